Context: an optimization exercise on an open-source flow, tuned for small area and a short achievable clock period. The choices shown serve that exercise and are no tape-out recipe.
RTL that was checked went through simulation tests only; none was proved equivalent to the original.
Order is by start time. A run may have started before the one above it ended, and the first run may already hold edits.
The series may have gaps, and a smaller design here may also do less where the tests do not look.
Only the layout flow was run in runs 22, 25 and 26; the RTL was not checked for function there.

<file path="run.sh">
#!/bin/bash
# synth_recipe.tcl (not shown) runs the flow's synth.tcl, then flattens the netlist and writes it again
# the make line also repeats each setting of config.mk as NAME=value (left out here)
make -C /OpenROAD-flow-scripts/flow DESIGN_CONFIG=/design/flow/config.mk WORK_HOME=/design/flow/orfs CLKGATE_MAP_FILE= SYNTH_SCRIPT=/design/flow/synth_recipe.tcl finish
</file>
<file path="config.mk">
export PLATFORM = sky130hd
export DESIGN_NAME = fir_pipe_1
export DESIGN_NICKNAME = fir_pipe_1
export VERILOG_FILES = /design/flow/design.v
export SDC_FILE = /design/flow/constraint.sdc
export NUM_CORES = 4
export LEC_CHECK = 0
export CAP_MARGIN = 20
export CORE_MARGIN = 2
export CORE_UTILIZATION = 40
export SLEW_MARGIN = 20
</file>
<file path="constraint.sdc">
create_clock -name core_clock -period 10.0 [get_ports {clk}]
set_input_delay 2.0000 -clock core_clock [delete_from_list [all_inputs] [get_ports {clk}]]
set_output_delay 2.0000 -clock core_clock [all_outputs]
set_load 0.01 [all_outputs]
</file>
<file path="design.v">
`timescale 1ns / 1ps
module fir_pipe_1(
    input clk,
    input reset_p,
    input [15:0]x,
    output [15:0]y
    );
    wire [15:0]w_x[0:9];
    wire [31:0]w_acc[0:9];
    wire [31:0]tmp_y;
    FIR_stage state_0_inst( .clk( clk), .reset_p( reset_p), .x_in( x), .acc_in( 32'b0), 
        .coef( 16'b1111111101111000), .x_out( w_x[0]), .acc_out( w_acc[0]));
    FIR_stage state_1_inst( .clk( clk), .reset_p( reset_p), .x_in( w_x[0]), .acc_in( w_acc[0]), 
        .coef( 16'b1111111001110011), .x_out( w_x[1]), .acc_out( w_acc[1]));
    FIR_stage state_2_inst( .clk( clk), .reset_p( reset_p), .x_in( w_x[1]), .acc_in( w_acc[1]), 
        .coef( 16'b1111111110101001), .x_out( w_x[2]), .acc_out( w_acc[2]));
    FIR_stage state_3_inst( .clk( clk), .reset_p( reset_p), .x_in( w_x[2]), .acc_in( w_acc[2]), 
        .coef( 16'b0000101110111100), .x_out( w_x[3]), .acc_out( w_acc[3]));
    FIR_stage state_4_inst( .clk( clk), .reset_p( reset_p), .x_in( w_x[3]), .acc_in( w_acc[3]), 
        .coef( 16'b0010000010010010), .x_out( w_x[4]), .acc_out( w_acc[4]));
    FIR_stage state_5_inst( .clk( clk), .reset_p( reset_p), .x_in( w_x[4]), .acc_in( w_acc[4]), 
        .coef( 16'b0010101110000110), .x_out( w_x[5]), .acc_out( w_acc[5]));
    FIR_stage state_6_inst( .clk( clk), .reset_p( reset_p), .x_in( w_x[5]), .acc_in( w_acc[5]), 
        .coef( 16'b0010000010010010), .x_out( w_x[6]), .acc_out( w_acc[6]));
    FIR_stage state_7_inst( .clk( clk), .reset_p( reset_p), .x_in( w_x[6]), .acc_in( w_acc[6]), 
        .coef( 16'b0000101110111100), .x_out( w_x[7]), .acc_out( w_acc[7]));
    FIR_stage state_8_inst( .clk( clk), .reset_p( reset_p), .x_in( w_x[7]), .acc_in( w_acc[7]), 
        .coef( 16'b1111111110101001), .x_out( w_x[8]), .acc_out( w_acc[8]));
    FIR_stage state_9_inst( .clk( clk), .reset_p( reset_p), .x_in( w_x[8]), .acc_in( w_acc[8]), 
        .coef( 16'b1111111001110011), .x_out( w_x[9]), .acc_out( w_acc[9]));
    FIR_stage state_10_inst( .clk( clk), .reset_p( reset_p), .x_in( w_x[9]), .acc_in( w_acc[9]), 
        .coef( 16'b1111111101111000), .x_out( ), .acc_out( tmp_y));
    assign y = tmp_y[31:16];
endmodule
module FIR_stage(
    input clk,
    input reset_p,
    input [15:0]x_in,
    input [31:0]acc_in,
    input [15:0]coef,
    output [15:0]x_out,
    output [31:0]acc_out
);
    reg [15:0]shift_reg;
    reg [15:0]pipe_reg_in;
    reg [31:0]pipe_reg_acc;
    always@( posedge clk or posedge reset_p)begin
        if( reset_p == 1'b1)begin
            shift_reg <= 16'b0;
            pipe_reg_in <= 16'b0;
            pipe_reg_acc <= 16'b0;
        end else begin
            pipe_reg_in <= x_in;
            shift_reg <= pipe_reg_in;
            pipe_reg_acc <= acc_in;
        end
    end
    assign x_out = shift_reg;
    assign acc_out = $signed(pipe_reg_acc) + ($signed(coef) * $signed(shift_reg));
endmodule
</file>
==> impl_metrics.json, run 1 <==
{
  "vias_per_cell": 4.92,
  "slew_headroom_pct": 35.9,
  "syn_area_mm2": 0.0647,
  "holdPathStages": 0,
  "tritoncts": "yes",
  "r2r_cells": 27,
  "finalNonFillerCells": 8673,
  "numCtsBuffers": 74,
  "vias": 42700,
  "end_kind": "output port",
  "syn_avg_cell_area_um2": 10.2,
  "synth_edf_count": 0,
  "setup_viol": 0,
  "layout_commonest_cell": "inv_1",
  "drt_iter0_drc": 1964,
  "synth-main-ff-cell": "dfrtp_1",
  "rsz0062_at_grt": "no",
  "n_fill_cell": 15300,
  "pre_cts_ws_ps": 393,
  "max_cap_viol_count": 0,
  "hold_slack_ps": 333,
  "drc": 0,
  "finalMaxSlewViolations": 0,
  "grt_pass1_wl_um": 226000,
  "area_growth_pct": 9.00,
  "syn_nets": 8091,
  "gp_congestion": 0.860,
  "root_buffer": "clkbuf_16",
  "outcome": "no timing/DRC/antenna violations",
  "grt_pass1_vias": 43800,
  "die_width_um": 406,
  "fmax_ghz": 0.105,
  "h-tree-depth": 3,
  "start_kind": "flip-flop",
  "start_util_pct": 40.3,
  "worstSkewPairLatency_ps": 670,
  "crit_fanout": 4,
  "path_buf_inv": 5,
  "crit_family": "adder cells",
  "ys_ff_latch": 657,
  "die_area_mm2": 0.165,
  "layout_setup_ws_ps": 447,
  "drive_above_1_share_pct": 3.58,
  "antenna_found_initial": 1,
  "grt_usage_pct": 17.0,
  "cpMostUsedCell": "inv_1",
  "clk_pin_slew_ps": 70,
  "cp.required_ps": 8000,
  "synthArstFlopShare_pct": 100,
  "core_region_area_mm2": 0.161,
  "grt_max_degree": 148,
  "synthCells": 6355,
  "dp.cells": 8540,
  "tns_ps": 0,
  "worst_slew_pin_slew_ps": 962,
  "period_share_pct": 95.5,
  "min_period_ps": 9550,
  "clk_path_buf_depth": 3,
  "wl_um": 134000,
  "die_h_um": 406,
  "grt_overflow": 0,
  "std_cell_rows": 147,
  "finClkSkew_ps": 33.1,
  "synth_cell_types": 98,
  "dp_hpwl_um": 110000,
  "boundaryPins": 34,
  "ys_seq_area_share_pct": 25.4,
  "drtAntennaViolNets": 0,
  "final_cell_mix": "inv_1 (1251), ha_1 (1126), dfrtp_1 (657), fa_1 (592), xnor2_1 (382)",
  "cp_slowest_cell": "fa_1",
  "critPathKind": "flip-flop to output port",
  "multi_input_area_mm2": 0.0435,
  "synth_warnings": 2,
  "cts_sinks": 657,
  "diodes": 0,
  "nets": 8196,
  "port_buffers": 33,
  "cp_num_cells": 30,
  "hp-class": "flip-flop to flip-flop",
  "ff_latch_area_mm2": 0.0164,
  "finalHoldViolations": 0,
  "critPathMaxStageDelay_ps": 550,
  "wl_per_cell_um": 15.4,
  "drtPass1Iterations": 5,
  "worstPathArrival_ps": 7550
}
final cells by class:
class,instances,share of cell area (%)
Multi-Input combinational cell,4426,61.7
Sequential cell,657,23.3
Tap cell,2160,3.83
Clock buffer,89,2.84
Inverter,1252,6.67
Timing Repair Buffer,49,0.703
Clock inverter,40,0.877
cells by family (layout without fill, tap and decap cells):
group	Yosys count	after routing	share of synthesized area, %
multiplexers	15	15	0.244
AND/OR/NAND/NOR	994	994	7.53
buffers and inverters	1272	1430	7.39
XOR/XNOR	523	523	7.15
flip-flops	657	657	25.4
adder cells (fa/ha/maj)	1718	1718	40.1
AO/OA/AOI/OAI	1176	1176	12.1
stage by stage:
stage	instance area, um2	util [%]
global route	70500	43.9
detailed placement	67700	42.2
finish	70500	43.9
floorplan	64700	-
CTS	70400	43.9
global placement	67700	42.2
worst paths after layout:
| path | start | end | slack, ps |
|---|---|---|---|
| setup reg to reg | state_9_inst.shift_reg[5] | state_10_inst.pipe_reg_acc[31] | 2290 |
| max in group asynchronous | reset_p | state_4_inst.shift_reg[14] | 6090 |
| setup / recovery | state_10_inst.shift_reg[4] | y[12] | 450 |
| hold / removal | state_7_inst.pipe_reg_in[10] | state_7_inst.shift_reg[10] | 330 |
| min in group asynchronous | reset_p | state_8_inst.pipe_reg_in[9] | 1830 |
| hold reg to reg | state_7_inst.pipe_reg_in[10] | state_7_inst.shift_reg[10] | 330 |
Yosys cell counts (8+ instances only):
cell / count / area (um2)
mux2i_1: 9 / 90.1
a21oi_1: 347 / 1740
and3_1: 39 / 244
a211o_1: 19 / 166
ha_1: 1126 / 14100
o211ai_1: 26 / 195
or3_1: 37 / 231
nand3b_1: 11 / 82.6
o21bai_1: 64 / 480
nand2_1: 179 / 672
nor4_1: 8 / 50.1
nor2_1: 302 / 1130
o31a_1: 12 / 105
dfrtp_1: 657 / 16400
o21a_1: 81 / 608
fa_1: 592 / 11900
nand2b_1: 66 / 413
or2_2: 24 / 150
nand4_1: 27 / 169
nor3_1: 89 / 445
a31oi_1: 38 / 238
a41oi_1: 8 / 70.1
and2_1: 25 / 156
o2111ai_1: 12 / 105
a31o_2: 11 / 96.3
xnor2_1: 383 / 3350
o31ai_1: 15 / 113
o21ai_0: 191 / 956
nand3_1: 94 / 470
xor2_1: 137 / 1200
clkbuf_1: 17 / 63.8
a2111oi_0: 9 / 78.8
a211oi_1: 45 / 338
a21boi_0: 16 / 120
inv_1: 1252 / 4700
a21o_1: 178 / 1340
and4_1: 11 / 96.3
nor2b_1: 62 / 388
metal layers:
metal	up-vias	global-route usage, %	part of all wire [%]
li1	21300	-	-
met1	20800	23.6	48
met2	492	28.1	47
met3	155	2.10	3.1
met4	0	4.08	2.3
met5	-	0	0
worst register-to-register path: stages (launching register included):
cell and delay (ps):
dfrtp_1 480, inv_1 210, fa_1 550, inv_1 60
fa_1 470, inv_1 50, fa_1 470, inv_1 50
fa_1 470, inv_1 50, fa_1 480, inv_1 40
ha_1 190, nor3_1 350, nand3_1 190, a31oi_1 450
o31a_1 290, a211oi_1 140, a211o_1 300, a21oi_1 180
xor2_1 530, ha_1 410, a21oi_1 170, o21ai_0 160
a21oi_4 180, o21ai_0 110, a21oi_1 200, xnor3_1 340
timing repair:
item	4_1_cts	5_1_grt
endpoints found under the setup margin	5	5
gates resized for setup	8	14
gates cloned	0	0
pin swaps	3	1
hold buffers	0	0
setup buffers	3	1
Power of run 1 is not shown: default switching activity piles up to over one toggle a cycle in this logic, so the estimate is an artifact.
==> run 2, diff against run 1 <==
==> design.v (replaced) <==
`timescale 1ns / 1ps
module fir_pipe_1(
    input clk,
    input reset_p,
    input [15:0]x,
    output [15:0]y
    );
    reg [15:0] d [1:19];
    integer i;
    always @(posedge clk or posedge reset_p) begin
        if (reset_p) begin
            for (i = 1; i <= 19; i = i + 1) d[i] <= 16'd0;
        end else begin
            d[1] <= x;
            for (i = 2; i <= 19; i = i + 1) d[i] <= d[i-1];
        end
    end
    reg [16:0] p0;
    reg [16:0] p1;
    reg [16:0] p2;
    reg [16:0] p3;
    reg [16:0] p4;
    always @(posedge clk or posedge reset_p) begin
        if (reset_p) begin
            p0 <= 17'd0;
            p1 <= 17'd0;
            p2 <= 17'd0;
            p3 <= 17'd0;
            p4 <= 17'd0;
        end else begin
            p0 <= {d[9][15], d[9]} + {d[19][15], d[19]};
            p1 <= {d[10][15], d[10]} + {d[18][15], d[18]};
            p2 <= {d[11][15], d[11]} + {d[17][15], d[17]};
            p3 <= {d[12][15], d[12]} + {d[16][15], d[16]};
            p4 <= {d[13][15], d[13]} + {d[15][15], d[15]};
        end
    end
    wire fs1, fc2;
    assign {fc2, fs1} = {1'b0, ~p0[7]} + {1'b0, ~p0[3]} + {1'b0, ~p1[10]};
    wire fs3, fc4;
    assign {fc4, fs3} = {1'b0, ~p0[8]} + {1'b0, ~p0[4]} + {1'b0, ~p1[11]};
    wire fs5, fc6;
    assign {fc6, fs5} = {1'b0, p1[9]} + {1'b0, ~p1[7]};
    wire fs7, fc8;
    assign {fc8, fs7} = {1'b0, ~p0[9]} + {1'b0, ~p0[5]} + {1'b0, ~p1[12]};
    wire fs9, fc10;
    assign {fc10, fs9} = {1'b0, p1[10]} + {1'b0, ~p1[8]} + {1'b0, p1[5]};
    wire fs11, fc12;
    assign {fc12, fs11} = {1'b0, ~p1[3]} + {1'b0, p2[12]} + {1'b0, p2[9]};
    wire fs13, fc14;
    assign {fc14, fs13} = {1'b0, ~p0[10]} + {1'b0, ~p0[6]} + {1'b0, ~p1[13]};
    wire fs15, fc16;
    assign {fc16, fs15} = {1'b0, p1[11]} + {1'b0, ~p1[9]} + {1'b0, p1[6]};
    wire fs17, fc18;
    assign {fc18, fs17} = {1'b0, ~p1[4]} + {1'b0, p2[13]} + {1'b0, p2[10]};
    wire fs19, fc20;
    assign {fc20, fs19} = {1'b0, p2[8]} + {1'b0, ~p2[6]} + {1'b0, ~p3[11]};
    wire fs21, fc22;
    assign {fc22, fs21} = {1'b0, ~p0[11]} + {1'b0, ~p0[7]} + {1'b0, ~p1[14]};
    wire fs23, fc24;
    assign {fc24, fs23} = {1'b0, p1[12]} + {1'b0, ~p1[10]} + {1'b0, p1[7]};
    wire fs25, fc26;
    assign {fc26, fs25} = {1'b0, ~p1[5]} + {1'b0, p2[14]} + {1'b0, p2[11]};
    wire fs27, fc28;
    assign {fc28, fs27} = {1'b0, p2[9]} + {1'b0, ~p2[7]} + {1'b0, ~p3[12]};
    wire fs29, fc30;
    assign {fc30, fs29} = {1'b0, ~p3[8]} + {1'b0, ~p3[4]} + {1'b0, p3[2]};
    wire fs31, fc32;
    assign {fc32, fs31} = {1'b0, ~p0[12]} + {1'b0, ~p0[8]} + {1'b0, ~p1[15]};
    wire fs33, fc34;
    assign {fc34, fs33} = {1'b0, p1[13]} + {1'b0, ~p1[11]} + {1'b0, p1[8]};
    wire fs35, fc36;
    assign {fc36, fs35} = {1'b0, ~p1[6]} + {1'b0, p2[15]} + {1'b0, p2[12]};
    wire fs37, fc38;
    assign {fc38, fs37} = {1'b0, p2[10]} + {1'b0, ~p2[8]} + {1'b0, ~p3[13]};
    wire fs39, fc40;
    assign {fc40, fs39} = {1'b0, ~p3[9]} + {1'b0, ~p3[5]} + {1'b0, p3[3]};
    wire fs41, fc42;
    assign {fc42, fs41} = {1'b0, p4[14]} + {1'b0, p4[11]};
    wire fs43, fc44;
    assign {fc44, fs43} = {1'b0, ~p0[13]} + {1'b0, ~p0[9]} + {1'b0, p1[16]};
    wire fs45, fc46;
    assign {fc46, fs45} = {1'b0, p1[14]} + {1'b0, ~p1[12]} + {1'b0, p1[9]};
    wire fs47, fc48;
    assign {fc48, fs47} = {1'b0, ~p1[7]} + {1'b0, ~p2[16]} + {1'b0, p2[13]};
    wire fs49, fc50;
    assign {fc50, fs49} = {1'b0, p2[11]} + {1'b0, ~p2[9]} + {1'b0, ~p3[14]};
    wire fs51, fc52;
    assign {fc52, fs51} = {1'b0, ~p3[10]} + {1'b0, ~p3[6]} + {1'b0, p3[4]};
    wire fs53, fc54;
    assign {fc54, fs53} = {1'b0, p4[15]} + {1'b0, p4[12]} + {1'b0, p4[9]};
    wire fs55, fc56;
    assign {fc56, fs55} = {1'b0, ~p0[14]} + {1'b0, ~p0[10]} + {1'b0, p1[15]};
    wire fs57, fc58;
    assign {fc58, fs57} = {1'b0, ~p1[13]} + {1'b0, p1[10]} + {1'b0, ~p1[8]};
    wire fs59, fc60;
    assign {fc60, fs59} = {1'b0, p2[14]} + {1'b0, p2[12]} + {1'b0, ~p2[10]};
    wire fs61, fc62;
    assign {fc62, fs61} = {1'b0, ~p3[15]} + {1'b0, ~p3[11]} + {1'b0, ~p3[7]};
    wire fs63, fc64;
    assign {fc64, fs63} = {1'b0, p3[5]} + {1'b0, ~p4[16]};
    wire fs65, fc66;
    assign {fc66, fs65} = {1'b0, ~p0[15]} + {1'b0, ~p0[11]} + {1'b0, ~p1[16]};
    wire fs67, fc68;
    assign {fc68, fs67} = {1'b0, ~p1[14]} + {1'b0, p1[11]} + {1'b0, ~p1[9]};
    wire fs69, fc70;
    assign {fc70, fs69} = {1'b0, p2[15]} + {1'b0, p2[13]} + {1'b0, ~p2[11]};
    wire fs71, fc72;
    assign {fc72, fs71} = {1'b0, p3[16]} + {1'b0, ~p3[12]};
    wire fs73, fc74;
    assign {fc74, fs73} = {1'b0, p0[16]} + {1'b0, ~p0[12]} + {1'b0, ~p1[15]};
    wire fs75, fc76;
    assign {fc76, fs75} = {1'b0, p1[12]} + {1'b0, ~p1[10]};
    wire fs77, fc78;
    assign {fc78, fs77} = {1'b0, ~p0[4]} + {1'b0, ~p0[0]} + {1'b0, ~p1[7]};
    wire fs79, fc80;
    assign {fc80, fs79} = {1'b0, p1[5]} + {1'b0, ~p1[3]} + {1'b0, p1[0]};
    wire fs81, fc82;
    assign {fc82, fs81} = {1'b0, p2[7]} + {1'b0, p2[4]};
    wire fs83, fc84;
    assign {fc84, fs83} = {1'b0, ~p0[5]} + {1'b0, ~p0[1]} + {1'b0, ~p1[8]};
    wire fs85, fc86;
    assign {fc86, fs85} = {1'b0, p1[6]} + {1'b0, ~p1[4]} + {1'b0, p1[1]};
    wire fs87, fc88;
    assign {fc88, fs87} = {1'b0, p2[8]} + {1'b0, p2[5]} + {1'b0, p2[3]};
    wire fs89, fc90;
    assign {fc90, fs89} = {1'b0, ~p2[1]} + {1'b0, ~p3[6]} + {1'b0, ~p3[2]};
    wire fs91, fc92;
    assign {fc92, fs91} = {1'b0, ~p0[6]} + {1'b0, ~p0[2]} + {1'b0, ~p1[9]};
    wire fs93, fc94;
    assign {fc94, fs93} = {1'b0, p1[7]} + {1'b0, ~p1[5]} + {1'b0, p1[2]};
    wire fs95, fc96;
    assign {fc96, fs95} = {1'b0, ~p1[0]} + {1'b0, p2[9]} + {1'b0, p2[6]};
    wire fs97, fc98;
    assign {fc98, fs97} = {1'b0, p2[4]} + {1'b0, ~p2[2]} + {1'b0, ~p3[7]};
    wire fs99, fc100;
    assign {fc100, fs99} = {1'b0, ~p3[3]} + {1'b0, p4[8]} + {1'b0, p4[5]};
    wire fs101, fc102;
    assign {fc102, fs101} = {1'b0, p1[8]} + {1'b0, ~p1[6]} + {1'b0, p1[3]};
    wire fs103, fc104;
    assign {fc104, fs103} = {1'b0, ~p1[1]} + {1'b0, p2[10]} + {1'b0, p2[7]};
    wire fs105, fc106;
    assign {fc106, fs105} = {1'b0, p2[5]} + {1'b0, ~p2[3]} + {1'b0, ~p3[8]};
    wire fs107, fc108;
    assign {fc108, fs107} = {1'b0, ~p3[4]} + {1'b0, ~p3[0]} + {1'b0, p4[9]};
    wire fs109, fc110;
    assign {fc110, fs109} = {1'b0, p4[6]} + {1'b0, p4[3]} + {1'b0, ~d[15][9]};
    wire fs111, fc112;
    assign {fc112, fs111} = {1'b0, d[15][7]} + {1'b0, ~d[15][3]};
    wire fs113, fc114;
    assign {fc114, fs113} = {1'b0, p1[4]} + {1'b0, ~p1[2]} + {1'b0, p2[11]};
    wire fs115, fc116;
    assign {fc116, fs115} = {1'b0, p2[8]} + {1'b0, p2[6]} + {1'b0, ~p2[4]};
    wire fs117, fc118;
    assign {fc118, fs117} = {1'b0, ~p3[9]} + {1'b0, ~p3[5]} + {1'b0, ~p3[1]};
    wire fs119, fc120;
    assign {fc120, fs119} = {1'b0, p4[10]} + {1'b0, p4[7]} + {1'b0, p4[4]};
    wire fs121, fc122;
    assign {fc122, fs121} = {1'b0, ~d[15][10]} + {1'b0, d[15][8]} + {1'b0, ~d[15][4]};
    wire fs123, fc124;
    assign {fc124, fs123} = {1'b0, ~d[15][1]} + {1'b0, fs5} + {1'b0, fc2};
    wire fs125, fc126;
    assign {fc126, fs125} = {1'b0, p2[7]} + {1'b0, ~p2[5]} + {1'b0, ~p3[10]};
    wire fs127, fc128;
    assign {fc128, fs127} = {1'b0, ~p3[6]} + {1'b0, ~p3[2]} + {1'b0, p3[0]};
    wire fs129, fc130;
    assign {fc130, fs129} = {1'b0, p4[11]} + {1'b0, p4[8]} + {1'b0, p4[5]};
    wire fs131, fc132;
    assign {fc132, fs131} = {1'b0, ~d[15][11]} + {1'b0, d[15][9]} + {1'b0, ~d[15][5]};
    wire fs133, fc134;
    assign {fc134, fs133} = {1'b0, ~d[15][2]} + {1'b0, ~d[15][0]} + {1'b0, fc6};
    wire fs135, fc136;
    assign {fc136, fs135} = {1'b0, fc4} + {1'b0, fs7} + {1'b0, fs9};
    wire fs137, fc138;
    assign {fc138, fs137} = {1'b0, ~p3[7]} + {1'b0, ~p3[3]} + {1'b0, p3[1]};
    wire fs139, fc140;
    assign {fc140, fs139} = {1'b0, p4[12]} + {1'b0, p4[9]} + {1'b0, p4[6]};
    wire fs141, fc142;
    assign {fc142, fs141} = {1'b0, p4[0]} + {1'b0, ~d[15][12]} + {1'b0, d[15][10]};
    wire fs143, fc144;
    assign {fc144, fs143} = {1'b0, ~d[15][6]} + {1'b0, ~d[15][3]} + {1'b0, ~d[15][1]};
    wire fs145, fc146;
    assign {fc146, fs145} = {1'b0, fc8} + {1'b0, fc10} + {1'b0, fc12};
    wire fs147, fc148;
    assign {fc148, fs147} = {1'b0, fs13} + {1'b0, fs15} + {1'b0, fs17};
    wire fs149, fc150;
    assign {fc150, fs149} = {1'b0, p4[13]} + {1'b0, p4[10]} + {1'b0, p4[7]};
    wire fs151, fc152;
    assign {fc152, fs151} = {1'b0, p4[1]} + {1'b0, ~d[15][13]} + {1'b0, d[15][11]};
    wire fs153, fc154;
    assign {fc154, fs153} = {1'b0, ~d[15][7]} + {1'b0, ~d[15][4]} + {1'b0, ~d[15][2]};
    wire fs155, fc156;
    assign {fc156, fs155} = {1'b0, d[15][0]} + {1'b0, fc14} + {1'b0, fc16};
    wire fs157, fc158;
    assign {fc158, fs157} = {1'b0, fc18} + {1'b0, fc20} + {1'b0, fs21};
    wire fs159, fc160;
    assign {fc160, fs159} = {1'b0, fs23} + {1'b0, fs25} + {1'b0, fs27};
    wire fs161, fc162;
    assign {fc162, fs161} = {1'b0, p4[8]} + {1'b0, p4[2]} + {1'b0, ~d[15][14]};
    wire fs163, fc164;
    assign {fc164, fs163} = {1'b0, d[15][12]} + {1'b0, ~d[15][8]} + {1'b0, ~d[15][5]};
    wire fs165, fc166;
    assign {fc166, fs165} = {1'b0, ~d[15][3]} + {1'b0, d[15][1]} + {1'b0, fs41};
    wire fs167, fc168;
    assign {fc168, fs167} = {1'b0, fc22} + {1'b0, fc24} + {1'b0, fc26};
    wire fs169, fc170;
    assign {fc170, fs169} = {1'b0, fc28} + {1'b0, fc30} + {1'b0, fs31};
    wire fs171, fc172;
    assign {fc172, fs171} = {1'b0, fs33} + {1'b0, fs35} + {1'b0, fs37};
    wire fs173, fc174;
    assign {fc174, fs173} = {1'b0, p4[3]} + {1'b0, d[15][15]} + {1'b0, d[15][13]};
    wire fs175, fc176;
    assign {fc176, fs175} = {1'b0, ~d[15][9]} + {1'b0, ~d[15][6]} + {1'b0, ~d[15][4]};
    wire fs177, fc178;
    assign {fc178, fs177} = {1'b0, d[15][2]} + {1'b0, fc42} + {1'b0, fc32};
    wire fs179, fc180;
    assign {fc180, fs179} = {1'b0, fc34} + {1'b0, fc36} + {1'b0, fc38};
    wire fs181, fc182;
    assign {fc182, fs181} = {1'b0, fc40} + {1'b0, fs43} + {1'b0, fs45};
    wire fs183, fc184;
    assign {fc184, fs183} = {1'b0, fs47} + {1'b0, fs49} + {1'b0, fs51};
    wire fs185, fc186;
    assign {fc186, fs185} = {1'b0, p4[13]} + {1'b0, p4[10]} + {1'b0, p4[4]};
    wire fs187, fc188;
    assign {fc188, fs187} = {1'b0, d[15][14]} + {1'b0, ~d[15][10]} + {1'b0, ~d[15][7]};
    wire fs189, fc190;
    assign {fc190, fs189} = {1'b0, ~d[15][5]} + {1'b0, d[15][3]} + {1'b0, fs63};
    wire fs191, fc192;
    assign {fc192, fs191} = {1'b0, fc44} + {1'b0, fc46} + {1'b0, fc48};
    wire fs193, fc194;
    assign {fc194, fs193} = {1'b0, fc50} + {1'b0, fc52} + {1'b0, fc54};
    wire fs195, fc196;
    assign {fc196, fs195} = {1'b0, fs55} + {1'b0, fs57} + {1'b0, fs59};
    wire fs197, fc198;
    assign {fc198, fs197} = {1'b0, ~p3[8]} + {1'b0, p3[6]} + {1'b0, p4[14]};
    wire fs199, fc200;
    assign {fc200, fs199} = {1'b0, p4[11]} + {1'b0, p4[5]} + {1'b0, ~d[15][15]};
    wire fs201, fc202;
    assign {fc202, fs201} = {1'b0, ~d[15][11]} + {1'b0, ~d[15][8]} + {1'b0, ~d[15][6]};
    wire fs203, fc204;
    assign {fc204, fs203} = {1'b0, d[15][4]} + {1'b0, fc64} + {1'b0, fs71};
    wire fs205, fc206;
    assign {fc206, fs205} = {1'b0, fc56} + {1'b0, fc58} + {1'b0, fc60};
    wire fs207, fc208;
    assign {fc208, fs207} = {1'b0, fc62} + {1'b0, fs65} + {1'b0, fs67};
    wire fs209, fc210;
    assign {fc210, fs209} = {1'b0, ~p2[16]} + {1'b0, p2[14]} + {1'b0, ~p2[12]};
    wire fs211, fc212;
    assign {fc212, fs211} = {1'b0, ~p3[13]} + {1'b0, ~p3[9]} + {1'b0, p3[7]};
    wire fs213, fc214;
    assign {fc214, fs213} = {1'b0, p4[15]} + {1'b0, p4[12]} + {1'b0, p4[6]};
    wire fs215, fc216;
    assign {fc216, fs215} = {1'b0, ~d[15][12]} + {1'b0, ~d[15][9]} + {1'b0, ~d[15][7]};
    wire fs217, fc218;
    assign {fc218, fs217} = {1'b0, d[15][5]} + {1'b0, fc72} + {1'b0, fs75};
    wire fs219, fc220;
    assign {fc220, fs219} = {1'b0, fc66} + {1'b0, fc68} + {1'b0, fc70};
    wire fs221, fc222;
    assign {fc222, fs221} = {1'b0, ~p0[13]} + {1'b0, p1[16]} + {1'b0, p1[13]};
    wire fs223, fc224;
    assign {fc224, fs223} = {1'b0, ~p1[11]} + {1'b0, p2[15]} + {1'b0, ~p2[13]};
    wire fs225, fc226;
    assign {fc226, fs225} = {1'b0, ~p3[14]} + {1'b0, ~p3[10]} + {1'b0, p3[8]};
    wire fs227, fc228;
    assign {fc228, fs227} = {1'b0, ~p4[16]} + {1'b0, p4[13]} + {1'b0, p4[7]};
    wire fs229, fc230;
    assign {fc230, fs229} = {1'b0, ~d[15][13]} + {1'b0, ~d[15][10]} + {1'b0, ~d[15][8]};
    wire fs231, fc232;
    assign {fc232, fs231} = {1'b0, d[15][6]} + {1'b0, fc76};
    wire fs233, fc234;
    assign {fc234, fs233} = {1'b0, ~p0[14]} + {1'b0, p1[14]} + {1'b0, ~p1[12]};
    wire fs235, fc236;
    assign {fc236, fs235} = {1'b0, ~p2[16]} + {1'b0, ~p2[14]} + {1'b0, ~p3[15]};
    wire fs237, fc238;
    assign {fc238, fs237} = {1'b0, ~p3[11]} + {1'b0, p3[9]} + {1'b0, p4[14]};
    wire fs239, fc240;
    assign {fc240, fs239} = {1'b0, p4[8]} + {1'b0, ~d[15][14]};
    wire fs241, fc242;
    assign {fc242, fs241} = {1'b0, ~p0[15]} + {1'b0, p1[15]} + {1'b0, ~p1[13]};
    wire fs243, fc244;
    assign {fc244, fs243} = {1'b0, ~p2[15]} + {1'b0, p3[16]} + {1'b0, ~p3[12]};
    wire fs245, fc246;
    assign {fc246, fs245} = {1'b0, ~p0[1]} + {1'b0, ~p1[4]} + {1'b0, p1[2]};
    wire fs247, fc248;
    assign {fc248, fs247} = {1'b0, ~p0[2]} + {1'b0, ~p1[5]} + {1'b0, p1[3]};
    wire fs249, fc250;
    assign {fc250, fs249} = {1'b0, ~p1[1]} + {1'b0, p2[5]} + {1'b0, p2[2]};
    wire fs251, fc252;
    assign {fc252, fs251} = {1'b0, ~p0[3]} + {1'b0, ~p1[6]} + {1'b0, p1[4]};
    wire fs253, fc254;
    assign {fc254, fs253} = {1'b0, ~p1[2]} + {1'b0, p2[6]} + {1'b0, p2[3]};
    wire fs255, fc256;
    assign {fc256, fs255} = {1'b0, p2[1]} + {1'b0, ~p3[4]} + {1'b0, ~p3[0]};
    wire fs257, fc258;
    assign {fc258, fs257} = {1'b0, p2[2]} + {1'b0, ~p2[0]} + {1'b0, ~p3[5]};
    wire fs259, fc260;
    assign {fc260, fs259} = {1'b0, ~p3[1]} + {1'b0, p4[6]} + {1'b0, p4[3]};
    wire fs261, fc262;
    assign {fc262, fs261} = {1'b0, p4[0]} + {1'b0, ~d[15][6]} + {1'b0, d[15][4]};
    wire fs263, fc264;
    assign {fc264, fs263} = {1'b0, ~d[15][0]} + {1'b0, fs81};
    wire fs265, fc266;
    assign {fc266, fs265} = {1'b0, p4[7]} + {1'b0, p4[4]} + {1'b0, p4[1]};
    wire fs267, fc268;
    assign {fc268, fs267} = {1'b0, ~d[15][7]} + {1'b0, d[15][5]} + {1'b0, ~d[15][1]};
    wire fs269, fc270;
    assign {fc270, fs269} = {1'b0, fc82} + {1'b0, fc78} + {1'b0, fc80};
    wire fs271, fc272;
    assign {fc272, fs271} = {1'b0, fs83} + {1'b0, fs85} + {1'b0, fs87};
    wire fs273, fc274;
    assign {fc274, fs273} = {1'b0, p4[2]} + {1'b0, ~d[15][8]} + {1'b0, d[15][6]};
    wire fs275, fc276;
    assign {fc276, fs275} = {1'b0, ~d[15][2]} + {1'b0, fc84} + {1'b0, fc86};
    wire fs277, fc278;
    assign {fc278, fs277} = {1'b0, fc88} + {1'b0, fc90} + {1'b0, fs91};
    wire fs279, fc280;
    assign {fc280, fs279} = {1'b0, fs93} + {1'b0, fs95} + {1'b0, fs97};
    wire fs281, fc282;
    assign {fc282, fs281} = {1'b0, ~d[15][0]} + {1'b0, fs111} + {1'b0, fc92};
    wire fs283, fc284;
    assign {fc284, fs283} = {1'b0, fc94} + {1'b0, fc96} + {1'b0, fc98};
    wire fs285, fc286;
    assign {fc286, fs285} = {1'b0, fc100} + {1'b0, fs101} + {1'b0, fs103};
    wire fs287, fc288;
    assign {fc288, fs287} = {1'b0, fs105} + {1'b0, fs107} + {1'b0, fs109};
    wire fs289, fc290;
    assign {fc290, fs289} = {1'b0, fc112} + {1'b0, fc102} + {1'b0, fc104};
    wire fs291, fc292;
    assign {fc292, fs291} = {1'b0, fc106} + {1'b0, fc108} + {1'b0, fc110};
    wire fs293, fc294;
    assign {fc294, fs293} = {1'b0, fs113} + {1'b0, fs115} + {1'b0, fs117};
    wire fs295, fc296;
    assign {fc296, fs295} = {1'b0, fs119} + {1'b0, fs121} + {1'b0, fs3};
    wire fs297, fc298;
    assign {fc298, fs297} = {1'b0, fc114} + {1'b0, fc116} + {1'b0, fc118};
    wire fs299, fc300;
    assign {fc300, fs299} = {1'b0, fc120} + {1'b0, fc122} + {1'b0, fs125};
    wire fs301, fc302;
    assign {fc302, fs301} = {1'b0, fs127} + {1'b0, fs129} + {1'b0, fs131};
    wire fs303, fc304;
    assign {fc304, fs303} = {1'b0, fs11} + {1'b0, fs133} + {1'b0, fc124};
    wire fs305, fc306;
    assign {fc306, fs305} = {1'b0, fc126} + {1'b0, fc128} + {1'b0, fc130};
    wire fs307, fc308;
    assign {fc308, fs307} = {1'b0, fc132} + {1'b0, fs137} + {1'b0, fs139};
    wire fs309, fc310;
    assign {fc310, fs309} = {1'b0, fs141} + {1'b0, fs143} + {1'b0, fs19};
    wire fs311, fc312;
    assign {fc312, fs311} = {1'b0, fc134} + {1'b0, fc136} + {1'b0, fs145};
    wire fs313, fc314;
    assign {fc314, fs313} = {1'b0, fc138} + {1'b0, fc140} + {1'b0, fc142};
    wire fs315, fc316;
    assign {fc316, fs315} = {1'b0, fc144} + {1'b0, fs149} + {1'b0, fs151};
    wire fs317, fc318;
    assign {fc318, fs317} = {1'b0, fs153} + {1'b0, fs29} + {1'b0, fc146};
    wire fs319, fc320;
    assign {fc320, fs319} = {1'b0, fc148} + {1'b0, fs155} + {1'b0, fs157};
    wire fs321, fc322;
    assign {fc322, fs321} = {1'b0, fc150} + {1'b0, fc152} + {1'b0, fc154};
    wire fs323, fc324;
    assign {fc324, fs323} = {1'b0, fs161} + {1'b0, fs163} + {1'b0, fs39};
    wire fs325, fc326;
    assign {fc326, fs325} = {1'b0, fs165} + {1'b0, fc156} + {1'b0, fc158};
    wire fs327, fc328;
    assign {fc328, fs327} = {1'b0, fc160} + {1'b0, fs167} + {1'b0, fs169};
    wire fs329, fc330;
    assign {fc330, fs329} = {1'b0, fc162} + {1'b0, fc164} + {1'b0, fs173};
    wire fs331, fc332;
    assign {fc332, fs331} = {1'b0, fs175} + {1'b0, fs53} + {1'b0, fc166};
    wire fs333, fc334;
    assign {fc334, fs333} = {1'b0, fc168} + {1'b0, fc170} + {1'b0, fc172};
    wire fs335, fc336;
    assign {fc336, fs335} = {1'b0, fs177} + {1'b0, fs179} + {1'b0, fs181};
    wire fs337, fc338;
    assign {fc338, fs337} = {1'b0, fc174} + {1'b0, fc176} + {1'b0, fs185};
    wire fs339, fc340;
    assign {fc340, fs339} = {1'b0, fs187} + {1'b0, fs61} + {1'b0, fs189};
    wire fs341, fc342;
    assign {fc342, fs341} = {1'b0, fc178} + {1'b0, fc180} + {1'b0, fc182};
    wire fs343, fc344;
    assign {fc344, fs343} = {1'b0, fc184} + {1'b0, fs191} + {1'b0, fs193};
    wire fs345, fc346;
    assign {fc346, fs345} = {1'b0, fc186} + {1'b0, fc188} + {1'b0, fs197};
    wire fs347, fc348;
    assign {fc348, fs347} = {1'b0, fs199} + {1'b0, fs201} + {1'b0, fs69};
    wire fs349, fc350;
    assign {fc350, fs349} = {1'b0, fc190} + {1'b0, fs203} + {1'b0, fc192};
    wire fs351, fc352;
    assign {fc352, fs351} = {1'b0, fc194} + {1'b0, fc196} + {1'b0, fs205};
    wire fs353, fc354;
    assign {fc354, fs353} = {1'b0, fc198} + {1'b0, fc200} + {1'b0, fc202};
    wire fs355, fc356;
    assign {fc356, fs355} = {1'b0, fs209} + {1'b0, fs211} + {1'b0, fs213};
    wire fs357, fc358;
    assign {fc358, fs357} = {1'b0, fs215} + {1'b0, fs73} + {1'b0, fc204};
    wire fs359, fc360;
    assign {fc360, fs359} = {1'b0, fs217} + {1'b0, fc206} + {1'b0, fc208};
    wire fs361, fc362;
    assign {fc362, fs361} = {1'b0, fc210} + {1'b0, fc212} + {1'b0, fc214};
    wire fs363, fc364;
    assign {fc364, fs363} = {1'b0, fc216} + {1'b0, fc74} + {1'b0, fs221};
    wire fs365, fc366;
    assign {fc366, fs365} = {1'b0, fs223} + {1'b0, fs225} + {1'b0, fs227};
    wire fs367, fc368;
    assign {fc368, fs367} = {1'b0, fs229} + {1'b0, fs231} + {1'b0, fc218};
    wire fs369, fc370;
    assign {fc370, fs369} = {1'b0, ~d[15][11]} + {1'b0, ~d[15][9]} + {1'b0, d[15][7]};
    wire fs371, fc372;
    assign {fc372, fs371} = {1'b0, fs239} + {1'b0, fc222} + {1'b0, fc224};
    wire fs373, fc374;
    assign {fc374, fs373} = {1'b0, fc226} + {1'b0, fc228} + {1'b0, fc230};
    wire fs375, fc376;
    assign {fc376, fs375} = {1'b0, fs233} + {1'b0, fs235} + {1'b0, fs237};
    wire fs377, fc378;
    assign {fc378, fs377} = {1'b0, p3[10]} + {1'b0, p4[15]} + {1'b0, p4[9]};
    wire fs379, fc380;
    assign {fc380, fs379} = {1'b0, d[15][15]} + {1'b0, ~d[15][12]} + {1'b0, ~d[15][10]};
    wire fs381, fc382;
    assign {fc382, fs381} = {1'b0, d[15][8]} + {1'b0, fc240} + {1'b0, fc234};
    wire fs383, fc384;
    assign {fc384, fs383} = {1'b0, fc236} + {1'b0, fc238} + {1'b0, fs241};
    wire fs385, fc386;
    assign {fc386, fs385} = {1'b0, p0[16]} + {1'b0, ~p1[16]} + {1'b0, ~p1[14]};
    wire fs387, fc388;
    assign {fc388, fs387} = {1'b0, p2[16]} + {1'b0, ~p3[13]} + {1'b0, p3[11]};
    wire fs389, fc390;
    assign {fc390, fs389} = {1'b0, ~p4[16]} + {1'b0, p4[10]} + {1'b0, ~d[15][13]};
    wire fs391, fc392;
    assign {fc392, fs391} = {1'b0, ~d[15][11]} + {1'b0, d[15][9]} + {1'b0, fc242};
    wire fs393, fc394;
    assign {fc394, fs393} = {1'b0, ~p1[15]} + {1'b0, ~p3[14]} + {1'b0, p3[12]};
    wire fs395, fc396;
    assign {fc396, fs395} = {1'b0, ~p0[0]} + {1'b0, ~p1[3]} + {1'b0, p1[1]};
    wire fs397, fc398;
    assign {fc398, fs397} = {1'b0, p2[3]} + {1'b0, p2[0]};
    wire fs399, fc400;
    assign {fc400, fs399} = {1'b0, ~p1[0]} + {1'b0, p2[4]} + {1'b0, p2[1]};
    wire fs401, fc402;
    assign {fc402, fs401} = {1'b0, ~p3[2]} + {1'b0, p4[3]} + {1'b0, p4[0]};
    wire fs403, fc404;
    assign {fc404, fs403} = {1'b0, ~d[15][3]} + {1'b0, d[15][1]};
    wire fs405, fc406;
    assign {fc406, fs405} = {1'b0, p2[0]} + {1'b0, ~p3[3]} + {1'b0, p4[4]};
    wire fs407, fc408;
    assign {fc408, fs407} = {1'b0, p4[1]} + {1'b0, ~d[15][4]} + {1'b0, d[15][2]};
    wire fs409, fc410;
    assign {fc410, fs409} = {1'b0, fc246} + {1'b0, fs247} + {1'b0, fs249};
    wire fs411, fc412;
    assign {fc412, fs411} = {1'b0, p4[5]} + {1'b0, p4[2]} + {1'b0, ~d[15][5]};
    wire fs413, fc414;
    assign {fc414, fs413} = {1'b0, d[15][3]} + {1'b0, fc248} + {1'b0, fc250};
    wire fs415, fc416;
    assign {fc416, fs415} = {1'b0, fs251} + {1'b0, fs253} + {1'b0, fs255};
    wire fs417, fc418;
    assign {fc418, fs417} = {1'b0, fc252} + {1'b0, fc254} + {1'b0, fc256};
    wire fs419, fc420;
    assign {fc420, fs419} = {1'b0, fs257} + {1'b0, fs259} + {1'b0, fs261};
    wire fs421, fc422;
    assign {fc422, fs421} = {1'b0, fs77} + {1'b0, fs79} + {1'b0, fs263};
    wire fs423, fc424;
    assign {fc424, fs423} = {1'b0, fc258} + {1'b0, fc260} + {1'b0, fc262};
    wire fs425, fc426;
    assign {fc426, fs425} = {1'b0, fs265} + {1'b0, fs267} + {1'b0, fs89};
    wire fs427, fc428;
    assign {fc428, fs427} = {1'b0, fc264} + {1'b0, fs269} + {1'b0, fs271};
    wire fs429, fc430;
    assign {fc430, fs429} = {1'b0, fc266} + {1'b0, fc268} + {1'b0, fs273};
    wire fs431, fc432;
    assign {fc432, fs431} = {1'b0, fs99} + {1'b0, fc270} + {1'b0, fc272};
    wire fs433, fc434;
    assign {fc434, fs433} = {1'b0, fs275} + {1'b0, fs277} + {1'b0, fs279};
    wire fs435, fc436;
    assign {fc436, fs435} = {1'b0, fc274} + {1'b0, fs1} + {1'b0, fc276};
    wire fs437, fc438;
    assign {fc438, fs437} = {1'b0, fc278} + {1'b0, fc280} + {1'b0, fs281};
    wire fs439, fc440;
    assign {fc440, fs439} = {1'b0, fs283} + {1'b0, fs285} + {1'b0, fs287};
    wire fs441, fc442;
    assign {fc442, fs441} = {1'b0, fc282} + {1'b0, fc284} + {1'b0, fc286};
    wire fs443, fc444;
    assign {fc444, fs443} = {1'b0, fc288} + {1'b0, fs289} + {1'b0, fs291};
    wire fs445, fc446;
    assign {fc446, fs445} = {1'b0, fs123} + {1'b0, fs293} + {1'b0, fs295};
    wire fs447, fc448;
    assign {fc448, fs447} = {1'b0, fc290} + {1'b0, fc292} + {1'b0, fc294};
    wire fs449, fc450;
    assign {fc450, fs449} = {1'b0, fc296} + {1'b0, fs297} + {1'b0, fs299};
    wire fs451, fc452;
    assign {fc452, fs451} = {1'b0, fs301} + {1'b0, fs135} + {1'b0, fs303};
    wire fs453, fc454;
    assign {fc454, fs453} = {1'b0, fc298} + {1'b0, fc300} + {1'b0, fc302};
    wire fs455, fc456;
    assign {fc456, fs455} = {1'b0, fs305} + {1'b0, fs307} + {1'b0, fs309};
    wire fs457, fc458;
    assign {fc458, fs457} = {1'b0, fs147} + {1'b0, fc304} + {1'b0, fs311};
    wire fs459, fc460;
    assign {fc460, fs459} = {1'b0, fc306} + {1'b0, fc308} + {1'b0, fc310};
    wire fs461, fc462;
    assign {fc462, fs461} = {1'b0, fs313} + {1'b0, fs315} + {1'b0, fs159};
    wire fs463, fc464;
    assign {fc464, fs463} = {1'b0, fc312} + {1'b0, fs317} + {1'b0, fs319};
    wire fs465, fc466;
    assign {fc466, fs465} = {1'b0, fc314} + {1'b0, fc316} + {1'b0, fs321};
    wire fs467, fc468;
    assign {fc468, fs467} = {1'b0, fs323} + {1'b0, fs171} + {1'b0, fc318};
    wire fs469, fc470;
    assign {fc470, fs469} = {1'b0, fc320} + {1'b0, fs325} + {1'b0, fs327};
    wire fs471, fc472;
    assign {fc472, fs471} = {1'b0, fc322} + {1'b0, fc324} + {1'b0, fs329};
    wire fs473, fc474;
    assign {fc474, fs473} = {1'b0, fs183} + {1'b0, fs331} + {1'b0, fc326};
    wire fs475, fc476;
    assign {fc476, fs475} = {1'b0, fc328} + {1'b0, fs333} + {1'b0, fs335};
    wire fs477, fc478;
    assign {fc478, fs477} = {1'b0, fc330} + {1'b0, fs337} + {1'b0, fs195};
    wire fs479, fc480;
    assign {fc480, fs479} = {1'b0, fc332} + {1'b0, fs339} + {1'b0, fc334};
    wire fs481, fc482;
    assign {fc482, fs481} = {1'b0, fc336} + {1'b0, fs341} + {1'b0, fs343};
    wire fs483, fc484;
    assign {fc484, fs483} = {1'b0, fc338} + {1'b0, fs345} + {1'b0, fs347};
    wire fs485, fc486;
    assign {fc486, fs485} = {1'b0, fs207} + {1'b0, fc340} + {1'b0, fc342};
    wire fs487, fc488;
    assign {fc488, fs487} = {1'b0, fc344} + {1'b0, fs349} + {1'b0, fs351};
    wire fs489, fc490;
    assign {fc490, fs489} = {1'b0, fc346} + {1'b0, fc348} + {1'b0, fs353};
    wire fs491, fc492;
    assign {fc492, fs491} = {1'b0, fs219} + {1'b0, fs355} + {1'b0, fs357};
    wire fs493, fc494;
    assign {fc494, fs493} = {1'b0, fc350} + {1'b0, fc352} + {1'b0, fs359};
    wire fs495, fc496;
    assign {fc496, fs495} = {1'b0, fc354} + {1'b0, fc220} + {1'b0, fc356};
    wire fs497, fc498;
    assign {fc498, fs497} = {1'b0, fs361} + {1'b0, fs363} + {1'b0, fs365};
    wire fs499, fc500;
    assign {fc500, fs499} = {1'b0, fc358} + {1'b0, fs367} + {1'b0, fc360};
    wire fs501, fc502;
    assign {fc502, fs501} = {1'b0, fs369} + {1'b0, fc232} + {1'b0, fc362};
    wire fs503, fc504;
    assign {fc504, fs503} = {1'b0, fc364} + {1'b0, fc366} + {1'b0, fs371};
    wire fs505, fc506;
    assign {fc506, fs505} = {1'b0, fs373} + {1'b0, fs375} + {1'b0, fc368};
    wire fs507, fc508;
    assign {fc508, fs507} = {1'b0, fc370} + {1'b0, fs377} + {1'b0, fs379};
    wire fs509, fc510;
    assign {fc510, fs509} = {1'b0, fs243} + {1'b0, fc372} + {1'b0, fc374};
    wire fs511, fc512;
    assign {fc512, fs511} = {1'b0, fc376} + {1'b0, fs381} + {1'b0, fs383};
    wire fs513, fc514;
    assign {fc514, fs513} = {1'b0, fc378} + {1'b0, fc380} + {1'b0, fc244};
    wire fs515, fc516;
    assign {fc516, fs515} = {1'b0, fs385} + {1'b0, fs387} + {1'b0, fs389};
    wire fs517, fc518;
    assign {fc518, fs517} = {1'b0, fc382} + {1'b0, fc384} + {1'b0, fs391};
    wire fs519, fc520;
    assign {fc520, fs519} = {1'b0, p4[11]} + {1'b0, ~d[15][14]} + {1'b0, ~d[15][12]};
    wire fs521, fc522;
    assign {fc522, fs521} = {1'b0, d[15][10]} + {1'b0, fc386} + {1'b0, fc388};
    wire fs523, fc524;
    assign {fc524, fs523} = {1'b0, fc390} + {1'b0, fs393} + {1'b0, fc392};
    wire fs525, fc526;
    assign {fc526, fs525} = {1'b0, p1[16]} + {1'b0, ~p3[15]} + {1'b0, p3[13]};
    wire fs527, fc528;
    assign {fc528, fs527} = {1'b0, p4[12]} + {1'b0, d[15][15]} + {1'b0, ~d[15][13]};
    wire fs529, fc530;
    assign {fc530, fs529} = {1'b0, d[15][11]} + {1'b0, fc394};
    wire fs531, fc532;
    assign {fc532, fs531} = {1'b0, p3[16]} + {1'b0, p3[14]} + {1'b0, p4[13]};
    wire fs533, fc534;
    assign {fc534, fs533} = {1'b0, ~p1[2]} + {1'b0, p1[0]} + {1'b0, p2[2]};
    wire fs535, fc536;
    assign {fc536, fs535} = {1'b0, ~p3[1]} + {1'b0, p4[2]} + {1'b0, ~d[15][2]};
    wire fs537, fc538;
    assign {fc538, fs537} = {1'b0, d[15][0]} + {1'b0, fs397};
    wire fs539, fc540;
    assign {fc540, fs539} = {1'b0, fc398} + {1'b0, fs403} + {1'b0, fc396};
    wire fs541, fc542;
    assign {fc542, fs541} = {1'b0, fs399} + {1'b0, fs401} + {1'b0, fs245};
    wire fs543, fc544;
    assign {fc544, fs543} = {1'b0, fc404} + {1'b0, fc400} + {1'b0, fc402};
    wire fs545, fc546;
    assign {fc546, fs545} = {1'b0, fs405} + {1'b0, fs407} + {1'b0, fs409};
    wire fs547, fc548;
    assign {fc548, fs547} = {1'b0, fc406} + {1'b0, fc408} + {1'b0, fs411};
    wire fs549, fc550;
    assign {fc550, fs549} = {1'b0, fc410} + {1'b0, fs413} + {1'b0, fs415};
    wire fs551, fc552;
    assign {fc552, fs551} = {1'b0, fc412} + {1'b0, fc414} + {1'b0, fc416};
    wire fs553, fc554;
    assign {fc554, fs553} = {1'b0, fs417} + {1'b0, fs419} + {1'b0, fs421};
    wire fs555, fc556;
    assign {fc556, fs555} = {1'b0, fc418} + {1'b0, fc420} + {1'b0, fs423};
    wire fs557, fc558;
    assign {fc558, fs557} = {1'b0, fs425} + {1'b0, fc422} + {1'b0, fs427};
    wire fs559, fc560;
    assign {fc560, fs559} = {1'b0, fc424} + {1'b0, fc426} + {1'b0, fs429};
    wire fs561, fc562;
    assign {fc562, fs561} = {1'b0, fc428} + {1'b0, fs431} + {1'b0, fs433};
    wire fs563, fc564;
    assign {fc564, fs563} = {1'b0, fc430} + {1'b0, fc432} + {1'b0, fs435};
    wire fs565, fc566;
    assign {fc566, fs565} = {1'b0, fc434} + {1'b0, fs437} + {1'b0, fs439};
    wire fs567, fc568;
    assign {fc568, fs567} = {1'b0, fc436} + {1'b0, fc438} + {1'b0, fc440};
    wire fs569, fc570;
    assign {fc570, fs569} = {1'b0, fs441} + {1'b0, fs443} + {1'b0, fs445};
    wire fs571, fc572;
    assign {fc572, fs571} = {1'b0, fc442} + {1'b0, fc444} + {1'b0, fc446};
    wire fs573, fc574;
    assign {fc574, fs573} = {1'b0, fs447} + {1'b0, fs449} + {1'b0, fs451};
    wire fs575, fc576;
    assign {fc576, fs575} = {1'b0, fc448} + {1'b0, fc450} + {1'b0, fs453};
    wire fs577, fc578;
    assign {fc578, fs577} = {1'b0, fs455} + {1'b0, fc452} + {1'b0, fs457};
    wire fs579, fc580;
    assign {fc580, fs579} = {1'b0, fc454} + {1'b0, fc456} + {1'b0, fs459};
    wire fs581, fc582;
    assign {fc582, fs581} = {1'b0, fs461} + {1'b0, fc458} + {1'b0, fs463};
    wire fs583, fc584;
    assign {fc584, fs583} = {1'b0, fc460} + {1'b0, fc462} + {1'b0, fs465};
    wire fs585, fc586;
    assign {fc586, fs585} = {1'b0, fs467} + {1'b0, fc464} + {1'b0, fs469};
    wire fs587, fc588;
    assign {fc588, fs587} = {1'b0, fc466} + {1'b0, fs471} + {1'b0, fc468};
    wire fs589, fc590;
    assign {fc590, fs589} = {1'b0, fs473} + {1'b0, fc470} + {1'b0, fs475};
    wire fs591, fc592;
    assign {fc592, fs591} = {1'b0, fc472} + {1'b0, fs477} + {1'b0, fc474};
    wire fs593, fc594;
    assign {fc594, fs593} = {1'b0, fs479} + {1'b0, fc476} + {1'b0, fs481};
    wire fs595, fc596;
    assign {fc596, fs595} = {1'b0, fc478} + {1'b0, fs483} + {1'b0, fc480};
    wire fs597, fc598;
    assign {fc598, fs597} = {1'b0, fc482} + {1'b0, fs485} + {1'b0, fs487};
    wire fs599, fc600;
    assign {fc600, fs599} = {1'b0, fc484} + {1'b0, fs489} + {1'b0, fs491};
    wire fs601, fc602;
    assign {fc602, fs601} = {1'b0, fc486} + {1'b0, fc488} + {1'b0, fs493};
    wire fs603, fc604;
    assign {fc604, fs603} = {1'b0, fc490} + {1'b0, fs495} + {1'b0, fs497};
    wire fs605, fc606;
    assign {fc606, fs605} = {1'b0, fc492} + {1'b0, fc494} + {1'b0, fs499};
    wire fs607, fc608;
    assign {fc608, fs607} = {1'b0, fc496} + {1'b0, fs501} + {1'b0, fc498};
    wire fs609, fc610;
    assign {fc610, fs609} = {1'b0, fs503} + {1'b0, fs505} + {1'b0, fc500};
    wire fs611, fc612;
    assign {fc612, fs611} = {1'b0, fs507} + {1'b0, fc502} + {1'b0, fc504};
    wire fs613, fc614;
    assign {fc614, fs613} = {1'b0, fs509} + {1'b0, fs511} + {1'b0, fc506};
    wire fs615, fc616;
    assign {fc616, fs615} = {1'b0, fc508} + {1'b0, fs513} + {1'b0, fs515};
    wire fs617, fc618;
    assign {fc618, fs617} = {1'b0, fc510} + {1'b0, fc512} + {1'b0, fs517};
    wire fs619, fc620;
    assign {fc620, fs619} = {1'b0, fs519} + {1'b0, fc514} + {1'b0, fc516};
    wire fs621, fc622;
    assign {fc622, fs621} = {1'b0, fs521} + {1'b0, fc518} + {1'b0, fs523};
    wire fs623, fc624;
    assign {fc624, fs623} = {1'b0, fc520} + {1'b0, fs525} + {1'b0, fs527};
    wire fs625, fc626;
    assign {fc626, fs625} = {1'b0, fs529} + {1'b0, fc522} + {1'b0, fc524};
    wire fs627, fc628;
    assign {fc628, fs627} = {1'b0, ~d[15][14]} + {1'b0, d[15][12]} + {1'b0, fc526};
    wire fs629, fc630;
    assign {fc630, fs629} = {1'b0, fc528} + {1'b0, fs531} + {1'b0, fc530};
    wire fs631, fc632;
    assign {fc632, fs631} = {1'b0, p3[15]} + {1'b0, p4[14]} + {1'b0, d[15][15]};
    wire fs633, fc634;
    assign {fc634, fs633} = {1'b0, d[15][13]} + {1'b0, fc532};
    wire fs635, fc636;
    assign {fc636, fs635} = {1'b0, ~p3[16]} + {1'b0, p4[15]};
    wire fs637, fc638;
    assign {fc638, fs637} = {1'b0, ~p1[1]} + {1'b0, p2[1]};
    wire fs639, fc640;
    assign {fc640, fs639} = {1'b0, ~p3[0]} + {1'b0, p4[1]} + {1'b0, ~d[15][1]};
    wire fs641, fc642;
    assign {fc642, fs641} = {1'b0, fc534} + {1'b0, fs535} + {1'b0, fs395};
    wire fs643, fc644;
    assign {fc644, fs643} = {1'b0, fc536} + {1'b0, fc538} + {1'b0, fs539};
    wire fs645, fc646;
    assign {fc646, fs645} = {1'b0, fc540} + {1'b0, fc542} + {1'b0, fs543};
    wire fs647, fc648;
    assign {fc648, fs647} = {1'b0, fc544} + {1'b0, fs547} + {1'b0, fc546};
    wire fs649, fc650;
    assign {fc650, fs649} = {1'b0, fc548} + {1'b0, fc550} + {1'b0, fs551};
    wire fs651, fc652;
    assign {fc652, fs651} = {1'b0, fc552} + {1'b0, fs555} + {1'b0, fc554};
    wire fs653, fc654;
    assign {fc654, fs653} = {1'b0, fc556} + {1'b0, fs559} + {1'b0, fc558};
    wire fs655, fc656;
    assign {fc656, fs655} = {1'b0, fc560} + {1'b0, fs563} + {1'b0, fc562};
    wire fs657, fc658;
    assign {fc658, fs657} = {1'b0, fc564} + {1'b0, fc566} + {1'b0, fs567};
    wire fs659, fc660;
    assign {fc660, fs659} = {1'b0, fc568} + {1'b0, fc570} + {1'b0, fs571};
    wire fs661, fc662;
    assign {fc662, fs661} = {1'b0, fc572} + {1'b0, fs575} + {1'b0, fc574};
    wire fs663, fc664;
    assign {fc664, fs663} = {1'b0, fc576} + {1'b0, fs579} + {1'b0, fc578};
    wire fs665, fc666;
    assign {fc666, fs665} = {1'b0, fc580} + {1'b0, fs583} + {1'b0, fc582};
    wire fs667, fc668;
    assign {fc668, fs667} = {1'b0, fc584} + {1'b0, fs587} + {1'b0, fc586};
    wire fs669, fc670;
    assign {fc670, fs669} = {1'b0, fc588} + {1'b0, fs591} + {1'b0, fs593};
    wire fs671, fc672;
    assign {fc672, fs671} = {1'b0, fc592} + {1'b0, fs595} + {1'b0, fc594};
    wire fs673, fc674;
    assign {fc674, fs673} = {1'b0, fs599} + {1'b0, fc596} + {1'b0, fc598};
    wire fs675, fc676;
    assign {fc676, fs675} = {1'b0, fs603} + {1'b0, fc600} + {1'b0, fc602};
    wire fs677, fc678;
    assign {fc678, fs677} = {1'b0, fc604} + {1'b0, fs607} + {1'b0, fc606};
    wire fs679, fc680;
    assign {fc680, fs679} = {1'b0, fc608} + {1'b0, fs611} + {1'b0, fs613};
    wire fs681, fc682;
    assign {fc682, fs681} = {1'b0, fs615} + {1'b0, fc612} + {1'b0, fs617};
    wire fs683, fc684;
    assign {fc684, fs683} = {1'b0, fc616} + {1'b0, fs619} + {1'b0, fc618};
    wire fs685, fc686;
    assign {fc686, fs685} = {1'b0, fs623} + {1'b0, fc620} + {1'b0, fc622};
    wire fs687, fc688;
    assign {fc688, fs687} = {1'b0, fc624} + {1'b0, fs627} + {1'b0, fs629};
    wire fs689, fc690;
    assign {fc690, fs689} = {1'b0, fs631} + {1'b0, fs633} + {1'b0, fc628};
    wire fs691, fc692;
    assign {fc692, fs691} = {1'b0, d[15][14]} + {1'b0, fs635} + {1'b0, fc632};
    wire fs693, fc694;
    assign {fc694, fs693} = {1'b0, ~p4[16]} + {1'b0, ~d[15][15]};
    reg [89:0] rr;
    wire [89:0] rr_d = {fc694, fc636, fs693, fc692, fc634, fs691, fc690, fc630, fs689, fc688, fc626, fs687, fc686, fs625, fs685, fc684, fs621, fs683, fc682, fc614, fs681, fc680, fc610, fs679, fc678, fs609, fs677, fc676, fs605, fs675, fc674, fs601, fs673, fc672, fs597, fs671, fc670, fc590, fs669, fc668, fs589, fs667, fc666, fs585, fs665, fc664, fs581, fs663, fc662, fs577, fs661, fc660, fs573, fs659, fc658, fs569, fs657, fc656, fs565, fs655, fc654, fs561, fs653, fc652, fs557, fs651, fc650, fs553, fs649, fc648, fs549, fs647, fc646, fs545, fs645, fc644, fs541, fs643, fc642, fs537, fs641, fc640, fs533, fs639, fc638, ~d[15][0], p4[0], fs637, p2[0], ~p1[0]};
    always @(posedge clk or posedge reset_p)
        if (reset_p) rr <= 90'h2118e3cb6f190bca37a1195;
        else rr <= rr_d;
    wire fs695, fc696;
    assign {fc696, fs695} = {1'b0, 1'b1} + {1'b0, rr[2]};
    wire fs697, fc698;
    assign {fc698, fs697} = {1'b0, 1'b1} + {1'b0, rr[5]} + {1'b0, rr[6]};
    wire fs699, fc700;
    assign {fc700, fs699} = {1'b0, 1'b1} + {1'b0, rr[8]} + {1'b0, rr[9]};
    wire fs701, fc702;
    assign {fc702, fs701} = {1'b0, 1'b1} + {1'b0, rr[11]} + {1'b0, rr[12]};
    wire fs703, fc704;
    assign {fc704, fs703} = {1'b0, rr[14]} + {1'b0, rr[15]};
    wire fs705, fc706;
    assign {fc706, fs705} = {1'b0, 1'b1} + {1'b0, rr[17]} + {1'b0, rr[18]};
    wire fs707, fc708;
    assign {fc708, fs707} = {1'b0, 1'b1} + {1'b0, rr[20]} + {1'b0, rr[21]};
    wire fs709, fc710;
    assign {fc710, fs709} = {1'b0, 1'b1} + {1'b0, rr[23]} + {1'b0, rr[24]};
    wire fs711, fc712;
    assign {fc712, fs711} = {1'b0, 1'b1} + {1'b0, rr[26]} + {1'b0, rr[27]};
    wire fs713, fc714;
    assign {fc714, fs713} = {1'b0, rr[29]} + {1'b0, rr[30]};
    wire fs715, fc716;
    assign {fc716, fs715} = {1'b0, 1'b1} + {1'b0, rr[32]} + {1'b0, rr[33]};
    wire fs717, fc718;
    assign {fc718, fs717} = {1'b0, 1'b1} + {1'b0, rr[35]} + {1'b0, rr[36]};
    wire fs719, fc720;
    assign {fc720, fs719} = {1'b0, rr[38]} + {1'b0, rr[39]};
    wire fs721, fc722;
    assign {fc722, fs721} = {1'b0, rr[41]} + {1'b0, rr[42]};
    wire fs723, fc724;
    assign {fc724, fs723} = {1'b0, rr[44]} + {1'b0, rr[45]};
    wire fs725, fc726;
    assign {fc726, fs725} = {1'b0, 1'b1} + {1'b0, rr[47]} + {1'b0, rr[48]};
    wire fs727, fc728;
    assign {fc728, fs727} = {1'b0, 1'b1} + {1'b0, rr[50]} + {1'b0, rr[51]};
    wire fs729, fc730;
    assign {fc730, fs729} = {1'b0, 1'b1} + {1'b0, rr[53]} + {1'b0, rr[54]};
    wire fs731, fc732;
    assign {fc732, fs731} = {1'b0, 1'b1} + {1'b0, rr[56]} + {1'b0, rr[57]};
    wire fs733, fc734;
    assign {fc734, fs733} = {1'b0, 1'b1} + {1'b0, rr[59]} + {1'b0, rr[60]};
    wire fs735, fc736;
    assign {fc736, fs735} = {1'b0, rr[62]} + {1'b0, rr[63]};
    wire fs737, fc738;
    assign {fc738, fs737} = {1'b0, rr[65]} + {1'b0, rr[66]};
    wire fs739, fc740;
    assign {fc740, fs739} = {1'b0, rr[68]} + {1'b0, rr[69]};
    wire fs741, fc742;
    assign {fc742, fs741} = {1'b0, 1'b1} + {1'b0, rr[71]} + {1'b0, rr[72]};
    wire fs743, fc744;
    assign {fc744, fs743} = {1'b0, rr[74]} + {1'b0, rr[75]};
    wire fs745, fc746;
    assign {fc746, fs745} = {1'b0, 1'b1} + {1'b0, rr[77]} + {1'b0, rr[78]};
    wire fs747, fc748;
    assign {fc748, fs747} = {1'b0, 1'b1} + {1'b0, rr[80]} + {1'b0, rr[81]};
    wire fs749, fc750;
    assign {fc750, fs749} = {1'b0, 1'b1} + {1'b0, rr[83]} + {1'b0, rr[84]};
    wire fs751, fc752;
    assign {fc752, fs751} = {1'b0, rr[86]} + {1'b0, rr[87]};
    wire fs753, fc754;
    assign {fc754, fs753} = {1'b0, 1'b1} + {1'b0, rr[0]};
    wire fs755, fc756;
    assign {fc756, fs755} = {1'b0, rr[3]} + {1'b0, rr[4]} + {1'b0, fs695};
    wire fs757, fc758;
    assign {fc758, fs757} = {1'b0, rr[7]} + {1'b0, fc696} + {1'b0, fs697};
    wire fs759, fc760;
    assign {fc760, fs759} = {1'b0, rr[10]} + {1'b0, fc698} + {1'b0, fs699};
    wire fs761, fc762;
    assign {fc762, fs761} = {1'b0, rr[13]} + {1'b0, fc700} + {1'b0, fs701};
    wire fs763, fc764;
    assign {fc764, fs763} = {1'b0, rr[16]} + {1'b0, fs703} + {1'b0, fc702};
    wire fs765, fc766;
    assign {fc766, fs765} = {1'b0, rr[19]} + {1'b0, fc704} + {1'b0, fs705};
    wire fs767, fc768;
    assign {fc768, fs767} = {1'b0, rr[22]} + {1'b0, fc706} + {1'b0, fs707};
    wire fs769, fc770;
    assign {fc770, fs769} = {1'b0, rr[25]} + {1'b0, fc708} + {1'b0, fs709};
    wire fs771, fc772;
    assign {fc772, fs771} = {1'b0, rr[28]} + {1'b0, fc710} + {1'b0, fs711};
    wire fs773, fc774;
    assign {fc774, fs773} = {1'b0, rr[31]} + {1'b0, fs713} + {1'b0, fc712};
    wire fs775, fc776;
    assign {fc776, fs775} = {1'b0, rr[34]} + {1'b0, fc714} + {1'b0, fs715};
    wire fs777, fc778;
    assign {fc778, fs777} = {1'b0, rr[37]} + {1'b0, fc716} + {1'b0, fs717};
    wire fs779, fc780;
    assign {fc780, fs779} = {1'b0, rr[40]} + {1'b0, fs719} + {1'b0, fc718};
    wire fs781, fc782;
    assign {fc782, fs781} = {1'b0, rr[43]} + {1'b0, fc720} + {1'b0, fs721};
    wire fs783, fc784;
    assign {fc784, fs783} = {1'b0, rr[46]} + {1'b0, fc722} + {1'b0, fs723};
    wire fs785, fc786;
    assign {fc786, fs785} = {1'b0, rr[49]} + {1'b0, fc724} + {1'b0, fs725};
    wire fs787, fc788;
    assign {fc788, fs787} = {1'b0, rr[52]} + {1'b0, fc726} + {1'b0, fs727};
    wire fs789, fc790;
    assign {fc790, fs789} = {1'b0, rr[55]} + {1'b0, fc728} + {1'b0, fs729};
    wire fs791, fc792;
    assign {fc792, fs791} = {1'b0, rr[58]} + {1'b0, fc730} + {1'b0, fs731};
    wire fs793, fc794;
    assign {fc794, fs793} = {1'b0, rr[61]} + {1'b0, fc732} + {1'b0, fs733};
    wire fs795, fc796;
    assign {fc796, fs795} = {1'b0, rr[64]} + {1'b0, fs735} + {1'b0, fc734};
    wire fs797, fc798;
    assign {fc798, fs797} = {1'b0, rr[67]} + {1'b0, fc736} + {1'b0, fs737};
    wire fs799, fc800;
    assign {fc800, fs799} = {1'b0, rr[70]} + {1'b0, fc738} + {1'b0, fs739};
    wire fs801, fc802;
    assign {fc802, fs801} = {1'b0, rr[73]} + {1'b0, fc740} + {1'b0, fs741};
    wire fs803, fc804;
    assign {fc804, fs803} = {1'b0, rr[76]} + {1'b0, fs743} + {1'b0, fc742};
    wire fs805, fc806;
    assign {fc806, fs805} = {1'b0, rr[79]} + {1'b0, fc744} + {1'b0, fs745};
    wire fs807, fc808;
    assign {fc808, fs807} = {1'b0, rr[82]} + {1'b0, fc746} + {1'b0, fs747};
    wire fs809, fc810;
    assign {fc810, fs809} = {1'b0, rr[85]} + {1'b0, fc748} + {1'b0, fs749};
    wire fs811, fc812;
    assign {fc812, fs811} = {1'b0, rr[88]} + {1'b0, fs751} + {1'b0, fc750};
    wire fs813, fc814;
    assign {fc814, fs813} = {1'b0, rr[89]} + {1'b0, fc752};
    wire [31:0] fa_ = {fc814, fc812, fc810, fc808, fc806, fc804, fc802, fc800, fc798, fc796, fc794, fc792, fc790, fc788, fc786, fc784, fc782, fc780, fc778, fc776, fc774, fc772, fc770, fc768, fc766, fc764, fc762, fc760, fc758, fc756, fc754, fs753};
    wire [31:0] fb_ = {1'b1, fs813, fs811, fs809, fs807, fs805, fs803, fs801, fs799, fs797, fs795, fs793, fs791, fs789, fs787, fs785, fs783, fs781, fs779, fs777, fs775, fs773, fs771, fs769, fs767, fs765, fs763, fs761, fs759, fs757, fs755, rr[1]};
    wire [31:0] acc = fa_ + fb_;
    reg [15:0] y_r;
    always @(posedge clk) y_r <= acc[31:16];
    assign y = y_r;
endmodule
==> run 2 against run 1 <==
Against the previous run:
- die area down 58%
- global-route usage up 1.1 points
- first-iteration DRC count shrank 49%
- clock skew is 2.2 ps higher
- critical path type is now flip-flop to flip-flop
==> impl_metrics.json, run 2 <==
{
  "outcome": "no timing/DRC/antenna violations",
  "drc": 0,
  "antenna_found_initial": 0,
  "synth_warnings": 2,
  "worst_slew_pin_slew_ps": 892,
  "grt_usage_pct": 18.1,
  "final_cell_mix": "inv_1 (518), dfrtp_1 (436), fa_1 (363), ha_1 (157), a21oi_1 (70)",
  "min_from": "d[14][9]",
  "synth_top_family_by_area": "adder cells",
  "slew_headroom_pct": 40.5,
  "ctsResizeCount": 0,
  "diodes": 0,
  "vias": 14700,
  "cts_sinks": 495,
  "die_area_mm2": 0.0695,
  "tns_ps": 0,
  "grt_overflow": 0,
  "hp-class": "flip-flop to flip-flop",
  "die_width_um": 264,
  "crit_family": "adder cells",
  "core_region_area_mm2": 0.0669,
  "n_fill_cell": 6016,
  "wl_um": 60200,
  "synth_cell_types": 73,
  "grt_pass1_wl_um": 94900,
  "cpMostUsedCell": "fa_1",
  "gp_congestion": 0.921,
  "setup_viol": 0,
  "reg_top3": "d (304), rr (90)",
  "cp.required_ps": 10470,
  "synth.most_common_cell": "inv_1",
  "synthSimpleGateAreaFrac_pct": 3.96,
  "max_cap_viol_count": 0,
  "grt_max_degree": 171,
  "synth_xor_area_share_pct": 2.18,
  "layout_commonest_cell": "inv_1",
  "synth.area.top_cells": "dfrtp_1 (40%), fa_1 (27%), ha_1 (7.3%), inv_1 (7.2%), dfstp_2 (4.2%)",
  "cp_slowest_cell": "fa_1",
  "h-tree-depth": 2,
  "end_kind": "flip-flop",
  "synthMuxAreaShare_pct": 0.186,
  "finClkSkew_ps": 35.3,
  "clk_pin_slew_ps": 60,
  "syn_area_mm2": 0.0269,
  "synth-compound-area-share_pct": 6.20,
  "drtPass1Iterations": 5,
  "worstSkewPairLatency_ps": 630,
  "nets": 2698,
  "cp-startpoint": "p3[4]",
  "root_buffer": "clkbuf_16",
  "drtAntennaViolNets": 0,
  "port_buffers": 33,
  "syn_avg_cell_area_um2": 13.0,
  "r2r-start": "p3[4]",
  "synthArstFlopShare_pct": 96.8,
  "ys_seq_area_share_pct": 45.9,
  "netlist.area_leader.share_pct": 40.5,
  "clk_path_buf_depth": 3,
  "synth_edf_count": 0,
  "period_share_pct": 40.1,
  "crit_chain": "inv_1 > fa_1 > fa_1 > fa_1 > inv_1 > fa_1 > inv_1 > fa_1 > inv_1 > fa_1",
  "finalMaxSlewViolations": 0,
  "cp_num_cells": 10,
  "vias_per_cell": 4.78,
  "fmax_ghz": 0.250,
  "drt_iter0_drc": 992,
  "min_period_ps": 4010,
  "ys_ff_latch": 495,
  "start_util_pct": 40.3,
  "die_h_um": 264,
  "path_buf_inv": 4,
  "dp_hpwl_um": 48500,
  "start_kind": "flip-flop",
  "hold_buffers": 0,
  "top_register": "d",
  "area_growth_pct": 12.5,
  "synth_common_cells": "inv_1 (519), dfrtp_1 (436), fa_1 (363)",
  "worstPathArrival_ps": 4480,
  "rsz0062_at_grt": "no",
  "tritoncts": "yes",
  "critPathKind": "flip-flop to flip-flop",
  "crit_fanout": 4,
  "boundaryPins": 34,
  "multi_input_area_mm2": 0.0126,
  "synthCells": 2074,
  "synth-main-ff-cell": "dfrtp_1",
  "synth_top_area_cell": "dfrtp_1",
  "drive_above_1_share_pct": 7.08,
  "r2r_cells": 10,
  "largest_reg_flops": 304,
  "grt_pass1_vias": 16300,
  "syn_nets": 2612,
  "numCtsBuffers": 52,
  "wl_per_cell_um": 19.6,
  "ff_latch_area_mm2": 0.0124,
  "finalHoldViolations": 0,
  "critPathMaxStageDelay_ps": 570,
  "holdPathStages": 0,
  "std_cell_rows": 95,
  "synthAdderAreaFrac_pct": 34.3,
  "cts_setup_buffers": 0
}
## run 2: cell types whose count changed in the layout (fill, tap and decap cells not counted), sizes merged, moves of 155 or more
cell	delta
a21oi	-281
dfrtp	-221
fa	-229
ha	-969
inv	-741
nor2	-246
o21ai	-155
xnor2	-337
## run 2: layer usage
layer / share of wire, % / GRT usage (%) / vias to the layer above / wire, um
met3: 3.7 / 2.39 / 86 / 2250
met1: 46 / 25.5 / 7711 / 28000
met2: 47 / 29.6 / 308 / 28500
li1: - / - / 6586 / -
met5: 0 / 0 / - / 0
met4: 2.4 / 4.90 / 0 / 1420
## run 2: worst reg2reg max path: stages, from the launching register on
cell	delay, ps
dfrtp_1	560
inv_1	120
fa_1	510
fa_1	440
fa_1	570
inv_1	70
fa_1	500
inv_1	50
fa_1	540
inv_1	70
fa_1	440
## run 2: path summary, 6_finish.rpt
path | endpoint | slack, ps
worst min-delay path | d[15][9] | 330
worst max register to register | rr[51] | 5990
max in group asynchronous | rr[59] | 6540
min in group asynchronous | d[1][6] | 1620
worst min register to register | d[15][9] | 330
worst max-delay path | rr[51] | 5990
## run 2: kinds of logic (layout without fill, tap and decap cells)
| kind of cell | Yosys count | count (layout) |
|---|---|---|
| AOI/OAI and AO/OA | 245 | 245 |
| xor gates and xnor gates | 67 | 67 |
| and+or+nand+nor | 215 | 215 |
| DFF | 495 | 495 |
| adders and majority gates | 520 | 520 |
| muxes | 5 | 5 |
| buffers and inverters | 527 | 656 |
## run 2: per-stage QoR
stage,util (%),hold slack (ps),cell area (um2),setup slack (ps),std cells
after CTS,45.3,334,30300,6000,3076
after global placement,42.4,331,28400,5680,2979
after detailed placement,42.4,335,28400,5600,2979
after global routing,45.3,331,30300,5830,3076
after floorplan,-,331,26900,1540,2074
final,45.3,329,30300,5990,3076
## run 2: final cells by class
class,count,area share [%]
clock buffers,66,4.66
clock inverters,31,1.67
inverters,520,6.45
multi-input cells,1052,41.6
flip-flops and latches,495,40.8
well taps,873,3.60
repair buffers,39,1.29
Power of run 2 is left out for the same reason.
==> run 3, diff against run 2 <==
--- a/design.v
+++ b/design.v
@@ -729,131 +729,131 @@
     assign {fc692, fs691} = {1'b0, d[15][14]} + {1'b0, fs635} + {1'b0, fc632};
     wire fs693, fc694;
     assign {fc694, fs693} = {1'b0, ~p4[16]} + {1'b0, ~d[15][15]};
-    reg [89:0] rr;
-    wire [89:0] rr_d = {fc694, fc636, fs693, fc692, fc634, fs691, fc690, fc630, fs689, fc688, fc626, fs687, fc686, fs625, fs685, fc684, fs621, fs683, fc682, fc614, fs681, fc680, fc610, fs679, fc678, fs609, fs677, fc676, fs605, fs675, fc674, fs601, fs673, fc672, fs597, fs671, fc670, fc590, fs669, fc668, fs589, fs667, fc666, fs585, fs665, fc664, fs581, fs663, fc662, fs577, fs661, fc660, fs573, fs659, fc658, fs569, fs657, fc656, fs565, fs655, fc654, fs561, fs653, fc652, fs557, fs651, fc650, fs553, fs649, fc648, fs549, fs647, fc646, fs545, fs645, fc644, fs541, fs643, fc642, fs537, fs641, fc640, fs533, fs639, fc638, ~d[15][0], p4[0], fs637, p2[0], ~p1[0]};
-    always @(posedge clk or posedge reset_p)
-        if (reset_p) rr <= 90'h2118e3cb6f190bca37a1195;
-        else rr <= rr_d;
     wire fs695, fc696;
-    assign {fc696, fs695} = {1'b0, 1'b1} + {1'b0, rr[2]};
+    assign {fc696, fs695} = {1'b0, p4[0]} + {1'b0, ~d[15][0]};
     wire fs697, fc698;
-    assign {fc698, fs697} = {1'b0, 1'b1} + {1'b0, rr[5]} + {1'b0, rr[6]};
+    assign {fc698, fs697} = {1'b0, fc638} + {1'b0, fs639} + {1'b0, fs533};
     wire fs699, fc700;
-    assign {fc700, fs699} = {1'b0, 1'b1} + {1'b0, rr[8]} + {1'b0, rr[9]};
+    assign {fc700, fs699} = {1'b0, fc640} + {1'b0, fs537} + {1'b0, fs641};
     wire fs701, fc702;
-    assign {fc702, fs701} = {1'b0, 1'b1} + {1'b0, rr[11]} + {1'b0, rr[12]};
+    assign {fc702, fs701} = {1'b0, fc642} + {1'b0, fs541} + {1'b0, fs643};
     wire fs703, fc704;
-    assign {fc704, fs703} = {1'b0, rr[14]} + {1'b0, rr[15]};
+    assign {fc704, fs703} = {1'b0, fc644} + {1'b0, fs645} + {1'b0, fs545};
     wire fs705, fc706;
-    assign {fc706, fs705} = {1'b0, 1'b1} + {1'b0, rr[17]} + {1'b0, rr[18]};
+    assign {fc706, fs705} = {1'b0, fc646} + {1'b0, fs549} + {1'b0, fs647};
     wire fs707, fc708;
-    assign {fc708, fs707} = {1'b0, 1'b1} + {1'b0, rr[20]} + {1'b0, rr[21]};
+    assign {fc708, fs707} = {1'b0, fs553} + {1'b0, fc648} + {1'b0, fs649};
     wire fs709, fc710;
-    assign {fc710, fs709} = {1'b0, 1'b1} + {1'b0, rr[23]} + {1'b0, rr[24]};
+    assign {fc710, fs709} = {1'b0, fc650} + {1'b0, fs557} + {1'b0, fs651};
     wire fs711, fc712;
-    assign {fc712, fs711} = {1'b0, 1'b1} + {1'b0, rr[26]} + {1'b0, rr[27]};
+    assign {fc712, fs711} = {1'b0, fs561} + {1'b0, fc652} + {1'b0, fs653};
     wire fs713, fc714;
-    assign {fc714, fs713} = {1'b0, rr[29]} + {1'b0, rr[30]};
+    assign {fc714, fs713} = {1'b0, fs565} + {1'b0, fc654} + {1'b0, fs655};
     wire fs715, fc716;
-    assign {fc716, fs715} = {1'b0, 1'b1} + {1'b0, rr[32]} + {1'b0, rr[33]};
+    assign {fc716, fs715} = {1'b0, fs569} + {1'b0, fc656} + {1'b0, fs657};
     wire fs717, fc718;
-    assign {fc718, fs717} = {1'b0, 1'b1} + {1'b0, rr[35]} + {1'b0, rr[36]};
+    assign {fc718, fs717} = {1'b0, fc658} + {1'b0, fs573} + {1'b0, fs659};
     wire fs719, fc720;
-    assign {fc720, fs719} = {1'b0, rr[38]} + {1'b0, rr[39]};
+    assign {fc720, fs719} = {1'b0, fc660} + {1'b0, fs577} + {1'b0, fs661};
     wire fs721, fc722;
-    assign {fc722, fs721} = {1'b0, rr[41]} + {1'b0, rr[42]};
+    assign {fc722, fs721} = {1'b0, fs581} + {1'b0, fc662} + {1'b0, fs663};
     wire fs723, fc724;
-    assign {fc724, fs723} = {1'b0, rr[44]} + {1'b0, rr[45]};
+    assign {fc724, fs723} = {1'b0, fs585} + {1'b0, fc664} + {1'b0, fs665};
     wire fs725, fc726;
-    assign {fc726, fs725} = {1'b0, 1'b1} + {1'b0, rr[47]} + {1'b0, rr[48]};
+    assign {fc726, fs725} = {1'b0, fs589} + {1'b0, fc666} + {1'b0, fs667};
     wire fs727, fc728;
-    assign {fc728, fs727} = {1'b0, 1'b1} + {1'b0, rr[50]} + {1'b0, rr[51]};
+    assign {fc728, fs727} = {1'b0, fc590} + {1'b0, fc668} + {1'b0, fs669};
     wire fs729, fc730;
-    assign {fc730, fs729} = {1'b0, 1'b1} + {1'b0, rr[53]} + {1'b0, rr[54]};
+    assign {fc730, fs729} = {1'b0, fs597} + {1'b0, fc670} + {1'b0, fs671};
     wire fs731, fc732;
-    assign {fc732, fs731} = {1'b0, 1'b1} + {1'b0, rr[56]} + {1'b0, rr[57]};
+    assign {fc732, fs731} = {1'b0, fs601} + {1'b0, fc672} + {1'b0, fs673};
     wire fs733, fc734;
-    assign {fc734, fs733} = {1'b0, 1'b1} + {1'b0, rr[59]} + {1'b0, rr[60]};
+    assign {fc734, fs733} = {1'b0, fs605} + {1'b0, fc674} + {1'b0, fs675};
     wire fs735, fc736;
-    assign {fc736, fs735} = {1'b0, rr[62]} + {1'b0, rr[63]};
+    assign {fc736, fs735} = {1'b0, fs609} + {1'b0, fc676} + {1'b0, fs677};
     wire fs737, fc738;
-    assign {fc738, fs737} = {1'b0, rr[65]} + {1'b0, rr[66]};
+    assign {fc738, fs737} = {1'b0, fc610} + {1'b0, fs679} + {1'b0, fc678};
     wire fs739, fc740;
-    assign {fc740, fs739} = {1'b0, rr[68]} + {1'b0, rr[69]};
+    assign {fc740, fs739} = {1'b0, fc614} + {1'b0, fs681} + {1'b0, fc680};
     wire fs741, fc742;
-    assign {fc742, fs741} = {1'b0, 1'b1} + {1'b0, rr[71]} + {1'b0, rr[72]};
+    assign {fc742, fs741} = {1'b0, fs621} + {1'b0, fc682} + {1'b0, fs683};
     wire fs743, fc744;
-    assign {fc744, fs743} = {1'b0, rr[74]} + {1'b0, rr[75]};
+    assign {fc744, fs743} = {1'b0, fs625} + {1'b0, fc684} + {1'b0, fs685};
     wire fs745, fc746;
-    assign {fc746, fs745} = {1'b0, 1'b1} + {1'b0, rr[77]} + {1'b0, rr[78]};
+    assign {fc746, fs745} = {1'b0, fs687} + {1'b0, fc626} + {1'b0, fc686};
     wire fs747, fc748;
-    assign {fc748, fs747} = {1'b0, 1'b1} + {1'b0, rr[80]} + {1'b0, rr[81]};
+    assign {fc748, fs747} = {1'b0, fc630} + {1'b0, fs689} + {1'b0, fc688};
     wire fs749, fc750;
-    assign {fc750, fs749} = {1'b0, 1'b1} + {1'b0, rr[83]} + {1'b0, rr[84]};
+    assign {fc750, fs749} = {1'b0, fc634} + {1'b0, fs691} + {1'b0, fc690};
     wire fs751, fc752;
-    assign {fc752, fs751} = {1'b0, rr[86]} + {1'b0, rr[87]};
+    assign {fc752, fs751} = {1'b0, fs693} + {1'b0, fc636} + {1'b0, fc692};
+    reg [61:0] rr;
+    wire [61:0] rr_d = {fc694, fc752, fs751, fc750, fs749, fc748, fs747, fc746, fs745, fc744, fs743, fc742, fs741, fc740, fs739, fc738, fs737, fc736, fs735, fc734, fs733, fc732, fs731, fc730, fs729, fc728, fs727, fc726, fs725, fc724, fs723, fc722, fs721, fc720, fs719, fc718, fs717, fc716, fs715, fc714, fs713, fc712, fs711, fc710, fs709, fc708, fs707, fc706, fs705, fc704, fs703, fc702, fs701, fc700, fs699, fc698, fs697, fc696, fs637, fs695, p2[0], ~p1[0]};
+    always @(posedge clk or posedge reset_p)
+        if (reset_p) rr <= 62'h22b34d6c8ec5c2ad;
+        else rr <= rr_d;
     wire fs753, fc754;
     assign {fc754, fs753} = {1'b0, 1'b1} + {1'b0, rr[0]};
     wire fs755, fc756;
-    assign {fc756, fs755} = {1'b0, rr[3]} + {1'b0, rr[4]} + {1'b0, fs695};
+    assign {fc756, fs755} = {1'b0, 1'b1} + {1'b0, rr[2]} + {1'b0, rr[3]};
     wire fs757, fc758;
-    assign {fc758, fs757} = {1'b0, rr[7]} + {1'b0, fc696} + {1'b0, fs697};
+    assign {fc758, fs757} = {1'b0, 1'b1} + {1'b0, rr[4]} + {1'b0, rr[5]};
     wire fs759, fc760;
-    assign {fc760, fs759} = {1'b0, rr[10]} + {1'b0, fc698} + {1'b0, fs699};
+    assign {fc760, fs759} = {1'b0, 1'b1} + {1'b0, rr[6]} + {1'b0, rr[7]};
     wire fs761, fc762;
-    assign {fc762, fs761} = {1'b0, rr[13]} + {1'b0, fc700} + {1'b0, fs701};
+    assign {fc762, fs761} = {1'b0, 1'b1} + {1'b0, rr[8]} + {1'b0, rr[9]};
     wire fs763, fc764;
-    assign {fc764, fs763} = {1'b0, rr[16]} + {1'b0, fs703} + {1'b0, fc702};
+    assign {fc764, fs763} = {1'b0, rr[10]} + {1'b0, rr[11]};
     wire fs765, fc766;
-    assign {fc766, fs765} = {1'b0, rr[19]} + {1'b0, fc704} + {1'b0, fs705};
+    assign {fc766, fs765} = {1'b0, 1'b1} + {1'b0, rr[12]} + {1'b0, rr[13]};
     wire fs767, fc768;
-    assign {fc768, fs767} = {1'b0, rr[22]} + {1'b0, fc706} + {1'b0, fs707};
+    assign {fc768, fs767} = {1'b0, 1'b1} + {1'b0, rr[14]} + {1'b0, rr[15]};
     wire fs769, fc770;
-    assign {fc770, fs769} = {1'b0, rr[25]} + {1'b0, fc708} + {1'b0, fs709};
+    assign {fc770, fs769} = {1'b0, 1'b1} + {1'b0, rr[16]} + {1'b0, rr[17]};
     wire fs771, fc772;
-    assign {fc772, fs771} = {1'b0, rr[28]} + {1'b0, fc710} + {1'b0, fs711};
+    assign {fc772, fs771} = {1'b0, 1'b1} + {1'b0, rr[18]} + {1'b0, rr[19]};
     wire fs773, fc774;
-    assign {fc774, fs773} = {1'b0, rr[31]} + {1'b0, fs713} + {1'b0, fc712};
+    assign {fc774, fs773} = {1'b0, rr[20]} + {1'b0, rr[21]};
     wire fs775, fc776;
-    assign {fc776, fs775} = {1'b0, rr[34]} + {1'b0, fc714} + {1'b0, fs715};
+    assign {fc776, fs775} = {1'b0, 1'b1} + {1'b0, rr[22]} + {1'b0, rr[23]};
     wire fs777, fc778;
-    assign {fc778, fs777} = {1'b0, rr[37]} + {1'b0, fc716} + {1'b0, fs717};
+    assign {fc778, fs777} = {1'b0, 1'b1} + {1'b0, rr[24]} + {1'b0, rr[25]};
     wire fs779, fc780;
-    assign {fc780, fs779} = {1'b0, rr[40]} + {1'b0, fs719} + {1'b0, fc718};
+    assign {fc780, fs779} = {1'b0, rr[26]} + {1'b0, rr[27]};
     wire fs781, fc782;
-    assign {fc782, fs781} = {1'b0, rr[43]} + {1'b0, fc720} + {1'b0, fs721};
+    assign {fc782, fs781} = {1'b0, rr[28]} + {1'b0, rr[29]};
     wire fs783, fc784;
-    assign {fc784, fs783} = {1'b0, rr[46]} + {1'b0, fc722} + {1'b0, fs723};
+    assign {fc784, fs783} = {1'b0, rr[30]} + {1'b0, rr[31]};
     wire fs785, fc786;
-    assign {fc786, fs785} = {1'b0, rr[49]} + {1'b0, fc724} + {1'b0, fs725};
+    assign {fc786, fs785} = {1'b0, 1'b1} + {1'b0, rr[32]} + {1'b0, rr[33]};
     wire fs787, fc788;
-    assign {fc788, fs787} = {1'b0, rr[52]} + {1'b0, fc726} + {1'b0, fs727};
+    assign {fc788, fs787} = {1'b0, 1'b1} + {1'b0, rr[34]} + {1'b0, rr[35]};
     wire fs789, fc790;
-    assign {fc790, fs789} = {1'b0, rr[55]} + {1'b0, fc728} + {1'b0, fs729};
+    assign {fc790, fs789} = {1'b0, 1'b1} + {1'b0, rr[36]} + {1'b0, rr[37]};
     wire fs791, fc792;
-    assign {fc792, fs791} = {1'b0, rr[58]} + {1'b0, fc730} + {1'b0, fs731};
+    assign {fc792, fs791} = {1'b0, 1'b1} + {1'b0, rr[38]} + {1'b0, rr[39]};
     wire fs793, fc794;
-    assign {fc794, fs793} = {1'b0, rr[61]} + {1'b0, fc732} + {1'b0, fs733};
+    assign {fc794, fs793} = {1'b0, 1'b1} + {1'b0, rr[40]} + {1'b0, rr[41]};
     wire fs795, fc796;
-    assign {fc796, fs795} = {1'b0, rr[64]} + {1'b0, fs735} + {1'b0, fc734};
+    assign {fc796, fs795} = {1'b0, rr[42]} + {1'b0, rr[43]};
     wire fs797, fc798;
-    assign {fc798, fs797} = {1'b0, rr[67]} + {1'b0, fc736} + {1'b0, fs737};
+    assign {fc798, fs797} = {1'b0, rr[44]} + {1'b0, rr[45]};
     wire fs799, fc800;
-    assign {fc800, fs799} = {1'b0, rr[70]} + {1'b0, fc738} + {1'b0, fs739};
+    assign {fc800, fs799} = {1'b0, rr[46]} + {1'b0, rr[47]};
     wire fs801, fc802;
-    assign {fc802, fs801} = {1'b0, rr[73]} + {1'b0, fc740} + {1'b0, fs741};
+    assign {fc802, fs801} = {1'b0, 1'b1} + {1'b0, rr[48]} + {1'b0, rr[49]};
     wire fs803, fc804;
-    assign {fc804, fs803} = {1'b0, rr[76]} + {1'b0, fs743} + {1'b0, fc742};
+    assign {fc804, fs803} = {1'b0, rr[50]} + {1'b0, rr[51]};
     wire fs805, fc806;
-    assign {fc806, fs805} = {1'b0, rr[79]} + {1'b0, fc744} + {1'b0, fs745};
+    assign {fc806, fs805} = {1'b0, 1'b1} + {1'b0, rr[52]} + {1'b0, rr[53]};
     wire fs807, fc808;
-    assign {fc808, fs807} = {1'b0, rr[82]} + {1'b0, fc746} + {1'b0, fs747};
+    assign {fc808, fs807} = {1'b0, 1'b1} + {1'b0, rr[54]} + {1'b0, rr[55]};
     wire fs809, fc810;
-    assign {fc810, fs809} = {1'b0, rr[85]} + {1'b0, fc748} + {1'b0, fs749};
+    assign {fc810, fs809} = {1'b0, 1'b1} + {1'b0, rr[56]} + {1'b0, rr[57]};
     wire fs811, fc812;
-    assign {fc812, fs811} = {1'b0, rr[88]} + {1'b0, fs751} + {1'b0, fc750};
+    assign {fc812, fs811} = {1'b0, rr[58]} + {1'b0, rr[59]};
     wire fs813, fc814;
-    assign {fc814, fs813} = {1'b0, rr[89]} + {1'b0, fc752};
+    assign {fc814, fs813} = {1'b0, rr[60]} + {1'b0, rr[61]};
     wire [31:0] fa_ = {fc814, fc812, fc810, fc808, fc806, fc804, fc802, fc800, fc798, fc796, fc794, fc792, fc790, fc788, fc786, fc784, fc782, fc780, fc778, fc776, fc774, fc772, fc770, fc768, fc766, fc764, fc762, fc760, fc758, fc756, fc754, fs753};
     wire [31:0] fb_ = {1'b1, fs813, fs811, fs809, fs807, fs805, fs803, fs801, fs799, fs797, fs795, fs793, fs791, fs789, fs787, fs785, fs783, fs781, fs779, fs777, fs775, fs773, fs771, fs769, fs767, fs765, fs763, fs761, fs759, fs757, fs755, rr[1]};
     wire [31:0] acc = fa_ + fb_;
==> run 3 against run 2 <==
Against the previous run:
- hold slack improved by 11 ps
- design area decreased by 4.7%
- critical endpoint is now rr[33]
- non-clock buffer count unchanged
- utilization increased by 0.41 points
- register-to-register slack got worse by 330 ps
- global-route usage about the same
- critical path depth decreased by 1
- sequential share of layout area decreased by 0.46 points
- critical path type unchanged
- maximum frequency decreased by 7.5%
- clock-buffer cell count increased by 1
- worst setup slack got worse by 330 ps
==> impl_metrics.json, run 3 <==
{
  "outcome": "no timing/DRC/antenna violations",
  "synthArstFlopShare_pct": 96.6,
  "synthCells": 1931,
  "synth.most_common_cell": "inv_1",
  "syn_area_mm2": 0.0257,
  "synth.area.top_cells": "dfrtp_1 (41%), fa_1 (28%), ha_1 (7.8%), inv_1 (6.7%), dfstp_2 (3.2%)",
  "fin_area_mm2": 0.0289,
  "drtPass1Iterations": 5,
  "tns_ps": 0,
  "cp_slowest_cell": "fa_1",
  "top_register": "d",
  "clk_path_buf_depth": 3,
  "h-tree-depth": 2,
  "drt_iter0_drc": 742,
  "drtAntennaViolNets": 0,
  "std_cell_rows": 92,
  "worst_slew_pin_slew_ps": 835,
  "hold_buffers": 0,
  "finalNonFillerCells": 2902,
  "synth_warnings": 2,
  "path_buf_inv": 2,
  "numCtsBuffers": 49,
  "finalMaxSlewViolations": 0,
  "die_h_um": 257,
  "wl_per_cell_um": 19.6,
  "max_cap_viol_count": 0,
  "setup_viol": 0,
  "synth_edf_count": 0,
  "start_kind": "flip-flop",
  "vias": 13600,
  "grt_pass1_vias": 15200,
  "nets": 2557,
  "critPathMaxStageDelay_ps": 580,
  "cpMostUsedCell": "fa_1",
  "critPathKind": "flip-flop to flip-flop",
  "end_kind": "flip-flop",
  "synth-main-ff-cell": "dfrtp_1",
  "netlist.area_leader.share_pct": 41.0,
  "dp.cells": 2812,
  "crit_family": "adder cells",
  "synth_cell_types": 56,
  "tritoncts": "yes",
  "wl_um": 56800,
  "boundaryPins": 34,
  "cts_setup_buffers": 0,
  "rsz0062_at_grt": "no",
  "dpl_cell_area_mm2": 0.0271,
  "synth_top_area_cell": "dfrtp_1",
  "drc": 0,
  "worstPathArrival_ps": 4820,
  "reg_top3": "d (304), rr (62)",
  "largest_reg_flops": 304,
  "start_util_pct": 40.6,
  "root_buffer": "clkbuf_16",
  "syn_nets": 2470,
  "crit_fanout": 3,
  "n_fill_cell": 5627,
  "min_period_ps": 4330,
  "gp_congestion": 0.909,
  "grt_pass1_wl_um": 89500,
  "syn_avg_cell_area_um2": 13.3,
  "finalHoldViolations": 0,
  "cts_sinks": 467,
  "ctsResizeCount": 0,
  "ys_seq_area_share_pct": 45.4,
  "period_share_pct": 43.3,
  "ys_ff_latch": 467,
  "antenna_found_initial": 0,
  "grt_overflow": 0,
  "crit_chain": "inv_1 > fa_1 > fa_1 > fa_1 > fa_1 > fa_1 > fa_1 > fa_1 > inv_1",
  "hp-class": "flip-flop to flip-flop",
  "synth_common_cells": "inv_1 (458), dfrtp_1 (420), fa_1 (362)",
  "grt_max_degree": 195,
  "die_area_mm2": 0.0662,
  "port_buffers": 33,
  "slew_headroom_pct": 42.9,
  "clk_pin_slew_ps": 60,
  "layout_commonest_cell": "inv_1",
  "dp_hpwl_um": 46500,
  "diodes": 0,
  "fmax_ghz": 0.231,
  "final_cell_mix": "inv_1 (457), dfrtp_1 (420), fa_1 (362), ha_1 (159), a21oi_1 (72)",
  "worstSkewPairLatency_ps": 610,
  "grt_usage_pct": 18.1,
  "cp.required_ps": 10480,
  "area_growth_pct": 12.6,
  "core_region_area_mm2": 0.0632,
  "drive_above_1_share_pct": 6.37,
  "finClkSkew_ps": 30.5,
  "die_width_um": 257,
  "vias_per_cell": 4.69
}
==> run 3: changes by cell type after synthesis, sizes merged, moves of 4 or more <==
cell	change
inv	-61
a21o	+18
xnor2	+7
nand4	-9
dfrtp	-16
nand2	-12
o21bai	-6
nand3b	-4
nor3	-15
nor4	-4
nor2b	+7
dfstp	-12
nor2	-7
==> run 3: path summary, 6_finish.rpt <==
check / startpoint / slack [ps] / to / depth (start not counted)
worst max-delay path: p1[7] / 5670 / rr[33] / 9
worst min-delay path: d[4][9] / 340 / d[5][9] / 0
worst max register to register: p1[7] / 5670 / rr[33] / 9
worst min register to register: d[4][9] / 340 / d[5][9] / 0
max in group asynchronous: reset_p / 6100 / d[2][11] / 5
min in group asynchronous: reset_p / 1820 / d[18][2] / 2
==> run 3: final cells by class <==
cell class | instances | area (um2) | area share (%)
Multi-Input combinational cell | 1003 | 12300 | 42.5
Sequential cell | 467 | 11600 | 40.3
Inverter | 458 | 1720 | 5.96
Clock buffer | 67 | 1370 | 4.75
Tap cell | 846 | 1060 | 3.66
Timing Repair Buffer | 39 | 408 | 1.41
Clock inverter | 22 | 405 | 1.40
==> run 3: per-layer routing <==
layer  vias up  part of all wire [%]  global-route usage, %
met5         -                     0                      0
met1      7128                    47                   25.9
met2       284                    47                   29.1
met3        83                   4.0                   2.64
li1       6118                     -                      -
met4         0                   2.2                   4.38
==> run 3: worst register-to-register path: cells and delay by family, from the launching register on <==
family / cells / cell delay [ps]
buffers and inverters: 2 / 230
flip-flops: 1 / 490
adder cells (fa/ha/maj): 7 / 3500
==> run 3: per-stage QoR <==
stage	hold slack, ps	util, %	setup WS [ps]
after detailed placement	335	42.9	5350
after global placement	332	42.9	5450
after global routing	350	45.7	5520
final	340	45.7	5670
after CTS	345	45.7	5640
after floorplan	331	-	1930
==> run 3: logic make-up (layout without fill, tap and decap cells) <==
| group | count (synthesis) | count (layout) | share of synthesized area [%] |
|---|---|---|---|
| multiplexers | 3 | 3 | 0.122 |
| AND/OR/NAND/NOR | 173 | 173 | 3.38 |
| adder cells (fa/ha/maj) | 521 | 521 | 36.0 |
| XOR/XNOR | 74 | 74 | 2.53 |
| flip-flops | 467 | 467 | 45.4 |
| AO/OA/AOI/OAI | 232 | 232 | 5.85 |
| buffers and inverters | 461 | 586 | 6.74 |
Power of run 3 is left out for the same reason.
==> run 4, diff against run 3 <==
==> design.v (replaced) <==
`timescale 1ns / 1ps
module fir_pipe_1(
    input clk,
    input reset_p,
    input [15:0]x,
    output [15:0]y
    );
    reg [15:0] d [1:19];
    integer i;
    always @(posedge clk or posedge reset_p) begin
        if (reset_p) begin
            for (i = 1; i <= 19; i = i + 1) d[i] <= 16'd0;
        end else begin
            d[1] <= x;
            for (i = 2; i <= 19; i = i + 1) d[i] <= d[i-1];
        end
    end
    reg [16:0] p0;
    reg [16:0] p1;
    reg [16:0] p2;
    reg [16:0] p3;
    reg [16:0] p4;
    always @(posedge clk or posedge reset_p) begin
        if (reset_p) begin
            p0 <= 17'd0;
            p1 <= 17'd0;
            p2 <= 17'd0;
            p3 <= 17'd0;
            p4 <= 17'd0;
        end else begin
            p0 <= {d[9][15], d[9]} + {d[19][15], d[19]};
            p1 <= {d[10][15], d[10]} + {d[18][15], d[18]};
            p2 <= {d[11][15], d[11]} + {d[17][15], d[17]};
            p3 <= {d[12][15], d[12]} + {d[16][15], d[16]};
            p4 <= {d[13][15], d[13]} + {d[15][15], d[15]};
        end
    end
    wire fs1, fc2;
    assign fs1 = p0[6] ^ p1[7];
    assign fc2 = p0[6] & p1[7];
    wire fs3, fc4;
    fa3 ufs3 (.a(p1[8]), .b(p1[3]), .c(p2[10]), .s(fs3), .co(fc4));
    wire fs5, fc6;
    fa3 ufs5 (.a(p2[7]), .b(p2[5]), .c(p4[9]), .s(fs5), .co(fc6));
    wire fs7, fc8;
    fa3 ufs7 (.a(p0[8]), .b(p1[9]), .c(p1[4]), .s(fs7), .co(fc8));
    wire fs9, fc10;
    fa3 ufs9 (.a(p2[11]), .b(p2[8]), .c(p2[6]), .s(fs9), .co(fc10));
    wire fs11, fc12;
    fa3 ufs11 (.a(p0[9]), .b(p1[10]), .c(p1[5]), .s(fs11), .co(fc12));
    wire fs13, fc14;
    fa3 ufs13 (.a(p2[12]), .b(p2[9]), .c(p2[7]), .s(fs13), .co(fc14));
    wire fs15, fc16;
    fa3 ufs15 (.a(p3[0]), .b(p4[11]), .c(p4[8]), .s(fs15), .co(fc16));
    wire fs17, fc18;
    assign fs17 = p4[5] ^ d[15][9];
    assign fc18 = p4[5] & d[15][9];
    wire fs19, fc20;
    fa3 ufs19 (.a(p1[11]), .b(p1[6]), .c(p2[13]), .s(fs19), .co(fc20));
    wire fs21, fc22;
    fa3 ufs21 (.a(p2[10]), .b(p2[8]), .c(p3[1]), .s(fs21), .co(fc22));
    wire fs23, fc24;
    fa3 ufs23 (.a(p4[12]), .b(p4[9]), .c(p4[6]), .s(fs23), .co(fc24));
    wire fs25, fc26;
    fa3 ufs25 (.a(p0[10]), .b(p0[6]), .c(p1[13]), .s(fs25), .co(fc26));
    wire fs27, fc28;
    fa3 ufs27 (.a(p1[9]), .b(p1[4]), .c(p2[6]), .s(fs27), .co(fc28));
    wire fs29, fc30;
    fa3 ufs29 (.a(p1[12]), .b(p1[7]), .c(p2[14]), .s(fs29), .co(fc30));
    wire fs31, fc32;
    fa3 ufs31 (.a(p2[11]), .b(p2[9]), .c(p3[2]), .s(fs31), .co(fc32));
    wire fs33, fc34;
    fa3 ufs33 (.a(p4[13]), .b(p4[10]), .c(p4[7]), .s(fs33), .co(fc34));
    wire fs35, fc36;
    fa3 ufs35 (.a(p4[1]), .b(d[15][11]), .c(d[15][0]), .s(fs35), .co(fc36));
    wire fs37, fc38;
    fa3 ufs37 (.a(p0[11]), .b(p0[7]), .c(p1[14]), .s(fs37), .co(fc38));
    wire fs39, fc40;
    assign fs39 = p1[10] ^ p1[5];
    assign fc40 = ~p1[10] & ~p1[5];
    wire fs41, fc42;
    fa3 ufs41 (.a(p1[13]), .b(p1[8]), .c(p2[15]), .s(fs41), .co(fc42));
    wire fs43, fc44;
    fa3 ufs43 (.a(p2[12]), .b(p2[10]), .c(p3[3]), .s(fs43), .co(fc44));
    wire fs45, fc46;
    fa3 ufs45 (.a(p4[14]), .b(p4[11]), .c(p4[8]), .s(fs45), .co(fc46));
    wire fs47, fc48;
    fa3 ufs47 (.a(p4[2]), .b(d[15][12]), .c(d[15][1]), .s(fs47), .co(fc48));
    wire fs49, fc50;
    fa3 ufs49 (.a(p0[12]), .b(p0[8]), .c(p1[15]), .s(fs49), .co(fc50));
    wire fs51, fc52;
    fa3 ufs51 (.a(p1[11]), .b(p1[6]), .c(p2[8]), .s(fs51), .co(fc52));
    wire fs53, fc54;
    fa3 ufs53 (.a(p0[13]), .b(p1[16]), .c(p1[14]), .s(fs53), .co(fc54));
    wire fs55, fc56;
    fa3 ufs55 (.a(p1[9]), .b(p2[13]), .c(p2[11]), .s(fs55), .co(fc56));
    wire fs57, fc58;
    fa3 ufs57 (.a(p3[4]), .b(p4[15]), .c(p4[12]), .s(fs57), .co(fc58));
    wire fs59, fc60;
    fa3 ufs59 (.a(p4[9]), .b(p4[3]), .c(d[15][15]), .s(fs59), .co(fc60));
    wire fs61, fc62;
    fa3 ufs61 (.a(p0[9]), .b(p1[12]), .c(p1[7]), .s(fs61), .co(fc62));
    wire fs63, fc64;
    fa3 ufs63 (.a(p2[16]), .b(p2[9]), .c(p3[14]), .s(fs63), .co(fc64));
    wire fs65, fc66;
    fa3 ufs65 (.a(p0[14]), .b(p1[15]), .c(p1[10]), .s(fs65), .co(fc66));
    wire fs67, fc68;
    fa3 ufs67 (.a(p2[14]), .b(p2[12]), .c(p3[5]), .s(fs67), .co(fc68));
    wire fs69, fc70;
    fa3 ufs69 (.a(p4[13]), .b(p4[10]), .c(p4[4]), .s(fs69), .co(fc70));
    wire fs71, fc72;
    fa3 ufs71 (.a(p0[10]), .b(p1[13]), .c(p1[8]), .s(fs71), .co(fc72));
    wire fs73, fc74;
    fa3 ufs73 (.a(p2[10]), .b(p3[15]), .c(p3[11]), .s(fs73), .co(fc74));
    wire fs75, fc76;
    fa3 ufs75 (.a(p0[15]), .b(p1[11]), .c(p2[15]), .s(fs75), .co(fc76));
    wire fs77, fc78;
    fa3 ufs77 (.a(p2[13]), .b(p3[16]), .c(p3[6]), .s(fs77), .co(fc78));
    wire fs79, fc80;
    fa3 ufs79 (.a(p4[14]), .b(p4[11]), .c(p4[5]), .s(fs79), .co(fc80));
    wire fs81, fc82;
    fa3 ufs81 (.a(p0[11]), .b(p1[16]), .c(p1[14]), .s(fs81), .co(fc82));
    wire fs83, fc84;
    fa3 ufs83 (.a(p1[12]), .b(p2[14]), .c(p3[7]), .s(fs83), .co(fc84));
    wire fs85, fc86;
    fa3 ufs85 (.a(p4[15]), .b(p4[12]), .c(p4[6]), .s(fs85), .co(fc86));
    wire fs87, fc88;
    fa3 ufs87 (.a(p0[4]), .b(p1[5]), .c(p1[0]), .s(fs87), .co(fc88));
    wire fs89, fc90;
    fa3 ufs89 (.a(p2[7]), .b(p2[4]), .c(p2[2]), .s(fs89), .co(fc90));
    wire fs91, fc92;
    fa3 ufs91 (.a(p4[6]), .b(p4[3]), .c(p4[0]), .s(fs91), .co(fc92));
    wire fs93, fc94;
    fa3 ufs93 (.a(p0[5]), .b(p1[6]), .c(p1[1]), .s(fs93), .co(fc94));
    wire fs95, fc96;
    fa3 ufs95 (.a(p2[8]), .b(p2[5]), .c(p2[3]), .s(fs95), .co(fc96));
    wire fs97, fc98;
    fa3 ufs97 (.a(p4[7]), .b(p4[4]), .c(p4[1]), .s(fs97), .co(fc98));
    wire fs99, fc100;
    fa3 ufs99 (.a(p0[1]), .b(p1[8]), .c(p1[4]), .s(fs99), .co(fc100));
    wire fs101, fc102;
    assign fs101 = d[15][5] ^ p2[1];
    assign fc102 = d[15][5] & ~p2[1];
    wire fs103, fc104;
    fa3 ufs103 (.a(p1[2]), .b(p2[9]), .c(p2[6]), .s(fs103), .co(fc104));
    wire fs105, fc106;
    fa3 ufs105 (.a(p2[4]), .b(p4[8]), .c(p4[5]), .s(fs105), .co(fc106));
    wire fs107, fc108;
    fa3 ufs107 (.a(p4[2]), .b(d[15][6]), .c(fs1), .s(fs107), .co(fc108));
    wire fs109, fc110;
    fa3 ufs109 (.a(p0[2]), .b(p1[9]), .c(p1[5]), .s(fs109), .co(fc110));
    wire fs111, fc112;
    fa3 ufs111 (.a(p1[0]), .b(p2[2]), .c(p3[7]), .s(fs111), .co(fc112));
    wire fs113, fc114;
    assign fs113 = p3[3] ^ d[15][8];
    assign fc114 = ~p3[3] & ~d[15][8];
    wire fs115, fc116;
    fa3 ufs115 (.a(p4[6]), .b(p4[3]), .c(d[15][7]), .s(fs115), .co(fc116));
    wire fs117, fc118;
    fa3 ufs117 (.a(p0[7]), .b(p0[3]), .c(p1[10]), .s(fs117), .co(fc118));
    wire fs119, fc120;
    fa3 ufs119 (.a(p1[6]), .b(p1[1]), .c(p2[3]), .s(fs119), .co(fc120));
    wire fs121, fc122;
    fa3 ufs121 (.a(p3[8]), .b(p3[4]), .c(p3[0]), .s(fs121), .co(fc122));
    wire fs123, fc124;
    fa3 ufs123 (.a(d[15][9]), .b(d[15][3]), .c(d[15][0]), .s(fs123), .co(fc124));
    wire fs125, fc126;
    fa3 ufs125 (.a(fc2), .b(fs3), .c(fs5), .s(fs125), .co(fc126));
    wire fs127, fc128;
    fa3 ufs127 (.a(p4[10]), .b(p4[7]), .c(p4[4]), .s(fs127), .co(fc128));
    wire fs129, fc130;
    fa3 ufs129 (.a(d[15][8]), .b(fc4), .c(fc6), .s(fs129), .co(fc130));
    wire fs131, fc132;
    fa3 ufs131 (.a(p0[4]), .b(p1[11]), .c(p1[7]), .s(fs131), .co(fc132));
    wire fs133, fc134;
    fa3 ufs133 (.a(p1[2]), .b(p2[4]), .c(p3[9]), .s(fs133), .co(fc134));
    wire fs135, fc136;
    fa3 ufs135 (.a(p3[5]), .b(p3[1]), .c(d[15][10]), .s(fs135), .co(fc136));
    wire fs137, fc138;
    fa3 ufs137 (.a(d[15][4]), .b(d[15][1]), .c(~fs7), .s(fs137), .co(fc138));
    wire fs139, fc140;
    fa3 ufs139 (.a(p0[5]), .b(p1[12]), .c(p1[8]), .s(fs139), .co(fc140));
    wire fs141, fc142;
    fa3 ufs141 (.a(p1[3]), .b(p2[5]), .c(p3[10]), .s(fs141), .co(fc142));
    wire fs143, fc144;
    fa3 ufs143 (.a(p3[6]), .b(p3[2]), .c(d[15][11]), .s(fs143), .co(fc144));
    wire fs145, fc146;
    fa3 ufs145 (.a(d[15][5]), .b(d[15][2]), .c(d[15][0]), .s(fs145), .co(fc146));
    wire fs147, fc148;
    fa3 ufs147 (.a(fs17), .b(fc8), .c(fc10), .s(fs147), .co(fc148));
    wire fs149, fc150;
    fa3 ufs149 (.a(fs11), .b(fs13), .c(fs15), .s(fs149), .co(fc150));
    wire fs151, fc152;
    fa3 ufs151 (.a(p4[0]), .b(d[15][10]), .c(fc18), .s(fs151), .co(fc152));
    wire fs153, fc154;
    fa3 ufs153 (.a(p3[11]), .b(p3[7]), .c(p3[3]), .s(fs153), .co(fc154));
    wire fs155, fc156;
    fa3 ufs155 (.a(d[15][12]), .b(d[15][6]), .c(d[15][3]), .s(fs155), .co(fc156));
    wire fs157, fc158;
    fa3 ufs157 (.a(d[15][1]), .b(p0[9]), .c(fs25), .s(fs157), .co(fc158));
    wire fs159, fc160;
    fa3 ufs159 (.a(fc12), .b(fc14), .c(fc16), .s(fs159), .co(fc160));
    wire fs161, fc162;
    fa3 ufs161 (.a(fs19), .b(fs21), .c(fs23), .s(fs161), .co(fc162));
    wire fs163, fc164;
    fa3 ufs163 (.a(p2[7]), .b(p3[12]), .c(p3[8]), .s(fs163), .co(fc164));
    wire fs165, fc166;
    fa3 ufs165 (.a(p3[4]), .b(d[15][13]), .c(d[15][7]), .s(fs165), .co(fc166));
    wire fs167, fc168;
    fa3 ufs167 (.a(d[15][4]), .b(d[15][2]), .c(fc26), .s(fs167), .co(fc168));
    wire fs169, fc170;
    fa3 ufs169 (.a(fs39), .b(fc20), .c(fc22), .s(fs169), .co(fc170));
    wire fs171, fc172;
    fa3 ufs171 (.a(fc24), .b(fs29), .c(fs31), .s(fs171), .co(fc172));
    wire fs173, fc174;
    fa3 ufs173 (.a(~fc28), .b(fs33), .c(fs35), .s(fs173), .co(fc174));
    wire fs175, fc176;
    fa3 ufs175 (.a(p3[13]), .b(p3[9]), .c(p3[5]), .s(fs175), .co(fc176));
    wire fs177, fc178;
    fa3 ufs177 (.a(d[15][14]), .b(d[15][8]), .c(d[15][5]), .s(fs177), .co(fc178));
    wire fs179, fc180;
    fa3 ufs179 (.a(d[15][3]), .b(fc38), .c(fs49), .s(fs179), .co(fc180));
    wire fs181, fc182;
    fa3 ufs181 (.a(fc40), .b(fc30), .c(fc32), .s(fs181), .co(fc182));
    wire fs183, fc184;
    fa3 ufs183 (.a(fc34), .b(fc36), .c(fs41), .s(fs183), .co(fc184));
    wire fs185, fc186;
    fa3 ufs185 (.a(fs43), .b(fs45), .c(fs47), .s(fs185), .co(fc186));
    wire fs187, fc188;
    fa3 ufs187 (.a(d[15][13]), .b(d[15][2]), .c(fc42), .s(fs187), .co(fc188));
    wire fs189, fc190;
    fa3 ufs189 (.a(p3[10]), .b(p3[6]), .c(d[15][9]), .s(fs189), .co(fc190));
    wire fs191, fc192;
    fa3 ufs191 (.a(d[15][6]), .b(d[15][4]), .c(fc50), .s(fs191), .co(fc192));
    wire fs193, fc194;
    fa3 ufs193 (.a(fc44), .b(fc46), .c(fc48), .s(fs193), .co(fc194));
    wire fs195, fc196;
    fa3 ufs195 (.a(fc52), .b(fs61), .c(fs63), .s(fs195), .co(fc196));
    wire fs197, fc198;
    fa3 ufs197 (.a(fs53), .b(fs55), .c(fs57), .s(fs197), .co(fc198));
    wire fs199, fc200;
    fa3 ufs199 (.a(d[15][14]), .b(d[15][3]), .c(fc54), .s(fs199), .co(fc200));
    wire fs201, fc202;
    fa3 ufs201 (.a(p3[7]), .b(p4[16]), .c(d[15][10]), .s(fs201), .co(fc202));
    wire fs203, fc204;
    fa3 ufs203 (.a(d[15][7]), .b(d[15][5]), .c(p0[13]), .s(fs203), .co(fc204));
    wire fs205, fc206;
    fa3 ufs205 (.a(fc56), .b(fc58), .c(fc60), .s(fs205), .co(fc206));
    wire fs207, fc208;
    fa3 ufs207 (.a(fc62), .b(fc64), .c(fs71), .s(fs207), .co(fc208));
    wire fs209, fc210;
    fa3 ufs209 (.a(fs65), .b(fs67), .c(fs69), .s(fs209), .co(fc210));
    wire fs211, fc212;
    fa3 ufs211 (.a(d[15][4]), .b(fc66), .c(fc68), .s(fs211), .co(fc212));
    wire fs213, fc214;
    fa3 ufs213 (.a(p1[9]), .b(p2[11]), .c(p3[12]), .s(fs213), .co(fc214));
    wire fs215, fc216;
    fa3 ufs215 (.a(p3[8]), .b(d[15][15]), .c(d[15][11]), .s(fs215), .co(fc216));
    wire fs217, fc218;
    fa3 ufs217 (.a(d[15][8]), .b(d[15][6]), .c(p0[14]), .s(fs217), .co(fc218));
    wire fs219, fc220;
    fa3 ufs219 (.a(fc70), .b(fs75), .c(fs77), .s(fs219), .co(fc220));
    wire fs221, fc222;
    fa3 ufs221 (.a(fc72), .b(fc74), .c(fs81), .s(fs221), .co(fc222));
    wire fs223, fc224;
    fa3 ufs223 (.a(d[15][5]), .b(fc76), .c(fc78), .s(fs223), .co(fc224));
    wire fs225, fc226;
    fa3 ufs225 (.a(p0[16]), .b(p0[12]), .c(p1[15]), .s(fs225), .co(fc226));
    wire fs227, fc228;
    fa3 ufs227 (.a(p1[10]), .b(p2[16]), .c(p2[12]), .s(fs227), .co(fc228));
    wire fs229, fc230;
    fa3 ufs229 (.a(p3[13]), .b(p3[9]), .c(d[15][12]), .s(fs229), .co(fc230));
    wire fs231, fc232;
    fa3 ufs231 (.a(d[15][9]), .b(d[15][7]), .c(p0[15]), .s(fs231), .co(fc232));
    wire fs233, fc234;
    fa3 ufs233 (.a(fc80), .b(fs83), .c(fs85), .s(fs233), .co(fc234));
    wire fs235, fc236;
    fa3 ufs235 (.a(p0[13]), .b(p1[16]), .c(p1[13]), .s(fs235), .co(fc236));
    wire fs237, fc238;
    fa3 ufs237 (.a(p2[15]), .b(p3[8]), .c(p4[13]), .s(fs237), .co(fc238));
    wire fs239, fc240;
    fa3 ufs239 (.a(p4[7]), .b(d[15][6]), .c(p0[16]), .s(fs239), .co(fc240));
    wire fs241, fc242;
    fa3 ufs241 (.a(p1[11]), .b(p2[13]), .c(p3[14]), .s(fs241), .co(fc242));
    wire fs243, fc244;
    fa3 ufs243 (.a(p3[10]), .b(p4[16]), .c(d[15][13]), .s(fs243), .co(fc244));
    wire fs245, fc246;
    fa3 ufs245 (.a(d[15][10]), .b(d[15][8]), .c(~fc84), .s(fs245), .co(fc246));
    wire fs247, fc248;
    fa3 ufs247 (.a(p1[14]), .b(p3[9]), .c(p4[14]), .s(fs247), .co(fc248));
    wire fs249, fc250;
    fa3 ufs249 (.a(p0[14]), .b(p1[12]), .c(p2[16]), .s(fs249), .co(fc250));
    wire fs251, fc252;
    fa3 ufs251 (.a(p2[14]), .b(p3[15]), .c(p3[11]), .s(fs251), .co(fc252));
    wire fs253, fc254;
    fa3 ufs253 (.a(d[15][14]), .b(d[15][11]), .c(d[15][9]), .s(fs253), .co(fc254));
    wire fs255, fc256;
    fa3 ufs255 (.a(p1[15]), .b(p3[16]), .c(p3[10]), .s(fs255), .co(fc256));
    wire fs257, fc258;
    fa3 ufs257 (.a(p4[15]), .b(p4[9]), .c(d[15][15]), .s(fs257), .co(fc258));
    wire fs259, fc260;
    assign fs259 = p0[0] ^ p1[1];
    assign fc260 = p0[0] & p1[1];
    wire fs261, fc262;
    fa3 ufs261 (.a(p0[1]), .b(p1[2]), .c(p2[4]), .s(fs261), .co(fc262));
    wire fs263, fc264;
    fa3 ufs263 (.a(p2[1]), .b(p4[3]), .c(p4[0]), .s(fs263), .co(fc264));
    wire fs265, fc266;
    fa3 ufs265 (.a(p1[3]), .b(p2[5]), .c(p2[2]), .s(fs265), .co(fc266));
    wire fs267, fc268;
    fa3 ufs267 (.a(p2[0]), .b(p4[4]), .c(p4[1]), .s(fs267), .co(fc268));
    wire fs269, fc270;
    fa3 ufs269 (.a(p0[2]), .b(p1[5]), .c(p1[1]), .s(fs269), .co(fc270));
    wire fs271, fc272;
    fa3 ufs271 (.a(p0[3]), .b(p1[4]), .c(p2[6]), .s(fs271), .co(fc272));
    wire fs273, fc274;
    fa3 ufs273 (.a(p2[3]), .b(p2[1]), .c(p4[5]), .s(fs273), .co(fc274));
    wire fs275, fc276;
    fa3 ufs275 (.a(p1[6]), .b(p1[2]), .c(p3[4]), .s(fs275), .co(fc276));
    wire fs277, fc278;
    assign fs277 = p4[2] ^ d[15][3];
    assign fc278 = p4[2] & d[15][3];
    wire fs279, fc280;
    fa3 ufs279 (.a(d[15][4]), .b(fs87), .c(fs89), .s(fs279), .co(fc280));
    wire fs281, fc282;
    fa3 ufs281 (.a(p0[0]), .b(p1[7]), .c(p1[3]), .s(fs281), .co(fc282));
    wire fs283, fc284;
    fa3 ufs283 (.a(p2[0]), .b(p3[5]), .c(p3[1]), .s(fs283), .co(fc284));
    wire fs285, fc286;
    fa3 ufs285 (.a(d[15][6]), .b(d[15][0]), .c(p0[3]), .s(fs285), .co(fc286));
    wire fs287, fc288;
    fa3 ufs287 (.a(p3[6]), .b(p3[2]), .c(d[15][7]), .s(fs287), .co(fc288));
    wire fs289, fc290;
    fa3 ufs289 (.a(d[15][1]), .b(p0[4]), .c(fs101), .s(fs289), .co(fc290));
    wire fs291, fc292;
    fa3 ufs291 (.a(fc88), .b(fc90), .c(fc92), .s(fs291), .co(fc292));
    wire fs293, fc294;
    fa3 ufs293 (.a(fs93), .b(fs95), .c(fs97), .s(fs293), .co(fc294));
    wire fs295, fc296;
    fa3 ufs295 (.a(d[15][2]), .b(p0[5]), .c(fc100), .s(fs295), .co(fc296));
    wire fs297, fc298;
    fa3 ufs297 (.a(fc102), .b(fs113), .c(fc94), .s(fs297), .co(fc298));
    wire fs299, fc300;
    fa3 ufs299 (.a(fc96), .b(fc98), .c(fs103), .s(fs299), .co(fc300));
    wire fs301, fc302;
    fa3 ufs301 (.a(~fs105), .b(fs109), .c(fs111), .s(fs301), .co(fc302));
    wire fs303, fc304;
    fa3 ufs303 (.a(p0[6]), .b(fc110), .c(fc112), .s(fs303), .co(fc304));
    wire fs305, fc306;
    fa3 ufs305 (.a(fc114), .b(fc104), .c(fc106), .s(fs305), .co(fc306));
    wire fs307, fc308;
    fa3 ufs307 (.a(fs115), .b(fc108), .c(fs125), .s(fs307), .co(fc308));
    wire fs309, fc310;
    fa3 ufs309 (.a(fs117), .b(fs119), .c(fs121), .s(fs309), .co(fc310));
    wire fs311, fc312;
    fa3 ufs311 (.a(fc116), .b(fs127), .c(fs9), .s(fs311), .co(fc312));
    wire fs313, fc314;
    fa3 ufs313 (.a(fc118), .b(fc120), .c(fc122), .s(fs313), .co(fc314));
    wire fs315, fc316;
    fa3 ufs315 (.a(fc124), .b(fs131), .c(fs133), .s(fs315), .co(fc316));
    wire fs317, fc318;
    fa3 ufs317 (.a(~fs135), .b(fc126), .c(fs129), .s(fs317), .co(fc318));
    wire fs319, fc320;
    fa3 ufs319 (.a(p0[8]), .b(fc132), .c(fc134), .s(fs319), .co(fc320));
    wire fs321, fc322;
    fa3 ufs321 (.a(fc128), .b(fc130), .c(fs147), .s(fs321), .co(fc322));
    wire fs323, fc324;
    fa3 ufs323 (.a(fc136), .b(fs139), .c(fs141), .s(fs323), .co(fc324));
    wire fs325, fc326;
    fa3 ufs325 (.a(fs143), .b(fs145), .c(fc138), .s(fs325), .co(fc326));
    wire fs327, fc328;
    fa3 ufs327 (.a(fc140), .b(fc142), .c(fc144), .s(fs327), .co(fc328));
    wire fs329, fc330;
    fa3 ufs329 (.a(fc146), .b(fs153), .c(fs155), .s(fs329), .co(fc330));
    wire fs331, fc332;
    fa3 ufs331 (.a(fs151), .b(fc148), .c(fc150), .s(fs331), .co(fc332));
    wire fs333, fc334;
    fa3 ufs333 (.a(~fs27), .b(fs159), .c(fs161), .s(fs333), .co(fc334));
    wire fs335, fc336;
    fa3 ufs335 (.a(fc154), .b(fc156), .c(fs163), .s(fs335), .co(fc336));
    wire fs337, fc338;
    fa3 ufs337 (.a(fs165), .b(fs37), .c(fc158), .s(fs337), .co(fc338));
    wire fs339, fc340;
    fa3 ufs339 (.a(fc152), .b(fc160), .c(fc162), .s(fs339), .co(fc340));
    wire fs341, fc342;
    fa3 ufs341 (.a(fs169), .b(fs171), .c(fs173), .s(fs341), .co(fc342));
    wire fs343, fc344;
    fa3 ufs343 (.a(fc164), .b(fc166), .c(fs175), .s(fs343), .co(fc344));
    wire fs345, fc346;
    fa3 ufs345 (.a(fs177), .b(fs51), .c(fc168), .s(fs345), .co(fc346));
    wire fs347, fc348;
    fa3 ufs347 (.a(fc170), .b(fc172), .c(fs181), .s(fs347), .co(fc348));
    wire fs349, fc350;
    fa3 ufs349 (.a(fs183), .b(fs185), .c(fc174), .s(fs349), .co(fc350));
    wire fs351, fc352;
    fa3 ufs351 (.a(fc176), .b(fc178), .c(fs189), .s(fs351), .co(fc352));
    wire fs353, fc354;
    fa3 ufs353 (.a(fs59), .b(fc182), .c(fc184), .s(fs353), .co(fc354));
    wire fs355, fc356;
    fa3 ufs355 (.a(fc186), .b(fs187), .c(fs193), .s(fs355), .co(fc356));
    wire fs357, fc358;
    fa3 ufs357 (.a(fc180), .b(fs191), .c(fs195), .s(fs357), .co(fc358));
    wire fs359, fc360;
    fa3 ufs359 (.a(fc190), .b(fs201), .c(fs203), .s(fs359), .co(fc360));
    wire fs361, fc362;
    fa3 ufs361 (.a(fs73), .b(fc192), .c(fc196), .s(fs361), .co(fc362));
    wire fs363, fc364;
    fa3 ufs363 (.a(fc188), .b(fc194), .c(fc198), .s(fs363), .co(fc364));
    wire fs365, fc366;
    fa3 ufs365 (.a(fs199), .b(fs205), .c(fs209), .s(fs365), .co(fc366));
    wire fs367, fc368;
    fa3 ufs367 (.a(fc202), .b(fc204), .c(fs213), .s(fs367), .co(fc368));
    wire fs369, fc370;
    fa3 ufs369 (.a(fs79), .b(fc200), .c(fc206), .s(fs369), .co(fc370));
    wire fs371, fc372;
    fa3 ufs371 (.a(fs215), .b(fs217), .c(fc208), .s(fs371), .co(fc372));
    wire fs373, fc374;
    fa3 ufs373 (.a(fc210), .b(fs211), .c(fs219), .s(fs373), .co(fc374));
    wire fs375, fc376;
    fa3 ufs375 (.a(fc214), .b(fc216), .c(fc218), .s(fs375), .co(fc376));
    wire fs377, fc378;
    fa3 ufs377 (.a(fc82), .b(fs225), .c(fs227), .s(fs377), .co(fc378));
    wire fs379, fc380;
    fa3 ufs379 (.a(fs229), .b(fs231), .c(fc222), .s(fs379), .co(fc380));
    wire fs381, fc382;
    fa3 ufs381 (.a(fc212), .b(fc220), .c(fs223), .s(fs381), .co(fc382));
    wire fs383, fc384;
    fa3 ufs383 (.a(fc86), .b(fs235), .c(fs237), .s(fs383), .co(fc384));
    wire fs385, fc386;
    fa3 ufs385 (.a(fc226), .b(fc228), .c(fc230), .s(fs385), .co(fc386));
    wire fs387, fc388;
    fa3 ufs387 (.a(fc232), .b(fs241), .c(fs243), .s(fs387), .co(fc388));
    wire fs389, fc390;
    fa3 ufs389 (.a(fs239), .b(fc224), .c(fc234), .s(fs389), .co(fc390));
    wire fs391, fc392;
    fa3 ufs391 (.a(p4[8]), .b(d[15][7]), .c(fc236), .s(fs391), .co(fc392));
    wire fs393, fc394;
    fa3 ufs393 (.a(p0[13]), .b(fc242), .c(fc244), .s(fs393), .co(fc394));
    wire fs395, fc396;
    fa3 ufs395 (.a(fc238), .b(fc240), .c(fs247), .s(fs395), .co(fc396));
    wire fs397, fc398;
    fa3 ufs397 (.a(fs249), .b(fs251), .c(fs253), .s(fs397), .co(fc398));
    wire fs399, fc400;
    fa3 ufs399 (.a(d[15][8]), .b(fc248), .c(fs255), .s(fs399), .co(fc400));
    wire fs401, fc402;
    fa3 ufs401 (.a(p0[15]), .b(p1[13]), .c(p2[15]), .s(fs401), .co(fc402));
    wire fs403, fc404;
    fa3 ufs403 (.a(p3[12]), .b(d[15][12]), .c(d[15][10]), .s(fs403), .co(fc404));
    wire fs405, fc406;
    fa3 ufs405 (.a(fc250), .b(fc252), .c(fc254), .s(fs405), .co(fc406));
    wire fs407, fc408;
    fa3 ufs407 (.a(p0[16]), .b(p2[16]), .c(p3[11]), .s(fs407), .co(fc408));
    wire fs409, fc410;
    fa3 ufs409 (.a(p4[10]), .b(d[15][9]), .c(fc256), .s(fs409), .co(fc410));
    wire fs411, fc412;
    fa3 ufs411 (.a(p1[16]), .b(p1[14]), .c(p3[13]), .s(fs411), .co(fc412));
    wire fs413, fc414;
    fa3 ufs413 (.a(p4[16]), .b(d[15][13]), .c(d[15][11]), .s(fs413), .co(fc414));
    wire fs415, fc416;
    fa3 ufs415 (.a(p1[15]), .b(p3[12]), .c(p4[11]), .s(fs415), .co(fc416));
    wire fs417, fc418;
    assign fs417 = p1[2] ^ p1[0];
    assign fc418 = p1[2] & p1[0];
    wire fs419, fc420;
    fa3 ufs419 (.a(p2[3]), .b(p2[0]), .c(p4[2]), .s(fs419), .co(fc420));
    wire fs421, fc422;
    fa3 ufs421 (.a(p1[3]), .b(p3[1]), .c(d[15][2]), .s(fs421), .co(fc422));
    wire fs423, fc424;
    fa3 ufs423 (.a(d[15][1]), .b(fc260), .c(fs261), .s(fs423), .co(fc424));
    wire fs425, fc426;
    fa3 ufs425 (.a(p1[4]), .b(p1[0]), .c(p3[2]), .s(fs425), .co(fc426));
    wire fs427, fc428;
    assign fs427 = d[15][3] ^ p0[0];
    assign fc428 = ~d[15][3] & ~p0[0];
    wire fs429, fc430;
    fa3 ufs429 (.a(d[15][2]), .b(fc262), .c(fc264), .s(fs429), .co(fc430));
    wire fs431, fc432;
    fa3 ufs431 (.a(p3[3]), .b(d[15][4]), .c(p0[1]), .s(fs431), .co(fc432));
    wire fs433, fc434;
    fa3 ufs433 (.a(fs265), .b(fs267), .c(~fs269), .s(fs433), .co(fc434));
    wire fs435, fc436;
    fa3 ufs435 (.a(p3[0]), .b(d[15][5]), .c(fc270), .s(fs435), .co(fc436));
    wire fs437, fc438;
    fa3 ufs437 (.a(fs277), .b(fc266), .c(fc268), .s(fs437), .co(fc438));
    wire fs439, fc440;
    fa3 ufs439 (.a(fs271), .b(fs273), .c(~fs275), .s(fs439), .co(fc440));
    wire fs441, fc442;
    fa3 ufs441 (.a(fc278), .b(fc272), .c(fc274), .s(fs441), .co(fc442));
    wire fs443, fc444;
    fa3 ufs443 (.a(fc276), .b(fs281), .c(fs283), .s(fs443), .co(fc444));
    wire fs445, fc446;
    fa3 ufs445 (.a(fs91), .b(~fs285), .c(fs279), .s(fs445), .co(fc446));
    wire fs447, fc448;
    fa3 ufs447 (.a(fc282), .b(fc284), .c(fc286), .s(fs447), .co(fc448));
    wire fs449, fc450;
    fa3 ufs449 (.a(fs287), .b(fs99), .c(fs289), .s(fs449), .co(fc450));
    wire fs451, fc452;
    fa3 ufs451 (.a(fc280), .b(fs291), .c(fs293), .s(fs451), .co(fc452));
    wire fs453, fc454;
    fa3 ufs453 (.a(fc288), .b(fc290), .c(fs295), .s(fs453), .co(fc454));
    wire fs455, fc456;
    fa3 ufs455 (.a(fs107), .b(fc292), .c(fc294), .s(fs455), .co(fc456));
    wire fs457, fc458;
    fa3 ufs457 (.a(fs297), .b(fs299), .c(~fs301), .s(fs457), .co(fc458));
    wire fs459, fc460;
    fa3 ufs459 (.a(fs123), .b(fc296), .c(fs303), .s(fs459), .co(fc460));
    wire fs461, fc462;
    fa3 ufs461 (.a(fc298), .b(fc300), .c(fs305), .s(fs461), .co(fc462));
    wire fs463, fc464;
    fa3 ufs463 (.a(fs309), .b(fc302), .c(~fs307), .s(fs463), .co(fc464));
    wire fs465, fc466;
    fa3 ufs465 (.a(fc306), .b(fs311), .c(fc308), .s(fs465), .co(fc466));
    wire fs467, fc468;
    fa3 ufs467 (.a(fc304), .b(fc310), .c(fs313), .s(fs467), .co(fc468));
    wire fs469, fc470;
    fa3 ufs469 (.a(fs315), .b(fs137), .c(~fs317), .s(fs469), .co(fc470));
    wire fs471, fc472;
    fa3 ufs471 (.a(fc312), .b(fs149), .c(fc318), .s(fs471), .co(fc472));
    wire fs473, fc474;
    fa3 ufs473 (.a(fc314), .b(fc316), .c(fs319), .s(fs473), .co(fc474));
    wire fs475, fc476;
    fa3 ufs475 (.a(fs323), .b(~fs321), .c(fs325), .s(fs475), .co(fc476));
    wire fs477, fc478;
    fa3 ufs477 (.a(fc320), .b(fc324), .c(fs327), .s(fs477), .co(fc478));
    wire fs479, fc480;
    fa3 ufs479 (.a(fs329), .b(fs157), .c(fc326), .s(fs479), .co(fc480));
    wire fs481, fc482;
    fa3 ufs481 (.a(fc322), .b(fs331), .c(fs333), .s(fs481), .co(fc482));
    wire fs483, fc484;
    fa3 ufs483 (.a(fc328), .b(fc330), .c(fs335), .s(fs483), .co(fc484));
    wire fs485, fc486;
    fa3 ufs485 (.a(fc332), .b(fc334), .c(fs339), .s(fs485), .co(fc486));
    wire fs487, fc488;
    fa3 ufs487 (.a(fs167), .b(fs337), .c(~fs341), .s(fs487), .co(fc488));
    wire fs489, fc490;
    fa3 ufs489 (.a(fc336), .b(fs343), .c(fs179), .s(fs489), .co(fc490));
    wire fs491, fc492;
    fa3 ufs491 (.a(fc340), .b(fc342), .c(fs347), .s(fs491), .co(fc492));
    wire fs493, fc494;
    fa3 ufs493 (.a(fc338), .b(fs345), .c(~fs349), .s(fs493), .co(fc494));
    wire fs495, fc496;
    fa3 ufs495 (.a(fs197), .b(fc348), .c(fc350), .s(fs495), .co(fc496));
    wire fs497, fc498;
    fa3 ufs497 (.a(fc344), .b(fs351), .c(fc346), .s(fs497), .co(fc498));
    wire fs499, fc500;
    fa3 ufs499 (.a(fs353), .b(fs355), .c(~fs357), .s(fs499), .co(fc500));
    wire fs501, fc502;
    fa3 ufs501 (.a(fc352), .b(fs359), .c(fs207), .s(fs501), .co(fc502));
    wire fs503, fc504;
    fa3 ufs503 (.a(fc354), .b(fc356), .c(fs363), .s(fs503), .co(fc504));
    wire fs505, fc506;
    fa3 ufs505 (.a(~fs365), .b(fc358), .c(fs361), .s(fs505), .co(fc506));
    wire fs507, fc508;
    fa3 ufs507 (.a(fc360), .b(fs367), .c(fs221), .s(fs507), .co(fc508));
    wire fs509, fc510;
    fa3 ufs509 (.a(fc364), .b(fs369), .c(fc366), .s(fs509), .co(fc510));
    wire fs511, fc512;
    fa3 ufs511 (.a(fc362), .b(~fs373), .c(fs371), .s(fs511), .co(fc512));
    wire fs513, fc514;
    fa3 ufs513 (.a(fs233), .b(fc370), .c(fc374), .s(fs513), .co(fc514));
    wire fs515, fc516;
    fa3 ufs515 (.a(fc368), .b(fs375), .c(fs377), .s(fs515), .co(fc516));
    wire fs517, fc518;
    fa3 ufs517 (.a(fc372), .b(~fs381), .c(fs379), .s(fs517), .co(fc518));
    wire fs519, fc520;
    fa3 ufs519 (.a(fs383), .b(fc382), .c(fs389), .s(fs519), .co(fc520));
    wire fs521, fc522;
    fa3 ufs521 (.a(fc376), .b(fc378), .c(fs385), .s(fs521), .co(fc522));
    wire fs523, fc524;
    fa3 ufs523 (.a(fs387), .b(fs245), .c(fc380), .s(fs523), .co(fc524));
    wire fs525, fc526;
    fa3 ufs525 (.a(fc384), .b(fs391), .c(fs395), .s(fs525), .co(fc526));
    wire fs527, fc528;
    fa3 ufs527 (.a(fc386), .b(fc388), .c(fs393), .s(fs527), .co(fc528));
    wire fs529, fc530;
    fa3 ufs529 (.a(fs397), .b(fc246), .c(~fc390), .s(fs529), .co(fc530));
    wire fs531, fc532;
    fa3 ufs531 (.a(fs257), .b(fc392), .c(fc396), .s(fs531), .co(fc532));
    wire fs533, fc534;
    fa3 ufs533 (.a(fs401), .b(fs403), .c(fc394), .s(fs533), .co(fc534));
    wire fs535, fc536;
    fa3 ufs535 (.a(~fs399), .b(fc398), .c(fs405), .s(fs535), .co(fc536));
    wire fs537, fc538;
    fa3 ufs537 (.a(fc258), .b(fs407), .c(fc400), .s(fs537), .co(fc538));
    wire fs539, fc540;
    fa3 ufs539 (.a(fc402), .b(fc404), .c(fs411), .s(fs539), .co(fc540));
    wire fs541, fc542;
    fa3 ufs541 (.a(fs413), .b(~fs409), .c(fc406), .s(fs541), .co(fc542));
    wire fs543, fc544;
    fa3 ufs543 (.a(d[15][10]), .b(fc408), .c(fs415), .s(fs543), .co(fc544));
    wire fs545, fc546;
    fa3 ufs545 (.a(p3[14]), .b(d[15][14]), .c(d[15][12]), .s(fs545), .co(fc546));
    wire fs547, fc548;
    fa3 ufs547 (.a(fc412), .b(fc414), .c(~fc410), .s(fs547), .co(fc548));
    wire fs549, fc550;
    fa3 ufs549 (.a(p1[16]), .b(p3[13]), .c(p4[12]), .s(fs549), .co(fc550));
    wire fs551, fc552;
    fa3 ufs551 (.a(d[15][15]), .b(d[15][11]), .c(fc416), .s(fs551), .co(fc552));
    wire fs553, fc554;
    fa3 ufs553 (.a(p3[15]), .b(d[15][13]), .c(p1[15]), .s(fs553), .co(fc554));
    wire fs555, fc556;
    fa3 ufs555 (.a(p3[14]), .b(p4[13]), .c(d[15][12]), .s(fs555), .co(fc556));
    wire fs557, fc558;
    assign fs557 = p1[1] ^ p2[1];
    assign fc558 = p1[1] & p2[1];
    wire fs559, fc560;
    fa3 ufs559 (.a(p2[2]), .b(p4[1]), .c(fs417), .s(fs559), .co(fc560));
    wire fs561, fc562;
    assign fs561 = p3[0] ^ d[15][1];
    assign fc562 = ~p3[0] & ~d[15][1];
    wire fs563, fc564;
    fa3 ufs563 (.a(d[15][0]), .b(fc418), .c(fs259), .s(fs563), .co(fc564));
    wire fs565, fc566;
    fa3 ufs565 (.a(p1[2]), .b(~fs419), .c(fs421), .s(fs565), .co(fc566));
    wire fs567, fc568;
    fa3 ufs567 (.a(fs427), .b(fc420), .c(fs263), .s(fs567), .co(fc568));
    wire fs569, fc570;
    fa3 ufs569 (.a(fc422), .b(fs425), .c(~fs423), .s(fs569), .co(fc570));
    wire fs571, fc572;
    fa3 ufs571 (.a(~fc428), .b(fc426), .c(fs431), .s(fs571), .co(fc572));
    wire fs573, fc574;
    fa3 ufs573 (.a(fc424), .b(fs429), .c(fs433), .s(fs573), .co(fc574));
    wire fs575, fc576;
    fa3 ufs575 (.a(fc430), .b(fs437), .c(fc434), .s(fs575), .co(fc576));
    wire fs577, fc578;
    fa3 ufs577 (.a(fc432), .b(fs435), .c(~fs439), .s(fs577), .co(fc578));
    wire fs579, fc580;
    fa3 ufs579 (.a(fc438), .b(fs441), .c(fc440), .s(fs579), .co(fc580));
    wire fs581, fc582;
    fa3 ufs581 (.a(fc436), .b(fs443), .c(~fs445), .s(fs581), .co(fc582));
    wire fs583, fc584;
    fa3 ufs583 (.a(fc442), .b(fc446), .c(fs451), .s(fs583), .co(fc584));
    wire fs585, fc586;
    fa3 ufs585 (.a(fc444), .b(fs447), .c(fs449), .s(fs585), .co(fc586));
    wire fs587, fc588;
    fa3 ufs587 (.a(fc448), .b(fc450), .c(fs453), .s(fs587), .co(fc588));
    wire fs589, fc590;
    fa3 ufs589 (.a(fc452), .b(fs455), .c(fs457), .s(fs589), .co(fc590));
    wire fs591, fc592;
    fa3 ufs591 (.a(fc456), .b(fs461), .c(fc458), .s(fs591), .co(fc592));
    wire fs593, fc594;
    fa3 ufs593 (.a(fc454), .b(fs459), .c(fs463), .s(fs593), .co(fc594));
    wire fs595, fc596;
    fa3 ufs595 (.a(fc460), .b(fs467), .c(fc464), .s(fs595), .co(fc596));
    wire fs597, fc598;
    fa3 ufs597 (.a(fc462), .b(fs465), .c(~fs469), .s(fs597), .co(fc598));
    wire fs599, fc600;
    fa3 ufs599 (.a(fc468), .b(fs473), .c(fc470), .s(fs599), .co(fc600));
    wire fs601, fc602;
    fa3 ufs601 (.a(fc466), .b(fs471), .c(~fs475), .s(fs601), .co(fc602));
    wire fs603, fc604;
    fa3 ufs603 (.a(fc474), .b(fs477), .c(fc476), .s(fs603), .co(fc604));
    wire fs605, fc606;
    fa3 ufs605 (.a(fc472), .b(fs481), .c(~fs479), .s(fs605), .co(fc606));
    wire fs607, fc608;
    fa3 ufs607 (.a(fc478), .b(fs483), .c(fc480), .s(fs607), .co(fc608));
    wire fs609, fc610;
    fa3 ufs609 (.a(fc482), .b(fs485), .c(~fs487), .s(fs609), .co(fc610));
    wire fs611, fc612;
    fa3 ufs611 (.a(fc484), .b(fs489), .c(fc488), .s(fs611), .co(fc612));
    wire fs613, fc614;
    fa3 ufs613 (.a(fc486), .b(fs491), .c(~fs493), .s(fs613), .co(fc614));
    wire fs615, fc616;
    fa3 ufs615 (.a(fc490), .b(fs497), .c(fc494), .s(fs615), .co(fc616));
    wire fs617, fc618;
    fa3 ufs617 (.a(fc492), .b(fs495), .c(fs499), .s(fs617), .co(fc618));
    wire fs619, fc620;
    fa3 ufs619 (.a(fs501), .b(fc498), .c(fs505), .s(fs619), .co(fc620));
    wire fs621, fc622;
    fa3 ufs621 (.a(fc496), .b(fs503), .c(fc500), .s(fs621), .co(fc622));
    wire fs623, fc624;
    fa3 ufs623 (.a(fc502), .b(fs507), .c(fc506), .s(fs623), .co(fc624));
    wire fs625, fc626;
    fa3 ufs625 (.a(fc504), .b(fs509), .c(~fs511), .s(fs625), .co(fc626));
    wire fs627, fc628;
    fa3 ufs627 (.a(fc508), .b(fs515), .c(fc512), .s(fs627), .co(fc628));
    wire fs629, fc630;
    fa3 ufs629 (.a(fc510), .b(fs513), .c(~fs517), .s(fs629), .co(fc630));
    wire fs631, fc632;
    fa3 ufs631 (.a(fc516), .b(fs521), .c(fs523), .s(fs631), .co(fc632));
    wire fs633, fc634;
    fa3 ufs633 (.a(fc514), .b(fs519), .c(~fc518), .s(fs633), .co(fc634));
    wire fs635, fc636;
    fa3 ufs635 (.a(fc522), .b(fs527), .c(fc524), .s(fs635), .co(fc636));
    wire fs637, fc638;
    fa3 ufs637 (.a(fs525), .b(fc520), .c(~fs529), .s(fs637), .co(fc638));
    wire fs639, fc640;
    fa3 ufs639 (.a(fc528), .b(fs533), .c(fs535), .s(fs639), .co(fc640));
    wire fs641, fc642;
    fa3 ufs641 (.a(fc526), .b(fs531), .c(~fc530), .s(fs641), .co(fc642));
    wire fs643, fc644;
    fa3 ufs643 (.a(fs539), .b(fc534), .c(fc536), .s(fs643), .co(fc644));
    wire fs645, fc646;
    fa3 ufs645 (.a(fc532), .b(fs537), .c(~fs541), .s(fs645), .co(fc646));
    wire fs647, fc648;
    fa3 ufs647 (.a(fs545), .b(~fs543), .c(fc540), .s(fs647), .co(fc648));
    wire fs649, fc650;
    fa3 ufs649 (.a(~fc538), .b(fc542), .c(fs547), .s(fs649), .co(fc650));
    wire fs651, fc652;
    fa3 ufs651 (.a(fs549), .b(fc544), .c(fs551), .s(fs651), .co(fc652));
    wire fs653, fc654;
    fa3 ufs653 (.a(fc546), .b(fs553), .c(fc548), .s(fs653), .co(fc654));
    wire fs655, fc656;
    fa3 ufs655 (.a(p3[16]), .b(d[15][14]), .c(fc554), .s(fs655), .co(fc656));
    wire fs657, fc658;
    fa3 ufs657 (.a(fc550), .b(fs555), .c(fc552), .s(fs657), .co(fc658));
    wire fs659, fc660;
    fa3 ufs659 (.a(p4[14]), .b(d[15][15]), .c(d[15][13]), .s(fs659), .co(fc660));
    wire fs661, fc662;
    fa3 ufs661 (.a(p3[16]), .b(~p3[15]), .c(fc556), .s(fs661), .co(fc662));
    wire fs663, fc664;
    fa3 ufs663 (.a(p3[16]), .b(p4[15]), .c(d[15][14]), .s(fs663), .co(fc664));
    reg [117:0] rr;
    wire [117:0] rr_d = {p3[16], d[15][15], p4[16], fc664, p3[15], fs663, fc662, fc660, fs661, fs659, fc658, fc656, fs657, fs655, fc654, fc652, fs653, fs651, fc650, fc648, fs649, fs647, fc646, fc644, fs645, fs643, fc642, fc640, fs641, fs639, fc638, fc636, fs637, fs635, fc634, fc632, fs633, fs631, fc630, fc628, fs629, fs627, fc626, fc624, fs625, fs623, fc622, fc620, fs621, fs619, fc618, fc616, fs617, fs615, fc614, fc612, fs613, fs611, fc610, fc608, fs609, fs607, fc606, fc604, fs605, fs603, fc602, fc600, fs601, fs599, fc598, fc596, fs597, fs595, fc594, fc592, fs593, fs591, fc590, fc588, fs589, fs587, fc586, fc584, fs585, fs583, fc582, fc580, fs581, fs579, fc578, fc576, fs577, fs575, fc574, fc572, fs573, fs571, fc570, fc568, fs569, fs567, fc566, fc564, fs565, fs563, fc562, fc560, p1[1], fs561, fs559, fc558, p1[0], d[15][0], p4[0], fs557, p2[0], p1[0]};
    always @(posedge clk or posedge reset_p)
        if (reset_p) rr <= 118'h2009030300122280030000222800;
        else rr <= rr_d;
    wire fs665, fc666;
    assign fs665 = rr[2] ^ rr[3];
    assign fc666 = rr[2] & rr[3];
    wire fs667, fc668;
    fa3 ufs667 (.a(rr[6]), .b(rr[7]), .c(rr[8]), .s(fs667), .co(fc668));
    wire fs669, fc670;
    fa3 ufs669 (.a(rr[10]), .b(rr[11]), .c(rr[12]), .s(fs669), .co(fc670));
    wire fs671, fc672;
    fa3 ufs671 (.a(rr[14]), .b(rr[16]), .c(~rr[15]), .s(fs671), .co(fc672));
    wire fs673, fc674;
    fa3 ufs673 (.a(rr[18]), .b(rr[21]), .c(~rr[19]), .s(fs673), .co(fc674));
    wire fs675, fc676;
    fa3 ufs675 (.a(rr[23]), .b(rr[24]), .c(~rr[22]), .s(fs675), .co(fc676));
    wire fs677, fc678;
    fa3 ufs677 (.a(rr[26]), .b(rr[28]), .c(~rr[27]), .s(fs677), .co(fc678));
    wire fs679, fc680;
    fa3 ufs679 (.a(rr[30]), .b(rr[32]), .c(~rr[31]), .s(fs679), .co(fc680));
    wire fs681, fc682;
    fa3 ufs681 (.a(rr[34]), .b(rr[37]), .c(~rr[35]), .s(fs681), .co(fc682));
    wire fs683, fc684;
    fa3 ufs683 (.a(rr[39]), .b(rr[40]), .c(~rr[38]), .s(fs683), .co(fc684));
    wire fs685, fc686;
    fa3 ufs685 (.a(rr[42]), .b(rr[45]), .c(~rr[43]), .s(fs685), .co(fc686));
    wire fs687, fc688;
    fa3 ufs687 (.a(rr[47]), .b(rr[49]), .c(~rr[46]), .s(fs687), .co(fc688));
    wire fs689, fc690;
    fa3 ufs689 (.a(rr[51]), .b(rr[53]), .c(~rr[50]), .s(fs689), .co(fc690));
    wire fs691, fc692;
    fa3 ufs691 (.a(rr[55]), .b(rr[57]), .c(~rr[54]), .s(fs691), .co(fc692));
    wire fs693, fc694;
    fa3 ufs693 (.a(rr[59]), .b(rr[61]), .c(~rr[58]), .s(fs693), .co(fc694));
    wire fs695, fc696;
    fa3 ufs695 (.a(rr[63]), .b(rr[65]), .c(~rr[62]), .s(fs695), .co(fc696));
    wire fs697, fc698;
    fa3 ufs697 (.a(rr[67]), .b(rr[69]), .c(~rr[66]), .s(fs697), .co(fc698));
    wire fs699, fc700;
    fa3 ufs699 (.a(rr[71]), .b(rr[73]), .c(~rr[70]), .s(fs699), .co(fc700));
    wire fs701, fc702;
    fa3 ufs701 (.a(rr[75]), .b(rr[77]), .c(~rr[74]), .s(fs701), .co(fc702));
    wire fs703, fc704;
    fa3 ufs703 (.a(rr[79]), .b(rr[81]), .c(~rr[78]), .s(fs703), .co(fc704));
    wire fs705, fc706;
    fa3 ufs705 (.a(rr[83]), .b(rr[85]), .c(~rr[82]), .s(fs705), .co(fc706));
    wire fs707, fc708;
    fa3 ufs707 (.a(rr[87]), .b(rr[89]), .c(~rr[86]), .s(fs707), .co(fc708));
    wire fs709, fc710;
    fa3 ufs709 (.a(rr[91]), .b(rr[93]), .c(~rr[90]), .s(fs709), .co(fc710));
    wire fs711, fc712;
    fa3 ufs711 (.a(rr[94]), .b(rr[96]), .c(rr[97]), .s(fs711), .co(fc712));
    wire fs713, fc714;
    fa3 ufs713 (.a(rr[98]), .b(rr[99]), .c(rr[101]), .s(fs713), .co(fc714));
    wire fs715, fc716;
    fa3 ufs715 (.a(rr[102]), .b(rr[105]), .c(~rr[103]), .s(fs715), .co(fc716));
    wire fs717, fc718;
    fa3 ufs717 (.a(rr[107]), .b(rr[108]), .c(rr[109]), .s(fs717), .co(fc718));
    wire fs719, fc720;
    fa3 ufs719 (.a(rr[110]), .b(rr[111]), .c(rr[112]), .s(fs719), .co(fc720));
    wire fs721, fc722;
    fa3 ufs721 (.a(rr[115]), .b(rr[116]), .c(rr[117]), .s(fs721), .co(fc722));
    wire fs723, fc724;
    assign fs723 = rr[4] ^ rr[5];
    assign fc724 = ~rr[4] & ~rr[5];
    wire fs725, fc726;
    fa3 ufs725 (.a(~rr[9]), .b(fc666), .c(fs667), .s(fs725), .co(fc726));
    wire fs727, fc728;
    fa3 ufs727 (.a(~rr[13]), .b(fc668), .c(fs669), .s(fs727), .co(fc728));
    wire fs729, fc730;
    fa3 ufs729 (.a(~rr[17]), .b(fc670), .c(fs671), .s(fs729), .co(fc730));
    wire fs731, fc732;
    fa3 ufs731 (.a(~rr[20]), .b(fc672), .c(fs673), .s(fs731), .co(fc732));
    wire fs733, fc734;
    fa3 ufs733 (.a(~rr[25]), .b(fc674), .c(fs675), .s(fs733), .co(fc734));
    wire fs735, fc736;
    fa3 ufs735 (.a(~rr[29]), .b(fc676), .c(fs677), .s(fs735), .co(fc736));
    wire fs737, fc738;
    fa3 ufs737 (.a(~rr[33]), .b(fc678), .c(fs679), .s(fs737), .co(fc738));
    wire fs739, fc740;
    fa3 ufs739 (.a(~rr[36]), .b(fc680), .c(fs681), .s(fs739), .co(fc740));
    wire fs741, fc742;
    fa3 ufs741 (.a(~rr[41]), .b(fc682), .c(fs683), .s(fs741), .co(fc742));
    wire fs743, fc744;
    fa3 ufs743 (.a(~rr[44]), .b(fc684), .c(fs685), .s(fs743), .co(fc744));
    wire fs745, fc746;
    fa3 ufs745 (.a(~rr[48]), .b(fc686), .c(fs687), .s(fs745), .co(fc746));
    wire fs747, fc748;
    fa3 ufs747 (.a(~rr[52]), .b(fc688), .c(fs689), .s(fs747), .co(fc748));
    wire fs749, fc750;
    fa3 ufs749 (.a(~rr[56]), .b(fc690), .c(fs691), .s(fs749), .co(fc750));
    wire fs751, fc752;
    fa3 ufs751 (.a(~rr[60]), .b(fc692), .c(fs693), .s(fs751), .co(fc752));
    wire fs753, fc754;
    fa3 ufs753 (.a(~rr[64]), .b(fc694), .c(fs695), .s(fs753), .co(fc754));
    wire fs755, fc756;
    fa3 ufs755 (.a(~rr[68]), .b(fc696), .c(fs697), .s(fs755), .co(fc756));
    wire fs757, fc758;
    fa3 ufs757 (.a(~rr[72]), .b(fc698), .c(fs699), .s(fs757), .co(fc758));
    wire fs759, fc760;
    fa3 ufs759 (.a(~rr[76]), .b(fc700), .c(fs701), .s(fs759), .co(fc760));
    wire fs761, fc762;
    fa3 ufs761 (.a(~rr[80]), .b(fc702), .c(fs703), .s(fs761), .co(fc762));
    wire fs763, fc764;
    fa3 ufs763 (.a(~rr[84]), .b(fc704), .c(fs705), .s(fs763), .co(fc764));
    wire fs765, fc766;
    fa3 ufs765 (.a(~rr[88]), .b(fc706), .c(fs707), .s(fs765), .co(fc766));
    wire fs767, fc768;
    fa3 ufs767 (.a(~rr[92]), .b(fc708), .c(fs709), .s(fs767), .co(fc768));
    wire fs769, fc770;
    fa3 ufs769 (.a(rr[95]), .b(fc710), .c(~fs711), .s(fs769), .co(fc770));
    wire fs771, fc772;
    fa3 ufs771 (.a(~rr[100]), .b(fc712), .c(fs713), .s(fs771), .co(fc772));
    wire fs773, fc774;
    fa3 ufs773 (.a(rr[104]), .b(fc714), .c(~fs715), .s(fs773), .co(fc774));
    wire fs775, fc776;
    fa3 ufs775 (.a(~rr[106]), .b(fc716), .c(fs717), .s(fs775), .co(fc776));
    wire fs777, fc778;
    fa3 ufs777 (.a(rr[113]), .b(fc718), .c(fs719), .s(fs777), .co(fc778));
    wire fs779, fc780;
    fa3 ufs779 (.a(rr[114]), .b(fc720), .c(~fs721), .s(fs779), .co(fc780));
    wire [31:0] fa_ = {1'b0, fc780, fc778, fc776, ~fc774, ~fc772, fc770, fc768, fc766, fc764, fc762, fc760, fc758, fc756, fc754, fc752, fc750, fc748, fc746, fc744, fc742, fc740, fc738, fc736, fc734, fc732, fc730, fc728, fc726, fc724, fs723, rr[0]};
    wire [31:0] fb_ = {1'b0, ~fc722, fs779, fs777, fs775, ~fs773, ~fs771, fs769, fs767, fs765, fs763, fs761, fs759, fs757, fs755, fs753, fs751, fs749, fs747, fs745, fs743, fs741, fs739, fs737, fs735, fs733, fs731, fs729, fs727, fs725, fs665, rr[1]};
    wire [31:0] acc = fa_ + fb_ + 32'd2147483648;
    reg [15:0] y_r;
    always @(posedge clk) y_r <= acc[31:16];
    assign y = y_r;
endmodule
module fa3(input a, input b, input c, output s, output co);
    assign s = a ^ b ^ c;
    assign co = (a & b) | (a & c) | (b & c);
endmodule
--- a/config.mk
+++ b/config.mk
@@ -9,3 +9,4 @@
 export CORE_MARGIN = 2
 export CORE_UTILIZATION = 40
 export SLEW_MARGIN = 20
+export SYNTH_HIERARCHICAL = 1
==> run 4 against run 3 <==
Against the previous run:
- still clean
- design area grew 0.39%
- first-iteration DRC count grew 16%
- register-to-register slack gained 420 ps
- area after synthesis grew 0.68%
- via count shrank 4.5%
- sequential share of layout area grew 4.4 points
- final cell count shrank 9.6%
- clock skew grew 3.3 ps
- die area grew 0.67%
- maximum frequency grew 11%
- synthesized cell count shrank 15%
- largest cell class is now flip-flops and latches
==> impl_metrics.json, run 4 <==
{
  "finalHoldViolations": 0,
  "tritoncts": "yes",
  "finClkSkew_ps": 33.8,
  "syn_area_mm2": 0.0258,
  "syn_avg_cell_area_um2": 15.8,
  "cp.required_ps": 10510,
  "ys_ff_latch": 520,
  "slew_headroom_pct": 25.2,
  "synth_warnings": 9,
  "nets": 2252,
  "clk_path_buf_depth": 3,
  "crit_family": "compound AO/OA/AOI/OAI gates",
  "synth_top_area_cell": "dfrtp_1",
  "drt_iter0_drc": 858,
  "cp_slowest_cell": "a311oi_1",
  "wl_um": 56800,
  "hp-class": "flip-flop to flip-flop",
  "hold_buffers": 0,
  "synthCells": 1637,
  "area_growth_pct": 12.3,
  "cts_setup_buffers": 0,
  "end_kind": "flip-flop",
  "netlist.area_leader.share_pct": 47.1,
  "synth-main-ff-cell": "dfrtp_1",
  "die_h_um": 258,
  "finalMaxSlewViolations": 0,
  "grt_overflow": 0,
  "multi_input_area_mm2": 0.0124,
  "period_share_pct": 39.1,
  "grt_max_degree": 171,
  "port_buffers": 33,
  "drive_above_1_share_pct": 7.24,
  "synth.most_common_cell": "dfrtp_1",
  "pre_cts_ws_ps": 5830,
  "antenna_found_initial": 0,
  "top_register": "d",
  "holdPathStages": 0,
  "max_cap_viol_count": 0,
  "critPathMaxStageDelay_ps": 930,
  "wl_per_cell_um": 21.7,
  "die_width_um": 258,
  "largest_reg_flops": 303,
  "grt_usage_pct": 18.1,
  "grt_pass1_vias": 14700,
  "ff_latch_area_mm2": 0.0130,
  "drtAntennaViolNets": 0,
  "tns_ps": 0,
  "worstSkewPairLatency_ps": 620,
  "crit_fanout": 4,
  "start_util_pct": 40.3,
  "boundaryPins": 34,
  "gp_congestion": 0.916,
  "crit_chain": "fa_1 > fa_1 > ha_1 > nand4_1 > a21oi_1 > nor2_1 > a311oi_1 > a21oi_1 > o211a_1 > a221oi_1",
  "synth_cell_types": 69,
  "numCtsBuffers": 54,
  "cts_sinks": 520,
  "syn_nets": 2160,
  "synth.area.top_cells": "dfrtp_1 (47%), fa_1 (30%), ha_1 (6.0%), dfstp_2 (1.8%), inv_1 (1.8%)",
  "rsz0062_at_grt": "no",
  "ys_seq_area_share_pct": 50.1,
  "root_buffer": "clkbuf_16",
  "cp_num_cells": 10,
  "worst_slew_pin_slew_ps": 1120,
  "dp_hpwl_um": 43600,
  "outcome": "no timing/DRC/antenna violations",
  "path_buf_inv": 0,
  "synth_common_cells": "dfrtp_1 (486), fa_1 (382), inv_1 (125)",
  "drtPass1Iterations": 6,
  "h-tree-depth": 2,
  "fin_util_pct": 45.2,
  "drc": 0,
  "vias": 13000,
  "core_region_area_mm2": 0.0641,
  "layout_setup_ws_ps": 6090,
  "n_fill_cell": 5537,
  "grt_pass1_wl_um": 89100,
  "worstPathArrival_ps": 4420,
  "synthArstFlopShare_pct": 96.9,
  "diodes": 0,
  "synth_edf_count": 0,
  "ctsResizeCount": 0,
  "r2r_cells": 10,
  "die_area_mm2": 0.0666,
  "clk_pin_slew_ps": 60,
  "critPathKind": "flip-flop to flip-flop",
  "final_cell_mix": "dfrtp_1 (486), fa_1 (382), inv_1 (124), ha_1 (123), a21oi_1 (68)",
  "fmax_ghz": 0.256,
  "std_cell_rows": 93,
  "reg_top3": "d (303), rr (116)",
  "start_kind": "flip-flop",
  "min_period_ps": 3910,
  "vias_per_cell": 4.95,
  "setup_viol": 0,
  "layout_commonest_cell": "dfrtp_1"
}
==> run 4: changes by cell type after synthesis, sizes merged, moves of 8 or more <==
cell	delta
inv	-333
dfrtp	+66
ha	-36
fa	+20
dfstp	-13
o21ai	-13
a21o	-11
o21bai	+11
nor2	-10
nor3b	+10
xnor2	-10
o21a	-8
==> run 4: cell families after synthesis <==
kind of cell / count (synthesis) / share of synthesized area, %
adder cells (fa/ha/maj): 505 / 35.6
AND/OR/NAND/NOR: 171 / 3.47
buffers and inverters: 127 / 1.87
XOR/XNOR: 71 / 2.41
flip-flops: 520 / 50.1
AO/OA/AOI/OAI: 239 / 6.39
multiplexers: 4 / 0.155
==> run 4: per-layer routing <==
layer	GRT usage [%]	vias to the layer above	wire, um
li1	-	5624	-
met1	25.1	6962	25700
met2	29.0	304	26500
met3	3.52	105	2830
met4	5.44	0	1750
met5	0	-	0
==> run 4: per-stage QoR <==
| step | hold WS, ps | instances | area (um2) |
|---|---|---|---|
| after floorplan | 331 | 1637 | 25800 |
| after global placement | 331 | 2528 | 27300 |
| after detailed placement | 335 | 2528 | 27300 |
| after CTS | 346 | 2623 | 29000 |
| after global routing | 348 | 2623 | 29000 |
| final | 345 | 2623 | 29000 |
==> run 4: layout make-up <==
type	count	area share, %
clock buffers	78	5.24
clock inverters	17	0.699
inverters	125	1.63
multi-input cells	990	42.7
flip-flops and latches	520	44.7
well taps	855	3.69
repair buffers	38	1.35
==> run 4: per-module statistics from Yosys (local to each module, per instance) <==
module,cells inside,times used
fa3,1,377
fir_pipe_1,1260,1
==> run 4: worst register-to-register path, cell delays in order, from the launching register on <==
cell      delay [ps]
dfstp_2          540
fa_1             430
fa_1             450
ha_1             300
nand4_1           90
a21oi_1          260
nor2_1           130
a311oi_1         930
a21oi_1          190
o211a_1          270
a221oi_1         220
==> run 4: worst paths after layout <==
kind | start | end | slack, ps
max | rr[21] | y_r[12] | 6090
min | d[8][14] | d[9][14] | 340
min reg2reg | d[8][14] | d[9][14] | 340
max in group asynchronous | reset_p | rr[106] | 6520
min in group asynchronous | reset_p | d[5][6] | 1730
max reg2reg | rr[21] | y_r[12] | 6090
Power of run 4 is left out for the same reason.
==> run 5, diff against run 4 <==
--- a/design.v
+++ b/design.v
@@ -710,131 +710,131 @@
     fa3 ufs661 (.a(p3[16]), .b(~p3[15]), .c(fc556), .s(fs661), .co(fc662));
     wire fs663, fc664;
     fa3 ufs663 (.a(p3[16]), .b(p4[15]), .c(d[15][14]), .s(fs663), .co(fc664));
-    reg [117:0] rr;
-    wire [117:0] rr_d = {p3[16], d[15][15], p4[16], fc664, p3[15], fs663, fc662, fc660, fs661, fs659, fc658, fc656, fs657, fs655, fc654, fc652, fs653, fs651, fc650, fc648, fs649, fs647, fc646, fc644, fs645, fs643, fc642, fc640, fs641, fs639, fc638, fc636, fs637, fs635, fc634, fc632, fs633, fs631, fc630, fc628, fs629, fs627, fc626, fc624, fs625, fs623, fc622, fc620, fs621, fs619, fc618, fc616, fs617, fs615, fc614, fc612, fs613, fs611, fc610, fc608, fs609, fs607, fc606, fc604, fs605, fs603, fc602, fc600, fs601, fs599, fc598, fc596, fs597, fs595, fc594, fc592, fs593, fs591, fc590, fc588, fs589, fs587, fc586, fc584, fs585, fs583, fc582, fc580, fs581, fs579, fc578, fc576, fs577, fs575, fc574, fc572, fs573, fs571, fc570, fc568, fs569, fs567, fc566, fc564, fs565, fs563, fc562, fc560, p1[1], fs561, fs559, fc558, p1[0], d[15][0], p4[0], fs557, p2[0], p1[0]};
-    always @(posedge clk or posedge reset_p)
-        if (reset_p) rr <= 118'h2009030300122280030000222800;
-        else rr <= rr_d;
     wire fs665, fc666;
-    assign fs665 = rr[2] ^ rr[3];
-    assign fc666 = rr[2] & rr[3];
+    assign fs665 = p4[0] ^ d[15][0];
+    assign fc666 = p4[0] & ~d[15][0];
     wire fs667, fc668;
-    fa3 ufs667 (.a(rr[6]), .b(rr[7]), .c(rr[8]), .s(fs667), .co(fc668));
+    fa3 ufs667 (.a(~p1[1]), .b(fc558), .c(fs561), .s(fs667), .co(fc668));
     wire fs669, fc670;
-    fa3 ufs669 (.a(rr[10]), .b(rr[11]), .c(rr[12]), .s(fs669), .co(fc670));
+    fa3 ufs669 (.a(fc562), .b(fc560), .c(fs563), .s(fs669), .co(fc670));
     wire fs671, fc672;
-    fa3 ufs671 (.a(rr[14]), .b(rr[16]), .c(~rr[15]), .s(fs671), .co(fc672));
+    fa3 ufs671 (.a(fc564), .b(fs567), .c(~fc566), .s(fs671), .co(fc672));
     wire fs673, fc674;
-    fa3 ufs673 (.a(rr[18]), .b(rr[21]), .c(~rr[19]), .s(fs673), .co(fc674));
+    fa3 ufs673 (.a(~fc568), .b(fs571), .c(fc570), .s(fs673), .co(fc674));
     wire fs675, fc676;
-    fa3 ufs675 (.a(rr[23]), .b(rr[24]), .c(~rr[22]), .s(fs675), .co(fc676));
+    fa3 ufs675 (.a(~fc572), .b(fc574), .c(fs575), .s(fs675), .co(fc676));
     wire fs677, fc678;
-    fa3 ufs677 (.a(rr[26]), .b(rr[28]), .c(~rr[27]), .s(fs677), .co(fc678));
+    fa3 ufs677 (.a(fc576), .b(fs579), .c(~fc578), .s(fs677), .co(fc678));
     wire fs679, fc680;
-    fa3 ufs679 (.a(rr[30]), .b(rr[32]), .c(~rr[31]), .s(fs679), .co(fc680));
+    fa3 ufs679 (.a(fc580), .b(~fs585), .c(fs583), .s(fs679), .co(fc680));
     wire fs681, fc682;
-    fa3 ufs681 (.a(rr[34]), .b(rr[37]), .c(~rr[35]), .s(fs681), .co(fc682));
+    fa3 ufs681 (.a(fc586), .b(fs587), .c(~fc584), .s(fs681), .co(fc682));
     wire fs683, fc684;
-    fa3 ufs683 (.a(rr[39]), .b(rr[40]), .c(~rr[38]), .s(fs683), .co(fc684));
+    fa3 ufs683 (.a(~fc588), .b(fc590), .c(fs591), .s(fs683), .co(fc684));
     wire fs685, fc686;
-    fa3 ufs685 (.a(rr[42]), .b(rr[45]), .c(~rr[43]), .s(fs685), .co(fc686));
+    fa3 ufs685 (.a(~fc592), .b(fc594), .c(fs595), .s(fs685), .co(fc686));
     wire fs687, fc688;
-    fa3 ufs687 (.a(rr[47]), .b(rr[49]), .c(~rr[46]), .s(fs687), .co(fc688));
+    fa3 ufs687 (.a(fc596), .b(~fc598), .c(fs599), .s(fs687), .co(fc688));
     wire fs689, fc690;
-    fa3 ufs689 (.a(rr[51]), .b(rr[53]), .c(~rr[50]), .s(fs689), .co(fc690));
+    fa3 ufs689 (.a(fc602), .b(fs605), .c(~fc600), .s(fs689), .co(fc690));
     wire fs691, fc692;
-    fa3 ufs691 (.a(rr[55]), .b(rr[57]), .c(~rr[54]), .s(fs691), .co(fc692));
+    fa3 ufs691 (.a(fs607), .b(~fc606), .c(fc604), .s(fs691), .co(fc692));
     wire fs693, fc694;
-    fa3 ufs693 (.a(rr[59]), .b(rr[61]), .c(~rr[58]), .s(fs693), .co(fc694));
+    fa3 ufs693 (.a(fc608), .b(fs611), .c(~fc610), .s(fs693), .co(fc694));
     wire fs695, fc696;
-    fa3 ufs695 (.a(rr[63]), .b(rr[65]), .c(~rr[62]), .s(fs695), .co(fc696));
+    fa3 ufs695 (.a(fc614), .b(fs617), .c(~fc612), .s(fs695), .co(fc696));
     wire fs697, fc698;
-    fa3 ufs697 (.a(rr[67]), .b(rr[69]), .c(~rr[66]), .s(fs697), .co(fc698));
+    fa3 ufs697 (.a(fc618), .b(fs621), .c(~fc616), .s(fs697), .co(fc698));
     wire fs699, fc700;
-    fa3 ufs699 (.a(rr[71]), .b(rr[73]), .c(~rr[70]), .s(fs699), .co(fc700));
+    fa3 ufs699 (.a(fc622), .b(fs625), .c(~fc620), .s(fs699), .co(fc700));
     wire fs701, fc702;
-    fa3 ufs701 (.a(rr[75]), .b(rr[77]), .c(~rr[74]), .s(fs701), .co(fc702));
+    fa3 ufs701 (.a(~fc624), .b(fc626), .c(fs629), .s(fs701), .co(fc702));
     wire fs703, fc704;
-    fa3 ufs703 (.a(rr[79]), .b(rr[81]), .c(~rr[78]), .s(fs703), .co(fc704));
+    fa3 ufs703 (.a(fc628), .b(fs631), .c(~fc630), .s(fs703), .co(fc704));
     wire fs705, fc706;
-    fa3 ufs705 (.a(rr[83]), .b(rr[85]), .c(~rr[82]), .s(fs705), .co(fc706));
+    fa3 ufs705 (.a(fc632), .b(fs635), .c(~fc634), .s(fs705), .co(fc706));
     wire fs707, fc708;
-    fa3 ufs707 (.a(rr[87]), .b(rr[89]), .c(~rr[86]), .s(fs707), .co(fc708));
+    fa3 ufs707 (.a(fs639), .b(fc636), .c(~fc638), .s(fs707), .co(fc708));
     wire fs709, fc710;
-    fa3 ufs709 (.a(rr[91]), .b(rr[93]), .c(~rr[90]), .s(fs709), .co(fc710));
+    fa3 ufs709 (.a(~fs645), .b(fc640), .c(fs643), .s(fs709), .co(fc710));
     wire fs711, fc712;
-    fa3 ufs711 (.a(rr[94]), .b(rr[96]), .c(rr[97]), .s(fs711), .co(fc712));
+    fa3 ufs711 (.a(fs647), .b(fc644), .c(fs649), .s(fs711), .co(fc712));
     wire fs713, fc714;
-    fa3 ufs713 (.a(rr[98]), .b(rr[99]), .c(rr[101]), .s(fs713), .co(fc714));
+    fa3 ufs713 (.a(fc648), .b(fs653), .c(fc650), .s(fs713), .co(fc714));
     wire fs715, fc716;
-    fa3 ufs715 (.a(rr[102]), .b(rr[105]), .c(~rr[103]), .s(fs715), .co(fc716));
+    fa3 ufs715 (.a(~fs655), .b(fc652), .c(fs657), .s(fs715), .co(fc716));
     wire fs717, fc718;
-    fa3 ufs717 (.a(rr[107]), .b(rr[108]), .c(rr[109]), .s(fs717), .co(fc718));
+    fa3 ufs717 (.a(fs659), .b(~fc656), .c(fs661), .s(fs717), .co(fc718));
     wire fs719, fc720;
-    fa3 ufs719 (.a(rr[110]), .b(rr[111]), .c(rr[112]), .s(fs719), .co(fc720));
+    fa3 ufs719 (.a(p3[15]), .b(fc660), .c(fs663), .s(fs719), .co(fc720));
     wire fs721, fc722;
-    fa3 ufs721 (.a(rr[115]), .b(rr[116]), .c(rr[117]), .s(fs721), .co(fc722));
+    fa3 ufs721 (.a(p4[16]), .b(d[15][15]), .c(p3[16]), .s(fs721), .co(fc722));
+    reg [89:0] rr;
+    wire [89:0] rr_d = {fc722, fc664, fs721, fc720, fc662, fs719, fc718, fc658, fs717, fc716, fc654, fs715, fc714, fs651, fs713, fc712, fc646, fs711, fc710, fc642, fs709, fc708, fs641, fs707, fc706, fs637, fs705, fc704, fs633, fs703, fc702, fs627, fs701, fc700, fs623, fs699, fc698, fs619, fs697, fc696, fs615, fs695, fc694, fs613, fs693, fc692, fs609, fs691, fc690, fs603, fs689, fc688, fs601, fs687, fc686, fs597, fs685, fc684, fs593, fs683, fc682, fs589, fs681, fc680, fc582, fs679, fc678, fs581, fs677, fc676, fs577, fs675, fc674, fs573, fs673, fc672, fs569, fs671, fc670, fs565, fs669, fc668, fs559, fs667, fc666, fs557, p1[0], fs665, p2[0], p1[0]};
+    always @(posedge clk or posedge reset_p)
+        if (reset_p) rr <= 90'h84938e25c68938925b640;
+        else rr <= rr_d;
     wire fs723, fc724;
-    assign fs723 = rr[4] ^ rr[5];
-    assign fc724 = ~rr[4] & ~rr[5];
+    assign fs723 = rr[4] ^ rr[2];
+    assign fc724 = rr[4] & ~rr[2];
     wire fs725, fc726;
-    fa3 ufs725 (.a(~rr[9]), .b(fc666), .c(fs667), .s(fs725), .co(fc726));
+    fa3 ufs725 (.a(rr[5]), .b(rr[6]), .c(rr[7]), .s(fs725), .co(fc726));
     wire fs727, fc728;
-    fa3 ufs727 (.a(~rr[13]), .b(fc668), .c(fs669), .s(fs727), .co(fc728));
+    fa3 ufs727 (.a(rr[8]), .b(rr[9]), .c(~rr[10]), .s(fs727), .co(fc728));
     wire fs729, fc730;
-    fa3 ufs729 (.a(~rr[17]), .b(fc670), .c(fs671), .s(fs729), .co(fc730));
+    fa3 ufs729 (.a(rr[11]), .b(rr[12]), .c(~rr[13]), .s(fs729), .co(fc730));
     wire fs731, fc732;
-    fa3 ufs731 (.a(~rr[20]), .b(fc672), .c(fs673), .s(fs731), .co(fc732));
+    fa3 ufs731 (.a(rr[14]), .b(rr[16]), .c(~rr[15]), .s(fs731), .co(fc732));
     wire fs733, fc734;
-    fa3 ufs733 (.a(~rr[25]), .b(fc674), .c(fs675), .s(fs733), .co(fc734));
+    fa3 ufs733 (.a(~rr[18]), .b(rr[17]), .c(rr[19]), .s(fs733), .co(fc734));
     wire fs735, fc736;
-    fa3 ufs735 (.a(~rr[29]), .b(fc676), .c(fs677), .s(fs735), .co(fc736));
+    fa3 ufs735 (.a(rr[20]), .b(rr[21]), .c(~rr[22]), .s(fs735), .co(fc736));
     wire fs737, fc738;
-    fa3 ufs737 (.a(~rr[33]), .b(fc678), .c(fs679), .s(fs737), .co(fc738));
+    fa3 ufs737 (.a(rr[23]), .b(rr[24]), .c(~rr[25]), .s(fs737), .co(fc738));
     wire fs739, fc740;
-    fa3 ufs739 (.a(~rr[36]), .b(fc680), .c(fs681), .s(fs739), .co(fc740));
+    fa3 ufs739 (.a(rr[26]), .b(rr[28]), .c(~rr[27]), .s(fs739), .co(fc740));
     wire fs741, fc742;
-    fa3 ufs741 (.a(~rr[41]), .b(fc682), .c(fs683), .s(fs741), .co(fc742));
+    fa3 ufs741 (.a(~rr[30]), .b(rr[29]), .c(rr[31]), .s(fs741), .co(fc742));
     wire fs743, fc744;
-    fa3 ufs743 (.a(~rr[44]), .b(fc684), .c(fs685), .s(fs743), .co(fc744));
+    fa3 ufs743 (.a(rr[32]), .b(rr[34]), .c(~rr[33]), .s(fs743), .co(fc744));
     wire fs745, fc746;
-    fa3 ufs745 (.a(~rr[48]), .b(fc686), .c(fs687), .s(fs745), .co(fc746));
+    fa3 ufs745 (.a(~rr[37]), .b(rr[35]), .c(rr[36]), .s(fs745), .co(fc746));
     wire fs747, fc748;
-    fa3 ufs747 (.a(~rr[52]), .b(fc688), .c(fs689), .s(fs747), .co(fc748));
+    fa3 ufs747 (.a(~rr[39]), .b(rr[38]), .c(rr[40]), .s(fs747), .co(fc748));
     wire fs749, fc750;
-    fa3 ufs749 (.a(~rr[56]), .b(fc690), .c(fs691), .s(fs749), .co(fc750));
+    fa3 ufs749 (.a(rr[41]), .b(rr[43]), .c(~rr[42]), .s(fs749), .co(fc750));
     wire fs751, fc752;
-    fa3 ufs751 (.a(~rr[60]), .b(fc692), .c(fs693), .s(fs751), .co(fc752));
+    fa3 ufs751 (.a(~rr[46]), .b(rr[44]), .c(rr[45]), .s(fs751), .co(fc752));
     wire fs753, fc754;
-    fa3 ufs753 (.a(~rr[64]), .b(fc694), .c(fs695), .s(fs753), .co(fc754));
+    fa3 ufs753 (.a(~rr[48]), .b(rr[47]), .c(rr[49]), .s(fs753), .co(fc754));
     wire fs755, fc756;
-    fa3 ufs755 (.a(~rr[68]), .b(fc696), .c(fs697), .s(fs755), .co(fc756));
+    fa3 ufs755 (.a(rr[50]), .b(rr[51]), .c(~rr[52]), .s(fs755), .co(fc756));
     wire fs757, fc758;
-    fa3 ufs757 (.a(~rr[72]), .b(fc698), .c(fs699), .s(fs757), .co(fc758));
+    fa3 ufs757 (.a(rr[53]), .b(rr[54]), .c(~rr[55]), .s(fs757), .co(fc758));
     wire fs759, fc760;
-    fa3 ufs759 (.a(~rr[76]), .b(fc700), .c(fs701), .s(fs759), .co(fc760));
+    fa3 ufs759 (.a(rr[56]), .b(rr[57]), .c(~rr[58]), .s(fs759), .co(fc760));
     wire fs761, fc762;
-    fa3 ufs761 (.a(~rr[80]), .b(fc702), .c(fs703), .s(fs761), .co(fc762));
+    fa3 ufs761 (.a(rr[59]), .b(rr[61]), .c(~rr[60]), .s(fs761), .co(fc762));
     wire fs763, fc764;
-    fa3 ufs763 (.a(~rr[84]), .b(fc704), .c(fs705), .s(fs763), .co(fc764));
+    fa3 ufs763 (.a(~rr[64]), .b(rr[62]), .c(rr[63]), .s(fs763), .co(fc764));
     wire fs765, fc766;
-    fa3 ufs765 (.a(~rr[88]), .b(fc706), .c(fs707), .s(fs765), .co(fc766));
+    fa3 ufs765 (.a(~rr[67]), .b(rr[65]), .c(rr[66]), .s(fs765), .co(fc766));
     wire fs767, fc768;
-    fa3 ufs767 (.a(~rr[92]), .b(fc708), .c(fs709), .s(fs767), .co(fc768));
+    fa3 ufs767 (.a(~rr[70]), .b(rr[68]), .c(rr[69]), .s(fs767), .co(fc768));
     wire fs769, fc770;
-    fa3 ufs769 (.a(rr[95]), .b(fc710), .c(~fs711), .s(fs769), .co(fc770));
+    fa3 ufs769 (.a(~rr[73]), .b(rr[71]), .c(rr[72]), .s(fs769), .co(fc770));
     wire fs771, fc772;
-    fa3 ufs771 (.a(~rr[100]), .b(fc712), .c(fs713), .s(fs771), .co(fc772));
+    fa3 ufs771 (.a(~rr[76]), .b(rr[74]), .c(rr[75]), .s(fs771), .co(fc772));
     wire fs773, fc774;
-    fa3 ufs773 (.a(rr[104]), .b(fc714), .c(~fs715), .s(fs773), .co(fc774));
+    fa3 ufs773 (.a(~rr[78]), .b(rr[77]), .c(rr[79]), .s(fs773), .co(fc774));
     wire fs775, fc776;
-    fa3 ufs775 (.a(~rr[106]), .b(fc716), .c(fs717), .s(fs775), .co(fc776));
+    fa3 ufs775 (.a(rr[80]), .b(rr[81]), .c(rr[82]), .s(fs775), .co(fc776));
     wire fs777, fc778;
-    fa3 ufs777 (.a(rr[113]), .b(fc718), .c(fs719), .s(fs777), .co(fc778));
+    fa3 ufs777 (.a(rr[83]), .b(rr[84]), .c(rr[85]), .s(fs777), .co(fc778));
     wire fs779, fc780;
-    fa3 ufs779 (.a(rr[114]), .b(fc720), .c(~fs721), .s(fs779), .co(fc780));
-    wire [31:0] fa_ = {1'b0, fc780, fc778, fc776, ~fc774, ~fc772, fc770, fc768, fc766, fc764, fc762, fc760, fc758, fc756, fc754, fc752, fc750, fc748, fc746, fc744, fc742, fc740, fc738, fc736, fc734, fc732, fc730, fc728, fc726, fc724, fs723, rr[0]};
-    wire [31:0] fb_ = {1'b0, ~fc722, fs779, fs777, fs775, ~fs773, ~fs771, fs769, fs767, fs765, fs763, fs761, fs759, fs757, fs755, fs753, fs751, fs749, fs747, fs745, fs743, fs741, fs739, fs737, fs735, fs733, fs731, fs729, fs727, fs725, fs665, rr[1]};
+    fa3 ufs779 (.a(rr[86]), .b(rr[88]), .c(~rr[87]), .s(fs779), .co(fc780));
+    wire [31:0] fa_ = {1'b0, fc780, fc778, fc776, ~fc774, ~fc772, ~fc770, ~fc768, ~fc766, ~fc764, fc762, fc760, fc758, fc756, ~fc754, ~fc752, fc750, ~fc748, ~fc746, fc744, ~fc742, fc740, fc738, fc736, ~fc734, fc732, fc730, fc728, fc726, fc724, ~fs723, rr[0]};
+    wire [31:0] fb_ = {1'b0, ~rr[89], fs779, fs777, fs775, ~fs773, ~fs771, ~fs769, ~fs767, ~fs765, ~fs763, fs761, fs759, fs757, fs755, ~fs753, ~fs751, fs749, ~fs747, ~fs745, fs743, ~fs741, fs739, fs737, fs735, ~fs733, fs731, fs729, fs727, fs725, ~rr[3], rr[1]};
     wire [31:0] acc = fa_ + fb_ + 32'd2147483648;
     reg [15:0] y_r;
     always @(posedge clk) y_r <= acc[31:16];
==> run 5 against run 4 <==
Against the previous run:
- wire length up 2.6%
- worst setup slack improved by 54 ps
- first-iteration DRC count down 4.3%
- design area decreased by 1.4%
- area after synthesis is 1.8% lower
- critical path depth decreased by 2
==> impl_metrics.json, run 5 <==
{
  "cts_setup_buffers": 0,
  "largest_reg_flops": 304,
  "tns_ps": 0,
  "numCtsBuffers": 51,
  "min_from": "d[4][1]",
  "worstPathArrival_ps": 4340,
  "final_cell_mix": "dfrtp_1 (444), fa_1 (382), inv_1 (161), ha_1 (123), a21oi_1 (81)",
  "top_register": "d",
  "synthArstFlopShare_pct": 96.8,
  "drtPass1Iterations": 5,
  "finalMaxSlewViolations": 0,
  "std_cell_rows": 92,
  "synth-main-ff-cell": "dfrtp_1",
  "cp-startpoint": "d[15][1]",
  "hold_buffers": 0,
  "gp_congestion": 0.925,
  "worst_slew_pin_slew_ps": 978,
  "ys_ff_latch": 494,
  "vias_per_cell": 5.00,
  "ys_seq_area_share_pct": 48.6,
  "setup_viol": 0,
  "vias": 13300,
  "grt_pass1_wl_um": 91700,
  "cp.required_ps": 10480,
  "grt_max_degree": 137,
  "grt_overflow": 0,
  "tritoncts": "yes",
  "area_growth_pct": 12.8,
  "root_buffer": "clkbuf_16",
  "grt_pass1_vias": 15200,
  "die_width_um": 256,
  "reg_top3": "d (304), rr (89)",
  "syn_avg_cell_area_um2": 15.1,
  "synth.most_common_cell": "dfrtp_1",
  "max_cap_viol_count": 0,
  "clk_pin_slew_ps": 60,
  "synth_warnings": 9,
  "drt_iter0_drc": 821,
  "layout_commonest_cell": "dfrtp_1",
  "fmax_ghz": 0.259,
  "critPathKind": "flip-flop to flip-flop",
  "wl_um": 58300,
  "finalNonFillerCells": 2657,
  "die_area_mm2": 0.0654,
  "drtAntennaViolNets": 0,
  "finClkSkew_ps": 22.8,
  "dpl_cell_area_mm2": 0.0268,
  "slew_headroom_pct": 34.8,
  "finalHoldViolations": 0,
  "outcome": "no timing/DRC/antenna violations",
  "start_kind": "flip-flop",
  "port_buffers": 33,
  "worstSkewPairLatency_ps": 620,
  "core_region_area_mm2": 0.0629,
  "synth_edf_count": 0,
  "boundaryPins": 34,
  "die_h_um": 256,
  "clk_path_buf_depth": 3,
  "drc": 0,
  "end_kind": "flip-flop",
  "synthCells": 1678,
  "drive_above_1_share_pct": 8.07,
  "hp-class": "flip-flop to flip-flop",
  "synth_top_area_cell": "dfrtp_1",
  "dp_hpwl_um": 45200,
  "netlist.area_leader.share_pct": 43.8,
  "ctsResizeCount": 0,
  "cts_sinks": 494,
  "start_util_pct": 40.4,
  "synth.area.top_cells": "dfrtp_1 (44%), fa_1 (30%), ha_1 (6.1%), dfstp_2 (3.5%), inv_1 (2.4%)",
  "grt_usage_pct": 18.8,
  "wl_per_cell_um": 21.9,
  "synth_cell_types": 60,
  "fin_area_mm2": 0.0286,
  "antenna_found_initial": 2,
  "r2r-start": "d[15][1]",
  "period_share_pct": 38.6,
  "n_fill_cell": 5568,
  "nets": 2292,
  "min_period_ps": 3860,
  "rsz0062_at_grt": "no",
  "synth_common_cells": "dfrtp_1 (444), fa_1 (382), inv_1 (162)",
  "syn_area_mm2": 0.0254,
  "crit_fanout": 9,
  "syn_nets": 2201,
  "dp.cells": 2562,
  "h-tree-depth": 2
}
-- run 5: changes by cell type after synthesis, moves of 7 or more --
cell and delta:
nor2b_1 -9, dfstp_2 +16, xnor2_1 +13, nor2_1 +20
dfrtp_1 -42, o21ai_1 +37, o211ai_1 +7, a31o_1 +7
nor3b_1 -10, a31o_2 -9, a21oi_1 +13, inv_1 +37
xor2_1 -8
-- run 5: worst max-delay path, cell delays in order, from the launching register on --
cell and delay [ps]:
dfrtp_1 730, fa_1 540, fa_1 470, fa_1 510, inv_1 50, fa_1 480, inv_1 50, fa_1 410
fa_1 500
-- run 5: cell type report --
cell class | instances | area (um2) | area share, %
sequential | 494 | 12300 | 43.1
antenna | 1 | 2.50 | 0.00875
clock buffer | 69 | 1460 | 5.09
tap | 846 | 1060 | 3.70
multi-input combinational | 1019 | 12400 | 43.4
timing repair buffer | 39 | 392 | 1.37
clock inverter | 25 | 329 | 1.15
inverter | 164 | 622 | 2.17
-- run 5: kinds of logic after synthesis --
| kind of cell | after synthesis | share of synthesized area, % |
|---|---|---|
| compound gates | 272 | 6.96 |
| fa+ha+maj | 505 | 36.2 |
| buf+inv | 165 | 2.45 |
| xor+xnor | 76 | 2.62 |
| flops | 494 | 48.6 |
| simple gates | 166 | 3.15 |
-- run 5: per-stage QoR --
step / setup WS, ps / hold WS (ps) / util (%)
after CTS: 6110 / 342 / 45.5
after global routing: 6010 / 348 / 45.5
after global placement: 5830 / 332 / 42.7
after floorplan: 1550 / 331 / -
after detailed placement: 5810 / 335 / 42.7
final: 6140 / 341 / 45.5
-- run 5: path summary, 6_finish.rpt --
| kind | endpoint | slack [ps] | cells after the start |
|---|---|---|---|
| max in group asynchronous | d[18][10] | 6670 | 4 |
| min in group asynchronous | d[1][5] | 1930 | 3 |
| min reg2reg | d[5][1] | 340 | 0 |
| max reg2reg | rr[48] | 6140 | 8 |
| max | rr[48] | 6140 | 8 |
| min | d[5][1] | 340 | 0 |
-- run 5: modules after synthesis, one instance, submodules excluded --
| module | copies in the design | cells inside | flops+latches | cell area (um2) |
|---|---|---|---|---|
| fir_pipe_1 | 1 | 1301 | 494 | 17800 |
| fa3 | 377 | 1 | 0 | 20.0 |
-- run 5: metal layers --
metal / vias up / wire [um] / GRT usage [%]
li1: 5687 / - / -
met5: - / 0 / 0
met4: 0 / 2120 / 6.81
met2: 351 / 27300 / 30.1
met3: 116 / 2750 / 2.91
met1: 7131 / 26200 / 26.3
Power of run 5 is not shown: the default activity estimate is doubtful for this run.
==> run 6, diff against run 5 <==
==> design.v: back to that of run 4 <==
==> flow/run.sh (new file) <==
#!/bin/bash
# Standard layout flow, with the timing repair steps asked to leave a setup
# margin below the clock period (the constraints themselves are unchanged).
set -euo pipefail
bash standard.sh SETUP_SLACK_MARGIN=${FLOW_MARGIN:-6.9} finish > standard.log 2>&1
==> standard.sh (new file) <==
#!/bin/bash
# synth_recipe.tcl (not shown) runs the flow's synth.tcl, then flattens the netlist and writes it again
# the make line also repeats each setting of config.mk as NAME=value (left out here)
make -C /OpenROAD-flow-scripts/flow DESIGN_CONFIG=/design/flow/config.mk WORK_HOME=/design/flow/orfs CLKGATE_MAP_FILE= SYNTH_SCRIPT=/design/flow/synth_recipe.tcl "${@:-finish}"
removed: run.sh
==> run 6 against run 5 <==
Against the previous run:
- non-clock buffer count up 78
- utilization up 1.9 points
- area after synthesis up 1.9%
- hold slack better by 2.2 ps
- critical path depth up 2
- largest cell class is now flip-flops and latches
==> impl_metrics.json, run 6 <==
{
  "max_cap_viol_count": 0,
  "cts_sinks": 520,
  "grt_pass1_vias": 15300,
  "worstPathArrival_ps": 3840,
  "drtPass1Iterations": 5,
  "area_growth_pct": 17.7,
  "ys_ff_latch": 520,
  "diodes": 0,
  "worst_slew_pin_slew_ps": 861,
  "largest_reg_flops": 303,
  "critPathKind": "flip-flop to flip-flop",
  "layout_commonest_cell": "dfrtp_1",
  "synth_edf_count": 0,
  "core_region_area_mm2": 0.0641,
  "synth.most_common_cell": "dfrtp_1",
  "rrSetupSlack_ps": 6670,
  "synth_common_cells": "dfrtp_1 (486), fa_1 (382), inv_1 (125)",
  "worstSkewPairLatency_ps": 610,
  "r2r_end": "y_r[14]",
  "netlist.area_leader.share_pct": 47.1,
  "tns_ps": 0,
  "rsz0062_at_grt": "yes",
  "dp_hpwl_um": 44300,
  "clk_pin_slew_ps": 60,
  "synth-main-ff-cell": "dfrtp_1",
  "grt_usage_pct": 18.6,
  "finalHoldViolations": 0,
  "synth_cell_types": 69,
  "reg_top3": "d (303), rr (116)",
  "holdPathStages": 0,
  "r2r_cells": 10,
  "die_h_um": 258,
  "syn_avg_cell_area_um2": 15.8,
  "start_kind": "flip-flop",
  "std_cell_rows": 93,
  "period_share_pct": 33.3,
  "synth_top_area_cell": "dfrtp_1",
  "clk_path_buf_depth": 3,
  "grt_overflow": 0,
  "synth_warnings": 9,
  "drc": 0,
  "fmax_ghz": 0.301,
  "end_kind": "flip-flop",
  "fin_util_pct": 47.4,
  "outcome": "no timing/DRC/antenna violations",
  "top_register": "d",
  "vias_per_cell": 5.00,
  "vias": 13600,
  "hold_buffers": 0,
  "port_buffers": 33,
  "drtAntennaViolNets": 0,
  "setup_viol": 0,
  "synth.area.top_cells": "dfrtp_1 (47%), fa_1 (30%), ha_1 (6.0%), dfstp_2 (1.8%), inv_1 (1.8%)",
  "cp-startpoint": "rr[40]",
  "crit_fanout": 3,
  "die_width_um": 258,
  "numCtsBuffers": 54,
  "r2r-start": "rr[40]",
  "antenna_found_initial": 3,
  "crit_path_end": "y_r[14]",
  "drt_iter0_drc": 822,
  "syn_area_mm2": 0.0258,
  "wl_um": 59700,
  "grt_pass1_wl_um": 91700,
  "h-tree-depth": 2,
  "die_area_mm2": 0.0666,
  "grt_max_degree": 176,
  "synthArstFlopShare_pct": 96.9,
  "start_util_pct": 40.3,
  "min_period_ps": 3330,
  "finClkSkew_ps": 17.9,
  "wl_per_cell_um": 22.0,
  "slew_headroom_pct": 42.3,
  "boundaryPins": 34,
  "final_cell_mix": "dfrtp_1 (420), fa_1 (333), inv_1 (114), ha_1 (112)",
  "nets": 2333,
  "tritoncts": "yes",
  "gp_congestion": 0.916,
  "drive_above_1_share_pct": 21.9,
  "synthCells": 1637,
  "syn_nets": 2160,
  "hp-class": "flip-flop to flip-flop",
  "ys_seq_area_share_pct": 50.1,
  "finalMaxSlewViolations": 0,
  "root_buffer": "clkbuf_16",
  "cp.required_ps": 10510
}
==> run 6: cell types whose count changed in the layout (fill, tap and decap cells not counted), moves of 16 or more <==
cell and delta:
inv_1 -47, dfrtp_2 +63, dfrtp_1 -24, buf_2 +16
nor2_1 -22, a21oi_1 -22, clkdlybuf4s50_1 -16, buf_4 +59
o21ai_1 -38, dfstp_2 -16, fa_1 -49, fa_2 +49
==> run 6: cell type report <==
| class | count | area, um2 |
|---|---|---|
| Multi-Input combinational cell | 990 | 12900 |
| Timing Repair Buffer | 117 | 1100 |
| Fill cell | 5469 | 33700 |
| Clock inverter | 30 | 317 |
| Clock buffer | 71 | 1490 |
| Tap cell | 855 | 1070 |
| Inverter | 125 | 473 |
| Timing Repair inverter | 2 | 10.0 |
| Sequential cell | 520 | 13000 |
==> run 6: critical path, stage by stage (launching register included) <==
cell and delay (ps):
dfstp_2 530, fa_1 420, fa_1 490, ha_4 330, nand2_4 80, o21ai_2 170
a21oi_4 80, o31a_1 340, a311o_1 430, a211o_1 280, o2111ai_2 70
==> run 6: layer usage <==
layer | wire (um) | GRT usage, % | vias up
met2 | 27900 | 29.7 | 372
li1 | - | - | 5785
met3 | 3180 | 3.37 | 106
met5 | 13 | 0 | -
met4 | 2090 | 6.20 | 2
met1 | 26500 | 25.9 | 7285
==> run 6: cells by family (layout without fill, tap and decap cells) <==
| logic type | after synthesis | in the layout | synth area share, % |
|---|---|---|---|
| compound gates | 239 | 239 | 6.39 |
| fa+ha+maj | 505 | 505 | 35.6 |
| simple gates | 171 | 171 | 3.47 |
| xor+xnor | 71 | 71 | 2.41 |
| flops | 520 | 520 | 50.1 |
| buf+inv | 127 | 345 | 1.87 |
| mux | 4 | 4 | 0.155 |
==> run 6: per-stage QoR <==
| step | std cells | worst slack, ps | hold slack, ps | area [um2] |
|---|---|---|---|---|
| floorplan | 1637 | 1170 | 331 | 25900 |
| global placement | 2529 | 5220 | 332 | 27300 |
| detailed placement | 2529 | 5120 | 335 | 27300 |
| CTS | 2686 | 6630 | 345 | 30000 |
| global route | 2710 | 6580 | 350 | 30400 |
| finish | 2710 | 6670 | 343 | 30400 |
==> run 6: timing repair <==
| action | 4_1_cts | 5_1_grt |
|---|---|---|
| buffers inserted | 53 | 23 |
| setup endpoints to repair | 418 | 352 |
| resized for setup | 212 | 65 |
| pin swaps | 44 | 46 |
| cloned | 3 | 1 |
==> run 6: how the worst min path moves through the flow <==
stage / endpoint / startpoint / slack [ps]
2_1_floorplan: d[15][0] / d[14][0] / 330
6_report: d[5][15] / d[4][15] / 340
5_1_grt: d[3][12] / d[2][12] / 350
3_5_place_dp: d[15][14] / d[14][14] / 330
4_1_cts: d[5][15] / d[4][15] / 350
3_3_place_gp: d[15][10] / d[14][10] / 330
==> run 6: Yosys stat by module, one instance, submodules excluded <==
module | times used | cells inside | flip-flops and latches | cell area (um2)
fa3 | 377 | 1 | 0 | 20.0
fir_pipe_1 | 1 | 1260 | 520 | 18300
Power of run 6 is not shown: default switching activity piles up to over one toggle a cycle in this logic, so the estimate is an artifact.
==> run 7, diff against run 6 <==
==> flow/run.sh (replaced) <==
#!/bin/bash
# Standard layout flow, with the timing repair steps asked to leave a setup
# margin below the clock period (the constraints themselves are unchanged).
set -euo pipefail
bash standard.sh SETUP_SLACK_MARGIN=${FLOW_MARGIN:-7.2} finish > standard.log 2>&1
==> run 7 against run 6 <==
Against the previous run:
- wire length is 2.8% higher
- global-route usage is 0.40 points higher
- via count is 1.2% higher
- critical path type unchanged
- register-to-register slack worse by 50 ps
- synthesized cell count stayed put
- clock skew is 9.1 ps higher
- die area stayed put
- sequential share of layout area is 0.83 points lower
- design area is 2.1% higher
- non-clock buffer count is 25 higher
- critical path depth stayed put
- worst setup slack worse by 52 ps
==> impl_metrics.json, run 7 <==
{
  "min_from": "d[7][3]",
  "finalHoldViolations": 0,
  "r2r-start": "rr[57]",
  "synth_top_family_by_area": "adder cells",
  "drtPass1Iterations": 5,
  "crit_fanout": 4,
  "ys_ff_latch": 520,
  "path_buf_inv": 0,
  "grt_overflow": 0,
  "clk_path_buf_depth": 3,
  "crit_chain": "fa_1 > fa_1 > ha_4 > nand2_4 > o21ai_4 > a21oi_2 > o31a_1 > a311o_1 > a211o_1 > o2111ai_1",
  "core_region_area_mm2": 0.0641,
  "crit_family": "compound AO/OA/AOI/OAI gates",
  "cts_sinks": 520,
  "die_area_mm2": 0.0666,
  "grt_max_degree": 93,
  "h-tree-depth": 2,
  "layout_setup_ws_ps": 6620,
  "grt_pass1_vias": 15300,
  "r2r_cells": 10,
  "wl_per_cell_um": 22.5,
  "synthCells": 1637,
  "drtAntennaViolNets": 0,
  "synth_cell_types": 69,
  "top_register": "d",
  "synth_edf_count": 0,
  "synth_top_area_cell": "dfrtp_1",
  "synth.area.top_cells": "dfrtp_1 (47%), fa_1 (30%), ha_1 (6.0%), dfstp_2 (1.8%), inv_1 (1.8%)",
  "gp_congestion": 0.919,
  "grt_pass1_wl_um": 94200,
  "hold-path-endpoint": "d[8][3]",
  "boundaryPins": 34,
  "drive_above_1_share_pct": 27.1,
  "synthAdderAreaFrac_pct": 35.6,
  "rrSetupSlack_ps": 6620,
  "pre_cts_ws_ps": 5720,
  "diodes": 0,
  "layout_commonest_cell": "dfrtp_1",
  "hp-class": "flip-flop to flip-flop",
  "syn_nets": 2160,
  "critPathMaxStageDelay_ps": 530,
  "ys_seq_area_share_pct": 50.1,
  "cp_slowest_cell": "dfstp_2",
  "vias_per_cell": 5.02,
  "cp.required_ps": 10520,
  "tns_ps": 0,
  "synth.most_common_cell": "dfrtp_1",
  "setup_viol": 0,
  "start_kind": "flip-flop",
  "synth_warnings": 9,
  "area_growth_pct": 20.2,
  "grt_usage_pct": 19.0,
  "synth-main-ff-cell": "dfrtp_1",
  "synthMuxAreaShare_pct": 0.155,
  "largest_reg_flops": 303,
  "synthSimpleGateAreaFrac_pct": 3.47,
  "std_cell_rows": 93,
  "synth_xor_area_share_pct": 2.41,
  "finClkSkew_ps": 27.0,
  "syn_avg_cell_area_um2": 15.8,
  "rsz0062_at_grt": "yes",
  "clk_pin_slew_ps": 60,
  "synth-compound-area-share_pct": 6.39,
  "finalMaxSlewViolations": 0,
  "die_h_um": 258,
  "worstPathArrival_ps": 3900,
  "slew_headroom_pct": 59.4,
  "netlist.area_leader.share_pct": 47.1,
  "reg_top3": "d (303), rr (116)",
  "fmax_ghz": 0.296,
  "die_width_um": 258,
  "numCtsBuffers": 53,
  "final_cell_mix": "dfrtp_1 (411), fa_1 (295), ha_1 (109), inv_1 (105), fa_2 (87)",
  "port_buffers": 33,
  "hold_buffers": 0,
  "start_util_pct": 40.3,
  "worstSkewPairLatency_ps": 620,
  "vias": 13700,
  "critPathKind": "flip-flop to flip-flop",
  "wl_um": 61400,
  "drc": 0,
  "outcome": "no timing/DRC/antenna violations",
  "cpMostUsedCell": "fa_1",
  "worst_slew_pin_slew_ps": 608,
  "synth_common_cells": "dfrtp_1 (486), fa_1 (382), inv_1 (125)",
  "end_kind": "flip-flop",
  "min_period_ps": 3380,
  "n_fill_cell": 5394,
  "root_buffer": "clkbuf_16",
  "period_share_pct": 33.8,
  "dp_hpwl_um": 43800,
  "max_cap_viol_count": 0,
  "tritoncts": "yes",
  "syn_area_mm2": 0.0258,
  "nets": 2355,
  "antenna_found_initial": 1,
  "holdPathStages": 0,
  "synthArstFlopShare_pct": 96.9,
  "drt_iter0_drc": 909,
  "r2r_end": "y_r[14]"
}
## run 7: final cells by class
| cell class | instances | area, um2 | area share, % |
|---|---|---|---|
| clock buffers | 75 | 1530 | 4.92 |
| clock inverters | 25 | 389 | 1.25 |
| multi-input cells | 990 | 13200 | 42.4 |
| repair buffers | 142 | 1360 | 4.37 |
| inverters | 125 | 473 | 1.52 |
| flip-flops and latches | 520 | 13100 | 42.1 |
| well taps | 855 | 1070 | 3.44 |
## run 7: worst reg2reg max path: stages (launching register included)
cell and delay [ps]:
dfstp_2 530, fa_1 430, fa_1 530, ha_4 330
nand2_4 60, o21ai_4 160, a21oi_2 70, o31a_1 360
a311o_1 450, a211o_1 290, o2111ai_1 80
## run 7: per-layer routing
metal | vias to the layer above | part of all wire (%) | track usage (%)
met2 | 342 | 47 | 30.6
met4 | 0 | 3.4 | 6.02
met3 | 111 | 4.6 | 3.07
li1 | 5835 | - | -
met5 | - | 0 | 0
met1 | 7421 | 45 | 26.6
## run 7: modules after synthesis, one instance, submodules excluded
| module | cells | times used |
|---|---|---|
| fa3 | 1 | 377 |
| fir_pipe_1 | 1260 | 1 |
## run 7: worst max path at each step
stage | from | endpoint | slack, ps | cells past startpoint
after detailed placement | reset_p | rr[83] | 5720 | 4
after floorplan | reset_p | d[10][0] | 1170 | 1
after CTS | rr[57] | y_r[14] | 6640 | 10
after global routing | rr[57] | y_r[14] | 6530 | 9
final | rr[57] | y_r[14] | 6620 | 10
after global placement | reset_p | rr[39] | 5780 | 4
## run 7: repair_timing
item,in CTS,in global routing
pin swaps,75,65
endpoints found under the setup margin,541,411
resized for setup,272,82
buffers inserted,63,36
gates cloned,2,4
## run 7: metrics by stage
stage | area, um2 | cells | hold WS (ps) | util, %
2_1_floorplan | 26000 | 1637 | 331 | -
4_1_cts | 30400 | 2692 | 346 | 47.5
5_1_grt | 31100 | 2732 | 352 | 48.4
3_5_place_dp | 27400 | 2527 | 335 | 42.8
6_report | 31100 | 2732 | 342 | 48.4
3_3_place_gp | 27400 | 2527 | 332 | 42.8
## run 7: cells by family after synthesis
| kind of cell | after synthesis |
|---|---|
| AO/OA/AOI/OAI | 239 |
| XOR/XNOR | 71 |
| adder cells (fa/ha/maj) | 505 |
| buffers and inverters | 127 |
| flip-flops | 520 |
| multiplexers | 4 |
| AND/OR/NAND/NOR | 171 |
Power of run 7 is left out for the same reason.
==> run 8, diff against run 7 <==
==> flow/run.sh (replaced) <==
#!/bin/bash
# Standard layout flow, with the timing repair steps asked to leave a setup
# margin below the clock period (the constraints themselves are unchanged).
set -euo pipefail
bash standard.sh SETUP_SLACK_MARGIN=${FLOW_MARGIN:-6.9} finish > standard.log 2>&1
--- a/config.mk
+++ b/config.mk
@@ -7,6 +7,6 @@
 export LEC_CHECK = 0
 export CAP_MARGIN = 20
 export CORE_MARGIN = 2
-export CORE_UTILIZATION = 40
+export CORE_UTILIZATION = 60
 export SLEW_MARGIN = 20
 export SYNTH_HIERARCHICAL = 1
==> run 8 against run 7 <==
Against the previous run:
- maximum frequency is 1.3% higher
- wire length down 5.1%
- sequential cell count did not move
- critical endpoint unchanged
- design area fell by 3.3%
- clock skew shrank 8.0 ps
- still clean
- hold slack better by 0.86 ps
- clock-buffer cell count increased by 1
- area after synthesis unchanged
- global-route usage up 9.1 points
==> impl_metrics.json, run 8 <==
{
  "layout_commonest_cell": "dfrtp_1",
  "grt_max_degree": 89,
  "worst_slew_pin_slew_ps": 819,
  "outcome": "no timing/DRC/antenna violations",
  "grt_usage_pct": 28.1,
  "ff_latch_area_mm2": 0.0130,
  "die_h_um": 212,
  "std_cell_rows": 76,
  "synth-compound-area-share_pct": 6.39,
  "critPathKind": "flip-flop to flip-flop",
  "synth_edf_count": 0,
  "max_cap_viol_count": 0,
  "end_kind": "flip-flop",
  "top_register": "d",
  "reg_top3": "d (303), rr (116)",
  "nets": 2343,
  "worstSkewPairLatency_ps": 600,
  "synthMuxAreaShare_pct": 0.155,
  "synth_common_cells": "dfrtp_1 (486), fa_1 (382), inv_1 (125)",
  "synthArstFlopShare_pct": 96.9,
  "root_buffer": "clkbuf_16",
  "diodes": 0,
  "grt_pass1_vias": 15400,
  "drc": 0,
  "tns_ps": 0,
  "synth.area.top_cells": "dfrtp_1 (47%), fa_1 (30%), ha_1 (6.0%), dfstp_2 (1.8%), inv_1 (1.8%)",
  "drtAntennaViolNets": 0,
  "synthAdderAreaFrac_pct": 35.6,
  "worstPathArrival_ps": 3840,
  "hold_buffers": 0,
  "die_area_mm2": 0.0447,
  "clk_path_buf_depth": 3,
  "grt_overflow": 0,
  "drtPass1Iterations": 5,
  "antenna_found_initial": 0,
  "core_region_area_mm2": 0.0428,
  "clk_pin_slew_ps": 60,
  "min_period_ps": 3340,
  "finClkSkew_ps": 19.0,
  "synth_top_family_by_area": "adder cells",
  "port_buffers": 33,
  "vias_per_cell": 5.68,
  "cts_sinks": 520,
  "synth.most_common_cell": "dfrtp_1",
  "wl_um": 58200,
  "cp.required_ps": 10510,
  "drive_above_1_share_pct": 21.7,
  "drt_iter0_drc": 875,
  "slew_headroom_pct": 45.4,
  "synth_cell_types": 69,
  "tritoncts": "yes",
  "synthCells": 1637,
  "syn_avg_cell_area_um2": 15.8,
  "boundaryPins": 34,
  "largest_reg_flops": 303,
  "multi_input_area_mm2": 0.0129,
  "syn_area_mm2": 0.0258,
  "area_growth_pct": 16.3,
  "period_share_pct": 33.4,
  "fmax_ghz": 0.300,
  "gp_congestion": 0.938,
  "dpl_cell_area_mm2": 0.0269,
  "start_kind": "flip-flop",
  "syn_nets": 2160,
  "synth_warnings": 9,
  "rsz0062_at_grt": "yes",
  "n_fill_cell": 2876,
  "finalHoldViolations": 0,
  "finalMaxSlewViolations": 0,
  "wl_per_cell_um": 24.2,
  "start_util_pct": 60.4,
  "setup_viol": 0,
  "synth-main-ff-cell": "dfrtp_1",
  "hp-class": "flip-flop to flip-flop",
  "vias": 13700,
  "fin_area_mm2": 0.0301,
  "ys_ff_latch": 520,
  "dp_hpwl_um": 42500,
  "synth_xor_area_share_pct": 2.41,
  "ys_seq_area_share_pct": 50.1,
  "synth_top_area_cell": "dfrtp_1",
  "grt_pass1_wl_um": 90700,
  "h-tree-depth": 2,
  "netlist.area_leader.share_pct": 47.1,
  "crit_fanout": 6,
  "die_width_um": 212,
  "final_cell_mix": "dfrtp_1 (421), fa_1 (341), inv_1 (118), ha_1 (112), buf_4 (81)",
  "synthSimpleGateAreaFrac_pct": 3.47,
  "numCtsBuffers": 52
}
==> run 8: changes by cell type in the layout (fill, tap and decap cells not counted), moves of 6 or more <==
cell and change:
fa_1 +46, fa_2 -46, inv_1 +13, inv_2 -13, buf_6 -10, dfrtp_1 +10
dfrtp_2 -9, a21oi_2 +6
==> run 8: kinds of logic after synthesis <==
family,Yosys count
buf+inv,127
simple gates,171
compound gates,239
mux,4
fa+ha+maj,505
xor+xnor,71
flops,520
==> run 8: worst max-delay path, cell delays in order (launching register included) <==
cell	delay (ps)
dfstp_2	530
fa_1	430
fa_2	420
ha_1	430
a21oi_2	110
o21ai_1	270
nor2_1	100
o21ba_2	230
a311o_1	360
a211o_1	300
o2111ai_1	80
==> run 8: cell type report <==
type / instances / area share, %
sequential: 520 / 43.4
multi-input combinational: 990 / 43.0
clock buffer: 76 / 5.00
timing repair buffer: 131 / 3.84
tap: 546 / 2.27
inverter: 125 / 1.57
clock inverter: 19 / 0.904
==> run 8: final timing paths <==
| kind | end | slack, ps | start | cells past startpoint |
|---|---|---|---|---|
| worst max register to register | y_r[14] | 6660 | rr[81] | 10 |
| min in group asynchronous | d[9][7] | 1940 | reset_p | 3 |
| worst min-delay path | d[15][9] | 340 | d[14][9] | 0 |
| worst min register to register | d[15][9] | 340 | d[14][9] | 0 |
| worst max-delay path | y_r[14] | 6660 | rr[81] | 10 |
| max in group asynchronous | rr[65] | 7030 | reset_p | 4 |
==> run 8: timing repair <==
item / 4_1_cts / 5_1_grt
setup buffers: 55 / 37
pin swaps: 45 / 53
hold endpoints to repair: 0 / 0
gates cloned: 2 / 0
setup endpoints to repair: 408 / 121
resized for setup: 198 / 71
==> run 8: routing by layer <==
layer  global-route usage, %  vias up  part of all wire [%]
met5                       0        -                     0
met4                    10.5        0                   3.8
met3                    4.64      126                   5.1
met2                    44.5      379                    47
met1                    40.1     7363                    44
li1                        -     5810                     -
==> run 8: through the flow <==
stage	instances	setup slack (ps)	hold WS (ps)	util (%)
after floorplan	1637	1170	331	-
after global placement	2218	5730	332	62.9
after detailed placement	2218	5680	335	62.9
after CTS	2370	6630	346	69.0
after global routing	2407	6580	352	70.2
final	2407	6660	343	70.2
==> run 8: per-module statistics from Yosys, one instance, submodules excluded <==
module      cells  area (um2)  flops+latches  copies in the design
fir_pipe_1   1260       18300            520                     1
fa3             1        20.0              0                   377
Power of run 8 is left out for the same reason.
==> run 9, diff against run 8 <==
--- a/config.mk
+++ b/config.mk
@@ -7,6 +7,7 @@
 export LEC_CHECK = 0
 export CAP_MARGIN = 20
 export CORE_MARGIN = 2
-export CORE_UTILIZATION = 60
+export CORE_UTILIZATION = 40
+export CTS_BUF_LIST = sky130_fd_sc_hd__clkbuf_8
 export SLEW_MARGIN = 20
 export SYNTH_HIERARCHICAL = 1
==> run 9 against run 8 <==
Against the previous run:
- first-iteration DRC count grew 0.23%
- final cell count up 15%
- wire length is 2.7% higher
- clock-buffer cell count up 33
- hold slack worse by 4.7 ps
- synthesized cell count is the same
- register-to-register slack better by 20 ps
- maximum frequency is 0.73% higher
- die area up 49%
- utilization decreased by 23 points
- non-clock buffer count is 9 lower
- global-route usage decreased by 9.4 points
- largest cell class unchanged
==> impl_metrics.json, run 9 <==
{
  "outcome": "no timing/DRC/antenna violations",
  "synth.most_common_cell": "dfrtp_1",
  "setup_viol": 0,
  "fin_area_mm2": 0.0304,
  "start_kind": "flip-flop",
  "syn_area_mm2": 0.0258,
  "gp_congestion": 0.916,
  "syn_avg_cell_area_um2": 15.8,
  "largest_reg_flops": 303,
  "cp_slowest_cell": "fa_1",
  "synth_xor_area_share_pct": 2.41,
  "tritoncts": "yes",
  "start_util_pct": 40.3,
  "synthSimpleGateAreaFrac_pct": 3.47,
  "port_buffers": 33,
  "cts_sinks": 520,
  "hold_slack_ps": 338,
  "path_buf_inv": 0,
  "ff_latch_area_mm2": 0.0131,
  "diodes": 0,
  "synth-compound-area-share_pct": 6.39,
  "ys_seq_area_share_pct": 50.1,
  "n_fill_cell": 5464,
  "grt_overflow": 0,
  "cpMostUsedCell": "fa_1",
  "std_cell_rows": 93,
  "top_register": "d",
  "die_h_um": 258,
  "synth_warnings": 9,
  "drt_iter0_drc": 877,
  "synthArstFlopShare_pct": 96.9,
  "dp_hpwl_um": 44300,
  "end_kind": "flip-flop",
  "boundaryPins": 34,
  "synth_edf_count": 0,
  "die_width_um": 258,
  "root_buffer": "clkbuf_8",
  "synth.area.top_cells": "dfrtp_1 (47%), fa_1 (30%), ha_1 (6.0%), dfstp_2 (1.8%), inv_1 (1.8%)",
  "multi_input_area_mm2": 0.0129,
  "final_cell_mix": "dfrtp_1 (422), fa_1 (331), inv_1 (141), ha_1 (112), clkbuf_8 (109)",
  "critPathKind": "flip-flop to flip-flop",
  "syn_nets": 2160,
  "hold_buffers": 0,
  "cp.required_ps": 10600,
  "wl_um": 59800,
  "worst_slew_pin_slew_ps": 845,
  "area_growth_pct": 17.8,
  "drc": 0,
  "antenna_found_initial": 3,
  "nets": 2370,
  "crit_chain": "fa_1 > fa_1 > ha_4 > nand2_4 > o21ai_4 > a21oi_2 > o31a_1 > a311o_1 > a211o_1 > o2111ai_2",
  "clk_path_buf_depth": 3,
  "synthAdderAreaFrac_pct": 35.6,
  "vias_per_cell": 4.94,
  "max_cap_viol_count": 0,
  "finalHoldViolations": 0,
  "vias": 13700,
  "critPathMaxStageDelay_ps": 530,
  "grt_usage_pct": 18.7,
  "finClkSkew_ps": 37.8,
  "min_period_ps": 3310,
  "crit_family": "compound AO/OA/AOI/OAI gates",
  "synthCells": 1637,
  "drive_above_1_share_pct": 23.8,
  "netlist.area_leader.share_pct": 47.1,
  "tns_ps": 0,
  "synth_common_cells": "dfrtp_1 (486), fa_1 (382), inv_1 (125)",
  "synthMuxAreaShare_pct": 0.155,
  "fin_util_pct": 47.5,
  "layout_commonest_cell": "dfrtp_1",
  "worstPathArrival_ps": 3910,
  "die_area_mm2": 0.0666,
  "synth_top_area_cell": "dfrtp_1",
  "numCtsBuffers": 86,
  "drtPass1Iterations": 5,
  "dpl_cell_area_mm2": 0.0273,
  "grt_pass1_vias": 15600,
  "hp-class": "flip-flop to flip-flop",
  "grt_max_degree": 176,
  "grt_pass1_wl_um": 91900,
  "wl_per_cell_um": 21.6,
  "h-tree-depth": 3,
  "drtAntennaViolNets": 0,
  "slew_headroom_pct": 43.3,
  "synth_cell_types": 69,
  "crit_fanout": 4,
  "worstSkewPairLatency_ps": 690,
  "ys_ff_latch": 520,
  "core_region_area_mm2": 0.0641,
  "period_share_pct": 33.1,
  "synth_top_family_by_area": "adder cells",
  "synth-main-ff-cell": "dfrtp_1",
  "rsz0062_at_grt": "yes",
  "reg_top3": "d (303), rr (116)",
  "fmax_ghz": 0.302,
  "clk_pin_slew_ps": 70,
  "finalMaxSlewViolations": 0
}
## run 9: metrics by stage
stage / std cells / setup WS, ps
6_report: 2768 / 6690
5_1_grt: 2768 / 6610
4_1_cts: 2738 / 6660
3_5_place_dp: 2529 / 5120
3_3_place_gp: 2529 / 5220
2_1_floorplan: 1637 / 1170
## run 9: area by class of cell
class                      count  share of cell area, %
sequential                   520                   42.9
multi-input combinational    990                   42.5
clock buffer                 109                   4.93
timing repair buffer         122                   3.69
tap                          855                   3.52
inverter                     125                   1.55
clock inverter                45                  0.876
timing repair inverter         2                 0.0329
## run 9: per-layer routing
layer	up-vias	track usage, %	share of wire [%]
li1	5874	-	-
met1	7284	25.4	45
met2	392	29.6	47
met3	132	3.86	4.8
met4	2	7.53	3.7
met5	-	0	0.022
## run 9: what timing repair did
action / 4_1_cts / 5_1_grt
resized for setup: 199 / 90
setup endpoints to repair: 419 / 287
buffers inserted: 52 / 29
gates cloned: 3 / 1
pin swaps: 36 / 50
## run 9: cell families after synthesis
logic type,Yosys count
DFF,520
adders and majority gates,505
AOI/OAI and AO/OA,239
and+or+nand+nor,171
buffers and inverters,127
xor gates and xnor gates,71
muxes,4
## run 9: final timing paths
kind	slack, ps	cells after the start	to	from
worst max-delay path	6690	10	y_r[14]	rr[57]
worst min-delay path	340	0	d[15][10]	d[14][10]
worst max register to register	6690	10	y_r[14]	rr[57]
worst min register to register	340	0	d[15][10]	d[14][10]
max in group asynchronous	7230	4	p1[16]	reset_p
min in group asynchronous	1820	2	d[6][0]	reset_p
## run 9: per-module statistics from Yosys (local to each module, per instance)
module | area [um2] | flip-flops and latches | copies in the design | cells inside
fa3 | 20.0 | 0 | 377 | 1
fir_pipe_1 | 18300 | 520 | 1 | 1260
Power of run 9 is left out for the same reason.
==> run 10, diff against run 9 <==
--- a/config.mk
+++ b/config.mk
@@ -8,6 +8,7 @@
 export CAP_MARGIN = 20
 export CORE_MARGIN = 2
 export CORE_UTILIZATION = 40
-export CTS_BUF_LIST = sky130_fd_sc_hd__clkbuf_8
+export CTS_BUF_LIST = sky130_fd_sc_hd__clkbuf_4 sky130_fd_sc_hd__clkbuf_8
+export CTS_CLUSTER_SIZE = 20
 export SLEW_MARGIN = 20
 export SYNTH_HIERARCHICAL = 1
==> run 10 against run 9 <==
Against the previous run:
- still clean
- sequential share of layout area fell by 0.16 points
- register-to-register slack barely moved
- final cell count rose by 0.11%
- synthesized cell count did not move
- critical endpoint unchanged
- highest routed layer unchanged
==> impl_metrics.json, run 10 <==
{
  "vias_per_cell": 4.95,
  "boundaryPins": 34,
  "rsz0062_at_grt": "yes",
  "grt_max_degree": 176,
  "layout_setup_ws_ps": 6690,
  "numCtsBuffers": 86,
  "grt_usage_pct": 18.7,
  "worst_slew_pin_slew_ps": 854,
  "synthArstFlopShare_pct": 96.9,
  "tritoncts": "yes",
  "critPathKind": "flip-flop to flip-flop",
  "dp_hpwl_um": 44300,
  "r2r-start": "rr[57]",
  "ys_ff_latch": 520,
  "synth_top_area_cell": "dfrtp_1",
  "pre_cts_ws_ps": 5120,
  "synthCells": 1637,
  "ff_latch_area_mm2": 0.0131,
  "synth_warnings": 9,
  "wl_um": 59800,
  "setup_viol": 0,
  "crit_family": "compound AO/OA/AOI/OAI gates",
  "port_buffers": 33,
  "drtAntennaViolNets": 0,
  "root_buffer": "clkbuf_8",
  "std_cell_rows": 93,
  "end_kind": "flip-flop",
  "max_cap_viol_count": 0,
  "worstSkewPairLatency_ps": 690,
  "dp.cells": 2529,
  "wl_per_cell_um": 21.6,
  "core_region_area_mm2": 0.0641,
  "syn_avg_cell_area_um2": 15.8,
  "path_buf_inv": 0,
  "ys_seq_area_share_pct": 50.1,
  "cpMostUsedCell": "fa_1",
  "drive_above_1_share_pct": 25.3,
  "antenna_found_initial": 3,
  "cp-startpoint": "rr[57]",
  "slew_headroom_pct": 42.7,
  "min_from": "d[14][10]",
  "fin_util_pct": 47.6,
  "die_h_um": 258,
  "n_fill_cell": 5438,
  "worstPathArrival_ps": 3910,
  "layout_commonest_cell": "dfrtp_1",
  "period_share_pct": 33.1,
  "synth_cell_types": 69,
  "start_util_pct": 40.3,
  "synth_edf_count": 0,
  "syn_area_mm2": 0.0258,
  "cp_slowest_cell": "fa_1",
  "h-tree-depth": 3,
  "hold_buffers": 0,
  "drtPass1Iterations": 5,
  "finalNonFillerCells": 2771,
  "drt_iter0_drc": 917,
  "hp-class": "flip-flop to flip-flop",
  "largest_reg_flops": 303,
  "clk_path_buf_depth": 3,
  "netlist.area_leader.share_pct": 47.1,
  "synth_common_cells": "dfrtp_1 (486), fa_1 (382), inv_1 (125)",
  "finClkSkew_ps": 34.4,
  "grt_pass1_wl_um": 91800,
  "cts_sinks": 520,
  "grt_overflow": 0,
  "crit_chain": "fa_1 > fa_1 > ha_4 > nand2_4 > o21ai_4 > a21oi_2 > o31a_1 > a311o_1 > a211o_1 > o2111ai_2",
  "min_period_ps": 3310,
  "clk_pin_slew_ps": 70,
  "grt_pass1_vias": 15600,
  "diodes": 0,
  "syn_nets": 2160,
  "multi_input_area_mm2": 0.0129,
  "die_area_mm2": 0.0666,
  "cp.required_ps": 10600,
  "fmax_ghz": 0.302,
  "top_register": "d",
  "nets": 2373,
  "area_growth_pct": 18.2,
  "outcome": "no timing/DRC/antenna violations",
  "tns_ps": 0,
  "synth.area.top_cells": "dfrtp_1 (47%), fa_1 (30%), ha_1 (6.0%), dfstp_2 (1.8%), inv_1 (1.8%)",
  "critPathMaxStageDelay_ps": 530,
  "reg_top3": "d (303), rr (116)",
  "finalMaxSlewViolations": 0,
  "vias": 13700,
  "crit_fanout": 4,
  "gp_congestion": 0.916,
  "start_kind": "flip-flop",
  "synth.most_common_cell": "dfrtp_1",
  "drc": 0,
  "final_cell_mix": "dfrtp_1 (422), fa_1 (333), inv_1 (114), ha_1 (113), clkbuf_8 (109)",
  "finalHoldViolations": 0,
  "die_width_um": 258,
  "synth-main-ff-cell": "dfrtp_1"
}
==> run 10: metrics by stage <==
step / hold slack, ps / cell area, um2
final: 336 / 30500
after global routing: 346 / 30500
after CTS: 338 / 30000
after detailed placement: 335 / 27300
after global placement: 332 / 27300
after floorplan: 331 / 25900
==> run 10: timing repair <==
action / CTS / global route
pin swaps: 36 / 54
setup endpoints to repair: 419 / 287
gates cloned: 3 / 1
gates resized for setup: 199 / 88
buffers inserted: 51 / 33
==> run 10: worst reg2reg max path, stage by stage (launching register included) <==
cell and delay, ps:
dfstp_2 520, fa_1 430, fa_1 530, ha_4 330, nand2_4 60, o21ai_4 180
a21oi_2 70, o31a_1 330, a311o_1 440, a211o_1 290, o2111ai_2 60
==> run 10: final timing paths <==
kind | depth (start not counted) | to | slack [ps]
worst max-delay path | 10 | y_r[14] | 6690
worst min-delay path | 0 | d[15][10] | 340
worst max register to register | 10 | y_r[14] | 6690
worst min register to register | 0 | d[15][10] | 340
max in group asynchronous | 4 | p1[16] | 7220
min in group asynchronous | 2 | d[2][0] | 1820
==> run 10: kinds of logic after synthesis <==
logic type	share of synthesized area (%)
adder cells (fa/ha/maj)	35.6
XOR/XNOR	2.41
multiplexers	0.155
AND/OR/NAND/NOR	3.47
AO/OA/AOI/OAI	6.39
buffers and inverters	1.87
flip-flops	50.1
==> run 10: area by class of cell <==
class                      instances  share of cell area, %
clock buffer                     137                   5.60
clock inverter                    17                  0.528
inverter                         125                   1.55
multi-input combinational        990                   42.3
sequential                       520                   42.7
tap                              855                   3.50
timing repair buffer             125                   3.75
timing repair inverter             2                 0.0328
==> run 10: Yosys stat by module (local to each module, per instance) <==
module      cells inside  copies in the design
fa3                    1                   377
fir_pipe_1          1260                     1
==> run 10: per-layer routing <==
metal  vias up  part of all wire, %  track usage (%)
li1       5880                    -                -
met1      7270                   44             25.4
met2       416                   47             29.5
met3       140                  5.1             3.84
met4         2                  3.9             7.66
met5         -                0.022                0
Power of run 10 is left out for the same reason.
==> run 11, diff against run 10 <==
--- a/design.v
+++ b/design.v
@@ -22,17 +22,17 @@
     reg [16:0] p4;
     always @(posedge clk or posedge reset_p) begin
         if (reset_p) begin
-            p0 <= 17'd0;
-            p1 <= 17'd0;
-            p2 <= 17'd0;
-            p3 <= 17'd0;
-            p4 <= 17'd0;
+            p0 <= 17'h0;
+            p1 <= 17'h0;
+            p2 <= 17'h0;
+            p3 <= 17'h0;
+            p4 <= 17'h0;
         end else begin
-            p0 <= {d[9][15], d[9]} + {d[19][15], d[19]};
-            p1 <= {d[10][15], d[10]} + {d[18][15], d[18]};
-            p2 <= {d[11][15], d[11]} + {d[17][15], d[17]};
-            p3 <= {d[12][15], d[12]} + {d[16][15], d[16]};
-            p4 <= {d[13][15], d[13]} + {d[15][15], d[15]};
+            p0 <= ({d[9][15], d[9]} + {d[19][15], d[19]});
+            p1 <= ({d[10][15], d[10]} + {d[18][15], d[18]});
+            p2 <= ({d[11][15], d[11]} + {d[17][15], d[17]});
+            p3 <= ({d[12][15], d[12]} + {d[16][15], d[16]});
+            p4 <= ({d[13][15], d[13]} + {d[15][15], d[15]});
         end
     end
     wire fs1, fc2;
@@ -710,131 +710,131 @@
     fa3 ufs661 (.a(p3[16]), .b(~p3[15]), .c(fc556), .s(fs661), .co(fc662));
     wire fs663, fc664;
     fa3 ufs663 (.a(p3[16]), .b(p4[15]), .c(d[15][14]), .s(fs663), .co(fc664));
-    reg [117:0] rr;
-    wire [117:0] rr_d = {p3[16], d[15][15], p4[16], fc664, p3[15], fs663, fc662, fc660, fs661, fs659, fc658, fc656, fs657, fs655, fc654, fc652, fs653, fs651, fc650, fc648, fs649, fs647, fc646, fc644, fs645, fs643, fc642, fc640, fs641, fs639, fc638, fc636, fs637, fs635, fc634, fc632, fs633, fs631, fc630, fc628, fs629, fs627, fc626, fc624, fs625, fs623, fc622, fc620, fs621, fs619, fc618, fc616, fs617, fs615, fc614, fc612, fs613, fs611, fc610, fc608, fs609, fs607, fc606, fc604, fs605, fs603, fc602, fc600, fs601, fs599, fc598, fc596, fs597, fs595, fc594, fc592, fs593, fs591, fc590, fc588, fs589, fs587, fc586, fc584, fs585, fs583, fc582, fc580, fs581, fs579, fc578, fc576, fs577, fs575, fc574, fc572, fs573, fs571, fc570, fc568, fs569, fs567, fc566, fc564, fs565, fs563, fc562, fc560, p1[1], fs561, fs559, fc558, p1[0], d[15][0], p4[0], fs557, p2[0], p1[0]};
-    always @(posedge clk or posedge reset_p)
-        if (reset_p) rr <= 118'h2009030300122280030000222800;
-        else rr <= rr_d;
     wire fs665, fc666;
-    assign fs665 = rr[2] ^ rr[3];
-    assign fc666 = rr[2] & rr[3];
+    fa3 ufs665 (.a(fc640), .b(fs643), .c(~fs645), .s(fs665), .co(fc666));
     wire fs667, fc668;
-    fa3 ufs667 (.a(rr[6]), .b(rr[7]), .c(rr[8]), .s(fs667), .co(fc668));
+    fa3 ufs667 (.a(fs647), .b(fc644), .c(~fc646), .s(fs667), .co(fc668));
     wire fs669, fc670;
-    fa3 ufs669 (.a(rr[10]), .b(rr[11]), .c(rr[12]), .s(fs669), .co(fc670));
+    fa3 ufs669 (.a(~fs651), .b(fc648), .c(fs653), .s(fs669), .co(fc670));
     wire fs671, fc672;
-    fa3 ufs671 (.a(rr[14]), .b(rr[16]), .c(~rr[15]), .s(fs671), .co(fc672));
+    fa3 ufs671 (.a(~fs655), .b(fc652), .c(fs657), .s(fs671), .co(fc672));
     wire fs673, fc674;
-    fa3 ufs673 (.a(rr[18]), .b(rr[21]), .c(~rr[19]), .s(fs673), .co(fc674));
+    fa3 ufs673 (.a(fs659), .b(~fc656), .c(fs661), .s(fs673), .co(fc674));
     wire fs675, fc676;
-    fa3 ufs675 (.a(rr[23]), .b(rr[24]), .c(~rr[22]), .s(fs675), .co(fc676));
+    fa3 ufs675 (.a(fc658), .b(fs673), .c(fc672), .s(fs675), .co(fc676));
     wire fs677, fc678;
-    fa3 ufs677 (.a(rr[26]), .b(rr[28]), .c(~rr[27]), .s(fs677), .co(fc678));
+    fa3 ufs677 (.a(p3[15]), .b(fc660), .c(fs663), .s(fs677), .co(fc678));
     wire fs679, fc680;
-    fa3 ufs679 (.a(rr[30]), .b(rr[32]), .c(~rr[31]), .s(fs679), .co(fc680));
+    fa3 ufs679 (.a(fc662), .b(fs677), .c(fc674), .s(fs679), .co(fc680));
     wire fs681, fc682;
-    fa3 ufs681 (.a(rr[34]), .b(rr[37]), .c(~rr[35]), .s(fs681), .co(fc682));
+    fa3 ufs681 (.a(p4[16]), .b(d[15][15]), .c(p3[16]), .s(fs681), .co(fc682));
     wire fs683, fc684;
-    fa3 ufs683 (.a(rr[39]), .b(rr[40]), .c(~rr[38]), .s(fs683), .co(fc684));
+    fa3 ufs683 (.a(fc664), .b(~fs681), .c(fc678), .s(fs683), .co(fc684));
+    reg [107:0] rr;
+    wire [107:0] rr_d = {fc684, fc682, fc680, fs683, fc676, fs679, fs675, fc670, fs671, fc654, fc668, fs669, fc650, fs667, fc666, fs649, fs665, fc642, fs641, fc638, fc636, fs639, fs637, fc634, fs635, fc632, fc630, fs633, fc628, fs631, fs629, fc626, fs627, fc624, fs625, fs623, fc620, fc622, fs619, fs621, fc618, fc616, fc614, fs617, fs615, fc612, fs613, fc610, fs611, fc608, fs609, fc606, fc604, fs607, fs605, fc602, fs603, fc600, fs601, fc598, fs599, fc596, fs597, fs595, fc594, fc592, fs593, fs591, fc590, fc588, fs589, fc584, fs587, fc586, fc582, fs583, fs585, fc580, fs581, fc578, fs579, fc576, fs577, fc574, fs575, fc572, fs573, fc570, fs571, fc568, fs569, fc566, fs567, fc564, fs565, fs563, fc560, fc562, fs559, fs561, fc558, p1[1], fs557, p1[0], d[15][0], p4[0], p2[0], p1[0]};
+    always @(posedge clk or posedge reset_p)
+        if (reset_p) rr <= 108'h14b8a4140212300030000222400;
+        else rr <= rr_d;
     wire fs685, fc686;
-    fa3 ufs685 (.a(rr[42]), .b(rr[45]), .c(~rr[43]), .s(fs685), .co(fc686));
+    assign fs685 = rr[2] ^ rr[5];
+    assign fc686 = rr[2] & rr[5];
     wire fs687, fc688;
-    fa3 ufs687 (.a(rr[47]), .b(rr[49]), .c(~rr[46]), .s(fs687), .co(fc688));
+    fa3 ufs687 (.a(rr[7]), .b(rr[8]), .c(rr[9]), .s(fs687), .co(fc688));
     wire fs689, fc690;
-    fa3 ufs689 (.a(rr[51]), .b(rr[53]), .c(~rr[50]), .s(fs689), .co(fc690));
+    fa3 ufs689 (.a(rr[10]), .b(rr[11]), .c(rr[12]), .s(fs689), .co(fc690));
     wire fs691, fc692;
-    fa3 ufs691 (.a(rr[55]), .b(rr[57]), .c(~rr[54]), .s(fs691), .co(fc692));
+    fa3 ufs691 (.a(rr[14]), .b(rr[15]), .c(~rr[16]), .s(fs691), .co(fc692));
     wire fs693, fc694;
-    fa3 ufs693 (.a(rr[59]), .b(rr[61]), .c(~rr[58]), .s(fs693), .co(fc694));
+    fa3 ufs693 (.a(rr[18]), .b(rr[21]), .c(~rr[19]), .s(fs693), .co(fc694));
     wire fs695, fc696;
-    fa3 ufs695 (.a(rr[63]), .b(rr[65]), .c(~rr[62]), .s(fs695), .co(fc696));
+    fa3 ufs695 (.a(rr[23]), .b(rr[24]), .c(~rr[22]), .s(fs695), .co(fc696));
     wire fs697, fc698;
-    fa3 ufs697 (.a(rr[67]), .b(rr[69]), .c(~rr[66]), .s(fs697), .co(fc698));
+    fa3 ufs697 (.a(rr[26]), .b(rr[27]), .c(~rr[28]), .s(fs697), .co(fc698));
     wire fs699, fc700;
-    fa3 ufs699 (.a(rr[71]), .b(rr[73]), .c(~rr[70]), .s(fs699), .co(fc700));
+    fa3 ufs699 (.a(rr[30]), .b(rr[32]), .c(~rr[31]), .s(fs699), .co(fc700));
     wire fs701, fc702;
-    fa3 ufs701 (.a(rr[75]), .b(rr[77]), .c(~rr[74]), .s(fs701), .co(fc702));
+    fa3 ufs701 (.a(rr[36]), .b(rr[37]), .c(~rr[34]), .s(fs701), .co(fc702));
     wire fs703, fc704;
-    fa3 ufs703 (.a(rr[79]), .b(rr[81]), .c(~rr[78]), .s(fs703), .co(fc704));
+    fa3 ufs703 (.a(rr[39]), .b(rr[40]), .c(~rr[38]), .s(fs703), .co(fc704));
     wire fs705, fc706;
-    fa3 ufs705 (.a(rr[83]), .b(rr[85]), .c(~rr[82]), .s(fs705), .co(fc706));
+    fa3 ufs705 (.a(rr[42]), .b(rr[45]), .c(~rr[43]), .s(fs705), .co(fc706));
     wire fs707, fc708;
-    fa3 ufs707 (.a(rr[87]), .b(rr[89]), .c(~rr[86]), .s(fs707), .co(fc708));
+    fa3 ufs707 (.a(rr[48]), .b(rr[49]), .c(~rr[46]), .s(fs707), .co(fc708));
     wire fs709, fc710;
-    fa3 ufs709 (.a(rr[91]), .b(rr[93]), .c(~rr[90]), .s(fs709), .co(fc710));
+    fa3 ufs709 (.a(rr[52]), .b(rr[53]), .c(~rr[50]), .s(fs709), .co(fc710));
     wire fs711, fc712;
-    fa3 ufs711 (.a(rr[94]), .b(rr[96]), .c(rr[97]), .s(fs711), .co(fc712));
+    fa3 ufs711 (.a(rr[56]), .b(rr[57]), .c(~rr[54]), .s(fs711), .co(fc712));
     wire fs713, fc714;
-    fa3 ufs713 (.a(rr[98]), .b(rr[99]), .c(rr[101]), .s(fs713), .co(fc714));
+    fa3 ufs713 (.a(rr[60]), .b(rr[61]), .c(~rr[58]), .s(fs713), .co(fc714));
     wire fs715, fc716;
-    fa3 ufs715 (.a(rr[102]), .b(rr[105]), .c(~rr[103]), .s(fs715), .co(fc716));
+    fa3 ufs715 (.a(rr[64]), .b(rr[65]), .c(~rr[62]), .s(fs715), .co(fc716));
     wire fs717, fc718;
-    fa3 ufs717 (.a(rr[107]), .b(rr[108]), .c(rr[109]), .s(fs717), .co(fc718));
+    fa3 ufs717 (.a(rr[67]), .b(rr[68]), .c(~rr[66]), .s(fs717), .co(fc718));
     wire fs719, fc720;
-    fa3 ufs719 (.a(rr[110]), .b(rr[111]), .c(rr[112]), .s(fs719), .co(fc720));
+    fa3 ufs719 (.a(rr[70]), .b(rr[73]), .c(~rr[71]), .s(fs719), .co(fc720));
     wire fs721, fc722;
-    fa3 ufs721 (.a(rr[115]), .b(rr[116]), .c(rr[117]), .s(fs721), .co(fc722));
+    fa3 ufs721 (.a(rr[76]), .b(rr[77]), .c(~rr[74]), .s(fs721), .co(fc722));
     wire fs723, fc724;
-    assign fs723 = rr[4] ^ rr[5];
-    assign fc724 = ~rr[4] & ~rr[5];
+    fa3 ufs723 (.a(rr[80]), .b(rr[81]), .c(~rr[78]), .s(fs723), .co(fc724));
     wire fs725, fc726;
-    fa3 ufs725 (.a(~rr[9]), .b(fc666), .c(fs667), .s(fs725), .co(fc726));
+    fa3 ufs725 (.a(rr[84]), .b(rr[85]), .c(~rr[82]), .s(fs725), .co(fc726));
     wire fs727, fc728;
-    fa3 ufs727 (.a(~rr[13]), .b(fc668), .c(fs669), .s(fs727), .co(fc728));
+    fa3 ufs727 (.a(rr[88]), .b(rr[89]), .c(~rr[86]), .s(fs727), .co(fc728));
     wire fs729, fc730;
-    fa3 ufs729 (.a(~rr[17]), .b(fc670), .c(fs671), .s(fs729), .co(fc730));
+    assign fs729 = rr[3] ^ rr[4];
+    assign fc730 = ~rr[3] & ~rr[4];
     wire fs731, fc732;
-    fa3 ufs731 (.a(~rr[20]), .b(fc672), .c(fs673), .s(fs731), .co(fc732));
+    fa3 ufs731 (.a(~rr[6]), .b(fc686), .c(fs687), .s(fs731), .co(fc732));
     wire fs733, fc734;
-    fa3 ufs733 (.a(~rr[25]), .b(fc674), .c(fs675), .s(fs733), .co(fc734));
+    fa3 ufs733 (.a(~rr[13]), .b(fc688), .c(fs689), .s(fs733), .co(fc734));
     wire fs735, fc736;
-    fa3 ufs735 (.a(~rr[29]), .b(fc676), .c(fs677), .s(fs735), .co(fc736));
+    fa3 ufs735 (.a(~rr[17]), .b(fc690), .c(fs691), .s(fs735), .co(fc736));
     wire fs737, fc738;
-    fa3 ufs737 (.a(~rr[33]), .b(fc678), .c(fs679), .s(fs737), .co(fc738));
+    fa3 ufs737 (.a(~rr[20]), .b(fc692), .c(fs693), .s(fs737), .co(fc738));
     wire fs739, fc740;
-    fa3 ufs739 (.a(~rr[36]), .b(fc680), .c(fs681), .s(fs739), .co(fc740));
+    fa3 ufs739 (.a(~rr[25]), .b(fc694), .c(fs695), .s(fs739), .co(fc740));
     wire fs741, fc742;
-    fa3 ufs741 (.a(~rr[41]), .b(fc682), .c(fs683), .s(fs741), .co(fc742));
+    fa3 ufs741 (.a(~rr[29]), .b(fc696), .c(fs697), .s(fs741), .co(fc742));
     wire fs743, fc744;
-    fa3 ufs743 (.a(~rr[44]), .b(fc684), .c(fs685), .s(fs743), .co(fc744));
+    fa3 ufs743 (.a(~rr[33]), .b(fc698), .c(fs699), .s(fs743), .co(fc744));
     wire fs745, fc746;
-    fa3 ufs745 (.a(~rr[48]), .b(fc686), .c(fs687), .s(fs745), .co(fc746));
+    fa3 ufs745 (.a(~rr[35]), .b(fc700), .c(fs701), .s(fs745), .co(fc746));
     wire fs747, fc748;
-    fa3 ufs747 (.a(~rr[52]), .b(fc688), .c(fs689), .s(fs747), .co(fc748));
+    fa3 ufs747 (.a(~rr[41]), .b(fc702), .c(fs703), .s(fs747), .co(fc748));
     wire fs749, fc750;
-    fa3 ufs749 (.a(~rr[56]), .b(fc690), .c(fs691), .s(fs749), .co(fc750));
+    fa3 ufs749 (.a(~rr[44]), .b(fc704), .c(fs705), .s(fs749), .co(fc750));
     wire fs751, fc752;
-    fa3 ufs751 (.a(~rr[60]), .b(fc692), .c(fs693), .s(fs751), .co(fc752));
+    fa3 ufs751 (.a(~rr[47]), .b(fc706), .c(fs707), .s(fs751), .co(fc752));
     wire fs753, fc754;
-    fa3 ufs753 (.a(~rr[64]), .b(fc694), .c(fs695), .s(fs753), .co(fc754));
+    fa3 ufs753 (.a(~rr[51]), .b(fc708), .c(fs709), .s(fs753), .co(fc754));
     wire fs755, fc756;
-    fa3 ufs755 (.a(~rr[68]), .b(fc696), .c(fs697), .s(fs755), .co(fc756));
+    fa3 ufs755 (.a(~rr[55]), .b(fc710), .c(fs711), .s(fs755), .co(fc756));
     wire fs757, fc758;
-    fa3 ufs757 (.a(~rr[72]), .b(fc698), .c(fs699), .s(fs757), .co(fc758));
+    fa3 ufs757 (.a(~rr[59]), .b(fc712), .c(fs713), .s(fs757), .co(fc758));
     wire fs759, fc760;
-    fa3 ufs759 (.a(~rr[76]), .b(fc700), .c(fs701), .s(fs759), .co(fc760));
+    fa3 ufs759 (.a(~rr[63]), .b(fc714), .c(fs715), .s(fs759), .co(fc760));
     wire fs761, fc762;
-    fa3 ufs761 (.a(~rr[80]), .b(fc702), .c(fs703), .s(fs761), .co(fc762));
+    fa3 ufs761 (.a(~rr[69]), .b(fc716), .c(fs717), .s(fs761), .co(fc762));
     wire fs763, fc764;
-    fa3 ufs763 (.a(~rr[84]), .b(fc704), .c(fs705), .s(fs763), .co(fc764));
+    fa3 ufs763 (.a(~rr[72]), .b(fc718), .c(fs719), .s(fs763), .co(fc764));
     wire fs765, fc766;
-    fa3 ufs765 (.a(~rr[88]), .b(fc706), .c(fs707), .s(fs765), .co(fc766));
+    fa3 ufs765 (.a(~rr[75]), .b(fc720), .c(fs721), .s(fs765), .co(fc766));
     wire fs767, fc768;
-    fa3 ufs767 (.a(~rr[92]), .b(fc708), .c(fs709), .s(fs767), .co(fc768));
+    fa3 ufs767 (.a(~rr[79]), .b(fc722), .c(fs723), .s(fs767), .co(fc768));
     wire fs769, fc770;
-    fa3 ufs769 (.a(rr[95]), .b(fc710), .c(~fs711), .s(fs769), .co(fc770));
+    fa3 ufs769 (.a(~rr[83]), .b(fc724), .c(fs725), .s(fs769), .co(fc770));
     wire fs771, fc772;
-    fa3 ufs771 (.a(~rr[100]), .b(fc712), .c(fs713), .s(fs771), .co(fc772));
+    fa3 ufs771 (.a(~rr[87]), .b(fc726), .c(fs727), .s(fs771), .co(fc772));
     wire fs773, fc774;
-    fa3 ufs773 (.a(rr[104]), .b(fc714), .c(~fs715), .s(fs773), .co(fc774));
+    fa3 ufs773 (.a(rr[90]), .b(~rr[91]), .c(fc728), .s(fs773), .co(fc774));
     wire fs775, fc776;
-    fa3 ufs775 (.a(~rr[106]), .b(fc716), .c(fs717), .s(fs775), .co(fc776));
+    fa3 ufs775 (.a(rr[92]), .b(rr[93]), .c(rr[94]), .s(fs775), .co(fc776));
     wire fs777, fc778;
-    fa3 ufs777 (.a(rr[113]), .b(fc718), .c(fs719), .s(fs777), .co(fc778));
+    fa3 ufs777 (.a(rr[95]), .b(rr[96]), .c(rr[97]), .s(fs777), .co(fc778));
     wire fs779, fc780;
-    fa3 ufs779 (.a(rr[114]), .b(fc720), .c(~fs721), .s(fs779), .co(fc780));
-    wire [31:0] fa_ = {1'b0, fc780, fc778, fc776, ~fc774, ~fc772, fc770, fc768, fc766, fc764, fc762, fc760, fc758, fc756, fc754, fc752, fc750, fc748, fc746, fc744, fc742, fc740, fc738, fc736, fc734, fc732, fc730, fc728, fc726, fc724, fs723, rr[0]};
-    wire [31:0] fb_ = {1'b0, ~fc722, fs779, fs777, fs775, ~fs773, ~fs771, fs769, fs767, fs765, fs763, fs761, fs759, fs757, fs755, fs753, fs751, fs749, fs747, fs745, fs743, fs741, fs739, fs737, fs735, fs733, fs731, fs729, fs727, fs725, fs665, rr[1]};
+    fa3 ufs779 (.a(~rr[99]), .b(rr[98]), .c(rr[100]), .s(fs779), .co(fc780));
+    wire [31:0] fa_ = {1'b0, rr[107], rr[104], rr[102], ~fc780, ~fc778, ~fc776, fc774, fc772, fc770, fc768, fc766, fc764, fc762, fc760, fc758, fc756, fc754, fc752, fc750, fc748, fc746, fc744, fc742, fc740, fc738, fc736, fc734, fc732, fc730, fs729, rr[0]};
+    wire [31:0] fb_ = {1'b0, ~rr[106], rr[105], rr[103], rr[101], ~fs779, ~fs777, ~fs775, fs773, fs771, fs769, fs767, fs765, fs763, fs761, fs759, fs757, fs755, fs753, fs751, fs749, fs747, fs745, fs743, fs741, fs739, fs737, fs735, fs733, fs731, fs685, rr[1]};
     wire [31:0] acc = fa_ + fb_ + 32'd2147483648;
     reg [15:0] y_r;
     always @(posedge clk) y_r <= acc[31:16];
--- a/config.mk
+++ b/config.mk
@@ -8,7 +8,6 @@
 export CAP_MARGIN = 20
 export CORE_MARGIN = 2
 export CORE_UTILIZATION = 40
-export CTS_BUF_LIST = sky130_fd_sc_hd__clkbuf_4 sky130_fd_sc_hd__clkbuf_8
-export CTS_CLUSTER_SIZE = 20
+export CTS_BUF_LIST = sky130_fd_sc_hd__clkbuf_8
 export SLEW_MARGIN = 20
 export SYNTH_HIERARCHICAL = 1
==> run 11 against run 10 <==
Against the previous run:
- maximum frequency shrank 1.6%
- area after synthesis shrank 2.2%
- critical path depth grew 4
- final cell count shrank 1.6%
- die area shrank 2.2%
- clock-buffer cell count shrank 30
- hold slack lost 13 ps
- largest cell class unchanged
==> impl_metrics.json, run 11 <==
{
  "outcome": "no timing/DRC/antenna violations",
  "boundaryPins": 34,
  "core_region_area_mm2": 0.0627,
  "start_kind": "flip-flop",
  "worstSkewPairLatency_ps": 700,
  "area_growth_pct": 18.6,
  "cp.required_ps": 10580,
  "clk_path_buf_depth": 3,
  "crit_fanout": 2,
  "drtAntennaViolNets": 0,
  "drc": 0,
  "grt_max_degree": 93,
  "die_h_um": 255,
  "netlist.area_leader.share_pct": 46.8,
  "period_share_pct": 33.6,
  "vias_per_cell": 4.85,
  "max_cap_viol_count": 0,
  "fmax_ghz": 0.297,
  "syn_nets": 2117,
  "synth.most_common_cell": "dfrtp_1",
  "start_util_pct": 40.3,
  "finalMaxSlewViolations": 0,
  "grt_pass1_wl_um": 90900,
  "dp_hpwl_um": 41700,
  "tritoncts": "yes",
  "grt_usage_pct": 18.6,
  "holdPathStages": 0,
  "die_area_mm2": 0.0652,
  "critPathMaxStageDelay_ps": 550,
  "r2r_cells": 14,
  "grt_pass1_vias": 15200,
  "syn_avg_cell_area_um2": 15.9,
  "vias": 13200,
  "std_cell_rows": 92,
  "worstPathArrival_ps": 3940,
  "grt_overflow": 0,
  "h-tree-depth": 3,
  "crit_chain": "fa_1 > fa_1 > ha_4 > nand4_1 > a21oi_2 > o211ai_1 > buf_4 > buf_6 > a2111oi_4 > buf_4 > o2111ai_4 > nand3b_1 > a21oi_2 > xnor2_1",
  "synth-main-ff-cell": "dfrtp_1",
  "finalHoldViolations": 0,
  "finalNonFillerCells": 2727,
  "fin_util_pct": 47.8,
  "synthCells": 1594,
  "drt_iter0_drc": 829,
  "synth_warnings": 9,
  "synth_top_area_cell": "dfrtp_1",
  "critPathKind": "flip-flop to flip-flop",
  "min_period_ps": 3360,
  "final_cell_mix": "dfrtp_1 (405), fa_1 (333), inv_1 (150), ha_1 (116), clkbuf_8 (107)",
  "synth_common_cells": "dfrtp_1 (473), fa_1 (382), inv_1 (132)",
  "wl_um": 57700,
  "drtPass1Iterations": 5,
  "rsz0062_at_grt": "yes",
  "finClkSkew_ps": 35.7,
  "dp.cells": 2479,
  "dpl_cell_area_mm2": 0.0267,
  "ys_seq_area_share_pct": 50.4,
  "end_kind": "flip-flop",
  "synth_edf_count": 0,
  "drive_above_1_share_pct": 24.1,
  "clk_pin_slew_ps": 60,
  "cts_sinks": 511,
  "synth.area.top_cells": "dfrtp_1 (47%), fa_1 (30%), ha_1 (6.1%), dfstp_2 (2.3%), inv_1 (2.0%)",
  "nets": 2331,
  "cp_slowest_cell": "fa_1",
  "ys_ff_latch": 511,
  "synthArstFlopShare_pct": 96.9,
  "largest_reg_flops": 304,
  "synth_cell_types": 51,
  "antenna_found_initial": 3,
  "root_buffer": "clkbuf_8",
  "numCtsBuffers": 86,
  "worst_slew_pin_slew_ps": 675,
  "setup_viol": 0,
  "syn_area_mm2": 0.0253,
  "reg_top3": "d (304), rr (106)",
  "fin_area_mm2": 0.0300,
  "slew_headroom_pct": 55.0,
  "top_register": "d",
  "die_width_um": 255,
  "gp_congestion": 0.942,
  "hold_buffers": 0,
  "hp-class": "flip-flop to flip-flop",
  "wl_per_cell_um": 21.1,
  "layout_commonest_cell": "dfrtp_1",
  "tns_ps": 0,
  "port_buffers": 33
}
-- run 11: cells by family after synthesis --
group	count (synthesis)	share of synthesized area (%)
simple gates	178	3.43
xor+xnor	71	2.46
fa+ha+maj	505	36.4
compound gates	197	5.40
flops	511	50.4
buf+inv	132	1.96
-- run 11: final cells by class --
class                   count  area (um2)
diodes                      2        5.00
inverters                 132         499
fillers                  5368       32800
clock buffers             107        1470
multi-input cells         951       12500
clock inverters            52         445
flip-flops and latches    511       12800
repair buffers            126        1150
well taps                 846        1060
-- run 11: per-stage QoR --
stage / worst slack, ps / hold WS [ps]
3_5_place_dp: 5660 / 335
3_3_place_gp: 5720 / 332
6_report: 6640 / 323
2_1_floorplan: 1300 / 331
4_1_cts: 6630 / 337
5_1_grt: 6440 / 343
-- run 11: worst max-delay path, delay by kind of cell (launching register included) --
family	cells	cell delay, ps
and+or+nand+nor	2	270
AOI/OAI and AO/OA	5	730
adders and majority gates	3	1300
DFF	1	380
xor gates and xnor gates	1	120
buffers and inverters	3	490
-- run 11: metal layers --
metal  global-route usage [%]  vias to the layer above  wire length [um]
met4                     7.14                        0              2000
met2                     29.3                      344             27000
met3                     3.80                      126              3000
li1                         -                     5676                 -
met5                        0                        -                 0
met1                     25.6                     7072             25600
-- run 11: modules after synthesis, one instance, submodules excluded --
| module | flops+latches | cell area, um2 | cells inside | copies in the design |
|---|---|---|---|---|
| fir_pipe_1 | 511 | 17700 | 1217 | 1 |
| fa3 | 0 | 20.0 | 1 | 377 |
-- run 11: worst paths after layout --
path	start	to	slack (ps)
worst min register to register	d[8][13]	d[9][13]	320
worst min-delay path	d[8][13]	d[9][13]	320
worst max register to register	rr[7]	y_r[9]	6640
worst max-delay path	rr[7]	y_r[9]	6640
max in group asynchronous	reset_p	rr[102]	7040
min in group asynchronous	reset_p	d[18][0]	1860
-- run 11: repair_timing --
item | in CTS | in global routing
endpoints found under the setup margin | 395 | 198
resized for setup | 211 | 65
gates cloned | 2 | 0
pin swaps | 44 | 42
setup buffers | 57 | 28
Power of run 11 is not shown: the default activity estimate is doubtful for this run.
==> run 12, diff against run 11 <==
--- a/design.v
+++ b/design.v
@@ -6,13 +6,20 @@
     output [15:0]y
     );
     reg [15:0] d [1:19];
+    reg [3:0] fill;
     integer i;
+    always @(posedge clk) begin
+        d[1] <= x;
+        for (i = 2; i <= 8; i = i + 1) d[i] <= d[i-1];
+    end
     always @(posedge clk or posedge reset_p) begin
         if (reset_p) begin
-            for (i = 1; i <= 19; i = i + 1) d[i] <= 16'd0;
+            fill <= 4'd0;
+            for (i = 9; i <= 19; i = i + 1) d[i] <= 16'd0;
         end else begin
-            d[1] <= x;
-            for (i = 2; i <= 19; i = i + 1) d[i] <= d[i-1];
+            if (fill != 4'd8) fill <= fill + 4'd1;
+            d[9] <= (fill == 4'd8) ? d[8] : 16'd0;
+            for (i = 10; i <= 19; i = i + 1) d[i] <= d[i-1];
         end
     end
     reg [16:0] p0;
@@ -20,6 +27,301 @@
     reg [16:0] p2;
     reg [16:0] p3;
     reg [16:0] p4;
+    wire [16:0] pa0_a = {d[9][15], d[9][15], d[9][14], d[9][13], d[9][12], d[9][11], d[9][10], d[9][9], d[9][8], d[9][7], d[9][6], d[9][5], d[9][4], d[9][3], d[9][2], d[9][1], d[9][0]};
+    wire [16:0] pa0_b = {d[19][15], d[19][15], d[19][14], d[19][13], d[19][12], d[19][11], d[19][10], d[19][9], d[19][8], d[19][7], d[19][6], d[19][5], d[19][4], d[19][3], d[19][2], d[19][1], d[19][0]};
+    wire [16:0] pa0_g = pa0_a & pa0_b;
+    wire [16:0] pa0_p = pa0_a ^ pa0_b;
+    wire pa0_G1 = pa0_g[1] | (pa0_p[1] & pa0_g[0]);
+    wire pa0_P1 = pa0_p[1] & pa0_p[0];
+    wire pa0_G2 = pa0_g[3] | (pa0_p[3] & pa0_g[2]);
+    wire pa0_P2 = pa0_p[3] & pa0_p[2];
+    wire pa0_G3 = pa0_g[5] | (pa0_p[5] & pa0_g[4]);
+    wire pa0_P3 = pa0_p[5] & pa0_p[4];
+    wire pa0_G4 = pa0_g[7] | (pa0_p[7] & pa0_g[6]);
+    wire pa0_P4 = pa0_p[7] & pa0_p[6];
+    wire pa0_G5 = pa0_g[9] | (pa0_p[9] & pa0_g[8]);
+    wire pa0_P5 = pa0_p[9] & pa0_p[8];
+    wire pa0_G6 = pa0_g[11] | (pa0_p[11] & pa0_g[10]);
+    wire pa0_P6 = pa0_p[11] & pa0_p[10];
+    wire pa0_G7 = pa0_g[13] | (pa0_p[13] & pa0_g[12]);
+    wire pa0_P7 = pa0_p[13] & pa0_p[12];
+    wire pa0_G8 = pa0_g[15] | (pa0_p[15] & pa0_g[14]);
+    wire pa0_P8 = pa0_p[15] & pa0_p[14];
+    wire pa0_G9 = pa0_G2 | (pa0_P2 & pa0_G1);
+    wire pa0_P9 = pa0_P2 & pa0_P1;
+    wire pa0_G10 = pa0_G4 | (pa0_P4 & pa0_G3);
+    wire pa0_P10 = pa0_P4 & pa0_P3;
+    wire pa0_G11 = pa0_G6 | (pa0_P6 & pa0_G5);
+    wire pa0_P11 = pa0_P6 & pa0_P5;
+    wire pa0_G12 = pa0_G8 | (pa0_P8 & pa0_G7);
+    wire pa0_P12 = pa0_P8 & pa0_P7;
+    wire pa0_G13 = pa0_G10 | (pa0_P10 & pa0_G9);
+    wire pa0_P13 = pa0_P10 & pa0_P9;
+    wire pa0_G14 = pa0_G12 | (pa0_P12 & pa0_G11);
+    wire pa0_P14 = pa0_P12 & pa0_P11;
+    wire pa0_G15 = pa0_G14 | (pa0_P14 & pa0_G13);
+    wire pa0_P15 = pa0_P14 & pa0_P13;
+    wire pa0_G16 = pa0_G11 | (pa0_P11 & pa0_G13);
+    wire pa0_P16 = pa0_P11 & pa0_P13;
+    wire pa0_G17 = pa0_G3 | (pa0_P3 & pa0_G9);
+    wire pa0_P17 = pa0_P3 & pa0_P9;
+    wire pa0_G18 = pa0_G5 | (pa0_P5 & pa0_G13);
+    wire pa0_P18 = pa0_P5 & pa0_P13;
+    wire pa0_G19 = pa0_G7 | (pa0_P7 & pa0_G16);
+    wire pa0_P19 = pa0_P7 & pa0_P16;
+    wire pa0_G20 = pa0_g[2] | (pa0_p[2] & pa0_G1);
+    wire pa0_P20 = pa0_p[2] & pa0_P1;
+    wire pa0_G21 = pa0_g[4] | (pa0_p[4] & pa0_G9);
+    wire pa0_P21 = pa0_p[4] & pa0_P9;
+    wire pa0_G22 = pa0_g[6] | (pa0_p[6] & pa0_G17);
+    wire pa0_P22 = pa0_p[6] & pa0_P17;
+    wire pa0_G23 = pa0_g[8] | (pa0_p[8] & pa0_G13);
+    wire pa0_P23 = pa0_p[8] & pa0_P13;
+    wire pa0_G24 = pa0_g[10] | (pa0_p[10] & pa0_G18);
+    wire pa0_P24 = pa0_p[10] & pa0_P18;
+    wire pa0_G25 = pa0_g[12] | (pa0_p[12] & pa0_G16);
+    wire pa0_P25 = pa0_p[12] & pa0_P16;
+    wire pa0_G26 = pa0_g[14] | (pa0_p[14] & pa0_G19);
+    wire pa0_P26 = pa0_p[14] & pa0_P19;
+    wire pa0_G27 = pa0_g[16] | (pa0_p[16] & pa0_G15);
+    wire pa0_P27 = pa0_p[16] & pa0_P15;
+    wire [16:0] pn0 = {pa0_p[16] ^ pa0_G15, pa0_p[15] ^ pa0_G26, pa0_p[14] ^ pa0_G19, pa0_p[13] ^ pa0_G25, pa0_p[12] ^ pa0_G16, pa0_p[11] ^ pa0_G24, pa0_p[10] ^ pa0_G18, pa0_p[9] ^ pa0_G23, pa0_p[8] ^ pa0_G13, pa0_p[7] ^ pa0_G22, pa0_p[6] ^ pa0_G17, pa0_p[5] ^ pa0_G21, pa0_p[4] ^ pa0_G9, pa0_p[3] ^ pa0_G20, pa0_p[2] ^ pa0_G1, pa0_p[1] ^ pa0_g[0], pa0_p[0]};
+    wire [16:0] pa1_a = {d[10][15], d[10][15], d[10][14], d[10][13], d[10][12], d[10][11], d[10][10], d[10][9], d[10][8], d[10][7], d[10][6], d[10][5], d[10][4], d[10][3], d[10][2], d[10][1], d[10][0]};
+    wire [16:0] pa1_b = {d[18][15], d[18][15], d[18][14], d[18][13], d[18][12], d[18][11], d[18][10], d[18][9], d[18][8], d[18][7], d[18][6], d[18][5], d[18][4], d[18][3], d[18][2], d[18][1], d[18][0]};
+    wire [16:0] pa1_g = pa1_a & pa1_b;
+    wire [16:0] pa1_p = pa1_a ^ pa1_b;
+    wire pa1_G1 = pa1_g[1] | (pa1_p[1] & pa1_g[0]);
+    wire pa1_P1 = pa1_p[1] & pa1_p[0];
+    wire pa1_G2 = pa1_g[3] | (pa1_p[3] & pa1_g[2]);
+    wire pa1_P2 = pa1_p[3] & pa1_p[2];
+    wire pa1_G3 = pa1_g[5] | (pa1_p[5] & pa1_g[4]);
+    wire pa1_P3 = pa1_p[5] & pa1_p[4];
+    wire pa1_G4 = pa1_g[7] | (pa1_p[7] & pa1_g[6]);
+    wire pa1_P4 = pa1_p[7] & pa1_p[6];
+    wire pa1_G5 = pa1_g[9] | (pa1_p[9] & pa1_g[8]);
+    wire pa1_P5 = pa1_p[9] & pa1_p[8];
+    wire pa1_G6 = pa1_g[11] | (pa1_p[11] & pa1_g[10]);
+    wire pa1_P6 = pa1_p[11] & pa1_p[10];
+    wire pa1_G7 = pa1_g[13] | (pa1_p[13] & pa1_g[12]);
+    wire pa1_P7 = pa1_p[13] & pa1_p[12];
+    wire pa1_G8 = pa1_g[15] | (pa1_p[15] & pa1_g[14]);
+    wire pa1_P8 = pa1_p[15] & pa1_p[14];
+    wire pa1_G9 = pa1_G2 | (pa1_P2 & pa1_G1);
+    wire pa1_P9 = pa1_P2 & pa1_P1;
+    wire pa1_G10 = pa1_G4 | (pa1_P4 & pa1_G3);
+    wire pa1_P10 = pa1_P4 & pa1_P3;
+    wire pa1_G11 = pa1_G6 | (pa1_P6 & pa1_G5);
+    wire pa1_P11 = pa1_P6 & pa1_P5;
+    wire pa1_G12 = pa1_G8 | (pa1_P8 & pa1_G7);
+    wire pa1_P12 = pa1_P8 & pa1_P7;
+    wire pa1_G13 = pa1_G10 | (pa1_P10 & pa1_G9);
+    wire pa1_P13 = pa1_P10 & pa1_P9;
+    wire pa1_G14 = pa1_G12 | (pa1_P12 & pa1_G11);
+    wire pa1_P14 = pa1_P12 & pa1_P11;
+    wire pa1_G15 = pa1_G14 | (pa1_P14 & pa1_G13);
+    wire pa1_P15 = pa1_P14 & pa1_P13;
+    wire pa1_G16 = pa1_G11 | (pa1_P11 & pa1_G13);
+    wire pa1_P16 = pa1_P11 & pa1_P13;
+    wire pa1_G17 = pa1_G3 | (pa1_P3 & pa1_G9);
+    wire pa1_P17 = pa1_P3 & pa1_P9;
+    wire pa1_G18 = pa1_G5 | (pa1_P5 & pa1_G13);
+    wire pa1_P18 = pa1_P5 & pa1_P13;
+    wire pa1_G19 = pa1_G7 | (pa1_P7 & pa1_G16);
+    wire pa1_P19 = pa1_P7 & pa1_P16;
+    wire pa1_G20 = pa1_g[2] | (pa1_p[2] & pa1_G1);
+    wire pa1_P20 = pa1_p[2] & pa1_P1;
+    wire pa1_G21 = pa1_g[4] | (pa1_p[4] & pa1_G9);
+    wire pa1_P21 = pa1_p[4] & pa1_P9;
+    wire pa1_G22 = pa1_g[6] | (pa1_p[6] & pa1_G17);
+    wire pa1_P22 = pa1_p[6] & pa1_P17;
+    wire pa1_G23 = pa1_g[8] | (pa1_p[8] & pa1_G13);
+    wire pa1_P23 = pa1_p[8] & pa1_P13;
+    wire pa1_G24 = pa1_g[10] | (pa1_p[10] & pa1_G18);
+    wire pa1_P24 = pa1_p[10] & pa1_P18;
+    wire pa1_G25 = pa1_g[12] | (pa1_p[12] & pa1_G16);
+    wire pa1_P25 = pa1_p[12] & pa1_P16;
+    wire pa1_G26 = pa1_g[14] | (pa1_p[14] & pa1_G19);
+    wire pa1_P26 = pa1_p[14] & pa1_P19;
+    wire pa1_G27 = pa1_g[16] | (pa1_p[16] & pa1_G15);
+    wire pa1_P27 = pa1_p[16] & pa1_P15;
+    wire [16:0] pn1 = {pa1_p[16] ^ pa1_G15, pa1_p[15] ^ pa1_G26, pa1_p[14] ^ pa1_G19, pa1_p[13] ^ pa1_G25, pa1_p[12] ^ pa1_G16, pa1_p[11] ^ pa1_G24, pa1_p[10] ^ pa1_G18, pa1_p[9] ^ pa1_G23, pa1_p[8] ^ pa1_G13, pa1_p[7] ^ pa1_G22, pa1_p[6] ^ pa1_G17, pa1_p[5] ^ pa1_G21, pa1_p[4] ^ pa1_G9, pa1_p[3] ^ pa1_G20, pa1_p[2] ^ pa1_G1, pa1_p[1] ^ pa1_g[0], pa1_p[0]};
+    wire [16:0] pa2_a = {d[11][15], d[11][15], d[11][14], d[11][13], d[11][12], d[11][11], d[11][10], d[11][9], d[11][8], d[11][7], d[11][6], d[11][5], d[11][4], d[11][3], d[11][2], d[11][1], d[11][0]};
+    wire [16:0] pa2_b = {d[17][15], d[17][15], d[17][14], d[17][13], d[17][12], d[17][11], d[17][10], d[17][9], d[17][8], d[17][7], d[17][6], d[17][5], d[17][4], d[17][3], d[17][2], d[17][1], d[17][0]};
+    wire [16:0] pa2_g = pa2_a & pa2_b;
+    wire [16:0] pa2_p = pa2_a ^ pa2_b;
+    wire pa2_G1 = pa2_g[1] | (pa2_p[1] & pa2_g[0]);
+    wire pa2_P1 = pa2_p[1] & pa2_p[0];
+    wire pa2_G2 = pa2_g[3] | (pa2_p[3] & pa2_g[2]);
+    wire pa2_P2 = pa2_p[3] & pa2_p[2];
+    wire pa2_G3 = pa2_g[5] | (pa2_p[5] & pa2_g[4]);
+    wire pa2_P3 = pa2_p[5] & pa2_p[4];
+    wire pa2_G4 = pa2_g[7] | (pa2_p[7] & pa2_g[6]);
+    wire pa2_P4 = pa2_p[7] & pa2_p[6];
+    wire pa2_G5 = pa2_g[9] | (pa2_p[9] & pa2_g[8]);
+    wire pa2_P5 = pa2_p[9] & pa2_p[8];
+    wire pa2_G6 = pa2_g[11] | (pa2_p[11] & pa2_g[10]);
+    wire pa2_P6 = pa2_p[11] & pa2_p[10];
+    wire pa2_G7 = pa2_g[13] | (pa2_p[13] & pa2_g[12]);
+    wire pa2_P7 = pa2_p[13] & pa2_p[12];
+    wire pa2_G8 = pa2_g[15] | (pa2_p[15] & pa2_g[14]);
+    wire pa2_P8 = pa2_p[15] & pa2_p[14];
+    wire pa2_G9 = pa2_G2 | (pa2_P2 & pa2_G1);
+    wire pa2_P9 = pa2_P2 & pa2_P1;
+    wire pa2_G10 = pa2_G4 | (pa2_P4 & pa2_G3);
+    wire pa2_P10 = pa2_P4 & pa2_P3;
+    wire pa2_G11 = pa2_G6 | (pa2_P6 & pa2_G5);
+    wire pa2_P11 = pa2_P6 & pa2_P5;
+    wire pa2_G12 = pa2_G8 | (pa2_P8 & pa2_G7);
+    wire pa2_P12 = pa2_P8 & pa2_P7;
+    wire pa2_G13 = pa2_G10 | (pa2_P10 & pa2_G9);
+    wire pa2_P13 = pa2_P10 & pa2_P9;
+    wire pa2_G14 = pa2_G12 | (pa2_P12 & pa2_G11);
+    wire pa2_P14 = pa2_P12 & pa2_P11;
+    wire pa2_G15 = pa2_G14 | (pa2_P14 & pa2_G13);
+    wire pa2_P15 = pa2_P14 & pa2_P13;
+    wire pa2_G16 = pa2_G11 | (pa2_P11 & pa2_G13);
+    wire pa2_P16 = pa2_P11 & pa2_P13;
+    wire pa2_G17 = pa2_G3 | (pa2_P3 & pa2_G9);
+    wire pa2_P17 = pa2_P3 & pa2_P9;
+    wire pa2_G18 = pa2_G5 | (pa2_P5 & pa2_G13);
+    wire pa2_P18 = pa2_P5 & pa2_P13;
+    wire pa2_G19 = pa2_G7 | (pa2_P7 & pa2_G16);
+    wire pa2_P19 = pa2_P7 & pa2_P16;
+    wire pa2_G20 = pa2_g[2] | (pa2_p[2] & pa2_G1);
+    wire pa2_P20 = pa2_p[2] & pa2_P1;
+    wire pa2_G21 = pa2_g[4] | (pa2_p[4] & pa2_G9);
+    wire pa2_P21 = pa2_p[4] & pa2_P9;
+    wire pa2_G22 = pa2_g[6] | (pa2_p[6] & pa2_G17);
+    wire pa2_P22 = pa2_p[6] & pa2_P17;
+    wire pa2_G23 = pa2_g[8] | (pa2_p[8] & pa2_G13);
+    wire pa2_P23 = pa2_p[8] & pa2_P13;
+    wire pa2_G24 = pa2_g[10] | (pa2_p[10] & pa2_G18);
+    wire pa2_P24 = pa2_p[10] & pa2_P18;
+    wire pa2_G25 = pa2_g[12] | (pa2_p[12] & pa2_G16);
+    wire pa2_P25 = pa2_p[12] & pa2_P16;
+    wire pa2_G26 = pa2_g[14] | (pa2_p[14] & pa2_G19);
+    wire pa2_P26 = pa2_p[14] & pa2_P19;
+    wire pa2_G27 = pa2_g[16] | (pa2_p[16] & pa2_G15);
+    wire pa2_P27 = pa2_p[16] & pa2_P15;
+    wire [16:0] pn2 = {pa2_p[16] ^ pa2_G15, pa2_p[15] ^ pa2_G26, pa2_p[14] ^ pa2_G19, pa2_p[13] ^ pa2_G25, pa2_p[12] ^ pa2_G16, pa2_p[11] ^ pa2_G24, pa2_p[10] ^ pa2_G18, pa2_p[9] ^ pa2_G23, pa2_p[8] ^ pa2_G13, pa2_p[7] ^ pa2_G22, pa2_p[6] ^ pa2_G17, pa2_p[5] ^ pa2_G21, pa2_p[4] ^ pa2_G9, pa2_p[3] ^ pa2_G20, pa2_p[2] ^ pa2_G1, pa2_p[1] ^ pa2_g[0], pa2_p[0]};
+    wire [16:0] pa3_a = {d[12][15], d[12][15], d[12][14], d[12][13], d[12][12], d[12][11], d[12][10], d[12][9], d[12][8], d[12][7], d[12][6], d[12][5], d[12][4], d[12][3], d[12][2], d[12][1], d[12][0]};
+    wire [16:0] pa3_b = {d[16][15], d[16][15], d[16][14], d[16][13], d[16][12], d[16][11], d[16][10], d[16][9], d[16][8], d[16][7], d[16][6], d[16][5], d[16][4], d[16][3], d[16][2], d[16][1], d[16][0]};
+    wire [16:0] pa3_g = pa3_a & pa3_b;
+    wire [16:0] pa3_p = pa3_a ^ pa3_b;
+    wire pa3_G1 = pa3_g[1] | (pa3_p[1] & pa3_g[0]);
+    wire pa3_P1 = pa3_p[1] & pa3_p[0];
+    wire pa3_G2 = pa3_g[3] | (pa3_p[3] & pa3_g[2]);
+    wire pa3_P2 = pa3_p[3] & pa3_p[2];
+    wire pa3_G3 = pa3_g[5] | (pa3_p[5] & pa3_g[4]);
+    wire pa3_P3 = pa3_p[5] & pa3_p[4];
+    wire pa3_G4 = pa3_g[7] | (pa3_p[7] & pa3_g[6]);
+    wire pa3_P4 = pa3_p[7] & pa3_p[6];
+    wire pa3_G5 = pa3_g[9] | (pa3_p[9] & pa3_g[8]);
+    wire pa3_P5 = pa3_p[9] & pa3_p[8];
+    wire pa3_G6 = pa3_g[11] | (pa3_p[11] & pa3_g[10]);
+    wire pa3_P6 = pa3_p[11] & pa3_p[10];
+    wire pa3_G7 = pa3_g[13] | (pa3_p[13] & pa3_g[12]);
+    wire pa3_P7 = pa3_p[13] & pa3_p[12];
+    wire pa3_G8 = pa3_g[15] | (pa3_p[15] & pa3_g[14]);
+    wire pa3_P8 = pa3_p[15] & pa3_p[14];
+    wire pa3_G9 = pa3_G2 | (pa3_P2 & pa3_G1);
+    wire pa3_P9 = pa3_P2 & pa3_P1;
+    wire pa3_G10 = pa3_G4 | (pa3_P4 & pa3_G3);
+    wire pa3_P10 = pa3_P4 & pa3_P3;
+    wire pa3_G11 = pa3_G6 | (pa3_P6 & pa3_G5);
+    wire pa3_P11 = pa3_P6 & pa3_P5;
+    wire pa3_G12 = pa3_G8 | (pa3_P8 & pa3_G7);
+    wire pa3_P12 = pa3_P8 & pa3_P7;
+    wire pa3_G13 = pa3_G10 | (pa3_P10 & pa3_G9);
+    wire pa3_P13 = pa3_P10 & pa3_P9;
+    wire pa3_G14 = pa3_G12 | (pa3_P12 & pa3_G11);
+    wire pa3_P14 = pa3_P12 & pa3_P11;
+    wire pa3_G15 = pa3_G14 | (pa3_P14 & pa3_G13);
+    wire pa3_P15 = pa3_P14 & pa3_P13;
+    wire pa3_G16 = pa3_G11 | (pa3_P11 & pa3_G13);
+    wire pa3_P16 = pa3_P11 & pa3_P13;
+    wire pa3_G17 = pa3_G3 | (pa3_P3 & pa3_G9);
+    wire pa3_P17 = pa3_P3 & pa3_P9;
+    wire pa3_G18 = pa3_G5 | (pa3_P5 & pa3_G13);
+    wire pa3_P18 = pa3_P5 & pa3_P13;
+    wire pa3_G19 = pa3_G7 | (pa3_P7 & pa3_G16);
+    wire pa3_P19 = pa3_P7 & pa3_P16;
+    wire pa3_G20 = pa3_g[2] | (pa3_p[2] & pa3_G1);
+    wire pa3_P20 = pa3_p[2] & pa3_P1;
+    wire pa3_G21 = pa3_g[4] | (pa3_p[4] & pa3_G9);
+    wire pa3_P21 = pa3_p[4] & pa3_P9;
+    wire pa3_G22 = pa3_g[6] | (pa3_p[6] & pa3_G17);
+    wire pa3_P22 = pa3_p[6] & pa3_P17;
+    wire pa3_G23 = pa3_g[8] | (pa3_p[8] & pa3_G13);
+    wire pa3_P23 = pa3_p[8] & pa3_P13;
+    wire pa3_G24 = pa3_g[10] | (pa3_p[10] & pa3_G18);
+    wire pa3_P24 = pa3_p[10] & pa3_P18;
+    wire pa3_G25 = pa3_g[12] | (pa3_p[12] & pa3_G16);
+    wire pa3_P25 = pa3_p[12] & pa3_P16;
+    wire pa3_G26 = pa3_g[14] | (pa3_p[14] & pa3_G19);
+    wire pa3_P26 = pa3_p[14] & pa3_P19;
+    wire pa3_G27 = pa3_g[16] | (pa3_p[16] & pa3_G15);
+    wire pa3_P27 = pa3_p[16] & pa3_P15;
+    wire [16:0] pn3 = {pa3_p[16] ^ pa3_G15, pa3_p[15] ^ pa3_G26, pa3_p[14] ^ pa3_G19, pa3_p[13] ^ pa3_G25, pa3_p[12] ^ pa3_G16, pa3_p[11] ^ pa3_G24, pa3_p[10] ^ pa3_G18, pa3_p[9] ^ pa3_G23, pa3_p[8] ^ pa3_G13, pa3_p[7] ^ pa3_G22, pa3_p[6] ^ pa3_G17, pa3_p[5] ^ pa3_G21, pa3_p[4] ^ pa3_G9, pa3_p[3] ^ pa3_G20, pa3_p[2] ^ pa3_G1, pa3_p[1] ^ pa3_g[0], pa3_p[0]};
+    wire [16:0] pa4_a = {d[13][15], d[13][15], d[13][14], d[13][13], d[13][12], d[13][11], d[13][10], d[13][9], d[13][8], d[13][7], d[13][6], d[13][5], d[13][4], d[13][3], d[13][2], d[13][1], d[13][0]};
+    wire [16:0] pa4_b = {d[15][15], d[15][15], d[15][14], d[15][13], d[15][12], d[15][11], d[15][10], d[15][9], d[15][8], d[15][7], d[15][6], d[15][5], d[15][4], d[15][3], d[15][2], d[15][1], d[15][0]};
+    wire [16:0] pa4_g = pa4_a & pa4_b;
+    wire [16:0] pa4_p = pa4_a ^ pa4_b;
+    wire pa4_G1 = pa4_g[1] | (pa4_p[1] & pa4_g[0]);
+    wire pa4_P1 = pa4_p[1] & pa4_p[0];
+    wire pa4_G2 = pa4_g[3] | (pa4_p[3] & pa4_g[2]);
+    wire pa4_P2 = pa4_p[3] & pa4_p[2];
+    wire pa4_G3 = pa4_g[5] | (pa4_p[5] & pa4_g[4]);
+    wire pa4_P3 = pa4_p[5] & pa4_p[4];
+    wire pa4_G4 = pa4_g[7] | (pa4_p[7] & pa4_g[6]);
+    wire pa4_P4 = pa4_p[7] & pa4_p[6];
+    wire pa4_G5 = pa4_g[9] | (pa4_p[9] & pa4_g[8]);
+    wire pa4_P5 = pa4_p[9] & pa4_p[8];
+    wire pa4_G6 = pa4_g[11] | (pa4_p[11] & pa4_g[10]);
+    wire pa4_P6 = pa4_p[11] & pa4_p[10];
+    wire pa4_G7 = pa4_g[13] | (pa4_p[13] & pa4_g[12]);
+    wire pa4_P7 = pa4_p[13] & pa4_p[12];
+    wire pa4_G8 = pa4_g[15] | (pa4_p[15] & pa4_g[14]);
+    wire pa4_P8 = pa4_p[15] & pa4_p[14];
+    wire pa4_G9 = pa4_G2 | (pa4_P2 & pa4_G1);
+    wire pa4_P9 = pa4_P2 & pa4_P1;
+    wire pa4_G10 = pa4_G4 | (pa4_P4 & pa4_G3);
+    wire pa4_P10 = pa4_P4 & pa4_P3;
+    wire pa4_G11 = pa4_G6 | (pa4_P6 & pa4_G5);
+    wire pa4_P11 = pa4_P6 & pa4_P5;
+    wire pa4_G12 = pa4_G8 | (pa4_P8 & pa4_G7);
+    wire pa4_P12 = pa4_P8 & pa4_P7;
+    wire pa4_G13 = pa4_G10 | (pa4_P10 & pa4_G9);
+    wire pa4_P13 = pa4_P10 & pa4_P9;
+    wire pa4_G14 = pa4_G12 | (pa4_P12 & pa4_G11);
+    wire pa4_P14 = pa4_P12 & pa4_P11;
+    wire pa4_G15 = pa4_G14 | (pa4_P14 & pa4_G13);
+    wire pa4_P15 = pa4_P14 & pa4_P13;
+    wire pa4_G16 = pa4_G11 | (pa4_P11 & pa4_G13);
+    wire pa4_P16 = pa4_P11 & pa4_P13;
+    wire pa4_G17 = pa4_G3 | (pa4_P3 & pa4_G9);
+    wire pa4_P17 = pa4_P3 & pa4_P9;
+    wire pa4_G18 = pa4_G5 | (pa4_P5 & pa4_G13);
+    wire pa4_P18 = pa4_P5 & pa4_P13;
+    wire pa4_G19 = pa4_G7 | (pa4_P7 & pa4_G16);
+    wire pa4_P19 = pa4_P7 & pa4_P16;
+    wire pa4_G20 = pa4_g[2] | (pa4_p[2] & pa4_G1);
+    wire pa4_P20 = pa4_p[2] & pa4_P1;
+    wire pa4_G21 = pa4_g[4] | (pa4_p[4] & pa4_G9);
+    wire pa4_P21 = pa4_p[4] & pa4_P9;
+    wire pa4_G22 = pa4_g[6] | (pa4_p[6] & pa4_G17);
+    wire pa4_P22 = pa4_p[6] & pa4_P17;
+    wire pa4_G23 = pa4_g[8] | (pa4_p[8] & pa4_G13);
+    wire pa4_P23 = pa4_p[8] & pa4_P13;
+    wire pa4_G24 = pa4_g[10] | (pa4_p[10] & pa4_G18);
+    wire pa4_P24 = pa4_p[10] & pa4_P18;
+    wire pa4_G25 = pa4_g[12] | (pa4_p[12] & pa4_G16);
+    wire pa4_P25 = pa4_p[12] & pa4_P16;
+    wire pa4_G26 = pa4_g[14] | (pa4_p[14] & pa4_G19);
+    wire pa4_P26 = pa4_p[14] & pa4_P19;
+    wire pa4_G27 = pa4_g[16] | (pa4_p[16] & pa4_G15);
+    wire pa4_P27 = pa4_p[16] & pa4_P15;
+    wire [16:0] pn4 = {pa4_p[16] ^ pa4_G15, pa4_p[15] ^ pa4_G26, pa4_p[14] ^ pa4_G19, pa4_p[13] ^ pa4_G25, pa4_p[12] ^ pa4_G16, pa4_p[11] ^ pa4_G24, pa4_p[10] ^ pa4_G18, pa4_p[9] ^ pa4_G23, pa4_p[8] ^ pa4_G13, pa4_p[7] ^ pa4_G22, pa4_p[6] ^ pa4_G17, pa4_p[5] ^ pa4_G21, pa4_p[4] ^ pa4_G9, pa4_p[3] ^ pa4_G20, pa4_p[2] ^ pa4_G1, pa4_p[1] ^ pa4_g[0], pa4_p[0]};
     always @(posedge clk or posedge reset_p) begin
         if (reset_p) begin
             p0 <= 17'h0;
@@ -28,11 +330,11 @@
             p3 <= 17'h0;
             p4 <= 17'h0;
         end else begin
-            p0 <= ({d[9][15], d[9]} + {d[19][15], d[19]});
-            p1 <= ({d[10][15], d[10]} + {d[18][15], d[18]});
-            p2 <= ({d[11][15], d[11]} + {d[17][15], d[17]});
-            p3 <= ({d[12][15], d[12]} + {d[16][15], d[16]});
-            p4 <= ({d[13][15], d[13]} + {d[15][15], d[15]});
+            p0 <= pn0;
+            p1 <= pn1;
+            p2 <= pn2;
+            p3 <= pn3;
+            p4 <= pn4;
         end
     end
     wire fs1, fc2;
==> run 12 against run 11 <==
Against the previous run:
- first-iteration DRC count is 20% lower
- die area shrank 1.9%
- synthesized cell count decreased by 2.7%
- global-route usage fell by 0.96 points
- highest routed layer unchanged
==> impl_metrics.json, run 12 <==
{
  "outcome": "no timing/DRC/antenna violations",
  "n_fill_cell": 5304,
  "cp-startpoint": "rr[34]",
  "ys_seq_area_share_pct": 49.2,
  "drive_above_1_share_pct": 24.5,
  "synth.area.top_cells": "dfrtp_1 (35%), fa_1 (34%), dfxtp_1 (12%), ha_1 (6.1%), inv_1 (3.0%)",
  "synth_cell_types": 56,
  "max_cap_viol_count": 0,
  "grt_pass1_vias": 14000,
  "netlist.area_leader.share_pct": 35.2,
  "worstPathArrival_ps": 4080,
  "cp.required_ps": 10570,
  "die_area_mm2": 0.0640,
  "synth_top_area_cell": "dfrtp_1",
  "highest_layer": "met4",
  "rsz0062_at_grt": "yes",
  "vias_per_cell": 4.67,
  "synthCells": 1551,
  "die_h_um": 253,
  "clk_pin_slew_ps": 60,
  "holdPathStages": 0,
  "clk_path_buf_depth": 3,
  "layout_commonest_cell": "fa_1",
  "dpl_cell_area_mm2": 0.0262,
  "drtAntennaViolNets": 0,
  "setup_viol": 0,
  "synth_common_cells": "fa_1 (417), dfrtp_1 (349), inv_1 (196)",
  "layout_setup_ws_ps": 6490,
  "synth_edf_count": 0,
  "finClkSkew_ps": 28.1,
  "period_share_pct": 35.1,
  "pre_cts_ws_ps": 5770,
  "dp_hpwl_um": 38800,
  "finalMaxSlewViolations": 0,
  "largest_reg_flops": 304,
  "start_util_pct": 40.3,
  "grt_max_degree": 85,
  "slew_headroom_pct": 45.3,
  "boundaryPins": 34,
  "routed-wl-met3_um": 2780,
  "gp_congestion": 0.917,
  "ys_ff_latch": 515,
  "numCtsBuffers": 88,
  "fmax_ghz": 0.285,
  "drt_iter0_drc": 660,
  "final_cell_mix": "fa_1 (370), dfrtp_1 (278), inv_1 (215), dfxtp_1 (143), clkbuf_8 (113)",
  "r2r_end": "y_r[14]",
  "nets": 2329,
  "tns_ps": 0,
  "reg_top3": "d (304), rr (106)",
  "grt_pass1_wl_um": 82200,
  "worst_slew_pin_slew_ps": 820,
  "tritoncts": "yes",
  "rrSetupSlack_ps": 6490,
  "worstSkewPairLatency_ps": 700,
  "fin_area_mm2": 0.0293,
  "wl_met1_um": 23100,
  "syn_avg_cell_area_um2": 16.0,
  "start_kind": "flip-flop",
  "top_register": "d",
  "grt_overflow": 0,
  "critPathKind": "flip-flop to flip-flop",
  "core_region_area_mm2": 0.0615,
  "hp-class": "flip-flop to flip-flop",
  "synth_warnings": 9,
  "dr_wl_met2_um": 25100,
  "area_growth_pct": 18.4,
  "crit_fanout": 2,
  "r2r-start": "rr[34]",
  "wl_per_cell_um": 20.1,
  "cts_sinks": 515,
  "end_kind": "flip-flop",
  "synth-main-ff-cell": "dfrtp_1",
  "drtPass1Iterations": 4,
  "hold_slack_ps": 319,
  "root_buffer": "clkbuf_8",
  "syn_area_mm2": 0.0248,
  "std_cell_rows": 91,
  "finalHoldViolations": 0,
  "r2r_cells": 11,
  "synth.most_common_cell": "fa_1",
  "vias": 12300,
  "port_buffers": 33,
  "drc": 0,
  "antenna_found_initial": 1,
  "grt_usage_pct": 17.7,
  "min_from": "d[2][12]",
  "die_width_um": 253,
  "hold-path-endpoint": "d[3][12]",
  "h-tree-depth": 3,
  "wl_um": 53100,
  "synthArstFlopShare_pct": 72.0,
  "min_period_ps": 3510,
  "syn_nets": 2106
}
-- run 12: changes by cell type after synthesis, moves of 14 or more --
cell	delta
nor3_1	-21
inv_1	+64
fa_1	+35
nor2_1	-22
nand3_1	-14
and2_1	+15
a21oi_1	-31
dfxtp_1	+128
dfrtp_1	-124
xnor2_1	-21
-- run 12: worst max-delay path by stage --
stage	endpoint	slack, ps
2_1_floorplan	d[10][0]	3040
3_3_place_gp	rr[72]	5800
3_5_place_dp	rr[71]	5770
4_1_cts	y_r[14]	6460
5_1_grt	y_r[14]	6390
6_report	y_r[14]	6490
-- run 12: worst max-delay path: stages, from the launching register on --
cell and delay (ps):
dfrtp_1 340, inv_2 40, fa_1 550, fa_1 460
ha_4 240, a21o_1 180, a31o_1 210, or4_4 540
a21oi_4 250, o311ai_4 140, o31a_4 310, xor2_1 140
-- run 12: per-layer routing --
metal	up-vias	GRT usage, %
li1	5361	-
met1	6526	23.4
met4	0	8.35
met5	-	0
met2	318	27.8
met3	110	3.81
-- run 12: cells by family after synthesis --
family,share of synthesized area [%]
AOI/OAI and AO/OA,3.57
xor gates and xnor gates,1.84
adders and majority gates,39.8
buffers and inverters,2.98
DFF,49.2
muxes,0.0454
and+or+nand+nor,2.60
-- run 12: modules after synthesis, one instance, submodules excluded --
module      cell area (um2)  flops+latches
fa3                    20.0              0
fir_pipe_1            17200            515
-- run 12: timing repair --
| action | 4_1_cts | 5_1_grt |
|---|---|---|
| pin swaps | 36 | 32 |
| hold buffers | 0 | 0 |
| gates cloned | 1 | 0 |
| setup endpoints to repair | 319 | 147 |
| buffers inserted | 52 | 41 |
| gates resized for setup | 190 | 51 |
-- run 12: layout make-up --
class                   count  area, um2  area share, %
flip-flops and latches    515      12300           41.9
multi-input cells         839      12200           41.6
clock buffers             113       1560           5.30
repair buffers            134       1170           4.00
well taps                 790        988           3.37
inverters                 196        739           2.52
clock inverters            51        377           1.28
diodes                      1       2.50        0.00853
-- run 12: stage by stage --
stage	instances	utilization (%)
final	2639	47.7
after global placement	2380	42.7
after CTS	2597	47.0
after global routing	2639	47.7
after detailed placement	2380	42.7
after floorplan	1551	-
Power of run 12 is not shown: default switching activity piles up to over one toggle a cycle in this logic, so the estimate is an artifact.
==> run 13, diff against run 12 <==
--- a/config.mk
+++ b/config.mk
@@ -7,7 +7,8 @@
 export LEC_CHECK = 0
 export CAP_MARGIN = 20
 export CORE_MARGIN = 2
-export CORE_UTILIZATION = 40
+export CORE_UTILIZATION = 60
 export CTS_BUF_LIST = sky130_fd_sc_hd__clkbuf_8
+export PLACE_DENSITY = 0.8
 export SLEW_MARGIN = 20
 export SYNTH_HIERARCHICAL = 1
==> run 13 against run 12 <==
Against the previous run:
- synthesized cell count did not move
- via count rose by 1.4%
- global-route usage rose by 7.7 points
- largest cell class unchanged
- critical path type unchanged
- clock skew rose by 15 ps
- still clean
- worst setup slack got worse by 9.2 ps
==> impl_metrics.json, run 13 <==
{
  "final_cell_mix": "fa_1 (365), dfrtp_1 (277), inv_1 (216), dfxtp_1 (140), ha_1 (112)",
  "wl_um": 51100,
  "numCtsBuffers": 80,
  "syn_area_mm2": 0.0248,
  "core_region_area_mm2": 0.0408,
  "finalNonFillerCells": 2355,
  "vias": 12500,
  "root_buffer": "clkbuf_8",
  "area_growth_pct": 15.7,
  "syn_avg_cell_area_um2": 16.0,
  "ys_seq_area_share_pct": 49.2,
  "syn_nets": 2106,
  "clk_pin_slew_ps": 60,
  "dpl_cell_area_mm2": 0.0259,
  "start_util_pct": 60.7,
  "top_register": "d",
  "max_cap_viol_count": 0,
  "hp-class": "flip-flop to flip-flop",
  "antenna_found_initial": 0,
  "die_area_mm2": 0.0429,
  "finClkSkew_ps": 43.3,
  "synth_top_area_cell": "dfrtp_1",
  "boundaryPins": 34,
  "synthCells": 1551,
  "start_kind": "flip-flop",
  "drc": 0,
  "fin_area_mm2": 0.0287,
  "hold_buffers": 0,
  "std_cell_rows": 74,
  "grt_pass1_vias": 14400,
  "tns_ps": 0,
  "rsz0062_at_grt": "yes",
  "drive_above_1_share_pct": 23.6,
  "nets": 2312,
  "dp.cells": 2120,
  "setup_viol": 0,
  "diodes": 0,
  "cp.required_ps": 10550,
  "h-tree-depth": 3,
  "grt_pass1_wl_um": 80800,
  "grt_max_degree": 143,
  "slew_headroom_pct": 45.5,
  "tritoncts": "yes",
  "worstPathArrival_ps": 4070,
  "outcome": "no timing/DRC/antenna violations",
  "wl_per_cell_um": 21.7,
  "grt_usage_pct": 25.4,
  "synth_warnings": 9,
  "ys_ff_latch": 515,
  "period_share_pct": 35.2,
  "die_h_um": 207,
  "crit_fanout": 3,
  "layout_setup_ws_ps": 6480,
  "pre_cts_ws_ps": 5700,
  "port_buffers": 33,
  "clk_path_buf_depth": 3,
  "worst_slew_pin_slew_ps": 818,
  "critPathKind": "flip-flop to flip-flop",
  "die_width_um": 207,
  "synth.most_common_cell": "fa_1",
  "min_period_ps": 3520,
  "fmax_ghz": 0.284,
  "drt_iter0_drc": 768,
  "end_kind": "flip-flop",
  "cts_sinks": 515,
  "drtAntennaViolNets": 0,
  "largest_reg_flops": 304,
  "gp_congestion": 0.935,
  "synth.area.top_cells": "dfrtp_1 (35%), fa_1 (34%), dfxtp_1 (12%), ha_1 (6.1%), inv_1 (3.0%)",
  "vias_per_cell": 5.30,
  "synth-main-ff-cell": "dfrtp_1",
  "synth_common_cells": "fa_1 (417), dfrtp_1 (349), inv_1 (196)",
  "netlist.area_leader.share_pct": 35.2,
  "grt_overflow": 0,
  "worstSkewPairLatency_ps": 680,
  "synth_edf_count": 0,
  "finalHoldViolations": 0,
  "finalMaxSlewViolations": 0,
  "layout_commonest_cell": "fa_1",
  "synth_cell_types": 56,
  "dp_hpwl_um": 37700,
  "synthArstFlopShare_pct": 72.0,
  "drtPass1Iterations": 5,
  "reg_top3": "d (304), rr (106)"
}
[run 13: path summary, 6_finish.rpt]
check	start	to	slack, ps	cells after the start
worst max-delay path	rr[42]	y_r[14]	6480	10
worst min-delay path	d[2][12]	d[3][12]	310	0
worst max register to register	rr[42]	y_r[14]	6480	10
worst min register to register	d[2][12]	d[3][12]	310	0
max in group asynchronous	reset_p	rr[86]	7100	4
min in group asynchronous	reset_p	d[11][0]	1880	3
[run 13: kinds of logic (layout without fill, tap and decap cells)]
| group | after synthesis | after routing | share of synthesized area [%] |
|---|---|---|---|
| DFF | 515 | 515 | 49.2 |
| AOI/OAI and AO/OA | 127 | 127 | 3.57 |
| muxes | 1 | 1 | 0.0454 |
| adders and majority gates | 537 | 537 | 39.8 |
| and+or+nand+nor | 122 | 122 | 2.60 |
| buffers and inverters | 197 | 469 | 2.98 |
| xor gates and xnor gates | 52 | 52 | 1.84 |
[run 13: through the flow]
stage          util, %  hold WS [ps]
3_3_place_gp      63.5           310
4_1_cts           69.2           305
5_1_grt           70.2           311
3_5_place_dp      63.5           312
6_report          70.2           306
2_1_floorplan        -           310
[run 13: layout make-up]
cell class | instances | area [um2]
Clock buffer | 100 | 1380
Fill cell | 2604 | 12200
Multi-Input combinational cell | 839 | 12200
Sequential cell | 515 | 12300
Clock inverter | 48 | 323
Inverter | 196 | 739
Tap cell | 532 | 666
Timing Repair Buffer | 125 | 1090
[run 13: modules after synthesis (local to each module, per instance)]
module	cell area, um2	cells
fa3	20.0	1
fir_pipe_1	17200	1174
[run 13: layer usage]
layer | vias up | share of wire (%) | track usage (%)
met3 | 108 | 7.4 | 5.98
met1 | 6646 | 41 | 35.1
met2 | 416 | 47 | 39.5
li1 | 5321 | - | -
met4 | 0 | 3.7 | 10.6
met5 | - | 0 | 0
[run 13: critical path, stage by stage, from the launching register on]
cell and delay [ps]:
dfrtp_1 390, fa_1 500, fa_1 550, ha_4 220
a21o_1 160, a31o_1 230, or4_4 540, a21oi_4 240
o311ai_4 130, o31a_4 310, xor2_1 140
[run 13: repair_timing]
item | in CTS | in global routing
setup buffers | 57 | 29
pin swaps | 32 | 39
hold endpoints to repair | 0 | 0
gates cloned | 0 | 1
resized for setup | 174 | 71
setup endpoints to repair | 385 | 362
Power of run 13 is left out for the same reason.
==> run 14, diff against run 13 <==
--- a/design.v
+++ b/design.v
@@ -6,22 +6,25 @@
     output [15:0]y
     );
     reg [15:0] d [1:19];
-    reg [3:0] fill;
+    reg [3:0] fill;        
+    reg y_ok;              
     integer i;
-    always @(posedge clk) begin
-        d[1] <= x;
-        for (i = 2; i <= 8; i = i + 1) d[i] <= d[i-1];
-    end
     always @(posedge clk or posedge reset_p) begin
         if (reset_p) begin
             fill <= 4'd0;
-            for (i = 9; i <= 19; i = i + 1) d[i] <= 16'd0;
+            y_ok <= 1'b0;
+            d[1] <= 16'd0;
         end else begin
-            if (fill != 4'd8) fill <= fill + 4'd1;
-            d[9] <= (fill == 4'd8) ? d[8] : 16'd0;
-            for (i = 10; i <= 19; i = i + 1) d[i] <= d[i-1];
+            if (fill != 4'd11) fill <= fill + 4'd1;
+            y_ok <= (fill == 4'd11);
+            d[1] <= x;
         end
     end
+    always @(posedge clk) begin
+        for (i = 2; i <= 10; i = i + 1) d[i] <= d[i-1];
+        d[11] <= (fill >= 4'd10) ? d[10] : 16'd0;
+        for (i = 12; i <= 19; i = i + 1) d[i] <= d[i-1];
+    end
     reg [16:0] p0;
     reg [16:0] p1;
     reg [16:0] p2;
@@ -322,14 +325,8 @@
     wire pa4_G27 = pa4_g[16] | (pa4_p[16] & pa4_G15);
     wire pa4_P27 = pa4_p[16] & pa4_P15;
     wire [16:0] pn4 = {pa4_p[16] ^ pa4_G15, pa4_p[15] ^ pa4_G26, pa4_p[14] ^ pa4_G19, pa4_p[13] ^ pa4_G25, pa4_p[12] ^ pa4_G16, pa4_p[11] ^ pa4_G24, pa4_p[10] ^ pa4_G18, pa4_p[9] ^ pa4_G23, pa4_p[8] ^ pa4_G13, pa4_p[7] ^ pa4_G22, pa4_p[6] ^ pa4_G17, pa4_p[5] ^ pa4_G21, pa4_p[4] ^ pa4_G9, pa4_p[3] ^ pa4_G20, pa4_p[2] ^ pa4_G1, pa4_p[1] ^ pa4_g[0], pa4_p[0]};
-    always @(posedge clk or posedge reset_p) begin
-        if (reset_p) begin
-            p0 <= 17'h0;
-            p1 <= 17'h0;
-            p2 <= 17'h0;
-            p3 <= 17'h0;
-            p4 <= 17'h0;
-        end else begin
+    always @(posedge clk) begin
+        begin
             p0 <= pn0;
             p1 <= pn1;
             p2 <= pn2;
@@ -1034,9 +1031,7 @@
     fa3 ufs683 (.a(fc664), .b(~fs681), .c(fc678), .s(fs683), .co(fc684));
     reg [107:0] rr;
     wire [107:0] rr_d = {fc684, fc682, fc680, fs683, fc676, fs679, fs675, fc670, fs671, fc654, fc668, fs669, fc650, fs667, fc666, fs649, fs665, fc642, fs641, fc638, fc636, fs639, fs637, fc634, fs635, fc632, fc630, fs633, fc628, fs631, fs629, fc626, fs627, fc624, fs625, fs623, fc620, fc622, fs619, fs621, fc618, fc616, fc614, fs617, fs615, fc612, fs613, fc610, fs611, fc608, fs609, fc606, fc604, fs607, fs605, fc602, fs603, fc600, fs601, fc598, fs599, fc596, fs597, fs595, fc594, fc592, fs593, fs591, fc590, fc588, fs589, fc584, fs587, fc586, fc582, fs583, fs585, fc580, fs581, fc578, fs579, fc576, fs577, fc574, fs575, fc572, fs573, fc570, fs571, fc568, fs569, fc566, fs567, fc564, fs565, fs563, fc560, fc562, fs559, fs561, fc558, p1[1], fs557, p1[0], d[15][0], p4[0], p2[0], p1[0]};
-    always @(posedge clk or posedge reset_p)
-        if (reset_p) rr <= 108'h14b8a4140212300030000222400;
-        else rr <= rr_d;
+    always @(posedge clk) rr <= rr_d;
     wire fs685, fc686;
     assign fs685 = rr[2] ^ rr[5];
     assign fc686 = rr[2] & rr[5];
@@ -1140,7 +1135,7 @@
     wire [31:0] acc = fa_ + fb_ + 32'd2147483648;
     reg [15:0] y_r;
     always @(posedge clk) y_r <= acc[31:16];
-    assign y = y_r;
+    assign y = y_r & {16{y_ok}};
 endmodule
 module fa3(input a, input b, input c, output s, output co);
     assign s = a ^ b ^ c;
--- a/config.mk
+++ b/config.mk
@@ -7,8 +7,7 @@
 export LEC_CHECK = 0
 export CAP_MARGIN = 20
 export CORE_MARGIN = 2
-export CORE_UTILIZATION = 60
+export CORE_UTILIZATION = 40
 export CTS_BUF_LIST = sky130_fd_sc_hd__clkbuf_8
-export PLACE_DENSITY = 0.8
 export SLEW_MARGIN = 20
 export SYNTH_HIERARCHICAL = 1
==> run 14 against run 13 <==
Against the previous run:
- critical endpoint is now y[4]
- maximum frequency is 1.6% lower
- synthesized cell count is 0.32% lower
- global-route usage is 7.9 points lower
- register-to-register slack better by 170 ps
==> impl_metrics.json, run 14 <==
{
  "worst_slew_pin_slew_ps": 816,
  "synth-main-ff-cell": "dfxtp_1",
  "synth.area.top_cells": "dfxtp_1 (43%), fa_1 (36%), ha_1 (6.5%), inv_1 (2.9%), dfrtp_1 (2.3%)",
  "core_region_area_mm2": 0.0566,
  "synth_edf_count": 0,
  "clk_pin_slew_ps": 60,
  "reg_top3": "d (304), rr (106)",
  "worstPathArrival_ps": 1570,
  "clk_path_buf_depth": 3,
  "ff_latch_area_mm2": 0.0107,
  "cts_sinks": 516,
  "dp.cells": 2331,
  "multi_input_area_mm2": 0.0122,
  "grt_pass1_wl_um": 77000,
  "crit_chain": "buf_12 > and2_4 > buf_6",
  "synth_cell_types": 52,
  "grt_overflow": 0,
  "finalNonFillerCells": 2539,
  "gp_congestion": 0.940,
  "drtPass1Iterations": 4,
  "root_buffer": "clkbuf_8",
  "boundaryPins": 34,
  "n_fill_cell": 4973,
  "path_buf_inv": 2,
  "outcome": "no timing/DRC/antenna violations",
  "synth_top_area_cell": "dfxtp_1",
  "tritoncts": "yes",
  "std_cell_rows": 87,
  "layout_setup_ws_ps": 6430,
  "synth_warnings": 9,
  "drt_iter0_drc": 478,
  "worstSkewPairLatency_ps": 670,
  "synth_common_cells": "dfxtp_1 (495), fa_1 (417), inv_1 (178)",
  "h-tree-depth": 3,
  "rrSetupSlack_ps": 6650,
  "wl_um": 48800,
  "holdPathStages": 0,
  "vias_per_cell": 4.54,
  "drive_above_1_share_pct": 20.0,
  "period_share_pct": 35.7,
  "final_cell_mix": "dfxtp_1 (417), fa_1 (407), inv_1 (200), ha_1 (110), clkbuf_8 (110)",
  "synth.most_common_cell": "dfxtp_1",
  "die_h_um": 244,
  "start_kind": "flip-flop",
  "hold_buffers": 0,
  "port_buffers": 33,
  "grt_usage_pct": 17.5,
  "ys_ff_latch": 516,
  "synthArstFlopShare_pct": 4.07,
  "slew_headroom_pct": 45.5,
  "syn_nets": 2101,
  "start_util_pct": 40.6,
  "vias": 11500,
  "min_from": "d[7][0]",
  "drc": 0,
  "finalHoldViolations": 0,
  "max_cap_viol_count": 0,
  "grt_pass1_vias": 13400,
  "r2r_cells": 12,
  "wl_per_cell_um": 19.2,
  "cp.required_ps": 8000,
  "largest_reg_flops": 304,
  "crit_fanout": 8,
  "pre_cts_ws_ps": 6410,
  "syn_avg_cell_area_um2": 14.9,
  "r2r-start": "rr[66]",
  "top_register": "d",
  "cp_slowest_cell": "dfrtp_4",
  "rsz0062_at_grt": "yes",
  "end_kind": "output port",
  "critPathMaxStageDelay_ps": 500,
  "critPathKind": "flip-flop to output port",
  "r2r_end": "y_r[15]",
  "antenna_found_initial": 1,
  "min_period_ps": 3570,
  "setup_viol": 0,
  "die_width_um": 244,
  "hp-class": "flip-flop to flip-flop",
  "ys_seq_area_share_pct": 45.4,
  "crit_family": "flip-flops",
  "syn_area_mm2": 0.0230,
  "tns_ps": 0,
  "grt_max_degree": 22,
  "area_growth_pct": 18.0,
  "synthCells": 1546,
  "netlist.area_leader.share_pct": 43.1,
  "hold-path-endpoint": "d[8][0]",
  "finClkSkew_ps": 42.2,
  "drtAntennaViolNets": 0,
  "layout_commonest_cell": "dfxtp_1",
  "die_area_mm2": 0.0594,
  "fmax_ghz": 0.280,
  "finalMaxSlewViolations": 0,
  "numCtsBuffers": 85,
  "dp_hpwl_um": 37100,
  "nets": 2270
}
-- run 14: metrics by stage --
step	hold WS, ps	cell area, um2	utilization, %
5_1_grt	316	27100	47.9
2_1_floorplan	310	23000	-
3_3_place_gp	310	24200	42.8
4_1_cts	313	26600	46.9
3_5_place_dp	312	24200	42.8
6_report	314	27100	47.9
-- run 14: logic make-up after synthesis --
group                      count (synthesis)  share of synthesized area (%)
and+or+nand+nor                          145                           3.46
buffers and inverters                    182                           3.00
muxes                                      3                          0.147
adders and majority gates                537                           42.8
AOI/OAI and AO/OA                        114                           3.29
DFF                                      516                           45.4
xor gates and xnor gates                  49                           1.87
-- run 14: worst register-to-register path, stage by stage, from the launching register on --
cell	delay, ps
dfxtp_1	310
inv_1	50
fa_1	520
fa_1	460
ha_4	340
nand4_4	100
or4_1	520
a21o_1	190
nand3_4	160
a21oi_4	120
nand2b_4	180
o21ai_4	170
a31oi_1	100
-- run 14: layer usage --
| layer | vias up | track usage, % | wire length, um |
|---|---|---|---|
| li1 | 5216 | - | - |
| met1 | 5932 | 22.7 | 21300 |
| met2 | 283 | 28.4 | 23100 |
| met3 | 93 | 4.04 | 2740 |
| met4 | 0 | 7.17 | 1610 |
| met5 | - | 0 | 0 |
-- run 14: worst max path at each step --
stage / start / to / slack, ps / cells past startpoint
floorplan: rr[67] / y_r[14] / 6910 / 12
global placement: rr[70] / y_r[14] / 6460 / 11
detailed placement: rr[70] / y_r[13] / 6410 / 11
CTS: y_ok / y[9] / 6350 / 3
global route: y_ok / y[15] / 6360 / 3
finish: y_ok / y[4] / 6430 / 3
-- run 14: repair_timing --
| item | CTS | global route |
|---|---|---|
| hold endpoints to repair | 0 | 0 |
| setup endpoints to repair | 88 | 63 |
| buffers inserted | 18 | 34 |
| resized for setup | 212 | 76 |
| pin swaps | 30 | 43 |
-- run 14: final cells by class --
cell class,instances,area share [%]
diodes,1,0.00923
multi-input cells,848,45.1
flip-flops and latches,516,39.3
well taps,756,3.49
clock inverters,44,1.11
clock buffers,110,5.58
repair buffers,86,2.99
inverters,178,2.46
-- run 14: Yosys stat by module, one instance, submodules excluded --
module	copies in the design	flip-flops and latches	area (um2)	cells inside
fa3	377	0	20.0	1
fir_pipe_1	1	516	15400	1169
Power of run 14 is left out for the same reason.
==> run 15, diff against run 14 <==
--- a/design.v
+++ b/design.v
@@ -7,16 +7,13 @@
     );
     reg [15:0] d [1:19];
     reg [3:0] fill;        
-    reg y_ok;              
     integer i;
     always @(posedge clk or posedge reset_p) begin
         if (reset_p) begin
             fill <= 4'd0;
-            y_ok <= 1'b0;
             d[1] <= 16'd0;
         end else begin
             if (fill != 4'd11) fill <= fill + 4'd1;
-            y_ok <= (fill == 4'd11);
             d[1] <= x;
         end
     end
@@ -1134,8 +1131,8 @@
     wire [31:0] fb_ = {1'b0, ~rr[106], rr[105], rr[103], rr[101], ~fs779, ~fs777, ~fs775, fs773, fs771, fs769, fs767, fs765, fs763, fs761, fs759, fs757, fs755, fs753, fs751, fs749, fs747, fs745, fs743, fs741, fs739, fs737, fs735, fs733, fs731, fs685, rr[1]};
     wire [31:0] acc = fa_ + fb_ + 32'd2147483648;
     reg [15:0] y_r;
-    always @(posedge clk) y_r <= acc[31:16];
-    assign y = y_r & {16{y_ok}};
+    always @(posedge clk) y_r <= (fill == 4'd11) ? acc[31:16] : 16'd0;
+    assign y = y_r;
 endmodule
 module fa3(input a, input b, input c, output s, output co);
     assign s = a ^ b ^ c;
==> run 15 against run 14 <==
Against the previous run:
- still clean
- via count up 5.8%
- non-clock buffer count down 4
- die area up 1.6%
- global-route usage up 1.2 points
- largest cell class unchanged
- highest routed layer is now met5
==> impl_metrics.json, run 15 <==
{
  "grt_overflow": 0,
  "die_area_mm2": 0.0604,
  "final_cell_mix": "fa_1 (407), dfxtp_1 (405), inv_1 (216), ha_1 (110), clkbuf_8 (109)",
  "wl_um": 53400,
  "period_share_pct": 31.6,
  "layout_commonest_cell": "fa_1",
  "largest_reg_flops": 304,
  "finalMaxSlewViolations": 0,
  "syn_nets": 2185,
  "die_width_um": 246,
  "area_growth_pct": 17.5,
  "h-tree-depth": 3,
  "reg_top3": "d (304), rr (106)",
  "synth-main-ff-cell": "dfxtp_1",
  "synth_top_area_cell": "dfxtp_1",
  "drive_above_1_share_pct": 19.1,
  "end_kind": "output port",
  "cts_sinks": 515,
  "crit_chain": "buf_6",
  "synth_cell_types": 53,
  "worstPathArrival_ps": 1160,
  "gp_congestion": 0.876,
  "tritoncts": "yes",
  "crit_family": "flip-flops",
  "holdPathStages": 0,
  "finalHoldViolations": 0,
  "top_register": "d",
  "clk_path_buf_depth": 3,
  "rsz0062_at_grt": "yes",
  "drtPass1Iterations": 4,
  "boundaryPins": 34,
  "start_util_pct": 40.5,
  "hold_buffers": 0,
  "grt_pass1_wl_um": 83300,
  "numCtsBuffers": 88,
  "cp.required_ps": 8000,
  "r2r_cells": 9,
  "diodes": 0,
  "drtAntennaViolNets": 0,
  "clk_pin_slew_ps": 60,
  "syn_avg_cell_area_um2": 14.3,
  "synth.area.top_cells": "dfxtp_1 (42%), fa_1 (36%), ha_1 (6.4%), inv_1 (3.1%), dfrtp_1 (2.1%)",
  "worstSkewPairLatency_ps": 690,
  "synth.most_common_cell": "dfxtp_1",
  "hp-class": "flip-flop to flip-flop",
  "setup_viol": 0,
  "synthCells": 1630,
  "wl_per_cell_um": 20.3,
  "dp_hpwl_um": 41800,
  "antenna_found_initial": 2,
  "drt_iter0_drc": 582,
  "tns_ps": 0,
  "grt_max_degree": 21,
  "netlist.area_leader.share_pct": 42.4,
  "fmax_ghz": 0.317,
  "grt_pass1_vias": 14100,
  "ys_seq_area_share_pct": 44.5,
  "max_cap_viol_count": 0,
  "path_buf_inv": 1,
  "nets": 2351,
  "vias_per_cell": 4.64,
  "cp_num_cells": 1,
  "port_buffers": 33,
  "min_period_ps": 3160,
  "synth_warnings": 9,
  "vias": 12200,
  "slew_headroom_pct": 40.9,
  "grt_usage_pct": 18.7,
  "root_buffer": "clkbuf_8",
  "critPathKind": "flip-flop to output port",
  "synth_edf_count": 0,
  "synthArstFlopShare_pct": 3.88,
  "start_kind": "flip-flop",
  "outcome": "no timing/DRC/antenna violations",
  "drc": 0,
  "ys_ff_latch": 515,
  "syn_area_mm2": 0.0234,
  "crit_fanout": 1,
  "worst_slew_pin_slew_ps": 886,
  "synth_common_cells": "dfxtp_1 (495), fa_1 (417), inv_1 (194)",
  "finClkSkew_ps": 43.0,
  "die_h_um": 246,
  "std_cell_rows": 88,
  "cp_slowest_cell": "dfxtp_4",
  "core_region_area_mm2": 0.0577,
  "critPathMaxStageDelay_ps": 360
}
-- run 15: cell types whose count changed after synthesis, sizes merged, moves of 6 or more --
cell and change:
a21oi +24, inv +17, and2 -16, nand2 +15
a21o +11, o21ai +11, o21a -10, nor2b +9
nor3 -9, nand3 +8, nand4 +8, o21bai +7
nand2b -6
-- run 15: cells by family after synthesis --
kind of cell	Yosys count	share of synthesized area [%]
adder cells (fa/ha/maj)	537	42.1
flip-flops	515	44.5
buffers and inverters	201	3.29
AO/OA/AOI/OAI	171	4.70
AND/OR/NAND/NOR	156	3.44
XOR/XNOR	47	1.76
multiplexers	3	0.134
-- run 15: modules after synthesis (local to each module, per instance) --
module	area [um2]	cells inside	copies in the design	flops+latches
fir_pipe_1	15800	1253	1	515
fa3	20.0	1	377	0
-- run 15: routing by layer --
metal	GRT usage (%)	wire [um]	vias to the layer above
met5	0	23	-
met4	7.43	1490	4
met3	3.75	2560	82
met2	30.0	25000	282
met1	24.9	24400	6305
li1	-	-	5525
-- run 15: worst paths after layout --
check,from,to,slack (ps)
worst min-delay path,d[3][13],d[4][13],310
max in group asynchronous,reset_p,d[1][15],7610
worst min register to register,d[3][13],d[4][13],310
worst max register to register,rr[36],y_r[15],6860
min in group asynchronous,reset_p,d[1][6],1820
worst max-delay path,y_r[10],y[10],6840
-- run 15: cell type report --
cell class | instances | area (um2)
clock buffer | 109 | 1500
clock inverter | 48 | 410
fill | 5090 | 30200
inverter | 195 | 732
multi-input combinational | 914 | 12500
sequential | 515 | 10600
tap | 765 | 957
timing repair buffer | 82 | 687
-- run 15: metrics by stage --
step	std cells	setup WS, ps	hold slack [ps]	instance area [um2]	util [%]
detailed placement	2423	6580	312	24600	42.7
finish	2628	6840	309	27500	47.6
global placement	2423	6600	310	24600	42.7
global route	2628	6750	299	27500	47.6
CTS	2582	6780	304	26800	46.4
floorplan	1630	6910	310	23400	-
-- run 15: repair_timing --
item / in CTS / in global routing
pin swaps: 10 / 35
gates cloned: 0 / 0
resized for setup: 186 / 93
setup buffers: 2 / 46
setup endpoints to repair: 75 / 49
Power of run 15 is left out for the same reason.
==> run 16, diff against run 15 <==
--- a/config.mk
+++ b/config.mk
@@ -8,6 +8,8 @@
 export CAP_MARGIN = 20
 export CORE_MARGIN = 2
 export CORE_UTILIZATION = 40
-export CTS_BUF_LIST = sky130_fd_sc_hd__clkbuf_8
+export CTS_BUF_LIST = sky130_fd_sc_hd__clkbuf_8 sky130_fd_sc_hd__clkbuf_16
+export CTS_CLUSTER_DIAMETER = 100
+export CTS_CLUSTER_SIZE = 30
 export SLEW_MARGIN = 20
 export SYNTH_HIERARCHICAL = 1
==> run 16 against run 15 <==
Against the previous run:
- via count down 3.9%
- first-iteration DRC count up 16%
- sequential cell count unchanged
- clock skew down 16 ps
- die area unchanged
- synthesized cell count unchanged
- still clean on timing, DRC and antenna
- non-clock buffer count down 2
- final cell count down 4.6%
- critical endpoint is now y_r[15]
- worst setup slack better by 16 ps
- hold slack better by 8.2 ps
- clock-buffer cell count down 85
- area after synthesis unchanged
==> impl_metrics.json, run 16 <==
{
  "fin_util_pct": 45.3,
  "start_util_pct": 40.5,
  "nets": 2284,
  "dp_hpwl_um": 41800,
  "wl_per_cell_um": 20.7,
  "hp-class": "flip-flop to flip-flop",
  "worst_slew_pin_slew_ps": 892,
  "final_cell_mix": "fa_1 (413), dfxtp_1 (411), inv_1 (199), ha_1 (111)",
  "grt_pass1_wl_um": 80900,
  "critPathMaxStageDelay_ps": 530,
  "slew_headroom_pct": 40.5,
  "outcome": "no timing/DRC/antenna violations",
  "numCtsBuffers": 23,
  "syn_nets": 2185,
  "drive_above_1_share_pct": 13.4,
  "synth.most_common_cell": "dfxtp_1",
  "vias": 11700,
  "finClkSkew_ps": 27.0,
  "tns_ps": 0,
  "synth_cell_types": 53,
  "drt_iter0_drc": 675,
  "tritoncts": "yes",
  "min_period_ps": 3140,
  "cp_slowest_cell": "fa_1",
  "syn_avg_cell_area_um2": 14.3,
  "wl_um": 52000,
  "grt_max_degree": 32,
  "port_buffers": 33,
  "die_width_um": 246,
  "cts_sinks": 515,
  "synthArstFlopShare_pct": 3.88,
  "cp.required_ps": 10430,
  "end_kind": "flip-flop",
  "synth_common_cells": "dfxtp_1 (495), fa_1 (417), inv_1 (194)",
  "clk_path_buf_depth": 3,
  "die_h_um": 246,
  "synth_top_area_cell": "dfxtp_1",
  "top_register": "d",
  "clk_pin_slew_ps": 110,
  "fmax_ghz": 0.319,
  "vias_per_cell": 4.67,
  "cpMostUsedCell": "fa_1",
  "grt_usage_pct": 18.1,
  "max_cap_viol_count": 0,
  "synth_warnings": 9,
  "synth.area.top_cells": "dfxtp_1 (42%), fa_1 (36%), ha_1 (6.4%), inv_1 (3.1%), dfrtp_1 (2.1%)",
  "std_cell_rows": 88,
  "finalHoldViolations": 0,
  "boundaryPins": 34,
  "crit_chain": "fa_1 > fa_1 > ha_4 > nand4_1 > a21o_1 > a211o_4 > o211ai_4 > a21oi_2 > o21ai_1 > a211oi_2",
  "ys_seq_area_share_pct": 44.5,
  "worstSkewPairLatency_ps": 590,
  "antenna_found_initial": 0,
  "hold_buffers": 0,
  "rrSetupSlack_ps": 6860,
  "syn_area_mm2": 0.0234,
  "drtPass1Iterations": 4,
  "gp_congestion": 0.876,
  "synth_edf_count": 0,
  "finalMaxSlewViolations": 0,
  "critPathKind": "flip-flop to flip-flop",
  "largest_reg_flops": 304,
  "rsz0062_at_grt": "yes",
  "h-tree-depth": 1,
  "netlist.area_leader.share_pct": 42.4,
  "reg_top3": "d (304), rr (106)",
  "synth-main-ff-cell": "dfxtp_1",
  "setup_viol": 0,
  "drc": 0,
  "grt_overflow": 0,
  "drtAntennaViolNets": 0,
  "core_region_area_mm2": 0.0577,
  "layout_commonest_cell": "fa_1",
  "ys_ff_latch": 515,
  "start_kind": "flip-flop",
  "synthCells": 1630,
  "crit_fanout": 5,
  "worstPathArrival_ps": 3570,
  "die_area_mm2": 0.0604,
  "period_share_pct": 31.4,
  "area_growth_pct": 11.9,
  "root_buffer": "clkbuf_16",
  "grt_pass1_vias": 13300
}
==> run 16: cells by family after synthesis <==
group | share of synthesized area, %
XOR/XNOR | 1.76
buffers and inverters | 3.29
adder cells (fa/ha/maj) | 42.1
flip-flops | 44.5
AO/OA/AOI/OAI | 4.70
AND/OR/NAND/NOR | 3.44
multiplexers | 0.134
==> run 16: final timing paths <==
kind	startpoint	to	cells past startpoint
worst min register to register	d[14][10]	d[15][10]	0
worst min-delay path	d[14][10]	d[15][10]	0
worst max-delay path	rr[9]	y_r[15]	10
worst max register to register	rr[9]	y_r[15]	10
max in group asynchronous	reset_p	fill[3]	2
min in group asynchronous	reset_p	d[1][4]	2
==> run 16: cell type report <==
class	count	area, um2
inverter	195	732
clock inverter	14	148
sequential	515	10600
antenna	1	2.50
timing repair buffer	80	647
tap	765	957
multi-input combinational	914	12400
fill	5182	31600
clock buffer	24	589
==> run 16: stage by stage <==
step | area, um2 | hold slack, ps | instances | setup WS, ps
2_1_floorplan | 23400 | 310 | 1630 | 6910
3_3_place_gp | 24600 | 310 | 2423 | 6600
3_5_place_dp | 24600 | 312 | 2423 | 6580
4_1_cts | 25600 | 320 | 2472 | 6850
5_1_grt | 26100 | 324 | 2507 | 6760
6_report | 26100 | 317 | 2508 | 6860
==> run 16: modules after synthesis (local to each module, per instance) <==
| module | cells | area (um2) | times used |
|---|---|---|---|
| fa3 | 1 | 20.0 | 377 |
| fir_pipe_1 | 1253 | 15800 | 1 |
==> run 16: worst max-delay path, delay by kind of cell, from the launching register on <==
| kind | cells | cell delay [ps] |
|---|---|---|
| fa+ha+maj | 3 | 1310 |
| compound gates | 6 | 1210 |
| simple gates | 1 | 110 |
| flops | 1 | 340 |
==> run 16: layer usage <==
layer	share of wire, %	vias to the layer above	global-route usage, %	wire length, um
li1	-	5339	-	-
met1	47	6087	25.3	24300
met2	47	235	30.3	24500
met3	3.6	61	1.96	1900
met4	2.5	0	4.24	1310
met5	0	-	0	0
==> run 16: what timing repair did <==
action / 4_1_cts / 5_1_grt
endpoints found under the setup margin: 76 / 35
setup buffers: 11 / 35
resized for setup: 187 / 62
pin swaps: 9 / 26
endpoints found under the hold margin: 0 / 0
Power of run 16 is left out for the same reason.
==> run 17, diff against run 16 <==
==> flow/run.sh (replaced) <==
#!/bin/bash
# Standard layout flow, with the timing repair steps asked to leave a setup
# margin below the clock period (the constraints themselves are unchanged).
set -euo pipefail
bash standard.sh SETUP_SLACK_MARGIN=${FLOW_MARGIN:-7.1} finish > standard.log 2>&1
==> run 17 against run 16 <==
Against the previous run:
- maximum frequency down 0.42%
- utilization up 0.72 points
- first-iteration DRC count down 19%
- clock-buffer cell count unchanged
- final cell count up 0.72%
- wire length down 0.37%
- clock skew down 3.1 ps
==> impl_metrics.json, run 17 <==
{
  "drtPass1Iterations": 4,
  "clk_path_buf_depth": 3,
  "cp.required_ps": 10460,
  "outcome": "no timing/DRC/antenna violations",
  "die_area_mm2": 0.0604,
  "top_register": "d",
  "synthArstFlopShare_pct": 3.88,
  "max_cap_viol_count": 0,
  "n_fill_cell": 5158,
  "cts_sinks": 515,
  "nets": 2305,
  "gp_congestion": 0.887,
  "dp_hpwl_um": 40700,
  "port_buffers": 33,
  "die_width_um": 246,
  "end_kind": "flip-flop",
  "core_region_area_mm2": 0.0577,
  "crit_chain": "fa_1 > fa_1 > fa_1 > inv_1 > fa_2 > fa_2",
  "synth_edf_count": 0,
  "synth_top_area_cell": "dfxtp_1",
  "worst_slew_pin_slew_ps": 881,
  "hold_buffers": 0,
  "tns_ps": 0,
  "root_buffer": "clkbuf_16",
  "ys_ff_latch": 515,
  "crit_path_end": "rr[64]",
  "diodes": 0,
  "synth-main-ff-cell": "dfxtp_1",
  "hp-class": "flip-flop to flip-flop",
  "synth_warnings": 9,
  "finClkSkew_ps": 23.9,
  "vias": 11800,
  "area_growth_pct": 13.6,
  "syn_avg_cell_area_um2": 14.3,
  "h-tree-depth": 1,
  "finalMaxSlewViolations": 0,
  "syn_area_mm2": 0.0234,
  "rrSetupSlack_ps": 6850,
  "syn_nets": 2185,
  "synth_cell_types": 53,
  "slew_headroom_pct": 41.2,
  "synth_common_cells": "dfxtp_1 (495), fa_1 (417), inv_1 (194)",
  "grt_overflow": 0,
  "synthCells": 1630,
  "die_h_um": 246,
  "rsz0062_at_grt": "yes",
  "cp-startpoint": "p0[9]",
  "wl_um": 51800,
  "r2r_cells": 6,
  "reg_top3": "d (304), rr (106)",
  "grt_usage_pct": 17.8,
  "critPathMaxStageDelay_ps": 590,
  "antenna_found_initial": 0,
  "fmax_ghz": 0.317,
  "start_util_pct": 40.5,
  "vias_per_cell": 4.69,
  "finalHoldViolations": 0,
  "min_period_ps": 3150,
  "wl_per_cell_um": 20.5,
  "drive_above_1_share_pct": 18.6,
  "final_cell_mix": "dfxtp_1 (409), fa_1 (353), inv_1 (193), ha_1 (112), fa_2 (64)",
  "start_kind": "flip-flop",
  "r2r-start": "p0[9]",
  "grt_max_degree": 32,
  "drc": 0,
  "clk_pin_slew_ps": 110,
  "boundaryPins": 34,
  "cpMostUsedCell": "fa_1",
  "worstPathArrival_ps": 3610,
  "worstSkewPairLatency_ps": 580,
  "tritoncts": "yes",
  "cp_slowest_cell": "fa_1",
  "critPathKind": "flip-flop to flip-flop",
  "drt_iter0_drc": 549,
  "layout_commonest_cell": "dfxtp_1",
  "ys_seq_area_share_pct": 44.5,
  "netlist.area_leader.share_pct": 42.4,
  "synth.area.top_cells": "dfxtp_1 (42%), fa_1 (36%), ha_1 (6.4%), inv_1 (3.1%), dfrtp_1 (2.1%)",
  "std_cell_rows": 88,
  "numCtsBuffers": 22,
  "setup_viol": 0,
  "grt_pass1_wl_um": 79500,
  "drtAntennaViolNets": 0,
  "period_share_pct": 31.5,
  "crit_fanout": 2,
  "largest_reg_flops": 304,
  "grt_pass1_vias": 13300,
  "synth.most_common_cell": "dfxtp_1",
  "r2r_end": "rr[64]"
}
[run 17: metrics by stage]
stage	hold WS [ps]	cells	util, %	setup WS (ps)	cell area, um2
after floorplan	309	1630	-	7030	23400
after global placement	310	2423	42.8	6670	24700
after detailed placement	312	2423	42.8	6610	24700
after CTS	329	2514	45.6	6890	26300
after global routing	337	2526	46.0	6760	26600
final	328	2526	46.0	6850	26600
[run 17: critical path, delay by kind of cell (launching register included)]
kind / cells / cell delay, ps
adders and majority gates: 5 / 2570
DFF: 1 / 390
buffers and inverters: 1 / 80
[run 17: repair_timing]
| item | CTS | global route |
|---|---|---|
| setup endpoints to repair | 92 | 84 |
| pin swaps | 43 | 37 |
| resized for setup | 250 | 51 |
| buffers inserted | 56 | 12 |
[run 17: cell families after synthesis]
| kind of cell | after synthesis | synth area share (%) |
|---|---|---|
| fa+ha+maj | 537 | 42.1 |
| mux | 3 | 0.134 |
| simple gates | 156 | 3.44 |
| flops | 515 | 44.5 |
| compound gates | 171 | 4.70 |
| buf+inv | 201 | 3.29 |
| xor+xnor | 47 | 1.76 |
[run 17: worst min path at each step]
stage	start	end	slack [ps]	depth (start not counted)
after global placement	d[8][6]	d[9][6]	310	0
after CTS	d[14][0]	d[15][0]	330	0
after detailed placement	d[14][11]	d[15][11]	310	0
final	d[14][0]	d[15][0]	330	0
after floorplan	d[14][0]	d[15][0]	310	0
after global routing	d[14][0]	d[15][0]	340	0
[run 17: final cells by class]
type | instances | area, um2 | area share, %
multi-input combinational | 914 | 12700 | 47.8
sequential | 515 | 10600 | 40.1
tap | 765 | 957 | 3.60
timing repair buffer | 102 | 852 | 3.21
inverter | 195 | 732 | 2.76
clock buffer | 24 | 589 | 2.22
clock inverter | 11 | 83.8 | 0.316
[run 17: metal layers]
metal / wire [um] / vias up / track usage, % / part of all wire, %
met3: 2600 / 71 / 3.28 / 5.0
met1: 23500 / 6139 / 24.0 / 45
met4: 1480 / 0 / 4.94 / 2.9
li1: - / 5371 / - / -
met2: 24200 / 259 / 29.6 / 47
met5: 0 / - / 0 / 0
[run 17: per-module statistics from Yosys, one instance, submodules excluded]
module / cell area [um2] / cells
fir_pipe_1: 15800 / 1253
fa3: 20.0 / 1
Power of run 17 is left out for the same reason.
==> run 18, diff against run 17 <==
==> flow/run.sh (replaced) <==
#!/bin/bash
# Standard layout flow, with the timing repair steps asked to leave a setup
# margin below the clock period (the constraints themselves are unchanged).
set -euo pipefail
bash standard.sh SETUP_SLACK_MARGIN=${FLOW_MARGIN:-6.9} finish > standard.log 2>&1
--- a/config.mk
+++ b/config.mk
@@ -8,8 +8,8 @@
 export CAP_MARGIN = 20
 export CORE_MARGIN = 2
 export CORE_UTILIZATION = 40
-export CTS_BUF_LIST = sky130_fd_sc_hd__clkbuf_8 sky130_fd_sc_hd__clkbuf_16
-export CTS_CLUSTER_DIAMETER = 100
-export CTS_CLUSTER_SIZE = 30
+export CTS_BUF_LIST = sky130_fd_sc_hd__clkbuf_16
+export CTS_CLUSTER_DIAMETER = 80
+export CTS_CLUSTER_SIZE = 25
 export SLEW_MARGIN = 20
 export SYNTH_HIERARCHICAL = 1
==> run 18 against run 17 <==
Against the previous run:
- critical endpoint is now y_r[15]
- first-iteration DRC count rose by 0.73%
- critical path type unchanged
- synthesized cell count did not move
- non-clock buffer count fell by 23
- critical path depth rose by 4
- still clean on timing, DRC and antenna
- sequential cell count did not move
- maximum frequency rose by 0.81%
- hold slack got worse by 4.0 ps
==> impl_metrics.json, run 18 <==
{
  "outcome": "no timing/DRC/antenna violations",
  "synth.most_common_cell": "dfxtp_1",
  "antenna_found_initial": 2,
  "numCtsBuffers": 30,
  "die_h_um": 246,
  "r2r_cells": 10,
  "syn_area_mm2": 0.0234,
  "start_util_pct": 40.5,
  "crit_fanout": 8,
  "area_growth_pct": 13.1,
  "grt_overflow": 0,
  "diodes": 0,
  "wl_um": 52300,
  "synth_warnings": 9,
  "clk_path_buf_depth": 3,
  "drtPass1Iterations": 5,
  "dp_hpwl_um": 41800,
  "synthCells": 1630,
  "fin_area_mm2": 0.0264,
  "min_period_ps": 3130,
  "crit_chain": "fa_1 > fa_1 > ha_2 > nand4_1 > nor3_2 > inv_2 > o211ai_4 > a21oi_2 > o21ai_1 > a211oi_2",
  "finClkSkew_ps": 26.4,
  "finalHoldViolations": 0,
  "grt_pass1_vias": 13500,
  "drive_above_1_share_pct": 14.7,
  "rsz0062_at_grt": "yes",
  "cts_sinks": 515,
  "drc": 0,
  "period_share_pct": 31.3,
  "slew_headroom_pct": 40.6,
  "cp.required_ps": 10460,
  "die_area_mm2": 0.0604,
  "h-tree-depth": 1,
  "syn_avg_cell_area_um2": 14.3,
  "root_buffer": "clkbuf_16",
  "port_buffers": 33,
  "dpl_cell_area_mm2": 0.0246,
  "hold_buffers": 0,
  "grt_max_degree": 27,
  "syn_nets": 2185,
  "setup_viol": 0,
  "grt_usage_pct": 18.2,
  "critPathMaxStageDelay_ps": 550,
  "cpMostUsedCell": "fa_1",
  "critPathKind": "flip-flop to flip-flop",
  "crit_family": "adder cells",
  "fmax_ghz": 0.320,
  "final_cell_mix": "fa_1 (408), dfxtp_1 (408), inv_1 (198), ha_1 (111)",
  "die_width_um": 246,
  "tns_ps": 0,
  "synthArstFlopShare_pct": 3.88,
  "clk_pin_slew_ps": 90,
  "boundaryPins": 34,
  "drt_iter0_drc": 553,
  "tritoncts": "yes",
  "ys_ff_latch": 515,
  "largest_reg_flops": 304,
  "reg_top3": "d (304), rr (106)",
  "top_register": "d",
  "rrSetupSlack_ps": 6870,
  "netlist.area_leader.share_pct": 42.4,
  "synth_edf_count": 0,
  "wl_per_cell_um": 20.8,
  "synth_common_cells": "dfxtp_1 (495), fa_1 (417), inv_1 (194)",
  "cp_num_cells": 10,
  "synth.area.top_cells": "dfxtp_1 (42%), fa_1 (36%), ha_1 (6.4%), inv_1 (3.1%), dfrtp_1 (2.1%)",
  "crit_path_end": "y_r[15]",
  "worstPathArrival_ps": 3580,
  "synth-main-ff-cell": "dfxtp_1",
  "nets": 2290,
  "r2r-start": "rr[67]",
  "synth_cell_types": 53,
  "cp_slowest_cell": "fa_1",
  "max_cap_viol_count": 0,
  "path_buf_inv": 1,
  "finalMaxSlewViolations": 0,
  "cp-startpoint": "rr[67]",
  "vias": 11800,
  "drtAntennaViolNets": 0,
  "std_cell_rows": 88,
  "ys_seq_area_share_pct": 44.5,
  "grt_pass1_wl_um": 81400,
  "core_region_area_mm2": 0.0577,
  "end_kind": "flip-flop",
  "vias_per_cell": 4.69,
  "hp-class": "flip-flop to flip-flop",
  "start_kind": "flip-flop",
  "synth_top_area_cell": "dfxtp_1",
  "worst_slew_pin_slew_ps": 890,
  "n_fill_cell": 5147,
  "worstSkewPairLatency_ps": 610,
  "r2r_end": "y_r[15]",
  "gp_congestion": 0.876
}
## run 18: cell type report
class / count / area, um2 / share of cell area [%]
clock buffer: 31 / 776 / 2.93
sequential: 515 / 10600 / 40.2
multi-input combinational: 914 / 12500 / 47.2
timing repair buffer: 79 / 646 / 2.44
tap: 765 / 957 / 3.62
clock inverter: 18 / 224 / 0.847
inverter: 195 / 732 / 2.77
## run 18: metrics by stage
step	utilization (%)	instances	worst slack, ps	hold slack, ps
after floorplan	-	1630	6910	310
after global placement	42.7	2423	6600	310
after detailed placement	42.7	2423	6580	312
after CTS	44.9	2482	6830	327
after global routing	45.8	2517	6730	324
final	45.8	2517	6870	324
## run 18: worst min-delay path by stage
stage	from	end	slack [ps]	cells past startpoint
finish	d[5][15]	d[6][15]	320	0
detailed placement	d[14][13]	d[15][13]	310	0
CTS	d[5][15]	d[6][15]	330	0
floorplan	d[14][12]	d[15][12]	310	0
global placement	d[7][5]	d[8][5]	310	0
global route	d[3][13]	d[4][13]	320	0
## run 18: modules after synthesis (local to each module, per instance)
module | flops+latches | cells
fa3 | 0 | 1
fir_pipe_1 | 515 | 1253
## run 18: cell families (layout without fill, tap and decap cells)
group	Yosys count	count (layout)	synth area share (%)
buffers and inverters	201	323	3.29
flip-flops	515	515	44.5
AND/OR/NAND/NOR	156	156	3.44
multiplexers	3	3	0.134
AO/OA/AOI/OAI	171	171	4.70
XOR/XNOR	47	47	1.76
adder cells (fa/ha/maj)	537	537	42.1
## run 18: what timing repair did
item                       CTS  global route
setup endpoints to repair   76            44
gates resized for setup    181            85
pin swaps                    9            36
buffers inserted            10            35
## run 18: routing by layer
layer | global-route usage [%] | up-vias | wire length, um
li1 | - | 5350 | -
met1 | 24.9 | 6122 | 24000
met4 | 5.15 | 4 | 1600
met2 | 30.3 | 241 | 24600
met3 | 2.39 | 79 | 2110
met5 | 0 | - | 23
Power of run 18 is left out for the same reason.
==> run 19, diff against run 18 <==
==> run.sh (new file) <==
#!/bin/bash
# synth_recipe.tcl (not shown) runs the flow's synth.tcl, then flattens the netlist and writes it again
# the make line also repeats each setting of config.mk as NAME=value (left out here)
make -C /OpenROAD-flow-scripts/flow DESIGN_CONFIG=/design/flow/config.mk WORK_HOME=/design/flow/orfs CLKGATE_MAP_FILE= SYNTH_SCRIPT=/design/flow/synth_recipe.tcl finish
--- a/config.mk
+++ b/config.mk
@@ -8,8 +8,9 @@
 export CAP_MARGIN = 20
 export CORE_MARGIN = 2
 export CORE_UTILIZATION = 40
-export CTS_BUF_LIST = sky130_fd_sc_hd__clkbuf_16
-export CTS_CLUSTER_DIAMETER = 80
-export CTS_CLUSTER_SIZE = 25
+export CTS_BUF_LIST = sky130_fd_sc_hd__clkbuf_8 sky130_fd_sc_hd__clkbuf_16
+export CTS_CLUSTER_DIAMETER = 100
+export CTS_CLUSTER_SIZE = 30
+export SETUP_SLACK_MARGIN = 5
 export SLEW_MARGIN = 20
 export SYNTH_HIERARCHICAL = 1
removed: flow/run.sh
removed: standard.sh
==> run 19 against run 18 <==
Against the previous run:
- die area unchanged
- highest routed layer is now met4
- final cell count fell by 2.3%
- wire length is 3.2% lower
- maximum frequency down 11%
- sequential share of layout area increased by 0.87 points
==> impl_metrics.json, run 19 <==
{
  "outcome": "no timing/DRC/antenna violations",
  "finalHoldViolations": 0,
  "max_cap_viol_count": 0,
  "die_width_um": 246,
  "die_area_mm2": 0.0604,
  "synthArstFlopShare_pct": 3.88,
  "path_buf_inv": 1,
  "worst_slew_pin_slew_ps": 867,
  "drt_iter0_drc": 646,
  "vias_per_cell": 4.71,
  "cp_slowest_cell": "clkdlybuf4s50_1",
  "final_cell_mix": "dfxtp_1 (495), fa_1 (417), inv_1 (199), ha_1 (120), a21oi_1 (54)",
  "slew_headroom_pct": 42.1,
  "synth_common_cells": "dfxtp_1 (495), fa_1 (417), inv_1 (194)",
  "fmax_ghz": 0.285,
  "min_from": "d[6][1]",
  "numCtsBuffers": 22,
  "setup_viol": 0,
  "multi_input_area_mm2": 0.0122,
  "layout_setup_ws_ps": 6490,
  "rsz0062_at_grt": "no",
  "syn_area_mm2": 0.0234,
  "ys_seq_area_share_pct": 44.5,
  "synthCells": 1630,
  "drtAntennaViolNets": 0,
  "cts_sinks": 515,
  "r2r-start": "d[15][12]",
  "grt_pass1_wl_um": 78700,
  "worstSkewPairLatency_ps": 580,
  "area_growth_pct": 8.37,
  "dp_hpwl_um": 41300,
  "ff_latch_area_mm2": 0.0104,
  "wl_um": 50600,
  "netlist.area_leader.share_pct": 42.4,
  "syn_nets": 2185,
  "root_buffer": "clkbuf_16",
  "cts_setup_buffers": 0,
  "antenna_found_initial": 0,
  "critPathKind": "flip-flop to output port",
  "grt_overflow": 0,
  "min_period_ps": 3510,
  "hold-path-endpoint": "d[7][1]",
  "hold_buffers": 0,
  "synth.most_common_cell": "dfxtp_1",
  "synth_warnings": 9,
  "r2r_end": "rr[61]",
  "clk_pin_slew_ps": 110,
  "finalMaxSlewViolations": 0,
  "cp.required_ps": 8000,
  "grt_pass1_vias": 12900,
  "drc": 0,
  "die_h_um": 246,
  "tritoncts": "yes",
  "grt_usage_pct": 17.7,
  "r2r_cells": 7,
  "holdPathStages": 0,
  "end_kind": "output port",
  "rrSetupSlack_ps": 6550,
  "critPathMaxStageDelay_ps": 560,
  "crit_chain": "clkdlybuf4s50_1",
  "tns_ps": 0,
  "synth-main-ff-cell": "dfxtp_1",
  "synth_cell_types": 53,
  "h-tree-depth": 1,
  "top_register": "d",
  "finClkSkew_ps": 16.0,
  "drtPass1Iterations": 4,
  "crit_family": "buffers and inverters",
  "clk_path_buf_depth": 3,
  "syn_avg_cell_area_um2": 14.3,
  "port_buffers": 33,
  "synth_edf_count": 0,
  "core_region_area_mm2": 0.0577,
  "worstPathArrival_ps": 1510,
  "drive_above_1_share_pct": 2.60,
  "vias": 11600,
  "n_fill_cell": 5254,
  "start_util_pct": 40.5,
  "ys_ff_latch": 515,
  "grt_max_degree": 32,
  "crit_fanout": 1,
  "ctsResizeCount": 0,
  "std_cell_rows": 88,
  "synth_top_area_cell": "dfxtp_1",
  "hp-class": "flip-flop to flip-flop",
  "largest_reg_flops": 304,
  "start_kind": "flip-flop",
  "layout_commonest_cell": "dfxtp_1",
  "pre_cts_ws_ps": 6560,
  "period_share_pct": 35.1,
  "nets": 2237,
  "wl_per_cell_um": 20.6,
  "diodes": 0,
  "gp_congestion": 0.902,
  "reg_top3": "d (304), rr (106)",
  "synth.area.top_cells": "dfxtp_1 (42%), fa_1 (36%), ha_1 (6.4%), inv_1 (3.1%), dfrtp_1 (2.1%)",
  "boundaryPins": 34
}
[run 19: cell counts after synthesis]
No cell type changed its count.
[run 19: how the worst max path moves through the flow]
stage / startpoint / endpoint / slack [ps] / cells after the start
4_1_cts: y_r[10] / y[10] / 6420 / 1
3_5_place_dp: d[15][12] / rr[61] / 6560 / 7
6_report: y_r[10] / y[10] / 6490 / 1
5_1_grt: rr[7] / y_r[4] / 6390 / 10
3_3_place_gp: d[15][12] / rr[61] / 6590 / 7
2_1_floorplan: d[15][12] / rr[61] / 6890 / 7
[run 19: area by class of cell]
class	count	area share, %
Timing Repair Buffer	34	1.33
Inverter	195	2.89
Multi-Input combinational cell	914	48.1
Tap cell	765	3.78
Clock buffer	24	2.33
Clock inverter	11	0.425
Sequential cell	515	41.1
[run 19: cell families (layout without fill, tap and decap cells)]
family,count (synthesis),count (layout),synth area share (%)
mux,3,3,0.134
buf+inv,201,264,3.29
xor+xnor,47,47,1.76
compound gates,171,171,4.70
simple gates,156,156,3.44
flops,515,515,44.5
fa+ha+maj,537,537,42.1
[run 19: per-layer routing]
metal	vias to the layer above	part of all wire, %	global-route usage, %
met5	-	0	0
met2	256	47	29.4
met1	5996	45	23.9
li1	5244	-	-
met4	0	2.8	4.90
met3	71	4.7	2.94
[run 19: modules after synthesis, one instance, submodules excluded]
module | flip-flops and latches | cells inside | times used
fa3 | 0 | 1 | 377
fir_pipe_1 | 515 | 1253 | 1
[run 19: metrics by stage]
stage	instance area, um2	utilization, %	cells	hold slack (ps)
after floorplan	23400	-	1630	310
after global placement	24600	42.7	2423	310
after detailed placement	24600	42.7	2423	312
after CTS	25300	43.9	2458	332
after global routing	25300	43.9	2458	337
final	25300	43.9	2458	330
Power of run 19 is left out for the same reason.
==> run 20, diff against run 19 <==
==> flow/run.sh (new file) <==
#!/bin/bash
# Standard layout flow, with the timing repair steps asked to leave a setup
# margin below the clock period (the constraints themselves are unchanged).
set -euo pipefail
bash standard.sh SETUP_SLACK_MARGIN=${FLOW_MARGIN:-6.9} finish > standard.log 2>&1
==> standard.sh (new file) <==
#!/bin/bash
# synth_recipe.tcl (not shown) runs the flow's synth.tcl, then flattens the netlist and writes it again
# the make line also repeats each setting of config.mk as NAME=value (left out here)
make -C /OpenROAD-flow-scripts/flow DESIGN_CONFIG=/design/flow/config.mk WORK_HOME=/design/flow/orfs CLKGATE_MAP_FILE= SYNTH_SCRIPT=/design/flow/synth_recipe.tcl "${@:-finish}"
==> config.mk (replaced) <==
export PLATFORM = sky130hd
export DESIGN_NAME = fir_pipe_1
export DESIGN_NICKNAME = fir_pipe_1
export VERILOG_FILES = /design/flow/design.v
export SDC_FILE = /design/flow/constraint.sdc
export NUM_CORES = 4
export LEC_CHECK = 0
export CAP_MARGIN = 20
export CORE_MARGIN = 2
export CORE_UTILIZATION = 50
export CTS_BUF_LIST = sky130_fd_sc_hd__clkbuf_16
export CTS_CLUSTER_DIAMETER = 80
export CTS_CLUSTER_SIZE = 25
export GPL_ROUTABILITY_DRIVEN = 0
export SLEW_MARGIN = 20
export SYNTH_HIERARCHICAL = 1
removed: run.sh
==> run 20 against run 19 <==
Against the previous run:
- synthesized cell count unchanged
- first-iteration DRC count up 12%
- utilization up 12 points
- sequential share of layout area about the same
- die area down 20%
- still clean on timing, DRC and antenna
==> impl_metrics.json, run 20 <==
{
  "port_buffers": 33,
  "grt_usage_pct": 20.7,
  "drc": 0,
  "r2r_end": "y_r[11]",
  "crit_family": "adder cells",
  "holdPathStages": 0,
  "grt_pass1_vias": 12700,
  "die_area_mm2": 0.0485,
  "ys_ff_latch": 515,
  "grt_max_degree": 27,
  "vias": 11700,
  "wl_per_cell_um": 20.3,
  "final_cell_mix": "dfxtp_1 (419), fa_1 (408), inv_1 (200), ha_1 (116), a21oi_1 (48)",
  "r2r-start": "rr[84]",
  "slew_headroom_pct": 43.0,
  "vias_per_cell": 5.00,
  "finalHoldViolations": 0,
  "critPathMaxStageDelay_ps": 520,
  "synth_top_family_by_area": "adder cells",
  "grt_overflow": 0,
  "rrSetupSlack_ps": 6880,
  "syn_nets": 2185,
  "synth_cell_types": 53,
  "critPathKind": "flip-flop to flip-flop",
  "tns_ps": 0,
  "min_from": "d[6][2]",
  "drtAntennaViolNets": 0,
  "root_buffer": "clkbuf_16",
  "grt_most_used_layer": "met2",
  "synth_common_cells": "dfxtp_1 (495), fa_1 (417), inv_1 (194)",
  "ys_seq_area_share_pct": 44.5,
  "min_period_ps": 3120,
  "std_cell_rows": 79,
  "cts_sinks": 515,
  "synth_xor_area_share_pct": 1.76,
  "r2r_cells": 10,
  "layout_commonest_cell": "dfxtp_1",
  "clk_path_buf_depth": 3,
  "syn_avg_cell_area_um2": 14.3,
  "largest_reg_flops": 304,
  "synth-main-ff-cell": "dfxtp_1",
  "hold_buffers": 0,
  "synthMuxAreaShare_pct": 0.134,
  "grt_use_met3_pct": 3.59,
  "hp-class": "flip-flop to flip-flop",
  "path_buf_inv": 0,
  "end_kind": "flip-flop",
  "crit_fanout": 7,
  "cp.required_ps": 10430,
  "met2_usage_pct": 32.4,
  "max_cap_viol_count": 0,
  "worst_slew_pin_slew_ps": 854,
  "die_h_um": 220,
  "area_growth_pct": 10.4,
  "fin_util_pct": 55.7,
  "synth_top_area_cell": "dfxtp_1",
  "drtPass1Iterations": 5,
  "worstSkewPairLatency_ps": 570,
  "antenna_found_initial": 0,
  "setup_viol": 0,
  "drive_above_1_share_pct": 12.1,
  "synth.most_common_cell": "dfxtp_1",
  "rsz0062_at_grt": "yes",
  "wl_um": 47600,
  "synthAdderAreaFrac_pct": 42.1,
  "outcome": "no timing/DRC/antenna violations",
  "synthArstFlopShare_pct": 3.88,
  "top_register": "d",
  "synth_edf_count": 0,
  "synthSimpleGateAreaFrac_pct": 3.44,
  "finalMaxSlewViolations": 0,
  "start_kind": "flip-flop",
  "start_util_pct": 50.4,
  "dp_hpwl_um": 38400,
  "die_width_um": 220,
  "nets": 2281,
  "fmax_ghz": 0.320,
  "finClkSkew_ps": 12.3,
  "crit_chain": "fa_1 > fa_1 > ha_2 > or2_4 > a21oi_2 > a21oi_1 > a311o_1 > a21oi_2 > xor2_1 > nor2_1",
  "netlist.area_leader.share_pct": 42.4,
  "worstPathArrival_ps": 3550,
  "use_met1_pct": 29.3,
  "hold-path-endpoint": "d[7][2]",
  "cp_slowest_cell": "fa_1",
  "reg_top3": "d (304), rr (106)",
  "synthCells": 1630,
  "grt_pass1_wl_um": 73900,
  "h-tree-depth": 1,
  "tritoncts": "yes",
  "period_share_pct": 31.2,
  "numCtsBuffers": 26,
  "synth.area.top_cells": "dfxtp_1 (42%), fa_1 (36%), ha_1 (6.4%), inv_1 (3.1%), dfrtp_1 (2.1%)",
  "core_region_area_mm2": 0.0464,
  "drt_iter0_drc": 726,
  "synth_warnings": 9,
  "synth-compound-area-share_pct": 4.70,
  "boundaryPins": 34,
  "syn_area_mm2": 0.0234,
  "clk_pin_slew_ps": 90
}
## run 20: worst max path at each step
stage / slack (ps) / startpoint / endpoint / cells after the start
after floorplan: 6910 / p1[15] / rr[73] / 7
after global placement: 6640 / rr[7] / y_r[10] / 10
after detailed placement: 6620 / d[15][1] / rr[61] / 7
after CTS: 6740 / y_r[12] / y[12] / 1
after global routing: 6760 / rr[7] / y_r[10] / 10
final: 6880 / rr[84] / y_r[11] / 10
## run 20: logic make-up after synthesis
| group | count (synthesis) |
|---|---|
| multiplexers | 3 |
| AND/OR/NAND/NOR | 156 |
| AO/OA/AOI/OAI | 171 |
| buffers and inverters | 201 |
| XOR/XNOR | 47 |
| flip-flops | 515 |
| adder cells (fa/ha/maj) | 537 |
## run 20: cell type report
class / count / area [um2]
inverter: 195 / 732
fill: 3734 / 20600
tap: 607 / 759
antenna: 1 / 2.50
sequential: 515 / 10600
clock inverter: 15 / 129
multi-input combinational: 914 / 12300
clock buffer: 27 / 676
timing repair buffer: 74 / 574
## run 20: what timing repair did
| action | CTS | global route |
|---|---|---|
| resized for setup | 154 | 65 |
| setup endpoints to repair | 69 | 36 |
| pin swaps | 8 | 26 |
| setup buffers | 8 | 32 |
## run 20: routing by layer
| layer | vias up | wire [um] |
|---|---|---|
| li1 | 5336 | - |
| met1 | 5996 | 21400 |
| met2 | 313 | 21500 |
| met3 | 104 | 2850 |
| met4 | 0 | 1750 |
| met5 | - | 0 |
## run 20: per-module statistics from Yosys, one instance, submodules excluded
module / flops+latches / cells inside
fir_pipe_1: 515 / 1253
fa3: 0 / 1
## run 20: stage by stage
stage	setup slack [ps]	instances	cell area (um2)	hold slack, ps
2_1_floorplan	6910	1630	23400	310
3_3_place_gp	6640	2265	24400	310
3_5_place_dp	6620	2265	24400	312
4_1_cts	6740	2315	25400	320
5_1_grt	6760	2347	25800	327
6_report	6880	2348	25800	321
Power of run 20 is left out for the same reason.
==> run 21, diff against run 20 <==
--- a/config.mk
+++ b/config.mk
@@ -7,9 +7,9 @@
 export LEC_CHECK = 0
 export CAP_MARGIN = 20
 export CORE_MARGIN = 2
-export CORE_UTILIZATION = 50
+export CORE_UTILIZATION = 60
 export CTS_BUF_LIST = sky130_fd_sc_hd__clkbuf_16
-export CTS_CLUSTER_DIAMETER = 80
+export CTS_CLUSTER_DIAMETER = 70
 export CTS_CLUSTER_SIZE = 25
 export GPL_ROUTABILITY_DRIVEN = 0
 export SLEW_MARGIN = 20
==> run 21 against run 20 <==
Against the previous run:
- die area down 16%
- synthesized cell count did not move
- critical endpoint is now y_r[15]
- critical path depth is the same
- first-iteration DRC count shrank 15%
==> impl_metrics.json, run 21 <==
{
  "grt_usage_pct": 24.9,
  "grt_max_degree": 27,
  "synth_warnings": 9,
  "hp-class": "flip-flop to flip-flop",
  "hold_slack_ps": 318,
  "worstSkewPairLatency_ps": 570,
  "syn_avg_cell_area_um2": 14.3,
  "wl_per_cell_um": 20.9,
  "std_cell_rows": 72,
  "fmax_ghz": 0.316,
  "synthCells": 1630,
  "drtAntennaViolNets": 0,
  "cp.required_ps": 10390,
  "start_util_pct": 60.6,
  "r2r_cells": 10,
  "clk_pin_slew_ps": 90,
  "layout_setup_ws_ps": 6840,
  "r2r-start": "rr[31]",
  "drtPass1Iterations": 5,
  "h-tree-depth": 2,
  "pre_cts_ws_ps": 6620,
  "top_register": "d",
  "dp_hpwl_um": 37900,
  "hold_buffers": 0,
  "die_h_um": 201,
  "grt_overflow": 0,
  "clk_path_buf_depth": 3,
  "synth_top_area_cell": "dfxtp_1",
  "tns_ps": 0,
  "drc": 0,
  "tritoncts": "yes",
  "rsz0062_at_grt": "yes",
  "ff_latch_area_mm2": 0.0106,
  "reg_top3": "d (304), rr (106)",
  "slew_headroom_pct": 42.3,
  "synth.most_common_cell": "dfxtp_1",
  "outcome": "no timing/DRC/antenna violations",
  "max_cap_viol_count": 0,
  "area_growth_pct": 12.4,
  "nets": 2301,
  "worst_slew_pin_slew_ps": 864,
  "die_width_um": 201,
  "synth_cell_types": 53,
  "synth.area.top_cells": "dfxtp_1 (42%), fa_1 (36%), ha_1 (6.4%), inv_1 (3.1%), dfrtp_1 (2.1%)",
  "die_area_mm2": 0.0405,
  "crit_path_end": "y_r[15]",
  "r2r_end": "y_r[15]",
  "n_fill_cell": 2835,
  "finClkSkew_ps": 41.2,
  "netlist.area_leader.share_pct": 42.4,
  "setup_viol": 0,
  "syn_nets": 2185,
  "layout_commonest_cell": "dfxtp_1",
  "synth_edf_count": 0,
  "ys_ff_latch": 515,
  "port_buffers": 33,
  "crit_fanout": 4,
  "vias": 11800,
  "end_kind": "flip-flop",
  "drt_iter0_drc": 619,
  "grt_pass1_vias": 12800,
  "min_period_ps": 3160,
  "largest_reg_flops": 304,
  "ys_seq_area_share_pct": 44.5,
  "core_region_area_mm2": 0.0386,
  "cts_sinks": 515,
  "antenna_found_initial": 1,
  "start_kind": "flip-flop",
  "numCtsBuffers": 34,
  "boundaryPins": 34,
  "synth_common_cells": "dfxtp_1 (495), fa_1 (417), inv_1 (194)",
  "worstPathArrival_ps": 3550,
  "critPathKind": "flip-flop to flip-flop",
  "cp-startpoint": "rr[31]",
  "synth-main-ff-cell": "dfxtp_1",
  "rrSetupSlack_ps": 6840,
  "vias_per_cell": 5.17,
  "multi_input_area_mm2": 0.0125,
  "grt_pass1_wl_um": 74600,
  "syn_area_mm2": 0.0234,
  "root_buffer": "clkbuf_16",
  "period_share_pct": 31.6,
  "finalHoldViolations": 0,
  "synthArstFlopShare_pct": 3.88,
  "drive_above_1_share_pct": 14.8,
  "final_cell_mix": "dfxtp_1 (418), fa_1 (404), inv_1 (198), ha_1 (112), buf_4 (52)",
  "finalMaxSlewViolations": 0,
  "wl_um": 47700
}
[run 21: cell counts after synthesis]
No cell type changed its count.
[run 21: layout make-up]
type	instances	share of cell area [%]
multi-input cells	914	47.4
flip-flops and latches	515	40.4
clock buffers	35	3.33
inverters	195	2.79
repair buffers	86	2.61
well taps	518	2.47
clock inverters	20	0.919
diodes	1	0.00953
[run 21: cells by family (layout without fill, tap and decap cells)]
| family | Yosys count | in the layout | share of synthesized area, % |
|---|---|---|---|
| simple gates | 156 | 156 | 3.44 |
| flops | 515 | 515 | 44.5 |
| mux | 3 | 3 | 0.134 |
| compound gates | 171 | 171 | 4.70 |
| buf+inv | 201 | 336 | 3.29 |
| fa+ha+maj | 537 | 537 | 42.1 |
| other cells | 0 | 1 | 0 |
| xor+xnor | 47 | 47 | 1.76 |
[run 21: worst min path at each step]
stage | startpoint | slack, ps | endpoint | cells past startpoint
after global placement | d[14][7] | 310 | d[15][7] | 0
final | d[7][4] | 320 | d[8][4] | 0
after floorplan | d[14][12] | 310 | d[15][12] | 0
after detailed placement | d[5][14] | 310 | d[6][14] | 0
after global routing | d[7][4] | 320 | d[8][4] | 0
after CTS | d[7][4] | 320 | d[8][4] | 0
[run 21: repair_timing]
| action | 4_1_cts | 5_1_grt |
|---|---|---|
| endpoints found under the setup margin | 71 | 52 |
| pin swaps | 10 | 37 |
| setup buffers | 3 | 50 |
| gates resized for setup | 139 | 101 |
[run 21: critical path, stage by stage (launching register included)]
cell and delay, ps:
dfxtp_1 320, inv_2 40, fa_1 490, fa_1 540, ha_4 290, nand4_1 270, a211o_4 420, o211ai_4 270
a21oi_2 120, o21ai_1 160, a211oi_2 80
[run 21: layer usage]
metal  GRT usage, %  share of wire, %
met1           36.5                46
met2           37.6                44
met3           4.94               6.4
met4           8.32               3.2
met5              0                 0
[run 21: metrics by stage]
| step | std cells | cell area, um2 | utilization [%] |
|---|---|---|---|
| 2_1_floorplan | 1630 | 23400 | - |
| 3_3_place_gp | 2175 | 24300 | 63.1 |
| 3_5_place_dp | 2175 | 24300 | 63.1 |
| 4_1_cts | 2233 | 25600 | 66.5 |
| 5_1_grt | 2283 | 26300 | 68.1 |
| 6_report | 2284 | 26300 | 68.1 |
[run 21: Yosys stat by module, one instance, submodules excluded]
module | cells | copies in the design | flip-flops and latches | area, um2
fa3 | 1 | 377 | 0 | 20.0
fir_pipe_1 | 1253 | 1 | 515 | 15800
Power of run 21 is left out for the same reason.
## Run 22: large edit since run 21, in outline
design.v: 1140 -> 1302 lines; modules unchanged: 1
  fir_pipe_1: edited, 1135 -> 1297 lines, shown in part
==> module fir_pipe_1, changes in run 22, first 36 of 1183 lines <==
@@ -338,28 +338,28 @@
     wire fs5, fc6;
     fa3 ufs5 (.a(p2[7]), .b(p2[5]), .c(p4[9]), .s(fs5), .co(fc6));
     wire fs7, fc8;
-    fa3 ufs7 (.a(p0[8]), .b(p1[9]), .c(p1[4]), .s(fs7), .co(fc8));
+    fa3 ufs7 (.a(p0[4]), .b(p1[11]), .c(p1[7]), .s(fs7), .co(fc8));
     wire fs9, fc10;
-    fa3 ufs9 (.a(p2[11]), .b(p2[8]), .c(p2[6]), .s(fs9), .co(fc10));
+    fa3 ufs9 (.a(p0[8]), .b(p1[9]), .c(p1[4]), .s(fs9), .co(fc10));
     wire fs11, fc12;
-    fa3 ufs11 (.a(p0[9]), .b(p1[10]), .c(p1[5]), .s(fs11), .co(fc12));
+    fa3 ufs11 (.a(p0[5]), .b(p1[12]), .c(p1[8]), .s(fs11), .co(fc12));
     wire fs13, fc14;
-    fa3 ufs13 (.a(p2[12]), .b(p2[9]), .c(p2[7]), .s(fs13), .co(fc14));
+    fa3 ufs13 (.a(p0[9]), .b(p1[10]), .c(p1[5]), .s(fs13), .co(fc14));
     wire fs15, fc16;
-    fa3 ufs15 (.a(p3[0]), .b(p4[11]), .c(p4[8]), .s(fs15), .co(fc16));
+    fa3 ufs15 (.a(p1[3]), .b(p2[5]), .c(p3[10]), .s(fs15), .co(fc16));
     wire fs17, fc18;
-    assign fs17 = p4[5] ^ d[15][9];
-    assign fc18 = p4[5] & d[15][9];
+    assign fs17 = p2[12] ^ p2[9];
+    assign fc18 = p2[12] & p2[9];
     wire fs19, fc20;
-    fa3 ufs19 (.a(p1[11]), .b(p1[6]), .c(p2[13]), .s(fs19), .co(fc20));
+    fa3 ufs19 (.a(p0[10]), .b(p0[6]), .c(p1[13]), .s(fs19), .co(fc20));
     wire fs21, fc22;
-    fa3 ufs21 (.a(p2[10]), .b(p2[8]), .c(p3[1]), .s(fs21), .co(fc22));
+    fa3 ufs21 (.a(p1[11]), .b(p1[6]), .c(p2[13]), .s(fs21), .co(fc22));
     wire fs23, fc24;
-    fa3 ufs23 (.a(p4[12]), .b(p4[9]), .c(p4[6]), .s(fs23), .co(fc24));
+    fa3 ufs23 (.a(p1[9]), .b(p1[4]), .c(p2[6]), .s(fs23), .co(fc24));
     wire fs25, fc26;
-    fa3 ufs25 (.a(p0[10]), .b(p0[6]), .c(p1[13]), .s(fs25), .co(fc26));
+    fa3 ufs25 (.a(p2[10]), .b(p2[8]), .c(p3[1]), .s(fs25), .co(fc26));
     wire fs27, fc28;
--- a/config.mk
+++ b/config.mk
@@ -7,9 +7,9 @@
 export LEC_CHECK = 0
 export CAP_MARGIN = 20
 export CORE_MARGIN = 2
-export CORE_UTILIZATION = 60
+export CORE_UTILIZATION = 50
 export CTS_BUF_LIST = sky130_fd_sc_hd__clkbuf_16
-export CTS_CLUSTER_DIAMETER = 70
+export CTS_CLUSTER_DIAMETER = 80
 export CTS_CLUSTER_SIZE = 25
 export GPL_ROUTABILITY_DRIVEN = 0
 export SLEW_MARGIN = 20
==> run 22 against run 21 <==
Against the previous run:
- still clean on timing, DRC and antenna
- first-iteration DRC count is 6.5% lower
- final cell count is 1.5% lower
- register-to-register slack worse by 160 ps
- clock-buffer cell count is 7 lower
- critical path depth is 3 higher
- non-clock buffer count is 3 lower
- global-route usage is 4.1 points lower
- area after synthesis is 2.5% lower
- worst setup slack worse by 160 ps
- hold slack worse by 4.8 ps
- critical endpoint is now y_r[14]
- largest cell class unchanged
- highest routed layer unchanged
==> impl_metrics.json, run 22 <==
{
  "outcome": "no timing/DRC/antenna violations",
  "synth_warnings": 9,
  "start_util_pct": 50.5,
  "synthArstFlopShare_pct": 3.88,
  "synth_edf_count": 0,
  "ys_ff_latch": 515,
  "finalHoldViolations": 0,
  "multi_input_area_mm2": 0.0120,
  "max_cap_viol_count": 0,
  "nets": 2191,
  "crit_fanout": 5,
  "area_growth_pct": 12.3,
  "root_buffer": "clkbuf_16",
  "hp-class": "flip-flop to flip-flop",
  "worstSkewPairLatency_ps": 620,
  "ff_latch_area_mm2": 0.0106,
  "top_register": "d",
  "syn_area_mm2": 0.0228,
  "clk_path_buf_depth": 3,
  "synth_common_cells": "dfxtp_1 (495), fa_1 (418), inv_1 (173)",
  "r2r_end": "y_r[14]",
  "synth_top_area_cell": "dfxtp_1",
  "hold_slack_ps": 313,
  "end_kind": "flip-flop",
  "fmax_ghz": 0.301,
  "die_width_um": 218,
  "drt_iter0_drc": 579,
  "hold-path-endpoint": "d[4][4]",
  "n_fill_cell": 3689,
  "port_buffers": 33,
  "die_h_um": 218,
  "min_period_ps": 3330,
  "finClkSkew_ps": 34.9,
  "clk_pin_slew_ps": 90,
  "drc": 0,
  "grt_max_degree": 27,
  "syn_avg_cell_area_um2": 14.9,
  "cts_sinks": 515,
  "critPathMaxStageDelay_ps": 560,
  "numCtsBuffers": 28,
  "finalMaxSlewViolations": 0,
  "holdPathStages": 0,
  "min_from": "d[3][4]",
  "path_buf_inv": 2,
  "synthCells": 1525,
  "diodes": 0,
  "layout_commonest_cell": "dfxtp_1",
  "vias_per_cell": 4.93,
  "cp.required_ps": 10530,
  "hold_buffers": 0,
  "grt_most_used_layer": "met2",
  "period_share_pct": 33.3,
  "grt_pass1_wl_um": 72600,
  "vias": 11100,
  "setup_viol": 0,
  "crit_family": "adder cells",
  "die_area_mm2": 0.0473,
  "std_cell_rows": 78,
  "syn_nets": 2081,
  "drive_above_1_share_pct": 15.3,
  "synth.area.top_cells": "dfxtp_1 (43%), fa_1 (37%), ha_1 (6.6%), inv_1 (2.8%), dfrtp_1 (2.2%)",
  "wl_per_cell_um": 20.4,
  "worst_slew_pin_slew_ps": 912,
  "wl_um": 45800,
  "ys_seq_area_share_pct": 45.7,
  "r2r-start": "rr[38]",
  "boundaryPins": 34,
  "met2_usage_pct": 33.7,
  "final_cell_mix": "dfxtp_1 (407), fa_1 (402), inv_1 (177), ha_1 (113), dfxtp_4 (51)",
  "tritoncts": "yes",
  "slew_headroom_pct": 39.1,
  "grt_usage_pct": 20.7,
  "tns_ps": 0,
  "grt_pass1_vias": 12300,
  "h-tree-depth": 1,
  "netlist.area_leader.share_pct": 43.5,
  "reg_top3": "d (304), rr (106)",
  "use_met1_pct": 30.1,
  "core_region_area_mm2": 0.0452,
  "dp_hpwl_um": 36500,
  "drtAntennaViolNets": 0,
  "start_kind": "flip-flop",
  "critPathKind": "flip-flop to flip-flop",
  "r2r_cells": 13,
  "synth-main-ff-cell": "dfxtp_1",
  "crit_chain": "fa_1 > fa_1 > ha_4 > and4_4 > nand2_1 > o22ai_2 > buf_6 > o21bai_4 > buf_6 > a21oi_4 > a21oi_4 > o21ai_2 > mux2i_1",
  "synth_cell_types": 48,
  "rrSetupSlack_ps": 6670,
  "largest_reg_flops": 304,
  "synth.most_common_cell": "dfxtp_1",
  "worstPathArrival_ps": 3860,
  "grt_overflow": 0,
  "cp_num_cells": 13,
  "cp_slowest_cell": "fa_1",
  "grt_use_met3_pct": 2.80,
  "fin_util_pct": 56.7,
  "rsz0062_at_grt": "yes",
  "antenna_found_initial": 0,
  "drtPass1Iterations": 4
}
run 22: through the flow:
stage	instances	area [um2]	setup WS [ps]
CTS	2216	25100	6660
finish	2249	25600	6670
global route	2249	25600	6530
global placement	2156	23900	6520
floorplan	1525	22800	6910
detailed placement	2156	23900	6400
run 22: repair_timing:
item	4_1_cts	5_1_grt
buffers inserted	16	33
pin swaps	33	44
resized for setup	203	81
endpoints found under the setup margin	90	64
run 22: per-module statistics from Yosys (local to each module, per instance):
module	cells inside	area, um2	flops+latches	times used
fir_pipe_1	1148	15300	515	1
fa3	1	20.0	0	377
run 22: cell type report:
class                           count  share of cell area, %
Multi-Input combinational cell    834                   46.9
Timing Repair Buffer               83                   2.65
Clock buffer                       28                   2.74
Sequential cell                   515                   41.6
Inverter                          173                   2.54
Tap cell                          600                   2.93
Clock inverter                     16                  0.689
run 22: worst register-to-register path: cells and delay by family (launching register included):
kind / cells / cell delay [ps]
DFF: 1 / 330
buffers and inverters: 2 / 270
AOI/OAI and AO/OA: 5 / 830
and+or+nand+nor: 2 / 280
adders and majority gates: 3 / 1310
muxes: 1 / 240
run 22: worst max path at each step:
stage               startpoint       to  slack (ps)
detailed placement      rr[38]  y_r[14]        6400
floorplan               rr[44]   y_r[1]        6910
global placement        p1[15]   rr[77]        6520
CTS                      rr[9]  y_r[11]        6660
finish                  rr[38]  y_r[14]        6670
global route            rr[44]  y_r[14]        6530
run 22: metal layers:
layer  part of all wire, %  vias up
li1                      -     5005
met1                    47     5795
met2                    46      228
met3                   4.5       60
met4                   2.1        0
met5                     0        -
run 22: cell families after synthesis:
logic type / after synthesis / synth area share, %
XOR/XNOR: 44 / 1.69
buffers and inverters: 176 / 2.90
multiplexers: 3 / 0.137
AO/OA/AOI/OAI: 118 / 3.30
flip-flops: 515 / 45.7
adder cells (fa/ha/maj): 538 / 43.3
AND/OR/NAND/NOR: 131 / 3.02
Power of run 22 is left out for the same reason.
==> run 23, diff against run 22 <==
==> design.v: back to that of run 15 <==
--- a/config.mk
+++ b/config.mk
@@ -9,7 +9,7 @@
 export CORE_MARGIN = 2
 export CORE_UTILIZATION = 50
 export CTS_BUF_LIST = sky130_fd_sc_hd__clkbuf_16
-export CTS_CLUSTER_DIAMETER = 80
+export CTS_CLUSTER_DIAMETER = 60
 export CTS_CLUSTER_SIZE = 25
 export GPL_ROUTABILITY_DRIVEN = 0
 export SLEW_MARGIN = 20
==> run 23 against run 22 <==
Against the previous run:
- hold slack improved by 6.9 ps
- design area increased by 2.8%
- area after synthesis up 2.5%
- non-clock buffer count is 4 lower
- synthesized cell count rose by 6.9%
- clock-buffer cell count is 8 higher
==> impl_metrics.json, run 23 <==
{
  "outcome": "no timing/DRC/antenna violations",
  "crit_chain": "fa_1 > fa_1 > ha_4 > nand4_1 > a211oi_4 > o21ai_2 > a211oi_2 > buf_4 > nor2_2 > xor2_1 > nor2_1",
  "synth-main-ff-cell": "dfxtp_1",
  "synth.area.top_cells": "dfxtp_1 (42%), fa_1 (36%), ha_1 (6.4%), inv_1 (3.1%), dfrtp_1 (2.1%)",
  "cp.required_ps": 10410,
  "clk_path_buf_depth": 3,
  "layout_commonest_cell": "dfxtp_1",
  "fmax_ghz": 0.318,
  "die_width_um": 220,
  "start_util_pct": 50.4,
  "netlist.area_leader.share_pct": 42.4,
  "die_area_mm2": 0.0485,
  "root_buffer": "clkbuf_16",
  "vias": 11900,
  "end_kind": "flip-flop",
  "synth_top_area_cell": "dfxtp_1",
  "synthCells": 1630,
  "tns_ps": 0,
  "synthArstFlopShare_pct": 3.88,
  "slew_headroom_pct": 43.0,
  "period_share_pct": 31.4,
  "numCtsBuffers": 34,
  "critPathMaxStageDelay_ps": 540,
  "grt_pass1_vias": 12900,
  "final_cell_mix": "dfxtp_1 (420), fa_1 (403), inv_1 (196), ha_1 (113), a21oi_1 (45)",
  "finalHoldViolations": 0,
  "r2r_cells": 11,
  "synth.most_common_cell": "dfxtp_1",
  "vias_per_cell": 5.01,
  "grt_pass1_wl_um": 74800,
  "diodes": 0,
  "dp_hpwl_um": 38400,
  "max_cap_viol_count": 0,
  "wl_per_cell_um": 20.2,
  "drt_iter0_drc": 734,
  "synth_edf_count": 0,
  "min_period_ps": 3140,
  "worstPathArrival_ps": 3560,
  "core_region_area_mm2": 0.0464,
  "rsz0062_at_grt": "yes",
  "syn_avg_cell_area_um2": 14.3,
  "synth_common_cells": "dfxtp_1 (495), fa_1 (417), inv_1 (194)",
  "syn_nets": 2185,
  "area_growth_pct": 12.6,
  "setup_viol": 0,
  "clk_pin_slew_ps": 90,
  "critPathKind": "flip-flop to flip-flop",
  "cts_sinks": 515,
  "die_h_um": 220,
  "drtPass1Iterations": 5,
  "drtAntennaViolNets": 0,
  "wl_um": 47900,
  "cpMostUsedCell": "fa_1",
  "tritoncts": "yes",
  "start_kind": "flip-flop",
  "worst_slew_pin_slew_ps": 854,
  "finalMaxSlewViolations": 0,
  "drc": 0,
  "boundaryPins": 34,
  "finClkSkew_ps": 36.7,
  "ys_seq_area_share_pct": 44.5,
  "syn_area_mm2": 0.0234,
  "grt_max_degree": 27,
  "drive_above_1_share_pct": 14.5,
  "port_buffers": 33,
  "holdPathStages": 0,
  "std_cell_rows": 79,
  "fin_area_mm2": 0.0263,
  "worstSkewPairLatency_ps": 580,
  "h-tree-depth": 2,
  "top_register": "d",
  "hp-class": "flip-flop to flip-flop",
  "crit_fanout": 2,
  "largest_reg_flops": 304,
  "antenna_found_initial": 0,
  "synth_warnings": 9,
  "synth_cell_types": 53,
  "grt_overflow": 0,
  "dpl_cell_area_mm2": 0.0244,
  "nets": 2294,
  "grt_usage_pct": 21.1,
  "cp_slowest_cell": "fa_1",
  "reg_top3": "d (304), rr (106)",
  "ys_ff_latch": 515
}
run 23: changes by cell type in the layout (fill, tap and decap cells not counted), sizes merged, moves of 7 or more:
cell / change
a21oi: +21
buf: -8
inv: +18
a21o: +17
clkinv: +9
clkbuf: +9
nand2: +9
nand4: +12
nor2: +15
a211oi: +7
nor3: -7
nor2b: +8
run 23: logic make-up (layout without fill, tap and decap cells):
logic type      after synthesis  after routing  synth area share [%]
compound gates              171            171                  4.70
xor+xnor                     47             47                  1.76
fa+ha+maj                   537            537                  42.1
buf+inv                     201            335                  3.29
flops                       515            515                  44.5
mux                           3              3                 0.134
simple gates                156            156                  3.44
run 23: final timing paths:
kind / endpoint / start / slack (ps)
worst min register to register: d[9][15] / d[8][15] / 320
worst max register to register: y_r[6] / rr[7] / 6860
worst max-delay path: y_r[6] / rr[7] / 6860
max in group asynchronous: fill[3] / reset_p / 7560
worst min-delay path: d[9][15] / d[8][15] / 320
min in group asynchronous: d[1][1] / reset_p / 1890
run 23: final cells by class:
| class | instances | area [um2] |
|---|---|---|
| Inverter | 195 | 732 |
| Multi-Input combinational cell | 914 | 12400 |
| Fill cell | 3689 | 20000 |
| Clock inverter | 25 | 278 |
| Sequential cell | 515 | 10600 |
| Timing Repair Buffer | 79 | 639 |
| Clock buffer | 36 | 901 |
| Tap cell | 607 | 759 |
run 23: critical path, delay by kind of cell (launching register included):
family / cells / cell delay [ps]
adders and majority gates: 3 / 1280
DFF: 1 / 330
and+or+nand+nor: 3 / 230
xor gates and xnor gates: 1 / 120
buffers and inverters: 1 / 170
AOI/OAI and AO/OA: 3 / 860
run 23: modules after synthesis (local to each module, per instance):
module,times used,flops+latches
fa3,377,0
fir_pipe_1,1,515
run 23: timing repair:
item	in CTS	in global routing
gates resized for setup	151	79
setup buffers	13	32
pin swaps	11	36
hold buffers	0	0
setup endpoints to repair	72	46
run 23: routing by layer:
layer / vias up / track usage (%) / part of all wire, %
met1: 6055 / 29.2 / 45
li1: 5384 / - / -
met2: 346 / 32.7 / 45
met5: - / 0 / 0
met4: 0 / 8.75 / 3.9
met3: 102 / 4.47 / 6.3
run 23: stage by stage:
stage	cells	hold WS [ps]	util (%)	setup slack (ps)
6_report	2371	320	56.8	6860
5_1_grt	2371	330	56.8	6750
4_1_cts	2339	323	55.9	6780
3_5_place_dp	2265	312	52.7	6620
3_3_place_gp	2265	310	52.7	6640
2_1_floorplan	1630	310	-	6910
Power of run 23 is left out for the same reason.
==> run 24, diff against run 23 <==
--- a/config.mk
+++ b/config.mk
@@ -9,8 +9,9 @@
 export CORE_MARGIN = 2
 export CORE_UTILIZATION = 50
 export CTS_BUF_LIST = sky130_fd_sc_hd__clkbuf_16
-export CTS_CLUSTER_DIAMETER = 60
+export CTS_CLUSTER_DIAMETER = 80
 export CTS_CLUSTER_SIZE = 25
 export GPL_ROUTABILITY_DRIVEN = 0
+export PLACE_DENSITY = 0.7
 export SLEW_MARGIN = 20
 export SYNTH_HIERARCHICAL = 1
==> run 24 against run 23 <==
Against the previous run:
- die area is the same
- still clean on timing, DRC and antenna
- critical path depth fell by 1
- design area fell by 2.4%
- final cell count decreased by 1.6%
- worst setup slack gained 8.7 ps
- hold slack worse by 6.4 ps
- clock-buffer cell count fell by 9
- first-iteration DRC count rose by 7.8%
- via count fell by 0.63%
- sequential cell count did not move
- wire length down 3.4%
- clock skew shrank 13 ps
==> impl_metrics.json, run 24 <==
{
  "outcome": "no timing/DRC/antenna violations",
  "ys_ff_latch": 515,
  "antenna_found_initial": 0,
  "synth.most_common_cell": "dfxtp_1",
  "crit_path_end": "y_r[15]",
  "synth_xor_area_share_pct": 1.76,
  "synthMuxAreaShare_pct": 0.134,
  "area_growth_pct": 9.84,
  "min_period_ps": 3140,
  "diodes": 0,
  "drtPass1Iterations": 5,
  "synth_warnings": 9,
  "final_cell_mix": "dfxtp_1 (421), fa_1 (412), inv_1 (199), ha_1 (118), a21oi_1 (50)",
  "worstPathArrival_ps": 3570,
  "drc": 0,
  "cp_slowest_cell": "fa_1",
  "drtAntennaViolNets": 0,
  "cp-startpoint": "rr[7]",
  "port_buffers": 33,
  "boundaryPins": 34,
  "synth_cell_types": 53,
  "die_width_um": 220,
  "die_area_mm2": 0.0485,
  "start_util_pct": 50.4,
  "synthArstFlopShare_pct": 3.88,
  "rrSetupSlack_ps": 6860,
  "crit_family": "adder cells",
  "end_kind": "flip-flop",
  "syn_avg_cell_area_um2": 14.3,
  "h-tree-depth": 1,
  "synth_edf_count": 0,
  "synthAdderAreaFrac_pct": 42.1,
  "drt_iter0_drc": 791,
  "cts_sinks": 515,
  "syn_area_mm2": 0.0234,
  "cp.required_ps": 10430,
  "finClkSkew_ps": 23.8,
  "r2r-start": "rr[7]",
  "r2r_end": "y_r[15]",
  "dp_hpwl_um": 37100,
  "start_kind": "flip-flop",
  "grt_usage_pct": 20.2,
  "grt_overflow": 0,
  "die_h_um": 220,
  "period_share_pct": 31.4,
  "std_cell_rows": 79,
  "hold_slack_ps": 314,
  "synth.area.top_cells": "dfxtp_1 (42%), fa_1 (36%), ha_1 (6.4%), inv_1 (3.1%), dfrtp_1 (2.1%)",
  "hold_buffers": 0,
  "synth-main-ff-cell": "dfxtp_1",
  "grt_max_degree": 27,
  "cpMostUsedCell": "fa_1",
  "largest_reg_flops": 304,
  "layout_commonest_cell": "dfxtp_1",
  "core_region_area_mm2": 0.0464,
  "finalHoldViolations": 0,
  "critPathMaxStageDelay_ps": 540,
  "tritoncts": "yes",
  "synth_top_area_cell": "dfxtp_1",
  "max_cap_viol_count": 0,
  "grt_pass1_wl_um": 73300,
  "wl_um": 46300,
  "synth-compound-area-share_pct": 4.70,
  "grt_pass1_vias": 13000,
  "r2r_cells": 10,
  "critPathKind": "flip-flop to flip-flop",
  "tns_ps": 0,
  "cp_num_cells": 10,
  "ys_seq_area_share_pct": 44.5,
  "synth_top_family_by_area": "adder cells",
  "top_register": "d",
  "rsz0062_at_grt": "yes",
  "path_buf_inv": 0,
  "wl_per_cell_um": 19.9,
  "hp-class": "flip-flop to flip-flop",
  "numCtsBuffers": 27,
  "synthSimpleGateAreaFrac_pct": 3.44,
  "synth_common_cells": "dfxtp_1 (495), fa_1 (417), inv_1 (194)",
  "clk_path_buf_depth": 3,
  "slew_headroom_pct": 40.6,
  "finalMaxSlewViolations": 0,
  "worst_slew_pin_slew_ps": 890,
  "crit_chain": "fa_1 > fa_1 > ha_1 > nand4_1 > a21o_1 > a211o_4 > o211ai_4 > a21oi_2 > o21ai_1 > a211oi_2",
  "vias_per_cell": 5.07,
  "worstSkewPairLatency_ps": 580,
  "synthCells": 1630,
  "netlist.area_leader.share_pct": 42.4,
  "syn_nets": 2185,
  "crit_fanout": 4,
  "reg_top3": "d (304), rr (106)",
  "fmax_ghz": 0.319,
  "drive_above_1_share_pct": 11.0,
  "vias": 11800,
  "nets": 2267,
  "clk_pin_slew_ps": 90,
  "root_buffer": "clkbuf_16",
  "setup_viol": 0
}
[run 24: area by class of cell]
cell class | instances | area (um2)
clock buffers | 27 | 676
fillers | 3646 | 20700
well taps | 607 | 759
flip-flops and latches | 515 | 10600
repair buffers | 59 | 445
inverters | 195 | 732
clock inverters | 15 | 128
multi-input cells | 914 | 12300
[run 24: worst min path at each step]
stage                         start         to  slack [ps]  cells after the start
after floorplan           d[14][12]  d[15][12]         310                      0
after CTS                 d[14][12]  d[15][12]         320                      0
after global placement      d[4][0]    d[5][0]         310                      0
after global routing      d[14][14]  d[15][14]         320                      0
after detailed placement  d[14][12]  d[15][12]         310                      0
final                     d[14][12]  d[15][12]         310                      0
[run 24: timing repair]
item                                   4_1_cts  5_1_grt
pin swaps                                    7       18
setup endpoints to repair                   71       38
endpoints found under the hold margin        0        0
setup buffers                                3       22
resized for setup                          146       65
[run 24: logic make-up (layout without fill, tap and decap cells)]
group	after synthesis	after routing
AOI/OAI and AO/OA	171	171
xor gates and xnor gates	47	47
adders and majority gates	537	537
buffers and inverters	201	296
DFF	515	515
muxes	3	3
and+or+nand+nor	156	156
[run 24: metrics by stage]
step	cells	utilization (%)	setup slack (ps)	cell area, um2
final	2332	55.4	6860	25700
after global routing	2332	55.4	6720	25700
after CTS	2310	54.7	6750	25300
after detailed placement	2265	52.7	6640	24400
after global placement	2265	52.7	6670	24400
after floorplan	1630	-	6910	23400
[run 24: worst reg2reg max path: stages (launching register included)]
cell	delay [ps]
dfxtp_2	330
fa_1	540
fa_1	420
ha_1	310
nand4_1	150
a21o_1	210
a211o_4	370
o211ai_4	280
a21oi_2	120
o21ai_1	170
a211oi_2	80
[run 24: metal layers]
| metal | vias up | share of wire (%) | track usage (%) |
|---|---|---|---|
| met4 | 0 | 4.2 | 7.79 |
| met3 | 114 | 6.9 | 3.12 |
| met1 | 5981 | 42 | 27.5 |
| met5 | - | 0 | 0 |
| met2 | 410 | 47 | 33.1 |
| li1 | 5307 | - | - |
[run 24: per-module statistics from Yosys (local to each module, per instance)]
module	flops+latches	cells
fir_pipe_1	515	1253
fa3	0	1
Power of run 24 is left out for the same reason.
==> run 25, diff against run 24 <==
--- a/design.v
+++ b/design.v
@@ -27,8 +27,8 @@
     reg [16:0] p2;
     reg [16:0] p3;
     reg [16:0] p4;
-    wire [16:0] pa0_a = {d[9][15], d[9][15], d[9][14], d[9][13], d[9][12], d[9][11], d[9][10], d[9][9], d[9][8], d[9][7], d[9][6], d[9][5], d[9][4], d[9][3], d[9][2], d[9][1], d[9][0]};
-    wire [16:0] pa0_b = {d[19][15], d[19][15], d[19][14], d[19][13], d[19][12], d[19][11], d[19][10], d[19][9], d[19][8], d[19][7], d[19][6], d[19][5], d[19][4], d[19][3], d[19][2], d[19][1], d[19][0]};
+    wire [16:0] pa0_a = {d[9][15],d[9][15],d[9][14],d[9][13],d[9][12],d[9][11],d[9][10],d[9][9],d[9][8],d[9][7],d[9][6],d[9][5],d[9][4],d[9][3],d[9][2],d[9][1],d[9][0]};
+    wire [16:0] pa0_b = {d[19][15],d[19][15],d[19][14],d[19][13],d[19][12],d[19][11],d[19][10],d[19][9],d[19][8],d[19][7],d[19][6],d[19][5],d[19][4],d[19][3],d[19][2],d[19][1],d[19][0]};
     wire [16:0] pa0_g = pa0_a & pa0_b;
     wire [16:0] pa0_p = pa0_a ^ pa0_b;
     wire pa0_G1 = pa0_g[1] | (pa0_p[1] & pa0_g[0]);
@@ -86,8 +86,8 @@
     wire pa0_G27 = pa0_g[16] | (pa0_p[16] & pa0_G15);
     wire pa0_P27 = pa0_p[16] & pa0_P15;
     wire [16:0] pn0 = {pa0_p[16] ^ pa0_G15, pa0_p[15] ^ pa0_G26, pa0_p[14] ^ pa0_G19, pa0_p[13] ^ pa0_G25, pa0_p[12] ^ pa0_G16, pa0_p[11] ^ pa0_G24, pa0_p[10] ^ pa0_G18, pa0_p[9] ^ pa0_G23, pa0_p[8] ^ pa0_G13, pa0_p[7] ^ pa0_G22, pa0_p[6] ^ pa0_G17, pa0_p[5] ^ pa0_G21, pa0_p[4] ^ pa0_G9, pa0_p[3] ^ pa0_G20, pa0_p[2] ^ pa0_G1, pa0_p[1] ^ pa0_g[0], pa0_p[0]};
-    wire [16:0] pa1_a = {d[10][15], d[10][15], d[10][14], d[10][13], d[10][12], d[10][11], d[10][10], d[10][9], d[10][8], d[10][7], d[10][6], d[10][5], d[10][4], d[10][3], d[10][2], d[10][1], d[10][0]};
-    wire [16:0] pa1_b = {d[18][15], d[18][15], d[18][14], d[18][13], d[18][12], d[18][11], d[18][10], d[18][9], d[18][8], d[18][7], d[18][6], d[18][5], d[18][4], d[18][3], d[18][2], d[18][1], d[18][0]};
+    wire [16:0] pa1_a = {d[10][15],d[10][15],d[10][14],d[10][13],d[10][12],d[10][11],d[10][10],d[10][9],d[10][8],d[10][7],d[10][6],d[10][5],d[10][4],d[10][3],d[10][2],d[10][1],d[10][0]};
+    wire [16:0] pa1_b = {d[18][15],d[18][15],d[18][14],d[18][13],d[18][12],d[18][11],d[18][10],d[18][9],d[18][8],d[18][7],d[18][6],d[18][5],d[18][4],d[18][3],d[18][2],d[18][1],d[18][0]};
     wire [16:0] pa1_g = pa1_a & pa1_b;
     wire [16:0] pa1_p = pa1_a ^ pa1_b;
     wire pa1_G1 = pa1_g[1] | (pa1_p[1] & pa1_g[0]);
@@ -145,8 +145,8 @@
     wire pa1_G27 = pa1_g[16] | (pa1_p[16] & pa1_G15);
     wire pa1_P27 = pa1_p[16] & pa1_P15;
     wire [16:0] pn1 = {pa1_p[16] ^ pa1_G15, pa1_p[15] ^ pa1_G26, pa1_p[14] ^ pa1_G19, pa1_p[13] ^ pa1_G25, pa1_p[12] ^ pa1_G16, pa1_p[11] ^ pa1_G24, pa1_p[10] ^ pa1_G18, pa1_p[9] ^ pa1_G23, pa1_p[8] ^ pa1_G13, pa1_p[7] ^ pa1_G22, pa1_p[6] ^ pa1_G17, pa1_p[5] ^ pa1_G21, pa1_p[4] ^ pa1_G9, pa1_p[3] ^ pa1_G20, pa1_p[2] ^ pa1_G1, pa1_p[1] ^ pa1_g[0], pa1_p[0]};
-    wire [16:0] pa2_a = {d[11][15], d[11][15], d[11][14], d[11][13], d[11][12], d[11][11], d[11][10], d[11][9], d[11][8], d[11][7], d[11][6], d[11][5], d[11][4], d[11][3], d[11][2], d[11][1], d[11][0]};
-    wire [16:0] pa2_b = {d[17][15], d[17][15], d[17][14], d[17][13], d[17][12], d[17][11], d[17][10], d[17][9], d[17][8], d[17][7], d[17][6], d[17][5], d[17][4], d[17][3], d[17][2], d[17][1], d[17][0]};
+    wire [16:0] pa2_a = {d[11][15],d[11][15],d[11][14],d[11][13],d[11][12],d[11][11],d[11][10],d[11][9],d[11][8],d[11][7],d[11][6],d[11][5],d[11][4],d[11][3],d[11][2],d[11][1],d[11][0]};
+    wire [16:0] pa2_b = {d[17][15],d[17][15],d[17][14],d[17][13],d[17][12],d[17][11],d[17][10],d[17][9],d[17][8],d[17][7],d[17][6],d[17][5],d[17][4],d[17][3],d[17][2],d[17][1],d[17][0]};
     wire [16:0] pa2_g = pa2_a & pa2_b;
     wire [16:0] pa2_p = pa2_a ^ pa2_b;
     wire pa2_G1 = pa2_g[1] | (pa2_p[1] & pa2_g[0]);
@@ -204,8 +204,8 @@
     wire pa2_G27 = pa2_g[16] | (pa2_p[16] & pa2_G15);
     wire pa2_P27 = pa2_p[16] & pa2_P15;
     wire [16:0] pn2 = {pa2_p[16] ^ pa2_G15, pa2_p[15] ^ pa2_G26, pa2_p[14] ^ pa2_G19, pa2_p[13] ^ pa2_G25, pa2_p[12] ^ pa2_G16, pa2_p[11] ^ pa2_G24, pa2_p[10] ^ pa2_G18, pa2_p[9] ^ pa2_G23, pa2_p[8] ^ pa2_G13, pa2_p[7] ^ pa2_G22, pa2_p[6] ^ pa2_G17, pa2_p[5] ^ pa2_G21, pa2_p[4] ^ pa2_G9, pa2_p[3] ^ pa2_G20, pa2_p[2] ^ pa2_G1, pa2_p[1] ^ pa2_g[0], pa2_p[0]};
-    wire [16:0] pa3_a = {d[12][15], d[12][15], d[12][14], d[12][13], d[12][12], d[12][11], d[12][10], d[12][9], d[12][8], d[12][7], d[12][6], d[12][5], d[12][4], d[12][3], d[12][2], d[12][1], d[12][0]};
-    wire [16:0] pa3_b = {d[16][15], d[16][15], d[16][14], d[16][13], d[16][12], d[16][11], d[16][10], d[16][9], d[16][8], d[16][7], d[16][6], d[16][5], d[16][4], d[16][3], d[16][2], d[16][1], d[16][0]};
+    wire [16:0] pa3_a = {d[12][15],d[12][15],d[12][14],d[12][13],d[12][12],d[12][11],d[12][10],d[12][9],d[12][8],d[12][7],d[12][6],d[12][5],d[12][4],d[12][3],d[12][2],d[12][1],d[12][0]};
+    wire [16:0] pa3_b = {d[16][15],d[16][15],d[16][14],d[16][13],d[16][12],d[16][11],d[16][10],d[16][9],d[16][8],d[16][7],d[16][6],d[16][5],d[16][4],d[16][3],d[16][2],d[16][1],d[16][0]};
     wire [16:0] pa3_g = pa3_a & pa3_b;
     wire [16:0] pa3_p = pa3_a ^ pa3_b;
     wire pa3_G1 = pa3_g[1] | (pa3_p[1] & pa3_g[0]);
@@ -263,8 +263,8 @@
     wire pa3_G27 = pa3_g[16] | (pa3_p[16] & pa3_G15);
     wire pa3_P27 = pa3_p[16] & pa3_P15;
     wire [16:0] pn3 = {pa3_p[16] ^ pa3_G15, pa3_p[15] ^ pa3_G26, pa3_p[14] ^ pa3_G19, pa3_p[13] ^ pa3_G25, pa3_p[12] ^ pa3_G16, pa3_p[11] ^ pa3_G24, pa3_p[10] ^ pa3_G18, pa3_p[9] ^ pa3_G23, pa3_p[8] ^ pa3_G13, pa3_p[7] ^ pa3_G22, pa3_p[6] ^ pa3_G17, pa3_p[5] ^ pa3_G21, pa3_p[4] ^ pa3_G9, pa3_p[3] ^ pa3_G20, pa3_p[2] ^ pa3_G1, pa3_p[1] ^ pa3_g[0], pa3_p[0]};
-    wire [16:0] pa4_a = {d[13][15], d[13][15], d[13][14], d[13][13], d[13][12], d[13][11], d[13][10], d[13][9], d[13][8], d[13][7], d[13][6], d[13][5], d[13][4], d[13][3], d[13][2], d[13][1], d[13][0]};
-    wire [16:0] pa4_b = {d[15][15], d[15][15], d[15][14], d[15][13], d[15][12], d[15][11], d[15][10], d[15][9], d[15][8], d[15][7], d[15][6], d[15][5], d[15][4], d[15][3], d[15][2], d[15][1], d[15][0]};
+    wire [16:0] pa4_a = {d[13][15],d[13][15],d[13][14],d[13][13],d[13][12],d[13][11],d[13][10],d[13][9],d[13][8],d[13][7],d[13][6],d[13][5],d[13][4],d[13][3],d[13][2],d[13][1],d[13][0]};
+    wire [16:0] pa4_b = {d[15][15],d[15][15],d[15][14],d[15][13],d[15][12],d[15][11],d[15][10],d[15][9],d[15][8],d[15][7],d[15][6],d[15][5],d[15][4],d[15][3],d[15][2],d[15][1],d[15][0]};
     wire [16:0] pa4_g = pa4_a & pa4_b;
     wire [16:0] pa4_p = pa4_a ^ pa4_b;
     wire pa4_G1 = pa4_g[1] | (pa4_p[1] & pa4_g[0]);
@@ -332,8 +332,8 @@
         end
     end
     wire fs1, fc2;
-    assign fs1 = p0[6] ^ p1[7];
-    assign fc2 = p0[6] & p1[7];
+    assign fs1 =p0[6] ^p1[7];
+    assign fc2 =p0[6] &p1[7];
     wire fs3, fc4;
     fa3 ufs3 (.a(p1[8]), .b(p1[3]), .c(p2[10]), .s(fs3), .co(fc4));
     wire fs5, fc6;
@@ -349,8 +349,8 @@
     wire fs15, fc16;
     fa3 ufs15 (.a(p3[0]), .b(p4[11]), .c(p4[8]), .s(fs15), .co(fc16));
     wire fs17, fc18;
-    assign fs17 = p4[5] ^ d[15][9];
-    assign fc18 = p4[5] & d[15][9];
+    assign fs17 =p4[5] ^d[15][9];
+    assign fc18 =p4[5] &d[15][9];
     wire fs19, fc20;
     fa3 ufs19 (.a(p1[11]), .b(p1[6]), .c(p2[13]), .s(fs19), .co(fc20));
     wire fs21, fc22;
@@ -372,7 +372,7 @@
     wire fs37, fc38;
     fa3 ufs37 (.a(p0[11]), .b(p0[7]), .c(p1[14]), .s(fs37), .co(fc38));
     wire fs39, fc40;
-    assign fs39 = p1[10] ^ p1[5];
+    assign fs39 =p1[10] ^p1[5];
     assign fc40 = ~p1[10] & ~p1[5];
     wire fs41, fc42;
     fa3 ufs41 (.a(p1[13]), .b(p1[8]), .c(p2[15]), .s(fs41), .co(fc42));
@@ -435,8 +435,8 @@
     wire fs99, fc100;
     fa3 ufs99 (.a(p0[1]), .b(p1[8]), .c(p1[4]), .s(fs99), .co(fc100));
     wire fs101, fc102;
-    assign fs101 = d[15][5] ^ p2[1];
-    assign fc102 = d[15][5] & ~p2[1];
+    assign fs101 =d[15][5] ^p2[1];
+    assign fc102 =d[15][5] & ~p2[1];
     wire fs103, fc104;
     fa3 ufs103 (.a(p1[2]), .b(p2[9]), .c(p2[6]), .s(fs103), .co(fc104));
     wire fs105, fc106;
@@ -448,7 +448,7 @@
     wire fs111, fc112;
     fa3 ufs111 (.a(p1[0]), .b(p2[2]), .c(p3[7]), .s(fs111), .co(fc112));
     wire fs113, fc114;
-    assign fs113 = p3[3] ^ d[15][8];
+    assign fs113 =p3[3] ^d[15][8];
     assign fc114 = ~p3[3] & ~d[15][8];
     wire fs115, fc116;
     fa3 ufs115 (.a(p4[6]), .b(p4[3]), .c(d[15][7]), .s(fs115), .co(fc116));
@@ -595,8 +595,8 @@
     wire fs257, fc258;
     fa3 ufs257 (.a(p4[15]), .b(p4[9]), .c(d[15][15]), .s(fs257), .co(fc258));
     wire fs259, fc260;
-    assign fs259 = p0[0] ^ p1[1];
-    assign fc260 = p0[0] & p1[1];
+    assign fs259 =p0[0] ^p1[1];
+    assign fc260 =p0[0] &p1[1];
     wire fs261, fc262;
     fa3 ufs261 (.a(p0[1]), .b(p1[2]), .c(p2[4]), .s(fs261), .co(fc262));
     wire fs263, fc264;
@@ -614,8 +614,8 @@
     wire fs275, fc276;
     fa3 ufs275 (.a(p1[6]), .b(p1[2]), .c(p3[4]), .s(fs275), .co(fc276));
     wire fs277, fc278;
-    assign fs277 = p4[2] ^ d[15][3];
-    assign fc278 = p4[2] & d[15][3];
+    assign fs277 =p4[2] ^d[15][3];
+    assign fc278 =p4[2] &d[15][3];
     wire fs279, fc280;
     fa3 ufs279 (.a(d[15][4]), .b(fs87), .c(fs89), .s(fs279), .co(fc280));
     wire fs281, fc282;
@@ -755,8 +755,8 @@
     wire fs415, fc416;
     fa3 ufs415 (.a(p1[15]), .b(p3[12]), .c(p4[11]), .s(fs415), .co(fc416));
     wire fs417, fc418;
-    assign fs417 = p1[2] ^ p1[0];
-    assign fc418 = p1[2] & p1[0];
+    assign fs417 =p1[2] ^p1[0];
+    assign fc418 =p1[2] &p1[0];
     wire fs419, fc420;
     fa3 ufs419 (.a(p2[3]), .b(p2[0]), .c(p4[2]), .s(fs419), .co(fc420));
     wire fs421, fc422;
@@ -766,7 +766,7 @@
     wire fs425, fc426;
     fa3 ufs425 (.a(p1[4]), .b(p1[0]), .c(p3[2]), .s(fs425), .co(fc426));
     wire fs427, fc428;
-    assign fs427 = d[15][3] ^ p0[0];
+    assign fs427 =d[15][3] ^p0[0];
     assign fc428 = ~d[15][3] & ~p0[0];
     wire fs429, fc430;
     fa3 ufs429 (.a(d[15][2]), .b(fc262), .c(fc264), .s(fs429), .co(fc430));
@@ -857,7 +857,7 @@
     wire fs515, fc516;
     fa3 ufs515 (.a(fc368), .b(fs375), .c(fs377), .s(fs515), .co(fc516));
     wire fs517, fc518;
-    fa3 ufs517 (.a(fc372), .b(~fs381), .c(fs379), .s(fs517), .co(fc518));
+    fa3 ufs517 (.a(~fc372), .b(fs381), .c(~fs379), .s(fs517), .co(fc518));
     wire fs519, fc520;
     fa3 ufs519 (.a(fs383), .b(fc382), .c(fs389), .s(fs519), .co(fc520));
     wire fs521, fc522;
@@ -869,7 +869,7 @@
     wire fs527, fc528;
     fa3 ufs527 (.a(fc386), .b(fc388), .c(fs393), .s(fs527), .co(fc528));
     wire fs529, fc530;
-    fa3 ufs529 (.a(fs397), .b(fc246), .c(~fc390), .s(fs529), .co(fc530));
+    fa3 ufs529 (.a(~fs397), .b(~fc246), .c(fc390), .s(fs529), .co(fc530));
     wire fs531, fc532;
     fa3 ufs531 (.a(fs257), .b(fc392), .c(fc396), .s(fs531), .co(fc532));
     wire fs533, fc534;
@@ -881,7 +881,7 @@
     wire fs539, fc540;
     fa3 ufs539 (.a(fc402), .b(fc404), .c(fs411), .s(fs539), .co(fc540));
     wire fs541, fc542;
-    fa3 ufs541 (.a(fs413), .b(~fs409), .c(fc406), .s(fs541), .co(fc542));
+    fa3 ufs541 (.a(~fs413), .b(fs409), .c(~fc406), .s(fs541), .co(fc542));
     wire fs543, fc544;
     fa3 ufs543 (.a(d[15][10]), .b(fc408), .c(fs415), .s(fs543), .co(fc544));
     wire fs545, fc546;
@@ -897,33 +897,33 @@
     wire fs555, fc556;
     fa3 ufs555 (.a(p3[14]), .b(p4[13]), .c(d[15][12]), .s(fs555), .co(fc556));
     wire fs557, fc558;
-    assign fs557 = p1[1] ^ p2[1];
-    assign fc558 = p1[1] & p2[1];
+    assign fs557 =p1[1] ^p2[1];
+    assign fc558 =p1[1] &p2[1];
     wire fs559, fc560;
     fa3 ufs559 (.a(p2[2]), .b(p4[1]), .c(fs417), .s(fs559), .co(fc560));
     wire fs561, fc562;
-    assign fs561 = p3[0] ^ d[15][1];
+    assign fs561 =p3[0] ^d[15][1];
     assign fc562 = ~p3[0] & ~d[15][1];
     wire fs563, fc564;
     fa3 ufs563 (.a(d[15][0]), .b(fc418), .c(fs259), .s(fs563), .co(fc564));
     wire fs565, fc566;
-    fa3 ufs565 (.a(p1[2]), .b(~fs419), .c(fs421), .s(fs565), .co(fc566));
+    fa3 ufs565 (.a(~p1[2]), .b(fs419), .c(~fs421), .s(fs565), .co(fc566));
     wire fs567, fc568;
     fa3 ufs567 (.a(fs427), .b(fc420), .c(fs263), .s(fs567), .co(fc568));
     wire fs569, fc570;
-    fa3 ufs569 (.a(fc422), .b(fs425), .c(~fs423), .s(fs569), .co(fc570));
+    fa3 ufs569 (.a(~fc422), .b(~fs425), .c(fs423), .s(fs569), .co(fc570));
     wire fs571, fc572;
-    fa3 ufs571 (.a(~fc428), .b(fc426), .c(fs431), .s(fs571), .co(fc572));
+    fa3 ufs571 (.a(fc428), .b(~fc426), .c(~fs431), .s(fs571), .co(fc572));
     wire fs573, fc574;
     fa3 ufs573 (.a(fc424), .b(fs429), .c(fs433), .s(fs573), .co(fc574));
     wire fs575, fc576;
     fa3 ufs575 (.a(fc430), .b(fs437), .c(fc434), .s(fs575), .co(fc576));
     wire fs577, fc578;
-    fa3 ufs577 (.a(fc432), .b(fs435), .c(~fs439), .s(fs577), .co(fc578));
+    fa3 ufs577 (.a(~fc432), .b(~fs435), .c(fs439), .s(fs577), .co(fc578));
     wire fs579, fc580;
     fa3 ufs579 (.a(fc438), .b(fs441), .c(fc440), .s(fs579), .co(fc580));
     wire fs581, fc582;
-    fa3 ufs581 (.a(fc436), .b(fs443), .c(~fs445), .s(fs581), .co(fc582));
+    fa3 ufs581 (.a(~fc436), .b(~fs443), .c(fs445), .s(fs581), .co(fc582));
     wire fs583, fc584;
     fa3 ufs583 (.a(fc442), .b(fc446), .c(fs451), .s(fs583), .co(fc584));
     wire fs585, fc586;
@@ -971,27 +971,27 @@
     wire fs627, fc628;
     fa3 ufs627 (.a(fc508), .b(fs515), .c(fc512), .s(fs627), .co(fc628));
     wire fs629, fc630;
-    fa3 ufs629 (.a(fc510), .b(fs513), .c(~fs517), .s(fs629), .co(fc630));
+    fa3 ufs629 (.a(fc510), .b(fs513), .c(fs517), .s(fs629), .co(fc630));
     wire fs631, fc632;
     fa3 ufs631 (.a(fc516), .b(fs521), .c(fs523), .s(fs631), .co(fc632));
     wire fs633, fc634;
-    fa3 ufs633 (.a(fc514), .b(fs519), .c(~fc518), .s(fs633), .co(fc634));
+    fa3 ufs633 (.a(fc514), .b(fs519), .c(fc518), .s(fs633), .co(fc634));
     wire fs635, fc636;
     fa3 ufs635 (.a(fc522), .b(fs527), .c(fc524), .s(fs635), .co(fc636));
     wire fs637, fc638;
-    fa3 ufs637 (.a(fs525), .b(fc520), .c(~fs529), .s(fs637), .co(fc638));
+    fa3 ufs637 (.a(fs525), .b(fc520), .c(fs529), .s(fs637), .co(fc638));
     wire fs639, fc640;
     fa3 ufs639 (.a(fc528), .b(fs533), .c(fs535), .s(fs639), .co(fc640));
     wire fs641, fc642;
-    fa3 ufs641 (.a(fc526), .b(fs531), .c(~fc530), .s(fs641), .co(fc642));
+    fa3 ufs641 (.a(fc526), .b(fs531), .c(fc530), .s(fs641), .co(fc642));
     wire fs643, fc644;
     fa3 ufs643 (.a(fs539), .b(fc534), .c(fc536), .s(fs643), .co(fc644));
     wire fs645, fc646;
-    fa3 ufs645 (.a(fc532), .b(fs537), .c(~fs541), .s(fs645), .co(fc646));
+    fa3 ufs645 (.a(fc532), .b(fs537), .c(fs541), .s(fs645), .co(fc646));
     wire fs647, fc648;
-    fa3 ufs647 (.a(fs545), .b(~fs543), .c(fc540), .s(fs647), .co(fc648));
+    fa3 ufs647 (.a(~fs545), .b(fs543), .c(~fc540), .s(fs647), .co(fc648));
     wire fs649, fc650;
-    fa3 ufs649 (.a(~fc538), .b(fc542), .c(fs547), .s(fs649), .co(fc650));
+    fa3 ufs649 (.a(fc538), .b(fc542), .c(~fs547), .s(fs649), .co(fc650));
     wire fs651, fc652;
     fa3 ufs651 (.a(fs549), .b(fc544), .c(fs551), .s(fs651), .co(fc652));
     wire fs653, fc654;
@@ -1007,11 +1007,11 @@
     wire fs663, fc664;
     fa3 ufs663 (.a(p3[16]), .b(p4[15]), .c(d[15][14]), .s(fs663), .co(fc664));
     wire fs665, fc666;
-    fa3 ufs665 (.a(fc640), .b(fs643), .c(~fs645), .s(fs665), .co(fc666));
+    fa3 ufs665 (.a(~fc640), .b(~fs643), .c(fs645), .s(fs665), .co(fc666));
     wire fs667, fc668;
-    fa3 ufs667 (.a(fs647), .b(fc644), .c(~fc646), .s(fs667), .co(fc668));
+    fa3 ufs667 (.a(fs647), .b(~fc644), .c(fc646), .s(fs667), .co(fc668));
     wire fs669, fc670;
-    fa3 ufs669 (.a(~fs651), .b(fc648), .c(fs653), .s(fs669), .co(fc670));
+    fa3 ufs669 (.a(fs651), .b(fc648), .c(~fs653), .s(fs669), .co(fc670));
     wire fs671, fc672;
     fa3 ufs671 (.a(~fs655), .b(fc652), .c(fs657), .s(fs671), .co(fc672));
     wire fs673, fc674;
@@ -1030,20 +1030,20 @@
     wire [107:0] rr_d = {fc684, fc682, fc680, fs683, fc676, fs679, fs675, fc670, fs671, fc654, fc668, fs669, fc650, fs667, fc666, fs649, fs665, fc642, fs641, fc638, fc636, fs639, fs637, fc634, fs635, fc632, fc630, fs633, fc628, fs631, fs629, fc626, fs627, fc624, fs625, fs623, fc620, fc622, fs619, fs621, fc618, fc616, fc614, fs617, fs615, fc612, fs613, fc610, fs611, fc608, fs609, fc606, fc604, fs607, fs605, fc602, fs603, fc600, fs601, fc598, fs599, fc596, fs597, fs595, fc594, fc592, fs593, fs591, fc590, fc588, fs589, fc584, fs587, fc586, fc582, fs583, fs585, fc580, fs581, fc578, fs579, fc576, fs577, fc574, fs575, fc572, fs573, fc570, fs571, fc568, fs569, fc566, fs567, fc564, fs565, fs563, fc560, fc562, fs559, fs561, fc558, p1[1], fs557, p1[0], d[15][0], p4[0], p2[0], p1[0]};
     always @(posedge clk) rr <= rr_d;
     wire fs685, fc686;
-    assign fs685 = rr[2] ^ rr[5];
-    assign fc686 = rr[2] & rr[5];
+    assign fs685 =rr[2] ^rr[5];
+    assign fc686 =rr[2] &rr[5];
     wire fs687, fc688;
     fa3 ufs687 (.a(rr[7]), .b(rr[8]), .c(rr[9]), .s(fs687), .co(fc688));
     wire fs689, fc690;
     fa3 ufs689 (.a(rr[10]), .b(rr[11]), .c(rr[12]), .s(fs689), .co(fc690));
     wire fs691, fc692;
-    fa3 ufs691 (.a(rr[14]), .b(rr[15]), .c(~rr[16]), .s(fs691), .co(fc692));
+    fa3 ufs691 (.a(rr[14]), .b(rr[15]), .c(rr[16]), .s(fs691), .co(fc692));
     wire fs693, fc694;
-    fa3 ufs693 (.a(rr[18]), .b(rr[21]), .c(~rr[19]), .s(fs693), .co(fc694));
+    fa3 ufs693 (.a(rr[18]), .b(rr[21]), .c(rr[19]), .s(fs693), .co(fc694));
     wire fs695, fc696;
-    fa3 ufs695 (.a(rr[23]), .b(rr[24]), .c(~rr[22]), .s(fs695), .co(fc696));
+    fa3 ufs695 (.a(rr[23]), .b(rr[24]), .c(rr[22]), .s(fs695), .co(fc696));
     wire fs697, fc698;
-    fa3 ufs697 (.a(rr[26]), .b(rr[27]), .c(~rr[28]), .s(fs697), .co(fc698));
+    fa3 ufs697 (.a(rr[26]), .b(rr[27]), .c(rr[28]), .s(fs697), .co(fc698));
     wire fs699, fc700;
     fa3 ufs699 (.a(rr[30]), .b(rr[32]), .c(~rr[31]), .s(fs699), .co(fc700));
     wire fs701, fc702;
@@ -1075,22 +1075,22 @@
     wire fs727, fc728;
     fa3 ufs727 (.a(rr[88]), .b(rr[89]), .c(~rr[86]), .s(fs727), .co(fc728));
     wire fs729, fc730;
-    assign fs729 = rr[3] ^ rr[4];
+    assign fs729 =rr[3] ^rr[4];
     assign fc730 = ~rr[3] & ~rr[4];
     wire fs731, fc732;
     fa3 ufs731 (.a(~rr[6]), .b(fc686), .c(fs687), .s(fs731), .co(fc732));
     wire fs733, fc734;
-    fa3 ufs733 (.a(~rr[13]), .b(fc688), .c(fs689), .s(fs733), .co(fc734));
+    fa3 ufs733 (.a(rr[13]), .b(fc688), .c(fs689), .s(fs733), .co(fc734));
     wire fs735, fc736;
-    fa3 ufs735 (.a(~rr[17]), .b(fc690), .c(fs691), .s(fs735), .co(fc736));
+    fa3 ufs735 (.a(rr[17]), .b(fc690), .c(fs691), .s(fs735), .co(fc736));
     wire fs737, fc738;
-    fa3 ufs737 (.a(~rr[20]), .b(fc692), .c(fs693), .s(fs737), .co(fc738));
+    fa3 ufs737 (.a(rr[20]), .b(fc692), .c(fs693), .s(fs737), .co(fc738));
     wire fs739, fc740;
-    fa3 ufs739 (.a(~rr[25]), .b(fc694), .c(fs695), .s(fs739), .co(fc740));
+    fa3 ufs739 (.a(rr[25]), .b(fc694), .c(fs695), .s(fs739), .co(fc740));
     wire fs741, fc742;
-    fa3 ufs741 (.a(~rr[29]), .b(fc696), .c(fs697), .s(fs741), .co(fc742));
+    fa3 ufs741 (.a(rr[29]), .b(fc696), .c(fs697), .s(fs741), .co(fc742));
     wire fs743, fc744;
-    fa3 ufs743 (.a(~rr[33]), .b(fc698), .c(fs699), .s(fs743), .co(fc744));
+    fa3 ufs743 (.a(rr[33]), .b(fc698), .c(fs699), .s(fs743), .co(fc744));
     wire fs745, fc746;
     fa3 ufs745 (.a(~rr[35]), .b(fc700), .c(fs701), .s(fs745), .co(fc746));
     wire fs747, fc748;
@@ -1120,15 +1120,15 @@
     wire fs771, fc772;
     fa3 ufs771 (.a(~rr[87]), .b(fc726), .c(fs727), .s(fs771), .co(fc772));
     wire fs773, fc774;
-    fa3 ufs773 (.a(rr[90]), .b(~rr[91]), .c(fc728), .s(fs773), .co(fc774));
+    fa3 ufs773 (.a(rr[90]), .b(rr[91]), .c(fc728), .s(fs773), .co(fc774));
     wire fs775, fc776;
     fa3 ufs775 (.a(rr[92]), .b(rr[93]), .c(rr[94]), .s(fs775), .co(fc776));
     wire fs777, fc778;
     fa3 ufs777 (.a(rr[95]), .b(rr[96]), .c(rr[97]), .s(fs777), .co(fc778));
     wire fs779, fc780;
-    fa3 ufs779 (.a(~rr[99]), .b(rr[98]), .c(rr[100]), .s(fs779), .co(fc780));
-    wire [31:0] fa_ = {1'b0, rr[107], rr[104], rr[102], ~fc780, ~fc778, ~fc776, fc774, fc772, fc770, fc768, fc766, fc764, fc762, fc760, fc758, fc756, fc754, fc752, fc750, fc748, fc746, fc744, fc742, fc740, fc738, fc736, fc734, fc732, fc730, fs729, rr[0]};
-    wire [31:0] fb_ = {1'b0, ~rr[106], rr[105], rr[103], rr[101], ~fs779, ~fs777, ~fs775, fs773, fs771, fs769, fs767, fs765, fs763, fs761, fs759, fs757, fs755, fs753, fs751, fs749, fs747, fs745, fs743, fs741, fs739, fs737, fs735, fs733, fs731, fs685, rr[1]};
+    fa3 ufs779 (.a(rr[99]), .b(~rr[98]), .c(rr[100]), .s(fs779), .co(fc780));
+    wire [31:0] fa_ = {1'b0,rr[107],rr[104],rr[102], fc780, fc778, fc776,fc774,fc772,fc770,fc768,fc766,fc764,fc762,fc760,fc758,fc756,fc754,fc752,fc750,fc748,fc746,fc744,fc742,fc740,fc738,fc736,fc734,fc732,fc730,fs729,rr[0]};
+    wire [31:0] fb_ = {1'b0, ~rr[106],rr[105],rr[103],rr[101], fs779, fs777, fs775,fs773,fs771,fs769,fs767,fs765,fs763,fs761,fs759,fs757,fs755,fs753,fs751,fs749,fs747,fs745,fs743,fs741,fs739,fs737,fs735,fs733,fs731,fs685,rr[1]};
     wire [31:0] acc = fa_ + fb_ + 32'd2147483648;
     reg [15:0] y_r;
     always @(posedge clk) y_r <= (fill == 4'd11) ? acc[31:16] : 16'd0;
--- a/config.mk
+++ b/config.mk
@@ -12,6 +12,5 @@
 export CTS_CLUSTER_DIAMETER = 80
 export CTS_CLUSTER_SIZE = 25
 export GPL_ROUTABILITY_DRIVEN = 0
-export PLACE_DENSITY = 0.7
 export SLEW_MARGIN = 20
 export SYNTH_HIERARCHICAL = 1
==> run 25 against run 24 <==
Against the previous run:
- still clean
- synthesized cell count fell by 2.2%
- non-clock buffer count rose by 21
- die area fell by 0.65%
- final cell count fell by 0.94%
- clock skew rose by 7.7 ps
- largest cell class unchanged
==> impl_metrics.json, run 25 <==
{
  "r2r_cells": 10,
  "core_region_area_mm2": 0.0456,
  "syn_avg_cell_area_um2": 14.6,
  "hp-class": "flip-flop to flip-flop",
  "grt_usage_pct": 21.0,
  "final_cell_mix": "dfxtp_1 (416), fa_1 (409), inv_1 (178), ha_1 (114), dfxtp_4 (53)",
  "clk_path_buf_depth": 3,
  "die_width_um": 219,
  "grt_pass1_vias": 12800,
  "grt_max_degree": 27,
  "drtPass1Iterations": 4,
  "clk_pin_slew_ps": 90,
  "setup_viol": 0,
  "synth_common_cells": "dfxtp_1 (495), fa_1 (417), inv_1 (175)",
  "hold_buffers": 0,
  "synth.area.top_cells": "dfxtp_1 (43%), fa_1 (36%), ha_1 (6.5%), inv_1 (2.8%), dfrtp_1 (2.2%)",
  "drtAntennaViolNets": 0,
  "largest_reg_flops": 304,
  "synth_warnings": 9,
  "die_area_mm2": 0.0482,
  "grt_pass1_wl_um": 74800,
  "cp.required_ps": 10470,
  "synth.most_common_cell": "dfxtp_1",
  "ys_ff_latch": 515,
  "fmax_ghz": 0.293,
  "root_buffer": "clkbuf_16",
  "max_cap_viol_count": 0,
  "syn_area_mm2": 0.0232,
  "synthCells": 1594,
  "worst_slew_pin_slew_ps": 903,
  "synthArstFlopShare_pct": 3.88,
  "cts_sinks": 515,
  "netlist.area_leader.share_pct": 42.7,
  "tritoncts": "yes",
  "start_kind": "flip-flop",
  "std_cell_rows": 78,
  "ys_seq_area_share_pct": 44.8,
  "wl_per_cell_um": 20.6,
  "boundaryPins": 34,
  "finClkSkew_ps": 31.5,
  "synth_top_area_cell": "dfxtp_1",
  "area_growth_pct": 11.4,
  "drive_above_1_share_pct": 13.4,
  "grt_overflow": 0,
  "die_h_um": 219,
  "worstPathArrival_ps": 3880,
  "pre_cts_ws_ps": 6400,
  "top_register": "d",
  "finalMaxSlewViolations": 0,
  "outcome": "no timing/DRC/antenna violations",
  "vias_per_cell": 5.06,
  "slew_headroom_pct": 39.8,
  "dp_hpwl_um": 38300,
  "h-tree-depth": 1,
  "finalHoldViolations": 0,
  "start_util_pct": 50.9,
  "wl_um": 47600,
  "vias": 11700,
  "crit_fanout": 3,
  "tns_ps": 0,
  "min_period_ps": 3410,
  "period_share_pct": 34.1,
  "layout_setup_ws_ps": 6590,
  "nets": 2252,
  "synth_edf_count": 0,
  "n_fill_cell": 3650,
  "end_kind": "flip-flop",
  "rsz0062_at_grt": "yes",
  "syn_nets": 2149,
  "port_buffers": 33,
  "numCtsBuffers": 27,
  "synth_cell_types": 53,
  "drt_iter0_drc": 798,
  "drc": 0,
  "layout_commonest_cell": "dfxtp_1",
  "worstSkewPairLatency_ps": 610,
  "antenna_found_initial": 1,
  "synth-main-ff-cell": "dfxtp_1",
  "reg_top3": "d (304), rr (106)",
  "holdPathStages": 0,
  "critPathKind": "flip-flop to flip-flop"
}
-- run 25: path summary, 6_finish.rpt --
path / start / end / slack (ps)
max: rr[7] / y_r[13] / 6590
min: d[6][14] / d[7][14] / 320
max reg2reg: rr[7] / y_r[13] / 6590
min reg2reg: d[6][14] / d[7][14] / 320
max in group asynchronous: reset_p / fill[2] / 7900
min in group asynchronous: reset_p / d[1][1] / 1560
-- run 25: cell families (layout without fill, tap and decap cells) --
| family | after synthesis | after routing | synth area share (%) |
|---|---|---|---|
| AO/OA/AOI/OAI | 159 | 159 | 4.53 |
| XOR/XNOR | 45 | 45 | 1.70 |
| adder cells (fa/ha/maj) | 537 | 537 | 42.4 |
| buffers and inverters | 181 | 296 | 2.93 |
| flip-flops | 515 | 515 | 44.8 |
| multiplexers | 4 | 4 | 0.178 |
| other | 0 | 1 | 0 |
| AND/OR/NAND/NOR | 153 | 153 | 3.41 |
-- run 25: routing by layer --
layer	part of all wire [%]	GRT usage, %	routed length, um
met1	46	30.3	21800
met5	0	0	0
met3	6.1	3.85	2880
met2	45	32.9	21200
met4	3.5	5.72	1640
-- run 25: Yosys stat by module, one instance, submodules excluded --
module      cells  copies in the design  flip-flops and latches  area, um2
fa3             1                   377                       0       20.0
fir_pipe_1   1217                     1                     515      15700
-- run 25: cell type report --
type | instances | area (um2) | share of cell area, %
well taps | 600 | 751 | 2.90
multi-input cells | 898 | 12400 | 47.8
diodes | 1 | 2.50 | 0.00967
repair buffers | 80 | 621 | 2.40
inverters | 175 | 657 | 2.54
clock inverters | 14 | 148 | 0.571
clock buffers | 27 | 676 | 2.61
flip-flops and latches | 515 | 10600 | 41.1
-- run 25: worst max-delay path, cell delays in order (launching register included) --
cell      delay, ps
dfxtp_2         330
fa_1            550
fa_1            420
ha_1            310
a21oi_1         120
and4_4          220
or4_4           570
a211o_1         340
a211oi_2        230
o21a_1          160
nor3_2           40
-- run 25: stage by stage --
step                      util, %  cell area [um2]  instances  hold slack (ps)
after floorplan                 -            23300       1594              310
after global placement       53.5            24400       2224              310
after detailed placement     53.5            24400       2224              312
after CTS                    55.7            25400       2274              325
after global routing         56.8            25900       2309              324
final                        56.8            25900       2310              321
-- run 25: timing repair --
action,4_1_cts,5_1_grt
gates resized for setup,169,74
setup endpoints to repair,77,42
buffers inserted,9,35
pin swaps,8,45
Power of run 25 is left out for the same reason.
==> run 26, diff against run 25 <==
--- a/design.v
+++ b/design.v
@@ -27,8 +27,8 @@
     reg [16:0] p2;
     reg [16:0] p3;
     reg [16:0] p4;
-    wire [16:0] pa0_a = {d[9][15],d[9][15],d[9][14],d[9][13],d[9][12],d[9][11],d[9][10],d[9][9],d[9][8],d[9][7],d[9][6],d[9][5],d[9][4],d[9][3],d[9][2],d[9][1],d[9][0]};
-    wire [16:0] pa0_b = {d[19][15],d[19][15],d[19][14],d[19][13],d[19][12],d[19][11],d[19][10],d[19][9],d[19][8],d[19][7],d[19][6],d[19][5],d[19][4],d[19][3],d[19][2],d[19][1],d[19][0]};
+    wire [16:0] pa0_a = {d[9][15], d[9][15], d[9][14], d[9][13], d[9][12], d[9][11], d[9][10], d[9][9], d[9][8], d[9][7], d[9][6], d[9][5], d[9][4], d[9][3], d[9][2], d[9][1], d[9][0]};
+    wire [16:0] pa0_b = {d[19][15], d[19][15], d[19][14], d[19][13], d[19][12], d[19][11], d[19][10], d[19][9], d[19][8], d[19][7], d[19][6], d[19][5], d[19][4], d[19][3], d[19][2], d[19][1], d[19][0]};
     wire [16:0] pa0_g = pa0_a & pa0_b;
     wire [16:0] pa0_p = pa0_a ^ pa0_b;
     wire pa0_G1 = pa0_g[1] | (pa0_p[1] & pa0_g[0]);
@@ -86,8 +86,8 @@
     wire pa0_G27 = pa0_g[16] | (pa0_p[16] & pa0_G15);
     wire pa0_P27 = pa0_p[16] & pa0_P15;
     wire [16:0] pn0 = {pa0_p[16] ^ pa0_G15, pa0_p[15] ^ pa0_G26, pa0_p[14] ^ pa0_G19, pa0_p[13] ^ pa0_G25, pa0_p[12] ^ pa0_G16, pa0_p[11] ^ pa0_G24, pa0_p[10] ^ pa0_G18, pa0_p[9] ^ pa0_G23, pa0_p[8] ^ pa0_G13, pa0_p[7] ^ pa0_G22, pa0_p[6] ^ pa0_G17, pa0_p[5] ^ pa0_G21, pa0_p[4] ^ pa0_G9, pa0_p[3] ^ pa0_G20, pa0_p[2] ^ pa0_G1, pa0_p[1] ^ pa0_g[0], pa0_p[0]};
-    wire [16:0] pa1_a = {d[10][15],d[10][15],d[10][14],d[10][13],d[10][12],d[10][11],d[10][10],d[10][9],d[10][8],d[10][7],d[10][6],d[10][5],d[10][4],d[10][3],d[10][2],d[10][1],d[10][0]};
-    wire [16:0] pa1_b = {d[18][15],d[18][15],d[18][14],d[18][13],d[18][12],d[18][11],d[18][10],d[18][9],d[18][8],d[18][7],d[18][6],d[18][5],d[18][4],d[18][3],d[18][2],d[18][1],d[18][0]};
+    wire [16:0] pa1_a = {d[10][15], d[10][15], d[10][14], d[10][13], d[10][12], d[10][11], d[10][10], d[10][9], d[10][8], d[10][7], d[10][6], d[10][5], d[10][4], d[10][3], d[10][2], d[10][1], d[10][0]};
+    wire [16:0] pa1_b = {d[18][15], d[18][15], d[18][14], d[18][13], d[18][12], d[18][11], d[18][10], d[18][9], d[18][8], d[18][7], d[18][6], d[18][5], d[18][4], d[18][3], d[18][2], d[18][1], d[18][0]};
     wire [16:0] pa1_g = pa1_a & pa1_b;
     wire [16:0] pa1_p = pa1_a ^ pa1_b;
     wire pa1_G1 = pa1_g[1] | (pa1_p[1] & pa1_g[0]);
@@ -145,8 +145,8 @@
     wire pa1_G27 = pa1_g[16] | (pa1_p[16] & pa1_G15);
     wire pa1_P27 = pa1_p[16] & pa1_P15;
     wire [16:0] pn1 = {pa1_p[16] ^ pa1_G15, pa1_p[15] ^ pa1_G26, pa1_p[14] ^ pa1_G19, pa1_p[13] ^ pa1_G25, pa1_p[12] ^ pa1_G16, pa1_p[11] ^ pa1_G24, pa1_p[10] ^ pa1_G18, pa1_p[9] ^ pa1_G23, pa1_p[8] ^ pa1_G13, pa1_p[7] ^ pa1_G22, pa1_p[6] ^ pa1_G17, pa1_p[5] ^ pa1_G21, pa1_p[4] ^ pa1_G9, pa1_p[3] ^ pa1_G20, pa1_p[2] ^ pa1_G1, pa1_p[1] ^ pa1_g[0], pa1_p[0]};
-    wire [16:0] pa2_a = {d[11][15],d[11][15],d[11][14],d[11][13],d[11][12],d[11][11],d[11][10],d[11][9],d[11][8],d[11][7],d[11][6],d[11][5],d[11][4],d[11][3],d[11][2],d[11][1],d[11][0]};
-    wire [16:0] pa2_b = {d[17][15],d[17][15],d[17][14],d[17][13],d[17][12],d[17][11],d[17][10],d[17][9],d[17][8],d[17][7],d[17][6],d[17][5],d[17][4],d[17][3],d[17][2],d[17][1],d[17][0]};
+    wire [16:0] pa2_a = {d[11][15], d[11][15], d[11][14], d[11][13], d[11][12], d[11][11], d[11][10], d[11][9], d[11][8], d[11][7], d[11][6], d[11][5], d[11][4], d[11][3], d[11][2], d[11][1], d[11][0]};
+    wire [16:0] pa2_b = {d[17][15], d[17][15], d[17][14], d[17][13], d[17][12], d[17][11], d[17][10], d[17][9], d[17][8], d[17][7], d[17][6], d[17][5], d[17][4], d[17][3], d[17][2], d[17][1], d[17][0]};
     wire [16:0] pa2_g = pa2_a & pa2_b;
     wire [16:0] pa2_p = pa2_a ^ pa2_b;
     wire pa2_G1 = pa2_g[1] | (pa2_p[1] & pa2_g[0]);
@@ -204,8 +204,8 @@
     wire pa2_G27 = pa2_g[16] | (pa2_p[16] & pa2_G15);
     wire pa2_P27 = pa2_p[16] & pa2_P15;
     wire [16:0] pn2 = {pa2_p[16] ^ pa2_G15, pa2_p[15] ^ pa2_G26, pa2_p[14] ^ pa2_G19, pa2_p[13] ^ pa2_G25, pa2_p[12] ^ pa2_G16, pa2_p[11] ^ pa2_G24, pa2_p[10] ^ pa2_G18, pa2_p[9] ^ pa2_G23, pa2_p[8] ^ pa2_G13, pa2_p[7] ^ pa2_G22, pa2_p[6] ^ pa2_G17, pa2_p[5] ^ pa2_G21, pa2_p[4] ^ pa2_G9, pa2_p[3] ^ pa2_G20, pa2_p[2] ^ pa2_G1, pa2_p[1] ^ pa2_g[0], pa2_p[0]};
-    wire [16:0] pa3_a = {d[12][15],d[12][15],d[12][14],d[12][13],d[12][12],d[12][11],d[12][10],d[12][9],d[12][8],d[12][7],d[12][6],d[12][5],d[12][4],d[12][3],d[12][2],d[12][1],d[12][0]};
-    wire [16:0] pa3_b = {d[16][15],d[16][15],d[16][14],d[16][13],d[16][12],d[16][11],d[16][10],d[16][9],d[16][8],d[16][7],d[16][6],d[16][5],d[16][4],d[16][3],d[16][2],d[16][1],d[16][0]};
+    wire [16:0] pa3_a = {d[12][15], d[12][15], d[12][14], d[12][13], d[12][12], d[12][11], d[12][10], d[12][9], d[12][8], d[12][7], d[12][6], d[12][5], d[12][4], d[12][3], d[12][2], d[12][1], d[12][0]};
+    wire [16:0] pa3_b = {d[16][15], d[16][15], d[16][14], d[16][13], d[16][12], d[16][11], d[16][10], d[16][9], d[16][8], d[16][7], d[16][6], d[16][5], d[16][4], d[16][3], d[16][2], d[16][1], d[16][0]};
     wire [16:0] pa3_g = pa3_a & pa3_b;
     wire [16:0] pa3_p = pa3_a ^ pa3_b;
     wire pa3_G1 = pa3_g[1] | (pa3_p[1] & pa3_g[0]);
@@ -263,8 +263,8 @@
     wire pa3_G27 = pa3_g[16] | (pa3_p[16] & pa3_G15);
     wire pa3_P27 = pa3_p[16] & pa3_P15;
     wire [16:0] pn3 = {pa3_p[16] ^ pa3_G15, pa3_p[15] ^ pa3_G26, pa3_p[14] ^ pa3_G19, pa3_p[13] ^ pa3_G25, pa3_p[12] ^ pa3_G16, pa3_p[11] ^ pa3_G24, pa3_p[10] ^ pa3_G18, pa3_p[9] ^ pa3_G23, pa3_p[8] ^ pa3_G13, pa3_p[7] ^ pa3_G22, pa3_p[6] ^ pa3_G17, pa3_p[5] ^ pa3_G21, pa3_p[4] ^ pa3_G9, pa3_p[3] ^ pa3_G20, pa3_p[2] ^ pa3_G1, pa3_p[1] ^ pa3_g[0], pa3_p[0]};
-    wire [16:0] pa4_a = {d[13][15],d[13][15],d[13][14],d[13][13],d[13][12],d[13][11],d[13][10],d[13][9],d[13][8],d[13][7],d[13][6],d[13][5],d[13][4],d[13][3],d[13][2],d[13][1],d[13][0]};
-    wire [16:0] pa4_b = {d[15][15],d[15][15],d[15][14],d[15][13],d[15][12],d[15][11],d[15][10],d[15][9],d[15][8],d[15][7],d[15][6],d[15][5],d[15][4],d[15][3],d[15][2],d[15][1],d[15][0]};
+    wire [16:0] pa4_a = {d[13][15], d[13][15], d[13][14], d[13][13], d[13][12], d[13][11], d[13][10], d[13][9], d[13][8], d[13][7], d[13][6], d[13][5], d[13][4], d[13][3], d[13][2], d[13][1], d[13][0]};
+    wire [16:0] pa4_b = {d[15][15], d[15][15], d[15][14], d[15][13], d[15][12], d[15][11], d[15][10], d[15][9], d[15][8], d[15][7], d[15][6], d[15][5], d[15][4], d[15][3], d[15][2], d[15][1], d[15][0]};
     wire [16:0] pa4_g = pa4_a & pa4_b;
     wire [16:0] pa4_p = pa4_a ^ pa4_b;
     wire pa4_G1 = pa4_g[1] | (pa4_p[1] & pa4_g[0]);
@@ -332,8 +332,8 @@
         end
     end
     wire fs1, fc2;
-    assign fs1 =p0[6] ^p1[7];
-    assign fc2 =p0[6] &p1[7];
+    assign fs1 = p0[6] ^ p1[7];
+    assign fc2 = p0[6] & p1[7];
     wire fs3, fc4;
     fa3 ufs3 (.a(p1[8]), .b(p1[3]), .c(p2[10]), .s(fs3), .co(fc4));
     wire fs5, fc6;
@@ -349,8 +349,8 @@
     wire fs15, fc16;
     fa3 ufs15 (.a(p3[0]), .b(p4[11]), .c(p4[8]), .s(fs15), .co(fc16));
     wire fs17, fc18;
-    assign fs17 =p4[5] ^d[15][9];
-    assign fc18 =p4[5] &d[15][9];
+    assign fs17 = p4[5] ^ d[15][9];
+    assign fc18 = p4[5] & d[15][9];
     wire fs19, fc20;
     fa3 ufs19 (.a(p1[11]), .b(p1[6]), .c(p2[13]), .s(fs19), .co(fc20));
     wire fs21, fc22;
@@ -372,7 +372,7 @@
     wire fs37, fc38;
     fa3 ufs37 (.a(p0[11]), .b(p0[7]), .c(p1[14]), .s(fs37), .co(fc38));
     wire fs39, fc40;
-    assign fs39 =p1[10] ^p1[5];
+    assign fs39 = p1[10] ^ p1[5];
     assign fc40 = ~p1[10] & ~p1[5];
     wire fs41, fc42;
     fa3 ufs41 (.a(p1[13]), .b(p1[8]), .c(p2[15]), .s(fs41), .co(fc42));
@@ -435,8 +435,8 @@
     wire fs99, fc100;
     fa3 ufs99 (.a(p0[1]), .b(p1[8]), .c(p1[4]), .s(fs99), .co(fc100));
     wire fs101, fc102;
-    assign fs101 =d[15][5] ^p2[1];
-    assign fc102 =d[15][5] & ~p2[1];
+    assign fs101 = d[15][5] ^ p2[1];
+    assign fc102 = d[15][5] & ~p2[1];
     wire fs103, fc104;
     fa3 ufs103 (.a(p1[2]), .b(p2[9]), .c(p2[6]), .s(fs103), .co(fc104));
     wire fs105, fc106;
@@ -448,7 +448,7 @@
     wire fs111, fc112;
     fa3 ufs111 (.a(p1[0]), .b(p2[2]), .c(p3[7]), .s(fs111), .co(fc112));
     wire fs113, fc114;
-    assign fs113 =p3[3] ^d[15][8];
+    assign fs113 = p3[3] ^ d[15][8];
     assign fc114 = ~p3[3] & ~d[15][8];
     wire fs115, fc116;
     fa3 ufs115 (.a(p4[6]), .b(p4[3]), .c(d[15][7]), .s(fs115), .co(fc116));
@@ -595,8 +595,8 @@
     wire fs257, fc258;
     fa3 ufs257 (.a(p4[15]), .b(p4[9]), .c(d[15][15]), .s(fs257), .co(fc258));
     wire fs259, fc260;
-    assign fs259 =p0[0] ^p1[1];
-    assign fc260 =p0[0] &p1[1];
+    assign fs259 = p0[0] ^ p1[1];
+    assign fc260 = p0[0] & p1[1];
     wire fs261, fc262;
     fa3 ufs261 (.a(p0[1]), .b(p1[2]), .c(p2[4]), .s(fs261), .co(fc262));
     wire fs263, fc264;
@@ -614,8 +614,8 @@
     wire fs275, fc276;
     fa3 ufs275 (.a(p1[6]), .b(p1[2]), .c(p3[4]), .s(fs275), .co(fc276));
     wire fs277, fc278;
-    assign fs277 =p4[2] ^d[15][3];
-    assign fc278 =p4[2] &d[15][3];
+    assign fs277 = p4[2] ^ d[15][3];
+    assign fc278 = p4[2] & d[15][3];
     wire fs279, fc280;
     fa3 ufs279 (.a(d[15][4]), .b(fs87), .c(fs89), .s(fs279), .co(fc280));
     wire fs281, fc282;
@@ -755,8 +755,8 @@
     wire fs415, fc416;
     fa3 ufs415 (.a(p1[15]), .b(p3[12]), .c(p4[11]), .s(fs415), .co(fc416));
     wire fs417, fc418;
-    assign fs417 =p1[2] ^p1[0];
-    assign fc418 =p1[2] &p1[0];
+    assign fs417 = p1[2] ^ p1[0];
+    assign fc418 = p1[2] & p1[0];
     wire fs419, fc420;
     fa3 ufs419 (.a(p2[3]), .b(p2[0]), .c(p4[2]), .s(fs419), .co(fc420));
     wire fs421, fc422;
@@ -766,7 +766,7 @@
     wire fs425, fc426;
     fa3 ufs425 (.a(p1[4]), .b(p1[0]), .c(p3[2]), .s(fs425), .co(fc426));
     wire fs427, fc428;
-    assign fs427 =d[15][3] ^p0[0];
+    assign fs427 = d[15][3] ^ p0[0];
     assign fc428 = ~d[15][3] & ~p0[0];
     wire fs429, fc430;
     fa3 ufs429 (.a(d[15][2]), .b(fc262), .c(fc264), .s(fs429), .co(fc430));
@@ -857,7 +857,7 @@
     wire fs515, fc516;
     fa3 ufs515 (.a(fc368), .b(fs375), .c(fs377), .s(fs515), .co(fc516));
     wire fs517, fc518;
-    fa3 ufs517 (.a(~fc372), .b(fs381), .c(~fs379), .s(fs517), .co(fc518));
+    fa3 ufs517 (.a(fc372), .b(~fs381), .c(fs379), .s(fs517), .co(fc518));
     wire fs519, fc520;
     fa3 ufs519 (.a(fs383), .b(fc382), .c(fs389), .s(fs519), .co(fc520));
     wire fs521, fc522;
@@ -869,7 +869,7 @@
     wire fs527, fc528;
     fa3 ufs527 (.a(fc386), .b(fc388), .c(fs393), .s(fs527), .co(fc528));
     wire fs529, fc530;
-    fa3 ufs529 (.a(~fs397), .b(~fc246), .c(fc390), .s(fs529), .co(fc530));
+    fa3 ufs529 (.a(fs397), .b(fc246), .c(~fc390), .s(fs529), .co(fc530));
     wire fs531, fc532;
     fa3 ufs531 (.a(fs257), .b(fc392), .c(fc396), .s(fs531), .co(fc532));
     wire fs533, fc534;
@@ -881,7 +881,7 @@
     wire fs539, fc540;
     fa3 ufs539 (.a(fc402), .b(fc404), .c(fs411), .s(fs539), .co(fc540));
     wire fs541, fc542;
-    fa3 ufs541 (.a(~fs413), .b(fs409), .c(~fc406), .s(fs541), .co(fc542));
+    fa3 ufs541 (.a(fs413), .b(~fs409), .c(fc406), .s(fs541), .co(fc542));
     wire fs543, fc544;
     fa3 ufs543 (.a(d[15][10]), .b(fc408), .c(fs415), .s(fs543), .co(fc544));
     wire fs545, fc546;
@@ -897,33 +897,33 @@
     wire fs555, fc556;
     fa3 ufs555 (.a(p3[14]), .b(p4[13]), .c(d[15][12]), .s(fs555), .co(fc556));
     wire fs557, fc558;
-    assign fs557 =p1[1] ^p2[1];
-    assign fc558 =p1[1] &p2[1];
+    assign fs557 = p1[1] ^ p2[1];
+    assign fc558 = p1[1] & p2[1];
     wire fs559, fc560;
     fa3 ufs559 (.a(p2[2]), .b(p4[1]), .c(fs417), .s(fs559), .co(fc560));
     wire fs561, fc562;
-    assign fs561 =p3[0] ^d[15][1];
+    assign fs561 = p3[0] ^ d[15][1];
     assign fc562 = ~p3[0] & ~d[15][1];
     wire fs563, fc564;
     fa3 ufs563 (.a(d[15][0]), .b(fc418), .c(fs259), .s(fs563), .co(fc564));
     wire fs565, fc566;
-    fa3 ufs565 (.a(~p1[2]), .b(fs419), .c(~fs421), .s(fs565), .co(fc566));
+    fa3 ufs565 (.a(p1[2]), .b(~fs419), .c(fs421), .s(fs565), .co(fc566));
     wire fs567, fc568;
     fa3 ufs567 (.a(fs427), .b(fc420), .c(fs263), .s(fs567), .co(fc568));
     wire fs569, fc570;
-    fa3 ufs569 (.a(~fc422), .b(~fs425), .c(fs423), .s(fs569), .co(fc570));
+    fa3 ufs569 (.a(fc422), .b(fs425), .c(~fs423), .s(fs569), .co(fc570));
     wire fs571, fc572;
-    fa3 ufs571 (.a(fc428), .b(~fc426), .c(~fs431), .s(fs571), .co(fc572));
+    fa3 ufs571 (.a(~fc428), .b(fc426), .c(fs431), .s(fs571), .co(fc572));
     wire fs573, fc574;
     fa3 ufs573 (.a(fc424), .b(fs429), .c(fs433), .s(fs573), .co(fc574));
     wire fs575, fc576;
     fa3 ufs575 (.a(fc430), .b(fs437), .c(fc434), .s(fs575), .co(fc576));
     wire fs577, fc578;
-    fa3 ufs577 (.a(~fc432), .b(~fs435), .c(fs439), .s(fs577), .co(fc578));
+    fa3 ufs577 (.a(fc432), .b(fs435), .c(~fs439), .s(fs577), .co(fc578));
     wire fs579, fc580;
     fa3 ufs579 (.a(fc438), .b(fs441), .c(fc440), .s(fs579), .co(fc580));
     wire fs581, fc582;
-    fa3 ufs581 (.a(~fc436), .b(~fs443), .c(fs445), .s(fs581), .co(fc582));
+    fa3 ufs581 (.a(fc436), .b(fs443), .c(~fs445), .s(fs581), .co(fc582));
     wire fs583, fc584;
     fa3 ufs583 (.a(fc442), .b(fc446), .c(fs451), .s(fs583), .co(fc584));
     wire fs585, fc586;
@@ -971,27 +971,27 @@
     wire fs627, fc628;
     fa3 ufs627 (.a(fc508), .b(fs515), .c(fc512), .s(fs627), .co(fc628));
     wire fs629, fc630;
-    fa3 ufs629 (.a(fc510), .b(fs513), .c(fs517), .s(fs629), .co(fc630));
+    fa3 ufs629 (.a(fc510), .b(fs513), .c(~fs517), .s(fs629), .co(fc630));
     wire fs631, fc632;
     fa3 ufs631 (.a(fc516), .b(fs521), .c(fs523), .s(fs631), .co(fc632));
     wire fs633, fc634;
-    fa3 ufs633 (.a(fc514), .b(fs519), .c(fc518), .s(fs633), .co(fc634));
+    fa3 ufs633 (.a(fc514), .b(fs519), .c(~fc518), .s(fs633), .co(fc634));
     wire fs635, fc636;
     fa3 ufs635 (.a(fc522), .b(fs527), .c(fc524), .s(fs635), .co(fc636));
     wire fs637, fc638;
-    fa3 ufs637 (.a(fs525), .b(fc520), .c(fs529), .s(fs637), .co(fc638));
+    fa3 ufs637 (.a(fs525), .b(fc520), .c(~fs529), .s(fs637), .co(fc638));
     wire fs639, fc640;
     fa3 ufs639 (.a(fc528), .b(fs533), .c(fs535), .s(fs639), .co(fc640));
     wire fs641, fc642;
-    fa3 ufs641 (.a(fc526), .b(fs531), .c(fc530), .s(fs641), .co(fc642));
+    fa3 ufs641 (.a(fc526), .b(fs531), .c(~fc530), .s(fs641), .co(fc642));
     wire fs643, fc644;
     fa3 ufs643 (.a(fs539), .b(fc534), .c(fc536), .s(fs643), .co(fc644));
     wire fs645, fc646;
-    fa3 ufs645 (.a(fc532), .b(fs537), .c(fs541), .s(fs645), .co(fc646));
+    fa3 ufs645 (.a(fc532), .b(fs537), .c(~fs541), .s(fs645), .co(fc646));
     wire fs647, fc648;
-    fa3 ufs647 (.a(~fs545), .b(fs543), .c(~fc540), .s(fs647), .co(fc648));
+    fa3 ufs647 (.a(fs545), .b(~fs543), .c(fc540), .s(fs647), .co(fc648));
     wire fs649, fc650;
-    fa3 ufs649 (.a(fc538), .b(fc542), .c(~fs547), .s(fs649), .co(fc650));
+    fa3 ufs649 (.a(~fc538), .b(fc542), .c(fs547), .s(fs649), .co(fc650));
     wire fs651, fc652;
     fa3 ufs651 (.a(fs549), .b(fc544), .c(fs551), .s(fs651), .co(fc652));
     wire fs653, fc654;
@@ -1007,11 +1007,11 @@
     wire fs663, fc664;
     fa3 ufs663 (.a(p3[16]), .b(p4[15]), .c(d[15][14]), .s(fs663), .co(fc664));
     wire fs665, fc666;
-    fa3 ufs665 (.a(~fc640), .b(~fs643), .c(fs645), .s(fs665), .co(fc666));
+    fa3 ufs665 (.a(fc640), .b(fs643), .c(~fs645), .s(fs665), .co(fc666));
     wire fs667, fc668;
-    fa3 ufs667 (.a(fs647), .b(~fc644), .c(fc646), .s(fs667), .co(fc668));
+    fa3 ufs667 (.a(fs647), .b(fc644), .c(~fc646), .s(fs667), .co(fc668));
     wire fs669, fc670;
-    fa3 ufs669 (.a(fs651), .b(fc648), .c(~fs653), .s(fs669), .co(fc670));
+    fa3 ufs669 (.a(~fs651), .b(fc648), .c(fs653), .s(fs669), .co(fc670));
     wire fs671, fc672;
     fa3 ufs671 (.a(~fs655), .b(fc652), .c(fs657), .s(fs671), .co(fc672));
     wire fs673, fc674;
@@ -1030,20 +1030,20 @@
     wire [107:0] rr_d = {fc684, fc682, fc680, fs683, fc676, fs679, fs675, fc670, fs671, fc654, fc668, fs669, fc650, fs667, fc666, fs649, fs665, fc642, fs641, fc638, fc636, fs639, fs637, fc634, fs635, fc632, fc630, fs633, fc628, fs631, fs629, fc626, fs627, fc624, fs625, fs623, fc620, fc622, fs619, fs621, fc618, fc616, fc614, fs617, fs615, fc612, fs613, fc610, fs611, fc608, fs609, fc606, fc604, fs607, fs605, fc602, fs603, fc600, fs601, fc598, fs599, fc596, fs597, fs595, fc594, fc592, fs593, fs591, fc590, fc588, fs589, fc584, fs587, fc586, fc582, fs583, fs585, fc580, fs581, fc578, fs579, fc576, fs577, fc574, fs575, fc572, fs573, fc570, fs571, fc568, fs569, fc566, fs567, fc564, fs565, fs563, fc560, fc562, fs559, fs561, fc558, p1[1], fs557, p1[0], d[15][0], p4[0], p2[0], p1[0]};
     always @(posedge clk) rr <= rr_d;
     wire fs685, fc686;
-    assign fs685 =rr[2] ^rr[5];
-    assign fc686 =rr[2] &rr[5];
+    assign fs685 = rr[2] ^ rr[5];
+    assign fc686 = rr[2] & rr[5];
     wire fs687, fc688;
     fa3 ufs687 (.a(rr[7]), .b(rr[8]), .c(rr[9]), .s(fs687), .co(fc688));
     wire fs689, fc690;
     fa3 ufs689 (.a(rr[10]), .b(rr[11]), .c(rr[12]), .s(fs689), .co(fc690));
     wire fs691, fc692;
-    fa3 ufs691 (.a(rr[14]), .b(rr[15]), .c(rr[16]), .s(fs691), .co(fc692));
+    fa3 ufs691 (.a(rr[14]), .b(rr[15]), .c(~rr[16]), .s(fs691), .co(fc692));
     wire fs693, fc694;
-    fa3 ufs693 (.a(rr[18]), .b(rr[21]), .c(rr[19]), .s(fs693), .co(fc694));
+    fa3 ufs693 (.a(rr[18]), .b(rr[21]), .c(~rr[19]), .s(fs693), .co(fc694));
     wire fs695, fc696;
-    fa3 ufs695 (.a(rr[23]), .b(rr[24]), .c(rr[22]), .s(fs695), .co(fc696));
+    fa3 ufs695 (.a(rr[23]), .b(rr[24]), .c(~rr[22]), .s(fs695), .co(fc696));
     wire fs697, fc698;
-    fa3 ufs697 (.a(rr[26]), .b(rr[27]), .c(rr[28]), .s(fs697), .co(fc698));
+    fa3 ufs697 (.a(rr[26]), .b(rr[27]), .c(~rr[28]), .s(fs697), .co(fc698));
     wire fs699, fc700;
     fa3 ufs699 (.a(rr[30]), .b(rr[32]), .c(~rr[31]), .s(fs699), .co(fc700));
     wire fs701, fc702;
@@ -1075,22 +1075,22 @@
     wire fs727, fc728;
     fa3 ufs727 (.a(rr[88]), .b(rr[89]), .c(~rr[86]), .s(fs727), .co(fc728));
     wire fs729, fc730;
-    assign fs729 =rr[3] ^rr[4];
+    assign fs729 = rr[3] ^ rr[4];
     assign fc730 = ~rr[3] & ~rr[4];
     wire fs731, fc732;
     fa3 ufs731 (.a(~rr[6]), .b(fc686), .c(fs687), .s(fs731), .co(fc732));
     wire fs733, fc734;
-    fa3 ufs733 (.a(rr[13]), .b(fc688), .c(fs689), .s(fs733), .co(fc734));
+    fa3 ufs733 (.a(~rr[13]), .b(fc688), .c(fs689), .s(fs733), .co(fc734));
     wire fs735, fc736;
-    fa3 ufs735 (.a(rr[17]), .b(fc690), .c(fs691), .s(fs735), .co(fc736));
+    fa3 ufs735 (.a(~rr[17]), .b(fc690), .c(fs691), .s(fs735), .co(fc736));
     wire fs737, fc738;
-    fa3 ufs737 (.a(rr[20]), .b(fc692), .c(fs693), .s(fs737), .co(fc738));
+    fa3 ufs737 (.a(~rr[20]), .b(fc692), .c(fs693), .s(fs737), .co(fc738));
     wire fs739, fc740;
-    fa3 ufs739 (.a(rr[25]), .b(fc694), .c(fs695), .s(fs739), .co(fc740));
+    fa3 ufs739 (.a(~rr[25]), .b(fc694), .c(fs695), .s(fs739), .co(fc740));
     wire fs741, fc742;
-    fa3 ufs741 (.a(rr[29]), .b(fc696), .c(fs697), .s(fs741), .co(fc742));
+    fa3 ufs741 (.a(~rr[29]), .b(fc696), .c(fs697), .s(fs741), .co(fc742));
     wire fs743, fc744;
-    fa3 ufs743 (.a(rr[33]), .b(fc698), .c(fs699), .s(fs743), .co(fc744));
+    fa3 ufs743 (.a(~rr[33]), .b(fc698), .c(fs699), .s(fs743), .co(fc744));
     wire fs745, fc746;
     fa3 ufs745 (.a(~rr[35]), .b(fc700), .c(fs701), .s(fs745), .co(fc746));
     wire fs747, fc748;
@@ -1120,16 +1120,160 @@
     wire fs771, fc772;
     fa3 ufs771 (.a(~rr[87]), .b(fc726), .c(fs727), .s(fs771), .co(fc772));
     wire fs773, fc774;
-    fa3 ufs773 (.a(rr[90]), .b(rr[91]), .c(fc728), .s(fs773), .co(fc774));
+    fa3 ufs773 (.a(rr[90]), .b(~rr[91]), .c(fc728), .s(fs773), .co(fc774));
     wire fs775, fc776;
     fa3 ufs775 (.a(rr[92]), .b(rr[93]), .c(rr[94]), .s(fs775), .co(fc776));
     wire fs777, fc778;
     fa3 ufs777 (.a(rr[95]), .b(rr[96]), .c(rr[97]), .s(fs777), .co(fc778));
     wire fs779, fc780;
-    fa3 ufs779 (.a(rr[99]), .b(~rr[98]), .c(rr[100]), .s(fs779), .co(fc780));
-    wire [31:0] fa_ = {1'b0,rr[107],rr[104],rr[102], fc780, fc778, fc776,fc774,fc772,fc770,fc768,fc766,fc764,fc762,fc760,fc758,fc756,fc754,fc752,fc750,fc748,fc746,fc744,fc742,fc740,fc738,fc736,fc734,fc732,fc730,fs729,rr[0]};
-    wire [31:0] fb_ = {1'b0, ~rr[106],rr[105],rr[103],rr[101], fs779, fs777, fs775,fs773,fs771,fs769,fs767,fs765,fs763,fs761,fs759,fs757,fs755,fs753,fs751,fs749,fs747,fs745,fs743,fs741,fs739,fs737,fs735,fs733,fs731,fs685,rr[1]};
-    wire [31:0] acc = fa_ + fb_ + 32'd2147483648;
+    fa3 ufs779 (.a(~rr[99]), .b(rr[98]), .c(rr[100]), .s(fs779), .co(fc780));
+    wire [31:0] fin_a = {1'b1, rr[107], rr[104], rr[102], ~fc780, ~fc778, ~fc776, fc774, fc772, fc770, fc768, fc766, fc764, fc762, fc760, fc758, fc756, fc754, fc752, fc750, fc748, fc746, fc744, fc742, fc740, fc738, fc736, fc734, fc732, fc730, fs729, rr[0]};
+    wire [31:0] fin_b = {1'b0, ~rr[106], rr[105], rr[103], rr[101], ~fs779, ~fs777, ~fs775, fs773, fs771, fs769, fs767, fs765, fs763, fs761, fs759, fs757, fs755, fs753, fs751, fs749, fs747, fs745, fs743, fs741, fs739, fs737, fs735, fs733, fs731, fs685, rr[1]};
+    wire [31:0] fin_g = fin_a & fin_b;
+    wire [31:0] fin_p = fin_a ^ fin_b;
+    wire fin_G1 = fin_g[1] | (fin_p[1] & fin_g[0]);
+    wire fin_P1 = fin_p[1] & fin_p[0];
+    wire fin_G2 = fin_g[3] | (fin_p[3] & fin_g[2]);
+    wire fin_P2 = fin_p[3] & fin_p[2];
+    wire fin_G3 = fin_g[5] | (fin_p[5] & fin_g[4]);
+    wire fin_P3 = fin_p[5] & fin_p[4];
+    wire fin_G4 = fin_g[7] | (fin_p[7] & fin_g[6]);
+    wire fin_P4 = fin_p[7] & fin_p[6];
+    wire fin_G5 = fin_g[9] | (fin_p[9] & fin_g[8]);
+    wire fin_P5 = fin_p[9] & fin_p[8];
+    wire fin_G6 = fin_g[11] | (fin_p[11] & fin_g[10]);
+    wire fin_P6 = fin_p[11] & fin_p[10];
+    wire fin_G7 = fin_g[13] | (fin_p[13] & fin_g[12]);
+    wire fin_P7 = fin_p[13] & fin_p[12];
+    wire fin_G8 = fin_g[15] | (fin_p[15] & fin_g[14]);
+    wire fin_P8 = fin_p[15] & fin_p[14];
+    wire fin_G9 = fin_G2 | (fin_P2 & fin_G1);
+    wire fin_P9 = fin_P2 & fin_P1;
+    wire fin_G10 = fin_G4 | (fin_P4 & fin_G3);
+    wire fin_P10 = fin_P4 & fin_P3;
+    wire fin_G11 = fin_G6 | (fin_P6 & fin_G5);
+    wire fin_P11 = fin_P6 & fin_P5;
+    wire fin_G12 = fin_G8 | (fin_P8 & fin_G7);
+    wire fin_P12 = fin_P8 & fin_P7;
+    wire fin_G13 = fin_G10 | (fin_P10 & fin_G9);
+    wire fin_P13 = fin_P10 & fin_P9;
+    wire fin_G14 = fin_G12 | (fin_P12 & fin_G11);
+    wire fin_P14 = fin_P12 & fin_P11;
+    wire fin_G15 = fin_G14 | (fin_P14 & fin_G13);
+    wire fin_G16 = fin_g[17] | (fin_p[17] & fin_g[16]);
+    wire fin_P16 = fin_p[17] & fin_p[16];
+    wire fin_G17 = fin_g[18] | (fin_p[18] & fin_g[17]);
+    wire fin_P17 = fin_p[18] & fin_p[17];
+    wire fin_G18 = fin_g[19] | (fin_p[19] & fin_g[18]);
+    wire fin_P18 = fin_p[19] & fin_p[18];
+    wire fin_G19 = fin_g[20] | (fin_p[20] & fin_g[19]);
+    wire fin_P19 = fin_p[20] & fin_p[19];
+    wire fin_G20 = fin_g[21] | (fin_p[21] & fin_g[20]);
+    wire fin_P20 = fin_p[21] & fin_p[20];
+    wire fin_G21 = fin_g[22] | (fin_p[22] & fin_g[21]);
+    wire fin_P21 = fin_p[22] & fin_p[21];
+    wire fin_G22 = fin_g[23] | (fin_p[23] & fin_g[22]);
+    wire fin_P22 = fin_p[23] & fin_p[22];
+    wire fin_G23 = fin_g[24] | (fin_p[24] & fin_g[23]);
+    wire fin_P23 = fin_p[24] & fin_p[23];
+    wire fin_G24 = fin_g[25] | (fin_p[25] & fin_g[24]);
+    wire fin_P24 = fin_p[25] & fin_p[24];
+    wire fin_G25 = fin_g[26] | (fin_p[26] & fin_g[25]);
+    wire fin_P25 = fin_p[26] & fin_p[25];
+    wire fin_G26 = fin_g[27] | (fin_p[27] & fin_g[26]);
+    wire fin_P26 = fin_p[27] & fin_p[26];
+    wire fin_G27 = fin_g[28] | (fin_p[28] & fin_g[27]);
+    wire fin_P27 = fin_p[28] & fin_p[27];
+    wire fin_G28 = fin_g[29] | (fin_p[29] & fin_g[28]);
+    wire fin_P28 = fin_p[29] & fin_p[28];
+    wire fin_G29 = fin_g[30] | (fin_p[30] & fin_g[29]);
+    wire fin_P29 = fin_p[30] & fin_p[29];
+    wire fin_G30 = fin_g[31] | (fin_p[31] & fin_g[30]);
+    wire fin_P30 = fin_p[31] & fin_p[30];
+    wire fin_G31 = fin_G17 | (fin_P17 & fin_g[16]);
+    wire fin_P31 = fin_P17 & fin_p[16];
+    wire fin_G32 = fin_G18 | (fin_P18 & fin_G16);
+    wire fin_P32 = fin_P18 & fin_P16;
+    wire fin_G33 = fin_G19 | (fin_P19 & fin_G17);
+    wire fin_P33 = fin_P19 & fin_P17;
+    wire fin_G34 = fin_G20 | (fin_P20 & fin_G18);
+    wire fin_P34 = fin_P20 & fin_P18;
+    wire fin_G35 = fin_G21 | (fin_P21 & fin_G19);
+    wire fin_P35 = fin_P21 & fin_P19;
+    wire fin_G36 = fin_G22 | (fin_P22 & fin_G20);
+    wire fin_P36 = fin_P22 & fin_P20;
+    wire fin_G37 = fin_G23 | (fin_P23 & fin_G21);
+    wire fin_P37 = fin_P23 & fin_P21;
+    wire fin_G38 = fin_G24 | (fin_P24 & fin_G22);
+    wire fin_P38 = fin_P24 & fin_P22;
+    wire fin_G39 = fin_G25 | (fin_P25 & fin_G23);
+    wire fin_P39 = fin_P25 & fin_P23;
+    wire fin_G40 = fin_G26 | (fin_P26 & fin_G24);
+    wire fin_P40 = fin_P26 & fin_P24;
+    wire fin_G41 = fin_G27 | (fin_P27 & fin_G25);
+    wire fin_P41 = fin_P27 & fin_P25;
+    wire fin_G42 = fin_G28 | (fin_P28 & fin_G26);
+    wire fin_P42 = fin_P28 & fin_P26;
+    wire fin_G43 = fin_G29 | (fin_P29 & fin_G27);
+    wire fin_P43 = fin_P29 & fin_P27;
+    wire fin_G44 = fin_G30 | (fin_P30 & fin_G28);
+    wire fin_P44 = fin_P30 & fin_P28;
+    wire fin_G45 = fin_G33 | (fin_P33 & fin_g[16]);
+    wire fin_P45 = fin_P33 & fin_p[16];
+    wire fin_G46 = fin_G34 | (fin_P34 & fin_G16);
+    wire fin_P46 = fin_P34 & fin_P16;
+    wire fin_G47 = fin_G35 | (fin_P35 & fin_G31);
+    wire fin_P47 = fin_P35 & fin_P31;
+    wire fin_G48 = fin_G36 | (fin_P36 & fin_G32);
+    wire fin_P48 = fin_P36 & fin_P32;
+    wire fin_G49 = fin_G37 | (fin_P37 & fin_G33);
+    wire fin_P49 = fin_P37 & fin_P33;
+    wire fin_G50 = fin_G38 | (fin_P38 & fin_G34);
+    wire fin_P50 = fin_P38 & fin_P34;
+    wire fin_G51 = fin_G39 | (fin_P39 & fin_G35);
+    wire fin_P51 = fin_P39 & fin_P35;
+    wire fin_G52 = fin_G40 | (fin_P40 & fin_G36);
+    wire fin_P52 = fin_P40 & fin_P36;
+    wire fin_G53 = fin_G41 | (fin_P41 & fin_G37);
+    wire fin_P53 = fin_P41 & fin_P37;
+    wire fin_G54 = fin_G42 | (fin_P42 & fin_G38);
+    wire fin_P54 = fin_P42 & fin_P38;
+    wire fin_G55 = fin_G43 | (fin_P43 & fin_G39);
+    wire fin_P55 = fin_P43 & fin_P39;
+    wire fin_G56 = fin_G44 | (fin_P44 & fin_G40);
+    wire fin_P56 = fin_P44 & fin_P40;
+    wire fin_G57 = fin_G49 | (fin_P49 & fin_g[16]);
+    wire fin_P57 = fin_P49 & fin_p[16];
+    wire fin_G58 = fin_G50 | (fin_P50 & fin_G16);
+    wire fin_P58 = fin_P50 & fin_P16;
+    wire fin_G59 = fin_G51 | (fin_P51 & fin_G31);
+    wire fin_P59 = fin_P51 & fin_P31;
+    wire fin_G60 = fin_G52 | (fin_P52 & fin_G32);
+    wire fin_P60 = fin_P52 & fin_P32;
+    wire fin_G61 = fin_G53 | (fin_P53 & fin_G45);
+    wire fin_P61 = fin_P53 & fin_P45;
+    wire fin_G62 = fin_G54 | (fin_P54 & fin_G46);
+    wire fin_P62 = fin_P54 & fin_P46;
+    wire fin_G63 = fin_G55 | (fin_P55 & fin_G47);
+    wire fin_P63 = fin_P55 & fin_P47;
+    wire fin_G64 = fin_G56 | (fin_P56 & fin_G48);
+    wire fin_P64 = fin_P56 & fin_P48;
+    wire fin_C65 = fin_g[16] | (fin_p[16] & fin_G15);
+    wire fin_C66 = fin_G16 | (fin_P16 & fin_G15);
+    wire fin_C67 = fin_G31 | (fin_P31 & fin_G15);
+    wire fin_C68 = fin_G32 | (fin_P32 & fin_G15);
+    wire fin_C69 = fin_G45 | (fin_P45 & fin_G15);
+    wire fin_C70 = fin_G46 | (fin_P46 & fin_G15);
+    wire fin_C71 = fin_G47 | (fin_P47 & fin_G15);
+    wire fin_C72 = fin_G48 | (fin_P48 & fin_G15);
+    wire fin_C73 = fin_G57 | (fin_P57 & fin_G15);
+    wire fin_C74 = fin_G58 | (fin_P58 & fin_G15);
+    wire fin_C75 = fin_G59 | (fin_P59 & fin_G15);
+    wire fin_C76 = fin_G60 | (fin_P60 & fin_G15);
+    wire fin_C77 = fin_G61 | (fin_P61 & fin_G15);
+    wire fin_C78 = fin_G62 | (fin_P62 & fin_G15);
+    wire fin_C79 = fin_G63 | (fin_P63 & fin_G15);
+    wire [31:0] acc = {fin_p[31] ^ fin_C79, fin_p[30] ^ fin_C78, fin_p[29] ^ fin_C77, fin_p[28] ^ fin_C76, fin_p[27] ^ fin_C75, fin_p[26] ^ fin_C74, fin_p[25] ^ fin_C73, fin_p[24] ^ fin_C72, fin_p[23] ^ fin_C71, fin_p[22] ^ fin_C70, fin_p[21] ^ fin_C69, fin_p[20] ^ fin_C68, fin_p[19] ^ fin_C67, fin_p[18] ^ fin_C66, fin_p[17] ^ fin_C65, fin_p[16] ^ fin_G15, 1'b0, 1'b0, 1'b0, 1'b0, 1'b0, 1'b0, 1'b0, 1'b0, 1'b0, 1'b0, 1'b0, 1'b0, 1'b0, 1'b0, 1'b0, 1'b0};
     reg [15:0] y_r;
     always @(posedge clk) y_r <= (fill == 4'd11) ? acc[31:16] : 16'd0;
     assign y = y_r;
==> run 26 against run 25 <==
Against the previous run:
- critical path depth rose by 1
- die area fell by 1.2%
- area after synthesis fell by 1.2%
- global-route usage fell by 0.80 points
- via count fell by 6.5%
- clock skew fell by 12 ps
- wire length fell by 6.3%
- worst setup slack improved by 97 ps
- maximum frequency rose by 2.9%
==> impl_metrics.json, run 26 <==
{
  "outcome": "no timing/DRC/antenna violations",
  "dp_hpwl_um": 35500,
  "synth_top_family_by_area": "adder cells",
  "finalHoldViolations": 0,
  "synthCells": 1540,
  "boundaryPins": 34,
  "root_buffer": "clkbuf_16",
  "port_buffers": 33,
  "grt_pass1_wl_um": 70400,
  "wl_um": 44600,
  "rsz0062_at_grt": "yes",
  "critPathKind": "flip-flop to flip-flop",
  "drive_above_1_share_pct": 15.0,
  "syn_avg_cell_area_um2": 14.9,
  "period_share_pct": 33.1,
  "multi_input_area_mm2": 0.0121,
  "grt_usage_pct": 20.2,
  "ff_latch_area_mm2": 0.0106,
  "synthArstFlopShare_pct": 3.88,
  "drtAntennaViolNets": 0,
  "numCtsBuffers": 28,
  "max_cap_viol_count": 0,
  "die_h_um": 218,
  "clk_pin_slew_ps": 100,
  "synth-main-ff-cell": "dfxtp_1",
  "clk_path_buf_depth": 3,
  "vias": 10900,
  "synthMuxAreaShare_pct": 0.0437,
  "start_util_pct": 50.6,
  "synthAdderAreaFrac_pct": 43.0,
  "drtPass1Iterations": 4,
  "cp.required_ps": 10480,
  "tritoncts": "yes",
  "hold_buffers": 0,
  "tns_ps": 0,
  "fmax_ghz": 0.302,
  "worstPathArrival_ps": 3790,
  "hp-class": "flip-flop to flip-flop",
  "ys_seq_area_share_pct": 45.4,
  "worstSkewPairLatency_ps": 610,
  "final_cell_mix": "fa_1 (406), dfxtp_1 (405), inv_1 (188), ha_1 (112), dfxtp_2 (55)",
  "reg_top3": "d (304), rr (106)",
  "crit_fanout": 6,
  "setup_viol": 0,
  "synth_cell_types": 59,
  "n_fill_cell": 3718,
  "synth.area.top_cells": "dfxtp_1 (43%), fa_1 (36%), ha_1 (6.5%), inv_1 (3.0%), dfrtp_1 (2.2%)",
  "diodes": 0,
  "layout_commonest_cell": "fa_1",
  "finClkSkew_ps": 19.2,
  "std_cell_rows": 78,
  "largest_reg_flops": 304,
  "synth.most_common_cell": "dfxtp_1",
  "netlist.area_leader.share_pct": 43.2,
  "grt_overflow": 0,
  "start_kind": "flip-flop",
  "synth_xor_area_share_pct": 1.80,
  "synth_warnings": 9,
  "grt_pass1_vias": 12300,
  "end_kind": "flip-flop",
  "synth_top_area_cell": "dfxtp_1",
  "cts_sinks": 515,
  "synth-compound-area-share_pct": 3.60,
  "h-tree-depth": 1,
  "drt_iter0_drc": 483,
  "core_region_area_mm2": 0.0453,
  "drc": 0,
  "synth_edf_count": 0,
  "top_register": "d",
  "die_area_mm2": 0.0476,
  "min_period_ps": 3310,
  "worst_slew_pin_slew_ps": 786,
  "antenna_found_initial": 0,
  "slew_headroom_pct": 47.6,
  "die_width_um": 218,
  "syn_nets": 2096,
  "wl_per_cell_um": 19.8,
  "rrSetupSlack_ps": 6690,
  "grt_max_degree": 27,
  "synth_common_cells": "dfxtp_1 (495), fa_1 (418), inv_1 (185)",
  "area_growth_pct": 11.6,
  "ys_ff_latch": 515,
  "vias_per_cell": 4.86,
  "synthSimpleGateAreaFrac_pct": 3.03,
  "nets": 2190,
  "finalMaxSlewViolations": 0,
  "syn_area_mm2": 0.0229
}
## run 26: metal layers
layer,global-route usage (%),vias up,routed length (um)
met1,27.2,5623,19600
met2,33.0,215,21000
met4,7.48,0,1770
li1,-,4997,-
met3,3.77,89,2200
met5,0,-,0
## run 26: logic make-up after synthesis
group / Yosys count
AO/OA/AOI/OAI: 116
XOR/XNOR: 47
adder cells (fa/ha/maj): 538
buffers and inverters: 188
flip-flops: 515
multiplexers: 1
AND/OR/NAND/NOR: 135
## run 26: area by class of cell
cell class                      count  area share, %
Multi-Input combinational cell    837           47.3
Sequential cell                   515           41.5
Tap cell                          600           2.93
Clock buffer                       28           2.74
Inverter                          185           2.71
Timing Repair Buffer               67           2.09
Clock inverter                     17          0.719
## run 26: repair_timing
action	CTS	global route
buffers inserted	10	24
gates resized for setup	192	65
hold endpoints to repair	0	0
endpoints found under the setup margin	90	54
pin swaps	32	34
## run 26: worst paths after layout
check,startpoint,end,cells past startpoint
max in group asynchronous,reset_p,d[1][14],2
min in group asynchronous,reset_p,fill[1],2
hold / removal,d[14][9],d[15][9],0
setup reg to reg,rr[80],y_r[12],11
hold reg to reg,d[14][9],d[15][9],0
setup / recovery,rr[80],y_r[12],11
## run 26: stage by stage
step,hold WS (ps),setup slack (ps),instances,cell area [um2],util (%)
2_1_floorplan,310,6910,1540,22900,-
3_3_place_gp,310,6480,2170,24000,53.0
3_5_place_dp,312,6400,2170,24000,53.0
4_1_cts,314,6630,2225,25200,55.6
5_1_grt,317,6540,2249,25600,56.5
6_report,313,6690,2249,25600,56.5
## run 26: per-module statistics from Yosys (local to each module, per instance)
module	area (um2)	times used	flops+latches
fa3	20.0	377	0
fir_pipe_1	15400	1	515
## run 26: worst max-delay path, cell delays in order, from the launching register on
cell and delay [ps]:
dfxtp_2 330, fa_1 500, fa_1 570, ha_4 240
and3_4 190, a221oi_4 320, o21a_1 210, o21a_1 170
o31ai_4 130, o311a_1 310, nor3_1 160, nor3b_1 80
Power of run 26 is left out for the same reason.

## port drivers added, routing unchanged
Ports are ideal in the flow. The routed layouts listed here were re-timed in OpenROAD. Step 1 (the two cells are an assumption about what drives the block):
set clk [get_ports {clk}]
set_driving_cell -lib_cell sky130_fd_sc_hd__clkbuf_16 $clk
set_driving_cell -lib_cell sky130_fd_sc_hd__buf_2 [delete_from_list [all_inputs] $clk]
Step 2 also shifts input and output timing later by t, the mid clock arrival at the registers, as if the neighbouring blocks saw the same clock. a / b / c = ideal / step 1 / step 2; a / b = the first two.
| run | shift t [ns] | slack for setup (ns) | pins driven straight from the clock port |
|---|---|---|---|
| run 1 | 0.724 | 0.447 / 0.373 / 1.097 | 1 |
| run 2 | 0.667 | 5.992 / 5.992 / 5.910 | 1 |
| run 3 | 0.653 | 5.666 / 5.666 / 5.476 | 1 |
| run 4 | 0.660 | 6.090 / 6.090 / 5.897 | 1 |
| run 5 | 0.670 | 6.144 / 6.144 / 6.041 | 1 |
| run 6 | 0.661 | 6.674 / 6.674 / 6.595 | 1 |
| run 7 | 0.669 | 6.622 / 6.622 / 6.622 | 1 |
| run 8 | 0.647 | 6.664 / 6.664 / 6.411 | 1 |
| run 9 | 0.725 | 6.688 / 6.688 / 6.533 | 1 |
| run 10 | 0.726 | 6.691 / 6.691 / 6.530 | 1 |
| run 11 | 0.734 | 6.638 / 6.638 / 6.338 | 1 |
| run 12 | 0.740 | 6.491 / 6.491 / 6.386 | 1 |
| run 13 | 0.706 | 6.482 / 6.482 / 6.417 | 1 |
| run 14 | 0.699 | 6.425 / 6.375 / 6.655 | 1 |
| run 15 | 0.726 | 6.845 / 6.788 / 6.855 | 1 |
| run 16 | 0.628 | 6.861 / 6.861 / 6.861 | 1 |
| run 17 | 0.619 | 6.848 / 6.848 / 6.848 | 1 |
| run 18 | 0.657 | 6.873 / 6.848 / 6.873 | 1 |
| run 19 | 0.635 | 6.487 / 6.425 / 6.552 | 1 |
| run 20 | 0.619 | 6.879 / 6.879 / 6.879 | 1 |
| run 21 | 0.601 | 6.837 / 6.837 / 6.837 | 1 |
| run 22 | 0.658 | 6.675 / 6.675 / 6.675 | 1 |
| run 23 | 0.620 | 6.856 / 6.856 / 6.856 | 1 |
| run 24 | 0.627 | 6.864 / 6.863 / 6.864 | 1 |
| run 25 | 0.647 | 6.592 / 6.592 / 6.592 | 1 |
| run 26 | 0.655 | 6.688 / 6.688 / 6.688 | 1 |
After both steps every run listed still meets setup and hold. The setup slack of run 11, which loses most, moves by 0.000 ns with the drivers and by -0.300 ns with both steps. The worst setup slack also covers recovery checks on asynchronous resets.
